This design comes from an exercise in tuning for small area on the open sky130 flow, not from production work.
At most, simulation tests tie the RTL to the original design; equivalence was not proved.
Runs are listed by start time; runs that overlapped did not see each other's results, and the first one shown may already differ from the original design.
The series may have gaps, and a smaller design here may also do less where the tests do not look.
The RTL of run 2 was laid out without a check of its function.

--- flow/run.sh ---
#!/bin/bash
# synth_recipe.tcl (not shown) runs the flow's synth.tcl, then flattens the netlist and writes it again
# the make line also repeats each setting of config.mk as NAME=value (left out here)
make -C /OpenROAD-flow-scripts/flow DESIGN_CONFIG=/design/flow/config.mk WORK_HOME=/design/flow/orfs CLKGATE_MAP_FILE= SYNTH_SCRIPT=/design/flow/synth_recipe.tcl finish
--- flow/config.mk ---
export PLATFORM = sky130hd
export DESIGN_NAME = top
export DESIGN_NICKNAME = top
export VERILOG_FILES = /design/flow/design.v
export SDC_FILE = /design/flow/constraint.sdc
export NUM_CORES = 8
export LEC_CHECK = 0
export CAP_MARGIN = 20
export CORE_MARGIN = 2
export CORE_UTILIZATION = 40
export SLEW_MARGIN = 20
--- flow/constraint.sdc ---
create_clock -name core_clock -period 11.0 [get_ports {Clk}]
set_input_delay 2.2000 -clock core_clock [delete_from_list [all_inputs] [get_ports {Clk}]]
set_output_delay 2.2000 -clock core_clock [all_outputs]
set_load 0.01 [all_outputs]
--- flow/design.v ---
module top#(
		parameter CORDIC_PIPE_STAGE = 8,
        parameter C_IWL = 5,
        parameter C_FWL = 15,
        parameter B_IWL = 5,
        parameter B_FWL = 15
)(
		input Clk,
		input Reset,  
		input InValid,
		input signed[C_IWL+C_FWL-1:0]InData1, 
		input signed[C_IWL+C_FWL-1:0]InData2, 
		input signed[C_IWL+C_FWL-1:0]InData3, 
		input signed[C_IWL+C_FWL-1:0]InData4, 
		output OutValid,
		output signed[C_IWL+C_FWL-1:0]OutData1, 
		output signed[C_IWL+C_FWL-1:0]OutData2, 
		output signed[C_IWL+C_FWL-1:0]OutData3, 
		output signed[C_IWL+C_FWL-1:0]OutData4
);
integer i;
localparam SKEW2 = 1;
localparam SKEW3 = 2 + CORDIC_PIPE_STAGE;
localparam SKEW4 = 3 + 2*CORDIC_PIPE_STAGE;
reg signed[C_IWL+C_FWL-1:0]skew2_r[0:SKEW2-1];
reg signed[C_IWL+C_FWL-1:0]skew3_r[0:SKEW3-1];
reg signed[C_IWL+C_FWL-1:0]skew4_r[0:SKEW4-1];
reg InValid_FF1_r, InValid_FF2_r;
reg signed[C_IWL+C_FWL-1:0]InData1_FF_r; 
reg signed[C_IWL+C_FWL-1:0]InData2_FF_r; 
reg signed[C_IWL+C_FWL-1:0]InData3_FF_r; 
reg signed[C_IWL+C_FWL-1:0]InData4_FF_r; 
wire vectoring_mode;
reg vectoring_mode_FF[0:(5*CORDIC_PIPE_STAGE + 4) - 1];  
wire signed[C_IWL+C_FWL-1:0]w_data_cordic_array[0:3]; 
wire w_in_valid_backsub;
wire w_out_valid_backsub;
wire signed[B_IWL+B_FWL-1:0]w_data_backsub[0:3]; 
assign vectoring_mode = (InValid_FF1_r==1) && (InValid_FF2_r==0);  
always@(posedge Clk or negedge Reset)begin
	if(!Reset)begin
		for(i = 0; i < (5*CORDIC_PIPE_STAGE + 4); i = i + 1)begin
			vectoring_mode_FF[i] <= 0;
		end
	end
	else begin
		vectoring_mode_FF[0] <= vectoring_mode;
		for(i = 1; i < (5*CORDIC_PIPE_STAGE + 4); i = i + 1)begin
			vectoring_mode_FF[i] <= vectoring_mode_FF[i - 1];
		end
	end	
end
CORDIC_ARRAY  #(.PIPE_STAGE(CORDIC_PIPE_STAGE), .C_IWL(C_IWL), .C_FWL(C_FWL)) CORDIC_ARRAY_u0(
	.Clk(Clk),
	.Reset(Reset),
	.i_vectoring_mode(vectoring_mode),
	.i_data_1(InData1_FF_r), 
	.i_data_2(skew2_r[SKEW2-1]), 
	.i_data_3(skew3_r[SKEW3-1]), 
	.i_data_4(skew4_r[SKEW4-1]), 
	.o_data_1(w_data_cordic_array[0]), 
	.o_data_2(w_data_cordic_array[1]), 
	.o_data_3(w_data_cordic_array[2]), 
	.o_data_4(w_data_cordic_array[3])
);
BACK_SUBSTITUTION #(
	.C_IWL(C_IWL),
	.C_FWL(C_FWL),
	.B_IWL(B_IWL),
	.B_FWL(B_FWL)
)BACK_SUBSTITUTION_u0 (
        .clk(Clk),
        .rst_n(Reset),
        .in_valid(w_in_valid_backsub), 
        .c3_x(w_data_cordic_array[0]), 
        .c5_x(w_data_cordic_array[1]),
        .c6_x(w_data_cordic_array[2]),
        .c6_y(w_data_cordic_array[3]),
        .out_valid(w_out_valid_backsub),
        .OutData1(w_data_backsub[0]),
        .OutData2(w_data_backsub[1]),
        .OutData3(w_data_backsub[2]),
        .OutData4(w_data_backsub[3]),
        .reciprocal()
);
assign w_in_valid_backsub = vectoring_mode_FF[(5*CORDIC_PIPE_STAGE + 4) - 1];
assign OutValid = w_out_valid_backsub;
assign OutData1 = w_data_backsub[0];
assign OutData2 = w_data_backsub[1];
assign OutData3 = w_data_backsub[2];
assign OutData4 = w_data_backsub[3];
always@(posedge Clk or negedge Reset)begin
	if(!Reset)begin
		InValid_FF1_r <= 0;
		InValid_FF2_r <= 0;
		InData1_FF_r <= 0;
		InData2_FF_r <= 0;
		InData3_FF_r <= 0;
		InData4_FF_r <= 0;
	end
	else begin
		InValid_FF1_r <= InValid;
		InValid_FF2_r <= InValid_FF1_r;
		InData1_FF_r <= InData1;
		InData2_FF_r <= InData2;
		InData3_FF_r <= InData3;
		InData4_FF_r <= InData4;
	end	
end
always@(posedge Clk or negedge Reset)begin
	if(!Reset)begin
		for(i = 0; i < SKEW2; i = i + 1) skew2_r[i] <= 0;
		for(i = 0; i < SKEW3; i = i + 1) skew3_r[i] <= 0;
		for(i = 0; i < SKEW4; i = i + 1) skew4_r[i] <= 0;
	end
	else begin
		skew2_r[0] <= InData2_FF_r;
		for(i = 1; i < SKEW2; i = i + 1) skew2_r[i] <= skew2_r[i - 1];
		skew3_r[0] <= InData3_FF_r;
		for(i = 1; i < SKEW3; i = i + 1) skew3_r[i] <= skew3_r[i - 1];
		skew4_r[0] <= InData4_FF_r;
		for(i = 1; i < SKEW4; i = i + 1) skew4_r[i] <= skew4_r[i - 1];
	end
end
endmodule
module DU_0#(
        parameter C_IWL = 5,
        parameter C_FWL = 15
)(
		input Clk,
		input Reset,  
		input i_vectoring_mode,
		input signed[C_IWL+C_FWL-1:0]i_data,   
		output reg o_vectoring_mode,
		output reg signed[C_IWL+C_FWL-1:0]o_data   
);
always@(posedge Clk or negedge Reset)begin
	if(!Reset)begin
		o_vectoring_mode <= 0;
		o_data <= 0;
	end
	else begin
		o_vectoring_mode <= i_vectoring_mode;
		o_data <= i_data;
	end
end
endmodule
module DU_1_2#(
		parameter PIPE_STAGE = 8,  
        parameter C_IWL = 5,
        parameter C_FWL = 15
)(
		input Clk,
		input Reset,  
		input i_vectoring_mode,
		input signed[C_IWL+C_FWL-1:0]i_data,   
		output reg o_vectoring_mode,
		output reg signed[C_IWL+C_FWL-1:0]o_data   
);
integer i;
reg vectoring_mode_FF_r;
reg pipe_reg_vectoring_mode_r[0:PIPE_STAGE-1];
reg signed[C_IWL+C_FWL-1:0]pipe_reg_data_r[0:PIPE_STAGE-1];
always@(posedge Clk or negedge Reset)begin
	if(!Reset)begin
		vectoring_mode_FF_r <= 0;
		for (i=0; i<PIPE_STAGE; i=i+1)begin
			pipe_reg_vectoring_mode_r[i] <= 0;
		end
		o_vectoring_mode <= 0;
		for (i=0; i<PIPE_STAGE; i=i+1)begin
			pipe_reg_data_r[i] <= 0;
		end
		o_data <= 0;
	end
	else begin
		vectoring_mode_FF_r <= i_vectoring_mode;
		pipe_reg_vectoring_mode_r[0] <= vectoring_mode_FF_r;
		for (i=1; i<PIPE_STAGE; i=i+1)begin
			pipe_reg_vectoring_mode_r[i] <= pipe_reg_vectoring_mode_r[i - 1];
		end
		o_vectoring_mode <= pipe_reg_vectoring_mode_r[PIPE_STAGE-1];
		pipe_reg_data_r[0] <= i_data;
		for (i=1; i<PIPE_STAGE; i=i+1)begin
			pipe_reg_data_r[i] <= pipe_reg_data_r[i - 1];
		end
		o_data <= pipe_reg_data_r[PIPE_STAGE-1];
	end
end
endmodule
module DU_3#(
        parameter C_IWL = 5,
        parameter C_FWL = 15
)(
		input Clk,
		input Reset,  
		input i_vectoring_mode,
		input signed[C_IWL+C_FWL-1:0]i_data,   
		output reg o_vectoring_mode,
		output reg signed[C_IWL+C_FWL-1:0]o_data   
);
reg vectoring_mode_FF_r;
always@(posedge Clk or negedge Reset)begin
	if(!Reset)begin
		o_vectoring_mode <= 0;
		vectoring_mode_FF_r <= 0;
		o_data <= 0;
	end
	else begin
		vectoring_mode_FF_r <= i_vectoring_mode;
		o_vectoring_mode <= vectoring_mode_FF_r;
		o_data <= i_data;
	end
end
endmodule
module CORDIC#(
        parameter C_IWL = 5,
        parameter C_FWL = 15
)(
		input Clk,
		input Reset,  
		input i_vectoring_mode,
		input signed[C_IWL+C_FWL-1:0]i_X, 
		input signed[C_IWL+C_FWL-1:0]i_Y, 
		output o_vectoring_mode,
		output signed[C_IWL+C_FWL-1:0]o_X,
		output signed[C_IWL+C_FWL-1:0]o_Y
);
integer i;
wire signed [C_IWL+C_FWL-1:0]wire_X [0:16];
wire signed [C_IWL+C_FWL-1:0]wire_Y [0:16];
wire wire_vectoring_mode[0:16];
reg signed [C_IWL+C_FWL-1:0]i_X_FF_r, i_Y_FF_r;
reg i_vectoring_mode_FF_r;
reg signed [C_IWL+C_FWL-1:0]o_X_FF_r, o_Y_FF_r;
reg o_vectoring_mode_FF_r;
wire o_vectoring_mode_FF_w;
reg rotate_180_mem_r;  
assign o_X = o_X_FF_r;
assign o_Y = o_Y_FF_r;
assign o_vectoring_mode = o_vectoring_mode_FF_r;
wire signed[C_IWL+C_FWL-1:0]neg_X = (~i_X_FF_r) + 1;  
wire signed[C_IWL+C_FWL-1:0]neg_Y = (~i_Y_FF_r) + 1;  
wire rotate_180_vector_mode = (i_X_FF_r < 0);  
wire current_rotate_180 = (i_vectoring_mode_FF_r)? rotate_180_vector_mode:rotate_180_mem_r;
assign wire_X[0] = (current_rotate_180)? neg_X:i_X_FF_r;
assign wire_Y[0] = (current_rotate_180)? neg_Y:i_Y_FF_r;
assign wire_vectoring_mode[0] = i_vectoring_mode_FF_r;
single_stage #(.STAGE_IDX( 0), .PIPE_FLAG(1), .C_IWL(C_IWL), .C_FWL(C_FWL)) single_stage_u0 (Clk, Reset, wire_vectoring_mode[ 0],  wire_X[ 0], wire_Y[ 0], wire_vectoring_mode[ 1], wire_X[ 1], wire_Y[ 1]);
single_stage #(.STAGE_IDX( 1), .PIPE_FLAG(0), .C_IWL(C_IWL), .C_FWL(C_FWL)) single_stage_u1 (Clk, Reset, wire_vectoring_mode[ 1],  wire_X[ 1], wire_Y[ 1], wire_vectoring_mode[ 2], wire_X[ 2], wire_Y[ 2]);
single_stage #(.STAGE_IDX( 2), .PIPE_FLAG(1), .C_IWL(C_IWL), .C_FWL(C_FWL)) single_stage_u2 (Clk, Reset, wire_vectoring_mode[ 2],  wire_X[ 2], wire_Y[ 2], wire_vectoring_mode[ 3], wire_X[ 3], wire_Y[ 3]);
single_stage #(.STAGE_IDX( 3), .PIPE_FLAG(0), .C_IWL(C_IWL), .C_FWL(C_FWL)) single_stage_u3 (Clk, Reset, wire_vectoring_mode[ 3],  wire_X[ 3], wire_Y[ 3], wire_vectoring_mode[ 4], wire_X[ 4], wire_Y[ 4]);
single_stage #(.STAGE_IDX( 4), .PIPE_FLAG(1), .C_IWL(C_IWL), .C_FWL(C_FWL)) single_stage_u4 (Clk, Reset, wire_vectoring_mode[ 4],  wire_X[ 4], wire_Y[ 4], wire_vectoring_mode[ 5], wire_X[ 5], wire_Y[ 5]);
single_stage #(.STAGE_IDX( 5), .PIPE_FLAG(0), .C_IWL(C_IWL), .C_FWL(C_FWL)) single_stage_u5 (Clk, Reset, wire_vectoring_mode[ 5],  wire_X[ 5], wire_Y[ 5], wire_vectoring_mode[ 6], wire_X[ 6], wire_Y[ 6]);
single_stage #(.STAGE_IDX( 6), .PIPE_FLAG(1), .C_IWL(C_IWL), .C_FWL(C_FWL)) single_stage_u6 (Clk, Reset, wire_vectoring_mode[ 6],  wire_X[ 6], wire_Y[ 6], wire_vectoring_mode[ 7], wire_X[ 7], wire_Y[ 7]);
single_stage #(.STAGE_IDX( 7), .PIPE_FLAG(0), .C_IWL(C_IWL), .C_FWL(C_FWL)) single_stage_u7 (Clk, Reset, wire_vectoring_mode[ 7],  wire_X[ 7], wire_Y[ 7], wire_vectoring_mode[ 8], wire_X[ 8], wire_Y[ 8]);
single_stage #(.STAGE_IDX( 8), .PIPE_FLAG(1), .C_IWL(C_IWL), .C_FWL(C_FWL)) single_stage_u8 (Clk, Reset, wire_vectoring_mode[ 8],  wire_X[ 8], wire_Y[ 8], wire_vectoring_mode[ 9], wire_X[ 9], wire_Y[ 9]);
single_stage #(.STAGE_IDX( 9), .PIPE_FLAG(0), .C_IWL(C_IWL), .C_FWL(C_FWL)) single_stage_u9 (Clk, Reset, wire_vectoring_mode[ 9],  wire_X[ 9], wire_Y[ 9], wire_vectoring_mode[10], wire_X[10], wire_Y[10]);
single_stage #(.STAGE_IDX(10), .PIPE_FLAG(1), .C_IWL(C_IWL), .C_FWL(C_FWL)) single_stage_u10(Clk, Reset, wire_vectoring_mode[10],  wire_X[10], wire_Y[10], wire_vectoring_mode[11], wire_X[11], wire_Y[11]);
single_stage #(.STAGE_IDX(11), .PIPE_FLAG(0), .C_IWL(C_IWL), .C_FWL(C_FWL)) single_stage_u11(Clk, Reset, wire_vectoring_mode[11],  wire_X[11], wire_Y[11], wire_vectoring_mode[12], wire_X[12], wire_Y[12]);
single_stage #(.STAGE_IDX(12), .PIPE_FLAG(1), .C_IWL(C_IWL), .C_FWL(C_FWL)) single_stage_u12(Clk, Reset, wire_vectoring_mode[12],  wire_X[12], wire_Y[12], wire_vectoring_mode[13], wire_X[13], wire_Y[13]);
single_stage #(.STAGE_IDX(13), .PIPE_FLAG(0), .C_IWL(C_IWL), .C_FWL(C_FWL)) single_stage_u13(Clk, Reset, wire_vectoring_mode[13],  wire_X[13], wire_Y[13], wire_vectoring_mode[14], wire_X[14], wire_Y[14]);
single_stage #(.STAGE_IDX(14), .PIPE_FLAG(1), .C_IWL(C_IWL), .C_FWL(C_FWL)) single_stage_u14(Clk, Reset, wire_vectoring_mode[14],  wire_X[14], wire_Y[14], wire_vectoring_mode[15], wire_X[15], wire_Y[15]); 
wire signed [C_IWL+C_FWL-1:0]csd_X_in = wire_X[15];
wire signed [C_IWL+C_FWL-1:0]csd_Y_in = wire_Y[15];
assign o_vectoring_mode_FF_w = wire_vectoring_mode[15];  
wire signed [C_IWL+C_FWL-1:0]X_shift_1 = csd_X_in >>> 1;
wire signed [C_IWL+C_FWL-1:0]X_shift_3 = csd_X_in >>> 3;
wire signed [C_IWL+C_FWL-1:0]X_shift_6 = csd_X_in >>> 6;
wire signed [C_IWL+C_FWL-1:0]X_shift_9 = csd_X_in >>> 9;
wire signed [C_IWL+C_FWL-1:0]X_shift_12 = csd_X_in >>> 12;
wire signed [C_IWL+C_FWL-1:0]X_shift_14 = csd_X_in >>> 14;
wire signed [C_IWL+C_FWL-1:0]X_sum_1_3 = X_shift_1 + X_shift_3;
wire signed [C_IWL+C_FWL-1:0]X_sum_1_3_14 = X_sum_1_3 + X_shift_14;
wire signed [C_IWL+C_FWL-1:0]X_sum_6_9 = X_shift_6 + X_shift_9;
wire signed [C_IWL+C_FWL-1:0]X_sum_6_9_12 = X_sum_6_9 + X_shift_12;
wire signed [C_IWL+C_FWL-1:0]X_sum = X_sum_1_3_14 - X_sum_6_9_12;
wire signed [C_IWL+C_FWL-1:0]Y_shift_1 = csd_Y_in >>> 1;
wire signed [C_IWL+C_FWL-1:0]Y_shift_3 = csd_Y_in >>> 3;
wire signed [C_IWL+C_FWL-1:0]Y_shift_6 = csd_Y_in >>> 6;
wire signed [C_IWL+C_FWL-1:0]Y_shift_9 = csd_Y_in >>> 9;
wire signed [C_IWL+C_FWL-1:0]Y_shift_12 = csd_Y_in >>> 12;
wire signed [C_IWL+C_FWL-1:0]Y_shift_14 = csd_Y_in >>> 14;
wire signed [C_IWL+C_FWL-1:0]Y_sum_1_3 = Y_shift_1 + Y_shift_3;
wire signed [C_IWL+C_FWL-1:0]Y_sum_1_3_14 = Y_sum_1_3 + Y_shift_14;
wire signed [C_IWL+C_FWL-1:0]Y_sum_6_9 = Y_shift_6 + Y_shift_9;
wire signed [C_IWL+C_FWL-1:0]Y_sum_6_9_12 = Y_sum_6_9 + Y_shift_12;
wire signed [C_IWL+C_FWL-1:0]Y_sum = Y_sum_1_3_14 - Y_sum_6_9_12;
wire signed [C_IWL+C_FWL-1:0]X_sum_set = X_sum;
wire signed [C_IWL+C_FWL-1:0]Y_sum_set = (o_vectoring_mode_FF_w)? 0:Y_sum;
always@(posedge Clk or negedge Reset)begin
	if(!Reset)begin
		rotate_180_mem_r <= 0;
	end
	else if(i_vectoring_mode_FF_r)begin
		rotate_180_mem_r <= rotate_180_vector_mode;
	end
end
always@(*)begin
	i_X_FF_r = i_X;
	i_Y_FF_r = i_Y;
	i_vectoring_mode_FF_r = i_vectoring_mode;
end
always@(posedge Clk or negedge Reset)begin
	if(!Reset)begin
		o_X_FF_r <= 0;
		o_Y_FF_r <= 0;
		o_vectoring_mode_FF_r <= 0;
	end
	else begin
		o_X_FF_r <= X_sum_set;
		o_Y_FF_r <= Y_sum_set;
		o_vectoring_mode_FF_r <= o_vectoring_mode_FF_w;
	end
end
endmodule
module single_stage #(
		parameter STAGE_IDX = 0,
		parameter PIPE_FLAG = 0,  
        parameter C_IWL = 5,
        parameter C_FWL = 15
)(
		input Clk,
		input Reset,
		input i_vectoring_mode,
		input signed [C_IWL+C_FWL-1:0]i_X, 
		input signed [C_IWL+C_FWL-1:0]i_Y, 
		output o_vectoring_mode,
		output signed [C_IWL+C_FWL-1:0]o_X,
		output signed [C_IWL+C_FWL-1:0]o_Y
);
wire signed[C_IWL+C_FWL-1:0]x_shift = i_X >>> STAGE_IDX;
wire signed[C_IWL+C_FWL-1:0]y_shift = i_Y >>> STAGE_IDX;
wire signed[C_IWL+C_FWL-1:0]neg_x_shift = (~x_shift) + 1;  
wire signed[C_IWL+C_FWL-1:0]neg_y_shift = (~y_shift) + 1;  
reg [1:0]ui_vector_mode;
reg [1:0]ui_mem_r; 
always@(*)begin
	if(i_Y > 0)begin
		ui_vector_mode = 'b11;  
	end
	else if(i_Y == 0)begin
		ui_vector_mode = 'b00;  
	end
	else begin  
		ui_vector_mode = 'b01;  
	end
end
wire [1:0]current_ui = (i_vectoring_mode)? ui_vector_mode:ui_mem_r;
always@(posedge Clk or negedge Reset)begin
	if(!Reset)begin
		ui_mem_r <= 0;
	end
	else if(i_vectoring_mode)begin
		ui_mem_r <= ui_vector_mode;
	end
end
reg signed[C_IWL+C_FWL-1:0]ui_X; 
reg signed[C_IWL+C_FWL-1:0]ui_Y; 
always@(*)begin
	if(current_ui=='b01)begin  
		ui_X = x_shift;
		ui_Y = neg_y_shift;
	end
	else if(current_ui=='b11)begin  
		ui_X = neg_x_shift;
		ui_Y = y_shift;
	end
	else begin  
		ui_X = 0;
		ui_Y = 0;
	end
end
wire signed[C_IWL+C_FWL-1:0]sum_X = i_X + ui_Y;
wire signed[C_IWL+C_FWL-1:0]sum_Y = i_Y + ui_X;
wire signed[C_IWL+C_FWL-1:0]tuncate_X;
wire signed[C_IWL+C_FWL-1:0]tuncate_Y;
wire w_vectoring_mode;
generate
	if(PIPE_FLAG)begin  
		reg signed[C_IWL+C_FWL-1:0]pipe_reg_X_r;
		reg signed[C_IWL+C_FWL-1:0]pipe_reg_Y_r;
		reg pipe_reg_vectoring_mode_r;
		always@(posedge Clk or negedge Reset)begin
			if(!Reset)begin
				pipe_reg_X_r <= 0;
				pipe_reg_Y_r <= 0;
				pipe_reg_vectoring_mode_r <= 0;
			end
			else begin
				pipe_reg_X_r <= sum_X[C_IWL+C_FWL-1:0];
				pipe_reg_Y_r <= sum_Y[C_IWL+C_FWL-1:0];
				pipe_reg_vectoring_mode_r <= i_vectoring_mode;
			end
		end
		assign tuncate_X = pipe_reg_X_r;
		assign tuncate_Y = pipe_reg_Y_r;
		assign w_vectoring_mode = pipe_reg_vectoring_mode_r;
	end
	else begin  
		assign tuncate_X = sum_X[C_IWL+C_FWL-1:0];
		assign tuncate_Y = sum_Y[C_IWL+C_FWL-1:0];
		assign w_vectoring_mode = i_vectoring_mode;
	end
endgenerate
assign o_X = tuncate_X;
assign o_Y = tuncate_Y;
assign o_vectoring_mode = w_vectoring_mode;
endmodule
module CORDIC_ARRAY#(
		parameter PIPE_STAGE = 8,  
        parameter C_IWL = 5,
        parameter C_FWL = 15
)(
		input Clk,
		input Reset,  
		input i_vectoring_mode,
		input signed[C_IWL+C_FWL-1:0]i_data_1, 
		input signed[C_IWL+C_FWL-1:0]i_data_2, 
		input signed[C_IWL+C_FWL-1:0]i_data_3, 
		input signed[C_IWL+C_FWL-1:0]i_data_4, 
		output signed[C_IWL+C_FWL-1:0]o_data_1, 
		output signed[C_IWL+C_FWL-1:0]o_data_2, 
		output signed[C_IWL+C_FWL-1:0]o_data_3, 
		output signed[C_IWL+C_FWL-1:0]o_data_4
);
integer i;
wire w_vectoring_mode_cordic[1:6];
wire w_vectoring_mode_du[0:3];
wire signed [C_IWL+C_FWL-1:0] w_X[1:6];
wire signed [C_IWL+C_FWL-1:0] w_Y[1:6];
wire signed [C_IWL+C_FWL-1:0] w_data_du[0:3];
wire signed[C_IWL+C_FWL-1:0] w_cordic_in_data_1, w_cordic_in_data_2, w_cordic_in_data_3, w_cordic_in_data_4;
wire signed[C_IWL+C_FWL-1:0] w_cordic_out_data_1, w_cordic_out_data_2, w_cordic_out_data_3, w_cordic_out_data_4;
reg signed[C_IWL+C_FWL-1:0]pipe_reg_o_data_1_r[0:PIPE_STAGE*2-1];
reg signed[C_IWL+C_FWL-1:0]pipe_reg_o_data_2_r[0:PIPE_STAGE-1]; 
assign o_data_1 = pipe_reg_o_data_1_r[PIPE_STAGE*2-1];
assign o_data_2 = pipe_reg_o_data_2_r[PIPE_STAGE-1];
assign o_data_3 = w_cordic_out_data_3;
assign o_data_4 = w_cordic_out_data_4;
always@(posedge Clk or negedge Reset)begin
	if(!Reset)begin
		for (i = 0; i < PIPE_STAGE; i = i + 1)begin
			pipe_reg_o_data_2_r[i] <= 0;
		end
		for (i = 0; i < PIPE_STAGE*2; i = i + 1)begin
			pipe_reg_o_data_1_r[i] <= 0;
		end
	end
	else begin
		pipe_reg_o_data_1_r[0] <= w_cordic_out_data_1;  
		for (i = 1; i < PIPE_STAGE*2; i = i + 1)begin
			pipe_reg_o_data_1_r[i] <= pipe_reg_o_data_1_r[i - 1];
		end
		pipe_reg_o_data_2_r[0] <= w_cordic_out_data_2;  
		for (i = 1; i < PIPE_STAGE; i = i + 1)begin
			pipe_reg_o_data_2_r[i] <= pipe_reg_o_data_2_r[i - 1];
		end
	end
end
assign w_cordic_in_data_1 = i_data_1;
assign w_cordic_in_data_2 = i_data_2;
assign w_cordic_in_data_3 = i_data_3;
assign w_cordic_in_data_4 = i_data_4;
assign w_cordic_out_data_1 = w_X[3];
assign w_cordic_out_data_2 = w_X[5];
assign w_cordic_out_data_3 = w_X[6];
assign w_cordic_out_data_4 = w_data_du[3];
DU_0 #(.C_IWL(C_IWL), .C_FWL(C_FWL)) DU_u0(
		.Clk(Clk),
		.Reset(Reset),
		.i_vectoring_mode(i_vectoring_mode),
		.i_data(w_cordic_in_data_1),   
		.o_vectoring_mode(w_vectoring_mode_du[0]),
		.o_data(w_data_du[0])   
);
CORDIC #(.C_IWL(C_IWL), .C_FWL(C_FWL))  CORDIC_u1(
		.Clk(Clk),
		.Reset(Reset),
		.i_vectoring_mode(w_vectoring_mode_du[0]),
		.i_X(w_data_du[0]), 
		.i_Y(w_cordic_in_data_2), 
		.o_vectoring_mode(w_vectoring_mode_cordic[1]),
		.o_X(w_X[1]),
		.o_Y(w_Y[1])
);
CORDIC #(.C_IWL(C_IWL), .C_FWL(C_FWL))  CORDIC_u2(
		.Clk(Clk),
		.Reset(Reset),
		.i_vectoring_mode(w_vectoring_mode_cordic[1]),
		.i_X(w_X[1]), 
		.i_Y(w_cordic_in_data_3), 
		.o_vectoring_mode(w_vectoring_mode_cordic[2]),
		.o_X(w_X[2]),
		.o_Y(w_Y[2])
);
CORDIC #(.C_IWL(C_IWL), .C_FWL(C_FWL))  CORDIC_u3(
		.Clk(Clk),
		.Reset(Reset),
		.i_vectoring_mode(w_vectoring_mode_cordic[2]),
		.i_X(w_X[2]), 
		.i_Y(w_cordic_in_data_4), 
		.o_vectoring_mode(w_vectoring_mode_cordic[3]),
		.o_X(w_X[3]),
		.o_Y(w_Y[3])
);
DU_1_2 #(.PIPE_STAGE(PIPE_STAGE), .C_IWL(C_IWL), .C_FWL(C_FWL))  DU_u1(
		.Clk(Clk),
		.Reset(Reset),
		.i_vectoring_mode(w_vectoring_mode_cordic[1]),
		.i_data(w_Y[1]),   
		.o_vectoring_mode(w_vectoring_mode_du[1]),
		.o_data(w_data_du[1])   
);
CORDIC #(.C_IWL(C_IWL), .C_FWL(C_FWL))  CORDIC_u4(
		.Clk(Clk),
		.Reset(Reset),
		.i_vectoring_mode(w_vectoring_mode_du[1]),
		.i_X(w_data_du[1]), 
		.i_Y(w_Y[2]), 
		.o_vectoring_mode(w_vectoring_mode_cordic[4]),
		.o_X(w_X[4]),
		.o_Y(w_Y[4])
);
CORDIC #(.C_IWL(C_IWL), .C_FWL(C_FWL))  CORDIC_u5(
		.Clk(Clk),
		.Reset(Reset),
		.i_vectoring_mode(w_vectoring_mode_cordic[4]),
		.i_X(w_X[4]), 
		.i_Y(w_Y[3]), 
		.o_vectoring_mode(w_vectoring_mode_cordic[5]),
		.o_X(w_X[5]),
		.o_Y(w_Y[5])
);
DU_1_2 #(.PIPE_STAGE(PIPE_STAGE), .C_IWL(C_IWL), .C_FWL(C_FWL))  DU_u2(
		.Clk(Clk),
		.Reset(Reset),
		.i_vectoring_mode(w_vectoring_mode_cordic[4]),
		.i_data(w_Y[4]),   
		.o_vectoring_mode(w_vectoring_mode_du[2]),
		.o_data(w_data_du[2])   
);
CORDIC #(.C_IWL(C_IWL), .C_FWL(C_FWL))  CORDIC_u6(
		.Clk(Clk),
		.Reset(Reset),
		.i_vectoring_mode(w_vectoring_mode_du[2]),
		.i_X(w_data_du[2]), 
		.i_Y(w_Y[5]), 
		.o_vectoring_mode(w_vectoring_mode_cordic[6]),
		.o_X(w_X[6]),
		.o_Y(w_Y[6])
);
DU_3 #(.C_IWL(C_IWL), .C_FWL(C_FWL))  DU_u3( 
		.Clk(Clk),
		.Reset(Reset),
		.i_vectoring_mode(w_vectoring_mode_cordic[6]),
		.i_data(w_Y[6]),   
		.o_vectoring_mode(w_vectoring_mode_du[3]),
		.o_data(w_data_du[3])   
);
endmodule
module BACK_SUBSTITUTION #(
        parameter C_IWL = 5,
        parameter C_FWL = 15,
        parameter B_IWL = 5,
        parameter B_FWL = 15
    ) (
        input clk,
        input rst_n,
        input in_valid, 
        input signed  [ C_IWL + C_FWL - 1 : 0]  c3_x, 
        input signed  [ C_IWL + C_FWL - 1 : 0]  c5_x,
        input signed  [ C_IWL + C_FWL - 1 : 0]  c6_x,
        input signed  [ C_IWL + C_FWL - 1 : 0]  c6_y,
        output                                  out_valid,
        output signed [ B_IWL + B_FWL - 1 : 0]  OutData1,
        output signed [ B_IWL + B_FWL - 1 : 0]  OutData2,
        output signed [ B_IWL + B_FWL - 1 : 0]  OutData3,
        output signed [ B_IWL + B_FWL - 1 : 0]  OutData4,
        output signed [ B_IWL + B_FWL - 1 : 0]  reciprocal
    );
    wire signed [ B_IWL + B_FWL - 1 : 0] c3_x_adjust_6 = fixed_resize(c3_x);
    wire signed [ B_IWL + B_FWL - 1 : 0] c5_x_adjust_6 = fixed_resize(c5_x);
    wire signed [ B_IWL + B_FWL - 1 : 0] c6_x_adjust_6 = fixed_resize(c6_x);
    wire signed [ B_IWL + B_FWL - 1 : 0] c6_y_adjust_6 = fixed_resize(c6_y);
    reg signed [ B_IWL + B_FWL - 1 : 0] c3_x_adjust_5, c5_x_adjust_5, c6_x_adjust_5, c6_y_adjust_5;
    reg signed [ B_IWL + B_FWL - 1 : 0] c3_x_adjust_4, c5_x_adjust_4, c6_x_adjust_4, c6_y_adjust_4;
    reg signed [ B_IWL + B_FWL - 1 : 0] c3_x_adjust_3, c5_x_adjust_3, c6_x_adjust_3, c6_y_adjust_3;
    reg signed [ B_IWL + B_FWL - 1 : 0] c3_x_adjust_2, c5_x_adjust_2, c6_x_adjust_2, c6_y_adjust_2;
    reg signed [ B_IWL + B_FWL - 1 : 0] c3_x_adjust_1, c5_x_adjust_1, c6_x_adjust_1, c6_y_adjust_1;
    reg signed [ B_IWL + B_FWL - 1 : 0] c3_x_adjust, c5_x_adjust, c6_x_adjust, c6_y_adjust;
    always @(posedge clk , negedge rst_n) begin
        if(!rst_n)begin
            {c3_x_adjust , c3_x_adjust_1, c3_x_adjust_2, c3_x_adjust_3, c3_x_adjust_4, c3_x_adjust_5} <= 0;
            {c5_x_adjust , c5_x_adjust_1, c5_x_adjust_2, c5_x_adjust_3, c5_x_adjust_4, c5_x_adjust_5} <= 0;
            {c6_x_adjust , c6_x_adjust_1, c6_x_adjust_2, c6_x_adjust_3, c6_x_adjust_4, c6_x_adjust_5} <= 0;
            {c6_y_adjust , c6_y_adjust_1, c6_y_adjust_2, c6_y_adjust_3, c6_y_adjust_4, c6_y_adjust_5} <= 0;
        end
        else begin 
            {c3_x_adjust , c3_x_adjust_1, c3_x_adjust_2, c3_x_adjust_3, c3_x_adjust_4, c3_x_adjust_5} <= {c3_x_adjust_1, c3_x_adjust_2, c3_x_adjust_3, c3_x_adjust_4, c3_x_adjust_5, c3_x_adjust_6};
            {c5_x_adjust , c5_x_adjust_1, c5_x_adjust_2, c5_x_adjust_3, c5_x_adjust_4, c5_x_adjust_5} <= {c5_x_adjust_1, c5_x_adjust_2, c5_x_adjust_3, c5_x_adjust_4, c5_x_adjust_5, c5_x_adjust_6};
            {c6_x_adjust , c6_x_adjust_1, c6_x_adjust_2, c6_x_adjust_3, c6_x_adjust_4, c6_x_adjust_5} <= {c6_x_adjust_1, c6_x_adjust_2, c6_x_adjust_3, c6_x_adjust_4, c6_x_adjust_5, c6_x_adjust_6};
            {c6_y_adjust , c6_y_adjust_1, c6_y_adjust_2, c6_y_adjust_3, c6_y_adjust_4, c6_y_adjust_5} <= {c6_y_adjust_1, c6_y_adjust_2, c6_y_adjust_3, c6_y_adjust_4, c6_y_adjust_5, c6_y_adjust_6};
        end
    end
    reg       in_valid1,in_valid2,in_valid3,in_valid4,in_valid5,in_valid6;
    reg       bankid_6, bankid_5, bankid_4, bankid_3, bankid_2, bankid_1;
    reg [2:0] in_cnt_bank1_6, in_cnt_bank1_5, in_cnt_bank1_4, in_cnt_bank1_3, in_cnt_bank1_2, in_cnt_bank1_1;
    reg [2:0] in_cnt_bank2_6, in_cnt_bank2_5, in_cnt_bank2_4, in_cnt_bank2_3, in_cnt_bank2_2, in_cnt_bank2_1;
    reg signed [ B_IWL + B_FWL - 1 : 0] recip_in;
    wire signed [ B_IWL + B_FWL - 1 : 0] recip_out;
    reg       bankid;
    reg [2:0] in_cnt_bank1,in_cnt_bank2;
    reg signed [ B_IWL + B_FWL - 1 : 0] R11_recip_bank1, R22_recip_bank1, R33_recip_bank1, R44_recip_bank1;
    reg signed [ B_IWL + B_FWL - 1 : 0] R12_bank1, R13_bank1, R14_bank1, R23_bank1, R24_bank1, R34_bank1;
    reg signed [ B_IWL + B_FWL - 1 : 0] z1_bank1, z2_bank1, z3_bank1, z4_bank1;
    reg signed [ B_IWL + B_FWL - 1 : 0] R11_recip_bank2, R22_recip_bank2, R33_recip_bank2, R44_recip_bank2;
    reg signed [ B_IWL + B_FWL - 1 : 0] R12_bank2, R13_bank2, R14_bank2, R23_bank2, R24_bank2, R34_bank2;
    reg signed [ B_IWL + B_FWL - 1 : 0] z1_bank2, z2_bank2, z3_bank2, z4_bank2;
    always @(posedge clk , negedge rst_n) begin
        if( !rst_n )begin
            {bankid_6, bankid_5, bankid_4, bankid_3, bankid_2, bankid_1} <= 0;
            bankid <= 0;
            {in_valid1,in_valid2,in_valid3,in_valid4,in_valid5,in_valid6} <= 0;
            {in_cnt_bank1_6, in_cnt_bank1_5, in_cnt_bank1_4, in_cnt_bank1_3, in_cnt_bank1_2, in_cnt_bank1_1} <= 0;
            in_cnt_bank1 <= 0;
            {in_cnt_bank2_6, in_cnt_bank2_5, in_cnt_bank2_4, in_cnt_bank2_3, in_cnt_bank2_2, in_cnt_bank2_1} <= 0;
            in_cnt_bank2   <= 0;
        end
        else begin
            if(in_valid)begin
                bankid_6 <= ~bankid_6;
                if(bankid_6 == 0)begin
                    in_cnt_bank1_6 <= 1;
                    if(in_cnt_bank2_6 != 0)begin
                        in_cnt_bank2_6 <= in_cnt_bank2_6+1;
                    end
                end
                else begin
                    in_cnt_bank2_6 <= 1;
                    if(in_cnt_bank1_6 != 0)begin
                        in_cnt_bank1_6 <= in_cnt_bank1_6+1;
                    end
                end                
            end
            else begin
                bankid_6 <= bankid_6;
                if (in_cnt_bank1_6 > 0 )begin
                    in_cnt_bank1_6 <= in_cnt_bank1_6 + 1;
                end 
                else begin
                    in_cnt_bank1_6 <= 0;
                end
                if (in_cnt_bank2_6 > 0 )begin
                    in_cnt_bank2_6 <= in_cnt_bank2_6 + 1;
                end 
                else begin
                    in_cnt_bank2_6 <= 0;
                end
            end 
            {bankid_5, bankid_4, bankid_3, bankid_2, bankid_1, bankid} <= {bankid_6, bankid_5, bankid_4, bankid_3, bankid_2, bankid_1};
            {in_cnt_bank1_5, in_cnt_bank1_4, in_cnt_bank1_3, in_cnt_bank1_2, in_cnt_bank1_1, in_cnt_bank1}  <= {in_cnt_bank1_6, in_cnt_bank1_5, in_cnt_bank1_4, in_cnt_bank1_3, in_cnt_bank1_2, in_cnt_bank1_1}; 
            {in_cnt_bank2_5, in_cnt_bank2_4, in_cnt_bank2_3, in_cnt_bank2_2, in_cnt_bank2_1, in_cnt_bank2}  <= {in_cnt_bank2_6, in_cnt_bank2_5, in_cnt_bank2_4, in_cnt_bank2_3, in_cnt_bank2_2, in_cnt_bank2_1} ;
            {in_valid1,in_valid2,in_valid3,in_valid4,in_valid5,in_valid6} <= {in_valid, in_valid1,in_valid2,in_valid3,in_valid4,in_valid5} ;
        end
    end
    reciprocal #(.IWL(B_IWL), .FWL(B_FWL)) u_recip (.clk(clk), .rst_n(rst_n), .in(recip_in), .out(recip_out));
    always @(*) begin
        recip_in = 0;
        if(in_valid)begin
            recip_in = c3_x_adjust_6;
        end
        else begin
            if (in_cnt_bank1_6 == 2 || in_cnt_bank2_6 == 2) begin
                recip_in = c5_x_adjust_6;
            end
            else if (in_cnt_bank1_6 == 4 || in_cnt_bank2_6 == 4) begin
                recip_in = c6_x_adjust_6;
            end
            else if(in_cnt_bank1_6 == 6 || in_cnt_bank2_6 == 6) begin
                recip_in = c6_y_adjust_6;
            end
        end
    end
    always @(posedge clk , negedge rst_n) begin
        if(!rst_n) begin
            R11_recip_bank1 <= 0; R22_recip_bank1 <= 0; R33_recip_bank1 <= 0; R44_recip_bank1 <= 0;
            R12_bank1 <= 0; R13_bank1 <= 0; R14_bank1 <= 0; R23_bank1 <= 0; R24_bank1 <= 0;R34_bank1 <= 0;
            z1_bank1 <= 0; z2_bank1 <= 0; z3_bank1 <= 0; z4_bank1 <= 0;
            R11_recip_bank2 <= 0;R22_recip_bank2 <= 0; R33_recip_bank2 <= 0;  R44_recip_bank2 <= 0;
            R12_bank2 <= 0; R13_bank2 <= 0; R14_bank2 <= 0; R23_bank2 <= 0;  R24_bank2 <= 0; R34_bank2 <= 0;
            z1_bank2 <= 0; z2_bank2 <= 0; z3_bank2 <= 0; z4_bank2 <= 0;
        end
        else begin
            R11_recip_bank1 <= R11_recip_bank1;R22_recip_bank1 <= R22_recip_bank1;
            R33_recip_bank1 <= R33_recip_bank1;R44_recip_bank1 <= R44_recip_bank1;
            R12_bank1 <= R12_bank1;R13_bank1 <= R13_bank1;
            R14_bank1 <= R14_bank1;R23_bank1 <= R23_bank1;
            R24_bank1 <= R24_bank1;R34_bank1 <= R34_bank1;
            z1_bank1 <= z1_bank1;z2_bank1 <= z2_bank1;z3_bank1 <= z3_bank1;z4_bank1 <= z4_bank1;
            R11_recip_bank2 <= R11_recip_bank2;R22_recip_bank2 <= R22_recip_bank2;
            R33_recip_bank2 <= R33_recip_bank2;R44_recip_bank2 <= R44_recip_bank2;
            R12_bank2 <= R12_bank2;R13_bank2 <= R13_bank2;
            R14_bank2 <= R14_bank2;R23_bank2 <= R23_bank2;
            R24_bank2 <= R24_bank2;R34_bank2 <= R34_bank2;
            z1_bank2 <= z1_bank2;z2_bank2 <= z2_bank2;z3_bank2 <= z3_bank2;z4_bank2 <= z4_bank2;
            case (in_cnt_bank1)
                0:begin
                    if(in_valid6 && bankid == 0)begin
                        R11_recip_bank1 <= recip_out;
                    end
                end
                1:begin
                    R12_bank1 <= c3_x_adjust;
                end
                2:begin
                    R13_bank1 <= c3_x_adjust;
                    R22_recip_bank1 <= recip_out;
                end
                3:begin
                    R14_bank1 <= c3_x_adjust;
                    R23_bank1 <= c5_x_adjust;
                end
                4:begin
                    z1_bank1 <= c3_x_adjust;
                    R24_bank1 <= c5_x_adjust;
                    R33_recip_bank1 <= recip_out;
                end
                5:begin
                    z2_bank1 <= c5_x_adjust;
                    R34_bank1 <= c6_x_adjust;
                end
                6:begin
                    z3_bank1 <= c6_x_adjust;
                    R44_recip_bank1 <= recip_out;
                end
                7:begin
                    z4_bank1 <= c6_y_adjust;
                end
            endcase
            case (in_cnt_bank2)
                0:begin
                    if(in_valid6 && bankid == 1)begin
                        R11_recip_bank2 <= recip_out;
                    end
                end
                1:begin
                    R12_bank2 <= c3_x_adjust;
                end
                2:begin
                    R13_bank2 <= c3_x_adjust;
                    R22_recip_bank2 <= recip_out;
                end
                3:begin
                    R14_bank2 <= c3_x_adjust;
                    R23_bank2 <= c5_x_adjust;
                end
                4:begin
                    z1_bank2 <= c3_x_adjust;
                    R24_bank2 <= c5_x_adjust;
                    R33_recip_bank2 <= recip_out;
                end
                5:begin
                    z2_bank2 <= c5_x_adjust;
                    R34_bank2 <= c6_x_adjust;
                end
                6:begin
                    z3_bank2 <= c6_x_adjust;
                    R44_recip_bank2 <= recip_out;
                end
                7:begin
                    z4_bank2 <= c6_y_adjust;
                end
            endcase
        end
    end
    reg signed [ B_IWL + B_FWL - 1 : 0] R11_recip, R22_recip, R33_recip, R44_recip; 
    reg signed [ B_IWL + B_FWL - 1 : 0] R12, R13, R14, R23, R24, R34;
    reg signed [ B_IWL + B_FWL - 1 : 0] z1_, z2_, z3_, z4_;
    reg back_sub_invalid;
    always @(*) begin
        back_sub_invalid = 0;
        {R11_recip, R22_recip, R33_recip, R44_recip} = 0;
        {R12, R13, R14, R23, R24, R34} = 0;
        {z1_, z2_, z3_, z4_} = 0;
        if(in_cnt_bank1 == 7)begin
            back_sub_invalid = 1;
            R11_recip = R11_recip_bank1; R22_recip = R22_recip_bank1;
            R33_recip = R33_recip_bank1; R44_recip = R44_recip_bank1;
            R12 = R12_bank1; R13 = R13_bank1; R14 = R14_bank1; 
            R23 = R23_bank1; R24 = R24_bank1; R34 = R34_bank1;
            z1_ = z1_bank1; z2_ = z2_bank1; z3_ = z3_bank1; 
            z4_ = c6_y_adjust;   
        end
        else if(in_cnt_bank2 == 7)begin
            back_sub_invalid = 1;
            R11_recip = R11_recip_bank2; R22_recip = R22_recip_bank2;
            R33_recip = R33_recip_bank2; R44_recip = R44_recip_bank2;
            R12 = R12_bank2; R13 = R13_bank2; R14 = R14_bank2; 
            R23 = R23_bank2; R24 = R24_bank2; R34 = R34_bank2;
            z1_ = z1_bank2; z2_ = z2_bank2; z3_ = z3_bank2;
            z4_ = c6_y_adjust;   
        end
    end
    back_sub_main #(.IWL(B_IWL), .FWL(B_FWL)) u_back_sub_main(
        .R11_recip(R11_recip), .R22_recip(R22_recip), 
        .R33_recip(R33_recip), .R44_recip(R44_recip),
        .R12(R12), .R13(R13), .R14(R14), .R23(R23), .R24(R24), .R34(R34),
        .z1_(z1_), .z2_(z2_), .z3_(z3_), .z4_(z4_),
        .in_valid(back_sub_invalid),
        .out_valid(out_valid),
        .clk(clk),
        .rst_n(rst_n),
        .x1_(OutData1),
        .x2_(OutData2),
        .x3_(OutData3),
        .x4_(OutData4)
    );
    function signed [B_IWL + B_FWL - 1 : 0] fixed_resize;
        input signed [C_IWL + C_FWL - 1 : 0] in;
        reg signed [B_IWL + B_FWL - 1 : 0] result;
        begin
            if (C_FWL - B_FWL > 0)
                result = in >>> (C_FWL - B_FWL);   
            else
                result = in <<< (B_FWL - C_FWL);   
            fixed_resize = result;
        end
    endfunction
endmodule
module reciprocal #(
        parameter IWL = 5, 
        parameter FWL = 15
    ) 
    (
        input signed[IWL+FWL-1:0] in,
        input clk,
        input rst_n,
        output reg signed[IWL+FWL-1:0] out
    );
    localparam [IWL+FWL-1:0] IN_MIN    = 1 << (FWL-IWL+1);
    localparam WL = IWL+FWL;
    wire sign_s1 ;
    reg  sign_s2, sign_s3, sign_s4, sign_s5, sign_s6, sign_s7;
    wire saturate_s1;
    reg saturate_s2, saturate_s3,saturate_s4, saturate_s5, saturate_s6, saturate_s7;
    wire [WL-1:0] divisor_s1 ;  
    reg  [WL-1:0] divisor_s2, divisor_s3, divisor_s4, divisor_s5, divisor_s6, divisor_s7;
    reg [WL-1:0] dividend_s1, dividend_s1_r, dividend_s2, dividend_s2_r, dividend_s3, dividend_s3_r, dividend_s4, dividend_s4_r, dividend_s5, dividend_s5_r, dividend_s6, dividend_s6_r, dividend_s7;
    reg [WL-2:0] quotient_s1, quotient_s1_r, quotient_s2, quotient_s2_r, quotient_s3, quotient_s3_r, quotient_s4, quotient_s4_r, quotient_s5, quotient_s5_r, quotient_s6, quotient_s6_r, quotient_s7; 
    assign saturate_s1 = (divisor_s1 <= IN_MIN );
    assign sign_s1 = (in < 0);
    assign divisor_s1 = (in >= 0)? in : -in ;
    integer i;
    always @(posedge clk, negedge rst_n) begin
        if(!rst_n) begin
            {sign_s2, sign_s3, sign_s4, sign_s5, sign_s6, sign_s7} <= 0;
            {saturate_s2, saturate_s3,saturate_s4, saturate_s5, saturate_s6, saturate_s7} <= 0;
            {divisor_s2, divisor_s3, divisor_s4, divisor_s5, divisor_s6, divisor_s7} <=0;
            {dividend_s1_r, dividend_s2_r, dividend_s3_r ,dividend_s4_r, dividend_s5_r, dividend_s6_r} <= 0;
            {quotient_s1_r, quotient_s2_r, quotient_s3_r, quotient_s4_r, quotient_s5_r, quotient_s6_r} <= 0;
        end
        else begin
            {sign_s2, sign_s3, sign_s4, sign_s5, sign_s6, sign_s7} <= {sign_s1, sign_s2, sign_s3, sign_s4, sign_s5, sign_s6}; 
            {saturate_s2, saturate_s3,saturate_s4, saturate_s5, saturate_s6, saturate_s7} <= {saturate_s1 ,saturate_s2, saturate_s3,saturate_s4, saturate_s5, saturate_s6};
            {divisor_s2, divisor_s3, divisor_s4, divisor_s5, divisor_s6, divisor_s7} <= {divisor_s1, divisor_s2, divisor_s3, divisor_s4, divisor_s5, divisor_s6};
            dividend_s1_r <= dividend_s1; dividend_s2_r <= dividend_s2; dividend_s3_r <= dividend_s3; 
            dividend_s4_r <= dividend_s4; dividend_s5_r <= dividend_s5; dividend_s6_r <= dividend_s6; 
            quotient_s1_r <= quotient_s1; quotient_s2_r <= quotient_s2; quotient_s3_r <= quotient_s3; 
            quotient_s4_r <= quotient_s4; quotient_s5_r <= quotient_s5; quotient_s6_r <= quotient_s6; 
        end
    end
    always @(*) begin
        dividend_s1 = 1 << (FWL-IWL+2);
        quotient_s1 = 0;
        for (i = WL-2; i >= 17; i = i-1)begin
            if (dividend_s1 >= divisor_s1)begin
                dividend_s1 = dividend_s1 - divisor_s1;
                quotient_s1[i] = 1;
            end
            dividend_s1 = dividend_s1<<1;
        end
    end
    always @(*) begin
        dividend_s2 = dividend_s1_r;
        quotient_s2 = quotient_s1_r;
        for (i = 16; i >= 14; i = i-1)begin
            if (dividend_s2 >= divisor_s2)begin
                dividend_s2 = dividend_s2 - divisor_s2;
                quotient_s2[i] = 1;
            end
            dividend_s2 = dividend_s2<<1;
        end
    end
    always @(*) begin
        dividend_s3 = dividend_s2_r;
        quotient_s3 = quotient_s2_r;
        for (i = 13; i >= 11; i = i-1)begin
            if (dividend_s3 >= divisor_s3)begin
                dividend_s3 = dividend_s3 - divisor_s3;
                quotient_s3[i] = 1;
            end
            dividend_s3 = dividend_s3<<1;
        end
    end
    always @(*) begin
        dividend_s4 = dividend_s3_r;
        quotient_s4 = quotient_s3_r;
        for (i = 10; i >= 8; i = i-1)begin
            if (dividend_s4 >= divisor_s4)begin
                dividend_s4 = dividend_s4 - divisor_s4;
                quotient_s4[i] = 1;
            end
            dividend_s4 = dividend_s4<<1;
        end
    end
    always @(*) begin
        dividend_s5 = dividend_s4_r;
        quotient_s5 = quotient_s4_r;
        for (i = 7; i >= 5; i = i-1)begin
            if (dividend_s5 >= divisor_s5)begin
                dividend_s5 = dividend_s5 - divisor_s5;
                quotient_s5[i] = 1;
            end
            dividend_s5 = dividend_s5<<1;
        end
    end
    always @(*) begin
        dividend_s6 = dividend_s5_r;
        quotient_s6 = quotient_s5_r;
        for (i = 4; i >= 2; i = i-1)begin
            if (dividend_s6 >= divisor_s6)begin
                dividend_s6 = dividend_s6 - divisor_s6;
                quotient_s6[i] = 1;
            end
            dividend_s6 = dividend_s6<<1;
        end
    end
    always @(*) begin
        dividend_s7 = dividend_s6_r;
        quotient_s7 = quotient_s6_r;
        for (i =1 ; i >= 0; i = i-1)begin
            if (dividend_s7 >= divisor_s7)begin
                dividend_s7 = dividend_s7 - divisor_s7;
                quotient_s7[i] = 1;
            end
            dividend_s7 = dividend_s7<<1;
        end
        case({saturate_s7,sign_s7})
            2'b00:out = quotient_s7;
            2'b01:out = -quotient_s7;
            2'b10:out = {1'b0, {(FWL+IWL-1){1'b1}}};
            2'b11:out = 1<<(FWL+IWL-1);
        endcase
    end
endmodule
module back_sub_main #(
        parameter IWL = 5,
        parameter FWL = 15
    )(
        input  wire                         clk,
        input  wire                         rst_n,
        input  wire signed [IWL+FWL-1:0]    R11_recip,
        input  wire signed [IWL+FWL-1:0]    R22_recip,
        input  wire signed [IWL+FWL-1:0]    R33_recip,
        input  wire signed [IWL+FWL-1:0]    R44_recip,
        input  wire signed [IWL+FWL-1:0]    R12,
        input  wire signed [IWL+FWL-1:0]    R13,
        input  wire signed [IWL+FWL-1:0]    R14,
        input  wire signed [IWL+FWL-1:0]    R23,
        input  wire signed [IWL+FWL-1:0]    R24,
        input  wire signed [IWL+FWL-1:0]    R34,
        input  wire signed [IWL+FWL-1:0]    z1_,
        input  wire signed [IWL+FWL-1:0]    z2_,
        input  wire signed [IWL+FWL-1:0]    z3_,
        input  wire signed [IWL+FWL-1:0]    z4_,
        input  wire                         in_valid,
        output                              out_valid,
        output reg  signed [IWL+FWL-1:0]    x1_,
        output reg  signed [IWL+FWL-1:0]    x2_,
        output reg  signed [IWL+FWL-1:0]    x3_,
        output reg  signed [IWL+FWL-1:0]    x4_
    );
    localparam WL = IWL + FWL;
    reg [7:1]in_v; 
    always @(posedge clk , negedge rst_n) begin
        if(!rst_n)begin
            in_v <= 0;
        end
        else begin
            in_v <= {in_v[6:1], in_valid};
        end
    end
    assign out_valid = in_v[7];
    reg signed [WL-1:0] R11_s0,R22_s0,R33_s0, R12_s0, R13_s0, R14_s0, R23_s0, R24_s0, R34_s0, z1_s0, z2_s0, z3_s0,x4_s0;
    wire signed [WL-1:0] prod_R44z4;
    fi_mul #(.IWL(IWL), .FWL(FWL)) mul_R44z4 ( .in1(R44_recip), .in2(z4_), .out(prod_R44z4) );
    always @(posedge clk, negedge rst_n ) begin
        if(!rst_n)begin
            {R11_s0,R22_s0,R33_s0, R12_s0, R13_s0, R14_s0, R23_s0, R24_s0, R34_s0, z1_s0, z2_s0, z3_s0,x4_s0} <= 0;
        end 
        else begin
            R11_s0 <= R11_recip;
            R22_s0 <= R22_recip;
            R33_s0 <= R33_recip;
            R12_s0 <= R12;
            R13_s0 <= R13;
            R14_s0 <= R14;
            R23_s0 <= R23;
            R24_s0 <= R24;
            R34_s0 <= R34;
            z1_s0 <= z1_;
            z2_s0 <= z2_;
            z3_s0 <= z3_;
            x4_s0 <= prod_R44z4;
        end
    end
    reg signed [WL-1:0]  R11_s1,R22_s1,R33_s1, R12_s1, R13_s1, x4R14_s1, R23_s1, x4R24_s1,  z1_s1, z2_s1, z3_diff_x4R34_s1, x4_s1;
    wire signed [WL-1:0] prod_x4R14, prod_x4R24, prod_x4R34;
    fi_mul #(.IWL(IWL), .FWL(FWL)) mul_x4R14 ( .in1(x4_s0), .in2(R14_s0), .out(prod_x4R14) );
    fi_mul #(.IWL(IWL), .FWL(FWL)) mul_x4R24 ( .in1(x4_s0), .in2(R24_s0), .out(prod_x4R24) );
    fi_mul #(.IWL(IWL), .FWL(FWL)) mul_x4R34 ( .in1(x4_s0), .in2(R34_s0), .out(prod_x4R34) );
    always @(posedge clk, negedge rst_n ) begin
        if(!rst_n)begin
            {R11_s1, R22_s1, R33_s1, R12_s1, R13_s1, x4R14_s1, R23_s1, x4R24_s1,  z1_s1, z2_s1, z3_diff_x4R34_s1, x4_s1} <= 0;
        end 
        else begin
            R11_s1 <= R11_s0;
            R22_s1 <= R22_s0;
            R33_s1 <= R33_s0;
            R12_s1 <= R12_s0;
            R13_s1 <= R13_s0;
            x4R14_s1 <= prod_x4R14;
            R23_s1 <= R23_s0;
            x4R24_s1 <= prod_x4R24;
            z1_s1 <= z1_s0;
            z2_s1 <= z2_s0;
            z3_diff_x4R34_s1 <= z3_s0 - prod_x4R34;
            x4_s1 <= x4_s0;
        end
    end
    reg signed [WL-1:0]  R11_s2, R22_s2, R12_s2, R13_s2, x4R14_s2, R23_s2, x4R24_s2,  z1_s2, z2_s2, x4_s2, x3_s2;
    wire signed[WL-1:0] prod_x3;
    fi_mul #(.IWL(IWL), .FWL(FWL)) mul_x3 ( .in1(R33_s1), .in2(z3_diff_x4R34_s1), .out(prod_x3) );
    always @(posedge clk, negedge rst_n ) begin
        if(!rst_n)begin
            {R11_s2, R22_s2, R12_s2, R13_s2, x4R14_s2, R23_s2, x4R24_s2,  z1_s2, z2_s2, x4_s2, x3_s2} <= 0; 
        end 
        else begin
            R11_s2 <= R11_s1;
            R22_s2 <= R22_s1;
            R12_s2 <= R12_s1;
            R13_s2 <= R13_s1;
            x4R14_s2 <= x4R14_s1;
            R23_s2 <= R23_s1;
            x4R24_s2 <= x4R24_s1;
            z1_s2 <= z1_s1;
            z2_s2 <= z2_s1;
            x4_s2 <= x4_s1;
            x3_s2 <= prod_x3;
        end
    end
    reg signed [WL-1:0] R11_s3, R22_s3, R12_s3, x3R13_s3, x4R14_s3, x4R24_s3, z1_s3, z2_diff_x3R23_s3, x4_s3, x3_s3;
    wire signed [WL-1:0] prod_x3R23, prod_x3R13;
    fi_mul #(.IWL(IWL), .FWL(FWL)) mul_x3R13 (.in1(x3_s2), .in2(R13_s2), .out(prod_x3R13));
    fi_mul #(.IWL(IWL), .FWL(FWL)) mul_x3R23 (.in1(x3_s2), .in2(R23_s2), .out(prod_x3R23));
    always @(posedge clk, negedge rst_n) begin
        if(!rst_n) begin
            {R11_s3, R22_s3, R12_s3, x3R13_s3, x4R14_s3, x4R24_s3, z1_s3, z2_diff_x3R23_s3, x4_s3, x3_s3} <= 0;
        end else begin
            R11_s3 <= R11_s2;
            R22_s3 <= R22_s2;
            R12_s3<= R12_s2;
            x3R13_s3 <= prod_x3R13;
            x4R14_s3 <= x4R14_s2;
            x4R24_s3 <= x4R24_s2;
            z1_s3 <= z1_s2;
            z2_diff_x3R23_s3 <= z2_s2 - prod_x3R23;
            x4_s3 <= x4_s2;
            x3_s3 <= x3_s2;
        end
    end
    reg  signed [WL-1:0] R11_s4, R12_s4, x3R13_s4, x4R14_s4,  z1_s4,  x4_s4, x3_s4, x2_s4;
    wire signed [WL-1:0] prod_x2, x2_diff_tmp;
    assign x2_diff_tmp = z2_diff_x3R23_s3 - x4R24_s3;
    fi_mul #(.IWL(IWL), .FWL(FWL)) mul_x2 (.in1(R22_s3), .in2(x2_diff_tmp), .out(prod_x2));
    always @(posedge clk, negedge rst_n) begin
        if(!rst_n) begin
            {R11_s4, R12_s4, x3R13_s4, x4R14_s4,  z1_s4,  x4_s4, x3_s4, x2_s4} <= 0;
        end else begin
            R11_s4 <= R11_s3;
            R12_s4 <= R12_s3;
            x3R13_s4 <= x3R13_s3;
            x4R14_s4 <= x4R14_s3;
            z1_s4 <= z1_s3;
            x4_s4 <= x4_s3;
            x3_s4 <= x3_s3;
            x2_s4 <= prod_x2;
        end
    end
    reg  signed [WL-1:0] R11_s5,  x4R14_s5,  z1_diff_x3R13_x2R12_s5,  x4_s5, x3_s5, x2_s5;
    wire signed [WL-1:0] prod_x2R12;
    fi_mul #(.IWL(IWL), .FWL(FWL)) mul_x2R12 (.in1(x2_s4), .in2(R12_s4), .out(prod_x2R12));
    always @(posedge clk, negedge rst_n) begin
        if(!rst_n) begin
            {R11_s5,  x4R14_s5,  z1_diff_x3R13_x2R12_s5,  x4_s5, x3_s5, x2_s5} <= 0;
        end else begin
            R11_s5 <= R11_s4;
            x4R14_s5 <= x4R14_s4;
            z1_diff_x3R13_x2R12_s5 <= z1_s4 - x3R13_s4 - prod_x2R12;
            x4_s5 <= x4_s4;
            x3_s5 <= x3_s4;
            x2_s5 <= x2_s4;
        end
    end
    reg  signed [WL-1:0] x4_s6, x3_s6, x2_s6, x1_s6;
    wire signed [WL-1:0] x1_diff_tmp, prod_x1;
    assign x1_diff_tmp = z1_diff_x3R13_x2R12_s5 - x4R14_s5;
    fi_mul #(.IWL(IWL), .FWL(FWL)) mul_x1 (.in1(x1_diff_tmp), .in2(R11_s5), .out(prod_x1));
    always @(posedge clk, negedge rst_n) begin
        if(!rst_n) begin
            {x4_s6, x3_s6, x2_s6, x1_s6} <= 0;
        end else begin
            x4_s6 <= x4_s5;
            x3_s6 <= x3_s5;
            x2_s6 <= x2_s5;
            x1_s6 <= prod_x1;
        end
    end
    always @(*) begin
        x1_ = x1_s6;
        x2_ = x2_s6;
        x3_ = x3_s6;
        x4_ = x4_s6;
    end
endmodule
module fi_mul #(
        parameter IWL = 5,
        parameter FWL = 15
    )(
        input  wire signed [IWL+FWL-1:0] in1,
        input  wire signed [IWL+FWL-1:0] in2,
        output wire signed [IWL+FWL-1:0] out
    );
    localparam WIDTH = IWL + FWL;
    wire signed [2*WIDTH-1:0] prod_tmp = in1 * in2;
    assign out = prod_tmp[WIDTH+FWL-1 : FWL];
endmodule
==> results of run 1 <==
-- cell usage after synthesis, types with 128 or more instances --
cell type | number | area [sq um]
sky130_fd_sc_hd__a21boi_0 | 580 | 4350
sky130_fd_sc_hd__nor2b_1 | 712 | 4450
sky130_fd_sc_hd__a211o_1 | 128 | 1120
sky130_fd_sc_hd__or3_1 | 791 | 4950
sky130_fd_sc_hd__a21o_1 | 862 | 6470
sky130_fd_sc_hd__a211oi_1 | 221 | 1660
sky130_fd_sc_hd__o21bai_1 | 365 | 2740
sky130_fd_sc_hd__a31oi_1 | 300 | 1880
sky130_fd_sc_hd__or4_1 | 187 | 1400
sky130_fd_sc_hd__nor2_1 | 5960 | 22400
sky130_fd_sc_hd__o41ai_1 | 189 | 1660
sky130_fd_sc_hd__o31ai_1 | 437 | 3280
sky130_fd_sc_hd__o21a_1 | 496 | 3720
sky130_fd_sc_hd__nor3_1 | 1221 | 6110
sky130_fd_sc_hd__nand2b_1 | 582 | 3640
sky130_fd_sc_hd__and2_1 | 1577 | 9870
sky130_fd_sc_hd__mux2_2 | 580 | 6530
sky130_fd_sc_hd__mux2i_1 | 208 | 2080
sky130_fd_sc_hd__xnor2_1 | 3676 | 32200
sky130_fd_sc_hd__or2_2 | 242 | 1510
sky130_fd_sc_hd__and3_1 | 346 | 2160
sky130_fd_sc_hd__nand2_1 | 5532 | 20800
sky130_fd_sc_hd__inv_1 | 7445 | 27900
sky130_fd_sc_hd__nor4_1 | 315 | 1970
sky130_fd_sc_hd__nand4_1 | 163 | 1020
sky130_fd_sc_hd__a21oi_1 | 4355 | 21800
sky130_fd_sc_hd__ha_1 | 5466 | 68400
sky130_fd_sc_hd__xor2_1 | 1764 | 15400
sky130_fd_sc_hd__clkbuf_1 | 1545 | 5800
sky130_fd_sc_hd__o21ai_0 | 2785 | 13900
sky130_fd_sc_hd__buf_1 | 148 | 556
sky130_fd_sc_hd__fa_1 | 4530 | 90700
sky130_fd_sc_hd__nand3_1 | 675 | 3380
sky130_fd_sc_hd__dfrtp_1 | 6585 | 165000
-- metal layers --
metal,GRT usage [%],vias up,share of wire (%)
met2,33.7,8624,47
met3,2.16,1791,4.5
met1,28.0,209000,46
met5,0,-,0.0089
met4,5.02,20,2.7
li1,-,207000,-
-- through the flow --
| step | setup TNS [ps] | hold slack, ps | worst slack, ps | area (sq um) | utilization [%] |
|---|---|---|---|---|---|
| after floorplan | 0 | 331 | 229 | 575000 | - |
| after global placement | 0 | 331 | 18.2 | 601000 | 41.9 |
| after detailed placement | 0 | 335 | 189 | 601000 | 41.9 |
| after CTS | 0 | 250 | 122 | 628000 | 43.8 |
| after global routing | -40.7 | 247 | -13.8 | 628000 | 43.8 |
| final | 0 | 229 | 559 | 628000 | 43.8 |
-- logic make-up after synthesis --
| kind of cell | synth area share, % |
|---|---|
| adders and majority gates | 27.7 |
| AOI/OAI and AO/OA | 12.6 |
| muxes | 1.50 |
| xor gates and xnor gates | 8.32 |
| and+or+nand+nor | 15.2 |
| DFF | 28.7 |
| buffers and inverters | 6.01 |
| other | 0.000653 |
-- area by class of cell --
cell class	instances	share of cell area, %
sequential	6585	26.2
clock buffer	1025	3.43
multi-input combinational	46800	59.9
clock inverter	354	0.834
inverter	7485	4.47
antenna	37	0.0147
timing repair buffer	991	1.33
tap	19000	3.79
timing repair inverter	1	0.000797
-- worst paths after layout --
check,to,slack (ps),cells past startpoint
worst max-delay path,register,560,43
worst min-delay path,CORDIC_ARRAY_u0.pipe_reg_o_data_2_r[4][1]$_DFF_PN0_,230,0
worst max register to register,register,560,43
worst min register to register,CORDIC_ARRAY_u0.pipe_reg_o_data_2_r[4][1]$_DFF_PN0_,230,0
max in group asynchronous,async pin,7220,4
min in group asynchronous,BACK_SUBSTITUTION_u0.u_back_sub_main.x1_s6[8]$_DFF_PN0_,940,1
-- worst reg2reg max path, delay by kind of cell, from the launching register on --
family / cells / cell delay [ps]
simple gates: 13 / 5030
compound gates: 21 / 3480
buf+inv: 5 / 640
fa+ha+maj: 2 / 580
flops: 1 / 370
xor+xnor: 2 / 300
-- what timing repair did --
action                     in CTS  in global routing
setup endpoints to repair       0                132
resized for setup               0                 80
buffers inserted                0                 14
==> results.txt, run 1 <==
Yosys
Of all flip-flops after synthesis, the portion carrying an async set or reset was 100%. For this run, the number of Yosys warnings is 38. For this run, the leading register cell type out of synthesis is sky130_fd_sc_hd__dfrtp_1. The number of enable-type register cells in the synthesized netlist is 0. The average instance in the mapped netlist occupies around 9.2 sq um.

The synthesized cell area is 0.575 sq mm. The post-synthesis instance total is roughly 63,000. Summing the sequential cell areas from Yosys gives roughly 29% of the chip area. The distinct cell type count of the synthesized netlist is around 110. Counting flops and latches in the post-synthesis netlist gives 6,585.

Clock network
The clock-pin slew on the worst setup and hold paths is around 60 ps. The worst-case clock buffer depth is 5. The number of buffers inserted for hold repair after clock tree synthesis is 0. The clock root buffer is sky130_fd_sc_hd__clkbuf_16. The clock latency at the later pin of the worst-skew pair is roughly 1200 ps. Clock tree synthesis inserted a total of 756 buffers.

TritonCTS built the clock tree. The depth of the CTS H-tree is 6. The clock sink count is about 6,600.

STA
Timing would allow up to around 96 MHz. The transition at the pin with the smallest max-transition slack is between 1000 and 1500 ps. The final hold violation count came to 0. After layout, the minimum clock period comes to around 10,000 ps.

Setup violations remaining at the end of the flow were counted as 0. The final count of pins violating max slew is 0. Measured against its own limit, the worst slew margin works out to between 10% and 20%.

Between clock sinks in the finished design, the worst skew comes to around 130 ps. The post-route fraction of the period consumed by the critical path is around 95%.

Layout
The sequential cells in the finished layout cover a total of 0.165 sq mm. The post-layout instance count excluding filler cells is 82,300. The number of fill cells in the layout is between 100k and 150k. In the final design database the tool counted between 70,000 and 80,000 nets. The area growth from synthesis to layout is 9.32%. The most frequent standard cell in the layout excluding fill and tap cells is sky130_fd_sc_hd__inv_1. Leaving out fill and tap cells, the most frequent cells in the layout are 7,442 x sky130_fd_sc_hd__inv_1, 6,559 x sky130_fd_sc_hd__dfrtp_1, 5,958 x sky130_fd_sc_hd__nor2_1. Cells with a size suffix above 1 make up 5.24% of the layout.

In the final layout, the multi-input gates occupy roughly 0.38 sq mm.

Detailed routing
The number of nets with antenna violations after detailed routing is 0. The final layout contains routed wiring with a total length of between 1,000,000 and 1,500,000 um. For this run, the detailed router's first-pass iteration total came to 9. Dividing the detail-routed wire length by the instance count gives approximately 18 um. After detailed routing, the number of remaining DRC violations is 0. Dividing the detail-routed via count by the number of cells gives just over 5.

The routed layout has 427,000 vias. The violation count after the first detailed-route iteration is 27,400.

Run status
The flow ran to the end and the layout has no timing, DRC or antenna violations.

Global route
The total track usage is 20.2%. The via count of the first global-routing pass is roughly 430k. The initial antenna violation count was 62. The pin count of the biggest net entering global routing is 181.

The first-pass GRT wire length is 2,370,000 um. After global routing the overflow that remains totals 0.

Floorplan
Measured along the x axis, the die boundary spans ~1200 um. The total area inside the core boundary comes to between 1 and 1.5 sq mm. The die height is roughly 1200 um. The floorplan step defined a die boundary enclosing about 1.4 sq mm. The effective utilization at floorplan is 40.1%. In this run the core area contains 440 standard-cell rows. The number of placed I/O pins is around 160.

Job
The number of max-cap violations is 0.

Placed design
The count of port buffers added during placement is between 150 and 200. Detailed placement ended at an HPWL of ~1,200,000 um. At the end of routability-driven placement, the weighted congestion stood at 0.892. The number of cells after detailed placement is a little over 80,000.

Setup path
The data required time of the worst path is between 10,000 and 15,000 ps. On the critical path the largest part of the delay comes from simple AND/OR/NAND/NOR gates. The maximum net fanout on the critical path is 28. The most prevalent standard cell on the critical path is sky130_fd_sc_hd__a21oi_2.

The arrival time at the worst endpoint is ~12,000 ps. The kind of end point of the critical path is a register. The number of buffers and inverters on the critical path is 5.

The worst setup path category is register to register. The longest individual stage delay on the worst path is between 500 and 600 ps. The cell at the slowest stage of the critical path is sky130_fd_sc_hd__or4b_4. The worst setup path is launched from a register.

Min path
The startpoint identified for the worst hold timing path is CORDIC_ARRAY_u0.pipe_reg_o_data_2_r[3][1]$_DFF_PN0_. The class of the worst hold path is register to register.
Power of run 1 is left out: the tool's default activity adds up to more than one toggle a clock period on the data nets, which glitch-free logic cannot reach.
==> inputs of run 2 (changes only) <==
==> flow/design.v (replaced) <==
module top (
  input         Clk,
  input         Reset,   
  input         InValid,
  input  [19:0] InData1,
  input  [19:0] InData2,
  input  [19:0] InData3,
  input  [19:0] InData4,
  output        OutValid,
  output [19:0] OutData1,
  output [19:0] OutData2,
  output [19:0] OutData3,
  output [19:0] OutData4
);
  localparam [16:0] PR1 = 17'b10100100100100100;
  localparam [16:0] PR2 = 17'b10100100100100100;
  localparam [16:0] PR3 = 17'b10100100100100100;
  localparam [16:0] PR4 = 17'b10100100100100100;
  localparam [16:0] PR5 = 17'b10100100100100100;
  localparam [16:0] PR6 = 17'b10100100100100100;
  localparam D = 5;
  function integer pc(input [16:0] v);
    integer i;
    begin
      pc = 0;
      for (i = 0; i < 17; i = i + 1) if (v[i]) pc = pc + 1;
    end
  endfunction
  localparam T1 = pc(PR1);
  localparam T2 = T1 + pc(PR2);
  localparam T3 = T2 + pc(PR3);
  localparam T4 = T2 + pc(PR4);
  localparam IN5 = (T3 > T4) ? T3 : T4;
  localparam T5 = IN5 + pc(PR5);
  localparam T6 = T5 + pc(PR6);
  localparam TL = T6 + 3 + D + 8;
  reg          inv_q;
  reg [TL-1:1] tl;
  wire [TL-1:0] vt = {tl, InValid & ~inv_q};
  always @(posedge Clk or negedge Reset) begin
    if (!Reset) begin
      inv_q <= 1'b0;
      tl    <= 0;
    end else begin
      inv_q <= InValid;
      tl    <= vt[TL-2:0];
    end
  end
  wire [19:0] r1, r2, r3, r4;
  CORDIC_ARRAY #(.PR1(PR1), .PR2(PR2), .PR3(PR3), .PR4(PR4), .PR5(PR5), .PR6(PR6), .TL(TL)) arr (
    .Clk(Clk), .vt(vt),
    .a1(InData1), .a2(InData2), .a3(InData3), .a4(InData4),
    .r1(r1), .r2(r2), .r3(r3), .r4(r4));
  BACKSUB #(.T3(T3), .T5(T5), .T6(T6), .D(D), .TL(TL)) bs (
    .Clk(Clk), .vt(vt), .r1(r1), .r2(r2), .r3(r3), .r4(r4),
    .OutValid(OutValid), .OutData1(OutData1), .OutData2(OutData2),
    .OutData3(OutData3), .OutData4(OutData4));
endmodule
module dly #(parameter W = 20, parameter N = 1) (
  input          Clk,
  input  [W-1:0] d,
  output [W-1:0] q
);
  generate
    if (N == 0) begin : z
      assign q = d;
    end else begin : s
      reg [W-1:0] r [0:N-1];
      integer i;
      always @(posedge Clk) begin
        r[0] <= d;
        for (i = 1; i < N; i = i + 1) r[i] <= r[i-1];
      end
      assign q = r[N-1];
    end
  endgenerate
endmodule
module hchain #(parameter W = 20, parameter K = 1) (
  input          Clk,
  input  [K-1:0] en,
  input  [W-1:0] d,
  output [W-1:0] q
);
  reg [W-1:0] r [0:K-1];
  genvar k;
  generate for (k = 0; k < K; k = k + 1) begin : s
    if (k == 0) begin : f
      always @(posedge Clk) if (en[0]) r[0] <= d;
    end else begin : n
      always @(posedge Clk) if (en[k]) r[k] <= r[k-1];
    end
  end endgenerate
  assign q = r[K-1];
endmodule
module cu #(
  parameter [16:0] PR = 17'h10000,
  parameter NS = 2
) (
  input             Clk,
  input  [NS-1:0]   vs,
  input  [19:0]     xi,
  input  [19:0]     yi,
  output [19:0]     xo,
  output [19:0]     yo
);
  function integer nreg(input integer p);
    integer i;
    begin
      nreg = 0;
      for (i = 0; i < p; i = i + 1) if (PR[i]) nreg = nreg + 1;
    end
  endfunction
  wire [19:0] x [0:17];
  wire [19:0] y [0:17];
  wire [19:0] px [0:16];
  wire [19:0] py [0:16];
  assign x[0] = xi;
  assign y[0] = yi;
  wire v0 = vs[nreg(0)];
  reg  r_mem;
  wire r = v0 ? x[0][19] : r_mem;
  always @(posedge Clk) if (v0) r_mem <= x[0][19];
  assign px[0] = r ? -x[0] : x[0];
  assign py[0] = r ? -y[0] : y[0];
  genvar p;
  generate for (p = 1; p <= 15; p = p + 1) begin : st
    localparam S = p - 1;
    wire v = vs[nreg(p)];
    wire signed [19:0] xx = x[p];
    wire signed [19:0] yy = y[p];
    wire signed [19:0] xsh = xx >>> S;
    wire signed [19:0] ysh = yy >>> S;
    reg  en_mem, d_mem;
    wire yz  = (yy == 20'd0);
    wire en  = v | en_mem;              
    wire d   = v ? ~yy[19] : d_mem;
    always @(posedge Clk) if (v) begin en_mem <= ~yz; d_mem <= ~yy[19]; end
    wire [19:0] opx = {20{en}} & (ysh ^ {20{~d}});
    wire [19:0] opy = {20{en}} & (xsh ^ {20{d}});
    wire [20:0] sx = {xx, 1'b1} + {opx, en & ~d};
    wire [20:0] sy = {yy, 1'b1} + {opy, en & d};
    assign px[p] = sx[20:1];
    assign py[p] = sy[20:1] & {20{~(v & yz)}};
  end endgenerate
  function [19:0] gk(input [19:0] a);
    reg signed [19:0] s;
    begin
      s = a;
      gk = (s >>> 1) + (s >>> 3) + (s >>> 14) - (s >>> 6) - (s >>> 9) - (s >>> 12);
    end
  endfunction
  assign px[16] = gk(x[16]);
  assign py[16] = gk(y[16]);
  generate for (p = 0; p <= 16; p = p + 1) begin : pr
    if (PR[p]) begin : r
      reg [19:0] rx, ry;
      always @(posedge Clk) begin rx <= px[p]; ry <= py[p]; end
      assign x[p+1] = rx;
      assign y[p+1] = ry;
    end else begin : w
      assign x[p+1] = px[p];
      assign y[p+1] = py[p];
    end
  end endgenerate
  assign xo = x[17];
  assign yo = y[17];
endmodule
module CORDIC_ARRAY #(
  parameter [16:0] PR1 = 17'h0, PR2 = 17'h0, PR3 = 17'h0,
  parameter [16:0] PR4 = 17'h0, PR5 = 17'h0, PR6 = 17'h0,
  parameter TL = 64
) (
  input          Clk,
  input  [TL-1:0] vt,
  input  [19:0]  a1, a2, a3, a4,      
  output [19:0]  r1,                  
  output [19:0]  r2,                  
  output [19:0]  r3,                  
  output [19:0]  r4                   
);
  function integer pc(input [16:0] v);
    integer i;
    begin
      pc = 0;
      for (i = 0; i < 17; i = i + 1) if (v[i]) pc = pc + 1;
    end
  endfunction
  localparam L1 = pc(PR1), L2 = pc(PR2), L3 = pc(PR3), L4 = pc(PR4), L5 = pc(PR5), L6 = pc(PR6);
  localparam T1 = L1;
  localparam T2 = T1 + L2;
  localparam T3 = T2 + L3;
  localparam T4 = T2 + L4;
  localparam IN5 = (T3 > T4) ? T3 : T4;
  localparam T5 = IN5 + L5;
  localparam T6 = T5 + L6;
  localparam E1 = 0, E2 = T1, E3 = T2, E4 = T2 + 1, E5 = IN5 + 1, E6 = T5 + 2;
  wire [19:0] x1, y1, x2, y2, x3, y3, x4, y4, x5, y5, x6, y6;
  wire [19:0] a3d, a4d, y1d, x4d, y3d, y4d;
  dly #(20, T1) d_a3 (Clk, a3, a3d);
  dly #(20, T2) d_a4 (Clk, a4, a4d);
  dly #(20, L2) d_y1 (Clk, y1, y1d);
  dly #(20, IN5 - T4) d_x4 (Clk, x4, x4d);
  dly #(20, IN5 - T3) d_y3 (Clk, y3, y3d);
  dly #(20, T5 - T4) d_y4 (Clk, y4, y4d);
  cu #(.PR(PR1), .NS(L1+1)) u1 (.Clk(Clk), .vs(vt[E1 +: L1+1]), .xi(a1),  .yi(a2),  .xo(x1), .yo(y1));
  cu #(.PR(PR2), .NS(L2+1)) u2 (.Clk(Clk), .vs(vt[E2 +: L2+1]), .xi(x1),  .yi(a3d), .xo(x2), .yo(y2));
  cu #(.PR(PR3), .NS(L3+1)) u3 (.Clk(Clk), .vs(vt[E3 +: L3+1]), .xi(x2),  .yi(a4d), .xo(x3), .yo(y3));
  cu #(.PR(PR4), .NS(L4+1)) u4 (.Clk(Clk), .vs(vt[E4 +: L4+1]), .xi(y1d), .yi(y2),  .xo(x4), .yo(y4));
  cu #(.PR(PR5), .NS(L5+1)) u5 (.Clk(Clk), .vs(vt[E5 +: L5+1]), .xi(x4d), .yi(y3d), .xo(x5), .yo(y5));
  cu #(.PR(PR6), .NS(L6+1)) u6 (.Clk(Clk), .vs(vt[E6 +: L6+1]), .xi(y4d), .yi(y5),  .xo(x6), .yo(y6));
  assign r1 = x3;
  assign r2 = x5;
  assign r3 = x6;
  assign r4 = y6;
endmodule
module BACKSUB #(
  parameter T3 = 0, T5 = 0, T6 = 0, D = 4, TL = 64
) (
  input           Clk,
  input  [TL-1:0] vt,
  input  [19:0]   r1, r2, r3, r4,
  output          OutValid,
  output [19:0]   OutData1, OutData2, OutData3, OutData4
);
  localparam TA = T6 + 3 + D;           
    wire [19:0] z4; 
    generate if ((TA) == (T6+4)) begin : g_z4 assign z4 = r4; end 
    else begin : g_z4 
      localparam K = ((TA) - (T6+4) + 4) / 5; 
      wire [K-1:0] e; 
      genvar k; 
      for (k = 0; k < K; k = k + 1) begin : ee assign e[k] = vt[(T6+4) + 5*k]; end 
      hchain #(20, K) h (Clk, e, r4, z4); 
    end endgenerate
    wire [19:0] R34; 
    generate if ((TA+1) == (T6+3)) begin : g_R34 assign R34 = r3; end 
    else begin : g_R34 
      localparam K = ((TA+1) - (T6+3) + 4) / 5; 
      wire [K-1:0] e; 
      genvar k; 
      for (k = 0; k < K; k = k + 1) begin : ee assign e[k] = vt[(T6+3) + 5*k]; end 
      hchain #(20, K) h (Clk, e, r3, R34); 
    end endgenerate
    wire [19:0] z3; 
    generate if ((TA+1) == (T6+4)) begin : g_z3 assign z3 = r3; end 
    else begin : g_z3 
      localparam K = ((TA+1) - (T6+4) + 4) / 5; 
      wire [K-1:0] e; 
      genvar k; 
      for (k = 0; k < K; k = k + 1) begin : ee assign e[k] = vt[(T6+4) + 5*k]; end 
      hchain #(20, K) h (Clk, e, r3, z3); 
    end endgenerate
    wire [19:0] R14; 
    generate if ((TA+2) == (T3+3)) begin : g_R14 assign R14 = r1; end 
    else begin : g_R14 
      localparam K = ((TA+2) - (T3+3) + 4) / 5; 
      wire [K-1:0] e; 
      genvar k; 
      for (k = 0; k < K; k = k + 1) begin : ee assign e[k] = vt[(T3+3) + 5*k]; end 
      hchain #(20, K) h (Clk, e, r1, R14); 
    end endgenerate
    wire [19:0] z1; 
    generate if ((TA+2) == (T3+4)) begin : g_z1 assign z1 = r1; end 
    else begin : g_z1 
      localparam K = ((TA+2) - (T3+4) + 4) / 5; 
      wire [K-1:0] e; 
      genvar k; 
      for (k = 0; k < K; k = k + 1) begin : ee assign e[k] = vt[(T3+4) + 5*k]; end 
      hchain #(20, K) h (Clk, e, r1, z1); 
    end endgenerate
    wire [19:0] R24; 
    generate if ((TA+3) == (T5+3)) begin : g_R24 assign R24 = r2; end 
    else begin : g_R24 
      localparam K = ((TA+3) - (T5+3) + 4) / 5; 
      wire [K-1:0] e; 
      genvar k; 
      for (k = 0; k < K; k = k + 1) begin : ee assign e[k] = vt[(T5+3) + 5*k]; end 
      hchain #(20, K) h (Clk, e, r2, R24); 
    end endgenerate
    wire [19:0] R23; 
    generate if ((TA+3) == (T5+2)) begin : g_R23 assign R23 = r2; end 
    else begin : g_R23 
      localparam K = ((TA+3) - (T5+2) + 4) / 5; 
      wire [K-1:0] e; 
      genvar k; 
      for (k = 0; k < K; k = k + 1) begin : ee assign e[k] = vt[(T5+2) + 5*k]; end 
      hchain #(20, K) h (Clk, e, r2, R23); 
    end endgenerate
    wire [19:0] z2; 
    generate if ((TA+3) == (T5+4)) begin : g_z2 assign z2 = r2; end 
    else begin : g_z2 
      localparam K = ((TA+3) - (T5+4) + 4) / 5; 
      wire [K-1:0] e; 
      genvar k; 
      for (k = 0; k < K; k = k + 1) begin : ee assign e[k] = vt[(T5+4) + 5*k]; end 
      hchain #(20, K) h (Clk, e, r2, z2); 
    end endgenerate
    wire [19:0] R13; 
    generate if ((TA+4) == (T3+2)) begin : g_R13 assign R13 = r1; end 
    else begin : g_R13 
      localparam K = ((TA+4) - (T3+2) + 4) / 5; 
      wire [K-1:0] e; 
      genvar k; 
      for (k = 0; k < K; k = k + 1) begin : ee assign e[k] = vt[(T3+2) + 5*k]; end 
      hchain #(20, K) h (Clk, e, r1, R13); 
    end endgenerate
    wire [19:0] R12; 
    generate if ((TA+5) == (T3+1)) begin : g_R12 assign R12 = r1; end 
    else begin : g_R12 
      localparam K = ((TA+5) - (T3+1) + 4) / 5; 
      wire [K-1:0] e; 
      genvar k; 
      for (k = 0; k < K; k = k + 1) begin : ee assign e[k] = vt[(T3+1) + 5*k]; end 
      hchain #(20, K) h (Clk, e, r1, R12); 
    end endgenerate
    wire [19:0] R33; 
    generate if ((T6+5) == (T6+2)) begin : g_R33 assign R33 = r3; end 
    else begin : g_R33 
      localparam K = ((T6+5) - (T6+2) + 4) / 5; 
      wire [K-1:0] e; 
      genvar k; 
      for (k = 0; k < K; k = k + 1) begin : ee assign e[k] = vt[(T6+2) + 5*k]; end 
      hchain #(20, K) h (Clk, e, r3, R33); 
    end endgenerate
    wire [19:0] R22; 
    generate if ((T6+7) == (T5+1)) begin : g_R22 assign R22 = r2; end 
    else begin : g_R22 
      localparam K = ((T6+7) - (T5+1) + 4) / 5; 
      wire [K-1:0] e; 
      genvar k; 
      for (k = 0; k < K; k = k + 1) begin : ee assign e[k] = vt[(T5+1) + 5*k]; end 
      hchain #(20, K) h (Clk, e, r2, R22); 
    end endgenerate
    wire [19:0] R11; 
    generate if ((T6+9) == (T3)) begin : g_R11 assign R11 = r1; end 
    else begin : g_R11 
      localparam K = ((T6+9) - (T3) + 4) / 5; 
      wire [K-1:0] e; 
      genvar k; 
      for (k = 0; k < K; k = k + 1) begin : ee assign e[k] = vt[(T3) + 5*k]; end 
      hchain #(20, K) h (Clk, e, r1, R11); 
    end endgenerate
  wire s_r44 = vt[T6+3], s_r33 = vt[T6+5], s_r22 = vt[T6+7];
  wire [19:0] rin = s_r44 ? r4 : s_r33 ? R33 : s_r22 ? R22 : R11;
  wire [19:0] rout;
  rcp #(D) u_rcp (.Clk(Clk), .in(rin), .out(rout));
  wire t0 = vt[TA], t1 = vt[TA+1], t2 = vt[TA+2], t3 = vt[TA+3];
  wire t4 = vt[TA+4], t5 = vt[TA+5], t6 = vt[TA+6];
  reg [19:0] x4r, x3r, x2r, x1r, x4o, tr, acc;
  wire [19:0] ma1 = t3 ? x4r : rout;
  wire [19:0] ma2 = t0 ? z4 : t3 ? R24 : (t2 | t4) ? tr : acc;
  wire [19:0] mb1 = (t1 | t2) ? x4r : (t3 | t4) ? x3r : x2r;
  wire [19:0] mb2 = t1 ? R34 : t2 ? R14 : t3 ? R23 : t4 ? R13 : R12;
  wire [19:0] pa, pb;
  fmul ua (.a(ma1), .b(ma2), .p(pa));
  fmul ub (.a(mb1), .b(mb2), .p(pb));
  wire [19:0] base = t1 ? z3 : t2 ? z1 : t3 ? z2 : acc;
  wire [19:0] sub  = base - pb - (t3 ? pa : 20'd0);
  always @(posedge Clk) begin
    if (t0) x4r <= pa;
    if (t2) x3r <= pa;
    if (t4) x2r <= pa;
    if (t6) x1r <= pa;
    if (t5) x4o <= x4r;
    if (t1 | t3) tr <= sub;
    if (t2 | t4 | t5) acc <= sub;
  end
  assign OutValid = vt[TA+7];
  assign OutData1 = x1r;
  assign OutData2 = x2r;
  assign OutData3 = x3r;
  assign OutData4 = x4o;
endmodule
module fmul (
  input  [19:0] a,
  input  [19:0] b,
  output [19:0] p
);
  wire signed [39:0] m = $signed(a) * $signed(b);
  assign p = m[34:15];
endmodule
module rcp #(parameter D = 4) (
  input         Clk,
  input  [19:0] in,
  output [19:0] out
);
  localparam NI = 19;                   
  wire [19:0] rem  [0:D];
  wire [18:0] quo  [0:D];
  wire [19:0] dvs  [0:D];
  wire        sgn  [0:D];
  wire        sat  [0:D];
  wire [19:0] ab = in[19] ? -in : in;
  assign rem[0] = 20'd4096;
  assign quo[0] = 19'd0;
  assign dvs[0] = ab;
  assign sgn[0] = in[19];
  assign sat[0] = (ab <= 20'd2048);
  genvar s;
  generate for (s = 0; s < D; s = s + 1) begin : sg
    localparam I0 = (s * NI) / D;
    localparam I1 = ((s + 1) * NI) / D;
    reg [19:0] rm;
    reg [18:0] qq;
    integer i;
    always @(*) begin
      rm = rem[s];
      qq = quo[s];
      for (i = I0; i < I1; i = i + 1) begin
        if (rm >= dvs[s]) begin
          rm = rm - dvs[s];
          qq[18 - i] = 1'b1;
        end
        rm = rm << 1;
      end
    end
    reg [19:0] r_rem, r_dvs;
    reg [18:0] r_quo;
    reg        r_sgn, r_sat;
    if (s < D - 1) begin : mid
      always @(posedge Clk) begin
        r_rem <= rm; r_quo <= qq; r_dvs <= dvs[s]; r_sgn <= sgn[s]; r_sat <= sat[s];
      end
      assign rem[s+1] = r_rem; assign quo[s+1] = r_quo; assign dvs[s+1] = r_dvs;
      assign sgn[s+1] = r_sgn; assign sat[s+1] = r_sat;
    end else begin : last
      reg [19:0] o;
      always @(posedge Clk)
        o <= sat[s] ? (sgn[s] ? 20'h80000 : 20'h7FFFF) : (sgn[s] ? -{1'b0, qq} : {1'b0, qq});
      assign out = o;
    end
  end endgenerate
endmodule
--- a/flow/config.mk
+++ b/flow/config.mk
@@ -7,2 +7,3 @@
 export LEC_CHECK = 0
+export ABC_AREA = 1
 export CAP_MARGIN = 20
==> run 2 against run 1 <==
  * Still clean on timing, DRC and antenna
  * Cell count shrank 17%
  * Synthesized area decreased by 33%
  * Via count decreased by 17%
  * Core utilization decreased by 0.38 points
  * Critical path depth fell by 1
  * Die area decreased by 33%
  * Sequential cell count is 3153 lower
  * Wire length shrank 21%
  * Worst hold slack improved by 27 ps
  * Largest cell class unchanged
==> results.txt, run 2 <==
Layout
The post-layout instance count excluding filler cells is 68,500 (-17%). The area growth from synthesis to layout is 8.23%. The area of all placed cells without fillers is 0.415 sq mm (-34%).

The total number of nets in the final design was 61,400 (-15%). The register ranked first by flip-flop count is arr.d_a4.s.r. The most frequent standard cell in the layout excluding fill and tap cells is sky130_fd_sc_hd__nand2_1. The fraction of layout cells with a size suffix above 1 is 3.85% (-1.4 points). The top cell types in the final layout, fill and taps aside, are 12,900 x sky130_fd_sc_hd__nand2_1, 7,925 x sky130_fd_sc_hd__inv_1, 5,136 x sky130_fd_sc_hd__a21oi_1. The share of the core filled with cells is 43.4% (-0.38 points). The flip-flop count of the largest register, all copies and words added is 240.

STA
The final sum of negative setup slack came to 0 ps (unchanged). The number of setup violations in the final report was 0 (unchanged). The final hold violation count came to 0 (unchanged). The setup clock skew after layout is 186 ps (+56.4 ps). The minimum clock period after layout came to 10,400 ps (-38.5 ps).

The post-route fraction of the period consumed by the critical path was 94.6% (-0.35 points). Setup repair after global routing left no endpoint under its margin. The final count of pins violating max slew is 0 (unchanged). The worst slew slack as a fraction of its limit is 28.7% (+8.8 points).

The timing-limited maximum frequency is 96.1 MHz (+0.37%). The transition at the pin with the smallest max-transition slack is 1060 ps (-141 ps).

Placed design
The detailed placer's ending HPWL is 965,000 um (-17%). The number of cells after detailed placement was 67,700 (-16%). The weighted congestion at the end of routability-driven global placement is 0.946 (+6.0%). The count of port buffers added during placement is 163 (unchanged).

The placed standard-cell area came to 0.401 sq mm (-33%).

Detailed routing
The violation count after the first detailed-route iteration is 26,500 (-3.5%). The iteration count of the initial detailed-routing pass is 7 (-2). The total number of vias is 353,000 (-17%). The total wire length after detailed routing is 1,160,000 um (-21%). The routed length per instance is 16.9 um (-5.5%). The number of nets with antenna violations after detailed routing was 0 (unchanged).

The DRC violations left is 0 (unchanged). The post-detailed-route via-to-cell ratio is 5.15 (-0.63%).

Floorplan
The width of the die is 983 um (-18%). The number of placed I/O pins came to 164 (unchanged). The number of core rows came to 359 (-18%). The floorplan die area is 0.966 sq mm (-33%).

The standard cell core area came to 0.955 sq mm (-33%). The die height is 983 um (-18%). The effective utilization at floorplan is 40.1% (+0.057 points).

Clock network
TritonCTS built the clock tree. The tree is rooted in a sky130_fd_sc_hd__clkbuf_16. The clock latency at the later pin of the worst-skew pair is 1140 ps (-100 ps). The depth of the CTS H-tree is 5 (-1). The clock-pin slew on the worst setup and hold paths came to 70 ps (about the same). The number of CTS-inserted buffers is 418 (-45%). The number of buffers inserted for hold repair after clock tree synthesis is 0 (unchanged). The worst-case clock buffer depth is 5 (unchanged).

The clock sink count came to 3,432 (-48%).

Setup path
The depth of the most critical reg-to-reg path is 42 (-2.3%). The endpoint identified for the worst register-to-register timing path is bs.acc[16]$_DFFE_PP_. The longest individual stage delay on the worst path is 540 ps (-20 ps). The setup slack of the most critical reg-to-reg path was 600 ps (+40 ps). The arrival time at the worst endpoint is 11,260 ps (-280 ps). The worst setup path category is register to register. The startpoint type of the worst setup path is a register. The maximum net fanout on the critical path is 20 (-29%).

The data required time of the worst path is 11,860 ps (-240 ps). The cell at the slowest stage of the critical path is sky130_fd_sc_hd__fa_1. STA classifies the critical path endpoint as a register. In this run the critical register-to-register path is launched from tl[40]$_DFF_PN0_.

Min path
The sink of the worst hold path is arr.d_y1.s.r[3][14]$_DFF_P_. The worst hold path startpoint is arr.d_y1.s.r[2][14]$_DFF_P_. The hold-critical path depth is 0 (unchanged). The class of the worst hold path is register to register.

Run status
The flow ran to the end and the layout has no timing, DRC or antenna violations.

Yosys
The distinct cell type count of the synthesized netlist came to 84 (-21%). Sorting the synthesized cells by how often they occur yields 12,900 x sky130_fd_sc_hd__nand2_1, 7,932 x sky130_fd_sc_hd__inv_1, 5,136 x sky130_fd_sc_hd__a21oi_1. The number of enable-type register cells in the synthesized netlist is 1,030 (+1,030). The top-area cell type share of the netlist area came to 14.0% (-15 points). The dominant cell type by area after synthesis is sky130_fd_sc_hd__ha_1. The synthesized area divided by synthesized cell count is 6.94 sq um (-24%). The yosys synthesis warning count came to 18 (-53%). In the synthesized netlist the dominant register cell turns out to be sky130_fd_sc_hd__dfxtp_1.

sky130_fd_sc_hd__nand2_1 is the most common cell in the netlist. Ranked by total cell area, the synthesized netlist is headed by sky130_fd_sc_hd__ha_1 14%, sky130_fd_sc_hd__nand2_1 13%, sky130_fd_sc_hd__dfxtp_1 12%. The share of synthesized area occupied by flip-flops and latches came to 20.7% (-8.0 points). The post-synthesis instance total is 55,300 (-12%). The fraction of registers with async set/reset is 1.34% (-99 points). The number of synthesized register bits is 3,432 (-48%). The synthesized cell area came to 0.383 sq mm (-33%).

Global route
The initial antenna violation count is 10 (-84%). The via count of the first global-routing pass is 333,000 (-22%). The total global routing overflow is 0 (unchanged). The pin count of the biggest net entering global routing is 55 (-70%). The first-pass GRT wire length is 1,840,000 um (-23%). The total track usage was 23.2% (+3.1 points).

Job
The number of max-cap violations was 0 (unchanged).
-- run 2: changes by cell type after synthesis, sizes merged, moves of 1493 or more --
| cell | change |
|---|---|
| and2 | -1512 |
| dfrtp | -6539 |
| dfxtp | +2356 |
| fa | -2950 |
| nand2 | +7409 |
| nand3 | +2431 |
| nor2 | -1493 |
| xnor2 | -2718 |
-- run 2: critical path: cells and delay by family (launching register included) --
family                   cells  cell delay, ps
adder cells (fa/ha/maj)     10            4590
AO/OA/AOI/OAI               13            2390
buffers and inverters       11            1480
AND/OR/NAND/NOR              6             850
flip-flops                   1             480
XOR/XNOR                     2             300
-- run 2: metrics by stage --
stage	hold slack, ps	setup slack, ps
floorplan	310	484
global route	263	5.33
finish	256	598
detailed placement	312	420
CTS	264	368
global placement	309	404
-- run 2: worst max-delay path by stage --
| stage | from | depth (start not counted) | end | slack (ps) |
|---|---|---|---|---|
| floorplan | tl[40]$_DFF_PN0_ | 48 | bs.acc[16]$_DFFE_PP_ | 480 |
| global placement | tl[42]$_DFF_PN0_ | 47 | bs.acc[16]$_DFFE_PP_ | 400 |
| detailed placement | tl[38]$_DFF_PN0_ | 42 | bs.acc[16]$_DFFE_PP_ | 420 |
| CTS | tl[42]$_DFF_PN0_ | 47 | bs.tr[16]$_DFFE_PP_ | 370 |
| global route | tl[13]$_DFF_PN0_ | 49 | arr.u3.pr[5].r.rx[19]$_DFF_P_ | 5 |
| finish | tl[40]$_DFF_PN0_ | 42 | bs.acc[16]$_DFFE_PP_ | 600 |
-- run 2: per-layer routing --
layer	vias to the layer above	GRT usage, %	share of wire (%)	wire [um]
li1	183000	-	-	-
met1	161000	33.0	48	558000
met2	7973	37.8	44	510000
met3	1392	2.09	4.9	56600
met4	4	6.36	3.1	35500
met5	-	0	0.0020	23
-- run 2: layout make-up --
| type | count | area [sq um] |
|---|---|---|
| Antenna cell | 6 | 15.0 |
| Clock buffer | 529 | 11500 |
| Clock inverter | 225 | 2380 |
| Fill cell | 99700 | 540000 |
| Inverter | 8034 | 30200 |
| Multi-Input combinational cell | 43000 | 271000 |
| Sequential cell | 3432 | 79300 |
| Tap cell | 12600 | 15800 |
| Timing Repair Buffer | 603 | 5090 |
-- run 2: cells by family after synthesis --
logic type	after synthesis	synth area share, %
fa+ha+maj	5858	22.2
flops	3432	20.7
compound gates	10700	15.2
simple gates	23100	25.5
other cells	1	0.000978
buf+inv	8844	8.78
xor+xnor	3122	7.16
mux	181	0.473
-- run 2: timing repair --
action | CTS | global route
endpoints found under the setup margin | 0 | 30
buffers inserted | 0 | 2
gates resized for setup | 0 | 43
Power of run 2 is left out for the same reason.
==> inputs of run 3 (changes only) <==
--- a/flow/design.v
+++ b/flow/design.v
@@ -14,10 +14,10 @@
 );
-  localparam [16:0] PR1 = 17'b10100100100100100;
-  localparam [16:0] PR2 = 17'b10100100100100100;
-  localparam [16:0] PR3 = 17'b10100100100100100;
-  localparam [16:0] PR4 = 17'b10100100100100100;
-  localparam [16:0] PR5 = 17'b10100100100100100;
-  localparam [16:0] PR6 = 17'b10100100100100100;
+  localparam [15:0] PR1 = 16'b1010010010010010;
+  localparam [15:0] PR2 = 16'b1100100100100100;
+  localparam [15:0] PR3 = 16'b1100100100100100;
+  localparam [15:0] PR4 = 16'b1100100100100100;
+  localparam [15:0] PR5 = 16'b1100100100100100;
+  localparam [15:0] PR6 = 16'b1100100100100100;
   localparam D = 5;
-  function integer pc(input [16:0] v);
+  function integer pc(input [15:0] v);
     integer i;
@@ -25,3 +25,3 @@
       pc = 0;
-      for (i = 0; i < 17; i = i + 1) if (v[i]) pc = pc + 1;
+      for (i = 0; i < 16; i = i + 1) if (v[i]) pc = pc + 1;
     end
@@ -94,4 +94,600 @@
 endmodule
+module fmul (input [19:0] a, input [19:0] b, output [19:0] p);
+  wire neg0 = b[1];
+  wire one0 = b[0] ^ 1'b0;
+  wire two0 = (b[1] & ~b[0] & ~1'b0) | (~b[1] & b[0] & 1'b0);
+  wire pp0_0 = ((one0 & a[0]) | (two0 & 1'b0)) ^ neg0;
+  wire pp0_1 = ((one0 & a[1]) | (two0 & a[0])) ^ neg0;
+  wire pp0_2 = ((one0 & a[2]) | (two0 & a[1])) ^ neg0;
+  wire pp0_3 = ((one0 & a[3]) | (two0 & a[2])) ^ neg0;
+  wire pp0_4 = ((one0 & a[4]) | (two0 & a[3])) ^ neg0;
+  wire pp0_5 = ((one0 & a[5]) | (two0 & a[4])) ^ neg0;
+  wire pp0_6 = ((one0 & a[6]) | (two0 & a[5])) ^ neg0;
+  wire pp0_7 = ((one0 & a[7]) | (two0 & a[6])) ^ neg0;
+  wire pp0_8 = ((one0 & a[8]) | (two0 & a[7])) ^ neg0;
+  wire pp0_9 = ((one0 & a[9]) | (two0 & a[8])) ^ neg0;
+  wire pp0_10 = ((one0 & a[10]) | (two0 & a[9])) ^ neg0;
+  wire pp0_11 = ((one0 & a[11]) | (two0 & a[10])) ^ neg0;
+  wire pp0_12 = ((one0 & a[12]) | (two0 & a[11])) ^ neg0;
+  wire pp0_13 = ((one0 & a[13]) | (two0 & a[12])) ^ neg0;
+  wire pp0_14 = ((one0 & a[14]) | (two0 & a[13])) ^ neg0;
+  wire pp0_15 = ((one0 & a[15]) | (two0 & a[14])) ^ neg0;
+  wire pp0_16 = ((one0 & a[16]) | (two0 & a[15])) ^ neg0;
+  wire pp0_17 = ((one0 & a[17]) | (two0 & a[16])) ^ neg0;
+  wire pp0_18 = ((one0 & a[18]) | (two0 & a[17])) ^ neg0;
+  wire pp0_19 = ((one0 & a[19]) | (two0 & a[18])) ^ neg0;
+  wire pp0_20 = ~(((one0 & a[19]) | (two0 & a[19])) ^ neg0);
+  wire neg1 = b[3];
+  wire one1 = b[2] ^ b[1];
+  wire two1 = (b[3] & ~b[2] & ~b[1]) | (~b[3] & b[2] & b[1]);
+  wire pp1_0 = ((one1 & a[0]) | (two1 & 1'b0)) ^ neg1;
+  wire pp1_1 = ((one1 & a[1]) | (two1 & a[0])) ^ neg1;
+  wire pp1_2 = ((one1 & a[2]) | (two1 & a[1])) ^ neg1;
+  wire pp1_3 = ((one1 & a[3]) | (two1 & a[2])) ^ neg1;
+  wire pp1_4 = ((one1 & a[4]) | (two1 & a[3])) ^ neg1;
+  wire pp1_5 = ((one1 & a[5]) | (two1 & a[4])) ^ neg1;
+  wire pp1_6 = ((one1 & a[6]) | (two1 & a[5])) ^ neg1;
+  wire pp1_7 = ((one1 & a[7]) | (two1 & a[6])) ^ neg1;
+  wire pp1_8 = ((one1 & a[8]) | (two1 & a[7])) ^ neg1;
+  wire pp1_9 = ((one1 & a[9]) | (two1 & a[8])) ^ neg1;
+  wire pp1_10 = ((one1 & a[10]) | (two1 & a[9])) ^ neg1;
+  wire pp1_11 = ((one1 & a[11]) | (two1 & a[10])) ^ neg1;
+  wire pp1_12 = ((one1 & a[12]) | (two1 & a[11])) ^ neg1;
+  wire pp1_13 = ((one1 & a[13]) | (two1 & a[12])) ^ neg1;
+  wire pp1_14 = ((one1 & a[14]) | (two1 & a[13])) ^ neg1;
+  wire pp1_15 = ((one1 & a[15]) | (two1 & a[14])) ^ neg1;
+  wire pp1_16 = ((one1 & a[16]) | (two1 & a[15])) ^ neg1;
+  wire pp1_17 = ((one1 & a[17]) | (two1 & a[16])) ^ neg1;
+  wire pp1_18 = ((one1 & a[18]) | (two1 & a[17])) ^ neg1;
+  wire pp1_19 = ((one1 & a[19]) | (two1 & a[18])) ^ neg1;
+  wire pp1_20 = ~(((one1 & a[19]) | (two1 & a[19])) ^ neg1);
+  wire neg2 = b[5];
+  wire one2 = b[4] ^ b[3];
+  wire two2 = (b[5] & ~b[4] & ~b[3]) | (~b[5] & b[4] & b[3]);
+  wire pp2_0 = ((one2 & a[0]) | (two2 & 1'b0)) ^ neg2;
+  wire pp2_1 = ((one2 & a[1]) | (two2 & a[0])) ^ neg2;
+  wire pp2_2 = ((one2 & a[2]) | (two2 & a[1])) ^ neg2;
+  wire pp2_3 = ((one2 & a[3]) | (two2 & a[2])) ^ neg2;
+  wire pp2_4 = ((one2 & a[4]) | (two2 & a[3])) ^ neg2;
+  wire pp2_5 = ((one2 & a[5]) | (two2 & a[4])) ^ neg2;
+  wire pp2_6 = ((one2 & a[6]) | (two2 & a[5])) ^ neg2;
+  wire pp2_7 = ((one2 & a[7]) | (two2 & a[6])) ^ neg2;
+  wire pp2_8 = ((one2 & a[8]) | (two2 & a[7])) ^ neg2;
+  wire pp2_9 = ((one2 & a[9]) | (two2 & a[8])) ^ neg2;
+  wire pp2_10 = ((one2 & a[10]) | (two2 & a[9])) ^ neg2;
+  wire pp2_11 = ((one2 & a[11]) | (two2 & a[10])) ^ neg2;
+  wire pp2_12 = ((one2 & a[12]) | (two2 & a[11])) ^ neg2;
+  wire pp2_13 = ((one2 & a[13]) | (two2 & a[12])) ^ neg2;
+  wire pp2_14 = ((one2 & a[14]) | (two2 & a[13])) ^ neg2;
+  wire pp2_15 = ((one2 & a[15]) | (two2 & a[14])) ^ neg2;
+  wire pp2_16 = ((one2 & a[16]) | (two2 & a[15])) ^ neg2;
+  wire pp2_17 = ((one2 & a[17]) | (two2 & a[16])) ^ neg2;
+  wire pp2_18 = ((one2 & a[18]) | (two2 & a[17])) ^ neg2;
+  wire pp2_19 = ((one2 & a[19]) | (two2 & a[18])) ^ neg2;
+  wire pp2_20 = ~(((one2 & a[19]) | (two2 & a[19])) ^ neg2);
+  wire neg3 = b[7];
+  wire one3 = b[6] ^ b[5];
+  wire two3 = (b[7] & ~b[6] & ~b[5]) | (~b[7] & b[6] & b[5]);
+  wire pp3_0 = ((one3 & a[0]) | (two3 & 1'b0)) ^ neg3;
+  wire pp3_1 = ((one3 & a[1]) | (two3 & a[0])) ^ neg3;
+  wire pp3_2 = ((one3 & a[2]) | (two3 & a[1])) ^ neg3;
+  wire pp3_3 = ((one3 & a[3]) | (two3 & a[2])) ^ neg3;
+  wire pp3_4 = ((one3 & a[4]) | (two3 & a[3])) ^ neg3;
+  wire pp3_5 = ((one3 & a[5]) | (two3 & a[4])) ^ neg3;
+  wire pp3_6 = ((one3 & a[6]) | (two3 & a[5])) ^ neg3;
+  wire pp3_7 = ((one3 & a[7]) | (two3 & a[6])) ^ neg3;
+  wire pp3_8 = ((one3 & a[8]) | (two3 & a[7])) ^ neg3;
+  wire pp3_9 = ((one3 & a[9]) | (two3 & a[8])) ^ neg3;
+  wire pp3_10 = ((one3 & a[10]) | (two3 & a[9])) ^ neg3;
+  wire pp3_11 = ((one3 & a[11]) | (two3 & a[10])) ^ neg3;
+  wire pp3_12 = ((one3 & a[12]) | (two3 & a[11])) ^ neg3;
+  wire pp3_13 = ((one3 & a[13]) | (two3 & a[12])) ^ neg3;
+  wire pp3_14 = ((one3 & a[14]) | (two3 & a[13])) ^ neg3;
+  wire pp3_15 = ((one3 & a[15]) | (two3 & a[14])) ^ neg3;
+  wire pp3_16 = ((one3 & a[16]) | (two3 & a[15])) ^ neg3;
+  wire pp3_17 = ((one3 & a[17]) | (two3 & a[16])) ^ neg3;
+  wire pp3_18 = ((one3 & a[18]) | (two3 & a[17])) ^ neg3;
+  wire pp3_19 = ((one3 & a[19]) | (two3 & a[18])) ^ neg3;
+  wire pp3_20 = ~(((one3 & a[19]) | (two3 & a[19])) ^ neg3);
+  wire neg4 = b[9];
+  wire one4 = b[8] ^ b[7];
+  wire two4 = (b[9] & ~b[8] & ~b[7]) | (~b[9] & b[8] & b[7]);
+  wire pp4_0 = ((one4 & a[0]) | (two4 & 1'b0)) ^ neg4;
+  wire pp4_1 = ((one4 & a[1]) | (two4 & a[0])) ^ neg4;
+  wire pp4_2 = ((one4 & a[2]) | (two4 & a[1])) ^ neg4;
+  wire pp4_3 = ((one4 & a[3]) | (two4 & a[2])) ^ neg4;
+  wire pp4_4 = ((one4 & a[4]) | (two4 & a[3])) ^ neg4;
+  wire pp4_5 = ((one4 & a[5]) | (two4 & a[4])) ^ neg4;
+  wire pp4_6 = ((one4 & a[6]) | (two4 & a[5])) ^ neg4;
+  wire pp4_7 = ((one4 & a[7]) | (two4 & a[6])) ^ neg4;
+  wire pp4_8 = ((one4 & a[8]) | (two4 & a[7])) ^ neg4;
+  wire pp4_9 = ((one4 & a[9]) | (two4 & a[8])) ^ neg4;
+  wire pp4_10 = ((one4 & a[10]) | (two4 & a[9])) ^ neg4;
+  wire pp4_11 = ((one4 & a[11]) | (two4 & a[10])) ^ neg4;
+  wire pp4_12 = ((one4 & a[12]) | (two4 & a[11])) ^ neg4;
+  wire pp4_13 = ((one4 & a[13]) | (two4 & a[12])) ^ neg4;
+  wire pp4_14 = ((one4 & a[14]) | (two4 & a[13])) ^ neg4;
+  wire pp4_15 = ((one4 & a[15]) | (two4 & a[14])) ^ neg4;
+  wire pp4_16 = ((one4 & a[16]) | (two4 & a[15])) ^ neg4;
+  wire pp4_17 = ((one4 & a[17]) | (two4 & a[16])) ^ neg4;
+  wire pp4_18 = ((one4 & a[18]) | (two4 & a[17])) ^ neg4;
+  wire pp4_19 = ((one4 & a[19]) | (two4 & a[18])) ^ neg4;
+  wire pp4_20 = ~(((one4 & a[19]) | (two4 & a[19])) ^ neg4);
+  wire neg5 = b[11];
+  wire one5 = b[10] ^ b[9];
+  wire two5 = (b[11] & ~b[10] & ~b[9]) | (~b[11] & b[10] & b[9]);
+  wire pp5_0 = ((one5 & a[0]) | (two5 & 1'b0)) ^ neg5;
+  wire pp5_1 = ((one5 & a[1]) | (two5 & a[0])) ^ neg5;
+  wire pp5_2 = ((one5 & a[2]) | (two5 & a[1])) ^ neg5;
+  wire pp5_3 = ((one5 & a[3]) | (two5 & a[2])) ^ neg5;
+  wire pp5_4 = ((one5 & a[4]) | (two5 & a[3])) ^ neg5;
+  wire pp5_5 = ((one5 & a[5]) | (two5 & a[4])) ^ neg5;
+  wire pp5_6 = ((one5 & a[6]) | (two5 & a[5])) ^ neg5;
+  wire pp5_7 = ((one5 & a[7]) | (two5 & a[6])) ^ neg5;
+  wire pp5_8 = ((one5 & a[8]) | (two5 & a[7])) ^ neg5;
+  wire pp5_9 = ((one5 & a[9]) | (two5 & a[8])) ^ neg5;
+  wire pp5_10 = ((one5 & a[10]) | (two5 & a[9])) ^ neg5;
+  wire pp5_11 = ((one5 & a[11]) | (two5 & a[10])) ^ neg5;
+  wire pp5_12 = ((one5 & a[12]) | (two5 & a[11])) ^ neg5;
+  wire pp5_13 = ((one5 & a[13]) | (two5 & a[12])) ^ neg5;
+  wire pp5_14 = ((one5 & a[14]) | (two5 & a[13])) ^ neg5;
+  wire pp5_15 = ((one5 & a[15]) | (two5 & a[14])) ^ neg5;
+  wire pp5_16 = ((one5 & a[16]) | (two5 & a[15])) ^ neg5;
+  wire pp5_17 = ((one5 & a[17]) | (two5 & a[16])) ^ neg5;
+  wire pp5_18 = ((one5 & a[18]) | (two5 & a[17])) ^ neg5;
+  wire pp5_19 = ((one5 & a[19]) | (two5 & a[18])) ^ neg5;
+  wire pp5_20 = ~(((one5 & a[19]) | (two5 & a[19])) ^ neg5);
+  wire neg6 = b[13];
+  wire one6 = b[12] ^ b[11];
+  wire two6 = (b[13] & ~b[12] & ~b[11]) | (~b[13] & b[12] & b[11]);
+  wire pp6_0 = ((one6 & a[0]) | (two6 & 1'b0)) ^ neg6;
+  wire pp6_1 = ((one6 & a[1]) | (two6 & a[0])) ^ neg6;
+  wire pp6_2 = ((one6 & a[2]) | (two6 & a[1])) ^ neg6;
+  wire pp6_3 = ((one6 & a[3]) | (two6 & a[2])) ^ neg6;
+  wire pp6_4 = ((one6 & a[4]) | (two6 & a[3])) ^ neg6;
+  wire pp6_5 = ((one6 & a[5]) | (two6 & a[4])) ^ neg6;
+  wire pp6_6 = ((one6 & a[6]) | (two6 & a[5])) ^ neg6;
+  wire pp6_7 = ((one6 & a[7]) | (two6 & a[6])) ^ neg6;
+  wire pp6_8 = ((one6 & a[8]) | (two6 & a[7])) ^ neg6;
+  wire pp6_9 = ((one6 & a[9]) | (two6 & a[8])) ^ neg6;
+  wire pp6_10 = ((one6 & a[10]) | (two6 & a[9])) ^ neg6;
+  wire pp6_11 = ((one6 & a[11]) | (two6 & a[10])) ^ neg6;
+  wire pp6_12 = ((one6 & a[12]) | (two6 & a[11])) ^ neg6;
+  wire pp6_13 = ((one6 & a[13]) | (two6 & a[12])) ^ neg6;
+  wire pp6_14 = ((one6 & a[14]) | (two6 & a[13])) ^ neg6;
+  wire pp6_15 = ((one6 & a[15]) | (two6 & a[14])) ^ neg6;
+  wire pp6_16 = ((one6 & a[16]) | (two6 & a[15])) ^ neg6;
+  wire pp6_17 = ((one6 & a[17]) | (two6 & a[16])) ^ neg6;
+  wire pp6_18 = ((one6 & a[18]) | (two6 & a[17])) ^ neg6;
+  wire pp6_19 = ((one6 & a[19]) | (two6 & a[18])) ^ neg6;
+  wire pp6_20 = ~(((one6 & a[19]) | (two6 & a[19])) ^ neg6);
+  wire neg7 = b[15];
+  wire one7 = b[14] ^ b[13];
+  wire two7 = (b[15] & ~b[14] & ~b[13]) | (~b[15] & b[14] & b[13]);
+  wire pp7_0 = ((one7 & a[0]) | (two7 & 1'b0)) ^ neg7;
+  wire pp7_1 = ((one7 & a[1]) | (two7 & a[0])) ^ neg7;
+  wire pp7_2 = ((one7 & a[2]) | (two7 & a[1])) ^ neg7;
+  wire pp7_3 = ((one7 & a[3]) | (two7 & a[2])) ^ neg7;
+  wire pp7_4 = ((one7 & a[4]) | (two7 & a[3])) ^ neg7;
+  wire pp7_5 = ((one7 & a[5]) | (two7 & a[4])) ^ neg7;
+  wire pp7_6 = ((one7 & a[6]) | (two7 & a[5])) ^ neg7;
+  wire pp7_7 = ((one7 & a[7]) | (two7 & a[6])) ^ neg7;
+  wire pp7_8 = ((one7 & a[8]) | (two7 & a[7])) ^ neg7;
+  wire pp7_9 = ((one7 & a[9]) | (two7 & a[8])) ^ neg7;
+  wire pp7_10 = ((one7 & a[10]) | (two7 & a[9])) ^ neg7;
+  wire pp7_11 = ((one7 & a[11]) | (two7 & a[10])) ^ neg7;
+  wire pp7_12 = ((one7 & a[12]) | (two7 & a[11])) ^ neg7;
+  wire pp7_13 = ((one7 & a[13]) | (two7 & a[12])) ^ neg7;
+  wire pp7_14 = ((one7 & a[14]) | (two7 & a[13])) ^ neg7;
+  wire pp7_15 = ((one7 & a[15]) | (two7 & a[14])) ^ neg7;
+  wire pp7_16 = ((one7 & a[16]) | (two7 & a[15])) ^ neg7;
+  wire pp7_17 = ((one7 & a[17]) | (two7 & a[16])) ^ neg7;
+  wire pp7_18 = ((one7 & a[18]) | (two7 & a[17])) ^ neg7;
+  wire pp7_19 = ((one7 & a[19]) | (two7 & a[18])) ^ neg7;
+  wire pp7_20 = ~(((one7 & a[19]) | (two7 & a[19])) ^ neg7);
+  wire neg8 = b[17];
+  wire one8 = b[16] ^ b[15];
+  wire two8 = (b[17] & ~b[16] & ~b[15]) | (~b[17] & b[16] & b[15]);
+  wire pp8_0 = ((one8 & a[0]) | (two8 & 1'b0)) ^ neg8;
+  wire pp8_1 = ((one8 & a[1]) | (two8 & a[0])) ^ neg8;
+  wire pp8_2 = ((one8 & a[2]) | (two8 & a[1])) ^ neg8;
+  wire pp8_3 = ((one8 & a[3]) | (two8 & a[2])) ^ neg8;
+  wire pp8_4 = ((one8 & a[4]) | (two8 & a[3])) ^ neg8;
+  wire pp8_5 = ((one8 & a[5]) | (two8 & a[4])) ^ neg8;
+  wire pp8_6 = ((one8 & a[6]) | (two8 & a[5])) ^ neg8;
+  wire pp8_7 = ((one8 & a[7]) | (two8 & a[6])) ^ neg8;
+  wire pp8_8 = ((one8 & a[8]) | (two8 & a[7])) ^ neg8;
+  wire pp8_9 = ((one8 & a[9]) | (two8 & a[8])) ^ neg8;
+  wire pp8_10 = ((one8 & a[10]) | (two8 & a[9])) ^ neg8;
+  wire pp8_11 = ((one8 & a[11]) | (two8 & a[10])) ^ neg8;
+  wire pp8_12 = ((one8 & a[12]) | (two8 & a[11])) ^ neg8;
+  wire pp8_13 = ((one8 & a[13]) | (two8 & a[12])) ^ neg8;
+  wire pp8_14 = ((one8 & a[14]) | (two8 & a[13])) ^ neg8;
+  wire pp8_15 = ((one8 & a[15]) | (two8 & a[14])) ^ neg8;
+  wire pp8_16 = ((one8 & a[16]) | (two8 & a[15])) ^ neg8;
+  wire pp8_17 = ((one8 & a[17]) | (two8 & a[16])) ^ neg8;
+  wire pp8_18 = ((one8 & a[18]) | (two8 & a[17])) ^ neg8;
+  wire pp8_19 = ((one8 & a[19]) | (two8 & a[18])) ^ neg8;
+  wire pp8_20 = ~(((one8 & a[19]) | (two8 & a[19])) ^ neg8);
+  wire neg9 = b[19];
+  wire one9 = b[18] ^ b[17];
+  wire two9 = (b[19] & ~b[18] & ~b[17]) | (~b[19] & b[18] & b[17]);
+  wire pp9_0 = ((one9 & a[0]) | (two9 & 1'b0)) ^ neg9;
+  wire pp9_1 = ((one9 & a[1]) | (two9 & a[0])) ^ neg9;
+  wire pp9_2 = ((one9 & a[2]) | (two9 & a[1])) ^ neg9;
+  wire pp9_3 = ((one9 & a[3]) | (two9 & a[2])) ^ neg9;
+  wire pp9_4 = ((one9 & a[4]) | (two9 & a[3])) ^ neg9;
+  wire pp9_5 = ((one9 & a[5]) | (two9 & a[4])) ^ neg9;
+  wire pp9_6 = ((one9 & a[6]) | (two9 & a[5])) ^ neg9;
+  wire pp9_7 = ((one9 & a[7]) | (two9 & a[6])) ^ neg9;
+  wire pp9_8 = ((one9 & a[8]) | (two9 & a[7])) ^ neg9;
+  wire pp9_9 = ((one9 & a[9]) | (two9 & a[8])) ^ neg9;
+  wire pp9_10 = ((one9 & a[10]) | (two9 & a[9])) ^ neg9;
+  wire pp9_11 = ((one9 & a[11]) | (two9 & a[10])) ^ neg9;
+  wire pp9_12 = ((one9 & a[12]) | (two9 & a[11])) ^ neg9;
+  wire pp9_13 = ((one9 & a[13]) | (two9 & a[12])) ^ neg9;
+  wire pp9_14 = ((one9 & a[14]) | (two9 & a[13])) ^ neg9;
+  wire pp9_15 = ((one9 & a[15]) | (two9 & a[14])) ^ neg9;
+  wire pp9_16 = ((one9 & a[16]) | (two9 & a[15])) ^ neg9;
+  wire pp9_17 = ((one9 & a[17]) | (two9 & a[16])) ^ neg9;
+  wire pp9_18 = ((one9 & a[18]) | (two9 & a[17])) ^ neg9;
+  wire pp9_19 = ((one9 & a[19]) | (two9 & a[18])) ^ neg9;
+  wire pp9_20 = ~(((one9 & a[19]) | (two9 & a[19])) ^ neg9);
+  wire m_1 = pp0_16 ^ pp1_14;
+  wire m_2 = pp0_16 & pp1_14;
+  wire m_3 = pp0_17 ^ pp1_15;
+  wire m_4 = pp0_17 & pp1_15;
+  wire m_5 = pp0_18 ^ pp1_16 ^ pp2_14;
+  wire m_6 = (pp0_18 & pp1_16) | (pp0_18 & pp2_14) | (pp1_16 & pp2_14);
+  wire m_7 = pp3_12 ^ pp4_10;
+  wire m_8 = pp3_12 & pp4_10;
+  wire m_9 = pp0_19 ^ pp1_17 ^ pp2_15;
+  wire m_10 = (pp0_19 & pp1_17) | (pp0_19 & pp2_15) | (pp1_17 & pp2_15);
+  wire m_11 = pp3_13 ^ pp4_11;
+  wire m_12 = pp3_13 & pp4_11;
+  wire m_13 = pp0_20 ^ pp1_18 ^ pp2_16;
+  wire m_14 = (pp0_20 & pp1_18) | (pp0_20 & pp2_16) | (pp1_18 & pp2_16);
+  wire m_15 = pp3_14 ^ pp4_12 ^ pp5_10;
+  wire m_16 = (pp3_14 & pp4_12) | (pp3_14 & pp5_10) | (pp4_12 & pp5_10);
+  wire m_17 = pp1_19 ^ pp2_17 ^ pp3_15;
+  wire m_18 = (pp1_19 & pp2_17) | (pp1_19 & pp3_15) | (pp2_17 & pp3_15);
+  wire m_19 = pp4_13 ^ pp5_11;
+  wire m_20 = pp4_13 & pp5_11;
+  wire m_21 = pp1_20 ^ pp2_18 ^ pp3_16;
+  wire m_22 = (pp1_20 & pp2_18) | (pp1_20 & pp3_16) | (pp2_18 & pp3_16);
+  wire m_23 = pp2_19 ^ pp3_17;
+  wire m_24 = pp2_19 & pp3_17;
+  wire m_25 = pp0_10 ^ pp1_8;
+  wire m_26 = pp0_10 & pp1_8;
+  wire m_27 = pp0_11 ^ pp1_9;
+  wire m_28 = pp0_11 & pp1_9;
+  wire m_29 = pp0_12 ^ pp1_10 ^ pp2_8;
+  wire m_30 = (pp0_12 & pp1_10) | (pp0_12 & pp2_8) | (pp1_10 & pp2_8);
+  wire m_31 = pp3_6 ^ pp4_4;
+  wire m_32 = pp3_6 & pp4_4;
+  wire m_33 = pp0_13 ^ pp1_11 ^ pp2_9;
+  wire m_34 = (pp0_13 & pp1_11) | (pp0_13 & pp2_9) | (pp1_11 & pp2_9);
+  wire m_35 = pp3_7 ^ pp4_5;
+  wire m_36 = pp3_7 & pp4_5;
+  wire m_37 = pp0_14 ^ pp1_12 ^ pp2_10;
+  wire m_38 = (pp0_14 & pp1_12) | (pp0_14 & pp2_10) | (pp1_12 & pp2_10);
+  wire m_39 = pp3_8 ^ pp4_6 ^ pp5_4;
+  wire m_40 = (pp3_8 & pp4_6) | (pp3_8 & pp5_4) | (pp4_6 & pp5_4);
+  wire m_41 = pp6_2 ^ pp7_0;
+  wire m_42 = pp6_2 & pp7_0;
+  wire m_43 = pp0_15 ^ pp1_13 ^ pp2_11;
+  wire m_44 = (pp0_15 & pp1_13) | (pp0_15 & pp2_11) | (pp1_13 & pp2_11);
+  wire m_45 = pp3_9 ^ pp4_7 ^ pp5_5;
+  wire m_46 = (pp3_9 & pp4_7) | (pp3_9 & pp5_5) | (pp4_7 & pp5_5);
+  wire m_47 = pp6_3 ^ pp7_1;
+  wire m_48 = pp6_3 & pp7_1;
+  wire m_49 = pp2_12 ^ pp3_10 ^ pp4_8;
+  wire m_50 = (pp2_12 & pp3_10) | (pp2_12 & pp4_8) | (pp3_10 & pp4_8);
+  wire m_51 = pp5_6 ^ pp6_4 ^ pp7_2;
+  wire m_52 = (pp5_6 & pp6_4) | (pp5_6 & pp7_2) | (pp6_4 & pp7_2);
+  wire m_53 = pp8_0 ^ neg8 ^ m_1;
+  wire m_54 = (pp8_0 & neg8) | (pp8_0 & m_1) | (neg8 & m_1);
+  wire m_55 = pp2_13 ^ pp3_11 ^ pp4_9;
+  wire m_56 = (pp2_13 & pp3_11) | (pp2_13 & pp4_9) | (pp3_11 & pp4_9);
+  wire m_57 = pp5_7 ^ pp6_5 ^ pp7_3;
+  wire m_58 = (pp5_7 & pp6_5) | (pp5_7 & pp7_3) | (pp6_5 & pp7_3);
+  wire m_59 = pp8_1 ^ m_2 ^ m_3;
+  wire m_60 = (pp8_1 & m_2) | (pp8_1 & m_3) | (m_2 & m_3);
+  wire m_61 = pp5_8 ^ pp6_6 ^ pp7_4;
+  wire m_62 = (pp5_8 & pp6_6) | (pp5_8 & pp7_4) | (pp6_6 & pp7_4);
+  wire m_63 = pp8_2 ^ pp9_0 ^ neg9;
+  wire m_64 = (pp8_2 & pp9_0) | (pp8_2 & neg9) | (pp9_0 & neg9);
+  wire m_65 = m_4 ^ m_5 ^ m_7;
+  wire m_66 = (m_4 & m_5) | (m_4 & m_7) | (m_5 & m_7);
+  wire m_67 = pp5_9 ^ pp6_7 ^ pp7_5;
+  wire m_68 = (pp5_9 & pp6_7) | (pp5_9 & pp7_5) | (pp6_7 & pp7_5);
+  wire m_69 = pp8_3 ^ pp9_1 ^ m_6;
+  wire m_70 = (pp8_3 & pp9_1) | (pp8_3 & m_6) | (pp9_1 & m_6);
+  wire m_71 = m_8 ^ m_9 ^ m_11;
+  wire m_72 = (m_8 & m_9) | (m_8 & m_11) | (m_9 & m_11);
+  wire m_73 = pp6_8 ^ pp7_6 ^ pp8_4;
+  wire m_74 = (pp6_8 & pp7_6) | (pp6_8 & pp8_4) | (pp7_6 & pp8_4);
+  wire m_75 = pp9_2 ^ 1'b1 ^ m_10;
+  wire m_76 = (pp9_2 & 1'b1) | (pp9_2 & m_10) | (1'b1 & m_10);
+  wire m_77 = m_12 ^ m_13 ^ m_15;
+  wire m_78 = (m_12 & m_13) | (m_12 & m_15) | (m_13 & m_15);
+  wire m_79 = pp6_9 ^ pp7_7 ^ pp8_5;
+  wire m_80 = (pp6_9 & pp7_7) | (pp6_9 & pp8_5) | (pp7_7 & pp8_5);
+  wire m_81 = pp9_3 ^ 1'b1 ^ m_14;
+  wire m_82 = (pp9_3 & 1'b1) | (pp9_3 & m_14) | (1'b1 & m_14);
+  wire m_83 = m_16 ^ m_17 ^ m_19;
+  wire m_84 = (m_16 & m_17) | (m_16 & m_19) | (m_17 & m_19);
+  wire m_85 = pp4_14 ^ pp5_12 ^ pp6_10;
+  wire m_86 = (pp4_14 & pp5_12) | (pp4_14 & pp6_10) | (pp5_12 & pp6_10);
+  wire m_87 = pp7_8 ^ pp8_6 ^ pp9_4;
+  wire m_88 = (pp7_8 & pp8_6) | (pp7_8 & pp9_4) | (pp8_6 & pp9_4);
+  wire m_89 = m_18 ^ m_20 ^ m_21;
+  wire m_90 = (m_18 & m_20) | (m_18 & m_21) | (m_20 & m_21);
+  wire m_91 = pp4_15 ^ pp5_13 ^ pp6_11;
+  wire m_92 = (pp4_15 & pp5_13) | (pp4_15 & pp6_11) | (pp5_13 & pp6_11);
+  wire m_93 = pp7_9 ^ pp8_7 ^ pp9_5;
+  wire m_94 = (pp7_9 & pp8_7) | (pp7_9 & pp9_5) | (pp8_7 & pp9_5);
+  wire m_95 = 1'b1 ^ m_22 ^ m_23;
+  wire m_96 = (1'b1 & m_22) | (1'b1 & m_23) | (m_22 & m_23);
+  wire m_97 = pp2_20 ^ pp3_18 ^ pp4_16;
+  wire m_98 = (pp2_20 & pp3_18) | (pp2_20 & pp4_16) | (pp3_18 & pp4_16);
+  wire m_99 = pp5_14 ^ pp6_12 ^ pp7_10;
+  wire m_100 = (pp5_14 & pp6_12) | (pp5_14 & pp7_10) | (pp6_12 & pp7_10);
+  wire m_101 = pp8_8 ^ pp9_6 ^ m_24;
+  wire m_102 = (pp8_8 & pp9_6) | (pp8_8 & m_24) | (pp9_6 & m_24);
+  wire m_103 = pp3_19 ^ pp4_17 ^ pp5_15;
+  wire m_104 = (pp3_19 & pp4_17) | (pp3_19 & pp5_15) | (pp4_17 & pp5_15);
+  wire m_105 = pp6_13 ^ pp7_11 ^ pp8_9;
+  wire m_106 = (pp6_13 & pp7_11) | (pp6_13 & pp8_9) | (pp7_11 & pp8_9);
+  wire m_107 = pp9_7 ^ 1'b1;
+  wire m_108 = pp9_7 & 1'b1;
+  wire m_109 = pp3_20 ^ pp4_18 ^ pp5_16;
+  wire m_110 = (pp3_20 & pp4_18) | (pp3_20 & pp5_16) | (pp4_18 & pp5_16);
+  wire m_111 = pp6_14 ^ pp7_12 ^ pp8_10;
+  wire m_112 = (pp6_14 & pp7_12) | (pp6_14 & pp8_10) | (pp7_12 & pp8_10);
+  wire m_113 = pp4_19 ^ pp5_17 ^ pp6_15;
+  wire m_114 = (pp4_19 & pp5_17) | (pp4_19 & pp6_15) | (pp5_17 & pp6_15);
+  wire m_115 = pp7_13 ^ pp8_11;
+  wire m_116 = pp7_13 & pp8_11;
+  wire m_117 = pp4_20 ^ pp5_18 ^ pp6_16;
+  wire m_118 = (pp4_20 & pp5_18) | (pp4_20 & pp6_16) | (pp5_18 & pp6_16);
+  wire m_119 = pp5_19 ^ pp6_17;
+  wire m_120 = pp5_19 & pp6_17;
+  wire m_121 = pp0_6 ^ pp1_4;
+  wire m_122 = pp0_6 & pp1_4;
+  wire m_123 = pp0_7 ^ pp1_5;
+  wire m_124 = pp0_7 & pp1_5;
+  wire m_125 = pp0_8 ^ pp1_6 ^ pp2_4;
+  wire m_126 = (pp0_8 & pp1_6) | (pp0_8 & pp2_4) | (pp1_6 & pp2_4);
+  wire m_127 = pp3_2 ^ pp4_0;
+  wire m_128 = pp3_2 & pp4_0;
+  wire m_129 = pp0_9 ^ pp1_7 ^ pp2_5;
+  wire m_130 = (pp0_9 & pp1_7) | (pp0_9 & pp2_5) | (pp1_7 & pp2_5);
+  wire m_131 = pp3_3 ^ pp4_1;
+  wire m_132 = pp3_3 & pp4_1;
+  wire m_133 = pp2_6 ^ pp3_4 ^ pp4_2;
+  wire m_134 = (pp2_6 & pp3_4) | (pp2_6 & pp4_2) | (pp3_4 & pp4_2);
+  wire m_135 = pp5_0 ^ neg5 ^ m_25;
+  wire m_136 = (pp5_0 & neg5) | (pp5_0 & m_25) | (neg5 & m_25);
+  wire m_137 = pp2_7 ^ pp3_5 ^ pp4_3;
+  wire m_138 = (pp2_7 & pp3_5) | (pp2_7 & pp4_3) | (pp3_5 & pp4_3);
+  wire m_139 = pp5_1 ^ m_26 ^ m_27;
+  wire m_140 = (pp5_1 & m_26) | (pp5_1 & m_27) | (m_26 & m_27);
+  wire m_141 = pp5_2 ^ pp6_0 ^ neg6;
+  wire m_142 = (pp5_2 & pp6_0) | (pp5_2 & neg6) | (pp6_0 & neg6);
+  wire m_143 = m_28 ^ m_29 ^ m_31;
+  wire m_144 = (m_28 & m_29) | (m_28 & m_31) | (m_29 & m_31);
+  wire m_145 = pp5_3 ^ pp6_1 ^ m_30;
+  wire m_146 = (pp5_3 & pp6_1) | (pp5_3 & m_30) | (pp6_1 & m_30);
+  wire m_147 = m_32 ^ m_33 ^ m_35;
+  wire m_148 = (m_32 & m_33) | (m_32 & m_35) | (m_33 & m_35);
+  wire m_149 = neg7 ^ m_34 ^ m_36;
+  wire m_150 = (neg7 & m_34) | (neg7 & m_36) | (m_34 & m_36);
+  wire m_151 = m_37 ^ m_39 ^ m_41;
+  wire m_152 = (m_37 & m_39) | (m_37 & m_41) | (m_39 & m_41);
+  wire m_153 = m_38 ^ m_40 ^ m_42;
+  wire m_154 = (m_38 & m_40) | (m_38 & m_42) | (m_40 & m_42);
+  wire m_155 = m_43 ^ m_45 ^ m_47;
+  wire m_156 = (m_43 & m_45) | (m_43 & m_47) | (m_45 & m_47);
+  wire m_157 = m_44 ^ m_46 ^ m_48;
+  wire m_158 = (m_44 & m_46) | (m_44 & m_48) | (m_46 & m_48);
+  wire m_159 = m_49 ^ m_51 ^ m_53;
+  wire m_160 = (m_49 & m_51) | (m_49 & m_53) | (m_51 & m_53);
+  wire m_161 = m_50 ^ m_52 ^ m_54;
+  wire m_162 = (m_50 & m_52) | (m_50 & m_54) | (m_52 & m_54);
+  wire m_163 = m_55 ^ m_57 ^ m_59;
+  wire m_164 = (m_55 & m_57) | (m_55 & m_59) | (m_57 & m_59);
+  wire m_165 = m_56 ^ m_58 ^ m_60;
+  wire m_166 = (m_56 & m_58) | (m_56 & m_60) | (m_58 & m_60);
+  wire m_167 = m_61 ^ m_63 ^ m_65;
+  wire m_168 = (m_61 & m_63) | (m_61 & m_65) | (m_63 & m_65);
+  wire m_169 = m_62 ^ m_64 ^ m_66;
+  wire m_170 = (m_62 & m_64) | (m_62 & m_66) | (m_64 & m_66);
+  wire m_171 = m_67 ^ m_69 ^ m_71;
+  wire m_172 = (m_67 & m_69) | (m_67 & m_71) | (m_69 & m_71);
+  wire m_173 = m_68 ^ m_70 ^ m_72;
+  wire m_174 = (m_68 & m_70) | (m_68 & m_72) | (m_70 & m_72);
+  wire m_175 = m_73 ^ m_75 ^ m_77;
+  wire m_176 = (m_73 & m_75) | (m_73 & m_77) | (m_75 & m_77);
+  wire m_177 = m_74 ^ m_76 ^ m_78;
+  wire m_178 = (m_74 & m_76) | (m_74 & m_78) | (m_76 & m_78);
+  wire m_179 = m_79 ^ m_81 ^ m_83;
+  wire m_180 = (m_79 & m_81) | (m_79 & m_83) | (m_81 & m_83);
+  wire m_181 = m_80 ^ m_82 ^ m_84;
+  wire m_182 = (m_80 & m_82) | (m_80 & m_84) | (m_82 & m_84);
+  wire m_183 = m_85 ^ m_87 ^ m_89;
+  wire m_184 = (m_85 & m_87) | (m_85 & m_89) | (m_87 & m_89);
+  wire m_185 = m_86 ^ m_88 ^ m_90;
+  wire m_186 = (m_86 & m_88) | (m_86 & m_90) | (m_88 & m_90);
+  wire m_187 = m_91 ^ m_93 ^ m_95;
+  wire m_188 = (m_91 & m_93) | (m_91 & m_95) | (m_93 & m_95);
+  wire m_189 = m_92 ^ m_94 ^ m_96;
+  wire m_190 = (m_92 & m_94) | (m_92 & m_96) | (m_94 & m_96);
+  wire m_191 = m_97 ^ m_99 ^ m_101;
+  wire m_192 = (m_97 & m_99) | (m_97 & m_101) | (m_99 & m_101);
+  wire m_193 = m_98 ^ m_100 ^ m_102;
+  wire m_194 = (m_98 & m_100) | (m_98 & m_102) | (m_100 & m_102);
+  wire m_195 = m_103 ^ m_105 ^ m_107;
+  wire m_196 = (m_103 & m_105) | (m_103 & m_107) | (m_105 & m_107);
+  wire m_197 = pp9_8 ^ m_104 ^ m_106;
+  wire m_198 = (pp9_8 & m_104) | (pp9_8 & m_106) | (m_104 & m_106);
+  wire m_199 = m_108 ^ m_109 ^ m_111;
+  wire m_200 = (m_108 & m_109) | (m_108 & m_111) | (m_109 & m_111);
+  wire m_201 = pp9_9 ^ 1'b1 ^ m_110;
+  wire m_202 = (pp9_9 & 1'b1) | (pp9_9 & m_110) | (1'b1 & m_110);
+  wire m_203 = m_112 ^ m_113 ^ m_115;
+  wire m_204 = (m_112 & m_113) | (m_112 & m_115) | (m_113 & m_115);
+  wire m_205 = pp7_14 ^ pp8_12 ^ pp9_10;
+  wire m_206 = (pp7_14 & pp8_12) | (pp7_14 & pp9_10) | (pp8_12 & pp9_10);
+  wire m_207 = m_114 ^ m_116 ^ m_117;
+  wire m_208 = (m_114 & m_116) | (m_114 & m_117) | (m_116 & m_117);
+  wire m_209 = pp7_15 ^ pp8_13 ^ pp9_11;
+  wire m_210 = (pp7_15 & pp8_13) | (pp7_15 & pp9_11) | (pp8_13 & pp9_11);
+  wire m_211 = 1'b1 ^ m_118 ^ m_119;
+  wire m_212 = (1'b1 & m_118) | (1'b1 & m_119) | (m_118 & m_119);
+  wire m_213 = pp5_20 ^ pp6_18 ^ pp7_16;
+  wire m_214 = (pp5_20 & pp6_18) | (pp5_20 & pp7_16) | (pp6_18 & pp7_16);
+  wire m_215 = pp8_14 ^ pp9_12 ^ m_120;
+  wire m_216 = (pp8_14 & pp9_12) | (pp8_14 & m_120) | (pp9_12 & m_120);
+  wire m_217 = pp6_19 ^ pp7_17 ^ pp8_15;
+  wire m_218 = (pp6_19 & pp7_17) | (pp6_19 & pp8_15) | (pp7_17 & pp8_15);
+  wire m_219 = pp9_13 ^ 1'b1;
+  wire m_220 = pp9_13 & 1'b1;
+  wire m_221 = pp6_20 ^ pp7_18 ^ pp8_16;
+  wire m_222 = (pp6_20 & pp7_18) | (pp6_20 & pp8_16) | (pp7_18 & pp8_16);
+  wire m_223 = pp7_19 ^ pp8_17;
+  wire m_224 = pp7_19 & pp8_17;
+  wire m_225 = pp0_4 ^ pp1_2;
+  wire m_226 = pp0_4 & pp1_2;
+  wire m_227 = pp0_5 ^ pp1_3;
+  wire m_228 = pp0_5 & pp1_3;
+  wire m_229 = pp2_2 ^ pp3_0 ^ neg3;
+  wire m_230 = (pp2_2 & pp3_0) | (pp2_2 & neg3) | (pp3_0 & neg3);
+  wire m_231 = pp2_3 ^ pp3_1 ^ m_122;
+  wire m_232 = (pp2_3 & pp3_1) | (pp2_3 & m_122) | (pp3_1 & m_122);
+  wire m_233 = neg4 ^ m_124 ^ m_125;
+  wire m_234 = (neg4 & m_124) | (neg4 & m_125) | (m_124 & m_125);
+  wire m_235 = m_126 ^ m_128 ^ m_129;
+  wire m_236 = (m_126 & m_128) | (m_126 & m_129) | (m_128 & m_129);
+  wire m_237 = m_130 ^ m_132 ^ m_133;
+  wire m_238 = (m_130 & m_132) | (m_130 & m_133) | (m_132 & m_133);
+  wire m_239 = m_134 ^ m_136 ^ m_137;
+  wire m_240 = (m_134 & m_136) | (m_134 & m_137) | (m_136 & m_137);
+  wire m_241 = m_138 ^ m_140 ^ m_141;
+  wire m_242 = (m_138 & m_140) | (m_138 & m_141) | (m_140 & m_141);
+  wire m_243 = m_142 ^ m_144 ^ m_145;
+  wire m_244 = (m_142 & m_144) | (m_142 & m_145) | (m_144 & m_145);
+  wire m_245 = m_146 ^ m_148 ^ m_149;
+  wire m_246 = (m_146 & m_148) | (m_146 & m_149) | (m_148 & m_149);
+  wire m_247 = m_150 ^ m_152 ^ m_153;
+  wire m_248 = (m_150 & m_152) | (m_150 & m_153) | (m_152 & m_153);
+  wire m_249 = m_154 ^ m_156 ^ m_157;
+  wire m_250 = (m_154 & m_156) | (m_154 & m_157) | (m_156 & m_157);
+  wire m_251 = m_158 ^ m_160 ^ m_161;
+  wire m_252 = (m_158 & m_160) | (m_158 & m_161) | (m_160 & m_161);
+  wire m_253 = m_162 ^ m_164 ^ m_165;
+  wire m_254 = (m_162 & m_164) | (m_162 & m_165) | (m_164 & m_165);
+  wire m_255 = m_166 ^ m_168 ^ m_169;
+  wire m_256 = (m_166 & m_168) | (m_166 & m_169) | (m_168 & m_169);
+  wire m_257 = m_170 ^ m_172 ^ m_173;
+  wire m_258 = (m_170 & m_172) | (m_170 & m_173) | (m_172 & m_173);
+  wire m_259 = m_174 ^ m_176 ^ m_177;
+  wire m_260 = (m_174 & m_176) | (m_174 & m_177) | (m_176 & m_177);
+  wire m_261 = m_178 ^ m_180 ^ m_181;
+  wire m_262 = (m_178 & m_180) | (m_178 & m_181) | (m_180 & m_181);
+  wire m_263 = m_182 ^ m_184 ^ m_185;
+  wire m_264 = (m_182 & m_184) | (m_182 & m_185) | (m_184 & m_185);
+  wire m_265 = m_186 ^ m_188 ^ m_189;
+  wire m_266 = (m_186 & m_188) | (m_186 & m_189) | (m_188 & m_189);
+  wire m_267 = m_190 ^ m_192 ^ m_193;
+  wire m_268 = (m_190 & m_192) | (m_190 & m_193) | (m_192 & m_193);
+  wire m_269 = m_194 ^ m_196 ^ m_197;
+  wire m_270 = (m_194 & m_196) | (m_194 & m_197) | (m_196 & m_197);
+  wire m_271 = m_198 ^ m_200 ^ m_201;
+  wire m_272 = (m_198 & m_200) | (m_198 & m_201) | (m_200 & m_201);
+  wire m_273 = m_202 ^ m_204 ^ m_205;
+  wire m_274 = (m_202 & m_204) | (m_202 & m_205) | (m_204 & m_205);
+  wire m_275 = m_206 ^ m_208 ^ m_209;
+  wire m_276 = (m_206 & m_208) | (m_206 & m_209) | (m_208 & m_209);
+  wire m_277 = m_210 ^ m_212 ^ m_213;
+  wire m_278 = (m_210 & m_212) | (m_210 & m_213) | (m_212 & m_213);
+  wire m_279 = m_214 ^ m_216 ^ m_217;
+  wire m_280 = (m_214 & m_216) | (m_214 & m_217) | (m_216 & m_217);
+  wire m_281 = pp9_14 ^ m_218 ^ m_220;
+  wire m_282 = (pp9_14 & m_218) | (pp9_14 & m_220) | (m_218 & m_220);
+  wire m_283 = pp9_15 ^ 1'b1 ^ m_222;
+  wire m_284 = (pp9_15 & 1'b1) | (pp9_15 & m_222) | (1'b1 & m_222);
+  wire m_285 = pp7_20 ^ pp8_18 ^ pp9_16;
+  wire m_286 = (pp7_20 & pp8_18) | (pp7_20 & pp9_16) | (pp8_18 & pp9_16);
+  wire m_287 = pp0_2 ^ pp1_0;
+  wire m_288 = pp0_2 & pp1_0;
+  wire m_289 = pp0_3 ^ pp1_1;
+  wire m_290 = pp0_3 & pp1_1;
+  wire m_291 = pp2_0 ^ neg2 ^ m_225;
+  wire m_292 = (pp2_0 & neg2) | (pp2_0 & m_225) | (neg2 & m_225);
+  wire m_293 = pp2_1 ^ m_226 ^ m_227;
+  wire m_294 = (pp2_1 & m_226) | (pp2_1 & m_227) | (m_226 & m_227);
+  wire m_295 = m_121 ^ m_228 ^ m_229;
+  wire m_296 = (m_121 & m_228) | (m_121 & m_229) | (m_228 & m_229);
+  wire m_297 = m_123 ^ m_230 ^ m_231;
+  wire m_298 = (m_123 & m_230) | (m_123 & m_231) | (m_230 & m_231);
+  wire m_299 = m_127 ^ m_232 ^ m_233;
+  wire m_300 = (m_127 & m_232) | (m_127 & m_233) | (m_232 & m_233);
+  wire m_301 = m_131 ^ m_234 ^ m_235;
+  wire m_302 = (m_131 & m_234) | (m_131 & m_235) | (m_234 & m_235);
+  wire m_303 = m_135 ^ m_236 ^ m_237;
+  wire m_304 = (m_135 & m_236) | (m_135 & m_237) | (m_236 & m_237);
+  wire m_305 = m_139 ^ m_238 ^ m_239;
+  wire m_306 = (m_139 & m_238) | (m_139 & m_239) | (m_238 & m_239);
+  wire m_307 = m_143 ^ m_240 ^ m_241;
+  wire m_308 = (m_143 & m_240) | (m_143 & m_241) | (m_240 & m_241);
+  wire m_309 = m_147 ^ m_242 ^ m_243;
+  wire m_310 = (m_147 & m_242) | (m_147 & m_243) | (m_242 & m_243);
+  wire m_311 = m_151 ^ m_244 ^ m_245;
+  wire m_312 = (m_151 & m_244) | (m_151 & m_245) | (m_244 & m_245);
+  wire m_313 = m_155 ^ m_246 ^ m_247;
+  wire m_314 = (m_155 & m_246) | (m_155 & m_247) | (m_246 & m_247);
+  wire m_315 = m_159 ^ m_248 ^ m_249;
+  wire m_316 = (m_159 & m_248) | (m_159 & m_249) | (m_248 & m_249);
+  wire m_317 = m_163 ^ m_250 ^ m_251;
+  wire m_318 = (m_163 & m_250) | (m_163 & m_251) | (m_250 & m_251);
+  wire m_319 = m_167 ^ m_252 ^ m_253;
+  wire m_320 = (m_167 & m_252) | (m_167 & m_253) | (m_252 & m_253);
+  wire m_321 = m_171 ^ m_254 ^ m_255;
+  wire m_322 = (m_171 & m_254) | (m_171 & m_255) | (m_254 & m_255);
+  wire m_323 = m_175 ^ m_256 ^ m_257;
+  wire m_324 = (m_175 & m_256) | (m_175 & m_257) | (m_256 & m_257);
+  wire m_325 = m_179 ^ m_258 ^ m_259;
+  wire m_326 = (m_179 & m_258) | (m_179 & m_259) | (m_258 & m_259);
+  wire m_327 = m_183 ^ m_260 ^ m_261;
+  wire m_328 = (m_183 & m_260) | (m_183 & m_261) | (m_260 & m_261);
+  wire m_329 = m_187 ^ m_262 ^ m_263;
+  wire m_330 = (m_187 & m_262) | (m_187 & m_263) | (m_262 & m_263);
+  wire m_331 = m_191 ^ m_264 ^ m_265;
+  wire m_332 = (m_191 & m_264) | (m_191 & m_265) | (m_264 & m_265);
+  wire m_333 = m_195 ^ m_266 ^ m_267;
+  wire m_334 = (m_195 & m_266) | (m_195 & m_267) | (m_266 & m_267);
+  wire m_335 = m_199 ^ m_268 ^ m_269;
+  wire m_336 = (m_199 & m_268) | (m_199 & m_269) | (m_268 & m_269);
+  wire m_337 = m_203 ^ m_270 ^ m_271;
+  wire m_338 = (m_203 & m_270) | (m_203 & m_271) | (m_270 & m_271);
+  wire m_339 = m_207 ^ m_272 ^ m_273;
+  wire m_340 = (m_207 & m_272) | (m_207 & m_273) | (m_272 & m_273);
+  wire m_341 = m_211 ^ m_274 ^ m_275;
+  wire m_342 = (m_211 & m_274) | (m_211 & m_275) | (m_274 & m_275);
+  wire m_343 = m_215 ^ m_276 ^ m_277;
+  wire m_344 = (m_215 & m_276) | (m_215 & m_277) | (m_276 & m_277);
+  wire m_345 = m_219 ^ m_278 ^ m_279;
+  wire m_346 = (m_219 & m_278) | (m_219 & m_279) | (m_278 & m_279);
+  wire m_347 = m_221 ^ m_280 ^ m_281;
+  wire m_348 = (m_221 & m_280) | (m_221 & m_281) | (m_280 & m_281);
+  wire m_349 = m_223 ^ m_282 ^ m_283;
+  wire m_350 = (m_223 & m_282) | (m_223 & m_283) | (m_282 & m_283);
+  wire m_351 = m_224 ^ m_284 ^ m_285;
+  wire m_352 = (m_224 & m_284) | (m_224 & m_285) | (m_284 & m_285);
+  wire [34:0] s = {m_350, m_348, m_346, m_344, m_342, m_340, m_338, m_336, m_334, m_332, m_330, m_328, m_326, m_324, m_322, m_320, m_318, m_316, m_314, m_312, m_310, m_308, m_306, m_304, m_302, m_300, m_298, m_296, m_294, m_292, m_290, m_288, neg1, pp0_1, pp0_0} + {m_351, m_349, m_347, m_345, m_343, m_341, m_339, m_337, m_335, m_333, m_331, m_329, m_327, m_325, m_323, m_321, m_319, m_317, m_315, m_313, m_311, m_309, m_307, m_305, m_303, m_301, m_299, m_297, m_295, m_293, m_291, m_289, m_287, 1'b0, neg0};
+  assign p = s[34:15];
+endmodule
 module cu #(
-  parameter [16:0] PR = 17'h10000,
+  parameter [15:0] PR = 16'h8000,
   parameter NS = 2
@@ -112,6 +708,6 @@
   endfunction
-  wire [19:0] x [0:17];
-  wire [19:0] y [0:17];
-  wire [19:0] px [0:16];
-  wire [19:0] py [0:16];
+  wire [19:0] x [0:16];
+  wire [19:0] y [0:16];
+  wire [19:0] px [0:15];
+  wire [19:0] py [0:15];
   assign x[0] = xi;
@@ -119,10 +715,21 @@
   wire v0 = vs[nreg(0)];
-  reg  r_mem;
-  wire r = v0 ? x[0][19] : r_mem;
-  always @(posedge Clk) if (v0) r_mem <= x[0][19];
-  assign px[0] = r ? -x[0] : x[0];
-  assign py[0] = r ? -y[0] : y[0];
+  wire [19:0] X = x[0];
+  wire [19:0] Y = y[0];
+  reg  r_mem, en0_mem, d0_mem;
+  wire yz0   = (Y == 20'd0);
+  wire ymin0 = Y[19] & (Y[18:0] == 19'd0);
+  wire r     = v0 ? X[19] : r_mem;
+  wire d0v   = X[19] ? (Y[19] & ~ymin0) : ~Y[19];    
+  wire en0   = v0 | en0_mem;
+  wire d0    = v0 ? d0v : d0_mem;
+  always @(posedge Clk) if (v0) begin r_mem <= X[19]; en0_mem <= ~yz0; d0_mem <= d0v; end
+  wire n1 = r ^ ~d0;                  
+  wire n2 = r ^ d0;                   
+  wire [19:0] ox = {20{en0}} & (Y ^ {20{n1}});
+  wire [19:0] oy = {20{en0}} & (X ^ {20{n2}});
+  assign px[0] = (X ^ {20{r}}) + ox + r + (en0 & n1);
+  assign py[0] = ((Y ^ {20{r}}) + oy + r + (en0 & n2)) & {20{~(v0 & yz0)}};
   genvar p;
-  generate for (p = 1; p <= 15; p = p + 1) begin : st
-    localparam S = p - 1;
+  generate for (p = 1; p <= 14; p = p + 1) begin : st
+    localparam S = p;
     wire v = vs[nreg(p)];
@@ -134,3 +741,3 @@
     wire yz  = (yy == 20'd0);
-    wire en  = v | en_mem;              
+    wire en  = v | en_mem;
     wire d   = v ? ~yy[19] : d_mem;
@@ -151,5 +758,5 @@
   endfunction
-  assign px[16] = gk(x[16]);
-  assign py[16] = gk(y[16]);
-  generate for (p = 0; p <= 16; p = p + 1) begin : pr
+  assign px[15] = gk(x[15]);
+  assign py[15] = gk(y[15]);
+  generate for (p = 0; p <= 15; p = p + 1) begin : pr
     if (PR[p]) begin : r
@@ -164,8 +771,8 @@
   end endgenerate
-  assign xo = x[17];
-  assign yo = y[17];
+  assign xo = x[16];
+  assign yo = y[16];
 endmodule
 module CORDIC_ARRAY #(
-  parameter [16:0] PR1 = 17'h0, PR2 = 17'h0, PR3 = 17'h0,
-  parameter [16:0] PR4 = 17'h0, PR5 = 17'h0, PR6 = 17'h0,
+  parameter [15:0] PR1 = 16'h0, PR2 = 16'h0, PR3 = 16'h0,
+  parameter [15:0] PR4 = 16'h0, PR5 = 16'h0, PR6 = 16'h0,
   parameter TL = 64
@@ -180,3 +787,3 @@
 );
-  function integer pc(input [16:0] v);
+  function integer pc(input [15:0] v);
     integer i;
@@ -184,3 +791,3 @@
       pc = 0;
-      for (i = 0; i < 17; i = i + 1) if (v[i]) pc = pc + 1;
+      for (i = 0; i < 16; i = i + 1) if (v[i]) pc = pc + 1;
     end
@@ -373,10 +980,2 @@
 endmodule
-module fmul (
-  input  [19:0] a,
-  input  [19:0] b,
-  output [19:0] p
-);
-  wire signed [39:0] m = $signed(a) * $signed(b);
-  assign p = m[34:15];
-endmodule
 module rcp #(parameter D = 4) (
@@ -387,7 +986,8 @@
   localparam NI = 19;                   
-  wire [19:0] rem  [0:D];
-  wire [18:0] quo  [0:D];
-  wire [19:0] dvs  [0:D];
-  wire        sgn  [0:D];
-  wire        sat  [0:D];
+  function integer seg0(input integer s); seg0 = (s * NI) / D; endfunction
+  wire [19:0] rem [0:D];
+  wire [18:0] quo [0:D];
+  wire [19:0] dvs [0:D];
+  wire        sgn [0:D];
+  wire        sat [0:D];
   wire [19:0] ab = in[19] ? -in : in;
@@ -398,26 +998,26 @@
   assign sat[0] = (ab <= 20'd2048);
-  genvar s;
+  genvar s, k;
   generate for (s = 0; s < D; s = s + 1) begin : sg
-    localparam I0 = (s * NI) / D;
-    localparam I1 = ((s + 1) * NI) / D;
-    reg [19:0] rm;
-    reg [18:0] qq;
-    integer i;
-    always @(*) begin
-      rm = rem[s];
-      qq = quo[s];
-      for (i = I0; i < I1; i = i + 1) begin
-        if (rm >= dvs[s]) begin
-          rm = rm - dvs[s];
-          qq[18 - i] = 1'b1;
-        end
-        rm = rm << 1;
-      end
+    localparam I0 = seg0(s);
+    localparam I1 = seg0(s + 1);
+    wire [19:0] r [I0:I1];
+    wire [18:0] q [I0:I1];
+    assign r[I0] = rem[s];
+    assign q[I0] = quo[s];
+    wire [19:0] dv = dvs[s];
+    for (k = I0; k < I1; k = k + 1) begin : it
+      localparam WK = (13 + k < 20) ? 13 + k : 20;
+      wire [WK:0] t = {1'b0, r[k][WK-1:0]} - {1'b0, dv[WK-1:0]};
+      wire hz = (WK < 20) ? ~|(dv >> WK) : 1'b1;
+      wire qb = hz & ~t[WK];
+      wire [19:0] rn = qb ? t[WK-1:0] : r[k][WK-1:0];
+      assign r[k+1] = {rn[18:0], 1'b0};
+      assign q[k+1] = q[k] | ({18'd0, qb} << (18 - k));
     end
-    reg [19:0] r_rem, r_dvs;
-    reg [18:0] r_quo;
-    reg        r_sgn, r_sat;
     if (s < D - 1) begin : mid
+      reg [19:0] r_rem, r_dvs;
+      reg [18:0] r_quo;
+      reg        r_sgn, r_sat;
       always @(posedge Clk) begin
-        r_rem <= rm; r_quo <= qq; r_dvs <= dvs[s]; r_sgn <= sgn[s]; r_sat <= sat[s];
+        r_rem <= r[I1]; r_quo <= q[I1]; r_dvs <= dv; r_sgn <= sgn[s]; r_sat <= sat[s];
       end
@@ -428,3 +1028,3 @@
       always @(posedge Clk)
-        o <= sat[s] ? (sgn[s] ? 20'h80000 : 20'h7FFFF) : (sgn[s] ? -{1'b0, qq} : {1'b0, qq});
+        o <= sat[s] ? (sgn[s] ? 20'h80000 : 20'h7FFFF) : (sgn[s] ? -{1'b0, q[I1]} : {1'b0, q[I1]});
       assign out = o;
==> run 3 against run 2 <==
  * Clock skew fell by 52 ps
  * Core utilization up 0.18 points
  * Via count shrank 7.9%
  * Synthesized area is 6.2% lower
  * Cell area is 5.7% lower
  * Fmax grew 1.0%
  * Setup slack improved by 110 ps
  * Cell count is 8.9% lower
  * Global-route usage shrank 0.86 points
  * Non-clock buffer count grew 35
  * First-iteration DRC count shrank 6.5%
  * Sequential cell count fell by 14
  * Critical endpoint is now bs.u_rcp.sg[4].last.o[18]$_DFF_P_
  * Highest routed layer unchanged
==> results.txt, run 3 <==
Min path
The min-delay analysis places its worst path in the category register to register. The hold-critical path depth is 0 (unchanged).

STA
The setup clock skew after layout is 135 ps (-51.7 ps). The minimum clock period after layout is 10,300 ps (-106 ps). The timing-limited maximum frequency is 97.1 MHz (+1.0%). The number of setup violations in the final report is 0 (unchanged). The post-route fraction of the period consumed by the critical path is 93.6% (-0.97 points).

The final count of pins violating max slew is 0 (unchanged). The setup slack after layout is 704 ps (+106 ps). The final sum of negative setup slack is 0 ps (unchanged). The worst hold slack across all endpoints is 257 ps (+0.909 ps). The transition at the pin with the smallest max-transition slack came to 1110 ps (+46.3 ps). The worst slew slack as a fraction of its limit is 25.4% (-3.3 points).

The final hold violation count is 0 (unchanged).

Clock network
The clock sink count is 3,418 (-0.41%). The worst-case clock buffer depth is 4 (-1). The number of CTS-inserted buffers is 400 (-4.3%).

The tree is rooted in a sky130_fd_sc_hd__clkbuf_16. The depth of the CTS H-tree is 5 (unchanged). The clock-pin slew on the worst setup and hold paths is 60 ps (about the same).

The clock latency at the later pin of the worst-skew pair was 1090 ps (-50 ps). TritonCTS built the clock tree.

Floorplan
The standard cell core area is 0.897 sq mm (-6.1%). The effective utilization at floorplan is 40.1% (about the same). The floorplan die area is 0.907 sq mm (-6.1%). The number of placed I/O pins is 164 (unchanged). The die height is 952 um (-3.1%).

The number of core rows is 348 (-3.1%). The width of the die is 952 um (-3.1%).

Run status
The flow ran to the end and the layout has no timing, DRC or antenna violations.

Detailed routing
The post-detailed-route via-to-cell ratio is 5.21 (+1.1%). The total wire length after detailed routing was 1,060,000 um (-8.5%). The iteration count of the initial detailed-routing pass was 7 (unchanged). The routed length per instance is 17.0 um (+0.44%). The DRC violations left came to 0 (unchanged).

The total number of vias came to 325,000 (-7.9%). The violation count after the first detailed-route iteration is 24,700 (-6.5%). The number of nets with antenna violations after detailed routing came to 0 (unchanged).

Global route
The total global routing overflow is 0 (unchanged). The pin count of the biggest net entering global routing is 63 (+15%). The total track usage is 22.4% (-0.86 points).

The initial antenna violation count is 31 (+21). The via count of the first global-routing pass is 306,000 (-8.1%). The first-pass GRT wire length was 1,680,000 um (-8.5%).

Placed design
The number of cells after detailed placement is 61,600 (-9.1%). The detailed placer's ending HPWL is 873,000 um (-9.4%). The pre-CTS setup slack came to 17.9 ps (-402 ps). The count of port buffers added during placement came to 163 (unchanged).

The weighted congestion at the end of routability-driven global placement is 0.948 (+0.27%).

Layout
Compared with the post-synthesis result, the final layout area differs by 8.76%. The number of fill cells in the layout came to 92,500 (-7.2%). The top cell types in the final layout, fill and taps aside, are 9,814 x sky130_fd_sc_hd__nand2_1, 6,033 x sky130_fd_sc_hd__inv_1, 5,059 x sky130_fd_sc_hd__a21oi_1. The register ranked first by flip-flop count is arr.d_a4.s.r.

The fraction of layout cells with a size suffix above 1 was 4.71% (+0.86 points). The most frequent standard cell in the layout excluding fill and tap cells is sky130_fd_sc_hd__nand2_1. The total number of nets in the final design is 55,700 (-9.3%). The post-layout instance count excluding filler cells is 62,400 (-8.9%). The flip-flop count of the largest register, all copies and words added is 240 (unchanged).

Yosys
The flip-flop cell with the highest count after synthesis is sky130_fd_sc_hd__dfxtp_1. Yosys instantiated no cell more often than sky130_fd_sc_hd__nand2_1. The yosys synthesis warning count is 19 (+1). The share of synthesized area occupied by flip-flops and latches is 21.9% (+1.3 points). sky130_fd_sc_hd__ha_1 takes more of the synthesized area than any other cell. The fraction of registers with async set/reset came to 1.35% (+0.0055 points). Ranked by total cell area, the synthesized netlist is headed by sky130_fd_sc_hd__ha_1 15%, sky130_fd_sc_hd__dfxtp_1 13%, sky130_fd_sc_hd__nand2_1 10%. Ranked by instance count, the synthesized netlist is headed by 9,838 x sky130_fd_sc_hd__nand2_1, 6,056 x sky130_fd_sc_hd__inv_1, 5,082 x sky130_fd_sc_hd__a21oi_1.

The number of synthesized register bits is 3,418 (-0.41%). The synthesized area divided by synthesized cell count is 7.21 sq um (+4.0%). The distinct cell type count of the synthesized netlist is 97 (+15%). The post-synthesis instance total is 49,900 (-9.7%). The top-area cell type share of the netlist area was 15.3% (+1.4 points). The synthesized cell area is 0.360 sq mm (-6.2%). The number of enable-type register cells in the synthesized netlist was 1,030 (unchanged).

Setup path
The worst setup path is launched from a register. The depth of the most critical reg-to-reg path is 64 (+52%). The arrival time at the worst endpoint was 11,180 ps (-80 ps). The data required time of the worst path came to 11,890 ps (+30 ps). In this design, the critical path's most frequently occurring cell is sky130_fd_sc_hd__nand2_1. The slowest stage of the critical path is the sky130_fd_sc_hd__fa_1 cell.

The maximum net fanout on the critical path came to 7 (-65%). The worst setup path is of the register to register kind. STA classifies the critical path endpoint as a register. The longest individual stage delay on the worst path is 450 ps (-90 ps).

Job
The number of max-cap violations is 0 (unchanged).
[run 3: cell count changes in the layout (fill, tap and decap cells not counted), sizes merged, moves of 370 or more]
| cell | change |
|---|---|
| o21ai | +393 |
| nand2 | -2993 |
| o22ai | +370 |
| nand3 | -825 |
| nor2 | -381 |
| inv | -1773 |
| fa | -468 |
[run 3: what timing repair did]
| action | CTS | global route |
|---|---|---|
| gates cloned | 0 | 8 |
| gates resized for setup | 2 | 236 |
| pin swaps | 0 | 22 |
| setup buffers | 0 | 64 |
| hold endpoints to repair | 0 | 0 |
| endpoints found under the setup margin | 2 | 179 |
| hold buffers | 0 | 0 |
[run 3: final timing paths]
kind	startpoint	end	slack, ps
min	arr.d_a4.s.r[5][2]$_DFF_P_	arr.d_a4.s.r[6][2]$_DFF_P_	260
max in group asynchronous	Reset	tl[13]$_DFF_PN0_	8140
min reg2reg	arr.d_a4.s.r[5][2]$_DFF_P_	arr.d_a4.s.r[6][2]$_DFF_P_	260
max reg2reg	bs.u_rcp.sg[3].mid.r_dvs[0]$_DFF_P_	bs.u_rcp.sg[4].last.o[18]$_DFF_P_	700
max	bs.u_rcp.sg[3].mid.r_dvs[0]$_DFF_P_	bs.u_rcp.sg[4].last.o[18]$_DFF_P_	700
min in group asynchronous	Reset	tl[26]$_DFF_PN0_	1190
[run 3: kinds of logic (layout without fill, tap and decap cells)]
logic type,after synthesis,after routing,share of synthesized area (%)
AO/OA/AOI/OAI,11400,11400,17.4
XOR/XNOR,3822,3822,9.33
adder cells (fa/ha/maj),5519,5519,21.5
buffers and inverters,7095,7657,7.54
flip-flops,3418,3418,21.9
multiplexers,208,208,0.582
other,0,4,0
AND/OR/NAND/NOR,18400,18400,21.7
[run 3: routing by layer]
metal	part of all wire [%]	global-route usage, %	up-vias
li1	-	-	168000
met1	48	32.0	148000
met2	45	36.9	7307
met3	4.8	1.75	1244
met4	2.4	4.73	2
met5	0.0012	0	-
[run 3: layout make-up]
cell class	instances	area (sq um)	share of cell area, %
well taps	11900	14900	3.80
repair inverters	7	45.0	0.0115
inverters	6271	23700	6.04
repair buffers	638	5290	1.35
multi-input cells	39400	254000	65.0
flip-flops and latches	3418	79000	20.2
diodes	4	10.0	0.00256
clock buffers	489	10900	2.78
clock inverters	252	3180	0.811
[run 3: critical path, delay by kind of cell (launching register included)]
kind	cells	cell delay (ps)
AND/OR/NAND/NOR	16	1550
adder cells (fa/ha/maj)	5	1480
XOR/XNOR	1	130
flip-flops	1	390
buffers and inverters	11	1200
AO/OA/AOI/OAI	31	5430
[run 3: per-stage QoR]
stage                     instance area (sq um)  util (%)
after floorplan                          360000         -
after global placement                   376000      41.9
after detailed placement                 376000      41.9
after CTS                                390000      43.5
after global routing                     391000      43.6
final                                    391000      43.6
Power of run 3 is left out for the same reason.
==> inputs of run 4 (changes only) <==
--- a/flow/design.v
+++ b/flow/design.v
@@ -77,18 +77,16 @@
 endmodule
-module hchain #(parameter W = 20, parameter K = 1) (
-  input          Clk,
-  input  [K-1:0] en,
-  input  [W-1:0] d,
-  output [W-1:0] q
+module tdl #(parameter W = 20, parameter N = 1) (
+  input            Clk,
+  input  [W-1:0]   d,
+  output [W*N-1:0] q
 );
-  reg [W-1:0] r [0:K-1];
-  genvar k;
-  generate for (k = 0; k < K; k = k + 1) begin : s
-    if (k == 0) begin : f
-      always @(posedge Clk) if (en[0]) r[0] <= d;
-    end else begin : n
-      always @(posedge Clk) if (en[k]) r[k] <= r[k-1];
+  reg [W*N-1:0] r;
+  generate
+    if (N == 1) begin : one
+      always @(posedge Clk) r <= d;
+    end else begin : many
+      always @(posedge Clk) r <= {r[W*(N-1)-1:0], d};
     end
-  end endgenerate
-  assign q = r[K-1];
+  endgenerate
+  assign q = r;
 endmodule
@@ -690,5 +688,274 @@
 endmodule
+module gk_fast (input [19:0] v, output [19:0] g);
+  wire gk_fast_1 = v[1] ^ v[3];
+  wire gk_fast_2 = v[1] & v[3];
+  wire gk_fast_3 = v[2] ^ v[4] ^ v[15];
+  wire gk_fast_4 = (v[2] & v[4]) | (v[2] & v[15]) | (v[4] & v[15]);
+  wire gk_fast_5 = v[3] ^ v[5];
+  wire gk_fast_6 = v[3] & v[5];
+  wire gk_fast_7 = v[4] ^ v[6];
+  wire gk_fast_8 = v[4] & v[6];
+  wire gk_fast_9 = v[5] ^ v[7];
+  wire gk_fast_10 = v[5] & v[7];
+  wire gk_fast_11 = v[6] ^ v[8] ^ ~v[19];
+  wire gk_fast_12 = (v[6] & v[8]) | (v[6] & ~v[19]) | (v[8] & ~v[19]);
+  wire gk_fast_13 = v[7] ^ v[9];
+  wire gk_fast_14 = v[7] & v[9];
+  wire gk_fast_15 = v[14] ^ ~v[6] ^ ~v[9];
+  wire gk_fast_16 = (v[14] & ~v[6]) | (v[14] & ~v[9]) | (~v[6] & ~v[9]);
+  wire gk_fast_17 = ~v[7] ^ ~v[10] ^ ~v[13];
+  wire gk_fast_18 = (~v[7] & ~v[10]) | (~v[7] & ~v[13]) | (~v[10] & ~v[13]);
+  wire gk_fast_19 = 1'b1 ^ gk_fast_2;
+  wire gk_fast_20 = 1'b1 & gk_fast_2;
+  wire gk_fast_21 = v[16] ^ ~v[8] ^ ~v[11];
+  wire gk_fast_22 = (v[16] & ~v[8]) | (v[16] & ~v[11]) | (~v[8] & ~v[11]);
+  wire gk_fast_23 = ~v[14] ^ gk_fast_4 ^ gk_fast_5;
+  wire gk_fast_24 = (~v[14] & gk_fast_4) | (~v[14] & gk_fast_5) | (gk_fast_4 & gk_fast_5);
+  wire gk_fast_25 = v[17] ^ ~v[9] ^ ~v[12];
+  wire gk_fast_26 = (v[17] & ~v[9]) | (v[17] & ~v[12]) | (~v[9] & ~v[12]);
+  wire gk_fast_27 = ~v[15] ^ gk_fast_6 ^ gk_fast_7;
+  wire gk_fast_28 = (~v[15] & gk_fast_6) | (~v[15] & gk_fast_7) | (gk_fast_6 & gk_fast_7);
+  wire gk_fast_29 = v[18] ^ ~v[10] ^ ~v[13];
+  wire gk_fast_30 = (v[18] & ~v[10]) | (v[18] & ~v[13]) | (~v[10] & ~v[13]);
+  wire gk_fast_31 = ~v[16] ^ gk_fast_8 ^ gk_fast_9;
+  wire gk_fast_32 = (~v[16] & gk_fast_8) | (~v[16] & gk_fast_9) | (gk_fast_8 & gk_fast_9);
+  wire gk_fast_33 = ~v[11] ^ ~v[14] ^ ~v[17];
+  wire gk_fast_34 = (~v[11] & ~v[14]) | (~v[11] & ~v[17]) | (~v[14] & ~v[17]);
+  wire gk_fast_35 = 1'b1 ^ gk_fast_10 ^ gk_fast_11;
+  wire gk_fast_36 = (1'b1 & gk_fast_10) | (1'b1 & gk_fast_11) | (gk_fast_10 & gk_fast_11);
+  wire gk_fast_37 = ~v[12] ^ ~v[15] ^ ~v[18];
+  wire gk_fast_38 = (~v[12] & ~v[15]) | (~v[12] & ~v[18]) | (~v[15] & ~v[18]);
+  wire gk_fast_39 = 1'b1 ^ gk_fast_12 ^ gk_fast_13;
+  wire gk_fast_40 = (1'b1 & gk_fast_12) | (1'b1 & gk_fast_13) | (gk_fast_12 & gk_fast_13);
+  wire gk_fast_41 = v[8] ^ v[10] ^ ~v[13];
+  wire gk_fast_42 = (v[8] & v[10]) | (v[8] & ~v[13]) | (v[10] & ~v[13]);
+  wire gk_fast_43 = ~v[16] ^ v[19] ^ gk_fast_14;
+  wire gk_fast_44 = (~v[16] & v[19]) | (~v[16] & gk_fast_14) | (v[19] & gk_fast_14);
+  wire gk_fast_45 = v[9] ^ v[11] ^ ~v[14];
+  wire gk_fast_46 = (v[9] & v[11]) | (v[9] & ~v[14]) | (v[11] & ~v[14]);
+  wire gk_fast_47 = ~v[17] ^ 1'b1;
+  wire gk_fast_48 = ~v[17] & 1'b1;
+  wire gk_fast_49 = v[10] ^ v[12] ^ ~v[15];
+  wire gk_fast_50 = (v[10] & v[12]) | (v[10] & ~v[15]) | (v[12] & ~v[15]);
+  wire gk_fast_51 = ~v[18] ^ 1'b1;
+  wire gk_fast_52 = ~v[18] & 1'b1;
+  wire gk_fast_53 = v[11] ^ v[13] ^ ~v[16];
+  wire gk_fast_54 = (v[11] & v[13]) | (v[11] & ~v[16]) | (v[13] & ~v[16]);
+  wire gk_fast_55 = v[12] ^ v[14];
+  wire gk_fast_56 = v[12] & v[14];
+  wire gk_fast_57 = v[13] ^ v[15];
+  wire gk_fast_58 = v[13] & v[15];
+  wire gk_fast_59 = ~v[12] ^ 1'b1;
+  wire gk_fast_60 = ~v[12] & 1'b1;
+  wire gk_fast_61 = gk_fast_3 ^ gk_fast_16 ^ gk_fast_17;
+  wire gk_fast_62 = (gk_fast_3 & gk_fast_16) | (gk_fast_3 & gk_fast_17) | (gk_fast_16 & gk_fast_17);
+  wire gk_fast_63 = gk_fast_18 ^ gk_fast_20 ^ gk_fast_21;
+  wire gk_fast_64 = (gk_fast_18 & gk_fast_20) | (gk_fast_18 & gk_fast_21) | (gk_fast_20 & gk_fast_21);
+  wire gk_fast_65 = gk_fast_22 ^ gk_fast_24 ^ gk_fast_25;
+  wire gk_fast_66 = (gk_fast_22 & gk_fast_24) | (gk_fast_22 & gk_fast_25) | (gk_fast_24 & gk_fast_25);
+  wire gk_fast_67 = gk_fast_26 ^ gk_fast_28 ^ gk_fast_29;
+  wire gk_fast_68 = (gk_fast_26 & gk_fast_28) | (gk_fast_26 & gk_fast_29) | (gk_fast_28 & gk_fast_29);
+  wire gk_fast_69 = gk_fast_30 ^ gk_fast_32 ^ gk_fast_33;
+  wire gk_fast_70 = (gk_fast_30 & gk_fast_32) | (gk_fast_30 & gk_fast_33) | (gk_fast_32 & gk_fast_33);
+  wire gk_fast_71 = gk_fast_34 ^ gk_fast_36 ^ gk_fast_37;
+  wire gk_fast_72 = (gk_fast_34 & gk_fast_36) | (gk_fast_34 & gk_fast_37) | (gk_fast_36 & gk_fast_37);
+  wire gk_fast_73 = gk_fast_38 ^ gk_fast_40 ^ gk_fast_41;
+  wire gk_fast_74 = (gk_fast_38 & gk_fast_40) | (gk_fast_38 & gk_fast_41) | (gk_fast_40 & gk_fast_41);
+  wire gk_fast_75 = gk_fast_42 ^ gk_fast_44 ^ gk_fast_45;
+  wire gk_fast_76 = (gk_fast_42 & gk_fast_44) | (gk_fast_42 & gk_fast_45) | (gk_fast_44 & gk_fast_45);
+  wire gk_fast_77 = gk_fast_46 ^ gk_fast_48 ^ gk_fast_49;
+  wire gk_fast_78 = (gk_fast_46 & gk_fast_48) | (gk_fast_46 & gk_fast_49) | (gk_fast_48 & gk_fast_49);
+  wire gk_fast_79 = v[19] ^ gk_fast_50 ^ gk_fast_52;
+  wire gk_fast_80 = (v[19] & gk_fast_50) | (v[19] & gk_fast_52) | (gk_fast_50 & gk_fast_52);
+  wire gk_fast_81 = ~v[17] ^ 1'b1 ^ gk_fast_54;
+  wire gk_fast_82 = (~v[17] & 1'b1) | (~v[17] & gk_fast_54) | (1'b1 & gk_fast_54);
+  wire gk_fast_83 = ~v[18] ^ 1'b1 ^ gk_fast_56;
+  wire gk_fast_84 = (~v[18] & 1'b1) | (~v[18] & gk_fast_56) | (1'b1 & gk_fast_56);
+  wire gk_fast_85 = v[14] ^ v[16] ^ v[19];
+  wire gk_fast_86 = (v[14] & v[16]) | (v[14] & v[19]) | (v[16] & v[19]);
+  wire gk_fast_87 = v[15] ^ v[17];
+  wire gk_fast_88 = v[15] & v[17];
+  wire gk_fast_89 = v[16] ^ v[18];
+  wire gk_fast_90 = v[16] & v[18];
+  wire gk_fast_91 = gk_fast_1 ^ gk_fast_15;
+  wire gk_fast_92 = gk_fast_1 & gk_fast_15;
+  wire gk_fast_93 = gk_fast_19 ^ gk_fast_60 ^ gk_fast_61;
+  wire gk_fast_94 = (gk_fast_19 & gk_fast_60) | (gk_fast_19 & gk_fast_61) | (gk_fast_60 & gk_fast_61);
+  wire gk_fast_95 = gk_fast_23 ^ gk_fast_62 ^ gk_fast_63;
+  wire gk_fast_96 = (gk_fast_23 & gk_fast_62) | (gk_fast_23 & gk_fast_63) | (gk_fast_62 & gk_fast_63);
+  wire gk_fast_97 = gk_fast_27 ^ gk_fast_64 ^ gk_fast_65;
+  wire gk_fast_98 = (gk_fast_27 & gk_fast_64) | (gk_fast_27 & gk_fast_65) | (gk_fast_64 & gk_fast_65);
+  wire gk_fast_99 = gk_fast_31 ^ gk_fast_66 ^ gk_fast_67;
+  wire gk_fast_100 = (gk_fast_31 & gk_fast_66) | (gk_fast_31 & gk_fast_67) | (gk_fast_66 & gk_fast_67);
+  wire gk_fast_101 = gk_fast_35 ^ gk_fast_68 ^ gk_fast_69;
+  wire gk_fast_102 = (gk_fast_35 & gk_fast_68) | (gk_fast_35 & gk_fast_69) | (gk_fast_68 & gk_fast_69);
+  wire gk_fast_103 = gk_fast_39 ^ gk_fast_70 ^ gk_fast_71;
+  wire gk_fast_104 = (gk_fast_39 & gk_fast_70) | (gk_fast_39 & gk_fast_71) | (gk_fast_70 & gk_fast_71);
+  wire gk_fast_105 = gk_fast_43 ^ gk_fast_72 ^ gk_fast_73;
+  wire gk_fast_106 = (gk_fast_43 & gk_fast_72) | (gk_fast_43 & gk_fast_73) | (gk_fast_72 & gk_fast_73);
+  wire gk_fast_107 = gk_fast_47 ^ gk_fast_74 ^ gk_fast_75;
+  wire gk_fast_108 = (gk_fast_47 & gk_fast_74) | (gk_fast_47 & gk_fast_75) | (gk_fast_74 & gk_fast_75);
+  wire gk_fast_109 = gk_fast_51 ^ gk_fast_76 ^ gk_fast_77;
+  wire gk_fast_110 = (gk_fast_51 & gk_fast_76) | (gk_fast_51 & gk_fast_77) | (gk_fast_76 & gk_fast_77);
+  wire gk_fast_111 = gk_fast_53 ^ gk_fast_78 ^ gk_fast_79;
+  wire gk_fast_112 = (gk_fast_53 & gk_fast_78) | (gk_fast_53 & gk_fast_79) | (gk_fast_78 & gk_fast_79);
+  wire gk_fast_113 = gk_fast_55 ^ gk_fast_80 ^ gk_fast_81;
+  wire gk_fast_114 = (gk_fast_55 & gk_fast_80) | (gk_fast_55 & gk_fast_81) | (gk_fast_80 & gk_fast_81);
+  wire gk_fast_115 = gk_fast_57 ^ gk_fast_82 ^ gk_fast_83;
+  wire gk_fast_116 = (gk_fast_57 & gk_fast_82) | (gk_fast_57 & gk_fast_83) | (gk_fast_82 & gk_fast_83);
+  wire gk_fast_117 = gk_fast_58 ^ gk_fast_84 ^ gk_fast_85;
+  wire gk_fast_118 = (gk_fast_58 & gk_fast_84) | (gk_fast_58 & gk_fast_85) | (gk_fast_84 & gk_fast_85);
+  wire gk_fast_119 = 1'b1 ^ gk_fast_86 ^ gk_fast_87;
+  wire gk_fast_120 = (1'b1 & gk_fast_86) | (1'b1 & gk_fast_87) | (gk_fast_86 & gk_fast_87);
+  wire gk_fast_121 = 1'b1 ^ gk_fast_88 ^ gk_fast_89;
+  wire gk_fast_122 = (1'b1 & gk_fast_88) | (1'b1 & gk_fast_89) | (gk_fast_88 & gk_fast_89);
+  wire gk_fast_123 = v[17] ^ ~v[19] ^ gk_fast_90;
+  wire gk_fast_124 = (v[17] & ~v[19]) | (v[17] & gk_fast_90) | (~v[19] & gk_fast_90);
+  wire gk_fast_125 = v[18] ^ 1'b1;
+  wire gk_fast_126 = v[18] & 1'b1;
+  wire [19:0] ra = {1'b1, ~v[19], gk_fast_124, gk_fast_122, gk_fast_120, gk_fast_118, gk_fast_116, gk_fast_114, gk_fast_112, gk_fast_110, gk_fast_108, gk_fast_106, gk_fast_104, gk_fast_102, gk_fast_100, gk_fast_98, gk_fast_96, gk_fast_94, gk_fast_92, gk_fast_59};
+  wire [19:0] rb = {1'b0, gk_fast_126, gk_fast_125, gk_fast_123, gk_fast_121, gk_fast_119, gk_fast_117, gk_fast_115, gk_fast_113, gk_fast_111, gk_fast_109, gk_fast_107, gk_fast_105, gk_fast_103, gk_fast_101, gk_fast_99, gk_fast_97, gk_fast_95, gk_fast_93, gk_fast_91};
+  padd #(20) fa (ra, rb, 1'b0, g);
+endmodule
+module gk_small (input [19:0] v, output [19:0] g);
+  wire gk_small_1 = v[1] ^ v[3];
+  wire gk_small_2 = v[1] & v[3];
+  wire gk_small_3 = v[2] ^ v[4] ^ v[15];
+  wire gk_small_4 = (v[2] & v[4]) | (v[2] & v[15]) | (v[4] & v[15]);
+  wire gk_small_5 = v[3] ^ v[5];
+  wire gk_small_6 = v[3] & v[5];
+  wire gk_small_7 = v[4] ^ v[6];
+  wire gk_small_8 = v[4] & v[6];
+  wire gk_small_9 = v[5] ^ v[7];
+  wire gk_small_10 = v[5] & v[7];
+  wire gk_small_11 = v[6] ^ v[8] ^ ~v[19];
+  wire gk_small_12 = (v[6] & v[8]) | (v[6] & ~v[19]) | (v[8] & ~v[19]);
+  wire gk_small_13 = v[7] ^ v[9];
+  wire gk_small_14 = v[7] & v[9];
+  wire gk_small_15 = v[14] ^ ~v[6] ^ ~v[9];
+  wire gk_small_16 = (v[14] & ~v[6]) | (v[14] & ~v[9]) | (~v[6] & ~v[9]);
+  wire gk_small_17 = ~v[7] ^ ~v[10] ^ ~v[13];
+  wire gk_small_18 = (~v[7] & ~v[10]) | (~v[7] & ~v[13]) | (~v[10] & ~v[13]);
+  wire gk_small_19 = 1'b1 ^ gk_small_2;
+  wire gk_small_20 = 1'b1 & gk_small_2;
+  wire gk_small_21 = v[16] ^ ~v[8] ^ ~v[11];
+  wire gk_small_22 = (v[16] & ~v[8]) | (v[16] & ~v[11]) | (~v[8] & ~v[11]);
+  wire gk_small_23 = ~v[14] ^ gk_small_4 ^ gk_small_5;
+  wire gk_small_24 = (~v[14] & gk_small_4) | (~v[14] & gk_small_5) | (gk_small_4 & gk_small_5);
+  wire gk_small_25 = v[17] ^ ~v[9] ^ ~v[12];
+  wire gk_small_26 = (v[17] & ~v[9]) | (v[17] & ~v[12]) | (~v[9] & ~v[12]);
+  wire gk_small_27 = ~v[15] ^ gk_small_6 ^ gk_small_7;
+  wire gk_small_28 = (~v[15] & gk_small_6) | (~v[15] & gk_small_7) | (gk_small_6 & gk_small_7);
+  wire gk_small_29 = v[18] ^ ~v[10] ^ ~v[13];
+  wire gk_small_30 = (v[18] & ~v[10]) | (v[18] & ~v[13]) | (~v[10] & ~v[13]);
+  wire gk_small_31 = ~v[16] ^ gk_small_8 ^ gk_small_9;
+  wire gk_small_32 = (~v[16] & gk_small_8) | (~v[16] & gk_small_9) | (gk_small_8 & gk_small_9);
+  wire gk_small_33 = ~v[11] ^ ~v[14] ^ ~v[17];
+  wire gk_small_34 = (~v[11] & ~v[14]) | (~v[11] & ~v[17]) | (~v[14] & ~v[17]);
+  wire gk_small_35 = 1'b1 ^ gk_small_10 ^ gk_small_11;
+  wire gk_small_36 = (1'b1 & gk_small_10) | (1'b1 & gk_small_11) | (gk_small_10 & gk_small_11);
+  wire gk_small_37 = ~v[12] ^ ~v[15] ^ ~v[18];
+  wire gk_small_38 = (~v[12] & ~v[15]) | (~v[12] & ~v[18]) | (~v[15] & ~v[18]);
+  wire gk_small_39 = 1'b1 ^ gk_small_12 ^ gk_small_13;
+  wire gk_small_40 = (1'b1 & gk_small_12) | (1'b1 & gk_small_13) | (gk_small_12 & gk_small_13);
+  wire gk_small_41 = v[8] ^ v[10] ^ ~v[13];
+  wire gk_small_42 = (v[8] & v[10]) | (v[8] & ~v[13]) | (v[10] & ~v[13]);
+  wire gk_small_43 = ~v[16] ^ v[19] ^ gk_small_14;
+  wire gk_small_44 = (~v[16] & v[19]) | (~v[16] & gk_small_14) | (v[19] & gk_small_14);
+  wire gk_small_45 = v[9] ^ v[11] ^ ~v[14];
+  wire gk_small_46 = (v[9] & v[11]) | (v[9] & ~v[14]) | (v[11] & ~v[14]);
+  wire gk_small_47 = ~v[17] ^ 1'b1;
+  wire gk_small_48 = ~v[17] & 1'b1;
+  wire gk_small_49 = v[10] ^ v[12] ^ ~v[15];
+  wire gk_small_50 = (v[10] & v[12]) | (v[10] & ~v[15]) | (v[12] & ~v[15]);
+  wire gk_small_51 = ~v[18] ^ 1'b1;
+  wire gk_small_52 = ~v[18] & 1'b1;
+  wire gk_small_53 = v[11] ^ v[13] ^ ~v[16];
+  wire gk_small_54 = (v[11] & v[13]) | (v[11] & ~v[16]) | (v[13] & ~v[16]);
+  wire gk_small_55 = v[12] ^ v[14];
+  wire gk_small_56 = v[12] & v[14];
+  wire gk_small_57 = v[13] ^ v[15];
+  wire gk_small_58 = v[13] & v[15];
+  wire gk_small_59 = ~v[12] ^ 1'b1;
+  wire gk_small_60 = ~v[12] & 1'b1;
+  wire gk_small_61 = gk_small_3 ^ gk_small_16 ^ gk_small_17;
+  wire gk_small_62 = (gk_small_3 & gk_small_16) | (gk_small_3 & gk_small_17) | (gk_small_16 & gk_small_17);
+  wire gk_small_63 = gk_small_18 ^ gk_small_20 ^ gk_small_21;
+  wire gk_small_64 = (gk_small_18 & gk_small_20) | (gk_small_18 & gk_small_21) | (gk_small_20 & gk_small_21);
+  wire gk_small_65 = gk_small_22 ^ gk_small_24 ^ gk_small_25;
+  wire gk_small_66 = (gk_small_22 & gk_small_24) | (gk_small_22 & gk_small_25) | (gk_small_24 & gk_small_25);
+  wire gk_small_67 = gk_small_26 ^ gk_small_28 ^ gk_small_29;
+  wire gk_small_68 = (gk_small_26 & gk_small_28) | (gk_small_26 & gk_small_29) | (gk_small_28 & gk_small_29);
+  wire gk_small_69 = gk_small_30 ^ gk_small_32 ^ gk_small_33;
+  wire gk_small_70 = (gk_small_30 & gk_small_32) | (gk_small_30 & gk_small_33) | (gk_small_32 & gk_small_33);
+  wire gk_small_71 = gk_small_34 ^ gk_small_36 ^ gk_small_37;
+  wire gk_small_72 = (gk_small_34 & gk_small_36) | (gk_small_34 & gk_small_37) | (gk_small_36 & gk_small_37);
+  wire gk_small_73 = gk_small_38 ^ gk_small_40 ^ gk_small_41;
+  wire gk_small_74 = (gk_small_38 & gk_small_40) | (gk_small_38 & gk_small_41) | (gk_small_40 & gk_small_41);
+  wire gk_small_75 = gk_small_42 ^ gk_small_44 ^ gk_small_45;
+  wire gk_small_76 = (gk_small_42 & gk_small_44) | (gk_small_42 & gk_small_45) | (gk_small_44 & gk_small_45);
+  wire gk_small_77 = gk_small_46 ^ gk_small_48 ^ gk_small_49;
+  wire gk_small_78 = (gk_small_46 & gk_small_48) | (gk_small_46 & gk_small_49) | (gk_small_48 & gk_small_49);
+  wire gk_small_79 = v[19] ^ gk_small_50 ^ gk_small_52;
+  wire gk_small_80 = (v[19] & gk_small_50) | (v[19] & gk_small_52) | (gk_small_50 & gk_small_52);
+  wire gk_small_81 = ~v[17] ^ 1'b1 ^ gk_small_54;
+  wire gk_small_82 = (~v[17] & 1'b1) | (~v[17] & gk_small_54) | (1'b1 & gk_small_54);
+  wire gk_small_83 = ~v[18] ^ 1'b1 ^ gk_small_56;
+  wire gk_small_84 = (~v[18] & 1'b1) | (~v[18] & gk_small_56) | (1'b1 & gk_small_56);
+  wire gk_small_85 = v[14] ^ v[16] ^ v[19];
+  wire gk_small_86 = (v[14] & v[16]) | (v[14] & v[19]) | (v[16] & v[19]);
+  wire gk_small_87 = v[15] ^ v[17];
+  wire gk_small_88 = v[15] & v[17];
+  wire gk_small_89 = v[16] ^ v[18];
+  wire gk_small_90 = v[16] & v[18];
+  wire gk_small_91 = gk_small_1 ^ gk_small_15;
+  wire gk_small_92 = gk_small_1 & gk_small_15;
+  wire gk_small_93 = gk_small_19 ^ gk_small_60 ^ gk_small_61;
+  wire gk_small_94 = (gk_small_19 & gk_small_60) | (gk_small_19 & gk_small_61) | (gk_small_60 & gk_small_61);
+  wire gk_small_95 = gk_small_23 ^ gk_small_62 ^ gk_small_63;
+  wire gk_small_96 = (gk_small_23 & gk_small_62) | (gk_small_23 & gk_small_63) | (gk_small_62 & gk_small_63);
+  wire gk_small_97 = gk_small_27 ^ gk_small_64 ^ gk_small_65;
+  wire gk_small_98 = (gk_small_27 & gk_small_64) | (gk_small_27 & gk_small_65) | (gk_small_64 & gk_small_65);
+  wire gk_small_99 = gk_small_31 ^ gk_small_66 ^ gk_small_67;
+  wire gk_small_100 = (gk_small_31 & gk_small_66) | (gk_small_31 & gk_small_67) | (gk_small_66 & gk_small_67);
+  wire gk_small_101 = gk_small_35 ^ gk_small_68 ^ gk_small_69;
+  wire gk_small_102 = (gk_small_35 & gk_small_68) | (gk_small_35 & gk_small_69) | (gk_small_68 & gk_small_69);
+  wire gk_small_103 = gk_small_39 ^ gk_small_70 ^ gk_small_71;
+  wire gk_small_104 = (gk_small_39 & gk_small_70) | (gk_small_39 & gk_small_71) | (gk_small_70 & gk_small_71);
+  wire gk_small_105 = gk_small_43 ^ gk_small_72 ^ gk_small_73;
+  wire gk_small_106 = (gk_small_43 & gk_small_72) | (gk_small_43 & gk_small_73) | (gk_small_72 & gk_small_73);
+  wire gk_small_107 = gk_small_47 ^ gk_small_74 ^ gk_small_75;
+  wire gk_small_108 = (gk_small_47 & gk_small_74) | (gk_small_47 & gk_small_75) | (gk_small_74 & gk_small_75);
+  wire gk_small_109 = gk_small_51 ^ gk_small_76 ^ gk_small_77;
+  wire gk_small_110 = (gk_small_51 & gk_small_76) | (gk_small_51 & gk_small_77) | (gk_small_76 & gk_small_77);
+  wire gk_small_111 = gk_small_53 ^ gk_small_78 ^ gk_small_79;
+  wire gk_small_112 = (gk_small_53 & gk_small_78) | (gk_small_53 & gk_small_79) | (gk_small_78 & gk_small_79);
+  wire gk_small_113 = gk_small_55 ^ gk_small_80 ^ gk_small_81;
+  wire gk_small_114 = (gk_small_55 & gk_small_80) | (gk_small_55 & gk_small_81) | (gk_small_80 & gk_small_81);
+  wire gk_small_115 = gk_small_57 ^ gk_small_82 ^ gk_small_83;
+  wire gk_small_116 = (gk_small_57 & gk_small_82) | (gk_small_57 & gk_small_83) | (gk_small_82 & gk_small_83);
+  wire gk_small_117 = gk_small_58 ^ gk_small_84 ^ gk_small_85;
+  wire gk_small_118 = (gk_small_58 & gk_small_84) | (gk_small_58 & gk_small_85) | (gk_small_84 & gk_small_85);
+  wire gk_small_119 = 1'b1 ^ gk_small_86 ^ gk_small_87;
+  wire gk_small_120 = (1'b1 & gk_small_86) | (1'b1 & gk_small_87) | (gk_small_86 & gk_small_87);
+  wire gk_small_121 = 1'b1 ^ gk_small_88 ^ gk_small_89;
+  wire gk_small_122 = (1'b1 & gk_small_88) | (1'b1 & gk_small_89) | (gk_small_88 & gk_small_89);
+  wire gk_small_123 = v[17] ^ ~v[19] ^ gk_small_90;
+  wire gk_small_124 = (v[17] & ~v[19]) | (v[17] & gk_small_90) | (~v[19] & gk_small_90);
+  wire gk_small_125 = v[18] ^ 1'b1;
+  wire gk_small_126 = v[18] & 1'b1;
+  wire [19:0] ra = {1'b1, ~v[19], gk_small_124, gk_small_122, gk_small_120, gk_small_118, gk_small_116, gk_small_114, gk_small_112, gk_small_110, gk_small_108, gk_small_106, gk_small_104, gk_small_102, gk_small_100, gk_small_98, gk_small_96, gk_small_94, gk_small_92, gk_small_59};
+  wire [19:0] rb = {1'b0, gk_small_126, gk_small_125, gk_small_123, gk_small_121, gk_small_119, gk_small_117, gk_small_115, gk_small_113, gk_small_111, gk_small_109, gk_small_107, gk_small_105, gk_small_103, gk_small_101, gk_small_99, gk_small_97, gk_small_95, gk_small_93, gk_small_91};
+  wire [20:0] rc;
+  assign rc[0] = 1'b0;
+  genvar i;
+  generate for (i = 0; i < 20; i = i + 1) begin : rp
+    assign g[i] = ra[i] ^ rb[i] ^ rc[i];
+    assign rc[i+1] = (ra[i] & rb[i]) | (ra[i] & rc[i]) | (rb[i] & rc[i]);
+  end endgenerate
+endmodule
 module cu #(
   parameter [15:0] PR = 16'h8000,
-  parameter NS = 2
+  parameter NS = 2,
+  parameter GS = 0               
 ) (
@@ -746,16 +1013,17 @@
     wire [19:0] opy = {20{en}} & (xsh ^ {20{d}});
-    wire [20:0] sx = {xx, 1'b1} + {opx, en & ~d};
-    wire [20:0] sy = {yy, 1'b1} + {opy, en & d};
-    assign px[p] = sx[20:1];
-    assign py[p] = sy[20:1] & {20{~(v & yz)}};
+    wire [19:0] sx, sy;
+    padd #(20) ax (xx, opx, en & ~d, sx);
+    padd #(20) ay (yy, opy, en & d, sy);
+    assign px[p] = sx;
+    assign py[p] = sy & {20{~(v & yz)}};
   end endgenerate
-  function [19:0] gk(input [19:0] a);
-    reg signed [19:0] s;
-    begin
-      s = a;
-      gk = (s >>> 1) + (s >>> 3) + (s >>> 14) - (s >>> 6) - (s >>> 9) - (s >>> 12);
+  generate
+    if (GS) begin : gs
+      gk_small gx (x[15], px[15]);
+      gk_small gy (y[15], py[15]);
+    end else begin : gf
+      gk_fast gx (x[15], px[15]);
+      gk_fast gy (y[15], py[15]);
     end
-  endfunction
-  assign px[15] = gk(x[15]);
-  assign py[15] = gk(y[15]);
+  endgenerate
   generate for (p = 0; p <= 15; p = p + 1) begin : pr
@@ -774,2 +1042,37 @@
 endmodule
+module padd #(parameter W = 20) (
+  input  [W-1:0] a,
+  input  [W-1:0] b,
+  input          ci,
+  output [W-1:0] s
+);
+  function integer lg2(input integer n);
+    integer k;
+    begin
+      lg2 = 0;
+      for (k = 1; k < n; k = k * 2) lg2 = lg2 + 1;
+    end
+  endfunction
+  localparam LV = lg2(W);
+  wire [W-1:0] p = a ^ b;
+  wire [W-1:0] g = a & b;
+  wire [W-1:0] G [0:LV];
+  wire [W-1:0] P [0:LV];
+  assign G[0] = {g[W-1:1], g[0] | (p[0] & ci)};
+  assign P[0] = p;
+  genvar i, l;
+  generate for (l = 0; l < LV; l = l + 1) begin : lv
+    for (i = 0; i < W; i = i + 1) begin : b
+      if ((i >> l) & 1) begin : m
+        localparam J = ((i >> l) << l) - 1;
+        assign G[l+1][i] = G[l][i] | (P[l][i] & G[l][J]);
+        assign P[l+1][i] = P[l][i] & P[l][J];
+      end else begin : k
+        assign G[l+1][i] = G[l][i];
+        assign P[l+1][i] = P[l][i];
+      end
+    end
+  end endgenerate
+  assign s = p ^ {G[LV][W-2:0], ci};
+endmodule
 module CORDIC_ARRAY #(
@@ -811,8 +1114,8 @@
   dly #(20, T5 - T4) d_y4 (Clk, y4, y4d);
-  cu #(.PR(PR1), .NS(L1+1)) u1 (.Clk(Clk), .vs(vt[E1 +: L1+1]), .xi(a1),  .yi(a2),  .xo(x1), .yo(y1));
-  cu #(.PR(PR2), .NS(L2+1)) u2 (.Clk(Clk), .vs(vt[E2 +: L2+1]), .xi(x1),  .yi(a3d), .xo(x2), .yo(y2));
-  cu #(.PR(PR3), .NS(L3+1)) u3 (.Clk(Clk), .vs(vt[E3 +: L3+1]), .xi(x2),  .yi(a4d), .xo(x3), .yo(y3));
-  cu #(.PR(PR4), .NS(L4+1)) u4 (.Clk(Clk), .vs(vt[E4 +: L4+1]), .xi(y1d), .yi(y2),  .xo(x4), .yo(y4));
-  cu #(.PR(PR5), .NS(L5+1)) u5 (.Clk(Clk), .vs(vt[E5 +: L5+1]), .xi(x4d), .yi(y3d), .xo(x5), .yo(y5));
-  cu #(.PR(PR6), .NS(L6+1)) u6 (.Clk(Clk), .vs(vt[E6 +: L6+1]), .xi(y4d), .yi(y5),  .xo(x6), .yo(y6));
+  cu #(.PR(PR1), .NS(L1+1), .GS(0)) u1 (.Clk(Clk), .vs(vt[E1 +: L1+1]), .xi(a1),  .yi(a2),  .xo(x1), .yo(y1));
+  cu #(.PR(PR2), .NS(L2+1), .GS(1)) u2 (.Clk(Clk), .vs(vt[E2 +: L2+1]), .xi(x1),  .yi(a3d), .xo(x2), .yo(y2));
+  cu #(.PR(PR3), .NS(L3+1), .GS(1)) u3 (.Clk(Clk), .vs(vt[E3 +: L3+1]), .xi(x2),  .yi(a4d), .xo(x3), .yo(y3));
+  cu #(.PR(PR4), .NS(L4+1), .GS(1)) u4 (.Clk(Clk), .vs(vt[E4 +: L4+1]), .xi(y1d), .yi(y2),  .xo(x4), .yo(y4));
+  cu #(.PR(PR5), .NS(L5+1), .GS(1)) u5 (.Clk(Clk), .vs(vt[E5 +: L5+1]), .xi(x4d), .yi(y3d), .xo(x5), .yo(y5));
+  cu #(.PR(PR6), .NS(L6+1), .GS(1)) u6 (.Clk(Clk), .vs(vt[E6 +: L6+1]), .xi(y4d), .yi(y5),  .xo(x6), .yo(y6));
   assign r1 = x3;
@@ -832,119 +1135,25 @@
   localparam TA = T6 + 3 + D;           
-    wire [19:0] z4; 
-    generate if ((TA) == (T6+4)) begin : g_z4 assign z4 = r4; end 
-    else begin : g_z4 
-      localparam K = ((TA) - (T6+4) + 4) / 5; 
-      wire [K-1:0] e; 
-      genvar k; 
-      for (k = 0; k < K; k = k + 1) begin : ee assign e[k] = vt[(T6+4) + 5*k]; end 
-      hchain #(20, K) h (Clk, e, r4, z4); 
-    end endgenerate
-    wire [19:0] R34; 
-    generate if ((TA+1) == (T6+3)) begin : g_R34 assign R34 = r3; end 
-    else begin : g_R34 
-      localparam K = ((TA+1) - (T6+3) + 4) / 5; 
-      wire [K-1:0] e; 
-      genvar k; 
-      for (k = 0; k < K; k = k + 1) begin : ee assign e[k] = vt[(T6+3) + 5*k]; end 
-      hchain #(20, K) h (Clk, e, r3, R34); 
-    end endgenerate
-    wire [19:0] z3; 
-    generate if ((TA+1) == (T6+4)) begin : g_z3 assign z3 = r3; end 
-    else begin : g_z3 
-      localparam K = ((TA+1) - (T6+4) + 4) / 5; 
-      wire [K-1:0] e; 
-      genvar k; 
-      for (k = 0; k < K; k = k + 1) begin : ee assign e[k] = vt[(T6+4) + 5*k]; end 
-      hchain #(20, K) h (Clk, e, r3, z3); 
-    end endgenerate
-    wire [19:0] R14; 
-    generate if ((TA+2) == (T3+3)) begin : g_R14 assign R14 = r1; end 
-    else begin : g_R14 
-      localparam K = ((TA+2) - (T3+3) + 4) / 5; 
-      wire [K-1:0] e; 
-      genvar k; 
-      for (k = 0; k < K; k = k + 1) begin : ee assign e[k] = vt[(T3+3) + 5*k]; end 
-      hchain #(20, K) h (Clk, e, r1, R14); 
-    end endgenerate
-    wire [19:0] z1; 
-    generate if ((TA+2) == (T3+4)) begin : g_z1 assign z1 = r1; end 
-    else begin : g_z1 
-      localparam K = ((TA+2) - (T3+4) + 4) / 5; 
-      wire [K-1:0] e; 
-      genvar k; 
-      for (k = 0; k < K; k = k + 1) begin : ee assign e[k] = vt[(T3+4) + 5*k]; end 
-      hchain #(20, K) h (Clk, e, r1, z1); 
-    end endgenerate
-    wire [19:0] R24; 
-    generate if ((TA+3) == (T5+3)) begin : g_R24 assign R24 = r2; end 
-    else begin : g_R24 
-      localparam K = ((TA+3) - (T5+3) + 4) / 5; 
-      wire [K-1:0] e; 
-      genvar k; 
-      for (k = 0; k < K; k = k + 1) begin : ee assign e[k] = vt[(T5+3) + 5*k]; end 
-      hchain #(20, K) h (Clk, e, r2, R24); 
-    end endgenerate
-    wire [19:0] R23; 
-    generate if ((TA+3) == (T5+2)) begin : g_R23 assign R23 = r2; end 
-    else begin : g_R23 
-      localparam K = ((TA+3) - (T5+2) + 4) / 5; 
-      wire [K-1:0] e; 
-      genvar k; 
-      for (k = 0; k < K; k = k + 1) begin : ee assign e[k] = vt[(T5+2) + 5*k]; end 
-      hchain #(20, K) h (Clk, e, r2, R23); 
-    end endgenerate
-    wire [19:0] z2; 
-    generate if ((TA+3) == (T5+4)) begin : g_z2 assign z2 = r2; end 
-    else begin : g_z2 
-      localparam K = ((TA+3) - (T5+4) + 4) / 5; 
-      wire [K-1:0] e; 
-      genvar k; 
-      for (k = 0; k < K; k = k + 1) begin : ee assign e[k] = vt[(T5+4) + 5*k]; end 
-      hchain #(20, K) h (Clk, e, r2, z2); 
-    end endgenerate
-    wire [19:0] R13; 
-    generate if ((TA+4) == (T3+2)) begin : g_R13 assign R13 = r1; end 
-    else begin : g_R13 
-      localparam K = ((TA+4) - (T3+2) + 4) / 5; 
-      wire [K-1:0] e; 
-      genvar k; 
-      for (k = 0; k < K; k = k + 1) begin : ee assign e[k] = vt[(T3+2) + 5*k]; end 
-      hchain #(20, K) h (Clk, e, r1, R13); 
-    end endgenerate
-    wire [19:0] R12; 
-    generate if ((TA+5) == (T3+1)) begin : g_R12 assign R12 = r1; end 
-    else begin : g_R12 
-      localparam K = ((TA+5) - (T3+1) + 4) / 5; 
-      wire [K-1:0] e; 
-      genvar k; 
-      for (k = 0; k < K; k = k + 1) begin : ee assign e[k] = vt[(T3+1) + 5*k]; end 
-      hchain #(20, K) h (Clk, e, r1, R12); 
-    end endgenerate
-    wire [19:0] R33; 
-    generate if ((T6+5) == (T6+2)) begin : g_R33 assign R33 = r3; end 
-    else begin : g_R33 
-      localparam K = ((T6+5) - (T6+2) + 4) / 5; 
-      wire [K-1:0] e; 
-      genvar k; 
-      for (k = 0; k < K; k = k + 1) begin : ee assign e[k] = vt[(T6+2) + 5*k]; end 
-      hchain #(20, K) h (Clk, e, r3, R33); 
-    end endgenerate
-    wire [19:0] R22; 
-    generate if ((T6+7) == (T5+1)) begin : g_R22 assign R22 = r2; end 
-    else begin : g_R22 
-      localparam K = ((T6+7) - (T5+1) + 4) / 5; 
-      wire [K-1:0] e; 
-      genvar k; 
-      for (k = 0; k < K; k = k + 1) begin : ee assign e[k] = vt[(T5+1) + 5*k]; end 
-      hchain #(20, K) h (Clk, e, r2, R22); 
-    end endgenerate
-    wire [19:0] R11; 
-    generate if ((T6+9) == (T3)) begin : g_R11 assign R11 = r1; end 
-    else begin : g_R11 
-      localparam K = ((T6+9) - (T3) + 4) / 5; 
-      wire [K-1:0] e; 
-      genvar k; 
-      for (k = 0; k < K; k = k + 1) begin : ee assign e[k] = vt[(T3) + 5*k]; end 
-      hchain #(20, K) h (Clk, e, r1, R11); 
-    end endgenerate
+  localparam N1 = TA + 5 - (T3 + 1);    
+  localparam N2 = TA + 3 - (T5 + 2);    
+  localparam N3 = TA + 1 - (T6 + 3);    
+  wire [20*N1-1:0] d1;
+  wire [20*N2-1:0] d2;
+  wire [20*N3-1:0] d3;
+  tdl #(20, N1) l1 (Clk, r1, d1);
+  tdl #(20, N2) l2 (Clk, r2, d2);
+  tdl #(20, N3) l3 (Clk, r3, d3);
+  wire [19:0] R11 = d1[20*((T6+9)-(T3))-1 -: 20];
+  wire [19:0] R12 = d1[20*((TA+5)-(T3+1))-1 -: 20];
+  wire [19:0] R13 = d1[20*((TA+4)-(T3+2))-1 -: 20];
+  wire [19:0] R14 = d1[20*((TA+2)-(T3+3))-1 -: 20];
+  wire [19:0] z1  = d1[20*((TA+2)-(T3+4))-1 -: 20];
+  wire [19:0] R22 = d2[20*((T6+7)-(T5+1))-1 -: 20];
+  wire [19:0] R23 = d2[20*((TA+3)-(T5+2))-1 -: 20];
+  wire [19:0] R24 = d2[20*((TA+3)-(T5+3))-1 -: 20];
+  wire [19:0] z2  = d2[20*((TA+3)-(T5+4))-1 -: 20];
+  wire [19:0] R33 = d3[20*((T6+5)-(T6+2))-1 -: 20];
+  wire [19:0] R34 = d3[20*((TA+1)-(T6+3))-1 -: 20];
+  wire [19:0] z3  = d3[20*((TA+1)-(T6+4))-1 -: 20];
+  reg  [19:0] z4;
+  always @(posedge Clk) if (vt[T6+4]) z4 <= r4;    
   wire s_r44 = vt[T6+3], s_r33 = vt[T6+5], s_r22 = vt[T6+7];
==> run 4 against run 3 <==
  * Still clean
  * Sequential cell count rose by 120
  * Worst hold slack worse by 21 ps
  * Fmax is 1.2% lower
  * Non-clock buffer count up 107
  * Largest cell class unchanged
==> results.txt, run 4 <==
Setup path
The longest individual stage delay on the worst path is 720 ps (+270 ps). The arrival time at the worst endpoint is 11,260 ps (+80 ps). The number of buffers and inverters on the critical path is 6 (-5). The worst setup path is launched from a register.

In this run the worst setup path begins at tl[41]$_DFF_PN0_. The dominant delay contributor by cell family on the critical path is adder cells. By instance count, the cell type seen most on the critical path is sky130_fd_sc_hd__nand2_1. The kind of end point of the critical path is a register. The cell at the slowest stage of the critical path is sky130_fd_sc_hd__xor2_1. The data required time of the worst path is 11,840 ps (-50 ps).

The startpoint identified for the worst register-to-register timing path is tl[41]$_DFF_PN0_. The maximum net fanout on the critical path is 34 (+27). The worst setup path category is register to register.

Yosys
The synthesized area divided by synthesized cell count is 7.68 sq um (+6.5%). The fraction of registers with async set/reset is 1.30% (-0.046 points). In the post-synthesis netlist, the biggest area contributors are sky130_fd_sc_hd__dfxtp_1 20%, sky130_fd_sc_hd__ha_1 16%, sky130_fd_sc_hd__fa_1 12%.

The number of synthesized register bits is 3,538 (+3.5%). The top-area cell type share of the netlist area was 20.2% (+4.9 points). By instance count, the leading cell after synthesis is sky130_fd_sc_hd__nand2_1. The distinct cell type count of the synthesized netlist is 94 (-3.1%). The biggest area contributor in the post-synthesis netlist is sky130_fd_sc_hd__dfxtp_1.

Among all flip-flop cells after synthesis, the most frequent one is sky130_fd_sc_hd__dfxtp_1. The yosys synthesis warning count came to 13 (-6). The number of enable-type register cells in the synthesized netlist is 250 (-76%). In the synthesized netlist, the cells that appear most often are 7,769 x sky130_fd_sc_hd__nand2_1, 7,510 x sky130_fd_sc_hd__inv_1, 4,015 x sky130_fd_sc_hd__ha_1. The post-synthesis instance total was 41,800 (-16%). The share of synthesized area occupied by flip-flops and latches is 22.9% (+0.96 points). The synthesized cell area is 0.321 sq mm (-11%).

Min path
The class of the worst hold path is register to register. The worst hold path startpoint is bs.l1.r[68]$_DFF_P_.

STA
The transition at the pin with the smallest max-transition slack was 1220 ps (+115 ps). The worst slew slack as a fraction of its limit came to 17.7% (-7.7 points). The setup slack after layout is 583 ps (-121 ps). The worst hold slack across all endpoints came to 236 ps (-20.9 ps). The final sum of negative setup slack is 0 ps (unchanged). The post-route fraction of the period consumed by the critical path is 94.7% (+1.1 points). The timing-limited maximum frequency came to 96.0 MHz (-1.2%).

The number of setup violations in the final report is 0 (unchanged). The final count of pins violating max slew is 0 (unchanged). The minimum clock period after layout is 10,420 ps (+121 ps). The setup clock skew after layout is 128 ps (-6.67 ps). The final hold violation count is 0 (unchanged).

Floorplan
The floorplan die area is 0.810 sq mm (-11%). The number of placed I/O pins came to 164 (unchanged). The effective utilization at floorplan came to 40.1% (about the same). The die height is 900 um (-5.5%). The width of the die was 900 um (-5.5%). The standard cell core area is 0.801 sq mm (-11%). The number of core rows came to 329 (-5.5%).

Clock network
The clock-pin slew on the worst setup and hold paths is 70 ps (about the same). The depth of the CTS H-tree is 5 (unchanged). The TritonCTS clock tree is built.

The worst-case clock buffer depth is 4 (unchanged). The clock latency at the later pin of the worst-skew pair was 1110 ps (+20 ps). The clock root buffer is sky130_fd_sc_hd__clkbuf_16. The clock sink count was 3,538 (+3.5%).

The number of CTS-inserted buffers is 400 (unchanged).

Layout
The area of all placed cells without fillers is 0.353 sq mm (-9.8%). The area growth from synthesis to layout is 9.95%. The fraction of layout cells with a size suffix above 1 came to 6.40% (+1.7 points).

The flip-flop count of the largest register, all copies and words added is 480 (+100%). The total number of nets in the final design is 48,300 (-13%). The most frequent standard cell in the layout excluding fill and tap cells is sky130_fd_sc_hd__nand2_1. The top cell types in the final layout, fill and taps aside, are 7,738 x sky130_fd_sc_hd__nand2_1, 7,495 x sky130_fd_sc_hd__inv_1, 3,999 x sky130_fd_sc_hd__ha_1. In the final layout, the registers with the most flip-flops are bs.l1.r: 480 flops, bs.l2.r: 300 flops, arr.d_a4.s.r: 240 flops. More flip-flops sit in one register than any other, and that register is bs.l1.r.

Run status
The run finished with no timing, DRC or antenna violations.

Detailed routing
The number of nets with antenna violations after detailed routing came to 0 (unchanged). The violation count after the first detailed-route iteration is 16,400 (-34%). The total number of vias was 266,000 (-18%). The total wire length after detailed routing is 864,000 um (-19%).

The post-detailed-route via-to-cell ratio is 5.01 (-3.8%). The routed length per instance is 16.3 um (-4.4%). The iteration count of the initial detailed-routing pass is 26 (+19). The DRC violations left came to 0 (unchanged).

Global route
The met3 global-route usage was 1.78% (+0.024 points). The initial antenna violation count is 16 (-48%). The via count of the first global-routing pass is 263,000 (-14%). The global-route track usage on met1 came to 28.0% (-4.0 points). The met2 demand-to-capacity share in global routing is 35.7% (-1.1 points). The pin count of the biggest net entering global routing was 81 (+29%). The total global routing overflow came to 0 (unchanged).

The first-pass GRT wire length was 1,390,000 um (-17%). The total track usage came to 20.7% (-1.6 points). The global-route layer with the greatest usage is met2.

Placed design
The pre-CTS setup slack is -64.9 ps (-82.8 ps). The count of port buffers added during placement came to 163 (unchanged). The placed standard-cell area is 0.336 sq mm (-11%).

The detailed placer's ending HPWL is 715,000 um (-18%). The weighted congestion at the end of routability-driven global placement is 0.916 (-3.4%).

Job
The number of max-cap violations came to 0 (unchanged).
## run 4: changes by cell type after synthesis, moves of 159 or more
cell                       change
sky130_fd_sc_hd__a21oi_1    -2501
sky130_fd_sc_hd__nand2_1    -2069
sky130_fd_sc_hd__nor2_1     -1506
sky130_fd_sc_hd__inv_1      +1454
sky130_fd_sc_hd__o21ai_0    -1399
sky130_fd_sc_hd__xor2_1      -971
sky130_fd_sc_hd__dfxtp_1     +900
sky130_fd_sc_hd__fa_1        +887
sky130_fd_sc_hd__edfxtp_1    -780
sky130_fd_sc_hd__nand3_1     -530
sky130_fd_sc_hd__ha_1        -392
sky130_fd_sc_hd__a31oi_1     -168
sky130_fd_sc_hd__xnor2_1     -167
sky130_fd_sc_hd__nor3_1      -159
## run 4: stage by stage
step,std cells,utilization (%)
after floorplan,41800,-
final,53100,44.0
after global routing,53100,44.0
after detailed placement,52300,42.0
after global placement,52300,42.0
after CTS,53000,43.8
## run 4: kinds of logic (layout without fill, tap and decap cells)
group,Yosys count,in the layout,synth area share [%]
AND/OR/NAND/NOR,13800,13800,18.5
buffers and inverters,8541,9234,10.2
AO/OA/AOI/OAI,7006,7006,12.2
adder cells (fa/ha/maj),6014,6014,28.1
flip-flops,3538,3538,22.9
XOR/XNOR,2677,2677,7.31
multiplexers,218,218,0.680
other,0,10,0
## run 4: what timing repair did
action / in CTS / in global routing
buffers inserted: 0 / 73
pin swaps: 0 / 49
gates cloned: 0 / 9
resized for setup: 4 / 598
endpoints found under the setup margin: 3 / 571
hold endpoints to repair: 0 / 0
hold buffers: 0 / 0
## run 4: final cells by class
class	instances	area, sq um
clock buffers	521	11400
clock inverters	218	2930
inverters	7743	29200
repair inverters	7	47.5
multi-input cells	29700	216000
well taps	10600	13300
diodes	10	25.0
fillers	79500	448000
flip-flops and latches	3538	73600
repair buffers	745	6220
## run 4: final timing paths
check / end / slack [ps] / cells after the start
hold reg to reg: bs.l1.r[88]$_DFF_P_ / 240 / 0
setup / recovery: bs.acc[19]$_DFFE_PP_ / 580 / 38
hold / removal: bs.l1.r[88]$_DFF_P_ / 240 / 0
setup reg to reg: bs.acc[19]$_DFFE_PP_ / 580 / 38
min in group asynchronous: tl[43]$_DFF_PN0_ / 1040 / 1
max in group asynchronous: tl[20]$_DFF_PN0_ / 8360 / 2
## run 4: worst register-to-register path: cells and delay by family, from the launching register on
| family | cells | cell delay, ps |
|---|---|---|
| XOR/XNOR | 2 | 910 |
| AO/OA/AOI/OAI | 9 | 2070 |
| AND/OR/NAND/NOR | 13 | 1760 |
| adder cells (fa/ha/maj) | 8 | 3590 |
| buffers and inverters | 6 | 1350 |
| flip-flops | 1 | 480 |
## run 4: metal layers
| metal | vias up | wire [um] |
|---|---|---|
| li1 | 135000 | - |
| met1 | 124000 | 400000 |
| met2 | 5494 | 402000 |
| met3 | 1232 | 36400 |
| met4 | 0 | 24900 |
| met5 | - | 0 |
Power of run 4 is left out for the same reason.
==> inputs of run 5 (changes only) <==
--- a/flow/design.v
+++ b/flow/design.v
@@ -685,3 +685,4 @@
   wire m_352 = (m_224 & m_284) | (m_224 & m_285) | (m_284 & m_285);
-  wire [34:0] s = {m_350, m_348, m_346, m_344, m_342, m_340, m_338, m_336, m_334, m_332, m_330, m_328, m_326, m_324, m_322, m_320, m_318, m_316, m_314, m_312, m_310, m_308, m_306, m_304, m_302, m_300, m_298, m_296, m_294, m_292, m_290, m_288, neg1, pp0_1, pp0_0} + {m_351, m_349, m_347, m_345, m_343, m_341, m_339, m_337, m_335, m_333, m_331, m_329, m_327, m_325, m_323, m_321, m_319, m_317, m_315, m_313, m_311, m_309, m_307, m_305, m_303, m_301, m_299, m_297, m_295, m_293, m_291, m_289, m_287, 1'b0, neg0};
+  wire [34:0] s;
+  padd #(35) fa ({m_350, m_348, m_346, m_344, m_342, m_340, m_338, m_336, m_334, m_332, m_330, m_328, m_326, m_324, m_322, m_320, m_318, m_316, m_314, m_312, m_310, m_308, m_306, m_304, m_302, m_300, m_298, m_296, m_294, m_292, m_290, m_288, neg1, pp0_1, pp0_0}, {m_351, m_349, m_347, m_345, m_343, m_341, m_339, m_337, m_335, m_333, m_331, m_329, m_327, m_325, m_323, m_321, m_319, m_317, m_315, m_313, m_311, m_309, m_307, m_305, m_303, m_301, m_299, m_297, m_295, m_293, m_291, m_289, m_287, 1'b0, neg0}, 1'b0, s);
   assign p = s[34:15];
@@ -1173,3 +1174,8 @@
   wire [19:0] base = t1 ? z3 : t2 ? z1 : t3 ? z2 : acc;
-  wire [19:0] sub  = base - pb - (t3 ? pa : 20'd0);
+  wire [19:0] npa = ~(t3 ? pa : 20'd0);
+  wire [19:0] npb = ~pb;
+  wire [19:0] cs_s = base ^ npa ^ npb;
+  wire [19:0] cs_c = (base & npa) | (base & npb) | (npa & npb);
+  wire [19:0] sub;
+  padd #(20) u_sub (cs_s, {cs_c[18:0], 1'b1}, 1'b1, sub);
   always @(posedge Clk) begin
@@ -1218,3 +1224,4 @@
       localparam WK = (13 + k < 20) ? 13 + k : 20;
-      wire [WK:0] t = {1'b0, r[k][WK-1:0]} - {1'b0, dv[WK-1:0]};
+      wire [WK:0] t;
+      padd #(WK+1) sb ({1'b0, r[k][WK-1:0]}, ~{1'b0, dv[WK-1:0]}, 1'b1, t);
       wire hz = (WK < 20) ? ~|(dv >> WK) : 1'b1;
==> run 5 against run 4 <==
  * Still clean
  * Setup slack improved by 79 ps
  * Worst hold slack improved by 4.1 ps
  * Global-route usage about the same
  * Cell area decreased by 0.15%
  * Sequential cell count unchanged
  * Synthesized cell count decreased by 1.8%
  * Cell count decreased by 0.88%
  * Synthesized area decreased by 1.3%
  * First-iteration DRC count decreased by 12%
  * Clock skew increased by 2.1 ps
==> results.txt, run 5 <==
Yosys
The synthesized cell area is 0.317 sq mm (-1.3%). The share of synthesized area occupied by flip-flops and latches came to 23.2% (+0.31 points). In the post-synthesis netlist, the biggest area contributors are sky130_fd_sc_hd__dfxtp_1 20%, sky130_fd_sc_hd__ha_1 16%, sky130_fd_sc_hd__fa_1 13%. By count the netlist is led by 7,699 x sky130_fd_sc_hd__nand2_1, 7,499 x sky130_fd_sc_hd__inv_1, 4,012 x sky130_fd_sc_hd__ha_1. The adder and majority gate portion of the synthesized area is 28.9% (+0.83 points). The parity-gate share of the synthesized area counting xor and xnor cells is 7.21% (-0.10 points). sky130_fd_sc_hd__dfxtp_1 takes more of the synthesized area than any other cell. The number of enable-type register cells in the synthesized netlist is 250 (unchanged). The fraction of registers with async set/reset is 1.30% (unchanged).

The complex-gate fraction of the synthesized area is 11.6% (-0.66 points). The top-area cell type share of the netlist area is 20.5% (+0.27 points). The distinct cell type count of the synthesized netlist was 86 (-8.5%). The synthesized area divided by synthesized cell count is 7.72 sq um (+0.53%). The post-synthesis instance total was 41,000 (-1.8%). The number of synthesized register bits is 3,538 (unchanged). The main combinational cell family by area after synthesis is adder cells. The most used flip-flop cell after synthesis is sky130_fd_sc_hd__dfxtp_1. By instance count, the leading cell after synthesis is sky130_fd_sc_hd__nand2_1. The fraction of synthesized area in multiplexers came to 0.610% (-0.070 points). The simple-gate share of the synthesized area is 18.3% (-0.26 points). The yosys synthesis warning count is 21 (+8).

Setup path
The kind of end point of the critical path is a register. The worst setup path is of the register to register kind. The longest individual stage delay on the worst path is 590 ps (-130 ps). The depth of the most critical reg-to-reg path came to 43 (+13%). The most prevalent standard cell on the critical path is sky130_fd_sc_hd__a21oi_1. The capture instance of the worst register-to-register path is bs.acc[15]$_DFFE_PP_. The arrival time at the worst endpoint is 11,170 ps (-90 ps). The setup slack of the most critical reg-to-reg path is 660 ps (+80 ps).

The startpoint type of the worst setup path is a register. The slowest stage of the critical path is the sky130_fd_sc_hd__fa_1 cell. The maximum net fanout on the critical path is 19 (-44%). The data required time of the worst path is 11,830 ps (about the same). The startpoint identified for the worst register-to-register timing path is tl[40]$_DFF_PN0_.

STA
Setup repair after global routing could not meet its margin everywhere. The setup clock skew after layout was 130 ps (+2.07 ps). The minimum clock period after layout is 10,340 ps (-78.6 ps). The post-route fraction of the period consumed by the critical path is 94.0% (-0.71 points).

The timing-limited maximum frequency came to 96.7 MHz (+0.76%). The final count of pins violating max slew came to 0 (unchanged). The worst slew slack as a fraction of its limit is 29.7% (+12 points). The number of setup violations in the final report is 0 (unchanged).

The worst hold slack across all endpoints is 240 ps (+4.13 ps). The transition at the pin with the smallest max-transition slack is 1040 ps (-178 ps). The final hold violation count is 0 (unchanged).

Global route
The total global routing overflow is 0 (unchanged). The total track usage was 20.7% (about the same). The pin count of the biggest net entering global routing is 54 (-33%). The via count of the first global-routing pass is 260,000 (-1.2%).

The initial antenna violation count is 17 (+1). The first-pass GRT wire length was 1,370,000 um (-1.7%).

Clock network
The clock-pin slew on the worst setup and hold paths is 60 ps (about the same). The clock root buffer is sky130_fd_sc_hd__clkbuf_16. The clock latency at the later pin of the worst-skew pair is 1100 ps (about the same). The depth of the CTS H-tree was 5 (unchanged).

The worst-case clock buffer depth is 4 (unchanged). The number of CTS-inserted buffers is 393 (-1.8%). TritonCTS built the clock tree.

The clock sink count is 3,538 (unchanged).

Floorplan
The floorplan die area is 0.799 sq mm (-1.3%). The die height is 894 um (-0.66%). The effective utilization at floorplan is 40.2% (+0.099 points). The width of the die is 894 um (-0.66%).

The number of core rows is 326 (-0.91%). The standard cell core area is 0.789 sq mm (-1.6%). The number of placed I/O pins is 164 (unchanged).

Layout
The total number of nets in the final design was 48,000 (-0.60%). In the layout the commonest cells are 7,617 x sky130_fd_sc_hd__nand2_1, 7,464 x sky130_fd_sc_hd__inv_1, 3,990 x sky130_fd_sc_hd__ha_1. The library cell used most frequently in the layout, excluding fill and tap cells, is sky130_fd_sc_hd__nand2_1. The flip-flop count of the largest register, all copies and words added was 480 (unchanged).

The register ranked first by flip-flop count is bs.l1.r. From synthesis to final layout, the design area changed by 11.3%. The fraction of layout cells with a size suffix above 1 is 7.32% (+0.92 points).

The largest registers in the layout are bs.l1.r: 480 flops, bs.l2.r: 300 flops, arr.d_a4.s.r: 240 flops.

Detailed routing
The violation count after the first detailed-route iteration is 14,500 (-12%). The total wire length after detailed routing was 851,000 um (-1.5%). The post-detailed-route via-to-cell ratio is 4.96 (-1.2%).

The routed length per instance came to 16.2 um (-0.59%). The DRC violations left came to 0 (unchanged). The number of nets with antenna violations after detailed routing is 0 (unchanged). The iteration count of the initial detailed-routing pass is 9 (-65%). The total number of vias was 261,000 (-2.0%).

Min path
The startpoint identified for the worst hold timing path is arr.u3.pr[15].r.rx[9]$_DFF_P_. The hold-critical path depth is 0 (unchanged). The sink of the worst hold path is bs.l1.r[9]$_DFF_P_. The class of the worst hold path is register to register.

Placed design
The detailed placer's ending HPWL is 707,000 um (-1.0%). The weighted congestion at the end of routability-driven global placement was 0.915 (-0.20%). The count of port buffers added during placement is 163 (unchanged).

Job
The number of max-cap violations is 0 (unchanged).

Run status
The run finished with no timing, DRC or antenna violations.
[run 5: changes by cell type after synthesis, moves of 40 or more]
cell / delta
sky130_fd_sc_hd__a21oi_1: -197
sky130_fd_sc_hd__o21ai_1: -137
sky130_fd_sc_hd__nor2_1: -86
sky130_fd_sc_hd__or2_2: +81
sky130_fd_sc_hd__fa_1: +73
sky130_fd_sc_hd__inv_2: -70
sky130_fd_sc_hd__nand2_1: -70
sky130_fd_sc_hd__clkbuf_1: +56
sky130_fd_sc_hd__xor2_1: -55
sky130_fd_sc_hd__nor4_1: -40
[run 5: worst max-delay path: cells and delay by family (launching register included)]
kind	cells	cell delay [ps]
buffers and inverters	7	1290
DFF	1	400
AOI/OAI and AO/OA	14	2740
adders and majority gates	8	3420
and+or+nand+nor	12	1760
xor gates and xnor gates	2	460
[run 5: worst max-delay path by stage]
stage	startpoint	slack, ps	to	depth (start not counted)
floorplan	bs.u_rcp.sg[0].mid.r_dvs[2]$_DFF_P_	560	bs.u_rcp.sg[1].mid.r_rem[16]$_DFF_P_	83
global placement	bs.u_rcp.sg[0].mid.r_rem[1]$_SDFF_PN0_	-690	bs.u_rcp.sg[1].mid.r_rem[16]$_DFF_P_	85
detailed placement	tl[27]$_DFF_PN0_	-280	arr.u6.pr[5].r.ry[16]$_DFF_P_	77
CTS	tl[27]$_DFF_PN0_	6	arr.u6.pr[5].r.ry[19]$_DFF_P_	78
global route	bs.u_rcp.sg[1].mid.r_dvs[2]$_DFF_P_	-150	bs.u_rcp.sg[2].mid.r_rem[16]$_DFF_P_	93
finish	tl[40]$_DFF_PN0_	660	bs.acc[15]$_DFFE_PP_	43
[run 5: through the flow]
step                      utilization, %  area [sq um]  setup slack (ps)  std cells  TNS (ps)
after floorplan                        -        317000               558      41000         0
after global placement              42.4        335000              -692      51800     -5940
after detailed placement            42.4        335000              -277      51800     -2800
after CTS                           44.2        349000              5.85      52500         0
after global routing                44.7        353000              -154      52600     -1090
final                               44.7        353000               662      52600         0
[run 5: routing by layer]
layer	wire length, um	global-route usage, %	share of wire, %
met4	27600	5.85	3.2
met5	36	0	0.0042
met3	31800	1.93	3.7
met2	421000	37.8	49
met1	371000	26.0	44
[run 5: cell families (layout without fill, tap and decap cells)]
family,count (synthesis),in the layout
and+or+nand+nor,13600,13600
buffers and inverters,8450,9550
AOI/OAI and AO/OA,6583,6583
adders and majority gates,6084,6084
DFF,3538,3538
xor gates and xnor gates,2608,2608
muxes,193,193
other,0,4
[run 5: area by class of cell]
type	count	area, sq um
antenna	4	10.0
clock buffer	537	11400
clock inverter	189	2420
fill	78500	436000
inverter	7662	28900
multi-input combinational	29000	214000
sequential	3538	73600
tap	10500	13100
timing repair buffer	1159	9410
timing repair inverter	3	22.5
[run 5: timing repair]
item                       4_1_cts  5_1_grt
resized for setup               15      914
setup buffers                    2      135
gates cloned                     0        9
setup endpoints to repair       40      702
hold buffers                     0        0
pin swaps                        1      112
Power of run 5 is left out for the same reason.
==> inputs of run 6 (changes only) <==
--- a/flow/design.v
+++ b/flow/design.v
@@ -980,4 +980,7 @@
   wire [19:0] py [0:15];
+  wire fz [0:16];
+  wire pfz [0:15];
   assign x[0] = xi;
   assign y[0] = yi;
+  assign fz[0] = 1'b0;
   wire v0 = vs[nreg(0)];
@@ -998,3 +1001,4 @@
   assign px[0] = (X ^ {20{r}}) + ox + r + (en0 & n1);
-  assign py[0] = ((Y ^ {20{r}}) + oy + r + (en0 & n2)) & {20{~(v0 & yz0)}};
+  assign py[0] = (Y ^ {20{r}}) + oy + r + (en0 & n2);
+  assign pfz[0] = yz0;
   genvar p;
@@ -1009,5 +1013,6 @@
     wire yz  = (yy == 20'd0);
-    wire en  = v | en_mem;
+    wire en  = v ? ~fz[p] : en_mem;
     wire d   = v ? ~yy[19] : d_mem;
-    always @(posedge Clk) if (v) begin en_mem <= ~yz; d_mem <= ~yy[19]; end
+    always @(posedge Clk) if (v) begin en_mem <= ~(fz[p] | yz); d_mem <= ~yy[19]; end
+    assign pfz[p] = fz[p] | yz;
     wire [19:0] opx = {20{en}} & (ysh ^ {20{~d}});
@@ -1018,3 +1023,3 @@
     assign px[p] = sx;
-    assign py[p] = sy & {20{~(v & yz)}};
+    assign py[p] = sy;
   end endgenerate
@@ -1029,2 +1034,3 @@
   endgenerate
+  assign pfz[15] = fz[15];
   generate for (p = 0; p <= 15; p = p + 1) begin : pr
@@ -1032,5 +1038,7 @@
       reg [19:0] rx, ry;
-      always @(posedge Clk) begin rx <= px[p]; ry <= py[p]; end
+      reg        rz;
+      always @(posedge Clk) begin rx <= px[p]; ry <= py[p]; rz <= pfz[p]; end
       assign x[p+1] = rx;
       assign y[p+1] = ry;
+      assign fz[p+1] = rz;
     end else begin : w
@@ -1038,2 +1046,3 @@
       assign y[p+1] = py[p];
+      assign fz[p+1] = pfz[p];
     end
==> run 6 against run 5 <==
  * Cell count decreased by 5.2%
  * Wire length decreased by 2.5%
  * Global-route usage decreased by 0.097 points
  * Synthesized cell count decreased by 5.6%
  * Fmax decreased by 0.45%
  * Largest cell class unchanged
==> results.txt, run 6 <==
Run status
The run finished with no timing, DRC or antenna violations.

Yosys
The synthesized cell area is 0.311 sq mm (-2.0%). The biggest area contributor in the post-synthesis netlist is sky130_fd_sc_hd__dfxtp_1. Ranked by total cell area, the synthesized netlist is headed by sky130_fd_sc_hd__dfxtp_1 21%, sky130_fd_sc_hd__ha_1 16%, sky130_fd_sc_hd__fa_1 13%. The fraction of registers with async set/reset was 1.29% (-0.0091 points). The synthesized area divided by synthesized cell count is 8.02 sq um (+3.8%).

The post-synthesis instance total came to 38,700 (-5.6%). The number of synthesized register bits is 3,563 (+0.71%). The top-area cell type share of the netlist area is 21.1% (+0.57 points). The number of enable-type register cells in the synthesized netlist is 250 (unchanged).

The distinct cell type count of the synthesized netlist is 83 (-3.5%). By instance count, the leading cell after synthesis is sky130_fd_sc_hd__nand2_1. The yosys synthesis warning count is 21 (unchanged).

Sorting the synthesized cells by how often they occur yields 7,123 x sky130_fd_sc_hd__nand2_1, 6,927 x sky130_fd_sc_hd__inv_1, 4,011 x sky130_fd_sc_hd__ha_1. The share of synthesized area occupied by flip-flops and latches is 23.8% (+0.63 points). For this run, the leading register cell type out of synthesis is sky130_fd_sc_hd__dfxtp_1.

STA
The final hold violation count is 0 (unchanged). The minimum clock period after layout was 10,390 ps (+46.7 ps). The setup clock skew after layout is 150 ps (+19.6 ps). The worst slew slack as a fraction of its limit is 29.4% (-0.27 points). The post-route fraction of the period consumed by the critical path is 94.4% (+0.42 points). The final count of pins violating max slew is 0 (unchanged). The timing-limited maximum frequency is 96.3 MHz (-0.45%). The transition at the pin with the smallest max-transition slack is 1060 ps (+12.6 ps). The number of setup violations in the final report is 0 (unchanged).

Min path
The sink of the worst hold path is bs.l1.r[400]$_DFF_P_. The worst hold path begins at bs.l1.r[380]$_DFF_P_. The worst hold path belongs to the class register to register.

The hold-critical path depth is 0 (unchanged).

Clock network
The TritonCTS clock tree is built. The number of CTS-inserted buffers came to 401 (+2.0%). The worst-case clock buffer depth is 4 (unchanged). The clock sink count is 3,563 (+0.71%).

The depth of the CTS H-tree is 5 (unchanged). The clock-pin slew on the worst setup and hold paths was 60 ps (about the same). The clock root buffer is sky130_fd_sc_hd__clkbuf_16. The number of buffers inserted for hold repair after clock tree synthesis is 0 (unchanged). The clock latency at the later pin of the worst-skew pair is 1080 ps (-20 ps).

Floorplan
The width of the die is 885 um (-0.98%). The floorplan die area was 0.784 sq mm (-2.0%). The number of placed I/O pins was 164 (unchanged). The die height is 885 um (-0.98%). The number of core rows is 323 (-0.92%).

The standard cell core area is 0.774 sq mm (-1.9%). The effective utilization at floorplan was 40.1% (about the same).

Detailed routing
The total wire length after detailed routing is 830,000 um (-2.5%). The total number of vias is 251,000 (-3.9%). The iteration count of the initial detailed-routing pass is 6 (-3). The DRC violations left is 0 (unchanged). The post-detailed-route via-to-cell ratio is 5.02 (+1.4%). The routed length per instance is 16.6 um (+2.9%).

The violation count after the first detailed-route iteration is 14,900 (+3.2%). The number of nets with antenna violations after detailed routing is 0 (unchanged).

Layout
The most frequent standard cell in the layout excluding fill and tap cells is sky130_fd_sc_hd__nand2_1. The fraction of layout cells with a size suffix above 1 is 5.86% (-1.5 points). The total area of sequential cells was 0.0741 sq mm (+0.68%).

The register with the most flip-flops in the final layout is bs.l1.r. The area of all placed cells without fillers came to 0.343 sq mm (-2.7%). The flip-flop count of the largest register, all copies and words added is 480 (unchanged). The number of fill cells in the layout is 76,500 (-2.6%). The total number of nets in the final design is 45,500 (-5.2%). In the layout the commonest cells are 7,105 x sky130_fd_sc_hd__nand2_1, 6,909 x sky130_fd_sc_hd__inv_1, 4,011 x sky130_fd_sc_hd__ha_1. From synthesis to final layout, the design area changed by 10.5%. The area of the multi-input gates is 0.209 sq mm (-2.4%). The largest registers in the layout are bs.l1.r: 480 flops, bs.l2.r: 300 flops, arr.d_a4.s.r: 240 flops.

Setup path
The depth of the most critical reg-to-reg path was 44 (+2.3%). The kind of end point of the critical path is a register. The startpoint type of the worst setup path is a register. The number of buffers and inverters on the critical path is 10 (+3).

The dominant delay contributor by cell family on the critical path is adder cells. The maximum net fanout on the critical path is 20 (+1). Counting stages on the worst path, the most repeated cell is sky130_fd_sc_hd__inv_1. The arrival time at the worst endpoint came to 11,210 ps (+40 ps). The data required time of the worst path is 11,820 ps (about the same). The endpoint identified for the worst register-to-register timing path is bs.tr[15]$_DFFE_PP_. The worst setup path category is register to register. The worst register-to-register path begins at tl[42]$_DFF_PN0_. The longest individual stage delay on the worst path came to 760 ps (+170 ps). The setup slack of the most critical reg-to-reg path is 610 ps (-50 ps). Among all stages on the critical path, the largest delay is contributed by sky130_fd_sc_hd__inv_1.

Job
The number of max-cap violations is 0 (unchanged).

Global route
The first-pass GRT wire length is 1,330,000 um (-2.5%). The total global routing overflow came to 0 (unchanged). The via count of the first global-routing pass was 251,000 (-3.4%). The total track usage is 20.6% (-0.097 points). The initial antenna violation count is 15 (-2). The pin count of the biggest net entering global routing is 42 (-22%).

Placed design
The count of port buffers added during placement is 163 (unchanged). The detailed placer's ending HPWL is 691,000 um (-2.3%). The weighted congestion at the end of routability-driven global placement is 0.916 (+0.16%). The placed standard-cell area came to 0.326 sq mm (-2.5%).
-- run 6: cell types whose count changed in the layout (fill, tap and decap cells not counted), sizes merged, moves of 89 or more --
cell,change
or2,-293
a21o,+110
mux2i,-141
nand3b,-89
a21oi,-255
o31ai,+103
o21ai,+346
nor2,-1100
inv,-526
buf,-361
nand2,-555
nand3,-300
xor2,+529
-- run 6: through the flow --
stage               hold slack (ps)  cells  setup slack [ps]  setup TNS (ps)  utilization [%]
floorplan                       310  38700              1090               0                -
finish                          262  49900               615               0             44.3
detailed placement              312  49000              -825          -12740             42.2
CTS                             247  49800              5.02               0             44.0
global placement                310  49000              -652           -9340             42.2
global route                    255  49900             -72.6            -396             44.3
-- run 6: how the worst max path moves through the flow --
stage / cells past startpoint / to / from / slack, ps
CTS: 61 / bs.u_rcp.sg[3].mid.r_rem[14]$_DFF_P_ / bs.u_rcp.sg[2].mid.r_dvs[2]$_DFF_P_ / 5
global placement: 61 / bs.u_rcp.sg[3].mid.r_rem[14]$_DFF_P_ / bs.u_rcp.sg[2].mid.r_dvs[2]$_DFF_P_ / -650
finish: 44 / bs.tr[15]$_DFFE_PP_ / tl[42]$_DFF_PN0_ / 610
floorplan: 72 / arr.u3.pr[2].r.rx[15]$_DFF_P_ / arr.d_a4.s.r[11][1]$_DFF_P_ / 1090
detailed placement: 62 / bs.u_rcp.sg[3].mid.r_rem[14]$_DFF_P_ / bs.u_rcp.sg[2].mid.r_dvs[2]$_DFF_P_ / -820
global route: 69 / arr.u5.pr[8].r.ry[15]$_DFF_P_ / tl[21]$_DFF_PN0_ / -70
-- run 6: area by class of cell --
cell class,count,share of cell area [%]
Inverter,7100,7.79
Sequential cell,3563,21.6
Antenna cell,6,0.00438
Clock inverter,243,0.932
Multi-Input combinational cell,27400,60.8
Tap cell,10200,3.73
Clock buffer,506,3.27
Timing Repair Buffer,797,1.92
-- run 6: cell families after synthesis --
family                   after synthesis  share of synthesized area (%)
AO/OA/AOI/OAI                       6902                           12.7
buffers and inverters               7737                           9.50
adder cells (fa/ha/maj)             6083                           29.5
AND/OR/NAND/NOR                    11200                           15.2
multiplexers                          52                          0.168
XOR/XNOR                            3206                           9.06
flip-flops                          3563                           23.8
-- run 6: timing repair --
item	CTS	global route
setup buffers	1	108
cloned	0	2
resized for setup	12	450
endpoints found under the setup margin	30	549
pin swaps	1	44
-- run 6: layer usage --
layer,track usage [%],vias to the layer above,part of all wire [%]
met5,0,-,0.0014
met4,5.80,2,3.2
met3,1.75,1339,3.9
met2,36.6,5058,48
met1,26.9,118000,45
li1,-,126000,-
Power of run 6 is left out for the same reason.
==> inputs of run 7 (changes only) <==
--- a/flow/config.mk
+++ b/flow/config.mk
@@ -11,2 +11,4 @@
 export CORE_UTILIZATION = 40
+export CTS_BUF_LIST = sky130_fd_sc_hd__clkbuf_4 sky130_fd_sc_hd__clkbuf_8
+export GPL_TIMING_DRIVEN = 0
 export SLEW_MARGIN = 20
==> run 7 against run 6 <==
  * Clock-buffer cell count grew 362
  * Via count increased by 1.3%
  * Critical path depth down 1
  * Die area stayed put
  * Critical endpoint is now bs.acc[15]$_DFFE_PP_
  * Largest cell class unchanged
==> results.txt, run 7 <==
Global route
The total track usage came to 21.0% (+0.37 points). The initial antenna violation count is 18 (+3). The pin count of the biggest net entering global routing is 25 (-40%). The first-pass GRT wire length is 1,350,000 um (+1.3%). The total global routing overflow is 0 (unchanged). The via count of the first global-routing pass is 254,000 (+1.3%).

STA
The worst slew slack as a fraction of its limit was 16.7% (-13 points). The final count of pins violating max slew is 0 (unchanged). The final hold violation count came to 0 (unchanged). The setup clock skew after layout was 84.6 ps (-65.2 ps).

The timing-limited maximum frequency was 93.8 MHz (-2.6%). The number of setup violations in the final report is 0 (unchanged). The minimum clock period after layout came to 10,660 ps (+277 ps).

Setup repair after global routing could not meet its margin everywhere. The transition at the pin with the smallest max-transition slack was 1250 ps (+193 ps). The post-route fraction of the period consumed by the critical path is 96.9% (+2.5 points).

Floorplan
The die height is 885 um (unchanged). The effective utilization at floorplan came to 40.1% (unchanged). The number of placed I/O pins was 164 (unchanged). The standard cell core area is 0.774 sq mm (unchanged). The number of core rows is 323 (unchanged). The width of the die is 885 um (unchanged). The floorplan die area is 0.784 sq mm (unchanged).

Yosys
The number of synthesized register bits was 3,563 (unchanged). The leading cell type by number of instances after synthesis is sky130_fd_sc_hd__nand2_1. The synthesized area divided by synthesized cell count is 8.02 sq um (unchanged). The share of synthesized area occupied by flip-flops and latches is 23.8% (unchanged).

Ranked by total cell area, the synthesized netlist is headed by sky130_fd_sc_hd__dfxtp_1 21%, sky130_fd_sc_hd__ha_1 16%, sky130_fd_sc_hd__fa_1 13%. The fraction of registers with async set/reset is 1.29% (unchanged). The top-area cell type share of the netlist area is 21.1% (unchanged). Ranked by instance count, the synthesized netlist is headed by 7,123 x sky130_fd_sc_hd__nand2_1, 6,927 x sky130_fd_sc_hd__inv_1, 4,011 x sky130_fd_sc_hd__ha_1. Among all flip-flop cells after synthesis, the most frequent one is sky130_fd_sc_hd__dfxtp_1. Of all cell types, the one taking the most synthesized area is sky130_fd_sc_hd__dfxtp_1.

The synthesized cell area was 0.311 sq mm (unchanged). The post-synthesis instance total came to 38,700 (unchanged). The number of enable-type register cells in the synthesized netlist was 250 (unchanged).

The distinct cell type count of the synthesized netlist was 83 (unchanged). The yosys synthesis warning count is 21 (unchanged).

Clock network
The clock latency at the later pin of the worst-skew pair is 1280 ps (+200 ps). The number of CTS-inserted buffers came to 617 (+54%). The depth of the CTS H-tree was 6 (+1). TritonCTS built the clock tree. The worst-case clock buffer depth is 4 (unchanged). The clock sink count is 3,563 (unchanged). The number of buffers inserted for hold repair after clock tree synthesis is 0 (unchanged). The clock-pin slew on the worst setup and hold paths is 70 ps (about the same). CTS placed an instance of sky130_fd_sc_hd__clkbuf_8 at the clock tree root.

Layout
The fraction of layout cells with a size suffix above 1 is 7.91% (+2.0 points). The largest registers in the layout are bs.l1.r: 480 flops, bs.l2.r: 300 flops, arr.d_a4.s.r: 240 flops. Compared with the post-synthesis result, the final layout area differs by 11.4%. The total number of nets in the final design came to 45,900 (+1.0%).

The flip-flop count of the largest register, all copies and words added is 480 (unchanged). The total area of sequential cells is 0.0741 sq mm (about the same). The post-layout instance count excluding filler cells was 50,500 (+1.2%). The number of fill cells in the layout is 76,300 (-0.29%). The library cells used most frequently in the layout, excluding fill and tap cells, are 7,066 x sky130_fd_sc_hd__nand2_1, 6,887 x sky130_fd_sc_hd__inv_1, 3,982 x sky130_fd_sc_hd__ha_1. The area of the multi-input gates is 0.211 sq mm (+1.1%). The register ranked first by flip-flop count is bs.l1.r.

The most frequent standard cell in the layout excluding fill and tap cells is sky130_fd_sc_hd__nand2_1.

Placed design
The count of port buffers added during placement is 163 (unchanged). The weighted congestion at the end of routability-driven global placement is 0.928 (+1.3%). The number of cells after detailed placement is 49,100 (+0.23%). The detailed placer's ending HPWL was 702,000 um (+1.6%).

Detailed routing
The total number of vias came to 254,000 (+1.3%). The routed length per instance is 16.8 um (+1.1%). The total wire length after detailed routing is 849,000 um (+2.3%).

The number of nets with antenna violations after detailed routing was 0 (unchanged). The iteration count of the initial detailed-routing pass came to 9 (+3). The DRC violations left came to 0 (unchanged). The post-detailed-route via-to-cell ratio came to 5.02 (about the same). The violation count after the first detailed-route iteration was 15,200 (+1.6%).

Setup path
The most prevalent standard cell on the critical path is sky130_fd_sc_hd__fa_1. The maximum net fanout on the critical path is 10 (-50%). The worst setup path is captured at a register. The longest individual stage delay on the worst path is 580 ps (-180 ps). The dominant delay contributor by cell family on the critical path is adder cells. The number of buffers and inverters on the critical path came to 11 (+1). The arrival time at the worst endpoint was 11,750 ps (+540 ps). The data required time of the worst path was 12,090 ps (+270 ps).

The worst setup path is of the register to register kind. The cell at the slowest stage of the critical path is sky130_fd_sc_hd__clkbuf_1. The worst setup path is launched from a register.

Min path
The class of the worst hold path is register to register.

Job
The number of max-cap violations is 0 (unchanged).

Run status
The flow ran to the end and the layout has no timing, DRC or antenna violations.
run 7: timing repair:
action                     4_1_cts  5_1_grt
setup endpoints to repair      608      789
pin swaps                       24      172
buffers inserted                36      229
resized for setup              519     1260
run 7: final cells by class:
cell class / count / area share (%)
clock buffer: 868 / 3.21
multi-input combinational: 27400 / 60.9
clock inverter: 240 / 0.916
buffer: 615 / 1.02
timing repair buffer: 429 / 1.07
sequential: 3563 / 21.4
tap: 10200 / 3.70
antenna: 17 / 0.0123
inverter: 7100 / 7.75
run 7: cells by family after synthesis:
| group | after synthesis | synth area share [%] |
|---|---|---|
| AO/OA/AOI/OAI | 6902 | 12.7 |
| XOR/XNOR | 3206 | 9.06 |
| adder cells (fa/ha/maj) | 6083 | 29.5 |
| buffers and inverters | 7737 | 9.50 |
| flip-flops | 3563 | 23.8 |
| multiplexers | 52 | 0.168 |
| AND/OR/NAND/NOR | 11200 | 15.2 |
run 7: final timing paths:
path                                                       from  slack [ps]  depth (start not counted)                                   end
max in group asynchronous                                 Reset        9260                          2                       tl[7]$_DFF_PN0_
min in group asynchronous                                 Reset         730                          1                      tl[45]$_DFF_PN0_
max reg2reg                                    tl[41]$_DFF_PN0_         340                         43                  bs.acc[15]$_DFFE_PP_
min                        bs.u_rcp.sg[1].mid.r_quo[18]$_DFF_P_         250                          0  bs.u_rcp.sg[2].mid.r_quo[18]$_DFF_P_
min reg2reg                bs.u_rcp.sg[1].mid.r_quo[18]$_DFF_P_         250                          0  bs.u_rcp.sg[2].mid.r_quo[18]$_DFF_P_
max                                            tl[41]$_DFF_PN0_         340                         43                  bs.acc[15]$_DFFE_PP_
run 7: through the flow:
stage	setup slack, ps	cell area (sq um)	hold slack [ps]	utilization, %	setup TNS (ps)
after global routing	-129	346000	244	44.7	-1600
after floorplan	1090	311000	310	-	0
final	338	346000	249	44.7	0
after detailed placement	-2520	325000	312	42.0	-385650
after global placement	-2680	325000	310	42.0	-301370
after CTS	0.206	341000	240	44.1	0
run 7: per-layer routing:
layer | up-vias | wire [um] | track usage (%)
met3 | 1384 | 39100 | 2.38
li1 | 128000 | - | -
met5 | - | 46 | 0
met4 | 6 | 26500 | 6.02
met2 | 5344 | 405000 | 36.8
met1 | 119000 | 378000 | 27.3
Power of run 7 is left out for the same reason.
==> inputs of run 8 (changes only) <==
--- a/flow/design.v
+++ b/flow/design.v
@@ -20,3 +20,3 @@
   localparam [15:0] PR6 = 16'b1100100100100100;
-  localparam D = 5;
+  localparam D = 6;
   function integer pc(input [15:0] v);
@@ -1020,4 +1020,9 @@
     wire [19:0] sx, sy;
-    padd #(20) ax (xx, opx, en & ~d, sx);
-    padd #(20) ay (yy, opy, en & d, sy);
+    if (S >= 6) begin : sa
+      sadd #(20, 20 - S) ax (xx, opx[19-S:0], opx[19], en & ~d, sx);
+      sadd #(20, 20 - S) ay (yy, opy[19-S:0], opy[19], en & d, sy);
+    end else begin : pa
+      padd #(20) ax (xx, opx, en & ~d, sx);
+      padd #(20) ay (yy, opy, en & d, sy);
+    end
     assign px[p] = sx;
@@ -1087,2 +1092,58 @@
 endmodule
+module sadd #(parameter W = 20, parameter L = 10) (
+  input  [W-1:0] a,
+  input  [L-1:0] bl,
+  input          bm,
+  input          ci,
+  output [W-1:0] s
+);
+  function integer lg2(input integer n);
+    integer k;
+    begin
+      lg2 = 0;
+      for (k = 1; k < n; k = k * 2) lg2 = lg2 + 1;
+    end
+  endfunction
+  localparam K = W - L;
+  localparam LV = lg2(L);
+  wire [L-1:0] p = a[L-1:0] ^ bl;
+  wire [L-1:0] g = a[L-1:0] & bl;
+  wire [L-1:0] G [0:LV];
+  wire [L-1:0] P [0:LV];
+  assign G[0] = {g[L-1:1], g[0] | (p[0] & ci)};
+  assign P[0] = p;
+  genvar i, l;
+  generate for (l = 0; l < LV; l = l + 1) begin : lv
+    for (i = 0; i < L; i = i + 1) begin : b
+      if ((i >> l) & 1) begin : m
+        localparam J = ((i >> l) << l) - 1;
+        assign G[l+1][i] = G[l][i] | (P[l][i] & G[l][J]);
+        assign P[l+1][i] = P[l][i] & P[l][J];
+      end else begin : k
+        assign G[l+1][i] = G[l][i];
+        assign P[l+1][i] = P[l][i];
+      end
+    end
+  end endgenerate
+  assign s[L-1:0] = p ^ {G[LV][L-2:0], ci};
+  generate if (K > 0) begin : hi
+    localparam KV = lg2(K);
+    wire kk = G[LV][L-1] ^ bm;
+    wire [K-1:0] t = a[W-1:L] ^ {K{bm}};
+    wire [K-1:0] A [0:KV];
+    assign A[0] = t;
+    for (l = 0; l < KV; l = l + 1) begin : lv
+      for (i = 0; i < K; i = i + 1) begin : b
+        if ((i >> l) & 1) begin : m
+          localparam J = ((i >> l) << l) - 1;
+          assign A[l+1][i] = A[l][i] & A[l][J];
+        end else begin : k
+          assign A[l+1][i] = A[l][i];
+        end
+      end
+    end
+    wire [K-1:0] pa = {A[KV][K-2:0], 1'b1};
+    assign s[W-1:L] = a[W-1:L] ^ ({K{kk}} & pa);
+  end endgenerate
+endmodule
 module CORDIC_ARRAY #(
--- a/flow/config.mk
+++ b/flow/config.mk
@@ -11,4 +11,2 @@
 export CORE_UTILIZATION = 40
-export CTS_BUF_LIST = sky130_fd_sc_hd__clkbuf_4 sky130_fd_sc_hd__clkbuf_8
-export GPL_TIMING_DRIVEN = 0
 export SLEW_MARGIN = 20
==> run 8 against run 7 <==
  * Still clean
  * Setup slack got worse by 74 ps
  * Global-route usage decreased by 0.23 points
  * Register-to-register slack got worse by 70 ps
  * Clock skew increased by 49 ps
  * Critical endpoint is now arr.u3.pr[2].r.rx[16]$_DFF_P_
  * Highest routed layer unchanged
==> results.txt, run 8 <==
Layout
The area growth from synthesis to layout is 14.2%. The post-layout instance count excluding filler cells is 50,100 (-0.88%). The flip-flop count of the largest register, all copies and words added is 500 (+4.2%). More flip-flops sit in one register than any other, and that register is bs.l1.r.

The most frequent standard cell in the layout excluding fill and tap cells is sky130_fd_sc_hd__nand2_1. In the final layout, the registers with the most flip-flops are bs.l1.r: 500 flops, bs.l2.r: 320 flops, arr.d_a4.s.r: 240 flops. Leaving out fill and tap cells, the most frequent cells in the layout are 7,685 x sky130_fd_sc_hd__nand2_1, 6,587 x sky130_fd_sc_hd__inv_1, 3,358 x sky130_fd_sc_hd__dfxtp_1.

The total number of nets in the final design came to 44,800 (-2.4%). The fraction of layout cells with a size suffix above 1 is 10.7% (+2.8 points).

Yosys
The synthesized cell area is 0.300 sq mm (-3.3%). Sorting the synthesized cells by area gives the leading types as sky130_fd_sc_hd__dfxtp_1 22%, sky130_fd_sc_hd__fa_1 13%, sky130_fd_sc_hd__ha_1 13%. The yosys synthesis warning count was 30 (+43%). The commonest cells after synthesis are 7,881 x sky130_fd_sc_hd__nand2_1, 6,669 x sky130_fd_sc_hd__inv_1, 3,376 x sky130_fd_sc_hd__dfxtp_1.

In the synthesized netlist the dominant register cell turns out to be sky130_fd_sc_hd__dfxtp_1. The number of enable-type register cells in the synthesized netlist came to 250 (unchanged). The fraction of registers with async set/reset came to 1.28% (-0.011 points).

The number of synthesized register bits is 3,673 (+3.1%). Among all cell types in the netlist, the one instantiated most often is sky130_fd_sc_hd__nand2_1. The top-area cell type share of the netlist area is 22.5% (+1.4 points). The post-synthesis instance total is 38,300 (-1.1%). The distinct cell type count of the synthesized netlist is 84 (+1.2%). The synthesized area divided by synthesized cell count is 7.84 sq um (-2.2%). Of all cell types, the one taking the most synthesized area is sky130_fd_sc_hd__dfxtp_1.

The share of synthesized area occupied by flip-flops and latches was 25.4% (+1.5 points).

Clock network
The worst-case clock buffer depth is 4 (unchanged). The depth of the CTS H-tree is 5 (-1). The clock-pin slew on the worst setup and hold paths is 80 ps (about the same). The TritonCTS clock tree is built. The clock sink count is 3,673 (+3.1%). The clock root buffer is sky130_fd_sc_hd__clkbuf_16.

The clock latency at the later pin of the worst-skew pair came to 1100 ps (-180 ps). The number of CTS-inserted buffers came to 408 (-34%).

Setup path
The launching instance or port of the critical path is arr.d_a4.s.r[11][4]$_DFF_P_. In this run the worst setup path terminates at arr.u3.pr[2].r.rx[16]$_DFF_P_. STA classifies the critical path endpoint as a register.

The capture instance of the worst register-to-register path is arr.u3.pr[2].r.rx[16]$_DFF_P_. The data required time of the worst path is 11,880 ps (-210 ps). The depth of the most critical reg-to-reg path was 83 (+93%). The worst setup path is of the register to register kind. The arrival time at the worst endpoint is 11,610 ps (-140 ps). The maximum net fanout on the critical path is 6 (-4). The startpoint type of the worst setup path is a register. The number of buffers and inverters on the critical path is 7 (-4). The longest individual stage delay on the worst path was 520 ps (-60 ps). On the critical path, the stage with the largest delay is an instance of sky130_fd_sc_hd__fa_2. The dominant delay contributor by cell family on the critical path is compound AO/OA/AOI/OAI gates.

The setup slack of the most critical reg-to-reg path is 260 ps (-70 ps). The path length in cells of the critical path was 83 (+93%). The cell that appears most often on the critical path is sky130_fd_sc_hd__nand2_2.

The launching point of the worst reg2reg path is arr.d_a4.s.r[11][4]$_DFF_P_.

Floorplan
The number of core rows is 318 (-1.5%). The effective utilization at floorplan is 40.1% (about the same). The standard cell core area came to 0.749 sq mm (-3.2%). The die height was 871 um (-1.7%). The floorplan die area is 0.758 sq mm (-3.3%). The width of the die is 871 um (-1.7%).

The number of placed I/O pins is 164 (unchanged).

Detailed routing
The total number of vias is 247,000 (-2.6%). The violation count after the first detailed-route iteration is 14,500 (-4.2%). The total wire length after detailed routing is 815,000 um (-4.0%). The post-detailed-route via-to-cell ratio is 4.94 (-1.8%). The iteration count of the initial detailed-routing pass is 9 (unchanged). The number of nets with antenna violations after detailed routing is 0 (unchanged). The routed length per instance is 16.3 um (-3.1%). The DRC violations left is 0 (unchanged).

STA
The setup clock skew after layout was 134 ps (+48.9 ps). The final sum of negative setup slack was 0 ps (unchanged). Setup repair after global routing could not meet its margin everywhere. The setup slack after layout was 264 ps (-74.0 ps). The worst slew slack as a fraction of its limit is 30.0% (+13 points). The transition at the pin with the smallest max-transition slack came to 1040 ps (-211 ps).

The minimum clock period after layout is 10,740 ps (+74.0 ps). The number of setup violations in the final report came to 0 (unchanged). The final count of pins violating max slew was 0 (unchanged).

The post-route fraction of the period consumed by the critical path was 97.6% (+0.67 points). The timing-limited maximum frequency is 93.1 MHz (-0.69%). The final hold violation count is 0 (unchanged).

Global route
The initial antenna violation count came to 15 (-3). The total track usage is 20.8% (-0.23 points). The total global routing overflow came to 0 (unchanged). The first-pass GRT wire length is 1,300,000 um (-4.0%). The pin count of the biggest net entering global routing was 45 (+80%). The via count of the first global-routing pass came to 244,000 (-3.8%).

Run status
The flow ran to the end and the layout has no timing, DRC or antenna violations.

Placed design
The weighted congestion at the end of routability-driven global placement is 0.919 (-0.92%). The count of port buffers added during placement is 163 (unchanged). The pre-CTS setup slack is -468 ps (+2060 ps). The detailed placer's ending HPWL is 670,000 um (-4.6%). The number of cells after detailed placement is 49,000 (-0.23%).

Job
The number of max-cap violations came to 0 (unchanged).

Min path
The class of the worst hold path is register to register.
[run 8: changes by cell type after synthesis, sizes merged, moves of 143 or more]
cell	before	now
inv	7069	6769
fa	2072	1929
o31ai	226	83
nand2	7222	8083
nor2	1369	1670
ha	4011	3026
a21oi	2133	1689
xor2	2021	2283
[run 8: worst min path at each step]
stage                                     start                     endpoint  cells past startpoint
detailed placement  arr.d_a3.s.r[1][10]$_DFF_P_  arr.d_a3.s.r[2][10]$_DFF_P_                      0
global placement           bs.l1.r[157]$_DFF_P_         bs.l1.r[177]$_DFF_P_                      0
finish               arr.d_y1.s.r[2][9]$_DFF_P_   arr.d_y1.s.r[3][9]$_DFF_P_                      0
floorplan            arr.d_a3.s.r[0][0]$_DFF_P_   arr.d_a3.s.r[1][0]$_DFF_P_                      0
CTS                  arr.d_y1.s.r[2][9]$_DFF_P_   arr.d_y1.s.r[3][9]$_DFF_P_                      0
global route         arr.d_y1.s.r[2][9]$_DFF_P_   arr.d_y1.s.r[3][9]$_DFF_P_                      0
[run 8: final cells by class]
type,instances,area (sq um)
Antenna cell,4,10.0
Clock buffer,516,11300
Clock inverter,242,3190
Fill cell,73500,406000
Inverter,6853,25900
Multi-Input combinational cell,27100,200000
Sequential cell,3673,76300
Tap cell,9920,12400
Timing Repair Buffer,1777,14200
Timing Repair inverter,2,15.0
[run 8: kinds of logic (layout without fill, tap and decap cells)]
kind of cell | after synthesis | after routing | synth area share [%]
compound gates | 5995 | 5995 | 11.1
xor+xnor | 3452 | 3452 | 10.1
fa+ha+maj | 4955 | 4955 | 25.5
buf+inv | 7552 | 9390 | 9.59
flops | 3673 | 3673 | 25.4
mux | 107 | 107 | 0.358
other cells | 0 | 4 | 0
simple gates | 12600 | 12600 | 18.0
[run 8: routing by layer]
metal | vias up | GRT usage [%] | part of all wire (%) | wire length, um
li1 | 125000 | - | - | -
met1 | 116000 | 26.3 | 44 | 355000
met2 | 4797 | 37.4 | 49 | 400000
met3 | 1301 | 1.76 | 3.7 | 29800
met4 | 2 | 6.76 | 3.7 | 29900
met5 | - | 0 | 0.00086 | 7
[run 8: through the flow]
| step | instance area [sq um] | hold slack [ps] | util (%) |
|---|---|---|---|
| after detailed placement | 322000 | 312 | 43.0 |
| after floorplan | 301000 | 310 | - |
| after CTS | 337000 | 216 | 44.9 |
| after global placement | 322000 | 310 | 43.0 |
| after global routing | 343000 | 212 | 45.8 |
| final | 343000 | 239 | 45.8 |
[run 8: repair_timing]
action	4_1_cts	5_1_grt
hold buffers	0	0
gates resized for setup	120	1375
pin swaps	32	533
endpoints found under the setup margin	121	658
buffers inserted	12	256
cloned	1	12
Power of run 8 is left out for the same reason.
==> inputs of run 9 (changes only) <==
--- a/flow/design.v
+++ b/flow/design.v
@@ -20,3 +20,3 @@
   localparam [15:0] PR6 = 16'b1100100100100100;
-  localparam D = 6;
+  localparam D = 5;
   function integer pc(input [15:0] v);
@@ -35,3 +35,3 @@
   localparam T6 = T5 + pc(PR6);
-  localparam TL = T6 + 3 + D + 8;
+  localparam TL = T6 + 3 + D + 7;
   reg          inv_q;
@@ -1020,9 +1020,4 @@
     wire [19:0] sx, sy;
-    if (S >= 6) begin : sa
-      sadd #(20, 20 - S) ax (xx, opx[19-S:0], opx[19], en & ~d, sx);
-      sadd #(20, 20 - S) ay (yy, opy[19-S:0], opy[19], en & d, sy);
-    end else begin : pa
-      padd #(20) ax (xx, opx, en & ~d, sx);
-      padd #(20) ay (yy, opy, en & d, sy);
-    end
+    padd #(20) ax (xx, opx, en & ~d, sx);
+    padd #(20) ay (yy, opy, en & d, sy);
     assign px[p] = sx;
@@ -1092,58 +1087,2 @@
 endmodule
-module sadd #(parameter W = 20, parameter L = 10) (
-  input  [W-1:0] a,
-  input  [L-1:0] bl,
-  input          bm,
-  input          ci,
-  output [W-1:0] s
-);
-  function integer lg2(input integer n);
-    integer k;
-    begin
-      lg2 = 0;
-      for (k = 1; k < n; k = k * 2) lg2 = lg2 + 1;
-    end
-  endfunction
-  localparam K = W - L;
-  localparam LV = lg2(L);
-  wire [L-1:0] p = a[L-1:0] ^ bl;
-  wire [L-1:0] g = a[L-1:0] & bl;
-  wire [L-1:0] G [0:LV];
-  wire [L-1:0] P [0:LV];
-  assign G[0] = {g[L-1:1], g[0] | (p[0] & ci)};
-  assign P[0] = p;
-  genvar i, l;
-  generate for (l = 0; l < LV; l = l + 1) begin : lv
-    for (i = 0; i < L; i = i + 1) begin : b
-      if ((i >> l) & 1) begin : m
-        localparam J = ((i >> l) << l) - 1;
-        assign G[l+1][i] = G[l][i] | (P[l][i] & G[l][J]);
-        assign P[l+1][i] = P[l][i] & P[l][J];
-      end else begin : k
-        assign G[l+1][i] = G[l][i];
-        assign P[l+1][i] = P[l][i];
-      end
-    end
-  end endgenerate
-  assign s[L-1:0] = p ^ {G[LV][L-2:0], ci};
-  generate if (K > 0) begin : hi
-    localparam KV = lg2(K);
-    wire kk = G[LV][L-1] ^ bm;
-    wire [K-1:0] t = a[W-1:L] ^ {K{bm}};
-    wire [K-1:0] A [0:KV];
-    assign A[0] = t;
-    for (l = 0; l < KV; l = l + 1) begin : lv
-      for (i = 0; i < K; i = i + 1) begin : b
-        if ((i >> l) & 1) begin : m
-          localparam J = ((i >> l) << l) - 1;
-          assign A[l+1][i] = A[l][i] & A[l][J];
-        end else begin : k
-          assign A[l+1][i] = A[l][i];
-        end
-      end
-    end
-    wire [K-1:0] pa = {A[KV][K-2:0], 1'b1};
-    assign s[W-1:L] = a[W-1:L] ^ ({K{kk}} & pa);
-  end endgenerate
-endmodule
 module CORDIC_ARRAY #(
@@ -1235,3 +1174,3 @@
   wire t4 = vt[TA+4], t5 = vt[TA+5], t6 = vt[TA+6];
-  reg [19:0] x4r, x3r, x2r, x1r, x4o, tr, acc;
+  reg [19:0] x4r, x3r, x2r, x4o, tr, acc;
   wire [19:0] ma1 = t3 ? x4r : rout;
@@ -1254,3 +1193,2 @@
     if (t4) x2r <= pa;
-    if (t6) x1r <= pa;
     if (t5) x4o <= x4r;
@@ -1259,4 +1197,4 @@
   end
-  assign OutValid = vt[TA+7];
-  assign OutData1 = x1r;
+  assign OutValid = t6;
+  assign OutData1 = pa;
   assign OutData2 = x2r;
--- a/flow/config.mk
+++ b/flow/config.mk
@@ -11,2 +11,5 @@
 export CORE_UTILIZATION = 40
+export CTS_CLUSTER_DIAMETER = 120
+export CTS_CLUSTER_SIZE = 22
+export GPL_TIMING_DRIVEN = 0
 export SLEW_MARGIN = 20
==> run 9 against run 8 <==
  * Sequential cell count fell by 131
  * Core utilization fell by 1.9 points
  * Die area rose by 3.1%
  * Global-route usage fell by 0.061 points
  * Fmax fell by 1.2%
  * Still clean on timing, DRC and antenna
  * Clock skew fell by 2.3 ps
  * Register-to-register slack improved by 30 ps
  * Sequential share of layout area fell by 0.55 points
  * Synthesized cell count rose by 0.98%
  * First-iteration DRC count rose by 3.5%
  * Cell area fell by 1.2%
  * Highest routed layer unchanged
==> results.txt, run 9 <==
Run status
The run finished with no timing, DRC or antenna violations.

Yosys
The share of synthesized area occupied by flip-flops and latches is 23.7% (-1.7 points). The synthesized area divided by synthesized cell count came to 8.01 sq um (+2.1%). The dominant cell type by area after synthesis is sky130_fd_sc_hd__dfxtp_1.

The post-synthesis instance total is 38,700 (+0.98%). The leading cell type by number of instances after synthesis is sky130_fd_sc_hd__nand2_1. Sorting the synthesized cells by area gives the leading types as sky130_fd_sc_hd__dfxtp_1 21%, sky130_fd_sc_hd__ha_1 16%, sky130_fd_sc_hd__fa_1 13%. The commonest cells after synthesis are 7,087 x sky130_fd_sc_hd__nand2_1, 6,935 x sky130_fd_sc_hd__inv_1, 4,011 x sky130_fd_sc_hd__ha_1. The number of synthesized register bits came to 3,542 (-3.6%). Among all flip-flop cells after synthesis, the most frequent one is sky130_fd_sc_hd__dfxtp_1.

The top-area cell type share of the netlist area is 21.1% (-1.4 points). The fraction of registers with async set/reset is 1.27% (-0.0091 points). The synthesized cell area was 0.310 sq mm (+3.1%).

The yosys synthesis warning count is 21 (-30%). The number of enable-type register cells in the synthesized netlist is 230 (-8.0%). The distinct cell type count of the synthesized netlist is 85 (+1.2%).

Job
The number of max-cap violations is 0 (unchanged).

Min path
The class of the worst hold path is register to register. The worst hold path begins at arr.d_y4.s.r[1][5]$_DFF_P_.

STA
The timing-limited maximum frequency came to 92.1 MHz (-1.2%). The number of setup violations in the final report is 0 (unchanged). The setup slack after layout is 137 ps (-127 ps).

The worst slew slack as a fraction of its limit is 28.5% (-1.6 points). The post-route fraction of the period consumed by the critical path is 98.8% (+1.2 points). The minimum clock period after layout came to 10,860 ps (+127 ps). The final count of pins violating max slew is 0 (unchanged). Setup repair after global routing could not meet its margin everywhere. The final hold violation count was 0 (unchanged). The transition at the pin with the smallest max-transition slack came to 1070 ps (+34.9 ps). The setup clock skew after layout is 131 ps (-2.30 ps). The worst hold slack across all endpoints was 251 ps (+11.6 ps).

Detailed routing
The number of nets with antenna violations after detailed routing was 0 (unchanged). The total number of vias was 251,000 (+1.6%). The violation count after the first detailed-route iteration was 15,000 (+3.5%). The post-detailed-route via-to-cell ratio was 5.05 (+2.3%). The DRC violations left is 0 (unchanged). The total wire length after detailed routing came to 836,000 um (+2.6%).

The routed length per instance is 16.8 um (+3.3%). The iteration count of the initial detailed-routing pass came to 6 (-3).

Global route
The total global routing overflow is 0 (unchanged). The first-pass GRT wire length came to 1,330,000 um (+2.6%). The via count of the first global-routing pass came to 249,000 (+1.7%).

The total track usage was 20.7% (-0.061 points). The pin count of the biggest net entering global routing came to 29 (-36%). The initial antenna violation count is 20 (+5).

Layout
The share of the core filled with cells was 43.9% (-1.9 points). The area of all placed cells without fillers is 0.339 sq mm (-1.2%). The area growth from synthesis to layout is 9.45%.

The most frequent standard cell in the layout excluding fill and tap cells is sky130_fd_sc_hd__nand2_1. The total number of nets in the final design was 45,500 (+1.5%). The flip-flop count of the largest register, all copies and words added is 480 (-4.0%). The register ranked first by flip-flop count is bs.l1.r. The fraction of layout cells with a size suffix above 1 was 6.48% (-4.2 points). In the final layout, the registers with the most flip-flops are bs.l1.r: 480 flops, bs.l2.r: 300 flops, arr.d_a4.s.r: 240 flops.

In the layout the commonest cells are 7,005 x sky130_fd_sc_hd__nand2_1, 6,900 x sky130_fd_sc_hd__inv_1, 3,980 x sky130_fd_sc_hd__ha_1.

Floorplan
The width of the die was 884 um (+1.5%). The die height came to 884 um (+1.5%). The number of core rows is 323 (+1.6%). The standard cell core area is 0.773 sq mm (+3.1%). The effective utilization at floorplan was 40.1% (about the same). The floorplan die area is 0.781 sq mm (+3.1%). The number of placed I/O pins came to 164 (unchanged).

Setup path
The worst setup path category is register to output port. In this run the critical register-to-register path is captured at bs.tr[19]$_DFFE_PP_. The most prevalent standard cell on the critical path is sky130_fd_sc_hd__fa_1. The maximum net fanout on the critical path came to 10 (+4). The path length in cells of the critical path is 31 (-63%). The data required time of the worst path is 8800 ps (-3080 ps). The kind of end point of the critical path is an output port. The arrival time at the worst endpoint is 8660 ps (-2950 ps).

The setup slack of the most critical reg-to-reg path came to 290 ps (+30 ps). The number of buffers and inverters on the critical path came to 10 (+3). The worst setup path is launched from a register.

The longest individual stage delay on the worst path is 560 ps (+40 ps). The depth of the most critical reg-to-reg path is 41 (-51%). The launching point of the worst reg2reg path is tl[40]$_DFF_PN0_. Among cell families on the critical path, the largest total delay comes from adder cells.

For this design, the slowest cell found on the critical path is sky130_fd_sc_hd__fa_1. The most critical setup path has its endpoint at OutData1[12]. Tracing the worst setup path back leads to its startpoint at tl[41]$_DFF_PN0_.

Placed design
The count of port buffers added during placement is 162 (-0.61%). The detailed placer's ending HPWL is 700,000 um (+4.5%). The placed standard-cell area is 0.324 sq mm (+0.72%). The pre-CTS setup slack is -2210 ps (-1750 ps). The weighted congestion at the end of routability-driven global placement is 0.943 (+2.6%).

Clock network
The clock latency at the later pin of the worst-skew pair is 1060 ps (-40 ps). TritonCTS built the clock tree. The number of buffers inserted for hold repair after clock tree synthesis was 0 (unchanged). The number of CTS-inserted buffers came to 209 (-49%). The depth of the CTS H-tree came to 4 (-1). The cell sitting at the root of the clock tree is a sky130_fd_sc_hd__clkbuf_16. The clock-pin slew on the worst setup and hold paths was 90 ps (about the same).

The worst-case clock buffer depth is 4 (unchanged). The clock sink count came to 3,542 (-3.6%).
run 9: layout make-up:
class	count	area (sq um)
Sequential cell	3542	73500
Fill cell	76500	434000
Tap cell	10200	12800
Timing Repair Buffer	477	4060
Timing Repair inverter	1	5.00
Clock inverter	67	990
Multi-Input combinational cell	27400	211000
Antenna cell	9	22.5
Inverter	7078	26700
Clock buffer	252	5490
Buffer	614	3840
run 9: worst min-delay path by stage:
stage                                       to  cells past startpoint
floorplan           arr.d_a3.s.r[1][0]$_DFF_P_                      0
global placement          bs.l2.r[215]$_DFF_P_                      0
detailed placement  arr.d_a4.s.r[8][7]$_DFF_P_                      0
CTS                 arr.d_y4.s.r[2][5]$_DFF_P_                      0
global route        arr.d_y4.s.r[1][4]$_DFF_P_                      0
finish              arr.d_y4.s.r[2][5]$_DFF_P_                      0
run 9: cell families (layout without fill, tap and decap cells):
family	Yosys count	count (layout)	share of synthesized area, %
simple gates	11200	11200	15.3
buf+inv	7709	8489	9.51
compound gates	6900	6900	12.7
fa+ha+maj	6083	6083	29.6
flops	3542	3542	23.7
xor+xnor	3176	3176	8.99
mux	60	60	0.194
other cells	0	9	0
run 9: what timing repair did:
| item | in CTS | in global routing |
|---|---|---|
| cloned | 0 | 1 |
| resized for setup | 738 | 1410 |
| endpoints found under the setup margin | 726 | 790 |
| pin swaps | 43 | 243 |
| setup buffers | 59 | 253 |
run 9: per-stage QoR:
step / setup TNS [ps] / cells
after CTS: 0 / 49400
after floorplan: 0 / 38700
after global placement: -385360 / 49100
final: 0 / 49700
after detailed placement: -499800 / 49100
after global routing: -2480 / 49700
run 9: worst reg2reg max path: cells and delay by family, from the launching register on:
family	cells	cell delay, ps
adder cells (fa/ha/maj)	8	3660
buffers and inverters	10	2560
AND/OR/NAND/NOR	14	1710
AO/OA/AOI/OAI	6	1370
XOR/XNOR	3	650
flip-flops	1	520
run 9: per-layer routing:
layer	wire (um)	part of all wire (%)	GRT usage [%]	vias up
met3	34800	4.2	1.77	1227
met1	369000	44	26.8	118000
li1	-	-	-	126000
met4	31500	3.8	6.76	2
met2	400000	48	36.5	5278
met5	12	0.0014	0	-
Power of run 9 is left out for the same reason.
==> inputs of run 10 (changes only) <==
--- a/flow/config.mk
+++ b/flow/config.mk
@@ -13,3 +13,2 @@
 export CTS_CLUSTER_SIZE = 22
-export GPL_TIMING_DRIVEN = 0
 export SLEW_MARGIN = 20
==> run 10 against run 9 <==
  * Critical path type unchanged
  * Sequential cell count stayed put
  * Register-to-register slack better by 320 ps
  * Synthesized area stayed put
  * Cell count is 0.48% lower
  * Fmax is 2.6% higher
  * Global-route usage is 0.095 points lower
  * Via count is 1.0% lower
  * Critical path depth is 5 lower
  * Sequential share of layout area is 0.22 points higher
==> results.txt, run 10 <==
Detailed routing
The routed length per instance was 16.8 um (-0.28%). The iteration count of the initial detailed-routing pass is 9 (+3). The number of nets with antenna violations after detailed routing is 0 (unchanged).

The post-detailed-route via-to-cell ratio was 5.02 (-0.54%). The total number of vias is 248,000 (-1.0%). The violation count after the first detailed-route iteration is 14,800 (-1.4%). The total wire length after detailed routing is 830,000 um (-0.76%). The DRC violations left was 0 (unchanged).

Setup path
The maximum net fanout on the critical path is 34 (+24). The launching point of the worst reg2reg path is tl[40]$_DFF_PN0_. The launching instance or port of the critical path is tl[41]$_DFF_PN0_. Counting stages on the worst path, the most repeated cell is sky130_fd_sc_hd__fa_1. The arrival time at the worst endpoint was 8390 ps (-270 ps). The kind of end point of the critical path is an output port. The startpoint type of the worst setup path is a register. The data required time of the worst path is 8800 ps (about the same). The longest individual stage delay on the worst path is 620 ps (+60 ps).

The cell at the slowest stage of the critical path is sky130_fd_sc_hd__dfrtp_4. The endpoint identified for the worst register-to-register timing path is bs.tr[15]$_DFFE_PP_. The depth of the most critical reg-to-reg path is 43 (+4.9%). The setup slack of the most critical reg-to-reg path is 610 ps (+320 ps). The worst setup path category is register to output port. The worst setup path endpoint is OutData1[17].

Layout
The top cell types in the final layout, fill and taps aside, are 7,060 x sky130_fd_sc_hd__nand2_1, 6,908 x sky130_fd_sc_hd__inv_1, 4,011 x sky130_fd_sc_hd__ha_1. The area of the multi-input gates came to 0.209 sq mm (-1.4%). The area of all placed cells without fillers is 0.335 sq mm (-1.1%). The area growth from synthesis to layout is 8.23%. The fraction of layout cells with a size suffix above 1 is 5.08% (-1.4 points).

The largest registers in the layout are bs.l1.r: 480 flops, bs.l2.r: 300 flops, arr.d_a4.s.r: 240 flops. The most frequent standard cell in the layout excluding fill and tap cells is sky130_fd_sc_hd__nand2_1. The flip-flop count of the largest register, all copies and words added is 480 (unchanged). The total area of sequential cells came to 0.0734 sq mm (-0.10%).

The register ranked first by flip-flop count is bs.l1.r. The total number of nets in the final design came to 45,300 (-0.54%). The number of fill cells in the layout is 76,800 (+0.37%).

Global route
The total track usage came to 20.6% (-0.095 points). The total global routing overflow was 0 (unchanged). The initial antenna violation count is 15 (-25%). The via count of the first global-routing pass is 247,000 (-0.43%). The pin count of the biggest net entering global routing came to 54 (+86%). The first-pass GRT wire length is 1,320,000 um (-0.36%).

Clock network
The worst-case clock buffer depth is 4 (unchanged). CTS placed an instance of sky130_fd_sc_hd__clkbuf_16 at the clock tree root. The depth of the CTS H-tree is 4 (unchanged). The clock latency at the later pin of the worst-skew pair was 1090 ps (+30 ps).

The number of CTS-inserted buffers is 214 (+2.4%). The clock sink count is 3,542 (unchanged). The clock-pin slew on the worst setup and hold paths is 90 ps (about the same). The TritonCTS clock tree is built.

Job
The number of max-cap violations is 0 (unchanged).

Floorplan
The number of placed I/O pins came to 164 (unchanged). The standard cell core area is 0.773 sq mm (unchanged). The width of the die was 884 um (unchanged). The floorplan die area came to 0.781 sq mm (unchanged). The effective utilization at floorplan came to 40.1% (unchanged). The die height is 884 um (unchanged). The number of core rows is 323 (unchanged).

Yosys
The yosys synthesis warning count is 21 (unchanged). The synthesized cell area is 0.310 sq mm (unchanged). The share of synthesized area occupied by flip-flops and latches is 23.7% (unchanged). The synthesized area divided by synthesized cell count is 8.01 sq um (unchanged). The number of enable-type register cells in the synthesized netlist was 230 (unchanged). The top-area cell type share of the netlist area is 21.1% (unchanged). The fraction of registers with async set/reset is 1.27% (unchanged). The number of synthesized register bits was 3,542 (unchanged). The flip-flop cell with the highest count after synthesis is sky130_fd_sc_hd__dfxtp_1. Counting instances in the post-synthesis netlist gives the leading cell types as 7,087 x sky130_fd_sc_hd__nand2_1, 6,935 x sky130_fd_sc_hd__inv_1, 4,011 x sky130_fd_sc_hd__ha_1. The post-synthesis instance total is 38,700 (unchanged). The synthesized design spends more area on one cell type than any other, namely sky130_fd_sc_hd__dfxtp_1.

The distinct cell type count of the synthesized netlist is 85 (unchanged). Yosys attributes the largest share of cell area to sky130_fd_sc_hd__dfxtp_1 21%, sky130_fd_sc_hd__ha_1 16%, sky130_fd_sc_hd__fa_1 13%. Yosys instantiated no cell more often than sky130_fd_sc_hd__nand2_1.

Placed design
The weighted congestion at the end of routability-driven global placement came to 0.929 (-1.5%). The detailed placer's ending HPWL is 696,000 um (-0.57%). The pre-CTS setup slack is -949 ps (+1270 ps). The placed standard-cell area is 0.326 sq mm (+0.44%). The count of port buffers added during placement is 163 (+0.62%).

STA
The setup slack after layout is 408 ps (+271 ps). The post-route fraction of the period consumed by the critical path is 96.3% (-2.5 points). The final count of pins violating max slew is 0 (unchanged).

The timing-limited maximum frequency is 94.4 MHz (+2.6%). The final sum of negative setup slack was 0 ps (unchanged). Setup repair after global routing could not meet its margin everywhere. The worst slew slack as a fraction of its limit came to 20.1% (-8.4 points). The setup clock skew after layout is 108 ps (-22.8 ps). The final hold violation count was 0 (unchanged). The number of setup violations in the final report is 0 (unchanged).

The transition at the pin with the smallest max-transition slack was 1190 ps (+118 ps). The minimum clock period after layout is 10,590 ps (-271 ps).

Run status
The run finished with no timing, DRC or antenna violations.

Min path
The path class of the tightest hold or removal check is register to register.
## run 10: cells by family (layout without fill, tap and decap cells)
kind of cell / after synthesis / after routing / synth area share [%]
other cells: 0 / 6 / 0
flops: 3542 / 3542 / 23.7
mux: 60 / 60 / 0.194
buf+inv: 7709 / 8250 / 9.51
simple gates: 11200 / 11200 / 15.3
compound gates: 6900 / 6901 / 12.7
xor+xnor: 3176 / 3176 / 8.99
fa+ha+maj: 6083 / 6083 / 29.6
## run 10: worst max-delay path, delay by kind of cell (launching register included)
family,cells,cell delay (ps)
adders and majority gates,7,3050
buffers and inverters,8,1730
AOI/OAI and AO/OA,4,830
and+or+nand+nor,6,790
DFF,1,620
xor gates and xnor gates,1,230
## run 10: repair_timing
| action | in CTS | in global routing |
|---|---|---|
| gates cloned | 1 | 4 |
| hold buffers | 0 | 0 |
| resized for setup | 56 | 572 |
| endpoints found under the hold margin | 0 | 0 |
| endpoints found under the setup margin | 59 | 595 |
| pin swaps | 0 | 47 |
| setup buffers | 6 | 111 |
## run 10: worst min path at each step
stage | from | endpoint | slack (ps) | cells past startpoint
4_1_cts | arr.d_y4.s.r[2][14]$_DFF_P_ | arr.d_y4.s.r[3][14]$_DFF_P_ | 280 | 0
6_report | bs.l2.r[188]$_DFF_P_ | bs.l2.r[208]$_DFF_P_ | 270 | 0
3_5_place_dp | arr.d_a4.s.r[0][2]$_DFF_P_ | arr.d_a4.s.r[1][2]$_DFF_P_ | 310 | 0
3_3_place_gp | bs.l2.r[148]$_DFF_P_ | bs.l2.r[168]$_DFF_P_ | 310 | 0
5_1_grt | arr.d_y4.s.r[2][12]$_DFF_P_ | arr.d_y4.s.r[3][12]$_DFF_P_ | 290 | 0
2_1_floorplan | arr.d_a3.s.r[0][0]$_DFF_P_ | arr.d_a3.s.r[1][0]$_DFF_P_ | 310 | 0
## run 10: cell type report
type	instances	share of cell area, %
antenna	6	0.00448
clock buffer	263	1.68
clock inverter	72	0.316
inverter	7078	7.96
timing repair inverter	3	0.00597
multi-input combinational	27400	62.2
sequential	3542	21.9
tap	10200	3.82
timing repair buffer	834	2.06
## run 10: per-layer routing
metal / part of all wire [%] / track usage [%] / vias to the layer above
li1: - / - / 126000
met1: 44 / 26.6 / 117000
met2: 49 / 37.2 / 4834
met3: 3.9 / 1.63 / 1178
met4: 3.1 / 5.42 / 2
met5: 0.0016 / 0 / -
## run 10: through the flow
stage	util, %	std cells	hold slack (ps)
3_5_place_dp	42.1	49000	312
5_1_grt	43.4	49500	288
6_report	43.4	49500	272
3_3_place_gp	42.1	49000	310
2_1_floorplan	-	38700	310
4_1_cts	43.0	49300	281
Power of run 10 is left out for the same reason.
==> inputs of run 11 (changes only) <==
--- a/flow/config.mk
+++ b/flow/config.mk
@@ -11,4 +11,5 @@
 export CORE_UTILIZATION = 40
-export CTS_CLUSTER_DIAMETER = 120
-export CTS_CLUSTER_SIZE = 22
+export CTS_CLUSTER_DIAMETER = 140
+export CTS_CLUSTER_SIZE = 25
+export PLACE_DENSITY = 0.7
 export SLEW_MARGIN = 20
==> run 11 against run 10 <==
  * Cell count down 0.23%
  * Still clean
  * Die area unchanged
  * Worst hold slack lost 37 ps
  * Synthesized area unchanged
  * Clock-buffer cell count is 30 lower
  * Register-to-register slack got worse by 40 ps
  * Critical path type unchanged
  * Largest cell class unchanged
  * Via count grew 1.2%
  * Critical endpoint is now OutData1[14]
  * Wire length fell by 3.6%
  * Core utilization fell by 0.20 points
  * Highest routed layer unchanged
  * Non-clock buffer count fell by 64
  * Clock skew rose by 11 ps
  * Sequential share of layout area rose by 0.10 points
==> results.txt, run 11 <==
STA
Setup repair after global routing could not meet its margin everywhere. The final count of pins violating max slew is 0 (unchanged). The number of setup violations in the final report is 0 (unchanged).

The setup clock skew after layout was 119 ps (+10.9 ps). The minimum clock period after layout is 10,730 ps (+137 ps). The final sum of negative setup slack came to 0 ps (unchanged). The final hold violation count is 0 (unchanged).

The transition at the pin with the smallest max-transition slack is 1010 ps (-183 ps). The worst hold slack across all endpoints is 235 ps (-37.1 ps). The worst slew slack as a fraction of its limit is 32.8% (+13 points). The timing-limited maximum frequency is 93.2 MHz (-1.3%). The post-route fraction of the period consumed by the critical path is 97.5% (+1.2 points).

Yosys
The top-area cell type share of the netlist area is 21.1% (unchanged). The number of enable-type register cells in the synthesized netlist is 230 (unchanged). In the synthesized netlist the dominant register cell turns out to be sky130_fd_sc_hd__dfxtp_1. The share of synthesized area occupied by flip-flops and latches is 23.7% (unchanged).

The synthesized cell area is 0.310 sq mm (unchanged). The fraction of registers with async set/reset is 1.27% (unchanged). The yosys synthesis warning count is 21 (unchanged). Sorting the synthesized cells by area gives the leading types as sky130_fd_sc_hd__dfxtp_1 21%, sky130_fd_sc_hd__ha_1 16%, sky130_fd_sc_hd__fa_1 13%. The dominant cell type by area after synthesis is sky130_fd_sc_hd__dfxtp_1. The number of synthesized register bits is 3,542 (unchanged). The post-synthesis instance total is 38,700 (unchanged).

The commonest cells after synthesis are 7,087 x sky130_fd_sc_hd__nand2_1, 6,935 x sky130_fd_sc_hd__inv_1, 4,011 x sky130_fd_sc_hd__ha_1. In the post-synthesis netlist, the cell with the most instances is sky130_fd_sc_hd__nand2_1. The distinct cell type count of the synthesized netlist came to 85 (unchanged). The synthesized area divided by synthesized cell count was 8.01 sq um (unchanged).

Floorplan
The standard cell core area came to 0.773 sq mm (unchanged). The effective utilization at floorplan was 40.1% (unchanged). The number of placed I/O pins came to 164 (unchanged). The floorplan die area is 0.781 sq mm (unchanged). The die height is 884 um (unchanged). The width of the die is 884 um (unchanged). The number of core rows is 323 (unchanged).

Setup path
The worst setup path is launched from a register. The data required time of the worst path is 8800 ps (about the same). The cell at the slowest stage of the critical path is sky130_fd_sc_hd__clkdlybuf4s50_1.

The cell that appears most often on the critical path is sky130_fd_sc_hd__fa_1. The worst setup path is of the register to output port kind. The maximum net fanout on the critical path is 14 (-59%). The setup slack of the most critical reg-to-reg path is 570 ps (-40 ps). The longest individual stage delay on the worst path came to 660 ps (+40 ps). The arrival time at the worst endpoint is 8530 ps (+140 ps).

The launching point of the worst reg2reg path is tl[41]$_DFF_PN0_. The worst setup path is captured at an output port. In this run the critical register-to-register path is captured at bs.acc[15]$_DFFE_PP_. The depth of the most critical reg-to-reg path is 46 (+7.0%).

Detailed routing
The DRC violations left was 0 (unchanged). The post-detailed-route via-to-cell ratio is 5.10 (+1.4%). The routed length per instance is 16.2 um (-3.4%).

The total wire length after detailed routing is 800,000 um (-3.6%). The violation count after the first detailed-route iteration is 16,200 (+9.3%). The total number of vias is 252,000 (+1.2%). The iteration count of the initial detailed-routing pass came to 8 (-1). The number of nets with antenna violations after detailed routing is 0 (unchanged).

Layout
The flip-flop count of the largest register, all copies and words added is 480 (unchanged). In the final layout, the registers with the most flip-flops are bs.l1.r: 480 flops, bs.l2.r: 300 flops, arr.d_a4.s.r: 240 flops. Counting flops per register, the top entry is bs.l1.r.

The library cell used most frequently in the layout, excluding fill and tap cells, is sky130_fd_sc_hd__nand2_1. The number of fill cells in the layout is 76,000 (-1.1%). In the layout the commonest cells are 7,053 x sky130_fd_sc_hd__nand2_1, 6,906 x sky130_fd_sc_hd__inv_1, 4,008 x sky130_fd_sc_hd__ha_1. The total number of nets in the final design is 45,200 (-0.21%). The post-layout instance count excluding filler cells is 49,300 (-0.23%). The area of all placed cells without fillers is 0.334 sq mm (-0.47%). The fraction of layout cells with a size suffix above 1 is 4.85% (-0.23 points). The area growth from synthesis to layout is 7.73%.

Clock network
The TritonCTS clock tree is built. The depth of the CTS H-tree is 4 (unchanged). The clock root buffer is sky130_fd_sc_hd__clkbuf_16. The number of buffers inserted for hold repair after clock tree synthesis is 0 (unchanged). The clock-pin slew on the worst setup and hold paths is 110 ps (+20 ps). The worst-case clock buffer depth is 4 (unchanged). The clock sink count is 3,542 (unchanged).

The clock latency at the later pin of the worst-skew pair was 1040 ps (-50 ps). The number of CTS-inserted buffers is 177 (-17%).

Placed design
The detailed placer's ending HPWL is 664,000 um (-4.6%). The number of cells after detailed placement was 48,900 (-0.20%). The count of port buffers added during placement is 163 (unchanged). The placed standard-cell area is 0.325 sq mm (-0.24%). The weighted congestion at the end of routability-driven global placement was 0.931 (+0.25%).

Global route
The via count of the first global-routing pass came to 251,000 (+1.5%). The total global routing overflow was 0 (unchanged). The global-route track usage on met1 came to 24.7% (-1.9 points). The first-pass GRT wire length came to 1,290,000 um (-2.5%).

The initial antenna violation count is 21 (+6). The pin count of the biggest net entering global routing was 58 (+7.4%). The met2 demand-to-capacity share in global routing was 36.0% (-1.2 points). The met3 global-route usage is 1.75% (+0.12 points). The global-route layer with the greatest usage is met2. The total track usage is 19.8% (-0.83 points).

Min path
The path with the worst hold slack has its endpoint at bs.l3.r[7]$_DFF_P_. The class of the worst hold path is register to register. The hold-critical path depth is 0 (unchanged). In this run the most critical hold path is launched from arr.u6.pr[15].r.rx[7]$_DFF_P_.

Run status
The flow ran to the end and the layout has no timing, DRC or antenna violations.

Job
The number of max-cap violations is 0 (unchanged).
## run 11: cells by family (layout without fill, tap and decap cells)
| group | Yosys count | after routing | synth area share, % |
|---|---|---|---|
| mux | 60 | 60 | 0.194 |
| flops | 3542 | 3542 | 23.7 |
| fa+ha+maj | 6083 | 6083 | 29.6 |
| buf+inv | 7709 | 8128 | 9.51 |
| compound gates | 6900 | 6901 | 12.7 |
| xor+xnor | 3176 | 3176 | 8.99 |
| other cells | 0 | 10 | 0 |
| simple gates | 11200 | 11200 | 15.3 |
## run 11: worst max-delay path by stage
stage / cells after the start / from / end
after detailed placement: 64 / bs.u_rcp.sg[2].mid.r_dvs[2]$_DFF_P_ / bs.u_rcp.sg[3].mid.r_rem[2]$_DFF_P_
after global placement: 64 / bs.u_rcp.sg[2].mid.r_dvs[2]$_DFF_P_ / bs.u_rcp.sg[3].mid.r_rem[2]$_DFF_P_
final: 29 / tl[40]$_DFF_PN0_ / OutData1[14]
after CTS: 62 / bs.u_rcp.sg[1].mid.r_dvs[2]$_DFF_P_ / bs.u_rcp.sg[2].mid.r_rem[16]$_DFF_P_
after global routing: 71 / arr.d_a4.s.r[11][13]$_DFF_P_ / arr.u3.pr[2].r.rx[15]$_DFF_P_
after floorplan: 74 / arr.u3.pr[15].r.ry[1]$_DFF_P_ / arr.u5.pr[2].r.rx[15]$_DFF_P_
## run 11: routing by layer
metal  vias to the layer above  wire, um
li1                     125000         -
met1                    119000    341000
met2                      5998    395000
met3                      1446     35600
met4                         8     28900
met5                         -        48
## run 11: final cells by class
type                            count  area (sq um)  area share [%]
Timing Repair Buffer              770          6460            1.94
Antenna cell                       10          25.0         0.00750
Inverter                         7078         26700            8.00
Tap cell                        10200         12800            3.84
Clock buffer                      233          4740            1.42
Timing Repair inverter              5          35.0          0.0105
Clock inverter                     42           654           0.196
Multi-Input combinational cell  27400        209000            62.6
Sequential cell                  3542         73500            22.0
## run 11: repair_timing
action | 4_1_cts | 5_1_grt
pin swaps | 1 | 52
buffers inserted | 11 | 138
cloned | 6 | 8
endpoints found under the setup margin | 66 | 622
resized for setup | 62 | 607
## run 11: per-stage QoR
stage               setup slack (ps)  util (%)
CTS                             11.6      42.8
global placement                -565      42.0
floorplan                       1090         -
detailed placement              -837      42.0
global route                    -126      43.2
finish                           271      43.2
## run 11: critical path: cells and delay by family (launching register included)
kind / cells / cell delay [ps]
simple gates: 8 / 1200
xor+xnor: 2 / 640
compound gates: 6 / 1070
buf+inv: 7 / 1270
fa+ha+maj: 6 / 2740
flops: 1 / 480
Power of run 11 is left out for the same reason.
==> inputs of run 12 (changes only) <==
--- a/flow/config.mk
+++ b/flow/config.mk
@@ -10,6 +10,5 @@
 export CORE_MARGIN = 2
-export CORE_UTILIZATION = 40
-export CTS_CLUSTER_DIAMETER = 140
-export CTS_CLUSTER_SIZE = 25
-export PLACE_DENSITY = 0.7
+export CORE_UTILIZATION = 55
+export CTS_CLUSTER_DIAMETER = 120
+export CTS_CLUSTER_SIZE = 22
 export SLEW_MARGIN = 20
==> run 12 against run 11 <==
  * Synthesized area stayed put
  * Die area is 27% lower
  * Still clean
  * First-iteration DRC count is 0.84% lower
  * Cell count is 5.4% lower
  * Critical path type unchanged
  * Register-to-register slack worse by 60 ps
  * Wire length is 5.6% higher
  * Fmax is 0.54% lower
  * Clock skew is 21 ps lower
==> results.txt, run 12 <==
Run status
The flow ran to the end and the layout has no timing, DRC or antenna violations.

Yosys
Sorting the synthesized cells by area gives the leading types as sky130_fd_sc_hd__dfxtp_1 21%, sky130_fd_sc_hd__ha_1 16%, sky130_fd_sc_hd__fa_1 13%. The yosys synthesis warning count is 21 (unchanged). The share of synthesized area occupied by flip-flops and latches is 23.7% (unchanged). The dominant cell type by area after synthesis is sky130_fd_sc_hd__dfxtp_1.

By count the netlist is led by 7,087 x sky130_fd_sc_hd__nand2_1, 6,935 x sky130_fd_sc_hd__inv_1, 4,011 x sky130_fd_sc_hd__ha_1. The post-synthesis instance total came to 38,700 (unchanged). The flip-flop cell with the highest count after synthesis is sky130_fd_sc_hd__dfxtp_1. The distinct cell type count of the synthesized netlist is 85 (unchanged). The leading cell type by number of instances after synthesis is sky130_fd_sc_hd__nand2_1. The fraction of registers with async set/reset is 1.27% (unchanged). The complex-gate fraction of the synthesized area is 12.7% (unchanged).

The fraction of synthesized area in multiplexers is 0.194% (unchanged). The number of enable-type register cells in the synthesized netlist is 230 (unchanged). The top-area cell type share of the netlist area is 21.1% (unchanged). The synthesized cell area came to 0.310 sq mm (unchanged). The simple-gate share of the synthesized area came to 15.3% (unchanged). The number of synthesized register bits is 3,542 (unchanged). The synthesized area divided by synthesized cell count is 8.01 sq um (unchanged). The parity-gate share of the synthesized area counting xor and xnor cells came to 8.99% (unchanged). The main combinational cell family by area after synthesis is adder cells.

The adder and majority gate portion of the synthesized area came to 29.6% (unchanged).

STA
The timing-limited maximum frequency came to 92.7 MHz (-0.54%). The final sum of negative setup slack is 0 ps (unchanged). The number of setup violations in the final report came to 0 (unchanged).

The worst slew slack as a fraction of its limit came to 32.5% (-0.29 points). The final count of pins violating max slew is 0 (unchanged). The setup clock skew after layout is 97.9 ps (-21.4 ps). The transition at the pin with the smallest max-transition slack is 1000 ps (-8.37 ps). The final hold violation count is 0 (unchanged). Setup repair after global routing could not meet its margin everywhere. The post-route fraction of the period consumed by the critical path is 98.1% (+0.53 points). The minimum clock period after layout is 10,790 ps (+58.8 ps).

Setup path
The number of buffers and inverters on the critical path was 7 (unchanged). The launching instance or port of the critical path is tl[41]$_DFF_PN0_. The longest individual stage delay on the worst path was 710 ps (+50 ps). The signal on the critical path passes through clkinv_2, buf_4, nand2_1, nand2_1, clkinv_1, buf_4, o22ai_1, xor2_1, fa_1, inv_1, fa_1, fa_1, fa_1, ha_1, a21oi_1, o21ai_2, nand2_1, and2_1, inv_1, a21oi_1, nand2_1, a21oi_1, xnor2_1, clkdlybuf4s50_1. The launching point of the worst reg2reg path is tl[42]$_DFF_PN0_. The worst setup path is captured at an output port. The dominant delay contributor by cell family on the critical path is adder cells. The worst setup path is launched from a register.

The setup slack of the most critical reg-to-reg path was 510 ps (-60 ps). The arrival time at the worst endpoint is 8590 ps (+60 ps). The worst setup path category is register to output port. The data required time of the worst path is 8800 ps (about the same). The cell at the slowest stage of the critical path is sky130_fd_sc_hd__xnor2_1.

The maximum net fanout on the critical path came to 14 (unchanged).

Clock network
The TritonCTS clock tree is built. The clock root buffer is sky130_fd_sc_hd__clkbuf_16. The number of buffers inserted for hold repair after clock tree synthesis is 0 (unchanged). The clock sink count is 3,542 (unchanged). The clock-pin slew on the worst setup and hold paths came to 100 ps (about the same).

The number of CTS-inserted buffers is 203 (+15%). The depth of the CTS H-tree is 4 (unchanged). The worst-case clock buffer depth is 4 (unchanged). The clock latency at the later pin of the worst-skew pair was 1060 ps (+20 ps).

Layout
Relative to the synthesized area, the layout overhead comes to 6.97%. Leaving out fill and tap cells, the most frequent cells in the layout are 7,064 x sky130_fd_sc_hd__nand2_1, 6,912 x sky130_fd_sc_hd__inv_1, 4,005 x sky130_fd_sc_hd__ha_1. bs.l1.r holds more flip-flops than any other register. The total number of nets in the final design is 45,200 (+0.16%). In the final layout, the registers with the most flip-flops are bs.l1.r: 480 flops, bs.l2.r: 300 flops, arr.d_a4.s.r: 240 flops.

The flip-flop count of the largest register, all copies and words added came to 480 (unchanged). The number of fill cells in the layout is 51,600 (-32%). The fraction of layout cells with a size suffix above 1 is 5.05% (+0.20 points). The library cell used most frequently in the layout, excluding fill and tap cells, is sky130_fd_sc_hd__nand2_1.

Detailed routing
The total wire length after detailed routing was 845,000 um (+5.6%). The routed length per instance was 18.1 um (+12%). The violation count after the first detailed-route iteration came to 16,100 (-0.84%).

The number of nets with antenna violations after detailed routing is 0 (unchanged). The met1 routed wirelength after detailed routing is 367,000 um (+7.7%). The wire length on met3 came to 32,300 um (-9.4%). The total length of routed met2 wires is 410,000 um (+3.9%). The total number of vias is 249,000 (-0.92%). The iteration count of the initial detailed-routing pass is 9 (+1).

The highest metal layer carrying signal wires in the routed design is met5. The post-detailed-route via-to-cell ratio is 5.34 (+4.8%). The DRC violations left is 0 (unchanged).

Floorplan
The width of the die is 754 um (-15%). The standard cell core area is 0.561 sq mm (-27%). The effective utilization at floorplan is 55.2% (+15 points). The floorplan die area came to 0.569 sq mm (-27%). The number of placed I/O pins is 164 (unchanged).

The die height is 754 um (-15%). The number of core rows is 275 (-15%).

Global route
The pin count of the biggest net entering global routing is 45 (-22%). The total global routing overflow came to 0 (unchanged). The first-pass GRT wire length is 1,340,000 um (+3.7%). The via count of the first global-routing pass is 246,000 (-2.1%). The total track usage came to 29.2% (+9.4 points). The initial antenna violation count is 13 (-38%).

Placed design
The weighted congestion at the end of routability-driven global placement is 0.943 (+1.3%). The detailed placer's ending HPWL came to 712,000 um (+7.3%). The count of port buffers added during placement is 163 (unchanged).

Min path
The worst hold path begins at bs.l1.r[443]$_DFF_P_. In this run the worst hold path is classified as register to register.

Job
The number of max-cap violations is 0 (unchanged).
[run 12: layout make-up]
class                           instances  area (sq um)  area share, %
Inverter                             7078         26700           8.05
Timing Repair Buffer                  822          6810           2.05
Sequential cell                      3542         73500           22.2
Tap cell                             7479          9360           2.83
Antenna cell                            4          10.0        0.00302
Timing Repair inverter                  2          15.0        0.00453
Multi-Input combinational cell      27400        209000           63.0
Clock buffer                          261          5450           1.65
Clock inverter                         52           791          0.239
[run 12: routing by layer]
| layer | vias up | GRT usage (%) |
|---|---|---|
| met3 | 1297 | 2.07 |
| li1 | 126000 | - |
| met5 | - | 0 |
| met1 | 117000 | 37.4 |
| met4 | 2 | 10.4 |
| met2 | 5260 | 51.7 |
[run 12: worst paths after layout]
kind	to	depth (start not counted)
worst max-delay path	OutData1[14]	24
worst max register to register	bs.acc[15]$_DFFE_PP_	48
worst min-delay path	bs.l1.r[463]$_DFF_P_	0
max in group asynchronous	tl[21]$_DFF_PN0_	2
min in group asynchronous	tl[29]$_DFF_PN0_	1
worst min register to register	bs.l1.r[463]$_DFF_P_	0
[run 12: cell families (layout without fill, tap and decap cells)]
| group | after synthesis | in the layout |
|---|---|---|
| AOI/OAI and AO/OA | 6900 | 6901 |
| xor gates and xnor gates | 3176 | 3176 |
| adders and majority gates | 6083 | 6083 |
| buffers and inverters | 7709 | 8215 |
| DFF | 3542 | 3542 |
| muxes | 60 | 60 |
| other | 0 | 4 |
| and+or+nand+nor | 11200 | 11200 |
[run 12: metrics by stage]
stage / instances / area (sq um) / setup WS (ps) / hold WS, ps / util (%)
5_1_grt: 46700 / 331000 / -111 / 293 / 59.1
6_report: 46700 / 331000 / 212 / 265 / 59.1
3_5_place_dp: 46200 / 322000 / -798 / 312 / 57.4
3_3_place_gp: 46200 / 322000 / -638 / 310 / 57.4
4_1_cts: 46600 / 329000 / 26.7 / 274 / 58.6
2_1_floorplan: 38700 / 310000 / 1090 / 310 / -
[run 12: what timing repair did]
action                                  in CTS  in global routing
endpoints found under the setup margin      48                626
gates resized for setup                     39                582
setup buffers                                9                 96
gates cloned                                 1                  6
pin swaps                                    2                 48
Power of run 12 is left out for the same reason.
==> inputs of run 13 (changes only) <==
--- a/flow/config.mk
+++ b/flow/config.mk
@@ -13,2 +13,3 @@
 export CTS_CLUSTER_SIZE = 22
+export PLACE_DENSITY = 0.72
 export SLEW_MARGIN = 20
==> run 13 against run 12 <==
  * Setup slack improved by 60 ps
  * Register-to-register slack improved by 160 ps
  * Critical path depth is 4 higher
  * Fmax rose by 0.56%
  * Global-route usage shrank 1.5 points
  * Die area stayed put
  * Synthesized area did not move
  * Largest cell class unchanged
==> results.txt, run 13 <==
Setup path
The setup slack of the most critical reg-to-reg path was 670 ps (+160 ps). The maximum net fanout on the critical path is 28 (+14). The most critical setup path has its endpoint at OutData1[18].

The slowest stage of the critical path is the sky130_fd_sc_hd__dfrtp_2 cell. The capture instance of the worst register-to-register path is bs.acc[15]$_DFFE_PP_. STA classifies the critical path endpoint as an output port. The data required time of the worst path is 8800 ps (about the same). The worst setup path is of the register to output port kind. The arrival time at the worst endpoint is 8530 ps (-60 ps). In this run the critical register-to-register path is launched from tl[42]$_DFF_PN0_.

Tracing the worst setup path back leads to its startpoint at tl[38]$_DFF_PN0_. The startpoint type of the worst setup path is a register. The longest individual stage delay on the worst path is 560 ps (-150 ps). The depth of the most critical reg-to-reg path is 44 (-8.3%).

Detailed routing
The number of nets with antenna violations after detailed routing was 0 (unchanged). The total wire length after detailed routing is 807,000 um (-4.5%). The routed length per instance was 17.3 um (-4.4%). The post-detailed-route via-to-cell ratio is 5.39 (+0.94%). The DRC violations left is 0 (unchanged). The iteration count of the initial detailed-routing pass is 6 (-3).

The total number of vias is 251,000 (+0.84%). The violation count after the first detailed-route iteration is 17,000 (+6.0%).

Placed design
The placed standard-cell area is 0.321 sq mm (-0.21%). The number of cells after detailed placement is 46,200 (-0.18%). The weighted congestion at the end of routability-driven global placement is 0.960 (+1.8%). The detailed placer's ending HPWL came to 671,000 um (-5.8%). The count of port buffers added during placement is 163 (unchanged). The pre-CTS setup slack is -428 ps (+370 ps).

Floorplan
The effective utilization at floorplan is 55.2% (unchanged). The width of the die is 754 um (unchanged). The standard cell core area is 0.561 sq mm (unchanged). The floorplan die area came to 0.569 sq mm (unchanged). The number of placed I/O pins is 164 (unchanged). The die height is 754 um (unchanged). The number of core rows is 275 (unchanged).

Run status
The run finished with no timing, DRC or antenna violations.

STA
The final hold violation count is 0 (unchanged). The minimum clock period after layout is 10,730 ps (-60.0 ps). The number of setup violations in the final report is 0 (unchanged). The timing-limited maximum frequency is 93.2 MHz (+0.56%). The post-route fraction of the period consumed by the critical path is 97.5% (-0.55 points). The final count of pins violating max slew is 0 (unchanged). The setup clock skew after layout is 119 ps (+21.0 ps). The final sum of negative setup slack is 0 ps (unchanged). The worst slew slack as a fraction of its limit came to 31.3% (-1.2 points). The transition at the pin with the smallest max-transition slack is 1020 ps (+20.2 ps).

The setup slack after layout came to 272 ps (+60.0 ps).

Yosys
After synthesis, the most frequently instantiated cells are 7,087 x sky130_fd_sc_hd__nand2_1, 6,935 x sky130_fd_sc_hd__inv_1, 4,011 x sky130_fd_sc_hd__ha_1. The post-synthesis instance total was 38,700 (unchanged). The number of enable-type register cells in the synthesized netlist is 230 (unchanged). Yosys instantiated no cell more often than sky130_fd_sc_hd__nand2_1. The yosys synthesis warning count is 21 (unchanged).

The share of synthesized area occupied by flip-flops and latches came to 23.7% (unchanged). The flip-flop cell with the highest count after synthesis is sky130_fd_sc_hd__dfxtp_1. Summed over all instances, the cell type with the most area after synthesis is sky130_fd_sc_hd__dfxtp_1. The synthesized area divided by synthesized cell count was 8.01 sq um (unchanged).

The number of synthesized register bits is 3,542 (unchanged). The synthesized cell area is 0.310 sq mm (unchanged). The distinct cell type count of the synthesized netlist is 85 (unchanged).

The fraction of registers with async set/reset came to 1.27% (unchanged). The top-area cell type share of the netlist area is 21.1% (unchanged). Yosys attributes the largest share of cell area to sky130_fd_sc_hd__dfxtp_1 21%, sky130_fd_sc_hd__ha_1 16%, sky130_fd_sc_hd__fa_1 13%.

Global route
The total global routing overflow is 0 (unchanged). The first-pass GRT wire length came to 1,290,000 um (-3.6%). The initial antenna violation count is 11 (-2). The total track usage is 27.7% (-1.5 points).

The pin count of the biggest net entering global routing is 78 (+73%). The via count of the first global-routing pass is 248,000 (+1.1%).

Layout
Leaving out fill and tap cells, the most frequent cell in the layout is sky130_fd_sc_hd__nand2_1. The post-layout instance count excluding filler cells was 46,600 (-0.11%). The flip-flop count of the largest register, all copies and words added is 480 (unchanged). In the layout the commonest cells are 7,059 x sky130_fd_sc_hd__nand2_1, 6,902 x sky130_fd_sc_hd__inv_1, 4,008 x sky130_fd_sc_hd__ha_1. The register with the most flip-flops in the final layout is bs.l1.r.

The fraction of layout cells with a size suffix above 1 is 4.88% (-0.17 points). The largest registers in the layout are bs.l1.r: 480 flops, bs.l2.r: 300 flops, arr.d_a4.s.r: 240 flops. The area of all placed cells without fillers is 0.331 sq mm (-0.17%). The area growth from synthesis to layout is 6.79%. The total number of nets in the final design is 45,200 (-0.10%).

Min path
The path class of the tightest hold or removal check is register to register.

Clock network
TritonCTS built the clock tree. The clock root buffer is sky130_fd_sc_hd__clkbuf_16. The clock latency at the later pin of the worst-skew pair is 1070 ps (about the same). The number of CTS-inserted buffers is 204 (+0.49%). The number of buffers inserted for hold repair after clock tree synthesis came to 0 (unchanged). The depth of the CTS H-tree is 4 (unchanged). The clock sink count was 3,542 (unchanged). The clock-pin slew on the worst setup and hold paths is 90 ps (about the same). The worst-case clock buffer depth came to 4 (unchanged).

Job
The number of max-cap violations is 0 (unchanged).
==> run 13: changes by cell type in the layout (fill, tap and decap cells not counted), sizes merged <==
cell | previous run | this run
buf | 660 | 613
bufinv | 2 | 3
clkbuf | 261 | 253
clkinv | 64 | 59
clkinvlp | 18 | 23
diode | 4 | 7
inv | 7048 | 7051
nor2 | 1420 | 1418
==> run 13: worst max-delay path: cells and delay by family (launching register included) <==
| kind | cells | cell delay (ps) |
|---|---|---|
| flip-flops | 1 | 560 |
| XOR/XNOR | 1 | 170 |
| adder cells (fa/ha/maj) | 6 | 2680 |
| AO/OA/AOI/OAI | 5 | 530 |
| buffers and inverters | 7 | 1940 |
| AND/OR/NAND/NOR | 9 | 1560 |
==> run 13: layout make-up <==
type                            count  area [sq um]
Fill cell                       50800        230000
Multi-Input combinational cell  27400        208000
Sequential cell                  3542         73500
Inverter                         7078         26700
Tap cell                         7479          9360
Timing Repair Buffer              776          6400
Clock buffer                      252          5390
Clock inverter                     55           858
Timing Repair inverter              3          22.5
Antenna cell                        7          17.5
==> run 13: what timing repair did <==
action	CTS	global route
endpoints found under the setup margin	58	628
resized for setup	33	562
pin swaps	1	51
gates cloned	0	6
setup buffers	4	136
==> run 13: worst min-delay path by stage <==
stage,startpoint,endpoint,slack (ps),cells after the start
global route,bs.l1.r[18]$_DFF_P_,bs.l1.r[38]$_DFF_P_,230,0
finish,arr.u3.pr[15].r.rx[17]$_DFF_P_,bs.l1.r[17]$_DFF_P_,260,0
detailed placement,arr.d_a4.s.r[3][19]$_DFF_P_,arr.d_a4.s.r[4][19]$_DFF_P_,310,0
global placement,bs.l2.r[172]$_DFF_P_,bs.l2.r[192]$_DFF_P_,310,0
floorplan,arr.d_a3.s.r[0][0]$_DFF_P_,arr.d_a3.s.r[1][0]$_DFF_P_,310,0
CTS,arr.u3.pr[15].r.rx[17]$_DFF_P_,bs.l1.r[17]$_DFF_P_,240,0
==> run 13: kinds of logic after synthesis <==
kind of cell               count (synthesis)  synth area share [%]
buffers and inverters                   7709                  9.51
DFF                                     3542                  23.7
adders and majority gates               6083                  29.6
muxes                                     60                 0.194
xor gates and xnor gates                3176                  8.99
AOI/OAI and AO/OA                       6900                  12.7
and+or+nand+nor                        11200                  15.3
==> run 13: metal layers <==
metal	track usage (%)	share of wire [%]
met5	0	0.0016
met1	34.7	42
met4	9.60	4.0
met3	2.36	4.5
met2	49.9	49
==> run 13: metrics by stage <==
stage | hold WS (ps) | util [%]
2_1_floorplan | 310 | -
3_3_place_gp | 309 | 57.3
3_5_place_dp | 312 | 57.3
4_1_cts | 240 | 58.5
5_1_grt | 230 | 59.0
6_report | 256 | 59.0
Power of run 13 is left out for the same reason.
==> inputs of run 14 (changes only) <==
--- a/flow/config.mk
+++ b/flow/config.mk
@@ -10,6 +10,6 @@
 export CORE_MARGIN = 2
-export CORE_UTILIZATION = 55
+export CORE_UTILIZATION = 65
 export CTS_CLUSTER_DIAMETER = 120
 export CTS_CLUSTER_SIZE = 22
-export PLACE_DENSITY = 0.72
+export PLACE_DENSITY = 0.8
 export SLEW_MARGIN = 20
==> run 14 against run 13 <==
  * Still clean
  * Core utilization is 10 points higher
  * Register-to-register slack worse by 240 ps
  * Sequential share of layout area is 0.12 points higher
  * Sequential cell count stayed put
  * Clock-buffer cell count is 5 higher
  * Synthesized area stayed put
  * Largest cell class unchanged
==> results.txt, run 14 <==
Run status
The flow ran to the end and the layout has no timing, DRC or antenna violations.

Global route
The total track usage is 33.1% (+5.4 points). The pin count of the biggest net entering global routing is 58 (-26%). The initial antenna violation count was 15 (+4). The via count of the first global-routing pass came to 254,000 (+2.2%). The first-pass GRT wire length is 1,300,000 um (+0.92%). The total global routing overflow came to 0 (unchanged).

Layout
The area of the multi-input gates was 0.209 sq mm (about the same). In the layout the commonest cells are 7,067 x sky130_fd_sc_hd__nand2_1, 6,905 x sky130_fd_sc_hd__inv_1, 4,008 x sky130_fd_sc_hd__ha_1. The register ranked first by flip-flop count is bs.l1.r.

The number of fill cells in the layout is 39,000 (-23%). The area growth from synthesis to layout is 6.22%. The total area of sequential cells came to 0.0735 sq mm (about the same). The largest registers in the layout are bs.l1.r: 480 flops, bs.l2.r: 300 flops, arr.d_a4.s.r: 240 flops. The fraction of layout cells with a size suffix above 1 is 4.74% (-0.14 points). The total number of nets in the final design is 45,100 (-0.10%). The flip-flop count of the largest register, all copies and words added is 480 (unchanged). The most frequent standard cell in the layout excluding fill and tap cells is sky130_fd_sc_hd__nand2_1.

Yosys
The fraction of registers with async set/reset is 1.27% (unchanged). The yosys synthesis warning count was 21 (unchanged). Sorting the synthesized cells by area gives the leading types as sky130_fd_sc_hd__dfxtp_1 21%, sky130_fd_sc_hd__ha_1 16%, sky130_fd_sc_hd__fa_1 13%.

By count the netlist is led by 7,087 x sky130_fd_sc_hd__nand2_1, 6,935 x sky130_fd_sc_hd__inv_1, 4,011 x sky130_fd_sc_hd__ha_1. The leading cell type by number of instances after synthesis is sky130_fd_sc_hd__nand2_1. The synthesized cell area is 0.310 sq mm (unchanged). The top-area cell type share of the netlist area is 21.1% (unchanged). The share of synthesized area occupied by flip-flops and latches is 23.7% (unchanged). The number of synthesized register bits is 3,542 (unchanged). The number of enable-type register cells in the synthesized netlist is 230 (unchanged).

The dominant cell type by area after synthesis is sky130_fd_sc_hd__dfxtp_1. The flip-flop cell with the highest count after synthesis is sky130_fd_sc_hd__dfxtp_1. The distinct cell type count of the synthesized netlist came to 85 (unchanged). The post-synthesis instance total is 38,700 (unchanged). The synthesized area divided by synthesized cell count came to 8.01 sq um (unchanged).

Floorplan
The die height is 694 um (-8.0%). The effective utilization at floorplan came to 65.3% (+10 points). The floorplan die area is 0.482 sq mm (-15%). The number of core rows is 253 (-8.0%).

The standard cell core area is 0.475 sq mm (-15%). The number of placed I/O pins is 164 (unchanged). The width of the die came to 694 um (-8.0%).

Placed design
The weighted congestion at the end of routability-driven global placement is 0.965 (+0.54%). The detailed placer's ending HPWL is 668,000 um (-0.47%). The count of port buffers added during placement came to 163 (unchanged).

Clock network
The clock latency at the later pin of the worst-skew pair came to 1040 ps (-30 ps). TritonCTS built the clock tree. The depth of the CTS H-tree is 4 (unchanged).

The tree is rooted in a sky130_fd_sc_hd__clkbuf_16. The clock-pin slew on the worst setup and hold paths is 90 ps (about the same). The number of CTS-inserted buffers came to 201 (-1.5%). The number of buffers inserted for hold repair after clock tree synthesis is 0 (unchanged).

The worst-case clock buffer depth is 4 (unchanged). The clock sink count was 3,542 (unchanged).

STA
The transition at the pin with the smallest max-transition slack was 1130 ps (+113 ps). The setup clock skew after layout was 138 ps (+19.3 ps). The final count of pins violating max slew came to 0 (unchanged). The worst slew slack as a fraction of its limit is 24.0% (-7.3 points).

The post-route fraction of the period consumed by the critical path came to 97.0% (-0.50 points). The worst hold slack across all endpoints is 223 ps (-33.7 ps). The final hold violation count was 0 (unchanged). The number of setup violations in the final report is 0 (unchanged).

The timing-limited maximum frequency is 93.7 MHz (+0.51%). The minimum clock period after layout is 10,670 ps (-54.6 ps).

Job
The number of max-cap violations is 0 (unchanged).

Setup path
The kind of end point of the critical path is an output port. The data required time of the worst path is 8800 ps (about the same). The longest individual stage delay on the worst path is 560 ps (about the same). The startpoint type of the worst setup path is a register.

The arrival time at the worst endpoint was 8470 ps (-60 ps). The kind of cell with the highest combined delay along the critical path is adder cells. The maximum net fanout on the critical path is 18 (-36%). The cell at the slowest stage of the critical path is sky130_fd_sc_hd__clkdlybuf4s50_1.

The number of buffers and inverters on the critical path is 8 (+1). Among the stages of the critical path, the cell type that occurs most often is sky130_fd_sc_hd__fa_1. The worst setup path category is register to output port.

Detailed routing
The violation count after the first detailed-route iteration was 18,800 (+11%). The post-detailed-route via-to-cell ratio was 5.62 (+4.2%). The number of nets with antenna violations after detailed routing is 0 (unchanged). The total wire length after detailed routing was 814,000 um (+0.90%). The routed length per instance is 18.0 um (+3.8%).

The DRC violations left is 0 (unchanged). The total number of vias is 255,000 (+1.4%). The iteration count of the initial detailed-routing pass is 7 (+1).

Min path
The path class of the tightest hold or removal check is register to register.
-- run 14: metal layers --
| layer | track usage [%] | part of all wire [%] | vias to the layer above |
|---|---|---|---|
| met2 | 58.9 | 49 | 7348 |
| met4 | 14.3 | 4.9 | 2 |
| li1 | - | - | 125000 |
| met1 | 40.8 | 41 | 120000 |
| met3 | 3.05 | 5.1 | 1889 |
| met5 | 0 | 0.0016 | - |
-- run 14: cells by family after synthesis --
family	share of synthesized area (%)
AOI/OAI and AO/OA	12.7
xor gates and xnor gates	8.99
adders and majority gates	29.6
buffers and inverters	9.51
DFF	23.7
muxes	0.194
and+or+nand+nor	15.3
-- run 14: final timing paths --
check | startpoint | endpoint | slack, ps | depth (start not counted)
min | arr.u4.pr[15].r.ry[5]$_DFF_P_ | arr.d_y4.s.r[0][5]$_DFF_P_ | 220 | 0
min reg2reg | arr.u4.pr[15].r.ry[5]$_DFF_P_ | arr.d_y4.s.r[0][5]$_DFF_P_ | 220 | 0
max | tl[40]$_DFF_PN0_ | OutData1[17] | 330 | 30
max in group asynchronous | Reset | tl[1]$_DFF_PN0_ | 8290 | 2
min in group asynchronous | Reset | tl[12]$_DFF_PN0_ | 1330 | 1
max reg2reg | tl[41]$_DFF_PN0_ | bs.acc[19]$_DFFE_PP_ | 430 | 44
-- run 14: area by class of cell --
cell class | instances | area share (%)
clock inverters | 50 | 0.232
multi-input cells | 27400 | 63.4
repair buffers | 727 | 1.86
flip-flops and latches | 3542 | 22.3
repair inverters | 7 | 0.0152
inverters | 7078 | 8.11
diodes | 4 | 0.00304
well taps | 6247 | 2.38
clock buffers | 257 | 1.65
-- run 14: what timing repair did --
action / 4_1_cts / 5_1_grt
endpoints found under the setup margin: 63 / 633
pin swaps: 0 / 47
cloned: 1 / 11
setup buffers: 7 / 126
endpoints found under the hold margin: 0 / 0
gates resized for setup: 46 / 587
-- run 14: stage by stage --
stage          worst slack [ps]  TNS [ps]  util [%]  instance area [sq um]  instances
2_1_floorplan              1090         0         -                 310000      38700
3_3_place_gp              -67.0     -70.6      67.4                 320000      44900
3_5_place_dp               -327     -7300      67.4                 320000      44900
4_1_cts                    1.17         0      68.7                 326000      45200
5_1_grt                    -100      -984      69.3                 329000      45300
6_report                    327         0      69.3                 329000      45300
-- run 14: worst reg2reg max path: cells and delay by family, from the launching register on --
kind,cells,cell delay [ps]
buffers and inverters,11,1940
xor gates and xnor gates,1,200
adders and majority gates,8,3490
AOI/OAI and AO/OA,9,2350
and+or+nand+nor,15,1730
DFF,1,610
Power of run 14 is left out for the same reason.

-- port drivers added, routing unchanged --
How much do the figures lean on ideal ports? The routed layouts below were timed once more, with nothing changed but the port constraints. Step 1 (the two cells are an assumption about what drives the block):
set clk [get_ports {Clk}]
set_driving_cell -lib_cell sky130_fd_sc_hd__clkbuf_16 $clk
set_driving_cell -lib_cell sky130_fd_sc_hd__buf_2 [delete_from_list [all_inputs] $clk]
Step 2 also shifts input and output timing later by t, the mid clock arrival at the registers, as if the neighbouring blocks saw the same clock. Slacks: no drivers / after step 1 / after step 2; pairs: no drivers / after step 1.
| run | t, ns | setup WS [ns] | pins driven straight from the clock port |
|---|---|---|---|
| run 1 | 1.329 | 0.559 / 0.559 / 0.559 | 1 |
| run 2 | 1.178 | 0.598 / 0.598 / 0.598 | 1 |
| run 3 | 1.153 | 0.704 / 0.704 / 0.559 | 1 |
| run 4 | 1.169 | 0.583 / 0.583 / 0.128 | 1 |
| run 5 | 1.175 | 0.662 / 0.662 / 0.132 | 1 |
| run 6 | 1.140 | 0.615 / 0.615 / 0.240 | 1 |
| run 7 | 1.374 | 0.338 / 0.338 / -0.490 | 1 |
| run 8 | 1.152 | 0.264 / 0.264 / 0.075 | 1 |
| run 9 | 1.129 | 0.137 / 0.001 / 0.056 | 1 |
| run 10 | 1.153 | 0.408 / 0.266 / 0.276 | 1 |
| run 11 | 1.143 | 0.271 / 0.135 / 0.025 | 1 |
| run 12 | 1.118 | 0.212 / 0.087 / 0.164 | 1 |
| run 13 | 1.116 | 0.272 / 0.149 / 0.244 | 1 |
| run 14 | 1.096 | 0.327 / 0.204 / 0.228 | 1 |
With both steps, setup timing fails in run 7, where it was met with ideal ports. The setup slack of run 7, which loses most, moves by 0.000 ns with the drivers and by -0.828 ns with both steps.
